What follows belongs to an exercise in optimizing a design on an open flow for small area and a short achievable clock period; a production flow would make more cautious choices. Where RTL was checked, it was by simulation tests only, not by an equivalence proof against the original. Order is by start time. A run may have started before the one above it ended, and the first run may already hold edits. Not every run is shown, and edits may drop behaviour that the tests do not exercise. For runs 2, 6 to 10, 15 to 19, 22 to 27, 35 to 38, 41, 46, 47, 49 to 51, 56 to 60, 62, 64, 69 to 73 and 75, only the layout was checked, not whether the RTL still works. Power and IR drop assume default switching activity.

--- design.v ---
module PE(
    input wire CLK,                          
    input wire RESET,                        
    input wire EN,                           
    input wire SELECTOR,                     
    input wire W_EN,                          
    input wire signed[7:0]active_left,
    output reg signed[7:0]active_right,
    input wire signed[15:0]in_sum,
    output reg signed[15:0]out_sum,
    input wire signed[7:0]in_weight_above,
    output wire signed[7:0]out_weight_below
	);
    reg signed[7:0] weight_1; 
    reg signed[7:0] weight_2;
    always @(negedge RESET or posedge CLK )begin
        if(~RESET)
        begin
            out_sum <= 0;
            active_right <= 0;
            weight_1 <= 0;
            weight_2 <= 0;
        end
        else
        begin
            if(EN)
            begin
                active_right <= active_left;              
                if(SELECTOR)
                begin                                       
                    out_sum <= weight_2*active_left+in_sum;
                    if(W_EN)
                    begin
                        weight_1 = in_weight_above;
                    end
                end  
                else
                begin
                    out_sum <= weight_1*active_left+in_sum;
                    if(W_EN)
                    begin
                        weight_2 = in_weight_above;
                    end
                end             
            end
        end
    end
    assign out_weight_below = (SELECTOR)?weight_1 :weight_2;
endmodule
--- run.sh ---
#!/bin/bash
# synth_recipe.tcl (not shown) runs the flow's synth.tcl, then flattens the netlist and writes it again
# the make line also repeats each setting of config.mk as NAME=value (left out here)
make -C /OpenROAD-flow-scripts/flow DESIGN_CONFIG=/design/flow/config.mk WORK_HOME=/design/flow/orfs CLKGATE_MAP_FILE= SYNTH_SCRIPT=/design/flow/synth_recipe.tcl finish
--- config.mk ---
export PLATFORM = sky130hd
export DESIGN_NAME = PE
export DESIGN_NICKNAME = PE
export VERILOG_FILES = /design/flow/design.v
export SDC_FILE = /design/flow/constraint.sdc
export NUM_CORES = 4
export LEC_CHECK = 0
export CAP_MARGIN = 20
export CORE_MARGIN = 2
export CORE_UTILIZATION = 40
export SETUP_SLACK_MARGIN = 0.5
export SLEW_MARGIN = 20
--- constraint.sdc ---
create_clock -name core_clock -period 5.5 [get_ports {CLK}]
set_input_delay 1.1000 -clock core_clock [delete_from_list [all_inputs] [get_ports {CLK}]]
set_output_delay 1.1000 -clock core_clock [all_outputs]
set_load 0.01 [all_outputs]
==> impl_metrics.yaml, run 1 <==
routing:
  first_iter_violations: 153
  highest_layer: "met4"
  drc: 0
  wl_per_cell_um: 16.92
  postRouteAntennaNets: 0
  wl_met3_um: 638
  wl_met2_um: 9973
  vias: 5575
  drt_first_pass_iters: 4
  wl_um: 19170
  vias_per_cell: 4.921
  wl_met1_um: 8257
logic_synthesis:
  synthTopCellsByArea: "fa_1, dfrtp_1, ha_1, inv_1, and2_1"
  synth_top_area_share_pct: 37.87
  synth_fp_nets: 994
  synth_cell_types: 43
  ys_seq_area_share_pct: 13.33
  synth-main-ff-cell: "dfrtp_1"
  avgSynthCellArea_um2: 10.13
  netlist_area_um2: 7507
  synth_seq_cells: 40
  synth_warnings: 1
  synth_edf_count: 0
  synth_cells: 741
  synth_area_leader_cell: "fa_1"
  synth-async-reset-ratio_pct: 100.0
global_routing:
  grt_max_degree: 41
  grtUsageTotal_pct: 20.32
  grt_overflow_total: 0
  antenna_found_initial: 0
  grt_pass1_vias: 5989
  grt_pass1_wl_um: 31060
critical_path:
  cp_max_fo: 7
  cpMostUsedCell: "fa_1"
  worstPathCellList: "buf_4 > buf_12 > nand2_2 > fa_1 > fa_1 > inv_2 > fa_1 > fa_1 > fa_2 > ha_4 > o21ai_4 > o21ai_4 > a2111oi_4 > or3b_1 > mux2_4 > o211ai_2"
  cpMaxStageDelayCell: "fa_1"
  end_kind: "flip-flop"
  slowest_delay_ns: 0.54
  path_class: "primary input to flip-flop"
  cp.arrival_ns: 5.35
  worst_ep_required_time_ns: 5.72
  r2r_setup_slack_ns: 0.67
  critPathTopFamily: "adder cells"
  crit_buf_inv: 3
  start_kind: "primary input"
final_layout:
  diodes: 0
  num-fill-cells: 1663
  multi_input_area_um2: 6518
  drive_gt1_share_pct: 29.59
  fin_area_um2: 10290
  final_nets: 1152
  register_area_um2: 1001
  area_delta_synth_final_pct: 37.02
place:
  place_area_um2: 9186
  numPortBuffers: 68
  place.gp.congestion: 0.8256
  hpwl_um: 14990
floorplanning:
  initial_core_util_pct: 40.40
  die_area_um2: 19880
  core-area_um2: 18580
  pin_count: 69
  die_h_um: 141.0
  rows: 50
  die_x_um: 141.0
hold_path:
  hp-class: "flip-flop to flip-flop"
sta:
  setup_violations: 0
  finalHoldViolations: 0
  finalCritPeriodShare_pct: 93.26
  slew_headroom_pct: 34.79
  skew_ns: 0.007144
  setup_tns_ns: 0
  fmax_mhz: 195.0
  grt_setup_unrepaired: "yes"
  final-max-slew-violation-count: 0
  fin_crit_ns: 5.129
  tightest_slew_ns: 0.9782
clocking:
  cts-root-buf: "clkbuf_16"
  clk_latency_ns: 0.30
  cts_num_sinks: 40
  htreeDepth: 2
  numCtsBuffers: 5
  cts_tree: "yes"
  hold_buffers: 0
  clock_path_buffers: 2
  clk_pin_slew_ns: 0.06
job:
  max-cap-violations: 0
status:
  status: "timing/DRC/antenna clean"
## registers in the layout (all words and copies together), names as in the netlist
name,flops
out_sum,16
active_right,8
weight_1,8
weight_2,8
## metal layers
layer,GRT usage (%),vias to the layer above
li1,-,2618
met1,26.97,2830
met2,35.76,107
met3,2.242,20
met4,5.000,0
met5,0,-
## cell usage in the layout, fill, tap and decap left out, types with 33 or more instances in the layout
cell type	count
clkdlybuf4s50_1	52
nand2_1	43
inv_1	121
mux2_2	34
and2_1	55
ha_1	49
dfrtp_1	40
fa_1	130
buf_4	88
xnor2_1	33
## synth_stat cells, types with 10 or more instances
cell	n
mux2_2	35
o21ai_0	17
nor2_1	31
and2_1	64
a21oi_1	22
clkbuf_1	26
fa_1	142
ha_1	74
dfrtp_1	40
inv_1	135
xnor2_1	33
nand2_1	53
mux2i_1	10
## path summary, 6_finish.rpt
check | start | cells after the start | to
min | active_right[4]$_DFFE_PN0P_ | 1 | active_right[4]$_DFFE_PN0P_
max reg2reg | weight_1[7]$_DFFE_PN0P_ | 15 | out_sum[15]$_DFFE_PN0P_
max in group asynchronous | RESET | 1 | weight_1[5]$_DFFE_PN0P_
min in group asynchronous | RESET | 1 | out_sum[1]$_DFFE_PN0P_
min reg2reg | active_right[4]$_DFFE_PN0P_ | 1 | active_right[4]$_DFFE_PN0P_
max | active_left[3] | 16 | out_sum[15]$_DFFE_PN0P_
## worst register-to-register path, stage by stage, from the launching register on
cell,delay (ns)
dfrtp_1,0.62
and2_4,0.26
inv_2,0.04
fa_1,0.47
inv_1,0.05
fa_1,0.51
fa_1,0.44
fa_1,0.54
fa_2,0.47
ha_4,0.30
o21ai_4,0.07
o21ai_4,0.22
a2111oi_4,0.10
or3b_1,0.35
mux2_4,0.27
o211ai_2,0.05
## through the flow
step	cells	worst slack [ns]	hold slack [ns]	util (%)
global route	1133	0.2304	0.5239	55.36
global placement	1096	-0.3809	0.4929	49.44
detailed placement	1096	-0.4544	0.4960	49.44
CTS	1129	0.3407	0.5092	54.03
floorplan	741	0.2662	0.5426	-
finish	1133	0.3708	0.5041	55.36
## final cells by class
type                            instances  share of cell area (%)
Clock buffer                            6                   1.253
Clock inverter                          1                 0.04866
Inverter                              135                   4.963
Multi-Input combinational cell        536                   63.36
Sequential cell                        40                   9.731
Tap cell                              234                   2.846
Timing Repair Buffer                  180                   17.75
Timing Repair inverter                  1                 0.04866
## logic make-up after synthesis
family	count (synthesis)	synth area share (%)
mux	45	6.583
simple gates	162	10.70
buf+inv	165	8.283
compound gates	76	6.583
fa+ha+maj	216	50.20
xor+xnor	37	4.317
flops	40	13.33
## what timing repair did
| item | 4_1_cts | 5_1_grt |
|---|---|---|
| endpoints found under the setup margin | 10 | 8 |
| cloned | 7 | 0 |
| hold endpoints to repair | 0 | 0 |
| gates resized for setup | 132 | 41 |
| pin swaps | 69 | 52 |
| setup buffers | 19 | 4 |
Power of run 1 is not shown: default switching activity piles up to over one toggle a cycle in this logic, so the estimate is an artifact.
## Run 2: large edit since run 1, in outline
design.v: 49 -> 220 lines; modules unchanged: 0
  PE: edited, 49 -> 220 lines, shown in part
==> module PE, changes in run 2, first 24 of 262 lines <==
@@ -1,49 +1,220 @@
 module PE(
-    input wire CLK,                          
-    input wire RESET,                        
-    input wire EN,                           
-    input wire SELECTOR,                     
-    input wire W_EN,                          
-    input wire signed[7:0]active_left,
-    output reg signed[7:0]active_right,
-    input wire signed[15:0]in_sum,
-    output reg signed[15:0]out_sum,
-    input wire signed[7:0]in_weight_above,
-    output wire signed[7:0]out_weight_below
-	);
-    reg signed[7:0] weight_1; 
-    reg signed[7:0] weight_2;
-    always @(negedge RESET or posedge CLK )begin
-        if(~RESET)
-        begin
+    input wire CLK,
+    input wire RESET,
+    input wire EN,
+    input wire SELECTOR,
+    input wire W_EN,
==> run 2 against run 1 <==
Against the previous run:
- the layout now fails its checks (setup timing)
- register-to-register slack worse by 1.5 ns
- synthesized cell count shrank 59%
- critical path depth increased by 8
- sequential cell count is the same
- die area is 51% lower
- largest cell class unchanged
==> impl_metrics.yaml, run 2 <==
status:
  status: "finished with violations"
  violations: "setup timing"
sta:
  timing.hold.ws_ns: 0.5278
  fmax_mhz: 143.4
  fin_crit_ns: 6.973
  setup_tns_ns: -5.327
  setup_violations: 6
  slew_headroom_pct: 38.60
  final-max-slew-violation-count: 0
  tightest_slew_ns: 0.9210
  grt_setup_unrepaired: "yes"
  setup_slack_ns: -1.473
logic_synthesis:
  synth_cells: 307
  synth_fp_nets: 415
  synth_top_area_share_pct: 34.37
  ys_seq_area_share_pct: 27.72
  synth_edf_count: 0
  synth_cell_types: 22
  synth-async-reset-ratio_pct: 100.0
  avgSynthCellArea_um2: 11.76
  yosysMostFrequentCell: "fa_1"
clocking:
  cts_num_sinks: 40
  cts_tree: "yes"
  htreeDepth: 2
  clk_latency_ns: 0.31
routing:
  first_iter_violations: 105
  wl_per_cell_um: 15.12
  wl_met2_um: 4045
  vias_per_cell: 4.681
  postRouteAntennaNets: 0
  drt_first_pass_iters: 4
  wl_met1_um: 3677
  drc: 0
final_layout:
  layout_common_cells: "clkdlybuf4s50_1, buf_4, inv_1"
  multi_input_area_um2: 2451
  layout_commonest_cell: "clkdlybuf4s50_1"
  register_area_um2: 1001
  drive_gt1_share_pct: 31.79
  fin_area_um2: 5021
  fin_util_pct: 57.58
  largest_reg_flops: 16
critical_path:
  r2r_setup_slack_ns: -0.79
  critPathLaunch: "SELECTOR"
  crit_path_end: "out_sum[14]$_DFF_PN0_"
  path_class: "primary input to flip-flop"
  worst_ep_required_time_ns: 5.75
  start_kind: "primary input"
  critPathTopFamily: "adder cells"
  cpMostUsedCell: "fa_2"
  cp.arrival_ns: 7.23
  cp_max_fo: 5
  crit_buf_inv: 7
  end_kind: "flip-flop"
global_routing:
  grt_pass1_vias: 2928
  grt_overflow_total: 0
  grt_max_degree: 41
  grt.busiest_layer: "met2"
  use_met3_pct: 3.972
  antenna_found_initial: 0
  grt_pass1_wl_um: 14200
  grtUsageTotal_pct: 18.61
  met2_usage_pct: 31.81
floorplanning:
  rows: 34
  die_x_um: 99.01
  initial_core_util_pct: 41.41
place:
  place_inst: 529
  post-place-ws_ns: -2.236
  hpwl_um: 6723
hold_path:
  hp-class: "flip-flop to flip-flop"
  hold_end: "active_right[0]$_DFFE_PN0P_"
job:
  max-cap-violations: 0
==> run 2: cell count changes after synthesis, moves of 9 or more <==
cell | before | now
inv_1 | 135 | 53
fa_1 | 142 | 62
ha_1 | 74 | 9
and2_1 | 64 | 1
nand2_1 | 53 | 11
xnor2_1 | 33 | 2
clkbuf_1 | 26 | 0
a21oi_1 | 22 | 0
nor2_1 | 31 | 44
o21ai_0 | 17 | 8
==> run 2: area by class of cell <==
| class | instances | area share (%) |
|---|---|---|
| tap | 108 | 2.691 |
| clock inverter | 3 | 0.9220 |
| clock buffer | 5 | 1.371 |
| multi-input combinational | 207 | 48.82 |
| inverter | 53 | 3.962 |
| sequential | 40 | 19.94 |
| timing repair buffer | 123 | 22.30 |
==> run 2: repair_timing <==
action / in CTS / in global routing
hold buffers: 0 / 0
pin swaps: 2 / 0
setup buffers: 2 / 0
endpoints found under the setup margin: 8 / 8
gates resized for setup: 18 / 2
==> run 2: power breakdown <==
group | internal [W] | switching (W) | leakage [nW]
logic | 0.000693 | 0.000645 | 1.70
clock network | 0.000137 | 0.000125 | 0.0548
registers | 0.000408 | 0.0000566 | 0.473
==> run 2: kinds of logic (layout without fill, tap and decap cells) <==
logic type                 count (synthesis)  in the layout  synth area share (%)
DFF                                       40             40                 27.72
AOI/OAI and AO/OA                          8              8                 1.109
and+or+nand+nor                           75             75                 9.356
adders and majority gates                 71             71                 37.49
muxes                                     51             51                 16.60
xor gates and xnor gates                   2              2                0.4852
buffers and inverters                     60            184                 7.242
==> run 3, diff against run 2 <==
--- a/design.v
+++ b/design.v
@@ -196,11 +196,5 @@
     wire [15:0] rx = {s_in[15], c110, c106, c100, c92, c82, c70, c56, s55, s41, s29, s19, s11, s5, s1, pp_0_0};
     wire [15:0] ry = {c112, s111, s109, s105, s99, s91, s81, s69, 1'b0, 1'b0, 1'b0, 1'b0, 1'b0, 1'b0, 1'b0, s_in[0]};
-    wire [16:0] rc;
-    wire [15:0] rs;
-    assign rc[0] = 1'b0;
-    genvar g;
-    generate for (g = 0; g < 16; g = g + 1) begin : rca
-        assign {rc[g+1], rs[g]} = rx[g] + ry[g] + rc[g];
-    end endgenerate
+    wire [15:0] rs = rx + ry;
     wire [15:0] sum = rs ^ 16'h8000;
     always @(negedge RESET or posedge CLK) begin
==> run 3 against run 2 <==
Against the previous run:
- via count is 13% higher
- now clean on timing, DRC and antenna
- worst setup slack better by 1.7 ns
- synthesized cell count grew 12%
- register-to-register slack improved by 1.6 ns
==> impl_metrics.yaml, run 3 <==
floorplanning:
  die_h_um: 102.4
  rows: 35
  die_area_um2: 10490
  pin_count: 69
place:
  hpwl_um: 7293
  place.gp.congestion: 0.8749
  post-place-ws_ns: -0.5779
  numPortBuffers: 68
routing:
  wl_per_cell_um: 15.16
  postRouteAntennaNets: 0
  vias_per_cell: 4.814
clocking:
  hold_buffers: 0
  cts_tree: "yes"
  clk_latency_ns: 0.31
  htreeDepth: 2
  clock_path_buffers: 2
  cts_num_sinks: 40
final_layout:
  final_nets: 563
  multi_input_area_um2: 2800
  num-fill-cells: 828
  sh_seq_area_pct: 18.83
  diodes: 0
  largest_class: "multi-input gates"
  seq_cell_count: 40
  layout_commonest_cell: "clkdlybuf4s50_1"
  largest_reg_flops: 16
  nonClkBufAreaFrac_pct: 20.32
  multi_input_area_share_pct: 52.68
  nClkBuffers: 5
  multiInputCombCellCount: 253
  top_register: "out_sum"
hold_path:
  hp-class: "flip-flop to flip-flop"
logic_synthesis:
  yosysMostFrequentCell: "fa_1"
  synth_area_leader_cell: "fa_1"
  ys_seq_area_share_pct: 25.84
  synthTopCellsByCount: "fa_1, inv_1, and2_1"
  avgSynthCellArea_um2: 11.29
  synth_cell_types: 41
  synth-main-ff-cell: "dfrtp_1"
  netlist_area_um2: 3874
  synth-async-reset-ratio_pct: 100.0
  synth_cells: 343
critical_path:
  cpMaxStageDelayCell: "fa_1"
  path_class: "primary input to flip-flop"
  cp_max_fo: 5
  worstPathCellList: "buf_6 > buf_8 > mux2i_2 > nor2b_4 > nand2_1 > fa_2 > fa_1 > fa_2 > fa_2 > fa_2 > fa_2 > fa_2 > inv_2 > ha_4 > nor3b_4 > nand3_2 > o221ai_4 > or4b_1 > nand3_1"
  slowest_delay_ns: 0.50
  end_kind: "flip-flop"
  start_kind: "primary input"
  cpMostUsedCell: "fa_2"
  critPathTopFamily: "adder cells"
  crit_buf_inv: 3
  cp.arrival_ns: 5.57
sta:
  final-max-slew-violation-count: 0
  skew_ns: 0.009941
  slew_headroom_pct: 63.00
  fmax_mhz: 187.9
  finalCritPeriodShare_pct: 96.74
  tightest_slew_ns: 0.5550
  fin_crit_ns: 5.321
job:
  max-cap-violations: 0
power_and_ir_drop:
  seq_power_share_pct: 14.0
  p_sw_w: 0.001359
  power_leader: "combinational logic"
  p_int_w: 0.001947
global_routing:
  grt.busiest_layer: "met2"
  grt_max_degree: 41
  antenna_found_initial: 0
  grt_pass1_wl_um: 15060
  grt_util_met1_pct: 25.01
status:
  status: "timing/DRC/antenna clean"
==> run 3: cell types whose count changed after synthesis, sizes merged, moves of 7 or more <==
cell | previous run | this run
inv | 53 | 42
fa | 62 | 55
and2 | 1 | 42
nor2b | 0 | 9
nand2 | 11 | 31
nor2 | 44 | 5
==> run 3: final timing paths <==
| kind | endpoint | cells past startpoint | start | slack (ns) |
|---|---|---|---|---|
| worst max-delay path | out_sum[13]$_DFF_PN0_ | 19 | SELECTOR | 0.18 |
| worst min-delay path | active_right[3]$_DFFE_PN0P_ | 1 | active_right[3]$_DFFE_PN0P_ | 0.51 |
| worst max register to register | out_sum[13]$_DFF_PN0_ | 18 | weight_2[2]$_DFFE_PN0P_ | 0.81 |
| worst min register to register | active_right[3]$_DFFE_PN0P_ | 1 | active_right[3]$_DFFE_PN0P_ | 0.51 |
| max in group asynchronous | weight_1[4]$_DFFE_PN0P_ | 1 | RESET | 4.34 |
| min in group asynchronous | out_sum[7]$_DFF_PN0_ | 1 | RESET | 0.77 |
==> run 3: cells by family (layout without fill, tap and decap cells) <==
group,Yosys count,in the layout,synth area share [%]
simple gates,106,106,15.67
fa+ha+maj,65,65,31.65
compound gates,13,13,2.972
buf+inv,50,169,5.297
xor+xnor,13,13,2.939
flops,40,40,25.84
mux,56,56,15.63
==> run 3: metrics by stage <==
stage               std cells  util, %  area, µm²
finish                    591    56.98       5315
global route              591    56.98       5315
CTS                       590    56.47       5268
detailed placement        575    54.33       5067
global placement          575    54.33       5067
floorplan                 343        -       3980
==> run 4, diff against run 3 <==
--- a/config.mk
+++ b/config.mk
@@ -9,4 +9,5 @@
 export CORE_MARGIN = 2
 export CORE_UTILIZATION = 40
-export SETUP_SLACK_MARGIN = 0.5
+export GPL_TIMING_DRIVEN = 0
+export SETUP_SLACK_MARGIN = 0
 export SLEW_MARGIN = 20
==> run 4 against run 3 <==
Against the previous run:
- final cell count down 7.3%
- sequential power down 1%
- global-route usage down 0.74 points
- clock power down 24%
- critical path depth down 1
- routed wire length down 3.5%
- design area down 7.5%
- hold slack better by 0.00073 ns
- fmax down 1.9%
- synthesized cell count unchanged
- largest cell class unchanged
- largest power group unchanged
==> impl_metrics.yaml, run 4 <==
logic_synthesis:
  synth-simple-area-share_pct: 15.67
  avgSynthCellArea_um2: 11.29
  synth_warnings: 1
  synth_area_leader_cell: "fa_1"
  synthTopCellsByArea: "fa_1, dfrtp_1, mux2_2, and2_1, mux2i_1"
  yosysMostFrequentCell: "fa_1"
  synth_top_family_by_area: "adder cells"
  synth_seq_cells: 40
  synth-main-ff-cell: "dfrtp_1"
  synth-compound-area-share_pct: 2.972
  synth_edf_count: 0
  synth_cells: 343
  synthTopCellsByCount: "fa_1, inv_1, and2_1"
sta:
  grt_setup_unrepaired: "yes"
  setup_slack_ns: 0.07838
  slew_headroom_pct: 59.68
  tightest_slew_ns: 0.6036
  setup_tns_ns: 0
  final-max-slew-violation-count: 0
  timing.hold.ws_ns: 0.5139
  skew_ns: 0.01492
  finalCritPeriodShare_pct: 98.57
critical_path:
  crit_buf_inv: 2
  cpMaxStageDelayCell: "or4b_1"
  worst_ep_required_time_ns: 5.73
  crit_cells: 18
  start_kind: "primary input"
  end_kind: "flip-flop"
  cp.arrival_ns: 5.65
  crit_path_end: "out_sum[13]$_DFF_PN0_"
  regToRegStartpoint: "weight_1[3]$_DFFE_PN0P_"
  critPathTopFamily: "adder cells"
  r2r_setup_slack_ns: 0.71
  slowest_delay_ns: 0.51
  cpMostUsedCell: "fa_2"
  path_class: "primary input to flip-flop"
  timing.rr.end: "out_sum[13]$_DFF_PN0_"
  cp_max_fo: 9
  worstPathCellList: "buf_6 > mux2i_4 > nor2b_4 > nand2_2 > fa_2 > fa_1 > fa_2 > fa_2 > fa_2 > fa_2 > fa_2 > inv_2 > ha_4 > nor3b_4 > nand3_2 > o221ai_4 > or4b_1 > nand3_1"
final_layout:
  diodes: 0
  final_nets: 521
  layout_common_cells: "clkdlybuf4s50_1, fa_1, inv_1, and2_1, dfrtp_1"
  drive_gt1_share_pct: 19.81
  area_delta_synth_final_pct: 26.97
  largest_reg_flops: 16
  fin_util_pct: 52.73
  layout_commonest_cell: "clkdlybuf4s50_1"
place:
  place.gp.congestion: 0.8146
  place_inst: 537
  hpwl_um: 6880
  post-place-ws_ns: -0.4282
global_routing:
  grtUsageTotal_pct: 17.97
  antenna_found_initial: 0
  grt_max_degree: 28
  grt_pass1_wl_um: 14240
  grt_pass1_vias: 2869
floorplanning:
  die_h_um: 102.4
  rows: 35
clocking:
  cts_tree: "yes"
  clk_pin_slew_ns: 0.08
  cts_num_sinks: 40
  cts-root-buf: "clkbuf_8"
routing:
  drt_first_pass_iters: 4
  vias: 2695
  vias_per_cell: 4.918
  postRouteAntennaNets: 0
  drc: 0
status:
  status: "timing/DRC/antenna clean"
hold_path:
  hold_end: "active_right[7]$_DFFE_PN0P_"
  hold_depth: 1
job:
  max-cap-violations: 0
[run 4: power by group]
group / leakage (nW) / switching [W] / internal (W) / total (W)
clock: 0.0400 / 0.000115 / 0.0000862 / 0.000201
combinational: 1.56 / 0.00106 / 0.00102 / 0.00208
sequential: 0.469 / 0.0000496 / 0.000409 / 0.000459
total: 2.07 / 0.00122 / 0.00151 / 0.00274
[run 4: final cells by class]
cell class / instances / area, µm²
flip-flops and latches: 40 / 1001
fillers: 856 / 4409
well taps: 129 / 161.4
clock buffers: 5 / 68.82
clock inverters: 2 / 12.51
inverters: 42 / 157.7
multi-input cells: 253 / 2768
repair buffers: 69 / 679.4
plain buffers: 8 / 70.07
[run 4: per-layer routing]
layer  global-route usage (%)  routed length (µm)
met5                        0                   0
met4                    4.103                 103
met3                    2.462                 382
met2                    31.12                4521
met1                    24.13                3642
[run 4: worst reg2reg max path: stages, from the launching register on]
cell and delay, ns:
dfrtp_1 0.41, mux2i_2 0.22, nor2b_4 0.11, and2_1 0.18, fa_1 0.50, inv_1 0.05, fa_1 0.39, fa_1 0.49
fa_2 0.40, fa_2 0.35, fa_2 0.36, inv_2 0.07, ha_4 0.19, nor3b_4 0.16, nand3_2 0.08, o221ai_4 0.14
or4b_1 0.51, nand3_1 0.10
[run 4: timing repair]
action                                  4_1_cts  5_1_grt
resized for setup                             8        2
hold buffers                                  0        0
endpoints found under the setup margin        3        3
pin swaps                                     0        0
buffers inserted                              0        4
==> run 5, diff against run 4 <==
==> flow/run.sh (new file) <==
#!/bin/bash
# Standard layout, but the port buffers are the smallest buffer cell.
set -euo pipefail
export BUFFER_PORTS_ARGS="-buffer_cell sky130_fd_sc_hd__buf_1"
bash standard.sh finish > flow_standard.log 2>&1
==> standard.sh (new file) <==
#!/bin/bash
# synth_recipe.tcl (not shown) runs the flow's synth.tcl, then flattens the netlist and writes it again
# the make line also repeats each setting of config.mk as NAME=value (left out here)
make -C /OpenROAD-flow-scripts/flow DESIGN_CONFIG=/design/flow/config.mk WORK_HOME=/design/flow/orfs CLKGATE_MAP_FILE= SYNTH_SCRIPT=/design/flow/synth_recipe.tcl "${@:-finish}"
removed: run.sh
==> run 5 against run 4 <==
Against the previous run:
- area after synthesis stayed put
- clock-buffer cell count stayed put
- sequential power hardly changed
- clock skew is 0.0078 ns lower
- critical path depth stayed put
- final cell count is 0.36% higher
- still clean on timing, DRC and antenna
- combinational power is 4% lower
- sequential cell count stayed put
==> impl_metrics.yaml, run 5 <==
status:
  status: "timing/DRC/antenna clean"
logic_synthesis:
  synth_cell_types: 41
  avgSynthCellArea_um2: 11.29
  synth_top_family_by_area: "adder cells"
  synth_seq_cells: 40
  ys_seq_area_share_pct: 25.84
  netlist_area_um2: 3874
  synthTopCellsByArea: "fa_1, dfrtp_1, mux2_2, and2_1, mux2i_1"
  synthTopCellsByCount: "fa_1, inv_1, and2_1"
  synth_xor_area_share_pct: 2.939
  synth_edf_count: 0
  synth_top_area_share_pct: 28.42
  synth_warnings: 1
  synth-async-reset-ratio_pct: 100.0
  synth_area_leader_cell: "fa_1"
routing:
  wl_met3_um: 277
  drt_first_pass_iters: 4
  vias: 2698
  wl_um: 8270
  highest_layer: "met4"
  wl_met1_um: 3634
  wl_per_cell_um: 15.04
  first_iter_violations: 86
  drc: 0
final_layout:
  fin_area_um2: 4614
  top_register: "out_sum"
  diodes: 0
  layoutNonFillerInstCount: 550
  fin_util_pct: 49.47
  area_delta_synth_final_pct: 19.12
  drive_gt1_share_pct: 20.90
  final_nets: 522
  largest_reg_flops: 16
  layout_common_cells: "buf_1, fa_1, inv_1, and2_1, dfrtp_1"
critical_path:
  reg2reg_depth: 18
  r2r_setup_slack_ns: 0.68
  timing.rr.end: "out_sum[13]$_DFF_PN0_"
  slowest_delay_ns: 0.54
  cp.arrival_ns: 5.67
  start_kind: "primary input"
  cpMostUsedCell: "fa_2"
sta:
  finalHoldViolations: 0
  slew_headroom_pct: 60.62
  setup_violations: 0
  final-max-slew-violation-count: 0
  grt_setup_unrepaired: "yes"
  setup_tns_ns: 0
  fmax_mhz: 184.4
  tightest_slew_ns: 0.5895
global_routing:
  grt_pass1_wl_um: 13580
  use_met3_pct: 2.394
  grt.busiest_layer: "met2"
  grt_pass1_vias: 2765
  grt_overflow_total: 0
  antenna_found_initial: 0
  grt_max_degree: 26
  met2_usage_pct: 29.20
  grt_util_met1_pct: 23.52
place:
  place.gp.congestion: 0.8190
  hpwl_um: 6588
  place_area_um2: 4403
  numPortBuffers: 64
clocking:
  clk_latency_ns: 0.30
  cts-root-buf: "clkbuf_8"
  cts_num_sinks: 40
  htreeDepth: 2
job:
  max-cap-violations: 0
hold_path:
  hp-class: "flip-flop to flip-flop"
  hold_end: "active_right[3]$_DFFE_PN0P_"
floorplanning:
  initial_core_util_pct: 41.53
  die_x_um: 102.4
-- run 5: final cells by class --
type / count / area [µm²]
buffer: 8 / 80.08
clock buffer: 5 / 68.82
multi-input combinational: 253 / 2788
clock inverter: 3 / 46.29
tap: 129 / 161.4
fill: 875 / 4713
inverter: 42 / 157.7
sequential: 40 / 1001
timing repair buffer: 70 / 311.5
-- run 5: through the flow --
stage	hold slack (ns)	setup slack (ns)	total power (W)
6_report	0.5084	0.07586	0.002717
4_1_cts	0.5169	0.03007	0.002686
5_1_grt	0.5302	-0.06995	0.003043
2_1_floorplan	0.4956	0.007442	0.002046
3_5_place_dp	0.4955	-0.3888	0.002407
3_3_place_gp	0.4902	-0.3374	0.002383
-- run 5: worst register-to-register path, cell delays in order (launching register included) --
cell	delay [ns]
dfrtp_1	0.42
mux2i_4	0.17
nor2b_4	0.08
buf_12	0.13
and2_1	0.16
fa_1	0.53
inv_1	0.05
fa_1	0.37
fa_1	0.49
fa_2	0.40
fa_2	0.35
fa_2	0.36
inv_2	0.07
ha_4	0.19
nor3b_4	0.16
nand3_2	0.08
o221ai_4	0.13
or4b_4	0.54
nand3_2	0.09
-- run 5: timing repair --
item,CTS,global route
pin swaps,0,4
hold buffers,0,0
setup buffers,0,5
resized for setup,3,9
gates cloned,0,0
setup endpoints to repair,1,2
-- run 5: power breakdown --
part	switching (W)	internal, W
registers	0.0000507	0.000409
clock network	0.000121	0.000137
logic	0.00106	0.000943
## Run 6: large edit since run 5, in outline
design.v: 214 -> 326 lines; modules unchanged: 0
  PE: edited, 214 -> 314 lines, not shown
  pe_fa: new, 3 lines, not shown
  pe_ha: new, 3 lines
  pe_ao22: new, 3 lines, not shown
  pe_aoi22: new, 3 lines, not shown
==> module pe_ha as of run 6 <==
module pe_ha(input wire a, input wire b, output wire s, output wire co);
    assign {co, s} = a + b;
endmodule
removed: flow/run.sh
removed: standard.sh
==> run.sh (new file) <==
#!/bin/bash
# synth_recipe.tcl (not shown) runs the flow's synth.tcl, then flattens the netlist and writes it again
# the make line also repeats each setting of config.mk as NAME=value (left out here)
make -C /OpenROAD-flow-scripts/flow DESIGN_CONFIG=/design/flow/config.mk WORK_HOME=/design/flow/orfs CLKGATE_MAP_FILE= SYNTH_SCRIPT=/design/flow/synth_recipe.tcl finish
--- a/config.mk
+++ b/config.mk
@@ -12,2 +12,3 @@
 export SETUP_SLACK_MARGIN = 0
 export SLEW_MARGIN = 20
+export SYNTH_HIERARCHICAL = 1
==> run 6 against run 5 <==
Against the previous run:
- die area fell by 4.8%
- clock power rose by 4%
- utilization rose by 5.6 points
- power fell by 9.7%
- non-clock buffer count did not move
- critical endpoint is now out_sum[14]$_DFF_PN0_
- largest power group unchanged
==> impl_metrics.yaml, run 6 <==
place:
  hpwl_um: 6895
  place.gp.congestion: 0.8392
sta:
  finalCritPeriodShare_pct: 97.45
  slew_headroom_pct: 60.81
  timing.hold.ws_ns: 0.5068
  finalHoldViolations: 0
  final-max-slew-violation-count: 0
  skew_ns: 0.007593
  tightest_slew_ns: 0.5846
routing:
  vias: 2794
  drt_first_pass_iters: 4
  wl_um: 9146
  vias_per_cell: 5.425
  wl_per_cell_um: 17.76
  drc: 0
  wl_met1_um: 4069
  wl_met3_um: 332
  first_iter_violations: 62
global_routing:
  grt_overflow_total: 0
  grt.busiest_layer: "met2"
  grt_pass1_vias: 3062
  grtUsageTotal_pct: 19.79
  use_met3_pct: 3.203
  grt_max_degree: 29
  grt_util_met1_pct: 26.70
  grt_pass1_wl_um: 15240
floorplanning:
  rows: 34
  die_area_um2: 9983
  pin_count: 69
  initial_core_util_pct: 41.79
  core-area_um2: 8806
  die_h_um: 99.92
logic_synthesis:
  synth-main-ff-cell: "dfrtp_1"
  ys_seq_area_share_pct: 27.20
  synth_top_area_share_pct: 28.29
  synth_edf_count: 0
  synth_warnings: 7
  synth_area_leader_cell: "fa_1"
  synthTopCellsByCount: "fa_1, nand2_1, a22o_1, dfrtp_1, inv_1"
  synthTopCellsByArea: "fa_1, dfrtp_1, a22o_1, ha_1, a22oi_2"
final_layout:
  multiInputCombCellCount: 248
  num-fill-cells: 795
  layout_commonest_cell: "clkdlybuf4s50_1"
  layout_common_cells: "clkdlybuf4s50_1, fa_1, nand2_1"
  buffers_excl_clock: 78
  area_delta_synth_final_pct: 31.86
  largest_class: "multi-input gates"
  largest_reg_flops: 16
  top_register: "out_sum"
clocking:
  postCtsSetupBuffers: 2
  cts-root-buf: "clkbuf_8"
  cts_tree: "yes"
  clock_path_buffers: 2
  hold_buffers: 0
hold_path:
  hold_depth: 1
  worstHoldStart: "active_right[1]$_DFF_PN0_"
job:
  max-cap-violations: 0
critical_path:
  cp_max_fo: 11
  reg2reg_depth: 12
  start_kind: "primary input"
  slowest_delay_ns: 0.53
  r2r_setup_slack_ns: 1.19
  cpMaxStageDelayCell: "fa_1"
  worst_ep_required_time_ns: 5.71
  regToRegStartpoint: "weight_2[2]$_DFF_PN0_"
  path_class: "primary input to flip-flop"
power_and_ir_drop:
  p_int_w: 0.001390
  seq_power_share_pct: 18.7
  p_sw_w: 0.001064
  pg_clk_w: 0.000268
status:
  status: "timing/DRC/antenna clean"
[run 6: cell count changes after synthesis, moves of 12 or more]
cell     before  now
ha_1         10   22
a22oi_2       0   16
mux2_2       36    1
and2_1       41   27
mux2i_1      20    0
a22o_1        0   40
[run 6: worst max path at each step]
stage / start / end / slack, ns / cells after the start
finish: SELECTOR / out_sum[14]$_DFF_PN0_ / 0.14 / 16
global placement: EN / out_sum[14]$_DFF_PN0_ / -3.11 / 15
global route: EN / out_sum[14]$_DFF_PN0_ / -0.01 / 17
floorplan: EN / out_sum[14]$_DFF_PN0_ / 0.0009 / 14
CTS: SELECTOR / out_sum[14]$_DFF_PN0_ / 0.03 / 15
detailed placement: EN / out_sum[14]$_DFF_PN0_ / -1.55 / 16
[run 6: cell families (layout without fill, tap and decap cells)]
| family | count (synthesis) | after routing | share of synthesized area, % |
|---|---|---|---|
| and+or+nand+nor | 86 | 86 | 11.49 |
| DFF | 40 | 40 | 27.20 |
| AOI/OAI and AO/OA | 79 | 79 | 19.96 |
| adders and majority gates | 74 | 74 | 35.77 |
| muxes | 1 | 1 | 0.3060 |
| buffers and inverters | 33 | 119 | 3.366 |
| xor gates and xnor gates | 8 | 8 | 1.904 |
[run 6: through the flow]
step	utilization (%)	cells	worst slack [ns]	TNS, ns	cell area [µm²]
global placement	51.09	497	-3.114	-33.90	4499
global route	55.10	515	-0.01109	-0.01109	4852
CTS	53.54	510	0.03138	0	4715
floorplan	-	321	0.0008984	0	3684
finish	55.10	515	0.1400	0	4852
detailed placement	51.52	499	-1.551	-12.88	4537
==> run 7, diff against run 6 <==
==> flow/run.sh (new file) <==
#!/bin/bash
# Standard layout, but the port buffers are the smallest buffer cell.
set -euo pipefail
export BUFFER_PORTS_ARGS="-buffer_cell sky130_fd_sc_hd__buf_1"
bash standard.sh finish > flow_standard.log 2>&1
==> standard.sh (new file) <==
#!/bin/bash
# synth_recipe.tcl (not shown) runs the flow's synth.tcl, then flattens the netlist and writes it again
# the make line also repeats each setting of config.mk as NAME=value (left out here)
make -C /OpenROAD-flow-scripts/flow DESIGN_CONFIG=/design/flow/config.mk WORK_HOME=/design/flow/orfs CLKGATE_MAP_FILE= SYNTH_SCRIPT=/design/flow/synth_recipe.tcl "${@:-finish}"
removed: run.sh
==> run 7 against run 6 <==
Against the previous run:
- register-to-register slack got worse by 0.02 ns
- die area did not move
- highest routed layer unchanged
- hold slack barely moved
- via count fell by 0.25%
- sequential power barely moved
- largest power group unchanged
- synthesized cell count did not move
- clock-buffer cell count did not move
- combinational power fell by 9.8%
- global-route usage fell by 0.86 points
- worst setup slack improved by 0.079 ns
- critical path depth did not move
- still clean on timing, DRC and antenna
==> impl_metrics.yaml, run 7 <==
routing:
  drc: 0
  postRouteAntennaNets: 0
  wl_um: 8749
  wl_per_cell_um: 16.86
  vias: 2787
  vias_per_cell: 5.370
final_layout:
  largest_reg_flops: 16
  diodes: 0
  seq_cell_count: 40
  clock_area_share_pct: 2.594
  top_register: "out_sum"
  buffers_excl_clock: 82
  fin_area_um2: 4437
  sh_seq_area_pct: 22.56
  fin_util_pct: 50.38
  num-fill-cells: 843
  n_all_inverters: 33
  multiInputCombCellCount: 248
  layout_commonest_cell: "buf_1"
  multi_input_area_share_pct: 59.48
  largest_class: "multi-input gates"
  register_area_um2: 1001
  area_delta_synth_final_pct: 20.57
logic_synthesis:
  synth_cell_types: 34
  synth_fp_nets: 432
  synth_warnings: 7
  ys_seq_area_share_pct: 27.20
  synth-main-ff-cell: "dfrtp_1"
  synth_seq_cells: 40
  synthTopCellsByCount: "fa_1, nand2_1, a22o_1, dfrtp_1, inv_1"
  synth_edf_count: 0
  synth-simple-area-share_pct: 11.49
  synthMuxAreaShare_pct: 0.3060
  synth_area_leader_cell: "fa_1"
clocking:
  clk_pin_slew_ns: 0.10
  cts-root-buf: "clkbuf_8"
  clk_latency_ns: 0.30
floorplanning:
  pin_count: 69
  tapCellCount: 108
  die_x_um: 99.92
  core-area_um2: 8806
global_routing:
  grt_max_degree: 29
  grt_overflow_total: 0
  grt_pass1_vias: 3022
  grt_pass1_wl_um: 14830
place:
  place_inst: 499
  post-place-ws_ns: -1.389
power_and_ir_drop:
  power_w: 0.002280
  p_clk_share_pct: 11.3
  swShare_pct: 44.88
  p_int_w: 0.001257
critical_path:
  worst_ep_required_time_ns: 5.70
  cpMaxStageDelayCell: "fa_1"
  start_kind: "primary input"
  cpMostUsedCell: "fa_1"
  cp.arrival_ns: 5.48
  worstPathCellList: "buf_6 > clkinvlp_4 > nor2_4 > buf_4 > a22o_4 > nand2_1 > fa_1 > fa_1 > fa_1 > fa_1 > ha_1 > and2_1 > a221oi_2 > o21a_1 > nand2_1 > a311oi_2"
  cp_max_fo: 15
  slowest_delay_ns: 0.53
sta:
  fmax_mhz: 189.4
  skew_ns: 0.008984
  fin_crit_ns: 5.281
  finalCritPeriodShare_pct: 96.01
  finalHoldViolations: 0
  setup_violations: 0
  tightest_slew_ns: 0.6072
  timing.hold.ws_ns: 0.5067
  final-max-slew-violation-count: 0
  slew_headroom_pct: 59.30
hold_path:
  hp-class: "flip-flop to flip-flop"
status:
  status: "timing/DRC/antenna clean"
## run 7: cell counts after synthesis
No cell type changed its count.
## run 7: metal layers
metal	global-route usage, %	share of wire, %
met1	25.78	45
met5	0	0
met2	33.26	50
met3	2.298	4.7
met4	3.056	0.43
## run 7: what timing repair did
item | in CTS | in global routing
hold endpoints to repair | 0 | 0
buffers inserted | 1 | 10
gates cloned | 1 | 0
endpoints found under the setup margin | 10 | 5
pin swaps | 0 | 2
gates resized for setup | 9 | 16
## run 7: critical path: cells and delay by family
kind                     cells  cell delay (ns)
AND/OR/NAND/NOR              4             0.59
buffers and inverters        3             0.53
AO/OA/AOI/OAI                4             1.05
adder cells (fa/ha/maj)      5             2.19
## run 7: power by group through the flow
stage	clock (W)	sequential, W	combinational [W]
global placement	0	0.000459	0.00150
finish	0.000259	0.000459	0.00156
CTS	0.000266	0.000457	0.00155
floorplan	0	0.000488	0.00117
global route	0.000277	0.000471	0.00179
detailed placement	0	0.000463	0.00153
## run 7: final timing paths
check                      cells after the start                   endpoint                      start  slack (ns)
max reg2reg                                   12      out_sum[14]$_DFF_PN0_      weight_2[0]$_DFF_PN0_        1.17
min reg2reg                                    1  active_right[0]$_DFF_PN0_  active_right[0]$_DFF_PN0_        0.51
max                                           16      out_sum[14]$_DFF_PN0_                         EN        0.22
min                                            1  active_right[0]$_DFF_PN0_  active_right[0]$_DFF_PN0_        0.51
min in group asynchronous                      1       out_sum[2]$_DFF_PN0_                      RESET        0.69
max in group asynchronous                      2      weight_1[5]$_DFF_PN0_                      RESET        4.34
==> run 8, diff against run 7 <==
--- a/config.mk
+++ b/config.mk
@@ -10,5 +10,5 @@
 export CORE_UTILIZATION = 40
 export GPL_TIMING_DRIVEN = 0
-export SETUP_SLACK_MARGIN = 0
+export SETUP_SLACK_MARGIN = 2.0
 export SLEW_MARGIN = 20
 export SYNTH_HIERARCHICAL = 1
==> run 8 against run 7 <==
Against the previous run:
- utilization grew 5.6 points
- power grew 28%
- sequential cell count is the same
- global-route usage grew 2.7 points
- critical endpoint is now out_sum[15]$_DFF_PN0_
==> impl_metrics.yaml, run 8 <==
power_and_ir_drop:
  combPwrFrac_pct: 75.1
  power_leader: "combinational logic"
  p_seq_w: 0.000460
  swShare_pct: 42.65
  p_clk_share_pct: 9.2
logic_synthesis:
  yosysMostFrequentCell: "fa_1"
  synthTopCellsByCount: "fa_1, nand2_1, a22o_1, dfrtp_1, inv_1"
  synth_warnings: 7
  synth_edf_count: 0
  synth_seq_cells: 40
  synth-async-reset-ratio_pct: 100.0
  synth_area_leader_cell: "fa_1"
  synthTopCellsByArea: "fa_1, dfrtp_1, a22o_1, ha_1, a22oi_2"
  ys_seq_area_share_pct: 27.20
  synth_fp_nets: 432
routing:
  drc: 0
  postRouteAntennaNets: 0
  wl_met1_um: 4269
  highest_layer: "met4"
  drt_first_pass_iters: 4
  wl_met2_um: 4952
  wl_per_cell_um: 18.45
global_routing:
  grt.busiest_layer: "met2"
  antenna_found_initial: 0
  grt_max_degree: 32
  grt_overflow_total: 0
  grtUsageTotal_pct: 21.65
job:
  max-cap-violations: 0
critical_path:
  critPathLaunch: "EN"
  path_class: "primary input to flip-flop"
  cp_max_fo: 8
  end_kind: "flip-flop"
  crit_path_end: "out_sum[15]$_DFF_PN0_"
  start_kind: "primary input"
  regToRegStartpoint: "weight_2[7]$_DFF_PN0_"
  r2r_setup_slack_ns: 1.39
  timing.rr.end: "out_sum[15]$_DFF_PN0_"
clocking:
  hold_buffers: 0
  numCtsBuffers: 5
  clock_path_buffers: 2
  cts-root-buf: "clkbuf_8"
  htreeDepth: 2
place:
  post-place-ws_ns: -1.544
floorplanning:
  die_h_um: 99.92
  core-area_um2: 8806
  die_x_um: 99.92
  pin_count: 69
  tapCellCount: 108
  rows: 34
  initial_core_util_pct: 41.79
final_layout:
  layout_commonest_cell: "buf_1"
  layoutNonFillerInstCount: 541
  multi_input_area_share_pct: 58.83
  top_register: "out_sum"
  n_all_inverters: 33
  largest_class: "multi-input gates"
  diodes: 0
  area_delta_synth_final_pct: 33.87
  sh_seq_area_pct: 20.32
sta:
  grt_setup_unrepaired: "yes"
  tightest_slew_ns: 0.6061
  setup_violations: 0
  setup_tns_ns: 0
  finalCritPeriodShare_pct: 89.38
  final-max-slew-violation-count: 0
  slew_headroom_pct: 59.59
  setup_slack_ns: 0.5841
hold_path:
  hold_end: "active_right[1]$_DFF_PN0_"
  hold_depth: 1
  hp-class: "flip-flop to flip-flop"
status:
  status: "timing/DRC/antenna clean"
==> run 8: cell counts after synthesis <==
Identical to the previous run, type by type.
==> run 8: cells by family (layout without fill, tap and decap cells) <==
kind of cell / after synthesis / after routing / share of synthesized area [%]
and+or+nand+nor: 86 / 86 / 11.49
buffers and inverters: 33 / 145 / 3.366
muxes: 1 / 1 / 0.3060
xor gates and xnor gates: 8 / 8 / 1.904
AOI/OAI and AO/OA: 79 / 79 / 19.96
DFF: 40 / 40 / 27.20
adders and majority gates: 74 / 74 / 35.77
==> run 8: worst max-delay path: stages <==
cell        delay [ns]
buf_16            0.11
clkinvlp_4        0.06
buf_6             0.12
nor2_4            0.05
buf_6             0.12
a22o_4            0.27
and2_4            0.15
fa_1              0.50
fa_2              0.38
fa_1              0.52
fa_1              0.46
ha_4              0.28
and2_4            0.17
a221oi_4          0.30
buf_4             0.17
o211a_1           0.16
a21oi_2           0.06
xnor2_1           0.12
==> run 8: what timing repair did <==
action                     4_1_cts  5_1_grt
pin swaps                       50        6
buffers inserted                30        3
gates resized for setup         41        8
gates cloned                     2        0
hold endpoints to repair         0        0
setup endpoints to repair       16       13
==> run 8: stage by stage <==
stage                     area [µm²]  hold slack (ns)
after detailed placement        4303           0.4812
final                           4926           0.5037
after CTS                       4872           0.5082
after floorplan                 3890           0.4870
after global routing            4926           0.5253
after global placement          4280           0.4782
==> run 8: Yosys stat by module, one instance, submodules excluded <==
module,flops+latches,copies in the design
pe_ha,0,1
pe_aoi22,0,16
pe_fa,0,48
PE,40,1
pe_ao22,0,40
==> run 9, diff against run 8 <==
--- a/config.mk
+++ b/config.mk
@@ -10,5 +10,5 @@
 export CORE_UTILIZATION = 40
 export GPL_TIMING_DRIVEN = 0
-export SETUP_SLACK_MARGIN = 2.0
+export SETUP_SLACK_MARGIN = 1.0
 export SLEW_MARGIN = 20
 export SYNTH_HIERARCHICAL = 1
==> run 9 against run 8 <==
Against the previous run:
- clock-buffer cell count is 1 higher
- clock skew is 0.00075 ns lower
- clock power is 4% lower
- first-iteration DRC count is 4.3% higher
- synthesized cell count stayed put
- critical path type unchanged
- largest power group unchanged
==> impl_metrics.yaml, run 9 <==
final_layout:
  sh_seq_area_pct: 20.51
  seq_cell_count: 40
  layout_commonest_cell: "buf_1"
  n_all_inverters: 33
  multi_input_area_share_pct: 58.73
  multiInputCombCellCount: 248
  top_register: "out_sum"
  final_nets: 541
  multi_input_area_um2: 2867
  largest_class: "multi-input gates"
logic_synthesis:
  ys_seq_area_share_pct: 27.20
  synth_cells: 321
  avgSynthCellArea_um2: 11.46
  yosysMostFrequentCell: "fa_1"
  synthTopCellsByCount: "fa_1, nand2_1, a22o_1, dfrtp_1, inv_1"
  synth_top_area_share_pct: 28.29
  synth_seq_cells: 40
  synthTopCellsByArea: "fa_1, dfrtp_1, a22o_1, ha_1, a22oi_2"
  synth_fp_nets: 432
  synth-async-reset-ratio_pct: 100.0
power_and_ir_drop:
  seq_power_share_pct: 15.2
  p_clk_share_pct: 8.6
  p_int_w: 0.001773
  power_w: 0.003033
  p_sw_w: 0.001260
sta:
  finalCritPeriodShare_pct: 90.95
  setup_violations: 0
  skew_ns: 0.003708
  grt_setup_unrepaired: "yes"
  slew_headroom_pct: 59.65
  setup_tns_ns: 0
critical_path:
  cp.arrival_ns: 5.21
  reg2reg_depth: 12
  worstPathCellList: "buf_16 > clkinvlp_4 > buf_6 > nor2_4 > buf_12 > buf_12 > a22o_4 > and2_4 > fa_1 > fa_2 > fa_1 > fa_1 > ha_4 > and2_4 > a221oi_4 > o21a_1 > nand2_2 > a311oi_2"
  r2r_setup_slack_ns: 1.35
  regToRegStartpoint: "weight_2[0]$_DFF_PN0_"
  path_class: "primary input to flip-flop"
  critPathTopFamily: "adder cells"
  crit_buf_inv: 5
  start_kind: "primary input"
  worst_ep_required_time_ns: 5.70
  cpMaxStageDelayCell: "fa_1"
clocking:
  cts_tree: "yes"
  hold_buffers: 0
  clk_latency_ns: 0.29
  clk_pin_slew_ns: 0.08
  numCtsBuffers: 5
  cts_num_sinks: 40
  clock_path_buffers: 2
floorplanning:
  rows: 34
  die_area_um2: 9983
  pin_count: 69
  tapCellCount: 108
  initial_core_util_pct: 41.79
status:
  status: "timing/DRC/antenna clean"
global_routing:
  grt_overflow_total: 0
  grt_util_met1_pct: 28.15
  met2_usage_pct: 34.46
  grt_pass1_wl_um: 15750
  use_met3_pct: 3.064
routing:
  vias: 2903
  drc: 0
  vias_per_cell: 5.386
  wl_met3_um: 372
  first_iter_violations: 97
hold_path:
  hold_depth: 1
  hp-class: "flip-flop to flip-flop"
place:
  hpwl_um: 6860
  post-place-ws_ns: -1.413
  numPortBuffers: 68
job:
  max-cap-violations: 0
==> run 9: cell counts after synthesis <==
No cell type changed its count.
==> run 9: power by group through the flow <==
stage / combinational (W) / sequential [W] / clock [W]
finish: 0.00231 / 0.000460 / 0.000259
global route: 0.00256 / 0.000472 / 0.000284
floorplan: 0.00143 / 0.000490 / 0
detailed placement: 0.00182 / 0.000465 / 0
CTS: 0.00210 / 0.000461 / 0.000269
global placement: 0.00181 / 0.000463 / 0
==> run 9: cells by family (layout without fill, tap and decap cells) <==
group | count (synthesis) | after routing | share of synthesized area [%]
adders and majority gates | 74 | 74 | 35.77
buffers and inverters | 33 | 143 | 3.366
DFF | 40 | 40 | 27.20
AOI/OAI and AO/OA | 79 | 79 | 19.96
muxes | 1 | 1 | 0.3060
and+or+nand+nor | 86 | 86 | 11.49
xor gates and xnor gates | 8 | 8 | 1.904
==> run 9: worst max-delay path by stage <==
stage	startpoint	depth (start not counted)	to	slack (ns)
floorplan	EN	14	out_sum[14]$_DFF_PN0_	0.23
global placement	EN	15	out_sum[14]$_DFF_PN0_	-2.61
detailed placement	EN	15	out_sum[14]$_DFF_PN0_	-1.41
CTS	EN	17	out_sum[14]$_DFF_PN0_	0.47
global route	EN	18	out_sum[14]$_DFF_PN0_	0.40
finish	EN	18	out_sum[14]$_DFF_PN0_	0.50
==> run 9: timing repair <==
action	CTS	global route
buffers inserted	22	9
gates cloned	2	0
setup endpoints to repair	14	10
endpoints found under the hold margin	0	0
gates resized for setup	29	8
pin swaps	37	25
## Run 10: large edit since run 9, in outline
design.v: 326 -> 331 lines; modules unchanged: 3
  PE: edited, 314 -> 310 lines, shown in part
  pe_mux2i: new, 3 lines, not shown
  pe_xnor2: new, 3 lines, not shown
  pe_xor2: new, 3 lines
  pe_or2: new, 3 lines
  removed: pe_aoi22
==> module PE, changes in run 10, first 4 of 234 lines <==
@@ -33,5 +33,5 @@
     end endgenerate
     generate for (gi = 0; gi < 16; gi = gi + 1) begin : sum_sel
-        pe_aoi22 u_si (.a1(EN), .a2(in_sum[gi]), .b1(en_n), .b2(out_sum[gi]), .y(s_in_n[gi]));
==> module pe_xor2 as of run 10 <==
module pe_xor2(input wire a, input wire b, output wire y);
    assign y = a ^ b;
endmodule
==> module pe_or2 as of run 10 <==
module pe_or2(input wire a, input wire b, output wire y);
    assign y = a | b;
endmodule
--- a/config.mk
+++ b/config.mk
@@ -10,5 +10,5 @@
 export CORE_UTILIZATION = 40
 export GPL_TIMING_DRIVEN = 0
-export SETUP_SLACK_MARGIN = 1.0
+export SETUP_SLACK_MARGIN = 0
 export SLEW_MARGIN = 20
 export SYNTH_HIERARCHICAL = 1
==> run 10 against run 9 <==
Against the previous run:
- largest power group unchanged
- sequential power is 1% lower
- via count is 12% lower
- worst setup slack worse by 0.31 ns
- die area is 6.5% lower
- non-clock buffer count is 20 lower
- critical path depth is 2 lower
- sequential share of layout area is 4.0 points higher
- combinational power is 35% lower
- still clean on timing, DRC and antenna
- routed wire length is 18% lower
- critical path type unchanged
==> impl_metrics.yaml, run 10 <==
status:
  status: "timing/DRC/antenna clean"
critical_path:
  worstPathCellList: "clkbuf_4 > clkinvlp_4 > nor2_4 > buf_4 > a22o_2 > nand2_1 > fa_1 > fa_1 > fa_1 > fa_1 > ha_1 > a21o_1 > a221oi_2 > o21ai_2 > a21o_1 > xnor2_1"
  critPathLaunch: "EN"
  r2r_setup_slack_ns: 1.33
  worst_ep_required_time_ns: 5.73
  crit_buf_inv: 3
  end_kind: "flip-flop"
  start_kind: "primary input"
  cpMostUsedCell: "fa_1"
  regToRegStartpoint: "weight_2[2]$_DFF_PN0_"
  timing.rr.end: "out_sum[14]$_DFF_PN0_"
  cpMaxStageDelayCell: "fa_1"
  critPathTopFamily: "adder cells"
  crit_cells: 16
  slowest_delay_ns: 0.51
logic_synthesis:
  synth-main-ff-cell: "dfrtp_1"
  synth_top_area_share_pct: 30.94
  synth_fp_nets: 398
  synth_warnings: 7
  synth_seq_cells: 40
  synth_edf_count: 0
  synthTopCellsByCount: "fa_1, nand2_1, a22o_1, dfrtp_1, xnor2_1"
  yosysMostFrequentCell: "fa_1"
  synth_cell_types: 24
  netlist_area_um2: 3430
sta:
  finalCritPeriodShare_pct: 96.55
  fin_crit_ns: 5.310
  timing.hold.ws_ns: 0.5076
  tightest_slew_ns: 0.4201
  finalHoldViolations: 0
  setup_slack_ns: 0.1900
  setup_tns_ns: 0
  skew_ns: 0.003585
global_routing:
  antenna_found_initial: 0
  grt_overflow_total: 0
  grt_max_degree: 31
  grtUsageTotal_pct: 18.94
  grt_pass1_vias: 2818
floorplanning:
  pin_count: 69
  core-area_um2: 8258
  die_x_um: 96.60
  die_area_um2: 9331
  rows: 33
final_layout:
  drive_gt1_share_pct: 8.661
  layoutNonFillerInstCount: 486
  fin_area_um2: 4076
  final_nets: 481
  largest_reg_flops: 16
  layout_commonest_cell: "buf_1"
  diodes: 0
  top_register: "out_sum"
clocking:
  cts-root-buf: "clkbuf_8"
  cts_num_sinks: 40
  clk_latency_ns: 0.30
  htreeDepth: 2
  cts_tree: "yes"
  clock_path_buffers: 2
  clk_pin_slew_ns: 0.09
routing:
  drt_first_pass_iters: 4
  postRouteAntennaNets: 0
  first_iter_violations: 88
  vias_per_cell: 5.251
  vias: 2552
place:
  place_area_um2: 3866
  place.gp.congestion: 0.7910
  hpwl_um: 6072
hold_path:
  hp-class: "flip-flop to flip-flop"
  hold_end: "active_right[5]$_DFF_PN0_"
  worstHoldStart: "active_right[5]$_DFF_PN0_"
  hold_depth: 1
power_and_ir_drop:
  power_w: 0.002221
==> run 10: report_power, final <==
group / total, W / internal (W) / switching, W / leakage [nW]
logic: 0.00151 / 0.000718 / 0.000787 / 1.07
clock network: 0.000261 / 0.000137 / 0.000124 / 0.0548
registers: 0.000455 / 0.000408 / 0.0000477 / 0.484
==> run 10: layout make-up <==
cell class	count	area, µm²
buffer	6	22.52
tap	105	131.4
timing repair buffer	76	354.1
fill	797	4182
inverter	12	52.55
clock inverter	3	46.29
sequential	40	1001
multi-input combinational	239	2400
clock buffer	5	68.82
==> run 10: metal layers <==
layer | up-vias | global-route usage [%] | part of all wire [%]
met3 | 8 | 3.026 | 4.5
li1 | 1183 | - | -
met5 | - | 0 | 0
met2 | 71 | 32.81 | 50
met4 | 0 | 5.399 | 1.4
met1 | 1290 | 24.69 | 44
==> run 10: timing repair <==
item / 4_1_cts / 5_1_grt
hold endpoints to repair: 0 / 0
pin swaps: 0 / 1
buffers inserted: 2 / 4
hold buffers: 0 / 0
resized for setup: 6 / 11
endpoints found under the setup margin: 8 / 7
==> run 10: logic make-up (layout without fill, tap and decap cells) <==
kind of cell / after synthesis / after routing / share of synthesized area, %
AO/OA/AOI/OAI: 52 / 52 / 12.81
XOR/XNOR: 18 / 18 / 4.597
adder cells (fa/ha/maj): 64 / 64 / 34.95
buffers and inverters: 18 / 102 / 1.970
flip-flops: 40 / 40 / 29.19
multiplexers: 16 / 16 / 4.670
AND/OR/NAND/NOR: 89 / 89 / 11.82
==> run 11, diff against run 10 <==
--- a/design.v
+++ b/design.v
@@ -234,10 +234,8 @@
     pe_fa u_t119 (.a(xn[3]), .b(yn[3]), .ci(rc118), .s(t119), .co(rc120));
     assign sum[3] = ~t119;
-    wire t121, rc122;
-    pe_fa u_t121 (.a(xn[4]), .b(yn[4]), .ci(rc120), .s(t121), .co(rc122));
-    assign sum[4] = ~t121;
-    wire t123, rc124;
-    pe_fa u_t123 (.a(xn[5]), .b(yn[5]), .ci(rc122), .s(t123), .co(rc124));
-    assign sum[5] = ~t123;
+    wire g4, p4;
+    pe_ha u_pg4 (.a(xn[4]), .b(yn[4]), .s(p4), .co(g4));
+    wire g5, p5;
+    pe_ha u_pg5 (.a(xn[5]), .b(yn[5]), .s(p5), .co(g5));
     wire g6, p6;
     pe_ha u_pg6 (.a(xn[6]), .b(yn[6]), .s(p6), .co(g6));
@@ -260,38 +258,48 @@
     wire g15, p15;
     pe_ha u_pg15 (.a(xn[15]), .b(yn[15]), .s(p15), .co(g15));
-    wire G125 = g6 | (p6 & rc124);
-    wire G126 = g8 | (p8 & g7);
-    wire P127 = p8 & p7;
-    wire G128 = g10 | (p10 & g9);
-    wire P129 = p10 & p9;
-    wire G130 = g12 | (p12 & g11);
-    wire P131 = p12 & p11;
-    wire G132 = g14 | (p14 & g13);
-    wire P133 = p14 & p13;
-    wire G134 = g7 | (p7 & G125);
-    wire G135 = G126 | (P127 & G125);
-    wire G136 = g11 | (p11 & G128);
-    wire P137 = p11 & P129;
-    wire G138 = G130 | (P131 & G128);
-    wire P139 = P131 & P129;
-    wire G140 = g15 | (p15 & G132);
-    wire P141 = p15 & P133;
-    wire G142 = g9 | (p9 & G135);
-    wire G143 = G128 | (P129 & G135);
-    wire G144 = G136 | (P137 & G135);
-    wire G145 = G138 | (P139 & G135);
-    wire G146 = g13 | (p13 & G145);
-    wire G147 = G132 | (P133 & G145);
-    wire G148 = G140 | (P141 & G145);
-    pe_xnor2 u_sum6 (.a(p6), .b(rc124), .y(sum[6]));
-    pe_xnor2 u_sum7 (.a(p7), .b(G125), .y(sum[7]));
-    pe_xnor2 u_sum8 (.a(p8), .b(G134), .y(sum[8]));
-    pe_xnor2 u_sum9 (.a(p9), .b(G135), .y(sum[9]));
-    pe_xnor2 u_sum10 (.a(p10), .b(G142), .y(sum[10]));
-    pe_xnor2 u_sum11 (.a(p11), .b(G143), .y(sum[11]));
-    pe_xnor2 u_sum12 (.a(p12), .b(G144), .y(sum[12]));
-    pe_xnor2 u_sum13 (.a(p13), .b(G145), .y(sum[13]));
-    pe_xnor2 u_sum14 (.a(p14), .b(G146), .y(sum[14]));
-    pe_xor2 u_sum15 (.a(p15), .b(G147), .y(sum[15]));
+    wire G121 = g4 | (p4 & rc120);
+    wire G122 = g6 | (p6 & g5);
+    wire P123 = p6 & p5;
+    wire G124 = g8 | (p8 & g7);
+    wire P125 = p8 & p7;
+    wire G126 = g10 | (p10 & g9);
+    wire P127 = p10 & p9;
+    wire G128 = g12 | (p12 & g11);
+    wire P129 = p12 & p11;
+    wire G130 = g14 | (p14 & g13);
+    wire P131 = p14 & p13;
+    wire G132 = g5 | (p5 & G121);
+    wire G133 = G122 | (P123 & G121);
+    wire G134 = g9 | (p9 & G124);
+    wire P135 = p9 & P125;
+    wire G136 = G126 | (P127 & G124);
+    wire P137 = P127 & P125;
+    wire G138 = g13 | (p13 & G128);
+    wire P139 = p13 & P129;
+    wire G140 = G130 | (P131 & G128);
+    wire P141 = P131 & P129;
+    wire G142 = g7 | (p7 & G133);
+    wire G143 = G124 | (P125 & G133);
+    wire G144 = G134 | (P135 & G133);
+    wire G145 = G136 | (P137 & G133);
+    wire G146 = g15 | (p15 & G140);
+    wire P147 = p15 & P141;
+    wire G148 = g11 | (p11 & G145);
+    wire G149 = G128 | (P129 & G145);
+    wire G150 = G138 | (P139 & G145);
+    wire G151 = G140 | (P141 & G145);
+    wire G152 = G146 | (P147 & G145);
+    pe_xnor2 u_sum4 (.a(p4), .b(rc120), .y(sum[4]));
+    pe_xnor2 u_sum5 (.a(p5), .b(G121), .y(sum[5]));
+    pe_xnor2 u_sum6 (.a(p6), .b(G132), .y(sum[6]));
+    pe_xnor2 u_sum7 (.a(p7), .b(G133), .y(sum[7]));
+    pe_xnor2 u_sum8 (.a(p8), .b(G142), .y(sum[8]));
+    pe_xnor2 u_sum9 (.a(p9), .b(G143), .y(sum[9]));
+    pe_xnor2 u_sum10 (.a(p10), .b(G144), .y(sum[10]));
+    pe_xnor2 u_sum11 (.a(p11), .b(G145), .y(sum[11]));
+    pe_xnor2 u_sum12 (.a(p12), .b(G148), .y(sum[12]));
+    pe_xnor2 u_sum13 (.a(p13), .b(G149), .y(sum[13]));
+    pe_xnor2 u_sum14 (.a(p14), .b(G150), .y(sum[14]));
+    pe_xor2 u_sum15 (.a(p15), .b(G151), .y(sum[15]));
     always @(negedge RESET or posedge CLK) begin
         if (~RESET) begin
==> run 11 against run 10 <==
Against the previous run:
- still clean on timing, DRC and antenna
- synthesized cell count fell by 0.34%
- design area up 0.49%
- global-route usage is 1.1 points lower
- fmax is 0.84% higher
- sequential share of layout area decreased by 0.12 points
- routed wire length grew 1.6%
- worst setup slack improved by 0.044 ns
- non-clock buffer count fell by 3
- critical path type unchanged
==> impl_metrics.yaml, run 11 <==
power_and_ir_drop:
  pg_clk_w: 0.000257
  p_sw_w: 0.0009597
  p_int_w: 0.001285
  p_comb_w: 0.00153
  p_seq_w: 0.000459
  swShare_pct: 42.76
  power_leader: "combinational logic"
  p_clk_share_pct: 11.5
  power_w: 0.002244
  combPwrFrac_pct: 68.1
global_routing:
  use_met3_pct: 2.890
  grtUsageTotal_pct: 17.80
  grt_pass1_wl_um: 13400
  grt_overflow_total: 0
logic_synthesis:
  netlist_area_um2: 3443
  synth-async-reset-ratio_pct: 100.0
  synth_fp_nets: 397
  synthAdderAreaFrac_pct: 34.38
  synth_warnings: 7
  synth_edf_count: 0
  synthTopCellsByArea: "fa_1, dfrtp_1, a22o_1, nand2_1, xnor2_1"
  synth-compound-area-share_pct: 13.95
  synth_cell_types: 26
  synth_xor_area_share_pct: 5.087
  synth-main-ff-cell: "dfrtp_1"
  avgSynthCellArea_um2: 11.63
  synthTopCellsByCount: "nand2_1, fa_1, a22o_1, dfrtp_1, xnor2_1"
  synth_top_family_by_area: "adder cells"
  synth_top_area_share_pct: 29.65
  yosysMostFrequentCell: "nand2_1"
critical_path:
  cp.arrival_ns: 5.46
  path_class: "primary input to flip-flop"
  worst_ep_required_time_ns: 5.70
place:
  hpwl_um: 5992
  numPortBuffers: 68
clocking:
  clk_latency_ns: 0.30
  postCtsSetupBuffers: 2
  cts-root-buf: "clkbuf_8"
  cts_num_sinks: 40
  numCtsBuffers: 5
  clock_path_buffers: 2
  clk_pin_slew_ns: 0.09
  cts_resized: 10
sta:
  finalCritPeriodShare_pct: 95.74
  tightest_slew_ns: 0.3833
  setup_tns_ns: 0
  slew_headroom_pct: 74.37
  timing.hold.ws_ns: 0.5008
  setup_slack_ns: 0.2343
  setup_violations: 0
  skew_ns: 0.008759
  fin_crit_ns: 5.266
routing:
  wl_um: 7909
  wl_met1_um: 3481
  vias_per_cell: 5.313
  postRouteAntennaNets: 0
  wl_met2_um: 3977
  drc: 0
final_layout:
  num-fill-cells: 771
  area_delta_synth_final_pct: 18.97
  layoutNonFillerInstCount: 482
  fin_area_um2: 4096
  top_register: "out_sum"
status:
  status: "timing/DRC/antenna clean"
floorplanning:
  core-area_um2: 8299
  die_h_um: 96.78
  rows: 33
  initial_core_util_pct: 41.49
  pin_count: 69
job:
  max-cap-violations: 0
hold_path:
  hp-class: "flip-flop to flip-flop"
## run 11: worst paths after layout
path / start / to / slack [ns] / cells past startpoint
max: EN / out_sum[15]$_DFF_PN0_ / 0.23 / 16
min: active_right[2]$_DFF_PN0_ / active_right[2]$_DFF_PN0_ / 0.50 / 1
max reg2reg: weight_2[0]$_DFF_PN0_ / out_sum[15]$_DFF_PN0_ / 1.24 / 13
min reg2reg: active_right[2]$_DFF_PN0_ / active_right[2]$_DFF_PN0_ / 0.50 / 1
max in group asynchronous: RESET / weight_2[2]$_DFF_PN0_ / 4.37 / 2
min in group asynchronous: RESET / out_sum[9]$_DFF_PN0_ / 0.67 / 1
## run 11: cell type report
type | count | area (µm²) | area share, %
clock buffers | 5 | 68.82 | 1.680
flip-flops and latches | 40 | 1001 | 24.43
multi-input cells | 240 | 2455 | 59.93
plain buffers | 6 | 22.52 | 0.5498
clock inverters | 3 | 46.29 | 1.130
repair buffers | 73 | 326.6 | 7.972
well taps | 105 | 131.4 | 3.207
inverters | 10 | 45.04 | 1.100
## run 11: critical path: stages
cell and delay (ns):
buf_12 0.18, clkinvlp_4 0.19, nor2_4 0.31, a22o_2 0.32, nand2_1 0.10, fa_1 0.44
fa_1 0.47, fa_1 0.51, fa_1 0.41, ha_1 0.36, a21oi_1 0.15, o21ai_0 0.12
a22oi_1 0.26, o21ai_1 0.15, a21o_1 0.21, xor2_1 0.16
--- run 12: outline of the changes from run 11 ---
design.v: 339 -> 460 lines; modules unchanged: 7
  PE: edited, 318 -> 430 lines, shown in part
  pe_nand2: new, 3 lines
  pe_nor2: new, 3 lines
  pe_xor3: new, 3 lines
==> module PE, changes in run 12, first 11 of 658 lines <==
@@ -20,11 +20,10 @@
     wire ld1_n = ~ld1;
     wire ld2_n = ~ld2;
-    wire sel2 = EN & SELECTOR;
-    wire sel1 = EN & ~SELECTOR;
-    wire [7:0] w_use, ar_d, w1_d, w2_d, wb;
-    wire [15:0] s_in_n;
+    wire [7:0] w_n, a_n, ar_d, w1_d, w2_d, wb;
+    wire [15:0] s_in;
     genvar gi;
     generate for (gi = 0; gi < 8; gi = gi + 1) begin : byte_sel
==> module pe_nand2 as of run 12 <==
module pe_nand2(input wire a, input wire b, output wire y);
    assign y = ~(a & b);
endmodule
==> module pe_nor2 as of run 12 <==
module pe_nor2(input wire a, input wire b, output wire y);
    assign y = ~(a | b);
endmodule
==> module pe_xor3 as of run 12 <==
module pe_xor3(input wire a, input wire b, input wire c, output wire y);
    assign y = a ^ b ^ c;
endmodule
==> run 12 against run 11 <==
Against the previous run:
- synthesized cell count decreased by 3.7%
- clock-buffer cell count unchanged
- clock skew shrank 0.0026 ns
- final cell count is 2.5% lower
- sequential power down 2%
- critical path type unchanged
- largest cell class unchanged
- largest power group unchanged
- highest routed layer unchanged
==> impl_metrics.yaml, run 12 <==
final_layout:
  drive_gt1_share_pct: 7.671
  buffers_excl_clock: 71
  multiInputCombCellCount: 239
  nClkBuffers: 5
  register_area_um2: 1001
  fin_util_pct: 49.14
  top_register: "out_sum"
  layoutNonFillerInstCount: 470
  largest_class: "multi-input gates"
  layout_commonest_cell: "buf_1"
  largest_reg_flops: 16
  multi_input_area_share_pct: 60.92
  diodes: 0
  seq_cell_count: 40
  area_delta_synth_final_pct: 18.73
logic_synthesis:
  synth-async-reset-ratio_pct: 100.0
  synth_area_leader_cell: "fa_1"
  synth-main-ff-cell: "dfrtp_1"
  synth_cell_types: 24
  synth_cells: 285
  yosysMostFrequentCell: "fa_1"
  synth_top_area_share_pct: 30.02
  synth_warnings: 7
  synth_edf_count: 0
  synth_seq_cells: 40
critical_path:
  end_kind: "flip-flop"
  slowest_delay_ns: 0.57
  cp.arrival_ns: 5.38
  crit_path_end: "out_sum[13]$_DFF_PN0_"
  path_class: "primary input to flip-flop"
  worst_ep_required_time_ns: 5.69
  reg2reg_depth: 13
  critPathLaunch: "SELECTOR"
floorplanning:
  rows: 33
  die_area_um2: 9255
  initial_core_util_pct: 41.39
  die_h_um: 96.21
  tapCellCount: 105
routing:
  wl_met1_um: 3886
  wl_um: 8046
  vias: 2501
  wl_met3_um: 426
  wl_met2_um: 3704
  drt_first_pass_iters: 4
status:
  status: "timing/DRC/antenna clean"
sta:
  timing.hold.ws_ns: 0.5028
  fmax_mhz: 192.6
  grt_setup_unrepaired: "no"
  finalHoldViolations: 0
  slew_headroom_pct: 62.63
  setup_violations: 0
  setup_slack_ns: 0.3080
  finalCritPeriodShare_pct: 94.40
  final-max-slew-violation-count: 0
job:
  max-cap-violations: 0
power_and_ir_drop:
  p_int_w: 0.001063
  swShare_pct: 43.92
  seq_power_share_pct: 23.7
clocking:
  numCtsBuffers: 5
  htreeDepth: 2
  hold_buffers: 0
  cts_tree: "yes"
hold_path:
  hold_depth: 1
  hp-class: "flip-flop to flip-flop"
place:
  post-place-ws_ns: -0.6711
  place.gp.congestion: 0.8144
global_routing:
  grt_max_degree: 37
  grt_pass1_wl_um: 13170
  antenna_found_initial: 0
  grt_pass1_vias: 2602
  grt_overflow_total: 0
run 12: logic make-up after synthesis:
| group | share of synthesized area [%] |
|---|---|
| AND/OR/NAND/NOR | 10.63 |
| adder cells (fa/ha/maj) | 37.38 |
| AO/OA/AOI/OAI | 16.19 |
| flip-flops | 29.43 |
| XOR/XNOR | 3.348 |
| multiplexers | 2.355 |
| buffers and inverters | 0.6622 |
run 12: layer usage:
| metal | vias up | global-route usage (%) |
|---|---|---|
| li1 | 1164 | - |
| met1 | 1263 | 28.11 |
| met2 | 72 | 29.57 |
| met3 | 2 | 2.584 |
| met4 | 0 | 4.643 |
| met5 | - | 0 |
run 12: repair_timing:
action	CTS	global route
gates resized for setup	11	10
endpoints found under the setup margin	6	5
buffers inserted	0	2
cloned	1	0
run 12: modules after synthesis (local to each module, per instance), excerpt:
| module | cells inside | area, µm² |
|---|---|---|
| pe_ao22 | 1 | 8.758 |
| pe_ha | 1 | 12.51 |
| pe_xor2 | 1 | 8.758 |
| pe_fa | 1 | 20.02 |
| pe_mux2i | 1 | 10.01 |
| pe_nand2 | 1 | 3.754 |
| PE | 72 | 1204 |
| pe_xnor2 | 1 | 8.758 |
run 12: power by group through the flow:
stage	Sequential (W)	Clock, W	Combinational, W
floorplan	0.000474	0	0.000856
finish	0.000450	0.000257	0.00119
global placement	0.000446	0	0.00115
CTS	0.000445	0.000269	0.00119
global route	0.000462	0.000281	0.00136
detailed placement	0.000449	0	0.00116
==> run 13, diff against run 12 <==
--- a/config.mk
+++ b/config.mk
@@ -10,5 +10,5 @@
 export CORE_UTILIZATION = 40
 export GPL_TIMING_DRIVEN = 0
-export SETUP_SLACK_MARGIN = 0
+export SETUP_SLACK_MARGIN = 0.5
 export SLEW_MARGIN = 20
 export SYNTH_HIERARCHICAL = 1
==> run 13 against run 12 <==
Against the previous run:
- combinational power rose by 12%
- final cell count increased by 2.3%
- sequential power about the same
- register-to-register slack better by 0.20 ns
- hold slack worse by 0.00093 ns
- design area up 4.4%
- non-clock buffer count rose by 11
- clock power barely moved
- worst setup slack improved by 0.34 ns
- critical path type unchanged
- critical endpoint is now out_sum[10]$_DFF_PN0_
==> impl_metrics.yaml, run 13 <==
status:
  status: "timing/DRC/antenna clean"
sta:
  final-max-slew-violation-count: 0
  finalCritPeriodShare_pct: 88.22
  skew_ns: 0.005804
  setup_slack_ns: 0.6482
clocking:
  numCtsBuffers: 5
  postCtsSetupBuffers: 3
  clk_latency_ns: 0.30
  hold_buffers: 0
  clock_path_buffers: 2
  cts_tree: "yes"
logic_synthesis:
  synth_fp_nets: 393
  ys_seq_area_share_pct: 29.43
  yosysMostFrequentCell: "fa_1"
  synth-async-reset-ratio_pct: 100.0
  synth_cells: 285
  synth-compound-area-share_pct: 16.19
  avgSynthCellArea_um2: 11.93
  synth_warnings: 7
  synth-simple-area-share_pct: 10.63
  synthMuxAreaShare_pct: 2.355
  netlist_area_um2: 3401
  synth_cell_types: 24
  synth_seq_cells: 40
final_layout:
  drive_gt1_share_pct: 11.97
  final_nets: 483
  multi_input_area_um2: 2526
  top_register: "out_sum"
  area_delta_synth_final_pct: 23.91
  largest_reg_flops: 16
  layout_commonest_cell: "buf_1"
global_routing:
  grt_pass1_wl_um: 13300
  use_met3_pct: 2.584
  grt.busiest_layer: "met2"
  grt_pass1_vias: 2616
  grtUsageTotal_pct: 19.16
job:
  max-cap-violations: 0
routing:
  wl_um: 8208
  wl_met3_um: 329
  postRouteAntennaNets: 0
  highest_layer: "met4"
  wl_met2_um: 3833
  wl_per_cell_um: 17.06
  vias: 2563
  drt_first_pass_iters: 4
critical_path:
  path_class: "primary input to flip-flop"
  slowest_delay_ns: 0.51
  start_kind: "primary input"
  critPathTopFamily: "adder cells"
  cpMostUsedCell: "fa_1"
  cpMaxStageDelayCell: "fa_1"
  worst_ep_required_time_ns: 5.69
  cp_max_fo: 36
  r2r_setup_slack_ns: 1.36
floorplanning:
  die_x_um: 96.21
  initial_core_util_pct: 41.39
  die_h_um: 96.21
  die_area_um2: 9255
  pin_count: 69
  rows: 33
  core-area_um2: 8217
power_and_ir_drop:
  p_sw_w: 0.0008740
  p_seq_w: 0.000451
  p_int_w: 0.001158
  seq_power_share_pct: 22.2
  power_w: 0.002032
  p_comb_w: 0.00133
  pg_clk_w: 0.000254
  p_clk_share_pct: 12.5
place:
  numPortBuffers: 68
  place_inst: 459
## run 13: final cells by class
cell class	instances	share of cell area [%]
clock buffer	5	1.633
inverter	6	0.6235
tap	105	3.118
timing repair buffer	82	9.709
sequential	40	23.75
clock inverter	3	1.099
multi-input combinational	239	59.95
timing repair inverter	1	0.1188
## run 13: per-module statistics from Yosys (local to each module, per instance), excerpt
| module | cells | copies in the design |
|---|---|---|
| PE | 72 | 1 |
| pe_ha | 1 | 20 |
| pe_mux2i | 1 | 8 |
| pe_xor2 | 1 | 11 |
| pe_ao22 | 1 | 48 |
| pe_xnor2 | 1 | 2 |
## run 13: metrics by stage
| stage | instance area [µm²] | TNS, ns |
|---|---|---|
| floorplan | 3401 | 0 |
| global placement | 3787 | -12.48 |
| detailed placement | 3810 | -3.568 |
| CTS | 4071 | 0 |
| global route | 4214 | 0 |
| finish | 4214 | 0 |
## run 13: path summary, 6_finish.rpt
check,startpoint,end,cells past startpoint
worst max register to register,weight_1[0]$_DFF_PN0_,out_sum[10]$_DFF_PN0_,13
worst min-delay path,active_right[0]$_DFF_PN0_,active_right[0]$_DFF_PN0_,1
worst max-delay path,EN,out_sum[10]$_DFF_PN0_,16
max in group asynchronous,RESET,weight_1[7]$_DFF_PN0_,2
min in group asynchronous,RESET,out_sum[3]$_DFF_PN0_,1
worst min register to register,active_right[0]$_DFF_PN0_,active_right[0]$_DFF_PN0_,1
==> run 14, diff against run 13 <==
--- a/config.mk
+++ b/config.mk
@@ -8,7 +8,7 @@
 export CAP_MARGIN = 20
 export CORE_MARGIN = 2
-export CORE_UTILIZATION = 40
+export CORE_UTILIZATION = 65
 export GPL_TIMING_DRIVEN = 0
-export SETUP_SLACK_MARGIN = 0.5
+export SETUP_SLACK_MARGIN = 0
 export SLEW_MARGIN = 20
 export SYNTH_HIERARCHICAL = 1
==> run 14 against run 13 <==
Against the previous run:
- combinational power shrank 11%
- clock-buffer cell count is the same
- fmax shrank 5.6%
- die area fell by 37%
- global-route usage up 11 points
- clock skew rose by 0.0038 ns
- largest cell class unchanged
- highest routed layer unchanged
==> impl_metrics.yaml, run 14 <==
status:
  status: "timing/DRC/antenna clean"
logic_synthesis:
  synthTopCellsByCount: "fa_1, nor2_1, a22o_1"
  synth-main-ff-cell: "dfrtp_1"
  synthTopCellsByArea: "fa_1, dfrtp_1, a22o_1, ha_1, nor2_1"
  synth_top_family_by_area: "adder cells"
  netlist_area_um2: 3401
  synth_warnings: 7
  synth_top_area_share_pct: 30.02
  synth-compound-area-share_pct: 16.19
  ys_seq_area_share_pct: 29.43
  synth_seq_cells: 40
  synthMuxAreaShare_pct: 2.355
  yosysMostFrequentCell: "fa_1"
power_and_ir_drop:
  seq_power_share_pct: 23.9
  p_clk_share_pct: 13.4
final_layout:
  layout_commonest_cell: "buf_1"
  layout_common_cells: "buf_1, fa_1, nor2_1"
  drive_gt1_share_pct: 7.923
  largest_reg_flops: 16
  fin_util_pct: 78.85
  num-fill-cells: 330
  top_register: "out_sum"
  diodes: 0
floorplanning:
  rows: 26
  die_x_um: 76.33
  die_h_um: 76.33
  die_area_um2: 5826
  pin_count: 69
critical_path:
  end_kind: "flip-flop"
  cp.arrival_ns: 5.33
  cp_max_fo: 18
  slowest_delay_ns: 0.54
  crit_cells: 14
  reg2reg_depth: 13
  path_class: "primary input to flip-flop"
  critPathLaunch: "SELECTOR"
  critPathTopFamily: "adder cells"
  worst_ep_required_time_ns: 5.69
  crit_path_end: "out_sum[13]$_DFF_PN0_"
  worstPathCellList: "clkbuf_4 > mux2i_2 > nor2_1 > fa_1 > fa_1 > fa_1 > fa_1 > ha_1 > a21oi_1 > o21ai_0 > a22oi_1 > nand2b_1 > a21o_1 > xor2_1"
sta:
  setup_violations: 0
  fin_crit_ns: 5.141
  finalCritPeriodShare_pct: 93.47
  grt_setup_unrepaired: "no"
place:
  post-place-ws_ns: -0.6085
  numPortBuffers: 68
  place.gp.congestion: 0.8425
routing:
  postRouteAntennaNets: 0
  wl_met1_um: 3292
  wl_per_cell_um: 18.26
  vias_per_cell: 6.014
  drt_first_pass_iters: 4
  wl_met3_um: 528
  wl_met2_um: 4072
clocking:
  numCtsBuffers: 5
  cts_tree: "yes"
  clock_path_buffers: 2
  clk_latency_ns: 0.30
  postCtsSetupBuffers: 0
  cts_resized: 8
  clk_pin_slew_ns: 0.09
  cts_num_sinks: 40
global_routing:
  grt_util_met1_pct: 41.83
  grt_overflow_total: 0
  antenna_found_initial: 0
  met2_usage_pct: 49.56
  grt_pass1_vias: 2753
hold_path:
  hold_depth: 1
  hold_end: "active_right[2]$_DFF_PN0_"
  hp-class: "flip-flop to flip-flop"
  worstHoldStart: "active_right[2]$_DFF_PN0_"
-- run 14: metrics by stage --
step | total power, W | hold WS (ns) | instance area (µm²) | setup TNS (ns) | std cells
after global routing | 0.002082 | 0.5283 | 4001 | 0 | 436
after floorplan | 0.001330 | 0.4852 | 3401 | 0 | 285
after global placement | 0.001577 | 0.4772 | 3744 | -10.31 | 423
after detailed placement | 0.001600 | 0.4868 | 3766 | -3.230 | 424
after CTS | 0.001886 | 0.5074 | 3915 | 0 | 433
final | 0.001890 | 0.5041 | 4001 | 0 | 436
-- run 14: modules after synthesis (local to each module, per instance), a selection --
module,flops+latches,cells inside,copies in the design,area (µm²)
PE,40,72,1,1204
pe_ao22,0,1,48,8.758
pe_xnor2,0,1,2,8.758
pe_mux2i,0,1,8,10.01
pe_nand2,0,1,8,3.754
pe_nor2,0,1,50,3.754
pe_ha,0,1,20,12.51
-- run 14: layout make-up --
cell class                      instances  area (µm²)  share of cell area [%]
Timing Repair Buffer                   72       306.5                   7.661
Sequential cell                        40        1001                   25.02
Inverter                                6       26.28                  0.6567
Tap cell                               70       87.58                   2.189
Multi-Input combinational cell        239        2460                   61.48
Clock buffer                            5       68.82                   1.720
Clock inverter                          3       46.29                   1.157
Timing Repair inverter                  1       5.005                  0.1251
-- run 14: power groups by stage --
stage	combinational, W	sequential (W)	clock, W
CTS	0.00118	0.000444	0.000258
floorplan	0.000856	0.000474	0
global route	0.00135	0.000462	0.000269
global placement	0.00113	0.000445	0
finish	0.00119	0.000452	0.000253
detailed placement	0.00115	0.000448	0
--- run 15: outline of the changes from run 14 ---
design.v: 460 -> 464 lines; modules unchanged: 10
  PE: edited, 430 -> 434 lines, shown in part
==> module PE, changes in run 15, first 5 of 137 lines <==
@@ -34,4 +34,8 @@
         pe_ao22 u_si (.a1(EN), .a2(in_sum[gi]), .b1(en_n), .b2(out_sum[gi]), .x(s_in[gi]));
     end endgenerate
+    wire [7:0] w_nb;
+    generate for (gi = 0; gi < 8; gi = gi + 1) begin : wdup
==> flow/run.sh (replaced) <==
#!/bin/bash
# Standard layout with two changes: the port buffers are the smallest buffer
# cell, and clock tree synthesis inserts no dummy loads.
set -euo pipefail
export BUFFER_PORTS_ARGS="-buffer_cell sky130_fd_sc_hd__buf_1"
export CTS_ARGS="-sink_clustering_enable -repair_clock_nets -dont_use_dummy_load"
bash standard.sh finish > flow_standard.log 2>&1
--- a/config.mk
+++ b/config.mk
@@ -10,5 +10,5 @@
 export CORE_UTILIZATION = 65
 export GPL_TIMING_DRIVEN = 0
-export SETUP_SLACK_MARGIN = 0
+export SETUP_SLACK_MARGIN = 0.5
 export SLEW_MARGIN = 20
 export SYNTH_HIERARCHICAL = 1
==> run 15 against run 14 <==
Against the previous run:
- still clean
- routed wire length is 3.7% lower
- sequential share of layout area is 0.28 points lower
- largest cell class unchanged
- via count is 0.27% higher
- global-route usage is 1.8 points lower
- design area is 1.1% higher
- synthesized cell count is 2.8% higher
- critical endpoint is now out_sum[10]$_DFF_PN0_
- critical path depth is 1 higher
- combinational power hardly changed
==> impl_metrics.yaml, run 15 <==
final_layout:
  final_nets: 480
  layoutNonFillerInstCount: 440
  diodes: 0
  layout_commonest_cell: "buf_1"
  largest_reg_flops: 16
  fin_area_um2: 4046
  fin_util_pct: 78.72
  top_register: "out_sum"
sta:
  tightest_slew_ns: 0.5338
  grt_setup_unrepaired: "no"
  setup_slack_ns: 0.6756
  final-max-slew-violation-count: 0
  finalCritPeriodShare_pct: 87.72
  skew_ns: 0.02526
  setup_violations: 0
  finalHoldViolations: 0
  fmax_mhz: 207.3
  fin_crit_ns: 4.824
floorplanning:
  core-area_um2: 5140
  rows: 26
  die_x_um: 77.18
logic_synthesis:
  synth_fp_nets: 401
  yosysMostFrequentCell: "fa_1"
  ys_seq_area_share_pct: 28.76
  synth_top_area_share_pct: 29.33
  netlist_area_um2: 3481
  synth_seq_cells: 40
  synthTopCellsByArea: "fa_1, dfrtp_1, a22o_1, ha_1, nor2_1"
  synth_cell_types: 24
  synth_area_leader_cell: "fa_1"
  synth_edf_count: 0
  synth-async-reset-ratio_pct: 100.0
critical_path:
  cp_max_fo: 36
  r2r_setup_slack_ns: 1.34
  cp.arrival_ns: 4.98
  worst_ep_required_time_ns: 5.66
  crit_buf_inv: 3
  slowest_delay_ns: 0.52
  regToRegStartpoint: "weight_2[5]$_DFF_PN0_"
  critPathTopFamily: "adder cells"
  cpMostUsedCell: "fa_1"
global_routing:
  grt_overflow_total: 0
  grtUsageTotal_pct: 28.03
  grt_max_degree: 37
  grt_pass1_wl_um: 13010
power_and_ir_drop:
  p_sw_w: 0.0007992
  p_int_w: 0.001017
  power_leader: "combinational logic"
  power_w: 0.001816
  p_seq_w: 0.000457
  p_clk_share_pct: 10.0
  p_comb_w: 0.00118
  swShare_pct: 44.01
  pg_clk_w: 0.000181
status:
  status: "timing/DRC/antenna clean"
clocking:
  cts-root-buf: "clkbuf_8"
  numCtsBuffers: 5
  clock_path_buffers: 2
  cts_tree: "yes"
  htreeDepth: 2
routing:
  drc: 0
  drt_first_pass_iters: 4
  vias_per_cell: 5.975
  postRouteAntennaNets: 0
  wl_um: 7668
hold_path:
  worstHoldStart: "active_right[0]$_DFF_PN0_"
  hold_end: "active_right[0]$_DFF_PN0_"
place:
  numPortBuffers: 68
  place_area_um2: 3855
  place.gp.congestion: 0.8540
  place_inst: 432
## run 15: logic make-up (layout without fill, tap and decap cells)
family,Yosys count,after routing,synth area share (%)
adders and majority gates,71,71,36.52
buffers and inverters,6,83,0.6470
AOI/OAI and AO/OA,65,65,15.82
muxes,16,16,4.601
xor gates and xnor gates,13,13,3.271
DFF,40,40,28.76
and+or+nand+nor,82,82,10.39
## run 15: metal layers
layer	GRT usage [%]	share of wire, %	vias to the layer above	wire length (µm)
met1	40.60	44	1343	3383
li1	-	-	1196	-
met2	45.74	50	82	3834
met3	3.882	4.9	8	375
met5	0	0	-	0
met4	6.250	0.97	0	74
## run 15: worst max path at each step
stage	slack, ns	to	cells after the start	startpoint
after global routing	0.47	out_sum[10]$_DFF_PN0_	15	EN
after global placement	-1.31	out_sum[15]$_DFF_PN0_	14	EN
after floorplan	0.74	out_sum[13]$_DFF_PN0_	13	EN
final	0.68	out_sum[10]$_DFF_PN0_	15	EN
after detailed placement	-0.55	out_sum[15]$_DFF_PN0_	14	EN
after CTS	0.54	out_sum[15]$_DFF_PN0_	14	EN
## run 15: area by class of cell
cell class	count	area [µm²]
Timing Repair Buffer	71	326.6
Inverter	6	26.28
Clock buffer	5	68.82
Timing Repair inverter	1	5.005
Fill cell	348	1094
Tap cell	70	87.58
Multi-Input combinational cell	247	2531
Sequential cell	40	1001
## run 15: timing repair
action,in CTS,in global routing
cloned,1,0
setup buffers,2,0
gates resized for setup,13,10
setup endpoints to repair,8,4
pin swaps,0,1
==> run 16: too many edits to list; what changed since run 15 <==
design.v: 464 -> 452 lines; modules unchanged: 10
  PE: edited, 434 -> 422 lines, not shown
==> run 16 against run 15 <==
Against the previous run:
- clock-buffer cell count is the same
- via count shrank 1.7%
- clock skew shrank 0.0087 ns
- combinational power grew 8%
- hold slack gained 0.0027 ns
- fmax shrank 1.5%
- clock power shrank 2%
- critical path depth shrank 1
- global-route usage grew 2.2 points
- sequential power is essentially flat
- still clean
- critical path type unchanged
- first-iteration DRC count shrank 12%
- sequential share of layout area grew 0.23 points
==> impl_metrics.yaml, run 16 <==
routing:
  wl_met3_um: 386
  first_iter_violations: 114
  vias_per_cell: 5.954
  wl_per_cell_um: 18.25
  wl_met2_um: 4114
  highest_layer: "met4"
logic_synthesis:
  synth-main-ff-cell: "dfrtp_1"
  avgSynthCellArea_um2: 11.90
  synth_top_family_by_area: "adder cells"
  synth_cell_types: 23
  synth_warnings: 7
  synth_fp_nets: 392
  yosysMostFrequentCell: "nor2_1"
  synth_seq_cells: 40
  netlist_area_um2: 3379
  synth_cells: 284
clocking:
  clock_path_buffers: 2
  cts-root-buf: "clkbuf_8"
  clk_latency_ns: 0.29
  clk_pin_slew_ns: 0.08
  cts_tree: "yes"
  cts_num_sinks: 40
place:
  hpwl_um: 5669
  numPortBuffers: 68
  place.gp.congestion: 0.8524
  post-place-ws_ns: -0.6999
final_layout:
  layout_commonest_cell: "buf_1"
  area_delta_synth_final_pct: 18.62
  largest_reg_flops: 16
  drive_gt1_share_pct: 8.516
  top_register: "out_sum"
  layout_common_cells: "buf_1, nor2_1, fa_1"
  layoutNonFillerInstCount: 434
  final_nets: 474
  diodes: 0
power_and_ir_drop:
  p_clk_share_pct: 9.3
  power_leader: "combinational logic"
  p_seq_w: 0.000456
  p_int_w: 0.001066
  power_w: 0.001906
  swShare_pct: 44.09
  p_sw_w: 0.0008405
global_routing:
  grt_overflow_total: 0
  grt.busiest_layer: "met2"
  use_met3_pct: 5.095
  grt_pass1_wl_um: 13580
status:
  status: "timing/DRC/antenna clean"
critical_path:
  cpMostUsedCell: "fa_1"
  cp_max_fo: 36
  crit_cells: 14
  critPathTopFamily: "adder cells"
  worst_ep_required_time_ns: 5.66
  slowest_delay_ns: 0.51
  worstPathCellList: "buf_12 > clkinvlp_4 > buf_4 > a22o_1 > fa_1 > fa_1 > fa_1 > fa_1 > ha_1 > and2_1 > a221oi_2 > o21ai_2 > a21o_1 > xor2_1"
  end_kind: "flip-flop"
floorplanning:
  die_x_um: 76.11
  initial_core_util_pct: 66.59
  core-area_um2: 5075
  die_h_um: 76.11
  rows: 26
  die_area_um2: 5792
hold_path:
  hp-class: "flip-flop to flip-flop"
  hold_depth: 1
sta:
  timing.hold.ws_ns: 0.5001
  skew_ns: 0.01653
  setup_violations: 0
  tightest_slew_ns: 0.5138
  grt_setup_unrepaired: "yes"
  setup_tns_ns: 0
  final-max-slew-violation-count: 0
  setup_slack_ns: 0.6039
==> run 16: cell families (layout without fill, tap and decap cells) <==
family / Yosys count / after routing
buffers and inverters: 6 / 86
AO/OA/AOI/OAI: 60 / 60
multiplexers: 8 / 8
adder cells (fa/ha/maj): 71 / 71
XOR/XNOR: 11 / 11
flip-flops: 40 / 40
AND/OR/NAND/NOR: 88 / 88
==> run 16: what timing repair did <==
item,4_1_cts,5_1_grt
pin swaps,0,3
gates resized for setup,24,7
endpoints found under the setup margin,10,5
buffers inserted,4,1
gates cloned,1,0
==> run 16: cell type report <==
type                            count  area [µm²]
Timing Repair Buffer               74       349.1
Inverter                            6       26.28
Tap cell                           70       87.58
Fill cell                         352        1066
Timing Repair inverter              1       5.005
Clock buffer                        5       68.82
Multi-Input combinational cell    238        2471
Sequential cell                    40        1001
==> run 16: worst paths after layout <==
kind | slack (ns) | startpoint | to
max in group asynchronous | 4.26 | RESET | weight_1[5]$_DFF_PN0_
min in group asynchronous | 0.75 | RESET | out_sum[3]$_DFF_PN0_
max reg2reg | 1.33 | weight_2[0]$_DFF_PN0_ | out_sum[15]$_DFF_PN0_
min reg2reg | 0.50 | active_right[0]$_DFF_PN0_ | active_right[0]$_DFF_PN0_
min | 0.50 | active_right[0]$_DFF_PN0_ | active_right[0]$_DFF_PN0_
max | 0.60 | EN | out_sum[14]$_DFF_PN0_
--- run 17: outline of the changes from run 16 ---
design.v: 452 -> 490 lines; modules unchanged: 10
  PE: edited, 422 -> 460 lines, not shown
==> run 17 against run 16 <==
Against the previous run:
- sequential power hardly changed
- critical path type unchanged
- still clean
- largest cell class unchanged
- global-route usage is 0.51 points higher
- design area is 0.87% higher
==> impl_metrics.yaml, run 17 <==
logic_synthesis:
  synth-async-reset-ratio_pct: 100.0
  netlist_area_um2: 3407
  synth_area_leader_cell: "fa_1"
  synth_cells: 283
  synth_seq_cells: 40
  synth-main-ff-cell: "dfrtp_1"
  ys_seq_area_share_pct: 29.38
  synthTopCellsByArea: "fa_1, dfrtp_1, a22o_1, ha_1, nor2_1"
clocking:
  htreeDepth: 2
  clock_path_buffers: 2
  hold_buffers: 0
  numCtsBuffers: 5
  cts-root-buf: "clkbuf_8"
  cts_tree: "yes"
  postCtsSetupBuffers: 5
floorplanning:
  die_x_um: 76.40
  die_area_um2: 5837
  rows: 26
  core-area_um2: 5075
  tapCellCount: 70
  die_h_um: 76.40
critical_path:
  critPathLaunch: "EN"
  timing.rr.end: "out_sum[13]$_DFF_PN0_"
  crit_cells: 13
  path_class: "primary input to flip-flop"
  cpMaxStageDelayCell: "fa_1"
  cp.arrival_ns: 5.03
  reg2reg_depth: 11
  slowest_delay_ns: 0.53
  worstPathCellList: "buf_12 > clkinvlp_4 > buf_4 > a22o_1 > fa_1 > fa_1 > fa_1 > fa_1 > ha_1 > a21oi_1 > o21ai_0 > a221o_1 > xnor2_1"
  end_kind: "flip-flop"
  cpMostUsedCell: "fa_1"
final_layout:
  top_register: "out_sum"
  buffers_excl_clock: 78
  sh_seq_area_pct: 24.75
  largest_reg_flops: 16
  largest_class: "multi-input gates"
  nClkBuffers: 5
  fin_area_um2: 4044
  layoutNonFillerInstCount: 437
  nonClkBufAreaFrac_pct: 9.189
  fin_util_pct: 79.68
  clock_area_share_pct: 1.702
  final_nets: 477
  n_all_inverters: 7
  drive_gt1_share_pct: 9.809
global_routing:
  grt.busiest_layer: "met2"
  grt_pass1_wl_um: 13860
  antenna_found_initial: 0
  grt_max_degree: 37
  grtUsageTotal_pct: 30.71
  grt_overflow_total: 0
sta:
  finalCritPeriodShare_pct: 88.20
  setup_slack_ns: 0.6488
  setup_tns_ns: 0
  setup_violations: 0
  skew_ns: 0.01939
routing:
  first_iter_violations: 207
  drc: 0
  postRouteAntennaNets: 0
  wl_per_cell_um: 18.46
  drt_first_pass_iters: 4
  vias_per_cell: 6.053
  wl_met3_um: 544
  wl_met2_um: 3846
status:
  status: "timing/DRC/antenna clean"
place:
  place_area_um2: 3772
  hpwl_um: 5723
  place_inst: 422
  place.gp.congestion: 0.8373
hold_path:
  hold_end: "active_right[0]$_DFF_PN0_"
==> run 17: where the power goes <==
| group | leakage (nW) | internal, W | total, W | switching (W) |
|---|---|---|---|---|
| registers | 0.485 | 0.000396 | 0.000453 | 0.0000563 |
| logic | 1.33 | 0.000581 | 0.00125 | 0.000674 |
| clock network | 0.0359 | 0.0000819 | 0.000180 | 0.0000981 |
==> run 17: logic make-up (layout without fill, tap and decap cells) <==
logic type | after synthesis | after routing | share of synthesized area (%)
adders and majority gates | 71 | 71 | 37.31
muxes | 8 | 8 | 2.350
DFF | 40 | 40 | 29.38
AOI/OAI and AO/OA | 66 | 66 | 16.86
buffers and inverters | 6 | 90 | 0.6610
and+or+nand+nor | 79 | 79 | 10.10
xor gates and xnor gates | 13 | 13 | 3.342
==> run 17: Yosys stat by module, one instance, submodules excluded <==
| module | copies in the design | cell area [µm²] | cells | flops+latches |
|---|---|---|---|---|
| PE | 1 | 1210 | 70 | 40 |
| pe_ao22 | 48 | 8.758 | 1 | 0 |
| pe_fa | 51 | 20.02 | 1 | 0 |
| pe_ha | 20 | 12.51 | 1 | 0 |
| pe_mux2i | 8 | 10.01 | 1 | 0 |
| pe_nand2 | 8 | 3.754 | 1 | 0 |
| pe_nor2 | 50 | 3.754 | 1 | 0 |
| pe_or2 | 15 | 6.256 | 1 | 0 |
| pe_xnor2 | 2 | 8.758 | 1 | 0 |
| pe_xor2 | 11 | 8.758 | 1 | 0 |
==> run 18, diff against run 17 <==
--- a/design.v
+++ b/design.v
@@ -371,77 +371,41 @@
     pe_ha u_x257 (.a(rx[15]), .b(ry[15]), .s(p15), .co(g15));
     wire G258 = g4 | (p4 & rc244);
-    wire G259 = g5 | (p5 & g4);
-    wire P260 = p5 & p4;
-    wire G261 = g6 | (p6 & g5);
-    wire P262 = p6 & p5;
-    wire G263 = g7 | (p7 & g6);
-    wire P264 = p7 & p6;
-    wire G265 = g8 | (p8 & g7);
-    wire P266 = p8 & p7;
-    wire G267 = g9 | (p9 & g8);
-    wire P268 = p9 & p8;
-    wire G269 = g10 | (p10 & g9);
-    wire P270 = p10 & p9;
-    wire G271 = g11 | (p11 & g10);
-    wire P272 = p11 & p10;
-    wire G273 = g12 | (p12 & g11);
-    wire P274 = p12 & p11;
-    wire G275 = g13 | (p13 & g12);
-    wire P276 = p13 & p12;
-    wire G277 = g14 | (p14 & g13);
-    wire P278 = p14 & p13;
-    wire G279 = g15 | (p15 & g14);
-    wire P280 = p15 & p14;
-    wire G281 = G259 | (P260 & rc244);
-    wire G282 = G261 | (P262 & G258);
-    wire G283 = G263 | (P264 & G259);
-    wire P284 = P264 & P260;
-    wire G285 = G265 | (P266 & G261);
-    wire P286 = P266 & P262;
-    wire G287 = G267 | (P268 & G263);
-    wire P288 = P268 & P264;
-    wire G289 = G269 | (P270 & G265);
-    wire P290 = P270 & P266;
-    wire G291 = G271 | (P272 & G267);
-    wire P292 = P272 & P268;
-    wire G293 = G273 | (P274 & G269);
-    wire P294 = P274 & P270;
-    wire G295 = G275 | (P276 & G271);
-    wire P296 = P276 & P272;
-    wire G297 = G277 | (P278 & G273);
-    wire P298 = P278 & P274;
-    wire G299 = G279 | (P280 & G275);
-    wire P300 = P280 & P276;
-    wire G301 = G283 | (P284 & rc244);
-    wire G302 = G285 | (P286 & G258);
-    wire G303 = G287 | (P288 & G281);
-    wire G304 = G289 | (P290 & G282);
-    wire G305 = G291 | (P292 & G283);
-    wire P306 = P292 & P284;
-    wire G307 = G293 | (P294 & G285);
-    wire P308 = P294 & P286;
-    wire G309 = G295 | (P296 & G287);
-    wire P310 = P296 & P288;
-    wire G311 = G297 | (P298 & G289);
-    wire P312 = P298 & P290;
-    wire G313 = G299 | (P300 & G291);
-    wire P314 = P300 & P292;
-    wire G315 = G305 | (P306 & rc244);
-    wire G316 = G307 | (P308 & G258);
-    wire G317 = G309 | (P310 & G281);
-    wire G318 = G311 | (P312 & G282);
-    wire G319 = G313 | (P314 & G301);
-    pe_xor2 u_x320 (.a(p4), .b(rc244), .y(sum[4]));
-    pe_xor2 u_x321 (.a(p5), .b(G258), .y(sum[5]));
-    pe_xor2 u_x322 (.a(p6), .b(G281), .y(sum[6]));
-    pe_xor2 u_x323 (.a(p7), .b(G282), .y(sum[7]));
-    pe_xor2 u_x324 (.a(p8), .b(G301), .y(sum[8]));
-    pe_xor2 u_x325 (.a(p9), .b(G302), .y(sum[9]));
-    pe_xor2 u_x326 (.a(p10), .b(G303), .y(sum[10]));
-    pe_xor2 u_x327 (.a(p11), .b(G304), .y(sum[11]));
-    pe_xor2 u_x328 (.a(p12), .b(G315), .y(sum[12]));
-    pe_xor2 u_x329 (.a(p13), .b(G316), .y(sum[13]));
-    pe_xor2 u_x330 (.a(p14), .b(G317), .y(sum[14]));
-    pe_xnor2 u_x331 (.a(p15), .b(G318), .y(sum[15]));
+    wire G259 = g6 | (p6 & g5);
+    wire P260 = p6 & p5;
+    wire G261 = g8 | (p8 & g7);
+    wire P262 = p8 & p7;
+    wire G263 = g10 | (p10 & g9);
+    wire P264 = p10 & p9;
+    wire G265 = g12 | (p12 & g11);
+    wire P266 = p12 & p11;
+    wire G267 = g14 | (p14 & g13);
+    wire P268 = p14 & p13;
+    wire G269 = G259 | (P260 & G258);
+    wire G270 = G263 | (P264 & G261);
+    wire P271 = P264 & P262;
+    wire G272 = G267 | (P268 & G265);
+    wire P273 = P268 & P266;
+    wire G274 = G270 | (P271 & G269);
+    wire G275 = G272 | (P273 & G274);
+    wire G276 = G261 | (P262 & G269);
+    wire G277 = G265 | (P266 & G274);
+    wire G278 = g5 | (p5 & G258);
+    wire G279 = g7 | (p7 & G269);
+    wire G280 = g9 | (p9 & G276);
+    wire G281 = g11 | (p11 & G274);
+    wire G282 = g13 | (p13 & G277);
+    wire G283 = g15 | (p15 & G275);
+    pe_xor2 u_x284 (.a(p4), .b(rc244), .y(sum[4]));
+    pe_xor2 u_x285 (.a(p5), .b(G258), .y(sum[5]));
+    pe_xor2 u_x286 (.a(p6), .b(G278), .y(sum[6]));
+    pe_xor2 u_x287 (.a(p7), .b(G269), .y(sum[7]));
+    pe_xor2 u_x288 (.a(p8), .b(G279), .y(sum[8]));
+    pe_xor2 u_x289 (.a(p9), .b(G276), .y(sum[9]));
+    pe_xor2 u_x290 (.a(p10), .b(G280), .y(sum[10]));
+    pe_xor2 u_x291 (.a(p11), .b(G274), .y(sum[11]));
+    pe_xor2 u_x292 (.a(p12), .b(G281), .y(sum[12]));
+    pe_xor2 u_x293 (.a(p13), .b(G277), .y(sum[13]));
+    pe_xor2 u_x294 (.a(p14), .b(G282), .y(sum[14]));
+    pe_xnor2 u_x295 (.a(p15), .b(G275), .y(sum[15]));
     always @(negedge RESET or posedge CLK) begin
         if (~RESET) begin
==> run 18 against run 17 <==
Against the previous run:
- power rose by 1.7%
- clock power about the same
- synthesized cell count is 2.8% higher
- worst setup slack better by 0.086 ns
- routed wire length fell by 0.21%
- clock-buffer cell count unchanged
- combinational power hardly changed
- via count is 2.0% higher
- first-iteration DRC count shrank 15%
- final cell count increased by 1.6%
- hold slack got worse by 0.00088 ns
==> impl_metrics.yaml, run 18 <==
logic_synthesis:
  synthTopCellsByCount: "nor2_1, fa_1, a22o_1"
  synth-simple-area-share_pct: 11.05
  yosysMostFrequentCell: "nor2_1"
  netlist_area_um2: 3408
  synth-compound-area-share_pct: 16.15
  synth-async-reset-ratio_pct: 100.0
  ys_seq_area_share_pct: 29.37
  synthMuxAreaShare_pct: 2.349
  synthAdderAreaFrac_pct: 37.30
  synth_xor_area_share_pct: 3.341
  synth_cell_types: 23
  synth_edf_count: 0
global_routing:
  met2_usage_pct: 50.62
  grtUsageTotal_pct: 31.10
  grt.busiest_layer: "met2"
  grt_max_degree: 37
critical_path:
  cp_max_fo: 36
  crit_cells: 13
  path_class: "primary input to flip-flop"
  r2r_setup_slack_ns: 1.46
  critPathTopFamily: "adder cells"
  reg2reg_depth: 12
  critPathLaunch: "EN"
  crit_buf_inv: 2
  worstPathCellList: "buf_8 > clkinvlp_4 > a22o_1 > fa_1 > fa_1 > fa_1 > fa_1 > ha_1 > a21oi_1 > o21ai_0 > a21o_1 > a21o_1 > xor2_1"
routing:
  first_iter_violations: 175
  vias_per_cell: 6.079
  drc: 0
  wl_met1_um: 3227
  postRouteAntennaNets: 0
clocking:
  clock_path_buffers: 2
  htreeDepth: 2
  cts-root-buf: "clkbuf_8"
  numCtsBuffers: 5
floorplanning:
  initial_core_util_pct: 67.16
  core-area_um2: 5075
  die_area_um2: 5838
final_layout:
  num-fill-cells: 351
  layout_common_cells: "buf_1, nor2_1, fa_1"
  layout_commonest_cell: "buf_1"
  multi_input_area_um2: 2501
  fin_area_um2: 4038
  drive_gt1_share_pct: 8.021
  largest_reg_flops: 16
  nClkBuffers: 5
  largest_class: "multi-input gates"
  layoutNonFillerInstCount: 444
  diodes: 0
  clock_area_share_pct: 1.704
  n_all_inverters: 5
  top_register: "out_sum"
  sh_seq_area_pct: 24.79
power_and_ir_drop:
  combPwrFrac_pct: 66.9
  p_sw_w: 0.0008684
  swShare_pct: 45.24
  power_w: 0.001919
sta:
  setup_tns_ns: 0
  slew_headroom_pct: 68.53
  fin_crit_ns: 4.766
  grt_setup_unrepaired: "no"
  finalCritPeriodShare_pct: 86.65
  timing.hold.ws_ns: 0.4968
  tightest_slew_ns: 0.4694
  skew_ns: 0.01830
place:
  place.gp.congestion: 0.8754
  place_area_um2: 3774
  post-place-ws_ns: -0.4825
  place_inst: 430
hold_path:
  worstHoldStart: "active_right[7]$_DFF_PN0_"
status:
  status: "timing/DRC/antenna clean"
job:
  max-cap-violations: 0
==> run 18: cell count changes after synthesis, sizes merged <==
| cell | before | now |
|---|---|---|
| a211oi | 1 | 0 |
| a221o | 2 | 0 |
| nand2b | 0 | 1 |
| nor2 | 50 | 56 |
| a31o | 3 | 1 |
| o211ai | 0 | 1 |
| o21ai | 2 | 3 |
| o21a | 0 | 1 |
| inv | 6 | 4 |
| or3 | 0 | 1 |
| nor3 | 0 | 1 |
| a21oi | 3 | 6 |
| and3 | 3 | 0 |
| nand2 | 9 | 12 |
==> run 18: power groups by stage <==
stage	combinational [W]	sequential [W]	clock (W)
final	0.00128	0.000456	0.000179
after global routing	0.00146	0.000469	0.000198
after CTS	0.00126	0.000453	0.000183
after detailed placement	0.00123	0.000450	0
after global placement	0.00118	0.000445	0
after floorplan	0.000896	0.000475	0
==> run 18: Yosys stat by module, one instance, submodules excluded <==
module,flip-flops and latches,area (µm²),times used,cells
pe_ha,0,12.51,20,1
pe_xor2,0,8.758,11,1
pe_mux2i,0,10.01,8,1
pe_nand2,0,3.754,8,1
PE,40,1211,1,78
pe_nor2,0,3.754,50,1
pe_xnor2,0,8.758,2,1
pe_ao22,0,8.758,48,1
pe_or2,0,6.256,15,1
pe_fa,0,20.02,51,1
==> run 18: what timing repair did <==
item                                    CTS  global route
setup buffers                             2             6
cloned                                    1             0
resized for setup                        23             5
endpoints found under the setup margin    9             4
--- run 19: outline of the changes from run 18 ---
design.v: 454 -> 470 lines; modules unchanged: 10
  PE: edited, 424 -> 440 lines, not shown
==> run 19 against run 18 <==
Against the previous run:
- still clean
- via count grew 2.9%
- synthesized cell count grew 1.7%
- non-clock buffer count grew 5
- register-to-register slack lost 0.12 ns
- combinational power is essentially flat
- critical path type unchanged
- largest cell class unchanged
==> impl_metrics.yaml, run 19 <==
status:
  status: "timing/DRC/antenna clean"
final_layout:
  num-fill-cells: 349
  fin_area_um2: 4149
  layout_common_cells: "buf_1, nor2_1, fa_1"
  multi_input_area_um2: 2546
  layout_commonest_cell: "buf_1"
  drive_gt1_share_pct: 10.94
  area_delta_synth_final_pct: 20.06
  fin_util_pct: 81.23
  diodes: 0
  final_nets: 494
critical_path:
  end_kind: "flip-flop"
  crit_path_end: "out_sum[15]$_DFF_PN0_"
  regToRegStartpoint: "weight_1[2]$_DFF_PN0_"
  critPathLaunch: "EN"
  timing.rr.end: "out_sum[13]$_DFF_PN0_"
  cp_max_fo: 36
  r2r_setup_slack_ns: 1.34
  path_class: "primary input to flip-flop"
  cp.arrival_ns: 5.07
clocking:
  clk_latency_ns: 0.30
  cts_resized: 26
  numCtsBuffers: 5
  clk_pin_slew_ns: 0.07
  hold_buffers: 0
  postCtsSetupBuffers: 13
power_and_ir_drop:
  p_int_w: 0.001069
  p_sw_w: 0.0008667
  power_leader: "combinational logic"
  swShare_pct: 44.78
  power_w: 0.001936
sta:
  finalCritPeriodShare_pct: 88.24
  tightest_slew_ns: 0.5192
  timing.hold.ws_ns: 0.4998
  skew_ns: 0.01500
  setup_slack_ns: 0.6467
  setup_tns_ns: 0
  slew_headroom_pct: 65.20
  fin_crit_ns: 4.853
  setup_violations: 0
floorplanning:
  core-area_um2: 5107
  die_x_um: 76.92
  rows: 26
  initial_core_util_pct: 67.66
routing:
  wl_met1_um: 3557
  wl_met3_um: 601
  wl_met2_um: 4395
  drc: 0
  drt_first_pass_iters: 4
  first_iter_violations: 182
global_routing:
  grtUsageTotal_pct: 31.84
  grt.busiest_layer: "met2"
  use_met3_pct: 6.588
  grt_pass1_wl_um: 14370
  met2_usage_pct: 52.81
  grt_overflow_total: 0
  grt_pass1_vias: 2882
place:
  place_inst: 435
  place.gp.congestion: 0.8361
  hpwl_um: 6138
logic_synthesis:
  synth-main-ff-cell: "dfrtp_1"
  synth_cell_types: 28
  avgSynthCellArea_um2: 11.68
  synth_area_leader_cell: "dfrtp_1"
  synth_warnings: 7
  netlist_area_um2: 3456
  synth-async-reset-ratio_pct: 100.0
  synth_cells: 296
  synthTopCellsByArea: "dfrtp_1, fa_1, a22o_1, ha_1, nor2_1"
hold_path:
  hp-class: "flip-flop to flip-flop"
job:
  max-cap-violations: 0
-- run 19: area by class of cell --
class	instances	area share (%)
timing repair inverter	1	0.1206
inverter	8	0.8142
sequential	40	24.13
multi-input combinational	248	61.37
tap	70	2.111
clock buffer	5	1.659
timing repair buffer	82	9.801
-- run 19: critical path, cell delays in order --
cell	delay, ns
buf_12	0.18
clkinvlp_4	0.20
buf_4	0.18
a22o_1	0.23
fa_1	0.49
fa_1	0.41
fa_1	0.53
fa_1	0.42
ha_1	0.35
and4_1	0.26
and4_1	0.27
nand2_1	0.11
a31oi_2	0.18
xnor2_1	0.13
-- run 19: how the worst min path moves through the flow --
stage,startpoint,end,slack (ns),cells after the start
3_3_place_gp,active_right[0]$_DFF_PN0_,active_right[0]$_DFF_PN0_,0.48,1
4_1_cts,active_right[0]$_DFF_PN0_,active_right[0]$_DFF_PN0_,0.50,1
5_1_grt,active_right[2]$_DFF_PN0_,active_right[2]$_DFF_PN0_,0.52,1
3_5_place_dp,active_right[0]$_DFF_PN0_,active_right[0]$_DFF_PN0_,0.48,1
6_report,active_right[5]$_DFF_PN0_,active_right[5]$_DFF_PN0_,0.50,1
2_1_floorplan,weight_1[0]$_DFF_PN0_,weight_1[0]$_DFF_PN0_,0.49,1
-- run 19: kinds of logic after synthesis --
kind of cell / after synthesis / synth area share (%)
flops: 40 / 28.96
buf+inv: 8 / 0.8690
mux: 8 / 2.317
simple gates: 84 / 10.75
xor+xnor: 15 / 3.802
compound gates: 70 / 16.94
fa+ha+maj: 71 / 36.35
==> run 20, diff against run 19 <==
==> design.v: back to that of run 12 <==
==> run 20 against run 19 <==
Against the previous run:
- combinational power about the same
- synthesized cell count down 3.7%
- utilization hardly changed
- power barely moved
- critical endpoint is now out_sum[10]$_DFF_PN0_
- largest cell class unchanged
==> impl_metrics.yaml, run 20 <==
logic_synthesis:
  avgSynthCellArea_um2: 11.93
  synth_edf_count: 0
  synthTopCellsByCount: "fa_1, nor2_1, a22o_1"
  yosysMostFrequentCell: "fa_1"
  synth_cells: 285
  synth_top_area_share_pct: 30.02
  synth_area_leader_cell: "fa_1"
  synth-async-reset-ratio_pct: 100.0
  ys_seq_area_share_pct: 29.43
  synth-main-ff-cell: "dfrtp_1"
  synth_cell_types: 24
  synth_fp_nets: 393
  synth_seq_cells: 40
sta:
  fmax_mhz: 206.6
  timing.hold.ws_ns: 0.5006
  grt_setup_unrepaired: "no"
  setup_slack_ns: 0.6586
  setup_violations: 0
  finalHoldViolations: 0
  slew_headroom_pct: 67.82
  final-max-slew-violation-count: 0
final_layout:
  drive_gt1_share_pct: 11.29
  largest_reg_flops: 16
  layout_commonest_cell: "buf_1"
  fin_util_pct: 81.21
  top_register: "out_sum"
routing:
  vias: 2666
  drc: 0
  drt_first_pass_iters: 4
  first_iter_violations: 142
  wl_per_cell_um: 18.15
  vias_per_cell: 6.032
hold_path:
  hold_end: "active_right[2]$_DFF_PN0_"
  hold_depth: 1
power_and_ir_drop:
  p_int_w: 0.001097
  combPwrFrac_pct: 67.4
  power_w: 0.001936
  p_clk_share_pct: 9.1
  seq_power_share_pct: 23.5
  p_seq_w: 0.000456
  p_sw_w: 0.0008390
place:
  place_inst: 424
  post-place-ws_ns: -0.6085
  hpwl_um: 5879
  place.gp.congestion: 0.8425
  place_area_um2: 3766
  numPortBuffers: 68
clocking:
  hold_buffers: 0
  clk_latency_ns: 0.30
  clock_path_buffers: 2
  cts-root-buf: "clkbuf_8"
  clk_pin_slew_ns: 0.07
  numCtsBuffers: 5
  htreeDepth: 2
critical_path:
  cpMostUsedCell: "fa_1"
  crit_path_end: "out_sum[10]$_DFF_PN0_"
  crit_buf_inv: 4
  critPathLaunch: "EN"
  timing.rr.end: "out_sum[15]$_DFF_PN0_"
  cpMaxStageDelayCell: "fa_1"
  cp_max_fo: 36
  reg2reg_depth: 13
global_routing:
  antenna_found_initial: 0
  grt_max_degree: 37
  grtUsageTotal_pct: 30.09
  grt_pass1_vias: 2782
status:
  status: "timing/DRC/antenna clean"
floorplanning:
  core-area_um2: 5075
  die_h_um: 76.33
  rows: 26
  die_area_um2: 5826
-- run 20: layer usage --
layer	vias to the layer above	share of wire, %	track usage, %
li1	1180	-	-
met1	1369	42	42.01
met2	106	50	48.67
met3	11	6.2	6.635
met4	0	1.4	8.000
met5	-	0	0
-- run 20: modules after synthesis, one instance, submodules excluded --
module    area [µm²]  copies in the design
pe_fa          20.02                    51
pe_xor2        8.758                    11
pe_nor2        3.754                    50
pe_ao22        8.758                    48
pe_ha          12.51                    20
pe_mux2i       10.01                     8
pe_or2         6.256                    15
pe_nand2       3.754                     8
PE              1204                     1
pe_xnor2       8.758                     2
-- run 20: logic make-up after synthesis --
| logic type | count (synthesis) | share of synthesized area, % |
|---|---|---|
| AOI/OAI and AO/OA | 65 | 16.19 |
| xor gates and xnor gates | 13 | 3.348 |
| adders and majority gates | 71 | 37.38 |
| buffers and inverters | 6 | 0.6622 |
| DFF | 40 | 29.43 |
| muxes | 8 | 2.355 |
| and+or+nand+nor | 82 | 10.63 |
-- run 20: cell type report --
class,instances,area (µm²),area share (%)
flip-flops and latches,40,1001,24.29
repair buffers,81,399.1,9.684
inverters,6,26.28,0.6375
multi-input cells,239,2534,61.48
repair inverters,1,5.005,0.1214
well taps,70,87.58,2.125
clock buffers,5,68.82,1.670
-- run 20: repair_timing --
action,4_1_cts,5_1_grt
setup endpoints to repair,8,5
gates resized for setup,25,12
gates cloned,1,0
buffers inserted,4,8
pin swaps,0,2
--- run 21: outline of the changes from run 20 ---
design.v: 460 -> 458 lines; modules unchanged: 10
  PE: edited, 430 -> 428 lines, not shown
==> run 21 against run 20 <==
Against the previous run:
- highest routed layer unchanged
- clock power up 4%
- critical endpoint is now out_sum[15]$_DFF_PN0_
- clock skew decreased by 0.0057 ns
- design area down 2.7%
- clock-buffer cell count stayed put
- combinational power is 3% lower
- routed wire length up 1.7%
- register-to-register slack better by 0.07 ns
- still clean on timing, DRC and antenna
- worst setup slack better by 0.046 ns
- synthesized cell count up 4.9%
- sequential power is essentially flat
- critical path type unchanged
- sequential share of layout area grew 0.68 points
- power shrank 2.0%
==> impl_metrics.yaml, run 21 <==
logic_synthesis:
  yosysMostFrequentCell: "nor2_1"
  synth_top_family_by_area: "adder cells"
  synth_seq_cells: 40
  ys_seq_area_share_pct: 28.69
  synth-main-ff-cell: "dfrtp_1"
  synth_cells: 299
  synthAdderAreaFrac_pct: 36.44
  synth-compound-area-share_pct: 15.78
  synth_cell_types: 23
  synth-simple-area-share_pct: 10.80
  synth-async-reset-ratio_pct: 100.0
  netlist_area_um2: 3488
  synthMuxAreaShare_pct: 4.591
  synthTopCellsByCount: "nor2_1, fa_1, a22o_1"
clocking:
  cts_num_sinks: 40
  clk_pin_slew_ns: 0.08
  clk_latency_ns: 0.29
  clock_path_buffers: 2
  hold_buffers: 0
  cts_tree: "yes"
  htreeDepth: 2
sta:
  final-max-slew-violation-count: 0
  finalCritPeriodShare_pct: 87.19
  finalHoldViolations: 0
  skew_ns: 0.01291
  fmax_mhz: 208.5
  fin_crit_ns: 4.795
  tightest_slew_ns: 0.4917
final_layout:
  top_register: "out_sum"
  drive_gt1_share_pct: 6.383
  diodes: 0
  n_all_inverters: 5
  layout_commonest_cell: "buf_1"
  layoutNonFillerInstCount: 446
  final_nets: 486
  area_delta_synth_final_pct: 14.92
  nClkBuffers: 5
  multi_input_area_um2: 2517
  clock_area_share_pct: 1.717
  num-fill-cells: 361
  fin_area_um2: 4009
  sh_seq_area_pct: 24.97
global_routing:
  antenna_found_initial: 0
  use_met3_pct: 4.000
  met2_usage_pct: 51.22
  grt_overflow_total: 0
  grt.busiest_layer: "met2"
job:
  max-cap-violations: 0
status:
  status: "timing/DRC/antenna clean"
floorplanning:
  initial_core_util_pct: 67.87
  core-area_um2: 5140
  pin_count: 69
place:
  post-place-ws_ns: -0.4810
  place_inst: 438
  place_area_um2: 3855
critical_path:
  timing.rr.end: "out_sum[15]$_DFF_PN0_"
  reg2reg_depth: 12
  start_kind: "primary input"
  worst_ep_required_time_ns: 5.67
power_and_ir_drop:
  p_comb_w: 0.00126
  p_int_w: 0.001034
  p_seq_w: 0.000454
  p_sw_w: 0.0008644
  p_clk_share_pct: 9.6
  power_leader: "combinational logic"
routing:
  wl_per_cell_um: 18.30
  vias_per_cell: 5.969
  postRouteAntennaNets: 0
  first_iter_violations: 182
  wl_um: 8160
hold_path:
  worstHoldStart: "active_right[7]$_DFF_PN0_"
-- run 21: timing repair --
| item | 4_1_cts | 5_1_grt |
|---|---|---|
| resized for setup | 5 | 12 |
| buffers inserted | 2 | 0 |
| endpoints found under the setup margin | 9 | 4 |
| gates cloned | 1 | 0 |
-- run 21: logic make-up (layout without fill, tap and decap cells) --
kind of cell	count (synthesis)	in the layout
buffers and inverters	4	81
multiplexers	16	16
flip-flops	40	40
AND/OR/NAND/NOR	88	88
AO/OA/AOI/OAI	67	67
XOR/XNOR	13	13
adder cells (fa/ha/maj)	71	71
-- run 21: how the worst min path moves through the flow --
stage | endpoint | slack (ns) | cells after the start
finish | active_right[7]$_DFF_PN0_ | 0.50 | 1
global route | active_right[2]$_DFF_PN0_ | 0.53 | 1
CTS | active_right[7]$_DFF_PN0_ | 0.50 | 1
detailed placement | active_right[4]$_DFF_PN0_ | 0.48 | 1
global placement | active_right[3]$_DFF_PN0_ | 0.48 | 1
floorplan | weight_1[0]$_DFF_PN0_ | 0.51 | 1
-- run 21: critical path, cell delays in order --
cell     delay [ns]
buf_6          0.26
mux2i_2        0.40
or2_1          0.18
fa_1           0.45
fa_1           0.45
fa_1           0.52
fa_1           0.43
ha_1           0.34
nand2_1        0.09
nor2_1         0.19
a21oi_2        0.11
o31ai_1        0.32
xnor2_1        0.13
-- run 21: per-layer routing --
metal,wire (µm),part of all wire [%]
met5,0,0
met4,70,0.86
met3,426,5.2
met2,4331,53
met1,3331,41
## Run 22: large edit since run 21, in outline
design.v: 458 -> 448 lines; modules unchanged: 10
  PE: edited, 428 -> 418 lines, not shown
==> run 22 against run 21 <==
Against the previous run:
- sequential power barely moved
- die area fell by 3.0%
- first-iteration DRC count fell by 32%
- fmax fell by 1.5%
- global-route usage fell by 1.4 points
- still clean
- highest routed layer unchanged
- design area fell by 0.16%
- critical path depth rose by 1
- area after synthesis fell by 3.1%
- sequential share of layout area barely moved
- utilization rose by 0.88 points
- worst setup slack got worse by 0.071 ns
- sequential cell count did not move
==> impl_metrics.yaml, run 22 <==
final_layout:
  num-fill-cells: 348
  drive_gt1_share_pct: 8.540
  seq_cell_count: 40
  nClkBuffers: 5
  multiInputCombCellCount: 238
  top_register: "out_sum"
  final_nets: 473
  largest_reg_flops: 16
  buffers_excl_clock: 73
  layout_commonest_cell: "buf_1"
  largest_class: "multi-input gates"
  clock_area_share_pct: 1.719
  area_delta_synth_final_pct: 18.44
  fin_util_pct: 78.87
power_and_ir_drop:
  power_w: 0.001893
  p_clk_share_pct: 9.7
  p_seq_w: 0.000452
  seq_power_share_pct: 23.9
  p_sw_w: 0.0008361
  pg_clk_w: 0.000183
logic_synthesis:
  synthTopCellsByCount: "nor2_1, fa_1, a22o_1"
  synth_top_area_share_pct: 31.40
  synth_fp_nets: 392
  synth_edf_count: 0
  synth_warnings: 7
  netlist_area_um2: 3379
  yosysMostFrequentCell: "nor2_1"
  synth_area_leader_cell: "fa_1"
sta:
  setup_tns_ns: 0
  setup_violations: 0
  skew_ns: 0.01903
  fin_crit_ns: 4.866
  final-max-slew-violation-count: 0
  finalHoldViolations: 0
clocking:
  clk_latency_ns: 0.30
  htreeDepth: 2
  numCtsBuffers: 5
  clk_pin_slew_ns: 0.06
  cts-root-buf: "clkbuf_8"
floorplanning:
  tapCellCount: 70
  rows: 26
  die_x_um: 76.11
  die_h_um: 76.11
  initial_core_util_pct: 66.59
  core-area_um2: 5075
hold_path:
  hp-class: "flip-flop to flip-flop"
  hold_depth: 1
  hold_end: "active_right[7]$_DFF_PN0_"
  worstHoldStart: "active_right[7]$_DFF_PN0_"
critical_path:
  regToRegStartpoint: "weight_2[0]$_DFF_PN0_"
  crit_buf_inv: 3
  cp.arrival_ns: 5.03
  worstPathCellList: "buf_12 > clkinvlp_4 > buf_4 > a22o_1 > fa_1 > fa_1 > fa_1 > fa_1 > ha_1 > and2_1 > a221oi_2 > o21ai_2 > a21o_1 > xor2_1"
  r2r_setup_slack_ns: 1.37
  start_kind: "primary input"
  crit_cells: 14
  cp_max_fo: 36
  critPathLaunch: "EN"
  critPathTopFamily: "adder cells"
  path_class: "primary input to flip-flop"
global_routing:
  antenna_found_initial: 0
  grt_util_met1_pct: 40.93
  grt.busiest_layer: "met2"
  grt_overflow_total: 0
routing:
  drt_first_pass_iters: 4
  wl_um: 7707
  drc: 0
  vias: 2583
place:
  place_inst: 423
  place_area_um2: 3752
status:
  status: "timing/DRC/antenna clean"
run 22: changes by cell type in the layout (fill, tap and decap cells not counted), moves of 2 or more:
| cell | change |
|---|---|
| xor2_1 | -2 |
| mux2i_4 | +6 |
| o21ai_0 | -2 |
| inv_1 | +2 |
| ha_1 | -3 |
| a21o_1 | -2 |
| mux2i_2 | -6 |
| nor2_1 | -2 |
| mux2i_1 | -8 |
| buf_4 | +2 |
| a21oi_1 | -2 |
run 22: kinds of logic (layout without fill, tap and decap cells):
logic type	after synthesis	count (layout)	share of synthesized area, %
muxes	8	8	2.370
adders and majority gates	71	71	38.06
AOI/OAI and AO/OA	60	60	15.07
buffers and inverters	6	85	0.6664
and+or+nand+nor	88	88	11.37
xor gates and xnor gates	11	11	2.851
DFF	40	40	29.62
run 22: Yosys stat by module (local to each module, per instance):
module	area (µm²)	copies in the design
pe_mux2i	10.01	8
pe_nor2	3.754	50
pe_or2	6.256	15
pe_ha	12.51	18
pe_fa	20.02	53
pe_xor2	8.758	9
pe_nand2	3.754	8
pe_ao22	8.758	48
pe_xnor2	8.758	2
PE	1185	1
run 22: timing repair:
| item | in CTS | in global routing |
|---|---|---|
| setup buffers | 4 | 0 |
| cloned | 1 | 0 |
| pin swaps | 0 | 1 |
| endpoints found under the setup margin | 10 | 6 |
| resized for setup | 20 | 12 |
| hold buffers | 0 | 0 |
run 22: metal layers:
layer / part of all wire (%) / routed length (µm)
met1: 45 / 3456
met2: 50 / 3842
met3: 3.7 / 286
met4: 1.6 / 121
met5: 0 / 0
==> run 23, diff against run 22 <==
--- a/design.v
+++ b/design.v
@@ -349,57 +349,62 @@
     pe_fa u_x248 (.a(rx[4]), .b(ry[4]), .ci(rc244), .s(t246), .co(rc247));
     assign sum[4] = t246;
-    wire t249, rc250;
-    pe_fa u_x251 (.a(rx[5]), .b(ry[5]), .ci(rc247), .s(t249), .co(rc250));
-    assign sum[5] = t249;
+    wire g5, p5;
+    pe_ha u_x249 (.a(rx[5]), .b(ry[5]), .s(p5), .co(g5));
     wire g6, p6;
-    pe_ha u_x252 (.a(rx[6]), .b(ry[6]), .s(p6), .co(g6));
+    pe_ha u_x250 (.a(rx[6]), .b(ry[6]), .s(p6), .co(g6));
     wire g7, p7;
-    pe_ha u_x253 (.a(rx[7]), .b(ry[7]), .s(p7), .co(g7));
+    pe_ha u_x251 (.a(rx[7]), .b(ry[7]), .s(p7), .co(g7));
     wire g8, p8;
-    pe_ha u_x254 (.a(rx[8]), .b(ry[8]), .s(p8), .co(g8));
+    pe_ha u_x252 (.a(rx[8]), .b(ry[8]), .s(p8), .co(g8));
     wire g9, p9;
-    pe_ha u_x255 (.a(rx[9]), .b(ry[9]), .s(p9), .co(g9));
+    pe_ha u_x253 (.a(rx[9]), .b(ry[9]), .s(p9), .co(g9));
     wire g10, p10;
-    pe_ha u_x256 (.a(rx[10]), .b(ry[10]), .s(p10), .co(g10));
+    pe_ha u_x254 (.a(rx[10]), .b(ry[10]), .s(p10), .co(g10));
     wire g11, p11;
-    pe_ha u_x257 (.a(rx[11]), .b(ry[11]), .s(p11), .co(g11));
+    pe_ha u_x255 (.a(rx[11]), .b(ry[11]), .s(p11), .co(g11));
     wire g12, p12;
-    pe_ha u_x258 (.a(rx[12]), .b(ry[12]), .s(p12), .co(g12));
+    pe_ha u_x256 (.a(rx[12]), .b(ry[12]), .s(p12), .co(g12));
     wire g13, p13;
-    pe_ha u_x259 (.a(rx[13]), .b(ry[13]), .s(p13), .co(g13));
+    pe_ha u_x257 (.a(rx[13]), .b(ry[13]), .s(p13), .co(g13));
     wire g14, p14;
-    pe_ha u_x260 (.a(rx[14]), .b(ry[14]), .s(p14), .co(g14));
+    pe_ha u_x258 (.a(rx[14]), .b(ry[14]), .s(p14), .co(g14));
     wire g15, p15;
-    pe_ha u_x261 (.a(rx[15]), .b(ry[15]), .s(p15), .co(g15));
-    wire G262 = g6 | (p6 & rc250);
-    wire G263 = g8 | (p8 & g7);
-    wire P264 = p8 & p7;
-    wire G265 = g10 | (p10 & g9);
-    wire P266 = p10 & p9;
-    wire G267 = g12 | (p12 & g11);
-    wire P268 = p12 & p11;
-    wire G269 = g14 | (p14 & g13);
-    wire P270 = p14 & p13;
-    wire G271 = G263 | (P264 & G262);
-    wire G272 = G267 | (P268 & G265);
-    wire P273 = P268 & P266;
-    wire G274 = G272 | (P273 & G271);
-    wire G275 = G265 | (P266 & G271);
-    wire G276 = G269 | (P270 & G274);
-    wire G277 = g7 | (p7 & G262);
-    wire G278 = g9 | (p9 & G271);
-    wire G279 = g11 | (p11 & G275);
-    wire G280 = g13 | (p13 & G274);
-    wire G281 = g15 | (p15 & G276);
-    pe_xor2 u_x282 (.a(p6), .b(rc250), .y(sum[6]));
-    pe_xor2 u_x283 (.a(p7), .b(G262), .y(sum[7]));
-    pe_xor2 u_x284 (.a(p8), .b(G277), .y(sum[8]));
-    pe_xor2 u_x285 (.a(p9), .b(G271), .y(sum[9]));
-    pe_xor2 u_x286 (.a(p10), .b(G278), .y(sum[10]));
-    pe_xor2 u_x287 (.a(p11), .b(G275), .y(sum[11]));
-    pe_xor2 u_x288 (.a(p12), .b(G279), .y(sum[12]));
-    pe_xor2 u_x289 (.a(p13), .b(G274), .y(sum[13]));
-    pe_xor2 u_x290 (.a(p14), .b(G280), .y(sum[14]));
-    pe_xnor2 u_x291 (.a(p15), .b(G276), .y(sum[15]));
+    pe_ha u_x259 (.a(rx[15]), .b(ry[15]), .s(p15), .co(g15));
+    wire G260 = g5 | (p5 & rc247);
+    wire G261 = g7 | (p7 & g6);
+    wire P262 = p7 & p6;
+    wire G263 = g9 | (p9 & g8);
+    wire P264 = p9 & p8;
+    wire G265 = g11 | (p11 & g10);
+    wire P266 = p11 & p10;
+    wire G267 = g13 | (p13 & g12);
+    wire P268 = p13 & p12;
+    wire G269 = g15 | (p15 & g14);
+    wire P270 = p15 & p14;
+    wire G271 = G261 | (P262 & G260);
+    wire G272 = G265 | (P266 & G263);
+    wire P273 = P266 & P264;
+    wire G274 = G269 | (P270 & G267);
+    wire P275 = P270 & P268;
+    wire G276 = G272 | (P273 & G271);
+    wire G277 = G274 | (P275 & G276);
+    wire G278 = G263 | (P264 & G271);
+    wire G279 = G267 | (P268 & G276);
+    wire G280 = g6 | (p6 & G260);
+    wire G281 = g8 | (p8 & G271);
+    wire G282 = g10 | (p10 & G278);
+    wire G283 = g12 | (p12 & G276);
+    wire G284 = g14 | (p14 & G279);
+    pe_xor2 u_x285 (.a(p5), .b(rc247), .y(sum[5]));
+    pe_xor2 u_x286 (.a(p6), .b(G260), .y(sum[6]));
+    pe_xor2 u_x287 (.a(p7), .b(G280), .y(sum[7]));
+    pe_xor2 u_x288 (.a(p8), .b(G271), .y(sum[8]));
+    pe_xor2 u_x289 (.a(p9), .b(G281), .y(sum[9]));
+    pe_xor2 u_x290 (.a(p10), .b(G278), .y(sum[10]));
+    pe_xor2 u_x291 (.a(p11), .b(G282), .y(sum[11]));
+    pe_xor2 u_x292 (.a(p12), .b(G276), .y(sum[12]));
+    pe_xor2 u_x293 (.a(p13), .b(G283), .y(sum[13]));
+    pe_xor2 u_x294 (.a(p14), .b(G279), .y(sum[14]));
+    pe_xnor2 u_x295 (.a(p15), .b(G284), .y(sum[15]));
     always @(negedge RESET or posedge CLK) begin
         if (~RESET) begin
==> run 23 against run 22 <==
Against the previous run:
- clock power about the same
- largest cell class unchanged
- via count is 0.39% lower
- hold slack worse by 0.0015 ns
- fmax increased by 0.47%
- global-route usage is 0.15 points lower
==> impl_metrics.yaml, run 23 <==
sta:
  final-max-slew-violation-count: 0
  finalHoldViolations: 0
  fmax_mhz: 206.5
  setup_violations: 0
  skew_ns: 0.01760
  setup_slack_ns: 0.6566
  fin_crit_ns: 4.843
  slew_headroom_pct: 66.84
place:
  post-place-ws_ns: -0.5614
hold_path:
  worstHoldStart: "active_right[3]$_DFF_PN0_"
  hp-class: "flip-flop to flip-flop"
  hold_depth: 1
floorplanning:
  die_h_um: 76.03
  rows: 26
  initial_core_util_pct: 66.87
  die_x_um: 76.03
final_layout:
  drive_gt1_share_pct: 7.163
  diodes: 0
  top_register: "out_sum"
  layoutNonFillerInstCount: 433
  layout_commonest_cell: "buf_1"
  fin_util_pct: 79.16
  layout_common_cells: "buf_1, fa_1, nor2_1"
  area_delta_synth_final_pct: 18.37
  fin_area_um2: 3991
logic_synthesis:
  synthTopCellsByArea: "fa_1, dfrtp_1, a22o_1, ha_1, nor2_1"
  synth_warnings: 7
  synth_fp_nets: 390
  avgSynthCellArea_um2: 11.96
  synth_cells: 282
  synthTopCellsByCount: "fa_1, nor2_1, a22o_1"
  synth-simple-area-share_pct: 10.09
  synth_edf_count: 0
  yosysMostFrequentCell: "fa_1"
  synth_area_leader_cell: "fa_1"
  ys_seq_area_share_pct: 29.68
  synth-compound-area-share_pct: 15.92
  synthAdderAreaFrac_pct: 37.92
  synth_cell_types: 20
routing:
  drc: 0
  wl_per_cell_um: 17.30
  vias_per_cell: 5.942
  postRouteAntennaNets: 0
  drt_first_pass_iters: 5
job:
  max-cap-violations: 0
power_and_ir_drop:
  seq_power_share_pct: 24.7
  p_comb_w: 0.00120
  power_leader: "combinational logic"
  p_sw_w: 0.0008091
  power_w: 0.001829
  p_int_w: 0.001019
critical_path:
  cp_max_fo: 18
  r2r_setup_slack_ns: 1.37
  worst_ep_required_time_ns: 5.68
  regToRegStartpoint: "weight_1[0]$_DFF_PN0_"
  worstPathCellList: "buf_6 > mux2i_4 > nor2_1 > fa_1 > fa_1 > fa_1 > fa_1 > ha_1 > a21o_1 > a31o_1 > a21o_1 > a31o_1 > xor2_1"
  reg2reg_depth: 12
  crit_buf_inv: 1
  slowest_delay_ns: 0.51
  timing.rr.end: "out_sum[11]$_DFF_PN0_"
  cpMostUsedCell: "fa_1"
  path_class: "primary input to flip-flop"
global_routing:
  grt_pass1_wl_um: 13040
  grt_max_degree: 37
  grt_pass1_vias: 2704
status:
  status: "timing/DRC/antenna clean"
clocking:
  hold_buffers: 0
  htreeDepth: 2
  cts_resized: 23
  clk_latency_ns: 0.30
  postCtsSetupBuffers: 5
-- run 23: cell types whose count changed in the layout (fill, tap and decap cells not counted), moves of 2 or more --
cell | before | now
a21o_1 | 3 | 6
inv_1 | 5 | 7
ha_1 | 17 | 19
nor2_1 | 54 | 50
a31o_1 | 0 | 2
nor3_1 | 2 | 0
buf_4 | 4 | 6
-- run 23: metal layers --
| layer | up-vias | part of all wire (%) |
|---|---|---|
| li1 | 1157 | - |
| met1 | 1299 | 44 |
| met2 | 100 | 48 |
| met3 | 17 | 6.2 |
| met4 | 0 | 1.9 |
| met5 | - | 0 |
-- run 23: layout make-up --
type / instances / area [µm²] / area share [%]
repair inverters: 1 / 5.005 / 0.1254
well taps: 70 / 87.58 / 2.194
inverters: 8 / 33.78 / 0.8464
multi-input cells: 234 / 2450 / 61.38
repair buffers: 75 / 345.3 / 8.652
flip-flops and latches: 40 / 1001 / 25.08
clock buffers: 5 / 68.82 / 1.724
-- run 23: how the worst max path moves through the flow --
stage                        start                     to  slack (ns)
after floorplan                 EN  out_sum[11]$_DFF_PN0_        0.71
after global placement          EN  out_sum[14]$_DFF_PN0_       -1.30
after detailed placement  SELECTOR  out_sum[14]$_DFF_PN0_       -0.56
after CTS                 SELECTOR  out_sum[14]$_DFF_PN0_        0.52
after global routing      SELECTOR  out_sum[14]$_DFF_PN0_        0.45
final                     SELECTOR  out_sum[11]$_DFF_PN0_        0.66
==> run 24, diff against run 23 <==
--- a/design.v
+++ b/design.v
@@ -343,68 +343,72 @@
     pe_fa u_x242 (.a(rx[2]), .b(ry[2]), .ci(rc238), .s(t240), .co(rc241));
     assign sum[2] = t240;
-    wire t243, rc244;
-    pe_fa u_x245 (.a(rx[3]), .b(ry[3]), .ci(rc241), .s(t243), .co(rc244));
-    assign sum[3] = t243;
-    wire t246, rc247;
-    pe_fa u_x248 (.a(rx[4]), .b(ry[4]), .ci(rc244), .s(t246), .co(rc247));
-    assign sum[4] = t246;
+    wire g3, p3;
+    pe_ha u_x243 (.a(rx[3]), .b(ry[3]), .s(p3), .co(g3));
+    wire g4, p4;
+    pe_ha u_x244 (.a(rx[4]), .b(ry[4]), .s(p4), .co(g4));
     wire g5, p5;
-    pe_ha u_x249 (.a(rx[5]), .b(ry[5]), .s(p5), .co(g5));
+    pe_ha u_x245 (.a(rx[5]), .b(ry[5]), .s(p5), .co(g5));
     wire g6, p6;
-    pe_ha u_x250 (.a(rx[6]), .b(ry[6]), .s(p6), .co(g6));
+    pe_ha u_x246 (.a(rx[6]), .b(ry[6]), .s(p6), .co(g6));
     wire g7, p7;
-    pe_ha u_x251 (.a(rx[7]), .b(ry[7]), .s(p7), .co(g7));
+    pe_ha u_x247 (.a(rx[7]), .b(ry[7]), .s(p7), .co(g7));
     wire g8, p8;
-    pe_ha u_x252 (.a(rx[8]), .b(ry[8]), .s(p8), .co(g8));
+    pe_ha u_x248 (.a(rx[8]), .b(ry[8]), .s(p8), .co(g8));
     wire g9, p9;
-    pe_ha u_x253 (.a(rx[9]), .b(ry[9]), .s(p9), .co(g9));
+    pe_ha u_x249 (.a(rx[9]), .b(ry[9]), .s(p9), .co(g9));
     wire g10, p10;
-    pe_ha u_x254 (.a(rx[10]), .b(ry[10]), .s(p10), .co(g10));
+    pe_ha u_x250 (.a(rx[10]), .b(ry[10]), .s(p10), .co(g10));
     wire g11, p11;
-    pe_ha u_x255 (.a(rx[11]), .b(ry[11]), .s(p11), .co(g11));
+    pe_ha u_x251 (.a(rx[11]), .b(ry[11]), .s(p11), .co(g11));
     wire g12, p12;
-    pe_ha u_x256 (.a(rx[12]), .b(ry[12]), .s(p12), .co(g12));
+    pe_ha u_x252 (.a(rx[12]), .b(ry[12]), .s(p12), .co(g12));
     wire g13, p13;
-    pe_ha u_x257 (.a(rx[13]), .b(ry[13]), .s(p13), .co(g13));
+    pe_ha u_x253 (.a(rx[13]), .b(ry[13]), .s(p13), .co(g13));
     wire g14, p14;
-    pe_ha u_x258 (.a(rx[14]), .b(ry[14]), .s(p14), .co(g14));
+    pe_ha u_x254 (.a(rx[14]), .b(ry[14]), .s(p14), .co(g14));
     wire g15, p15;
-    pe_ha u_x259 (.a(rx[15]), .b(ry[15]), .s(p15), .co(g15));
-    wire G260 = g5 | (p5 & rc247);
-    wire G261 = g7 | (p7 & g6);
-    wire P262 = p7 & p6;
-    wire G263 = g9 | (p9 & g8);
-    wire P264 = p9 & p8;
-    wire G265 = g11 | (p11 & g10);
-    wire P266 = p11 & p10;
-    wire G267 = g13 | (p13 & g12);
-    wire P268 = p13 & p12;
-    wire G269 = g15 | (p15 & g14);
-    wire P270 = p15 & p14;
-    wire G271 = G261 | (P262 & G260);
+    pe_ha u_x255 (.a(rx[15]), .b(ry[15]), .s(p15), .co(g15));
+    wire G256 = g3 | (p3 & rc241);
+    wire G257 = g5 | (p5 & g4);
+    wire P258 = p5 & p4;
+    wire G259 = g7 | (p7 & g6);
+    wire P260 = p7 & p6;
+    wire G261 = g9 | (p9 & g8);
+    wire P262 = p9 & p8;
+    wire G263 = g11 | (p11 & g10);
+    wire P264 = p11 & p10;
+    wire G265 = g13 | (p13 & g12);
+    wire P266 = p13 & p12;
+    wire G267 = g15 | (p15 & g14);
+    wire P268 = p15 & p14;
+    wire G269 = G257 | (P258 & G256);
+    wire G270 = G261 | (P262 & G259);
+    wire P271 = P262 & P260;
     wire G272 = G265 | (P266 & G263);
     wire P273 = P266 & P264;
-    wire G274 = G269 | (P270 & G267);
-    wire P275 = P270 & P268;
-    wire G276 = G272 | (P273 & G271);
-    wire G277 = G274 | (P275 & G276);
-    wire G278 = G263 | (P264 & G271);
-    wire G279 = G267 | (P268 & G276);
-    wire G280 = g6 | (p6 & G260);
-    wire G281 = g8 | (p8 & G271);
-    wire G282 = g10 | (p10 & G278);
-    wire G283 = g12 | (p12 & G276);
-    wire G284 = g14 | (p14 & G279);
-    pe_xor2 u_x285 (.a(p5), .b(rc247), .y(sum[5]));
-    pe_xor2 u_x286 (.a(p6), .b(G260), .y(sum[6]));
-    pe_xor2 u_x287 (.a(p7), .b(G280), .y(sum[7]));
-    pe_xor2 u_x288 (.a(p8), .b(G271), .y(sum[8]));
-    pe_xor2 u_x289 (.a(p9), .b(G281), .y(sum[9]));
-    pe_xor2 u_x290 (.a(p10), .b(G278), .y(sum[10]));
-    pe_xor2 u_x291 (.a(p11), .b(G282), .y(sum[11]));
-    pe_xor2 u_x292 (.a(p12), .b(G276), .y(sum[12]));
-    pe_xor2 u_x293 (.a(p13), .b(G283), .y(sum[13]));
-    pe_xor2 u_x294 (.a(p14), .b(G279), .y(sum[14]));
-    pe_xnor2 u_x295 (.a(p15), .b(G284), .y(sum[15]));
+    wire G274 = G270 | (P271 & G269);
+    wire G275 = G272 | (P273 & G274);
+    wire G276 = G259 | (P260 & G269);
+    wire G277 = G263 | (P264 & G274);
+    wire G278 = G267 | (P268 & G275);
+    wire G279 = g4 | (p4 & G256);
+    wire G280 = g6 | (p6 & G269);
+    wire G281 = g8 | (p8 & G276);
+    wire G282 = g10 | (p10 & G274);
+    wire G283 = g12 | (p12 & G277);
+    wire G284 = g14 | (p14 & G275);
+    pe_xor2 u_x285 (.a(p3), .b(rc241), .y(sum[3]));
+    pe_xor2 u_x286 (.a(p4), .b(G256), .y(sum[4]));
+    pe_xor2 u_x287 (.a(p5), .b(G279), .y(sum[5]));
+    pe_xor2 u_x288 (.a(p6), .b(G269), .y(sum[6]));
+    pe_xor2 u_x289 (.a(p7), .b(G280), .y(sum[7]));
+    pe_xor2 u_x290 (.a(p8), .b(G276), .y(sum[8]));
+    pe_xor2 u_x291 (.a(p9), .b(G281), .y(sum[9]));
+    pe_xor2 u_x292 (.a(p10), .b(G274), .y(sum[10]));
+    pe_xor2 u_x293 (.a(p11), .b(G282), .y(sum[11]));
+    pe_xor2 u_x294 (.a(p12), .b(G277), .y(sum[12]));
+    pe_xor2 u_x295 (.a(p13), .b(G283), .y(sum[13]));
+    pe_xor2 u_x296 (.a(p14), .b(G275), .y(sum[14]));
+    pe_xnor2 u_x297 (.a(p15), .b(G284), .y(sum[15]));
     always @(negedge RESET or posedge CLK) begin
         if (~RESET) begin
==> run 24 against run 23 <==
Against the previous run:
- critical endpoint is now out_sum[12]$_DFF_PN0_
- still clean on timing, DRC and antenna
- hold slack improved by 0.0032 ns
- routed wire length increased by 21%
- final cell count increased by 4.8%
- register-to-register slack got worse by 0.19 ns
==> impl_metrics.yaml, run 24 <==
power_and_ir_drop:
  p_clk_share_pct: 8.5
  power_w: 0.002092
  combPwrFrac_pct: 69.7
clocking:
  htreeDepth: 2
  cts_num_sinks: 40
  cts-root-buf: "clkbuf_8"
  clock_path_buffers: 2
  hold_buffers: 0
  cts_tree: "yes"
critical_path:
  reg2reg_depth: 13
  regToRegStartpoint: "weight_1[0]$_DFF_PN0_"
  crit_buf_inv: 2
  start_kind: "primary input"
  r2r_setup_slack_ns: 1.18
  cp_max_fo: 18
  timing.rr.end: "out_sum[12]$_DFF_PN0_"
  worst_ep_required_time_ns: 5.66
  end_kind: "flip-flop"
  cp.arrival_ns: 5.15
  cpMaxStageDelayCell: "fa_1"
  critPathTopFamily: "adder cells"
  cpMostUsedCell: "fa_1"
  path_class: "primary input to flip-flop"
  crit_path_end: "out_sum[12]$_DFF_PN0_"
  slowest_delay_ns: 0.55
logic_synthesis:
  synth_fp_nets: 394
  synth_cells: 286
  synth_top_area_share_pct: 29.48
  synthTopCellsByArea: "dfrtp_1, fa_1, a22o_1, ha_1, nor2_1"
  synth_seq_cells: 40
  synth_area_leader_cell: "dfrtp_1"
sta:
  setup_violations: 0
  grt_setup_unrepaired: "no"
  skew_ns: 0.02131
  timing.hold.ws_ns: 0.5022
  fin_crit_ns: 4.997
  tightest_slew_ns: 0.4343
  final-max-slew-violation-count: 0
  fmax_mhz: 200.1
routing:
  wl_met2_um: 4687
  first_iter_violations: 217
  wl_met3_um: 603
  wl_per_cell_um: 19.99
  drt_first_pass_iters: 4
  postRouteAntennaNets: 0
  wl_um: 9075
hold_path:
  hold_depth: 1
  hold_end: "active_right[7]$_DFF_PN0_"
  worstHoldStart: "active_right[7]$_DFF_PN0_"
final_layout:
  largest_reg_flops: 16
  layout_commonest_cell: "buf_1"
  drive_gt1_share_pct: 13.54
  area_delta_synth_final_pct: 25.57
  num-fill-cells: 301
  final_nets: 494
  layout_common_cells: "buf_1, nor2_1, a22o_1, fa_1, dfrtp_1"
place:
  post-place-ws_ns: -0.7199
  hpwl_um: 6036
  place_area_um2: 3769
  place_inst: 425
floorplanning:
  die_area_um2: 5819
  die_x_um: 76.28
  pin_count: 69
  initial_core_util_pct: 66.91
status:
  status: "timing/DRC/antenna clean"
global_routing:
  grt_overflow_total: 0
  grt.busiest_layer: "met2"
  met2_usage_pct: 52.12
  antenna_found_initial: 0
  grt_util_met1_pct: 39.92
job:
  max-cap-violations: 0
==> run 24: cell types whose count changed after synthesis, moves of 2 or more <==
| cell | delta |
|---|---|
| ha_1 | +2 |
| a31o_1 | -2 |
| inv_1 | -4 |
| xor2_1 | +2 |
| nor2_1 | +2 |
| a21o_1 | +4 |
| fa_1 | -2 |
==> run 24: cells by family (layout without fill, tap and decap cells) <==
family                     after synthesis  count (layout)  share of synthesized area (%)
and+or+nand+nor                         83              83                          10.61
adders and majority gates               71              71                          37.21
AOI/OAI and AO/OA                       66              66                          16.29
DFF                                     40              40                          29.48
xor gates and xnor gates                14              14                          3.611
muxes                                    8               8                          2.358
buffers and inverters                    4             102                         0.4420
==> run 24: power groups by stage <==
stage               logic, W  registers (W)  clock network, W
floorplan           0.000846       0.000474                 0
global placement     0.00113       0.000445                 0
detailed placement   0.00118       0.000448                 0
CTS                  0.00124       0.000453          0.000180
global route         0.00157       0.000464          0.000194
finish               0.00146       0.000456          0.000178
==> run 24: cell type report <==
cell class,instances,area (µm²),share of cell area [%]
Inverter,4,18.77,0.4401
Timing Repair Buffer,92,538.0,12.62
Sequential cell,40,1001,23.47
Multi-Input combinational cell,242,2545,59.68
Clock buffer,5,68.82,1.614
Timing Repair inverter,1,5.005,0.1174
Tap cell,70,87.58,2.054
==> run 24: timing repair <==
action                     4_1_cts  5_1_grt
setup endpoints to repair        9        3
resized for setup               28       14
gates cloned                     1        1
buffers inserted                13        9
pin swaps                        0        1
==> run 25, diff against run 24 <==
==> design.v: back to that of run 18 <==
--- a/config.mk
+++ b/config.mk
@@ -9,4 +9,6 @@
 export CORE_MARGIN = 2
 export CORE_UTILIZATION = 65
+export CTS_CLUSTER_DIAMETER = 100
+export CTS_CLUSTER_SIZE = 20
 export GPL_TIMING_DRIVEN = 0
 export SETUP_SLACK_MARGIN = 0.5
==> run 25 against run 24 <==
Against the previous run:
- critical path depth decreased by 1
- critical path type unchanged
- still clean on timing, DRC and antenna
- utilization decreased by 4.5 points
- non-clock buffer count decreased by 15
- highest routed layer unchanged
- worst setup slack improved by 0.23 ns
- sequential cell count unchanged
- area after synthesis increased by 0.37%
==> impl_metrics.yaml, run 25 <==
floorplanning:
  die_area_um2: 5838
  core-area_um2: 5075
  die_x_um: 76.41
  initial_core_util_pct: 67.16
  rows: 26
final_layout:
  fin_area_um2: 4038
  diodes: 0
  drive_gt1_share_pct: 8.021
  layoutNonFillerInstCount: 444
  fin_util_pct: 79.56
  layout_commonest_cell: "buf_1"
  layout_common_cells: "buf_1, nor2_1, fa_1"
sta:
  skew_ns: 0.01830
  finalHoldViolations: 0
  slew_headroom_pct: 68.53
  setup_violations: 0
  tightest_slew_ns: 0.4694
  setup_tns_ns: 0
power_and_ir_drop:
  p_sw_w: 0.0008684
  p_comb_w: 0.00128
  seq_power_share_pct: 23.7
  p_seq_w: 0.000456
  pg_clk_w: 0.000179
  p_clk_share_pct: 9.3
  power_w: 0.001919
  combPwrFrac_pct: 66.9
logic_synthesis:
  synth_edf_count: 0
  yosysMostFrequentCell: "nor2_1"
  synth_seq_cells: 40
  synth_fp_nets: 399
  synth-main-ff-cell: "dfrtp_1"
  synth_cells: 291
  synthTopCellsByCount: "nor2_1, fa_1, a22o_1"
  synth-simple-area-share_pct: 11.05
  synth_top_area_share_pct: 29.96
  synth-async-reset-ratio_pct: 100.0
  synthTopCellsByArea: "fa_1, dfrtp_1, a22o_1, ha_1, nor2_1"
clocking:
  cts-root-buf: "clkbuf_8"
  hold_buffers: 0
  clock_path_buffers: 2
  clk_pin_slew_ns: 0.07
  numCtsBuffers: 5
job:
  max-cap-violations: 0
place:
  post-place-ws_ns: -0.4825
  hpwl_um: 5864
  place_area_um2: 3774
  place.gp.congestion: 0.8754
global_routing:
  met2_usage_pct: 50.62
  use_met3_pct: 5.569
  grt_max_degree: 37
  grt_overflow_total: 0
  grtUsageTotal_pct: 31.10
hold_path:
  hold_depth: 1
  hp-class: "flip-flop to flip-flop"
  worstHoldStart: "active_right[7]$_DFF_PN0_"
critical_path:
  critPathLaunch: "EN"
  crit_buf_inv: 2
  cpMostUsedCell: "fa_1"
  crit_cells: 13
  worstPathCellList: "buf_8 > clkinvlp_4 > a22o_1 > fa_1 > fa_1 > fa_1 > fa_1 > ha_1 > a21oi_1 > o21ai_0 > a21o_1 > a21o_1 > xor2_1"
  path_class: "primary input to flip-flop"
  slowest_delay_ns: 0.54
routing:
  drc: 0
  wl_met2_um: 4168
  highest_layer: "met4"
  first_iter_violations: 175
  drt_first_pass_iters: 7
  wl_met1_um: 3227
  vias: 2699
  vias_per_cell: 6.079
status:
  status: "timing/DRC/antenna clean"
-- run 25: cell count changes in the layout (fill, tap and decap cells not counted), moves of 4 or more --
| cell | previous run | this run |
|---|---|---|
| buf_4 | 20 | 8 |
| a21o_1 | 10 | 5 |
| nor2_1 | 52 | 56 |
| nand2_1 | 7 | 12 |
| ha_4 | 4 | 0 |
-- run 25: logic make-up (layout without fill, tap and decap cells) --
logic type                 count (synthesis)  count (layout)
DFF                                       40              40
xor gates and xnor gates                  13              13
muxes                                      8               8
and+or+nand+nor                           88              88
adders and majority gates                 71              71
AOI/OAI and AO/OA                         67              67
buffers and inverters                      4              87
-- run 25: final cells by class --
class | count | area, µm²
Multi-Input combinational cell | 247 | 2501
Sequential cell | 40 | 1001
Inverter | 4 | 18.77
Timing Repair inverter | 1 | 5.005
Clock buffer | 5 | 68.82
Tap cell | 70 | 87.58
Fill cell | 351 | 1037
Timing Repair Buffer | 77 | 355.3
-- run 25: per-module statistics from Yosys, one instance, submodules excluded, a selection --
module    flip-flops and latches  cells
pe_fa                          0      1
pe_or2                         0      1
pe_nor2                        0      1
pe_xor2                        0      1
pe_mux2i                       0      1
pe_ao22                        0      1
-- run 25: worst reg2reg max path: cells and delay by family, from the launching register on --
family / cells / cell delay, ns
compound gates: 4 / 0.69
xor+xnor: 1 / 0.15
fa+ha+maj: 5 / 2.24
flops: 1 / 0.44
mux: 1 / 0.15
simple gates: 1 / 0.26
==> run 26, diff against run 25 <==
--- a/config.mk
+++ b/config.mk
@@ -8,8 +8,7 @@
 export CAP_MARGIN = 20
 export CORE_MARGIN = 2
-export CORE_UTILIZATION = 65
-export CTS_CLUSTER_DIAMETER = 100
-export CTS_CLUSTER_SIZE = 20
+export CORE_UTILIZATION = 75
 export GPL_TIMING_DRIVEN = 0
+export PLACE_DENSITY = 0.8
 export SETUP_SLACK_MARGIN = 0.5
 export SLEW_MARGIN = 20
==> run 26 against run 25 <==
Against the previous run:
- highest routed layer unchanged
- largest power group unchanged
- critical path type unchanged
- fmax shrank 2.4%
- worst setup slack lost 0.12 ns
- still clean on timing, DRC and antenna
- final cell count decreased by 4.3%
==> impl_metrics.yaml, run 26 <==
final_layout:
  final_nets: 483
  seq_cell_count: 40
  nonClkBufAreaFrac_pct: 8.818
  num-fill-cells: 174
  largest_class: "multi-input gates"
  layout_common_cells: "buf_1, nor2_1, fa_1"
  n_all_inverters: 5
  drive_gt1_share_pct: 7.775
  diodes: 0
  register_area_um2: 1001
  buffers_excl_clock: 76
  top_register: "out_sum"
  clock_area_share_pct: 1.720
critical_path:
  slowest_delay_ns: 0.53
  reg2reg_depth: 12
  cpMostUsedCell: "fa_1"
  worstPathCellList: "buf_6 > mux2i_4 > or2_1 > fa_1 > fa_1 > fa_1 > fa_1 > ha_1 > a21oi_1 > o21ai_0 > a21o_1 > a21o_1 > xor2_1"
  critPathLaunch: "SELECTOR"
  start_kind: "primary input"
  path_class: "primary input to flip-flop"
  cp.arrival_ns: 5.05
  end_kind: "flip-flop"
  timing.rr.end: "out_sum[12]$_DFF_PN0_"
logic_synthesis:
  synth_warnings: 7
  synth-compound-area-share_pct: 16.15
  synth_top_area_share_pct: 29.96
  synth-main-ff-cell: "dfrtp_1"
  synth_cell_types: 23
  synth-simple-area-share_pct: 11.05
  synth_seq_cells: 40
  synthTopCellsByCount: "nor2_1, fa_1, a22o_1"
  synth-async-reset-ratio_pct: 100.0
  synthMuxAreaShare_pct: 2.349
  synth_fp_nets: 399
  netlist_area_um2: 3408
global_routing:
  grtUsageTotal_pct: 37.09
  grt_overflow_total: 0
  grt_pass1_vias: 2815
  antenna_found_initial: 0
routing:
  first_iter_violations: 249
  wl_um: 9590
  postRouteAntennaNets: 0
  wl_per_cell_um: 22.56
  drt_first_pass_iters: 5
  drc: 0
  vias: 2922
hold_path:
  hp-class: "flip-flop to flip-flop"
  hold_end: "active_right[5]$_DFF_PN0_"
  hold_depth: 1
sta:
  grt_setup_unrepaired: "no"
  finalHoldViolations: 0
  final-max-slew-violation-count: 0
  slew_headroom_pct: 66.74
  fmax_mhz: 204.7
job:
  max-cap-violations: 0
power_and_ir_drop:
  seq_power_share_pct: 23.8
  power_w: 0.001938
  p_sw_w: 0.0008882
  power_leader: "combinational logic"
clocking:
  htreeDepth: 2
  cts_resized: 22
  cts-root-buf: "clkbuf_8"
  clock_path_buffers: 2
  clk_latency_ns: 0.30
floorplanning:
  die_x_um: 71.41
  core-area_um2: 4354
  die_h_um: 71.41
status:
  status: "timing/DRC/antenna clean"
place:
  hpwl_um: 6249
  numPortBuffers: 68
  place.gp.congestion: 0.8809
[run 26: cell counts after synthesis]
No cell type changed its count.
[run 26: worst max path at each step]
stage / slack (ns) / endpoint / depth (start not counted)
4_1_cts: 0.53 / out_sum[14]$_DFF_PN0_ / 13
5_1_grt: 0.48 / out_sum[12]$_DFF_PN0_ / 13
3_3_place_gp: -1.12 / out_sum[14]$_DFF_PN0_ / 13
2_1_floorplan: 0.84 / out_sum[12]$_DFF_PN0_ / 12
3_5_place_dp: -0.44 / out_sum[14]$_DFF_PN0_ / 13
6_report: 0.62 / out_sum[12]$_DFF_PN0_ / 13
[run 26: metrics by stage]
stage | setup TNS [ns] | area (µm²) | std cells | hold slack, ns | setup WS [ns]
2_1_floorplan | 0 | 3408 | 291 | 0.4852 | 0.8431
3_3_place_gp | -8.437 | 3729 | 411 | 0.4772 | -1.123
3_5_place_dp | -2.145 | 3751 | 412 | 0.4837 | -0.4369
4_1_cts | 0 | 3936 | 420 | 0.5051 | 0.5337
5_1_grt | 0 | 4001 | 425 | 0.5204 | 0.4781
6_report | 0 | 4001 | 425 | 0.5043 | 0.6153
[run 26: metal layers]
| metal | global-route usage (%) | up-vias | routed length [µm] |
|---|---|---|---|
| met2 | 59.26 | 228 | 4887 |
| li1 | - | 1202 | - |
| met3 | 7.876 | 48 | 835 |
| met4 | 15.09 | 0 | 365 |
| met5 | 0 | - | 0 |
| met1 | 50.45 | 1444 | 3502 |
==> run 27, diff against run 26 <==
==> flow/run.sh (replaced) <==
#!/bin/bash
# Standard layout with two changes: the port buffers are the smallest buffer
# cell, and clock tree synthesis inserts no dummy loads, and
# power recovery downsizes gates off the critical paths after global routing.
set -euo pipefail
export BUFFER_PORTS_ARGS="-buffer_cell sky130_fd_sc_hd__buf_1"
export RECOVER_POWER=100
export CTS_ARGS="-sink_clustering_enable -repair_clock_nets -dont_use_dummy_load"
bash standard.sh finish > flow_standard.log 2>&1
--- a/config.mk
+++ b/config.mk
@@ -8,7 +8,6 @@
 export CAP_MARGIN = 20
 export CORE_MARGIN = 2
-export CORE_UTILIZATION = 75
+export CORE_UTILIZATION = 65
 export GPL_TIMING_DRIVEN = 0
-export PLACE_DENSITY = 0.8
 export SETUP_SLACK_MARGIN = 0.5
 export SLEW_MARGIN = 20
==> run 27 against run 26 <==
Against the previous run:
- non-clock buffer count rose by 1
- critical path depth did not move
- fmax fell by 1.2%
- first-iteration DRC count fell by 38%
- final cell count rose by 4.5%
- area after synthesis did not move
- hold slack got worse by 0.0070 ns
- sequential power fell by 1%
- register-to-register slack improved by 0.15 ns
- combinational power barely moved
- utilization fell by 13 points
- critical endpoint is now out_sum[15]$_DFF_PN0_
- largest power group unchanged
==> impl_metrics.yaml, run 27 <==
status:
  status: "timing/DRC/antenna clean"
power_and_ir_drop:
  swShare_pct: 45.26
  p_clk_share_pct: 9.4
  combPwrFrac_pct: 66.7
sta:
  skew_ns: 0.02109
  setup_violations: 0
  slew_headroom_pct: 8.615
  finalHoldViolations: 0
  fin_crit_ns: 4.942
logic_synthesis:
  synth_area_leader_cell: "fa_1"
  synthTopCellsByArea: "fa_1, dfrtp_1, a22o_1, ha_1, nor2_1"
  yosysMostFrequentCell: "nor2_1"
  synth_seq_cells: 40
  synthMuxAreaShare_pct: 2.349
  synth-compound-area-share_pct: 16.15
  synthAdderAreaFrac_pct: 37.30
  synth_warnings: 7
  synth_cell_types: 23
  synth_fp_nets: 399
final_layout:
  top_register: "out_sum"
  multi_input_area_share_pct: 62.18
  largest_reg_flops: 16
  nClkBuffers: 5
  layoutNonFillerInstCount: 444
  n_all_inverters: 5
  seq_cell_count: 40
  multiInputCombCellCount: 247
  multi_input_area_um2: 2487
  buffers_excl_clock: 77
  nonClkBufAreaFrac_pct: 8.352
  diodes: 0
floorplanning:
  pin_count: 69
  rows: 26
  core-area_um2: 5075
  die_x_um: 76.41
critical_path:
  regToRegStartpoint: "weight_2[0]$_DFF_PN0_"
  start_kind: "primary input"
  worst_ep_required_time_ns: 5.67
  cpMaxStageDelayCell: "fa_1"
  slowest_delay_ns: 0.53
  crit_path_end: "out_sum[15]$_DFF_PN0_"
  worstPathCellList: "buf_8 > clkinvlp_2 > clkbuf_1 > a22o_1 > fa_1 > fa_1 > fa_1 > fa_1 > ha_1 > o21a_1 > nor2_1 > o31ai_1 > xnor2_1"
  cp.arrival_ns: 5.11
  cpMostUsedCell: "fa_1"
  critPathLaunch: "EN"
  timing.rr.end: "out_sum[12]$_DFF_PN0_"
  reg2reg_depth: 12
routing:
  vias: 2666
  first_iter_violations: 154
  wl_met1_um: 3230
  vias_per_cell: 6.005
  drt_first_pass_iters: 4
  drc: 0
  postRouteAntennaNets: 0
  wl_met3_um: 531
  wl_um: 8064
clocking:
  clk_pin_slew_ns: 0.07
  cts_tree: "yes"
  cts-root-buf: "clkbuf_8"
  clk_latency_ns: 0.30
  cts_num_sinks: 40
  htreeDepth: 2
  numCtsBuffers: 5
place:
  hpwl_um: 5864
global_routing:
  grt_max_degree: 37
  grtUsageTotal_pct: 31.10
  antenna_found_initial: 0
  grt_overflow_total: 0
  grt_pass1_wl_um: 14120
job:
  max-cap-violations: 0
hold_path:
  hold_end: "active_right[1]$_DFF_PN0_"
-- run 27: through the flow --
step	power (W)	area [µm²]	setup slack [ns]	util, %
after floorplan	0.001371	3408	0.8431	-
after global placement	0.001630	3751	-1.228	73.92
after detailed placement	0.001679	3774	-0.4825	74.36
after CTS	0.001899	3968	0.5484	78.18
after global routing	0.002111	4000	0.3346	78.82
final	0.001907	4000	0.5577	78.82
-- run 27: per-layer routing --
layer,global-route usage (%),up-vias
met5,0,-
met4,10.00,0
met3,5.569,17
met2,50.62,112
met1,43.13,1344
li1,-,1193
-- run 27: power by group through the flow --
stage | clock [W] | sequential (W) | combinational [W]
6_report | 0.000180 | 0.000455 | 0.00127
5_1_grt | 0.000198 | 0.000469 | 0.00145
4_1_cts | 0.000183 | 0.000453 | 0.00126
3_5_place_dp | 0 | 0.000450 | 0.00123
3_3_place_gp | 0 | 0.000445 | 0.00118
2_1_floorplan | 0 | 0.000475 | 0.000896
-- run 27: logic make-up (layout without fill, tap and decap cells) --
family | Yosys count | in the layout
flip-flops | 40 | 40
AO/OA/AOI/OAI | 67 | 67
buffers and inverters | 4 | 87
AND/OR/NAND/NOR | 88 | 88
adder cells (fa/ha/maj) | 71 | 71
multiplexers | 8 | 8
XOR/XNOR | 13 | 13
-- run 27: repair_timing --
item,in CTS,in global routing
hold buffers,0,0
setup buffers,2,6
setup endpoints to repair,9,4
gates resized for setup,23,5
endpoints found under the hold margin,0,0
cloned,1,0
==> run 28, diff against run 27 <==
==> design.v: back to that of run 21 <==
==> flow/run.sh (replaced) <==
#!/bin/bash
# Standard layout with two changes: the port buffers are the smallest buffer
# cell, and clock tree synthesis inserts no dummy loads.
set -euo pipefail
export BUFFER_PORTS_ARGS="-buffer_cell sky130_fd_sc_hd__buf_1"
export CTS_ARGS="-sink_clustering_enable -repair_clock_nets -dont_use_dummy_load"
bash standard.sh finish > flow_standard.log 2>&1
--- a/config.mk
+++ b/config.mk
@@ -10,5 +10,5 @@
 export CORE_UTILIZATION = 65
 export GPL_TIMING_DRIVEN = 0
-export SETUP_SLACK_MARGIN = 0.5
+export SETUP_SLACK_MARGIN = 0.3
 export SLEW_MARGIN = 20
 export SYNTH_HIERARCHICAL = 1
==> run 28 against run 27 <==
Against the previous run:
- final cell count increased by 0.45%
- clock-buffer cell count unchanged
- register-to-register slack got worse by 0.06 ns
- first-iteration DRC count increased by 30%
- synthesized cell count increased by 2.7%
- die area increased by 2.2%
- clock power increased by 2%
- worst setup slack got worse by 0.021 ns
- routed wire length increased by 0.30%
- clock skew decreased by 0.0080 ns
- largest cell class unchanged
==> impl_metrics.yaml, run 28 <==
status:
  status: "timing/DRC/antenna clean"
hold_path:
  hp-class: "flip-flop to flip-flop"
place:
  numPortBuffers: 68
  hpwl_um: 6207
  place_area_um2: 3855
  place_inst: 438
global_routing:
  grtUsageTotal_pct: 30.26
  met2_usage_pct: 51.13
  grt_util_met1_pct: 42.42
  grt_pass1_vias: 2848
  antenna_found_initial: 0
  grt_overflow_total: 0
  grt.busiest_layer: "met2"
sta:
  setup_tns_ns: 0
  timing.hold.ws_ns: 0.5001
  skew_ns: 0.01310
  final-max-slew-violation-count: 0
  setup_violations: 0
  finalCritPeriodShare_pct: 90.24
  grt_setup_unrepaired: "no"
  setup_slack_ns: 0.5367
routing:
  drt_first_pass_iters: 4
  vias: 2658
  postRouteAntennaNets: 0
  wl_met2_um: 4259
  wl_met3_um: 412
  highest_layer: "met4"
  vias_per_cell: 5.960
logic_synthesis:
  synth_cell_types: 23
  synth-main-ff-cell: "dfrtp_1"
  synthTopCellsByCount: "nor2_1, fa_1, a22o_1"
  synth_top_family_by_area: "adder cells"
  synth_top_area_share_pct: 29.27
  synth_seq_cells: 40
  synthAdderAreaFrac_pct: 36.44
  synth_cells: 299
  ys_seq_area_share_pct: 28.69
  synth_warnings: 7
  yosysMostFrequentCell: "nor2_1"
critical_path:
  cpMaxStageDelayCell: "fa_1"
  end_kind: "flip-flop"
  path_class: "primary input to flip-flop"
  start_kind: "primary input"
  worst_ep_required_time_ns: 5.68
power_and_ir_drop:
  p_int_w: 0.001029
  p_clk_share_pct: 9.7
  swShare_pct: 45.35
  combPwrFrac_pct: 66.2
clocking:
  clk_pin_slew_ns: 0.08
  clk_latency_ns: 0.30
  cts_num_sinks: 40
  numCtsBuffers: 5
  cts_tree: "yes"
  cts-root-buf: "clkbuf_8"
  hold_buffers: 0
final_layout:
  area_delta_synth_final_pct: 14.20
  layoutNonFillerInstCount: 446
  seq_cell_count: 40
  multiInputCombCellCount: 255
  multi_input_area_share_pct: 62.75
  final_nets: 486
  largest_reg_flops: 16
  largest_class: "multi-input gates"
  layout_commonest_cell: "buf_1"
  register_area_um2: 1001
  num-fill-cells: 369
floorplanning:
  die_h_um: 77.26
  rows: 26
  tapCellCount: 70
  core-area_um2: 5140
  initial_core_util_pct: 67.87
-- run 28: changes by cell type in the layout (fill, tap and decap cells not counted), moves of 3 or more --
cell      before  now
mux2i_4        8    1
mux2i_2        0    4
buf_4          6    2
clkbuf_1       3    0
mux2i_1        0   11
-- run 28: power by group through the flow --
stage               Combinational, W  Clock, W  Sequential, W
floorplan                   0.000901         0       0.000478
detailed placement           0.00124         0       0.000454
finish                       0.00125  0.000184       0.000452
global placement             0.00118         0       0.000450
global route                 0.00142  0.000200       0.000461
CTS                          0.00125  0.000188       0.000449
-- run 28: repair_timing --
item | in CTS | in global routing
gates cloned | 1 | 0
setup endpoints to repair | 7 | 4
pin swaps | 0 | 0
setup buffers | 2 | 0
gates resized for setup | 3 | 7
-- run 28: worst paths after layout --
kind | from | to | slack (ns) | cells after the start
worst max register to register | weight_2[2]$_DFF_PN0_ | out_sum[14]$_DFF_PN0_ | 1.38 | 12
max in group asynchronous | RESET | weight_2[5]$_DFF_PN0_ | 4.35 | 2
worst max-delay path | SELECTOR | out_sum[14]$_DFF_PN0_ | 0.54 | 13
worst min register to register | active_right[4]$_DFF_PN0_ | active_right[4]$_DFF_PN0_ | 0.50 | 1
min in group asynchronous | RESET | out_sum[4]$_DFF_PN0_ | 0.69 | 1
worst min-delay path | active_right[4]$_DFF_PN0_ | active_right[4]$_DFF_PN0_ | 0.50 | 1
==> run 29, diff against run 28 <==
--- a/config.mk
+++ b/config.mk
@@ -6,9 +6,9 @@
 export NUM_CORES = 4
 export LEC_CHECK = 0
-export CAP_MARGIN = 20
+export CAP_MARGIN = 0
 export CORE_MARGIN = 2
 export CORE_UTILIZATION = 65
 export GPL_TIMING_DRIVEN = 0
-export SETUP_SLACK_MARGIN = 0.3
-export SLEW_MARGIN = 20
+export SETUP_SLACK_MARGIN = 0.5
+export SLEW_MARGIN = 0
 export SYNTH_HIERARCHICAL = 1
==> run 29 against run 28 <==
Against the previous run:
- largest cell class unchanged
- still clean
- sequential cell count unchanged
- hold slack worse by 0.00065 ns
- via count down 0.53%
- area after synthesis is the same
- critical path depth unchanged
- clock skew is 0.00051 ns higher
==> impl_metrics.yaml, run 29 <==
critical_path:
  reg2reg_depth: 12
  start_kind: "primary input"
  crit_path_end: "out_sum[15]$_DFF_PN0_"
  cpMaxStageDelayCell: "fa_1"
  regToRegStartpoint: "weight_2[2]$_DFF_PN0_"
  critPathTopFamily: "adder cells"
  slowest_delay_ns: 0.53
  critPathLaunch: "EN"
  cp_max_fo: 36
  r2r_setup_slack_ns: 1.43
  cpMostUsedCell: "fa_1"
logic_synthesis:
  avgSynthCellArea_um2: 11.67
  synth-async-reset-ratio_pct: 100.0
  synth_seq_cells: 40
  synth_warnings: 7
  netlist_area_um2: 3488
  synth_area_leader_cell: "fa_1"
  synth_fp_nets: 407
  synthTopCellsByArea: "fa_1, dfrtp_1, a22o_1, ha_1, nor2_1"
  synth_cells: 299
  yosysMostFrequentCell: "nor2_1"
  synth_edf_count: 0
power_and_ir_drop:
  p_sw_w: 0.0008623
  p_int_w: 0.001032
  p_comb_w: 0.00126
  p_seq_w: 0.000454
  power_leader: "combinational logic"
  combPwrFrac_pct: 66.5
  power_w: 0.001895
  p_clk_share_pct: 9.6
  seq_power_share_pct: 23.9
final_layout:
  top_register: "out_sum"
  num-fill-cells: 363
  diodes: 0
  register_area_um2: 1001
  multi_input_area_um2: 2511
  area_delta_synth_final_pct: 14.74
sta:
  finalCritPeriodShare_pct: 87.31
  finalHoldViolations: 0
  fmax_mhz: 208.3
  fin_crit_ns: 4.802
  tightest_slew_ns: 0.5072
  grt_setup_unrepaired: "no"
  final-max-slew-violation-count: 0
  skew_ns: 0.01361
routing:
  wl_um: 8117
  postRouteAntennaNets: 0
  first_iter_violations: 177
  drc: 0
  wl_per_cell_um: 18.20
global_routing:
  grt_pass1_vias: 2836
  grtUsageTotal_pct: 30.03
  grt_max_degree: 37
  antenna_found_initial: 0
job:
  max-cap-violations: 0
clocking:
  clk_latency_ns: 0.30
  htreeDepth: 2
  numCtsBuffers: 5
  clk_pin_slew_ns: 0.07
  cts-root-buf: "clkbuf_8"
  cts_num_sinks: 40
status:
  status: "timing/DRC/antenna clean"
place:
  hpwl_um: 6213
hold_path:
  hold_end: "active_right[7]$_DFF_PN0_"
  hp-class: "flip-flop to flip-flop"
  worstHoldStart: "active_right[7]$_DFF_PN0_"
floorplanning:
  die_x_um: 77.26
  die_area_um2: 5968
  rows: 26
  pin_count: 69
  core-area_um2: 5140
==> run 29: cell counts after synthesis <==
Identical to the previous run, type by type.
==> run 29: cell type report <==
class / instances / share of cell area (%)
tap: 70 / 2.188
sequential: 40 / 25.01
clock buffer: 5 / 1.719
timing repair inverter: 1 / 0.1250
timing repair buffer: 71 / 7.752
inverter: 4 / 0.4689
multi-input combinational: 255 / 62.74
==> run 29: timing repair <==
item / 4_1_cts / 5_1_grt
resized for setup: 9 / 10
gates cloned: 1 / 0
endpoints found under the setup margin: 9 / 4
hold buffers: 0 / 0
setup buffers: 2 / 0
==> run 29: per-layer routing <==
layer / global-route usage, % / wire length [µm]
met5: 0 / 0
met3: 3.176 / 403
met4: 7.679 / 102
met2: 49.91 / 4220
met1: 42.82 / 3392
==> run 29: cells by family after synthesis <==
logic type | Yosys count | synth area share, %
mux | 16 | 4.591
fa+ha+maj | 71 | 36.44
compound gates | 67 | 15.78
xor+xnor | 13 | 3.264
simple gates | 88 | 10.80
buf+inv | 4 | 0.4303
flops | 40 | 28.69
==> run 29: metrics by stage <==
step | setup slack [ns] | util [%] | cell area (µm²) | TNS, ns
floorplan | 0.8630 | - | 3488 | 0
global placement | -1.234 | 74.54 | 3831 | -9.399
detailed placement | -0.6948 | 74.98 | 3854 | -3.914
CTS | 0.5314 | 77.04 | 3960 | 0
global route | 0.5102 | 77.87 | 4003 | 0
finish | 0.6981 | 77.87 | 4003 | 0
==> run 30, diff against run 29 <==
--- a/config.mk
+++ b/config.mk
@@ -6,9 +6,9 @@
 export NUM_CORES = 4
 export LEC_CHECK = 0
-export CAP_MARGIN = 0
+export CAP_MARGIN = 20
 export CORE_MARGIN = 2
 export CORE_UTILIZATION = 65
 export GPL_TIMING_DRIVEN = 0
-export SETUP_SLACK_MARGIN = 0.5
-export SLEW_MARGIN = 0
+export SETUP_SLACK_MARGIN = 0.8
+export SLEW_MARGIN = 20
 export SYNTH_HIERARCHICAL = 1
==> run 30 against run 29 <==
Against the previous run:
- still clean on timing, DRC and antenna
- via count up 4.1%
- worst setup slack better by 0.23 ns
- register-to-register slack better by 0.12 ns
- sequential share of layout area down 1.0 points
- design area up 4.3%
- largest power group unchanged
==> impl_metrics.yaml, run 30 <==
status:
  status: "timing/DRC/antenna clean"
logic_synthesis:
  synth-async-reset-ratio_pct: 100.0
  synth_warnings: 7
  netlist_area_um2: 3488
  yosysMostFrequentCell: "nor2_1"
  synthMuxAreaShare_pct: 4.591
  synthTopCellsByArea: "fa_1, dfrtp_1, a22o_1, ha_1, nor2_1"
  synth_cells: 299
  synth_xor_area_share_pct: 3.264
  synth_seq_cells: 40
  synth-main-ff-cell: "dfrtp_1"
  synthAdderAreaFrac_pct: 36.44
  synth_fp_nets: 407
  ys_seq_area_share_pct: 28.69
  synth_cell_types: 23
  avgSynthCellArea_um2: 11.67
routing:
  postRouteAntennaNets: 0
  drc: 0
  wl_um: 8678
  vias: 2753
  vias_per_cell: 6.159
  first_iter_violations: 206
  wl_per_cell_um: 19.41
  drt_first_pass_iters: 6
critical_path:
  slowest_delay_ns: 0.52
  worstPathCellList: "buf_12 > mux2i_4 > or2_1 > fa_1 > fa_1 > fa_1 > fa_1 > ha_4 > nand2_1 > o211ai_1 > a21oi_2 > o31ai_2 > xnor2_1"
  crit_buf_inv: 1
  cp_max_fo: 26
  cp.arrival_ns: 4.79
  cpMostUsedCell: "fa_1"
  critPathTopFamily: "adder cells"
  start_kind: "primary input"
final_layout:
  final_nets: 487
  diodes: 0
  area_delta_synth_final_pct: 19.73
  largest_reg_flops: 16
  fin_area_um2: 4177
  fin_util_pct: 81.26
  top_register: "out_sum"
  layoutNonFillerInstCount: 447
  layout_common_cells: "buf_1, nor2_1, fa_1"
clocking:
  cts_tree: "yes"
  cts_num_sinks: 40
  clock_path_buffers: 2
  numCtsBuffers: 5
  htreeDepth: 2
  cts-root-buf: "clkbuf_8"
global_routing:
  grtUsageTotal_pct: 30.51
  antenna_found_initial: 0
  grt_pass1_wl_um: 14040
sta:
  setup_violations: 0
  final-max-slew-violation-count: 0
  grt_setup_unrepaired: "no"
  slew_headroom_pct: 66.71
  setup_tns_ns: 0
  finalCritPeriodShare_pct: 83.09
  fin_crit_ns: 4.570
  setup_slack_ns: 0.9300
power_and_ir_drop:
  pg_clk_w: 0.000184
  p_seq_w: 0.000460
  p_int_w: 0.001139
  p_sw_w: 0.0009308
  power_leader: "combinational logic"
  p_comb_w: 0.00143
  seq_power_share_pct: 22.2
  combPwrFrac_pct: 68.9
place:
  numPortBuffers: 68
  place.gp.congestion: 0.8511
job:
  max-cap-violations: 0
floorplanning:
  rows: 26
  die_area_um2: 5968
-- run 30: final timing paths --
kind                                      startpoint                        end  slack, ns  cells past startpoint
max                                         SELECTOR      out_sum[15]$_DFF_PN0_       0.93                     13
min                        active_right[7]$_DFF_PN0_  active_right[7]$_DFF_PN0_       0.50                      1
max reg2reg                    weight_2[2]$_DFF_PN0_      out_sum[15]$_DFF_PN0_       1.55                     12
min reg2reg                active_right[7]$_DFF_PN0_  active_right[7]$_DFF_PN0_       0.50                      1
max in group asynchronous                      RESET      weight_2[5]$_DFF_PN0_       4.34                      2
min in group asynchronous                      RESET       out_sum[4]$_DFF_PN0_       0.68                      1
-- run 30: area by class of cell --
cell class              instances  area, µm²
multi-input cells             255       2639
flip-flops and latches         40       1001
fillers                       319      963.4
repair buffers                 72      356.6
well taps                      70      87.58
clock buffers                   5      68.82
inverters                       4      18.77
repair inverters                1      5.005
-- run 30: what timing repair did --
item	4_1_cts	5_1_grt
resized for setup	18	20
buffers inserted	2	0
cloned	1	1
pin swaps	0	2
setup endpoints to repair	9	6
-- run 30: layer usage --
metal  wire, µm  track usage [%]  up-vias  part of all wire (%)
met4        160            7.321        0                   1.8
met5          0                0        -                     0
met3        413            4.000       13                   4.8
li1           -                -     1218                     -
met1       3566            42.36     1410                    41
met2       4538            51.65      112                    52
==> run 31, diff against run 30 <==
--- a/config.mk
+++ b/config.mk
@@ -10,5 +10,5 @@
 export CORE_UTILIZATION = 65
 export GPL_TIMING_DRIVEN = 0
-export SETUP_SLACK_MARGIN = 0.8
+export SETUP_SLACK_MARGIN = 0.7
 export SLEW_MARGIN = 20
 export SYNTH_HIERARCHICAL = 1
==> run 31 against run 30 <==
Against the previous run:
- synthesized cell count unchanged
- still clean
- design area decreased by 3.5%
- non-clock buffer count down 1
- hold slack better by 0.0018 ns
- die area unchanged
- sequential share of layout area increased by 0.86 points
- critical endpoint is now out_sum[12]$_DFF_PN0_
- fmax down 2.6%
==> impl_metrics.yaml, run 31 <==
status:
  status: "timing/DRC/antenna clean"
global_routing:
  grt_max_degree: 37
  antenna_found_initial: 0
  grt_pass1_vias: 2861
  grt.busiest_layer: "met2"
  grt_pass1_wl_um: 13980
  grt_util_met1_pct: 42.13
  met2_usage_pct: 51.48
logic_synthesis:
  synth_area_leader_cell: "fa_1"
  synth_fp_nets: 407
  avgSynthCellArea_um2: 11.67
  synth_seq_cells: 40
  synth_warnings: 7
  synth-async-reset-ratio_pct: 100.0
  synth_cells: 299
  synth_top_area_share_pct: 29.27
  synthTopCellsByCount: "nor2_1, fa_1, a22o_1"
  ys_seq_area_share_pct: 28.69
  synth_cell_types: 23
  synthTopCellsByArea: "fa_1, dfrtp_1, a22o_1, ha_1, nor2_1"
sta:
  setup_tns_ns: 0
  grt_setup_unrepaired: "yes"
  final-max-slew-violation-count: 0
  setup_violations: 0
  slew_headroom_pct: 66.22
  skew_ns: 0.01282
  timing.hold.ws_ns: 0.5003
  finalHoldViolations: 0
clocking:
  numCtsBuffers: 5
  clk_pin_slew_ns: 0.07
  cts_num_sinks: 40
  hold_buffers: 0
  cts-root-buf: "clkbuf_8"
  clk_latency_ns: 0.29
final_layout:
  layoutNonFillerInstCount: 446
  num-fill-cells: 354
  largest_reg_flops: 16
  sh_seq_area_pct: 24.83
  buffers_excl_clock: 71
  fin_area_um2: 4031
  area_delta_synth_final_pct: 15.57
  layout_commonest_cell: "buf_1"
  register_area_um2: 1001
  layout_common_cells: "buf_1, nor2_1, fa_1"
  multi_input_area_share_pct: 62.66
  largest_class: "multi-input gates"
  multiInputCombCellCount: 255
  clock_area_share_pct: 1.707
routing:
  postRouteAntennaNets: 0
  drt_first_pass_iters: 4
  first_iter_violations: 232
  drc: 0
  wl_um: 8173
  wl_met2_um: 4324
  vias_per_cell: 5.989
floorplanning:
  die_x_um: 77.26
  tapCellCount: 70
  core-area_um2: 5140
  rows: 26
critical_path:
  worstPathCellList: "buf_12 > clkinvlp_4 > buf_4 > a22o_1 > ha_1 > fa_1 > fa_1 > fa_1 > ha_1 > a21o_1 > a31o_4 > a21o_1 > a21o_1 > xor2_1"
  crit_buf_inv: 3
  critPathTopFamily: "adder cells"
  r2r_setup_slack_ns: 1.46
  cpMaxStageDelayCell: "fa_1"
  start_kind: "primary input"
  critPathLaunch: "EN"
  worst_ep_required_time_ns: 5.68
  cp.arrival_ns: 4.87
place:
  place.gp.congestion: 0.8511
  hpwl_um: 6207
hold_path:
  hp-class: "flip-flop to flip-flop"
## run 31: cell counts after synthesis
Identical to the previous run, type by type.
## run 31: final timing paths
check                                       endpoint  cells after the start
setup reg to reg               out_sum[12]$_DFF_PN0_                     12
max in group asynchronous      weight_2[5]$_DFF_PN0_                      2
setup / recovery               out_sum[12]$_DFF_PN0_                     14
min in group asynchronous       out_sum[4]$_DFF_PN0_                      1
hold reg to reg            active_right[7]$_DFF_PN0_                      1
hold / removal             active_right[7]$_DFF_PN0_                      1
## run 31: timing repair
item / CTS / global route
setup endpoints to repair: 9 / 4
gates resized for setup: 11 / 11
cloned: 1 / 0
setup buffers: 2 / 0
## run 31: cells by family (layout without fill, tap and decap cells)
family / count (synthesis) / in the layout / share of synthesized area, %
buf+inv: 4 / 81 / 0.4303
compound gates: 67 / 67 / 15.78
mux: 16 / 16 / 4.591
flops: 40 / 40 / 28.69
xor+xnor: 13 / 13 / 3.264
fa+ha+maj: 71 / 71 / 36.44
simple gates: 88 / 88 / 10.80
## run 31: stage by stage
stage | setup slack, ns | power [W]
6_report | 0.8082 | 0.001917
4_1_cts | 0.7324 | 0.001901
2_1_floorplan | 0.8630 | 0.001379
3_5_place_dp | -0.4810 | 0.001691
3_3_place_gp | -1.234 | 0.001630
5_1_grt | 0.6954 | 0.002110
## run 31: power by group
part           switching [W]  total [W]  internal, W  leakage [nW]
clock network      0.0000997   0.000182    0.0000820        0.0359
logic               0.000719    0.00128     0.000563          1.34
registers          0.0000573   0.000454     0.000397         0.485
total               0.000876    0.00192      0.00104          1.86
==> run 32, diff against run 31 <==
--- a/config.mk
+++ b/config.mk
@@ -10,5 +10,5 @@
 export CORE_UTILIZATION = 65
 export GPL_TIMING_DRIVEN = 0
-export SETUP_SLACK_MARGIN = 0.7
+export SETUP_SLACK_MARGIN = 0.9
 export SLEW_MARGIN = 20
 export SYNTH_HIERARCHICAL = 1
==> run 32 against run 31 <==
Against the previous run:
- register-to-register slack gained 0.14 ns
- via count grew 4.0%
- worst setup slack gained 0.21 ns
- area after synthesis is the same
- power grew 8.8%
==> impl_metrics.yaml, run 32 <==
status:
  status: "timing/DRC/antenna clean"
critical_path:
  timing.rr.end: "out_sum[12]$_DFF_PN0_"
  start_kind: "primary input"
  reg2reg_depth: 12
  path_class: "primary input to flip-flop"
  r2r_setup_slack_ns: 1.60
  cp.arrival_ns: 4.67
  critPathLaunch: "EN"
  crit_path_end: "out_sum[12]$_DFF_PN0_"
  worst_ep_required_time_ns: 5.69
sta:
  timing.hold.ws_ns: 0.5057
  setup_slack_ns: 1.014
  final-max-slew-violation-count: 0
  setup_tns_ns: 0
  grt_setup_unrepaired: "yes"
  finalCritPeriodShare_pct: 81.56
  slew_headroom_pct: 64.19
  setup_violations: 0
  fin_crit_ns: 4.486
  finalHoldViolations: 0
logic_synthesis:
  synth_seq_cells: 40
  synth_edf_count: 0
  synthTopCellsByCount: "nor2_1, fa_1, a22o_1"
  synth_cells: 299
  ys_seq_area_share_pct: 28.69
  synth_warnings: 7
  synth-main-ff-cell: "dfrtp_1"
  synth-async-reset-ratio_pct: 100.0
  netlist_area_um2: 3488
job:
  max-cap-violations: 0
floorplanning:
  die_x_um: 77.26
  core-area_um2: 5140
  pin_count: 69
  die_area_um2: 5968
  rows: 26
  initial_core_util_pct: 67.87
clocking:
  htreeDepth: 2
  cts-root-buf: "clkbuf_8"
  clk_pin_slew_ns: 0.07
  hold_buffers: 0
  postCtsSetupBuffers: 3
  clock_path_buffers: 2
  cts_tree: "yes"
global_routing:
  grt_max_degree: 37
  grtUsageTotal_pct: 30.61
  grt_overflow_total: 0
  grt_pass1_wl_um: 14090
  antenna_found_initial: 0
routing:
  vias_per_cell: 6.130
  wl_um: 8912
  postRouteAntennaNets: 0
  wl_per_cell_um: 19.67
final_layout:
  layout_commonest_cell: "buf_1"
  largest_reg_flops: 16
  area_delta_synth_final_pct: 23.06
  top_register: "out_sum"
  fin_util_pct: 83.52
  layout_common_cells: "buf_1, nor2_1, a22o_1"
  num-fill-cells: 282
  multi_input_area_um2: 2664
  layoutNonFillerInstCount: 453
  fin_area_um2: 4293
  final_nets: 493
place:
  place.gp.congestion: 0.8378
  numPortBuffers: 68
  place_inst: 438
  place_area_um2: 3871
hold_path:
  worstHoldStart: "active_right[7]$_DFF_PN0_"
  hold_end: "active_right[7]$_DFF_PN0_"
  hp-class: "flip-flop to flip-flop"
power_and_ir_drop:
  power_w: 0.002086
run 32: critical path, cell delays in order:
cell	delay, ns
buf_16	0.14
clkinvlp_4	0.16
buf_4	0.17
a22o_1	0.20
ha_1	0.31
fa_1	0.38
fa_1	0.51
fa_1	0.41
ha_1	0.34
a21o_1	0.20
a31o_4	0.24
a21o_1	0.18
a21o_1	0.19
xor2_1	0.15
run 32: kinds of logic (layout without fill, tap and decap cells):
logic type | Yosys count | count (layout) | share of synthesized area [%]
adders and majority gates | 71 | 71 | 36.44
muxes | 16 | 16 | 4.591
AOI/OAI and AO/OA | 67 | 67 | 15.78
and+or+nand+nor | 88 | 88 | 10.80
DFF | 40 | 40 | 28.69
xor gates and xnor gates | 13 | 13 | 3.264
buffers and inverters | 4 | 88 | 0.4303
run 32: per-layer routing:
layer / vias to the layer above / part of all wire (%) / track usage [%]
li1: 1234 / - / -
met1: 1398 / 38 / 39.56
met2: 126 / 53 / 53.48
met3: 19 / 7.3 / 6.000
met4: 0 / 2.2 / 7.321
met5: - / 0 / 0
run 32: power by group:
| group | total (W) | internal, W | switching, W |
|---|---|---|---|
| registers | 0.000464 | 0.000397 | 0.0000673 |
| logic | 0.00144 | 0.000674 | 0.000768 |
| clock network | 0.000179 | 0.0000818 | 0.0000976 |
run 32: area by class of cell:
cell class              instances  share of cell area, %
multi-input cells             255                  62.05
well taps                      70                  2.040
repair buffers                 78                  10.43
flip-flops and latches         40                  23.32
repair inverters                1                 0.1166
inverters                       4                 0.4372
clock buffers                   5                  1.603
==> run 33, diff against run 32 <==
--- a/config.mk
+++ b/config.mk
@@ -10,5 +10,5 @@
 export CORE_UTILIZATION = 65
 export GPL_TIMING_DRIVEN = 0
-export SETUP_SLACK_MARGIN = 0.9
+export SETUP_SLACK_MARGIN = 0.6
 export SLEW_MARGIN = 20
 export SYNTH_HIERARCHICAL = 1
==> run 33 against run 32 <==
Against the previous run:
- largest power group unchanged
- still clean on timing, DRC and antenna
- clock skew shrank 0.014 ns
- first-iteration DRC count rose by 13%
- sequential share of layout area increased by 1.6 points
- final cell count decreased by 1.5%
- synthesized cell count is the same
- register-to-register slack worse by 0.15 ns
==> impl_metrics.yaml, run 33 <==
floorplanning:
  initial_core_util_pct: 67.87
  die_x_um: 77.26
  core-area_um2: 5140
  pin_count: 69
  die_h_um: 77.26
  die_area_um2: 5968
critical_path:
  critPathLaunch: "SELECTOR"
  reg2reg_depth: 12
  regToRegStartpoint: "weight_2[2]$_DFF_PN0_"
  start_kind: "primary input"
  path_class: "primary input to flip-flop"
  end_kind: "flip-flop"
  cp.arrival_ns: 4.90
  r2r_setup_slack_ns: 1.45
  worst_ep_required_time_ns: 5.68
hold_path:
  hp-class: "flip-flop to flip-flop"
  worstHoldStart: "active_right[4]$_DFF_PN0_"
  hold_depth: 1
  hold_end: "active_right[4]$_DFF_PN0_"
sta:
  final-max-slew-violation-count: 0
  finalCritPeriodShare_pct: 85.77
  tightest_slew_ns: 0.4938
  finalHoldViolations: 0
  skew_ns: 0.01082
  fmax_mhz: 212.0
  setup_slack_ns: 0.7828
  slew_headroom_pct: 66.90
  grt_setup_unrepaired: "no"
final_layout:
  diodes: 0
  drive_gt1_share_pct: 6.649
  final_nets: 486
  fin_util_pct: 78.26
  top_register: "out_sum"
  layout_commonest_cell: "buf_1"
  largest_reg_flops: 16
  layout_common_cells: "buf_1, nor2_1, fa_1"
  layoutNonFillerInstCount: 446
clocking:
  clk_latency_ns: 0.29
  clock_path_buffers: 2
  numCtsBuffers: 5
  cts_tree: "yes"
  cts-root-buf: "clkbuf_8"
global_routing:
  grtUsageTotal_pct: 30.29
  use_met3_pct: 4.118
  grt_pass1_vias: 2861
  antenna_found_initial: 0
  grt_overflow_total: 0
  met2_usage_pct: 51.48
  grt_util_met1_pct: 42.13
logic_synthesis:
  synth_area_leader_cell: "fa_1"
  synth_top_area_share_pct: 29.27
  netlist_area_um2: 3488
  yosysMostFrequentCell: "nor2_1"
  avgSynthCellArea_um2: 11.67
  synth_cell_types: 23
  synth_cells: 299
  synth_edf_count: 0
  synthTopCellsByArea: "fa_1, dfrtp_1, a22o_1, ha_1, nor2_1"
status:
  status: "timing/DRC/antenna clean"
place:
  numPortBuffers: 68
  place_area_um2: 3855
  post-place-ws_ns: -0.4810
  place_inst: 438
routing:
  vias_per_cell: 6.018
  wl_met1_um: 3289
  wl_um: 8208
  wl_met3_um: 471
  drt_first_pass_iters: 4
  drc: 0
power_and_ir_drop:
  power_w: 0.001909
job:
  max-cap-violations: 0
## run 33: per-module statistics from Yosys, one instance, submodules excluded, excerpt
module    cell area [µm²]  times used
pe_fa               20.02          51
pe_ao22             8.758          48
PE                   1211           1
pe_mux2i            10.01          16
pe_nor2             3.754          50
pe_or2              6.256          15
pe_ha               12.51          20
## run 33: report_power, final
part	total, W	switching, W	internal [W]
sequential	0.000454	0.0000578	0.000397
clock	0.000183	0.000101	0.0000820
combinational	0.00127	0.000712	0.000559
## run 33: kinds of logic after synthesis
family	synth area share (%)
mux	4.591
xor+xnor	3.264
fa+ha+maj	36.44
buf+inv	0.4303
simple gates	10.80
compound gates	15.78
flops	28.69
## run 33: layout make-up
type / instances / area, µm²
Sequential cell: 40 / 1001
Multi-Input combinational cell: 255 / 2522
Timing Repair Buffer: 71 / 319.1
Timing Repair inverter: 1 / 5.005
Tap cell: 70 / 87.58
Fill cell: 357 / 1117
Inverter: 4 / 18.77
Clock buffer: 5 / 68.82
## run 33: critical path, cell delays in order
cell and delay, ns:
buf_8 0.22, mux2i_2 0.38, or2_1 0.18, fa_1 0.45
fa_1 0.45, fa_1 0.52, fa_1 0.43, ha_1 0.33
a21oi_1 0.20, o21ai_0 0.11, a21o_1 0.18, a21o_1 0.19
xor2_1 0.15
## run 33: repair_timing
action	CTS	global route
setup buffers	2	0
resized for setup	10	10
endpoints found under the setup margin	9	4
gates cloned	1	0
hold endpoints to repair	0	0
==> run 34, diff against run 33 <==
--- a/config.mk
+++ b/config.mk
@@ -9,6 +9,6 @@
 export CORE_MARGIN = 2
 export CORE_UTILIZATION = 65
-export GPL_TIMING_DRIVEN = 0
-export SETUP_SLACK_MARGIN = 0.6
+export GPL_TIMING_DRIVEN = 1
+export SETUP_SLACK_MARGIN = 0.7
 export SLEW_MARGIN = 20
 export SYNTH_HIERARCHICAL = 1
==> run 34 against run 33 <==
Against the previous run:
- utilization up 3.5 points
- power up 7.9%
- largest power group unchanged
- still clean
- design area up 4.4%
- sequential cell count unchanged
==> impl_metrics.yaml, run 34 <==
status:
  status: "timing/DRC/antenna clean"
clocking:
  cts-root-buf: "clkbuf_8"
  numCtsBuffers: 5
  clock_path_buffers: 2
  hold_buffers: 0
  clk_latency_ns: 0.30
  clk_pin_slew_ns: 0.07
place:
  place_inst: 445
  numPortBuffers: 68
  place_area_um2: 3905
  place.gp.congestion: 0.8581
  hpwl_um: 6476
routing:
  wl_um: 8460
  wl_met2_um: 4456
  drc: 0
  postRouteAntennaNets: 0
  first_iter_violations: 203
  wl_met3_um: 435
  vias: 2765
  highest_layer: "met4"
logic_synthesis:
  synth_cells: 299
  synthAdderAreaFrac_pct: 36.44
  yosysMostFrequentCell: "nor2_1"
  synth_edf_count: 0
  synth_xor_area_share_pct: 3.264
  synth_seq_cells: 40
  synthTopCellsByCount: "nor2_1, fa_1, a22o_1"
  synth-main-ff-cell: "dfrtp_1"
  synth_fp_nets: 407
  synthMuxAreaShare_pct: 4.591
  synth_area_leader_cell: "fa_1"
  synth_top_area_share_pct: 29.27
  synth-compound-area-share_pct: 15.78
global_routing:
  grt_overflow_total: 0
  grt_pass1_wl_um: 14200
  grtUsageTotal_pct: 30.87
  met2_usage_pct: 52.00
  antenna_found_initial: 0
  use_met3_pct: 5.529
  grt_util_met1_pct: 41.20
  grt_pass1_vias: 2938
  grt_max_degree: 41
final_layout:
  largest_reg_flops: 16
  num-fill-cells: 344
  layoutNonFillerInstCount: 455
  layout_commonest_cell: "buf_1"
  drive_gt1_share_pct: 11.95
  layout_common_cells: "buf_1, nor2_1, fa_1"
  register_area_um2: 1001
  area_delta_synth_final_pct: 20.41
floorplanning:
  die_area_um2: 5968
  die_h_um: 77.26
  rows: 26
sta:
  setup_tns_ns: 0
  tightest_slew_ns: 0.9194
  final-max-slew-violation-count: 0
  setup_slack_ns: 0.8168
  setup_violations: 0
  finalHoldViolations: 0
  timing.hold.ws_ns: 0.4978
critical_path:
  regToRegStartpoint: "weight_1[0]$_DFF_PN0_"
  end_kind: "flip-flop"
  slowest_delay_ns: 0.56
  worstPathCellList: "clkbuf_4 > buf_12 > mux2i_1 > buf_4 > or2_1 > fa_2 > fa_2 > fa_1 > fa_1 > ha_4 > a21oi_2 > o21ai_0 > a21o_1 > a21o_1 > xor2_1"
  start_kind: "primary input"
  cp_max_fo: 7
  critPathTopFamily: "adder cells"
  cp.arrival_ns: 4.87
power_and_ir_drop:
  power_w: 0.002060
hold_path:
  hp-class: "flip-flop to flip-flop"
job:
  max-cap-violations: 0
-- run 34: cell type report --
type,count,area share [%]
clock buffers,5,1.638
inverters,4,0.3575
multi-input cells,255,62.23
flip-flops and latches,40,23.83
well taps,70,2.085
repair buffers,81,9.860
-- run 34: cell families after synthesis --
kind of cell             Yosys count
AO/OA/AOI/OAI                     67
XOR/XNOR                          13
adder cells (fa/ha/maj)           71
buffers and inverters              4
flip-flops                        40
multiplexers                      16
AND/OR/NAND/NOR                   88
-- run 34: final timing paths --
check | end | slack (ns) | depth (start not counted)
setup / recovery | out_sum[12]$_DFF_PN0_ | 0.82 | 15
hold / removal | active_right[7]$_DFF_PN0_ | 0.50 | 1
setup reg to reg | out_sum[12]$_DFF_PN0_ | 1.53 | 13
hold reg to reg | active_right[7]$_DFF_PN0_ | 0.50 | 1
max in group asynchronous | weight_1[4]$_DFF_PN0_ | 3.99 | 1
min in group asynchronous | weight_2[0]$_DFF_PN0_ | 0.94 | 1
-- run 34: power breakdown --
part | leakage [nW] | switching, W | total [W] | internal, W
sequential | 0.485 | 0.0000609 | 0.000457 | 0.000397
combinational | 1.40 | 0.000763 | 0.00142 | 0.000656
clock | 0.0359 | 0.000101 | 0.000182 | 0.0000820
total | 1.92 | 0.000925 | 0.00206 | 0.00113
-- run 34: what timing repair did --
item | CTS | global route
gates cloned | 0 | 2
pin swaps | 0 | 3
buffers inserted | 0 | 3
setup endpoints to repair | 4 | 6
resized for setup | 4 | 31
==> run 35, diff against run 34 <==
--- a/design.v
+++ b/design.v
@@ -350,66 +350,65 @@
     pe_fa u_x245 (.a(rx[3]), .b(ry[3]), .ci(rc241), .s(t243), .co(rc244));
     assign sum[3] = t243;
-    wire g4, p4;
-    pe_ha u_x246 (.a(rx[4]), .b(ry[4]), .s(p4), .co(g4));
+    wire t246, rc247;
+    pe_fa u_x248 (.a(rx[4]), .b(ry[4]), .ci(rc244), .s(t246), .co(rc247));
+    assign sum[4] = t246;
     wire g5, p5;
-    pe_ha u_x247 (.a(rx[5]), .b(ry[5]), .s(p5), .co(g5));
+    pe_ha u_x249 (.a(rx[5]), .b(ry[5]), .s(p5), .co(g5));
     wire g6, p6;
-    pe_ha u_x248 (.a(rx[6]), .b(ry[6]), .s(p6), .co(g6));
+    pe_ha u_x250 (.a(rx[6]), .b(ry[6]), .s(p6), .co(g6));
     wire g7, p7;
-    pe_ha u_x249 (.a(rx[7]), .b(ry[7]), .s(p7), .co(g7));
+    pe_ha u_x251 (.a(rx[7]), .b(ry[7]), .s(p7), .co(g7));
     wire g8, p8;
-    pe_ha u_x250 (.a(rx[8]), .b(ry[8]), .s(p8), .co(g8));
+    pe_ha u_x252 (.a(rx[8]), .b(ry[8]), .s(p8), .co(g8));
     wire g9, p9;
-    pe_ha u_x251 (.a(rx[9]), .b(ry[9]), .s(p9), .co(g9));
+    pe_ha u_x253 (.a(rx[9]), .b(ry[9]), .s(p9), .co(g9));
     wire g10, p10;
-    pe_ha u_x252 (.a(rx[10]), .b(ry[10]), .s(p10), .co(g10));
+    pe_ha u_x254 (.a(rx[10]), .b(ry[10]), .s(p10), .co(g10));
     wire g11, p11;
-    pe_ha u_x253 (.a(rx[11]), .b(ry[11]), .s(p11), .co(g11));
+    pe_ha u_x255 (.a(rx[11]), .b(ry[11]), .s(p11), .co(g11));
     wire g12, p12;
-    pe_ha u_x254 (.a(rx[12]), .b(ry[12]), .s(p12), .co(g12));
+    pe_ha u_x256 (.a(rx[12]), .b(ry[12]), .s(p12), .co(g12));
     wire g13, p13;
-    pe_ha u_x255 (.a(rx[13]), .b(ry[13]), .s(p13), .co(g13));
+    pe_ha u_x257 (.a(rx[13]), .b(ry[13]), .s(p13), .co(g13));
     wire g14, p14;
-    pe_ha u_x256 (.a(rx[14]), .b(ry[14]), .s(p14), .co(g14));
+    pe_ha u_x258 (.a(rx[14]), .b(ry[14]), .s(p14), .co(g14));
     wire g15, p15;
-    pe_ha u_x257 (.a(rx[15]), .b(ry[15]), .s(p15), .co(g15));
-    wire G258 = g4 | (p4 & rc244);
-    wire G259 = g6 | (p6 & g5);
-    wire P260 = p6 & p5;
-    wire G261 = g8 | (p8 & g7);
-    wire P262 = p8 & p7;
-    wire G263 = g10 | (p10 & g9);
-    wire P264 = p10 & p9;
-    wire G265 = g12 | (p12 & g11);
-    wire P266 = p12 & p11;
-    wire G267 = g14 | (p14 & g13);
-    wire P268 = p14 & p13;
-    wire G269 = G259 | (P260 & G258);
-    wire G270 = G263 | (P264 & G261);
-    wire P271 = P264 & P262;
-    wire G272 = G267 | (P268 & G265);
-    wire P273 = P268 & P266;
-    wire G274 = G270 | (P271 & G269);
-    wire G275 = G272 | (P273 & G274);
-    wire G276 = G261 | (P262 & G269);
-    wire G277 = G265 | (P266 & G274);
-    wire G278 = g5 | (p5 & G258);
-    wire G279 = g7 | (p7 & G269);
-    wire G280 = g9 | (p9 & G276);
-    wire G281 = g11 | (p11 & G274);
-    wire G282 = g13 | (p13 & G277);
-    wire G283 = g15 | (p15 & G275);
-    pe_xor2 u_x284 (.a(p4), .b(rc244), .y(sum[4]));
-    pe_xor2 u_x285 (.a(p5), .b(G258), .y(sum[5]));
-    pe_xor2 u_x286 (.a(p6), .b(G278), .y(sum[6]));
-    pe_xor2 u_x287 (.a(p7), .b(G269), .y(sum[7]));
-    pe_xor2 u_x288 (.a(p8), .b(G279), .y(sum[8]));
-    pe_xor2 u_x289 (.a(p9), .b(G276), .y(sum[9]));
-    pe_xor2 u_x290 (.a(p10), .b(G280), .y(sum[10]));
-    pe_xor2 u_x291 (.a(p11), .b(G274), .y(sum[11]));
-    pe_xor2 u_x292 (.a(p12), .b(G281), .y(sum[12]));
-    pe_xor2 u_x293 (.a(p13), .b(G277), .y(sum[13]));
-    pe_xor2 u_x294 (.a(p14), .b(G282), .y(sum[14]));
-    pe_xnor2 u_x295 (.a(p15), .b(G275), .y(sum[15]));
+    pe_ha u_x259 (.a(rx[15]), .b(ry[15]), .s(p15), .co(g15));
+    wire G260 = g5 | (p5 & rc247);
+    wire G261 = g7 | (p7 & g6);
+    wire P262 = p7 & p6;
+    wire G263 = g9 | (p9 & g8);
+    wire P264 = p9 & p8;
+    wire G265 = g11 | (p11 & g10);
+    wire P266 = p11 & p10;
+    wire G267 = g13 | (p13 & g12);
+    wire P268 = p13 & p12;
+    wire G269 = g15 | (p15 & g14);
+    wire P270 = p15 & p14;
+    wire G271 = G261 | (P262 & G260);
+    wire G272 = G265 | (P266 & G263);
+    wire P273 = P266 & P264;
+    wire G274 = G269 | (P270 & G267);
+    wire P275 = P270 & P268;
+    wire G276 = G272 | (P273 & G271);
+    wire G277 = G274 | (P275 & G276);
+    wire G278 = G263 | (P264 & G271);
+    wire G279 = G267 | (P268 & G276);
+    wire G280 = g6 | (p6 & G260);
+    wire G281 = g8 | (p8 & G271);
+    wire G282 = g10 | (p10 & G278);
+    wire G283 = g12 | (p12 & G276);
+    wire G284 = g14 | (p14 & G279);
+    pe_xor2 u_x285 (.a(p5), .b(rc247), .y(sum[5]));
+    pe_xor2 u_x286 (.a(p6), .b(G260), .y(sum[6]));
+    pe_xor2 u_x287 (.a(p7), .b(G280), .y(sum[7]));
+    pe_xor2 u_x288 (.a(p8), .b(G271), .y(sum[8]));
+    pe_xor2 u_x289 (.a(p9), .b(G281), .y(sum[9]));
+    pe_xor2 u_x290 (.a(p10), .b(G278), .y(sum[10]));
+    pe_xor2 u_x291 (.a(p11), .b(G282), .y(sum[11]));
+    pe_xor2 u_x292 (.a(p12), .b(G276), .y(sum[12]));
+    pe_xor2 u_x293 (.a(p13), .b(G283), .y(sum[13]));
+    pe_xor2 u_x294 (.a(p14), .b(G279), .y(sum[14]));
+    pe_xnor2 u_x295 (.a(p15), .b(G284), .y(sum[15]));
     always @(negedge RESET or posedge CLK) begin
         if (~RESET) begin
--- a/config.mk
+++ b/config.mk
@@ -9,5 +9,5 @@
 export CORE_MARGIN = 2
 export CORE_UTILIZATION = 65
-export GPL_TIMING_DRIVEN = 1
+export GPL_TIMING_DRIVEN = 0
 export SETUP_SLACK_MARGIN = 0.7
 export SLEW_MARGIN = 20
==> run 35 against run 34 <==
Against the previous run:
- critical path depth did not move
- area after synthesis shrank 1.0%
- synthesized cell count down 3.0%
- first-iteration DRC count decreased by 33%
- via count shrank 2.8%
- combinational power fell by 8%
- design area shrank 2.1%
- sequential share of layout area grew 0.51 points
- clock-buffer cell count did not move
- clock power shrank 3%
- largest power group unchanged
- highest routed layer unchanged
==> impl_metrics.yaml, run 35 <==
status:
  status: "timing/DRC/antenna clean"
place:
  hpwl_um: 5989
  place_inst: 429
  numPortBuffers: 68
  place.gp.congestion: 0.8081
sta:
  finalCritPeriodShare_pct: 85.11
  tightest_slew_ns: 0.5512
  skew_ns: 0.01359
  finalHoldViolations: 0
  fmax_mhz: 213.6
  grt_setup_unrepaired: "yes"
  setup_slack_ns: 0.8188
  setup_tns_ns: 0
  fin_crit_ns: 4.681
logic_synthesis:
  synth-main-ff-cell: "dfrtp_1"
  synth_top_area_share_pct: 30.16
  ys_seq_area_share_pct: 29.00
  synth_edf_count: 0
  synthTopCellsByArea: "fa_1, dfrtp_1, a22o_1, ha_1, nor2_1"
  synth_seq_cells: 40
  synthTopCellsByCount: "fa_1, nor2_1, a22o_1"
final_layout:
  clock_area_share_pct: 1.673
  drive_gt1_share_pct: 8.378
  sh_seq_area_pct: 24.34
  area_delta_synth_final_pct: 19.14
  layoutNonFillerInstCount: 440
  n_all_inverters: 9
  diodes: 0
  top_register: "out_sum"
  nonClkBufAreaFrac_pct: 9.036
  multi_input_area_share_pct: 61.88
  seq_cell_count: 40
  multiInputCombCellCount: 242
  layout_commonest_cell: "buf_1"
  final_nets: 480
global_routing:
  grt.busiest_layer: "met2"
  grtUsageTotal_pct: 30.32
  use_met3_pct: 5.059
  grt_pass1_vias: 2865
  met2_usage_pct: 53.60
  grt_overflow_total: 0
  grt_pass1_wl_um: 13740
  antenna_found_initial: 0
  grt_max_degree: 37
routing:
  wl_um: 8319
  wl_met3_um: 443
  wl_per_cell_um: 18.91
  wl_met2_um: 4492
  highest_layer: "met4"
  drt_first_pass_iters: 4
  postRouteAntennaNets: 0
critical_path:
  slowest_delay_ns: 0.41
  start_kind: "primary input"
  reg2reg_depth: 13
  cpMaxStageDelayCell: "fa_1"
  worst_ep_required_time_ns: 5.67
  cpMostUsedCell: "fa_1"
clocking:
  cts_tree: "yes"
  clock_path_buffers: 2
  cts-root-buf: "clkbuf_8"
power_and_ir_drop:
  power_leader: "combinational logic"
  p_comb_w: 0.00130
  pg_clk_w: 0.000176
  p_seq_w: 0.000458
  swShare_pct: 44.63
  p_int_w: 0.001071
job:
  max-cap-violations: 0
floorplanning:
  die_x_um: 76.88
  tapCellCount: 70
  core-area_um2: 5107
  initial_core_util_pct: 67.59
run 35: changes by cell type after synthesis, moves of 2 or more:
| cell | previous run | this run |
|---|---|---|
| nor2_1 | 56 | 50 |
| inv_1 | 4 | 8 |
| a21oi_1 | 6 | 3 |
| a31o_1 | 0 | 2 |
| nand2_1 | 12 | 10 |
run 35: path summary, 6_finish.rpt:
kind | startpoint | slack, ns | to
worst max-delay path | EN | 0.82 | out_sum[11]$_DFF_PN0_
worst min-delay path | active_right[3]$_DFF_PN0_ | 0.50 | active_right[3]$_DFF_PN0_
worst max register to register | weight_2[0]$_DFF_PN0_ | 1.46 | out_sum[15]$_DFF_PN0_
worst min register to register | active_right[3]$_DFF_PN0_ | 0.50 | active_right[3]$_DFF_PN0_
max in group asynchronous | RESET | 4.34 | out_sum[4]$_DFF_PN0_
min in group asynchronous | RESET | 0.70 | out_sum[13]$_DFF_PN0_
run 35: timing repair:
action	in CTS	in global routing
endpoints found under the setup margin	9	6
hold buffers	0	0
buffers inserted	4	0
resized for setup	19	13
cloned	1	1
run 35: worst max-delay path: cells and delay by family:
family,cells,cell delay (ns)
xor gates and xnor gates,1,0.16
adders and majority gates,5,1.88
AOI/OAI and AO/OA,5,1.14
buffers and inverters,4,0.53
run 35: cell families after synthesis:
logic type | Yosys count | share of synthesized area, %
compound gates | 64 | 15.55
buf+inv | 8 | 0.8699
fa+ha+maj | 71 | 37.04
flops | 40 | 29.00
simple gates | 79 | 9.859
xor+xnor | 12 | 3.045
mux | 16 | 4.639
==> run 36, diff against run 35 <==
==> design.v: back to that of run 15 <==
==> run 36 against run 35 <==
Against the previous run:
- largest cell class unchanged
- worst setup slack lost 0.0093 ns
- utilization grew 1.3 points
- final cell count grew 0.68%
- clock skew grew 0.011 ns
- power grew 0.82%
==> impl_metrics.yaml, run 36 <==
critical_path:
  slowest_delay_ns: 0.50
  start_kind: "primary input"
  cp.arrival_ns: 4.86
  path_class: "primary input to flip-flop"
  reg2reg_depth: 13
  critPathTopFamily: "adder cells"
  worstPathCellList: "buf_16 > clkinvlp_4 > buf_6 > a22o_1 > ha_1 > fa_1 > fa_1 > fa_1 > ha_2 > a21oi_4 > o22ai_2 > or2_4 > a21o_1 > a21o_1 > xor2_1"
  crit_path_end: "out_sum[10]$_DFF_PN0_"
  crit_cells: 15
  cp_max_fo: 18
  regToRegStartpoint: "weight_1[0]$_DFF_PN0_"
routing:
  drt_first_pass_iters: 4
  postRouteAntennaNets: 0
  highest_layer: "met4"
  wl_per_cell_um: 18.97
  wl_met2_um: 4198
  wl_um: 8403
  first_iter_violations: 149
  wl_met3_um: 263
sta:
  finalHoldViolations: 0
  fin_crit_ns: 4.690
  tightest_slew_ns: 0.5336
  setup_violations: 0
  grt_setup_unrepaired: "yes"
  fmax_mhz: 213.2
  final-max-slew-violation-count: 0
power_and_ir_drop:
  power_w: 0.001950
global_routing:
  use_met3_pct: 3.647
  grtUsageTotal_pct: 29.01
  grt_util_met1_pct: 40.55
  antenna_found_initial: 0
  grt.busiest_layer: "met2"
  met2_usage_pct: 48.35
  grt_pass1_vias: 2784
logic_synthesis:
  synth_cell_types: 24
  avgSynthCellArea_um2: 11.88
  yosysMostFrequentCell: "fa_1"
  synth_top_family_by_area: "adder cells"
  synthTopCellsByCount: "fa_1, nor2_1, a22o_1"
  synth_warnings: 7
  synthTopCellsByArea: "fa_1, dfrtp_1, a22o_1, ha_1, nor2_1"
  synth_area_leader_cell: "fa_1"
  synth_xor_area_share_pct: 3.271
  synth-async-reset-ratio_pct: 100.0
  synth-main-ff-cell: "dfrtp_1"
  synth_seq_cells: 40
  synthMuxAreaShare_pct: 4.601
  synth-compound-area-share_pct: 15.82
hold_path:
  hold_depth: 1
  hold_end: "active_right[0]$_DFF_PN0_"
clocking:
  cts_num_sinks: 40
  clock_path_buffers: 2
  numCtsBuffers: 5
  htreeDepth: 2
  cts-root-buf: "clkbuf_8"
  clk_latency_ns: 0.30
floorplanning:
  rows: 26
  core-area_um2: 5140
  pin_count: 69
final_layout:
  drive_gt1_share_pct: 9.383
  largest_reg_flops: 16
  fin_util_pct: 81.82
  layout_common_cells: "buf_1, fa_1, nor2_1"
  area_delta_synth_final_pct: 20.81
  final_nets: 483
place:
  place_inst: 432
  place.gp.congestion: 0.8540
  numPortBuffers: 68
  hpwl_um: 5814
status:
  status: "timing/DRC/antenna clean"
job:
  max-cap-violations: 0
[run 36: report_power, final]
group / internal (W) / switching [W] / total [W]
Combinational: 0.000624 / 0.000683 / 0.00131
Sequential: 0.000396 / 0.0000659 / 0.000462
Clock: 0.0000820 / 0.0000994 / 0.000181
Total: 0.00110 / 0.000848 / 0.00195
[run 36: through the flow]
step / TNS (ns) / hold slack, ns / setup WS [ns]
after floorplan: 0 / 0.5068 / 0.7354
after global placement: -9.505 / 0.4779 / -1.311
after detailed placement: -2.572 / 0.4808 / -0.5517
after CTS: 0 / 0.5014 / 0.7070
after global routing: 0 / 0.5277 / 0.6534
final: 0 / 0.4972 / 0.8095
[run 36: repair_timing]
| item | CTS | global route |
|---|---|---|
| hold buffers | 0 | 0 |
| pin swaps | 2 | 1 |
| gates cloned | 1 | 2 |
| endpoints found under the hold margin | 0 | 0 |
| setup endpoints to repair | 9 | 5 |
| setup buffers | 2 | 1 |
| gates resized for setup | 27 | 9 |
[run 36: layout make-up]
| class | instances | area (µm²) | area share, % |
|---|---|---|---|
| flip-flops and latches | 40 | 1001 | 23.80 |
| clock buffers | 5 | 68.82 | 1.636 |
| repair inverters | 1 | 5.005 | 0.1190 |
| inverters | 6 | 26.28 | 0.6248 |
| well taps | 70 | 87.58 | 2.083 |
| repair buffers | 74 | 407.9 | 9.699 |
| multi-input cells | 247 | 2609 | 62.04 |
==> run 37, diff against run 36 <==
--- a/design.v
+++ b/design.v
@@ -350,72 +350,60 @@
     pe_fa u_x245 (.a(rx[3]), .b(ry[3]), .ci(rc241), .s(t243), .co(rc244));
     assign sum[3] = t243;
-    wire g4, p4;
-    pe_ha u_x246 (.a(rx[4]), .b(ry[4]), .s(p4), .co(g4));
-    wire g5, p5;
-    pe_ha u_x247 (.a(rx[5]), .b(ry[5]), .s(p5), .co(g5));
+    wire t246, rc247;
+    pe_fa u_x248 (.a(rx[4]), .b(ry[4]), .ci(rc244), .s(t246), .co(rc247));
+    assign sum[4] = t246;
+    wire t249, rc250;
+    pe_fa u_x251 (.a(rx[5]), .b(ry[5]), .ci(rc247), .s(t249), .co(rc250));
+    assign sum[5] = t249;
     wire g6, p6;
-    pe_ha u_x248 (.a(rx[6]), .b(ry[6]), .s(p6), .co(g6));
+    pe_ha u_x252 (.a(rx[6]), .b(ry[6]), .s(p6), .co(g6));
     wire g7, p7;
-    pe_ha u_x249 (.a(rx[7]), .b(ry[7]), .s(p7), .co(g7));
+    pe_ha u_x253 (.a(rx[7]), .b(ry[7]), .s(p7), .co(g7));
     wire g8, p8;
-    pe_ha u_x250 (.a(rx[8]), .b(ry[8]), .s(p8), .co(g8));
+    pe_ha u_x254 (.a(rx[8]), .b(ry[8]), .s(p8), .co(g8));
     wire g9, p9;
-    pe_ha u_x251 (.a(rx[9]), .b(ry[9]), .s(p9), .co(g9));
+    pe_ha u_x255 (.a(rx[9]), .b(ry[9]), .s(p9), .co(g9));
     wire g10, p10;
-    pe_ha u_x252 (.a(rx[10]), .b(ry[10]), .s(p10), .co(g10));
+    pe_ha u_x256 (.a(rx[10]), .b(ry[10]), .s(p10), .co(g10));
     wire g11, p11;
-    pe_ha u_x253 (.a(rx[11]), .b(ry[11]), .s(p11), .co(g11));
+    pe_ha u_x257 (.a(rx[11]), .b(ry[11]), .s(p11), .co(g11));
     wire g12, p12;
-    pe_ha u_x254 (.a(rx[12]), .b(ry[12]), .s(p12), .co(g12));
+    pe_ha u_x258 (.a(rx[12]), .b(ry[12]), .s(p12), .co(g12));
     wire g13, p13;
-    pe_ha u_x255 (.a(rx[13]), .b(ry[13]), .s(p13), .co(g13));
+    pe_ha u_x259 (.a(rx[13]), .b(ry[13]), .s(p13), .co(g13));
     wire g14, p14;
-    pe_ha u_x256 (.a(rx[14]), .b(ry[14]), .s(p14), .co(g14));
+    pe_ha u_x260 (.a(rx[14]), .b(ry[14]), .s(p14), .co(g14));
     wire g15, p15;
-    pe_ha u_x257 (.a(rx[15]), .b(ry[15]), .s(p15), .co(g15));
-    wire G258 = g4 | (p4 & rc244);
-    wire G259 = g6 | (p6 & g5);
-    wire P260 = p6 & p5;
-    wire G261 = g8 | (p8 & g7);
-    wire P262 = p8 & p7;
-    wire G263 = g10 | (p10 & g9);
-    wire P264 = p10 & p9;
-    wire G265 = g12 | (p12 & g11);
-    wire P266 = p12 & p11;
-    wire G267 = g14 | (p14 & g13);
-    wire P268 = p14 & p13;
-    wire G269 = g5 | (p5 & G258);
-    wire G270 = G259 | (P260 & G258);
-    wire G271 = g9 | (p9 & G261);
-    wire P272 = p9 & P262;
-    wire G273 = G263 | (P264 & G261);
-    wire P274 = P264 & P262;
-    wire G275 = g13 | (p13 & G265);
-    wire P276 = p13 & P266;
-    wire G277 = G267 | (P268 & G265);
-    wire P278 = P268 & P266;
-    wire G279 = g7 | (p7 & G270);
-    wire G280 = G261 | (P262 & G270);
-    wire G281 = G271 | (P272 & G270);
-    wire G282 = G273 | (P274 & G270);
-    wire G283 = g15 | (p15 & G277);
-    wire P284 = p15 & P278;
-    wire G285 = g11 | (p11 & G282);
-    wire G286 = G265 | (P266 & G282);
-    wire G287 = G275 | (P276 & G282);
-    wire G288 = G277 | (P278 & G282);
-    wire G289 = G283 | (P284 & G282);
-    pe_xor2 u_x290 (.a(p4), .b(rc244), .y(sum[4]));
-    pe_xor2 u_x291 (.a(p5), .b(G258), .y(sum[5]));
-    pe_xor2 u_x292 (.a(p6), .b(G269), .y(sum[6]));
-    pe_xor2 u_x293 (.a(p7), .b(G270), .y(sum[7]));
-    pe_xor2 u_x294 (.a(p8), .b(G279), .y(sum[8]));
-    pe_xor2 u_x295 (.a(p9), .b(G280), .y(sum[9]));
-    pe_xor2 u_x296 (.a(p10), .b(G281), .y(sum[10]));
-    pe_xor2 u_x297 (.a(p11), .b(G282), .y(sum[11]));
-    pe_xor2 u_x298 (.a(p12), .b(G285), .y(sum[12]));
-    pe_xor2 u_x299 (.a(p13), .b(G286), .y(sum[13]));
-    pe_xor2 u_x300 (.a(p14), .b(G287), .y(sum[14]));
-    pe_xnor2 u_x301 (.a(p15), .b(G288), .y(sum[15]));
+    pe_ha u_x261 (.a(rx[15]), .b(ry[15]), .s(p15), .co(g15));
+    wire G262 = g6 | (p6 & rc250);
+    wire G263 = g8 | (p8 & g7);
+    wire P264 = p8 & p7;
+    wire G265 = g10 | (p10 & g9);
+    wire P266 = p10 & p9;
+    wire G267 = g12 | (p12 & g11);
+    wire P268 = p12 & p11;
+    wire G269 = g14 | (p14 & g13);
+    wire P270 = p14 & p13;
+    wire G271 = G263 | (P264 & G262);
+    wire G272 = G267 | (P268 & G265);
+    wire P273 = P268 & P266;
+    wire G274 = G272 | (P273 & G271);
+    wire G275 = G265 | (P266 & G271);
+    wire G276 = G269 | (P270 & G274);
+    wire G277 = g7 | (p7 & G262);
+    wire G278 = g9 | (p9 & G271);
+    wire G279 = g11 | (p11 & G275);
+    wire G280 = g13 | (p13 & G274);
+    wire G281 = g15 | (p15 & G276);
+    pe_xor2 u_x282 (.a(p6), .b(rc250), .y(sum[6]));
+    pe_xor2 u_x283 (.a(p7), .b(G262), .y(sum[7]));
+    pe_xor2 u_x284 (.a(p8), .b(G277), .y(sum[8]));
+    pe_xor2 u_x285 (.a(p9), .b(G271), .y(sum[9]));
+    pe_xor2 u_x286 (.a(p10), .b(G278), .y(sum[10]));
+    pe_xor2 u_x287 (.a(p11), .b(G275), .y(sum[11]));
+    pe_xor2 u_x288 (.a(p12), .b(G279), .y(sum[12]));
+    pe_xor2 u_x289 (.a(p13), .b(G274), .y(sum[13]));
+    pe_xor2 u_x290 (.a(p14), .b(G280), .y(sum[14]));
+    pe_xnor2 u_x291 (.a(p15), .b(G276), .y(sum[15]));
     always @(negedge RESET or posedge CLK) begin
         if (~RESET) begin
==> run 37 against run 36 <==
Against the previous run:
- still clean
- fmax down 0.34%
- worst setup slack worse by 0.016 ns
- combinational power about the same
- register-to-register slack gained 0.06 ns
- global-route usage rose by 0.91 points
- first-iteration DRC count is 4.7% lower
- critical path type unchanged
- largest cell class unchanged
==> impl_metrics.yaml, run 37 <==
status:
  status: "timing/DRC/antenna clean"
logic_synthesis:
  synth_edf_count: 0
  ys_seq_area_share_pct: 28.93
  synthTopCellsByCount: "nor2_1, fa_1, a22o_1"
  synth-main-ff-cell: "dfrtp_1"
  yosysMostFrequentCell: "nor2_1"
  synth_fp_nets: 400
  synth-async-reset-ratio_pct: 100.0
  netlist_area_um2: 3460
  synth_cell_types: 23
  synthTopCellsByArea: "fa_1, dfrtp_1, a22o_1, ha_1, nor2_1"
critical_path:
  cp_max_fo: 18
  crit_buf_inv: 4
  reg2reg_depth: 12
  worstPathCellList: "buf_16 > clkinvlp_4 > buf_4 > buf_12 > a22o_1 > fa_2 > fa_1 > fa_1 > fa_1 > ha_4 > a21o_1 > a221oi_2 > o21ai_2 > a21o_1 > xor2_1"
  cpMaxStageDelayCell: "fa_1"
  cpMostUsedCell: "fa_1"
  timing.rr.end: "out_sum[14]$_DFF_PN0_"
  path_class: "primary input to flip-flop"
  slowest_delay_ns: 0.53
  end_kind: "flip-flop"
  start_kind: "primary input"
final_layout:
  layout_common_cells: "buf_1, nor2_1, fa_1"
  area_delta_synth_final_pct: 19.86
  num-fill-cells: 333
  diodes: 0
  final_nets: 483
  fin_util_pct: 81.19
  layout_commonest_cell: "buf_1"
routing:
  wl_um: 8087
  drt_first_pass_iters: 4
  first_iter_violations: 142
  wl_per_cell_um: 18.26
  vias_per_cell: 5.928
  drc: 0
floorplanning:
  die_h_um: 76.96
  core-area_um2: 5107
  die_area_um2: 5922
  die_x_um: 76.96
power_and_ir_drop:
  combPwrFrac_pct: 67.8
  power_leader: "combinational logic"
  swShare_pct: 42.91
  power_w: 0.001968
  p_clk_share_pct: 9.0
  p_comb_w: 0.00134
  pg_clk_w: 0.000176
  seq_power_share_pct: 23.2
place:
  place_area_um2: 3834
  place_inst: 431
  post-place-ws_ns: -0.5628
sta:
  setup_slack_ns: 0.7933
  finalCritPeriodShare_pct: 85.58
  timing.hold.ws_ns: 0.4970
  slew_headroom_pct: 63.85
  grt_setup_unrepaired: "yes"
  fmax_mhz: 212.5
  setup_violations: 0
  tightest_slew_ns: 0.5393
clocking:
  cts_resized: 16
  clock_path_buffers: 2
  clk_pin_slew_ns: 0.06
  cts_num_sinks: 40
  hold_buffers: 0
  htreeDepth: 2
  cts_tree: "yes"
global_routing:
  grt_pass1_wl_um: 13540
  grt_max_degree: 27
  grt_overflow_total: 0
  antenna_found_initial: 0
  grtUsageTotal_pct: 29.93
hold_path:
  hp-class: "flip-flop to flip-flop"
==> run 37: cell type report <==
type,instances,area [µm²],area share [%]
Clock buffer,5,68.82,1.660
Timing Repair Buffer,75,406.6,9.807
Multi-Input combinational cell,246,2551,61.53
Inverter,6,26.28,0.6337
Sequential cell,40,1001,24.14
Tap cell,70,87.58,2.112
Timing Repair inverter,1,5.005,0.1207
==> run 37: metal layers <==
metal  GRT usage [%]  part of all wire, %
met5               0                    0
met4           9.091                 0.96
met3           4.824                  5.4
met2           48.77                   52
met1           41.84                   41
==> run 37: how the worst max path moves through the flow <==
| stage | depth (start not counted) | to | slack [ns] |
|---|---|---|---|
| final | 15 | out_sum[14]$_DFF_PN0_ | 0.79 |
| after global routing | 16 | out_sum[11]$_DFF_PN0_ | 0.69 |
| after CTS | 15 | out_sum[12]$_DFF_PN0_ | 0.70 |
| after detailed placement | 15 | out_sum[12]$_DFF_PN0_ | -0.56 |
| after global placement | 15 | out_sum[12]$_DFF_PN0_ | -1.42 |
| after floorplan | 13 | out_sum[14]$_DFF_PN0_ | 0.70 |
==> run 37: kinds of logic (layout without fill, tap and decap cells) <==
logic type | after synthesis | after routing | share of synthesized area (%)
fa+ha+maj | 71 | 71 | 37.18
buf+inv | 6 | 87 | 0.6509
mux | 16 | 16 | 4.629
compound gates | 60 | 60 | 14.72
flops | 40 | 40 | 28.93
xor+xnor | 11 | 11 | 2.785
simple gates | 88 | 88 | 11.10
==> run 38, diff against run 37 <==
==> design.v: back to that of run 18 <==
==> run 38 against run 37 <==
Against the previous run:
- still clean on timing, DRC and antenna
- global-route usage increased by 1.8 points
- register-to-register slack gained 0.07 ns
- sequential power is essentially flat
- non-clock buffer count grew 7
- sequential share of layout area grew 0.28 points
- first-iteration DRC count up 39%
- clock power about the same
- hold slack better by 0.0024 ns
- die area down 1.4%
- via count up 3.2%
- combinational power about the same
- final cell count increased by 1.4%
- critical path type unchanged
==> impl_metrics.yaml, run 38 <==
sta:
  setup_slack_ns: 0.8611
  fin_crit_ns: 4.639
  slew_headroom_pct: 68.15
  fmax_mhz: 215.6
  finalHoldViolations: 0
  tightest_slew_ns: 0.4752
  final-max-slew-violation-count: 0
  finalCritPeriodShare_pct: 84.34
logic_synthesis:
  synth_top_area_share_pct: 29.96
  synth-simple-area-share_pct: 11.05
  synth-async-reset-ratio_pct: 100.0
  synth_area_leader_cell: "fa_1"
  avgSynthCellArea_um2: 11.71
  synth_cell_types: 23
  synth_fp_nets: 399
  synthAdderAreaFrac_pct: 37.30
  synthMuxAreaShare_pct: 2.349
  synth_seq_cells: 40
  synthTopCellsByArea: "fa_1, dfrtp_1, a22o_1, ha_1, nor2_1"
place:
  hpwl_um: 5864
  numPortBuffers: 68
  post-place-ws_ns: -0.4825
  place_area_um2: 3774
final_layout:
  layout_common_cells: "buf_1, nor2_1, fa_1"
  sh_seq_area_pct: 24.42
  multi_input_area_share_pct: 61.39
  n_all_inverters: 5
  register_area_um2: 1001
  final_nets: 489
  clock_area_share_pct: 1.679
  fin_util_pct: 80.77
  num-fill-cells: 339
  layoutNonFillerInstCount: 449
  largest_reg_flops: 16
  nonClkBufAreaFrac_pct: 9.799
  seq_cell_count: 40
  diodes: 0
critical_path:
  cpMaxStageDelayCell: "fa_1"
  slowest_delay_ns: 0.54
  crit_buf_inv: 2
  cp_max_fo: 36
  crit_cells: 13
  r2r_setup_slack_ns: 1.54
  crit_path_end: "out_sum[12]$_DFF_PN0_"
  worstPathCellList: "buf_12 > clkinvlp_4 > a22o_1 > fa_1 > fa_1 > fa_1 > fa_1 > ha_2 > a21oi_2 > o21ai_0 > a21o_1 > a21o_1 > xor2_1"
power_and_ir_drop:
  p_int_w: 0.001075
  power_w: 0.001968
  p_clk_share_pct: 9.0
  seq_power_share_pct: 23.2
  swShare_pct: 45.36
routing:
  drt_first_pass_iters: 4
  wl_per_cell_um: 18.79
  vias: 2710
  vias_per_cell: 6.036
floorplanning:
  pin_count: 69
  die_area_um2: 5838
  initial_core_util_pct: 67.16
  core-area_um2: 5075
status:
  status: "timing/DRC/antenna clean"
clocking:
  cts_num_sinks: 40
  clock_path_buffers: 2
  cts_tree: "yes"
  numCtsBuffers: 5
  clk_latency_ns: 0.30
  clk_pin_slew_ns: 0.07
hold_path:
  hold_end: "active_right[7]$_DFF_PN0_"
global_routing:
  grt.busiest_layer: "met2"
  grt_overflow_total: 0
  grtUsageTotal_pct: 31.75
  grt_pass1_vias: 2928
job:
  max-cap-violations: 0
==> run 38: layer usage <==
| metal | part of all wire (%) | wire [µm] | vias to the layer above |
|---|---|---|---|
| li1 | - | - | 1209 |
| met1 | 40 | 3374 | 1364 |
| met2 | 51 | 4296 | 121 |
| met3 | 7.5 | 631 | 16 |
| met4 | 1.6 | 135 | 0 |
| met5 | 0 | 0 | - |
==> run 38: what timing repair did <==
item                                    CTS  global route
resized for setup                        26             9
endpoints found under the setup margin    9             6
pin swaps                                 0             1
setup buffers                            13             0
gates cloned                              1             0
==> run 38: power by group through the flow <==
stage | Clock [W] | Sequential (W) | Combinational, W
global placement | 0 | 0.000445 | 0.00118
finish | 0.000178 | 0.000457 | 0.00133
detailed placement | 0 | 0.000450 | 0.00123
global route | 0.000197 | 0.000470 | 0.00151
floorplan | 0 | 0.000475 | 0.000896
CTS | 0.000183 | 0.000453 | 0.00130
==> run 38: worst reg2reg max path, delay by kind of cell, from the launching register on <==
| kind | cells | cell delay (ns) |
|---|---|---|
| compound gates | 4 | 0.64 |
| simple gates | 1 | 0.25 |
| flops | 1 | 0.44 |
| xor+xnor | 1 | 0.15 |
| mux | 1 | 0.12 |
| fa+ha+maj | 5 | 2.24 |
==> run 39, diff against run 38 <==
==> design.v: back to that of run 21 <==
--- a/flow/run.sh
+++ b/flow/run.sh
@@ -4,4 +4,4 @@
 set -euo pipefail
 export BUFFER_PORTS_ARGS="-buffer_cell sky130_fd_sc_hd__buf_1"
-export CTS_ARGS="-sink_clustering_enable -repair_clock_nets -dont_use_dummy_load"
+export CTS_ARGS="-sink_clustering_enable -repair_clock_nets -dont_use_dummy_load -sink_clustering_size 20 -sink_clustering_max_diameter 100"
 bash standard.sh finish > flow_standard.log 2>&1
==> run 39 against run 38 <==
Against the previous run:
- sequential cell count unchanged
- design area fell by 1.6%
- final cell count decreased by 0.67%
- routed wire length fell by 3.1%
- synthesized cell count rose by 2.7%
- largest power group unchanged
==> impl_metrics.yaml, run 39 <==
floorplanning:
  pin_count: 69
  die_area_um2: 5968
  initial_core_util_pct: 67.87
  rows: 26
  die_h_um: 77.26
  die_x_um: 77.26
  tapCellCount: 70
final_layout:
  nonClkBufAreaFrac_pct: 8.038
  nClkBuffers: 5
  layout_commonest_cell: "buf_1"
  sh_seq_area_pct: 24.83
  largest_class: "multi-input gates"
  area_delta_synth_final_pct: 15.57
  multi_input_area_um2: 2526
  n_all_inverters: 5
  multiInputCombCellCount: 255
  largest_reg_flops: 16
  buffers_excl_clock: 71
  layout_common_cells: "buf_1, nor2_1, fa_1"
  drive_gt1_share_pct: 6.915
  top_register: "out_sum"
routing:
  postRouteAntennaNets: 0
  vias: 2671
  first_iter_violations: 232
  drt_first_pass_iters: 4
  wl_um: 8173
logic_synthesis:
  yosysMostFrequentCell: "nor2_1"
  synth_cells: 299
  avgSynthCellArea_um2: 11.67
  synth_seq_cells: 40
  synth_fp_nets: 407
  netlist_area_um2: 3488
  synthTopCellsByCount: "nor2_1, fa_1, a22o_1"
  synth_warnings: 7
  synthTopCellsByArea: "fa_1, dfrtp_1, a22o_1, ha_1, nor2_1"
job:
  max-cap-violations: 0
clocking:
  postCtsSetupBuffers: 2
  hold_buffers: 0
  cts_tree: "yes"
  cts-root-buf: "clkbuf_8"
  numCtsBuffers: 5
critical_path:
  worstPathCellList: "buf_12 > clkinvlp_4 > buf_4 > a22o_1 > ha_1 > fa_1 > fa_1 > fa_1 > ha_1 > a21o_1 > a31o_4 > a21o_1 > a21o_1 > xor2_1"
  cpMaxStageDelayCell: "fa_1"
  slowest_delay_ns: 0.51
  r2r_setup_slack_ns: 1.46
  start_kind: "primary input"
  cp.arrival_ns: 4.87
  path_class: "primary input to flip-flop"
sta:
  grt_setup_unrepaired: "yes"
  timing.hold.ws_ns: 0.5003
  setup_violations: 0
  fmax_mhz: 213.1
  fin_crit_ns: 4.692
  skew_ns: 0.01282
  final-max-slew-violation-count: 0
  slew_headroom_pct: 66.22
  setup_tns_ns: 0
power_and_ir_drop:
  p_sw_w: 0.0008756
  p_seq_w: 0.000454
  p_int_w: 0.001041
  p_comb_w: 0.00128
  seq_power_share_pct: 23.7
  swShare_pct: 45.68
place:
  post-place-ws_ns: -0.4810
  hpwl_um: 6207
  place.gp.congestion: 0.8511
global_routing:
  antenna_found_initial: 0
  grt_pass1_wl_um: 13980
  grtUsageTotal_pct: 30.29
  grt_max_degree: 37
status:
  status: "timing/DRC/antenna clean"
-- run 39: cell families (layout without fill, tap and decap cells) --
family | count (synthesis) | in the layout | synth area share [%]
compound gates | 67 | 67 | 15.78
xor+xnor | 13 | 13 | 3.264
fa+ha+maj | 71 | 71 | 36.44
buf+inv | 4 | 81 | 0.4303
flops | 40 | 40 | 28.69
mux | 16 | 16 | 4.591
simple gates | 88 | 88 | 10.80
-- run 39: worst paths after layout --
| check | cells after the start | from | to |
|---|---|---|---|
| setup / recovery | 14 | EN | out_sum[12]$_DFF_PN0_ |
| hold / removal | 1 | active_right[7]$_DFF_PN0_ | active_right[7]$_DFF_PN0_ |
| setup reg to reg | 12 | weight_2[2]$_DFF_PN0_ | out_sum[12]$_DFF_PN0_ |
| hold reg to reg | 1 | active_right[7]$_DFF_PN0_ | active_right[7]$_DFF_PN0_ |
| max in group asynchronous | 2 | RESET | weight_2[5]$_DFF_PN0_ |
| min in group asynchronous | 1 | RESET | out_sum[4]$_DFF_PN0_ |
-- run 39: per-layer routing --
layer	track usage, %	share of wire (%)	vias to the layer above
met5	0	0	-
met3	4.118	4.8	7
met2	51.48	53	99
met1	42.13	41	1351
li1	-	-	1214
met4	6.429	0.86	0
-- run 39: worst max-delay path: cells and delay by family --
| family | cells | cell delay [ns] |
|---|---|---|
| adder cells (fa/ha/maj) | 5 | 1.97 |
| buffers and inverters | 3 | 0.59 |
| AO/OA/AOI/OAI | 5 | 1.04 |
| XOR/XNOR | 1 | 0.15 |
==> run 40, diff against run 39 <==
==> flow/run.sh (replaced) <==
#!/bin/bash
# Standard layout with two changes: the port buffers are the smallest buffer
# cell, and clock tree synthesis inserts no dummy loads.
set -euo pipefail
export BUFFER_PORTS_ARGS="-buffer_cell sky130_fd_sc_hd__buf_1"
export CTS_ARGS="-repair_clock_nets -dont_use_dummy_load -buf_list sky130_fd_sc_hd__clkbuf_16"
bash standard.sh finish > flow_standard.log 2>&1
==> run 40 against run 39 <==
Against the previous run:
- worst setup slack better by 0.0022 ns
- synthesized cell count unchanged
- via count grew 2.1%
- largest power group unchanged
- sequential share of layout area decreased by 0.62 points
- design area grew 2.6%
- utilization is 2.0 points higher
- power is 9.5% higher
- register-to-register slack better by 0.12 ns
- still clean
- clock power grew about 50%
- critical path type unchanged
- largest cell class unchanged
==> impl_metrics.yaml, run 40 <==
status:
  status: "timing/DRC/antenna clean"
final_layout:
  layout_commonest_cell: "buf_1"
  diodes: 0
  layout_common_cells: "buf_1, nor2_1, fa_1"
  drive_gt1_share_pct: 7.979
  fin_area_um2: 4135
  largest_reg_flops: 16
  final_nets: 486
  layoutNonFillerInstCount: 446
  top_register: "out_sum"
global_routing:
  antenna_found_initial: 0
  grt_max_degree: 37
  met2_usage_pct: 51.74
  grt.busiest_layer: "met2"
  grtUsageTotal_pct: 30.68
  use_met3_pct: 4.118
  grt_util_met1_pct: 41.64
floorplanning:
  rows: 26
  initial_core_util_pct: 67.87
  die_area_um2: 5968
  die_x_um: 77.26
  die_h_um: 77.26
  core-area_um2: 5140
routing:
  drc: 0
  first_iter_violations: 227
  wl_met1_um: 3378
  vias_per_cell: 6.117
  wl_um: 8483
  wl_per_cell_um: 19.02
  postRouteAntennaNets: 0
  highest_layer: "met4"
logic_synthesis:
  synth_cells: 299
  synth_top_area_share_pct: 29.27
  synth_seq_cells: 40
  synth_warnings: 7
  ys_seq_area_share_pct: 28.69
  synth-async-reset-ratio_pct: 100.0
  synth_fp_nets: 407
  netlist_area_um2: 3488
  synth_edf_count: 0
  avgSynthCellArea_um2: 11.67
  synth_area_leader_cell: "fa_1"
  synth_cell_types: 23
  synthTopCellsByCount: "nor2_1, fa_1, a22o_1"
  synthTopCellsByArea: "fa_1, dfrtp_1, a22o_1, ha_1, nor2_1"
  synth-main-ff-cell: "dfrtp_1"
sta:
  grt_setup_unrepaired: "no"
  fin_crit_ns: 4.690
  setup_violations: 0
  skew_ns: 0.009883
  finalCritPeriodShare_pct: 85.27
  setup_slack_ns: 0.8104
  timing.hold.ws_ns: 0.4913
place:
  place_area_um2: 3855
  post-place-ws_ns: -0.4810
  numPortBuffers: 68
clocking:
  htreeDepth: 2
  clk_pin_slew_ns: 0.06
  cts-root-buf: "clkbuf_16"
  clock_path_buffers: 2
  numCtsBuffers: 5
critical_path:
  cp.arrival_ns: 4.86
  end_kind: "flip-flop"
  reg2reg_depth: 12
  cp_max_fo: 36
  regToRegStartpoint: "weight_2[2]$_DFF_PN0_"
  timing.rr.end: "out_sum[15]$_DFF_PN0_"
  start_kind: "primary input"
power_and_ir_drop:
  power_w: 0.002099
job:
  max-cap-violations: 0
hold_path:
  hp-class: "flip-flop to flip-flop"
run 40: cell counts after synthesis:
No cell type changed its count.
run 40: area by class of cell:
cell class	count	area, µm²
Multi-Input combinational cell	255	2566
Fill cell	334	1005
Sequential cell	40	1001
Timing Repair Buffer	71	331.6
Clock buffer	5	125.1
Tap cell	70	87.58
Inverter	4	18.77
Timing Repair inverter	1	5.005
run 40: kinds of logic after synthesis:
group                    count (synthesis)  share of synthesized area, %
multiplexers                            16                         4.591
flip-flops                              40                         28.69
AND/OR/NAND/NOR                         88                         10.80
XOR/XNOR                                13                         3.264
adder cells (fa/ha/maj)                 71                         36.44
AO/OA/AOI/OAI                           67                         15.78
buffers and inverters                    4                        0.4303
run 40: what timing repair did:
| item | in CTS | in global routing |
|---|---|---|
| gates cloned | 1 | 0 |
| resized for setup | 12 | 16 |
| endpoints found under the setup margin | 9 | 4 |
| buffers inserted | 2 | 0 |
run 40: worst max-delay path, cell delays in order:
cell and delay (ns):
buf_16 0.18, clkinvlp_4 0.20, buf_4 0.20, a22o_1 0.22
ha_1 0.32, fa_1 0.38, fa_1 0.51, fa_1 0.42
ha_1 0.34, a21o_1 0.21, a31o_4 0.23, a21o_1 0.18
a21o_1 0.19, xor2_1 0.15
run 40: power by group:
| group | internal (W) | switching [W] |
|---|---|---|
| sequential | 0.000397 | 0.0000589 |
| clock | 0.000161 | 0.000113 |
| combinational | 0.000618 | 0.000751 |
==> run 41, diff against run 40 <==
--- a/design.v
+++ b/design.v
@@ -14,5 +14,8 @@
     reg signed [7:0] weight_1;
     reg signed [7:0] weight_2;
-    wire en_n = ~EN;
+    wire en_n, en_n_lo, en_n_hi;
+    pe_inv u_enn (.a(EN), .y(en_n));
+    pe_inv u_ennl (.a(EN), .y(en_n_lo));
+    pe_inv u_ennh (.a(EN), .y(en_n_hi));
     wire sel_n = ~SELECTOR;
     wire ld1 = EN & W_EN & SELECTOR;
@@ -32,5 +35,5 @@
     end endgenerate
     generate for (gi = 0; gi < 16; gi = gi + 1) begin : sum_sel
-        pe_ao22 u_si (.a1(EN), .a2(in_sum[gi]), .b1(en_n), .b2(out_sum[gi]), .x(s_in[gi]));
+        pe_ao22 u_si (.a1(EN), .a2(in_sum[gi]), .b1(gi < 8 ? en_n_lo : en_n_hi), .b2(out_sum[gi]), .x(s_in[gi]));
     end endgenerate
     wire [7:0] w_nb;
@@ -439,4 +442,7 @@
     assign y = ~(s ? a1 : a0);
 endmodule
+module pe_inv(input wire a, output wire y);
+    assign y = ~a;
+endmodule
 module pe_nand2(input wire a, input wire b, output wire y);
     assign y = ~(a & b);
==> flow/run.sh (replaced) <==
#!/bin/bash
# Standard layout with two changes: the port buffers are the smallest buffer
# cell, and clock tree synthesis inserts no dummy loads.
set -euo pipefail
export BUFFER_PORTS_ARGS="-buffer_cell sky130_fd_sc_hd__buf_1"
export CTS_ARGS="-sink_clustering_enable -repair_clock_nets -dont_use_dummy_load"
bash standard.sh finish > flow_standard.log 2>&1
==> run 41 against run 40 <==
Against the previous run:
- still clean on timing, DRC and antenna
- fmax about the same
- clock power decreased by 32%
- final cell count increased by 0.45%
- global-route usage decreased by 1.3 points
- design area decreased by 1.8%
- power decreased by 10%
- synthesized cell count increased by 0.67%
- sequential power increased by 2%
- via count increased by 1.8%
- clock-buffer cell count unchanged
- largest cell class unchanged
- largest power group unchanged
- highest routed layer unchanged
==> impl_metrics.yaml, run 41 <==
sta:
  setup_slack_ns: 0.8129
  fmax_mhz: 213.4
  grt_setup_unrepaired: "no"
  fin_crit_ns: 4.687
  skew_ns: 0.01563
  timing.hold.ws_ns: 0.5036
  final-max-slew-violation-count: 0
  slew_headroom_pct: 70.55
  setup_violations: 0
  setup_tns_ns: 0
  finalHoldViolations: 0
final_layout:
  top_register: "out_sum"
  fin_area_um2: 4061
  final_nets: 488
  layout_commonest_cell: "buf_1"
  largest_reg_flops: 16
  layoutNonFillerInstCount: 448
  diodes: 0
  drive_gt1_share_pct: 6.614
  area_delta_synth_final_pct: 16.18
  fin_util_pct: 79.02
  layout_common_cells: "buf_1, nor2_1, fa_1"
critical_path:
  cp.arrival_ns: 4.85
  regToRegStartpoint: "weight_1[6]$_DFF_PN0_"
  start_kind: "primary input"
  worst_ep_required_time_ns: 5.67
  timing.rr.end: "out_sum[15]$_DFF_PN0_"
  r2r_setup_slack_ns: 1.45
  critPathLaunch: "EN"
  end_kind: "flip-flop"
  crit_path_end: "out_sum[15]$_DFF_PN0_"
logic_synthesis:
  synth_cells: 301
  synth_edf_count: 0
  synth-async-reset-ratio_pct: 100.0
  synth-main-ff-cell: "dfrtp_1"
  synth_top_area_share_pct: 29.21
  synth_fp_nets: 409
  netlist_area_um2: 3496
  synth_cell_types: 23
hold_path:
  worstHoldStart: "active_right[5]$_DFF_PN0_"
  hold_end: "active_right[5]$_DFF_PN0_"
  hp-class: "flip-flop to flip-flop"
routing:
  first_iter_violations: 169
  wl_per_cell_um: 18.23
  postRouteAntennaNets: 0
  drt_first_pass_iters: 4
  wl_um: 8168
  vias_per_cell: 6.196
  drc: 0
global_routing:
  grt_pass1_vias: 2756
  grt_pass1_wl_um: 13570
  grtUsageTotal_pct: 29.36
floorplanning:
  pin_count: 69
  die_area_um2: 5981
  core-area_um2: 5140
  die_x_um: 77.34
  die_h_um: 77.34
clocking:
  cts-root-buf: "clkbuf_8"
  clk_pin_slew_ns: 0.08
  htreeDepth: 2
  cts_num_sinks: 40
  cts_tree: "yes"
  numCtsBuffers: 5
place:
  hpwl_um: 6262
  place_inst: 440
  post-place-ws_ns: -0.04855
  place.gp.congestion: 0.8779
  numPortBuffers: 68
job:
  max-cap-violations: 0
status:
  status: "timing/DRC/antenna clean"
power_and_ir_drop:
  power_w: 0.001888
[run 41: logic make-up after synthesis]
logic type	share of synthesized area (%)
AO/OA/AOI/OAI	15.75
XOR/XNOR	3.257
adder cells (fa/ha/maj)	36.36
buffers and inverters	0.6442
flip-flops	28.63
multiplexers	4.581
AND/OR/NAND/NOR	10.77
[run 41: what timing repair did]
item | CTS | global route
endpoints found under the hold margin | 0 | 0
gates resized for setup | 12 | 12
hold buffers | 0 | 0
endpoints found under the setup margin | 8 | 4
setup buffers | 0 | 3
[run 41: layer usage]
| layer | GRT usage (%) | vias up | share of wire (%) |
|---|---|---|---|
| li1 | - | 1223 | - |
| met5 | 0 | - | 0 |
| met3 | 5.930 | 16 | 6.0 |
| met2 | 49.83 | 114 | 52 |
| met1 | 39.66 | 1423 | 41 |
| met4 | 6.429 | 0 | 1.4 |
[run 41: critical path: stages]
cell,delay [ns]
buf_12,0.18
nand2_1,0.24
or2_1,0.31
fa_1,0.47
fa_1,0.42
fa_1,0.51
fa_1,0.41
ha_1,0.34
nand2_1,0.10
nor2_1,0.19
a21oi_2,0.11
o31ai_1,0.33
xnor2_1,0.12
[run 41: report_power, final]
group,internal [W],switching (W),total (W)
clock,0.0000820,0.000103,0.000185
sequential,0.000397,0.0000669,0.000464
combinational,0.000550,0.000689,0.00124
[run 41: layout make-up]
type	count	area [µm²]
Clock buffer	5	68.82
Multi-Input combinational cell	255	2546
Tap cell	70	87.58
Timing Repair Buffer	72	331.6
Sequential cell	40	1001
Fill cell	348	1079
Inverter	6	26.28
==> run 42: too many edits to list; what changed since run 41 <==
design.v: 464 -> 422 lines; modules unchanged: 11
  PE: edited, 431 -> 383 lines, shown in part
  pe_and2: new, 3 lines
  pe_and3b: new, 3 lines
==> module PE as of run 42, first 10 of 383 lines <==
module PE(
    input wire CLK,
    input wire RESET,
    input wire EN,
    input wire SELECTOR,
    input wire W_EN,
    input wire signed [7:0] active_left,
    output reg signed [7:0] active_right,
    input wire signed [15:0] in_sum,
    output reg signed [15:0] out_sum,
==> module pe_and2 as of run 42 <==
module pe_and2(input wire a, input wire b, output wire y);
    assign y = a & b;
endmodule
==> module pe_and3b as of run 42 <==
module pe_and3b(input wire an, input wire b, input wire c, output wire y);
    assign y = ~an & b & c;
endmodule
--- a/config.mk
+++ b/config.mk
@@ -10,5 +10,5 @@
 export CORE_UTILIZATION = 65
 export GPL_TIMING_DRIVEN = 0
-export SETUP_SLACK_MARGIN = 0.7
+export SETUP_SLACK_MARGIN = 0.9
 export SLEW_MARGIN = 20
 export SYNTH_HIERARCHICAL = 1
==> run 42 against run 41 <==
Against the previous run:
- hold slack got worse by 0.0048 ns
- first-iteration DRC count is 16% lower
- fmax rose by 3.2%
- sequential share of layout area decreased by 0.53 points
- routed wire length shrank 7.8%
- synthesized cell count shrank 1.3%
- via count shrank 2.1%
- combinational power is 14% higher
- critical path type unchanged
==> impl_metrics.yaml, run 42 <==
status:
  status: "timing/DRC/antenna clean"
final_layout:
  largest_reg_flops: 16
  final_nets: 475
  drive_gt1_share_pct: 10.39
  diodes: 0
  area_delta_synth_final_pct: 19.52
  layout_common_cells: "a22o_1, buf_1, xor2_1"
  fin_util_pct: 80.77
  top_register: "out_sum"
floorplanning:
  rows: 26
  initial_core_util_pct: 67.58
  core-area_um2: 5140
  pin_count: 69
  die_area_um2: 5944
routing:
  first_iter_violations: 142
  drc: 0
  wl_per_cell_um: 16.55
  wl_um: 7528
  drt_first_pass_iters: 4
  vias_per_cell: 5.976
  postRouteAntennaNets: 0
  wl_met2_um: 3677
  wl_met1_um: 3441
  wl_met3_um: 350
logic_synthesis:
  synth_fp_nets: 385
  synth_cell_types: 24
  synth_warnings: 7
  netlist_area_um2: 3473
  synth_cells: 297
  yosysMostFrequentCell: "a22o_1"
  synth-main-ff-cell: "dfrtp_1"
  ys_seq_area_share_pct: 28.82
  synth-async-reset-ratio_pct: 100.0
  synth_seq_cells: 40
global_routing:
  grt_pass1_vias: 2685
  grt_overflow_total: 0
  grt_util_met1_pct: 36.68
  antenna_found_initial: 0
  grt.busiest_layer: "met2"
place:
  place.gp.congestion: 0.8186
  hpwl_um: 5624
  numPortBuffers: 68
  post-place-ws_ns: -0.2603
  place_inst: 436
sta:
  fin_crit_ns: 4.540
  final-max-slew-violation-count: 0
  setup_slack_ns: 0.9597
  finalCritPeriodShare_pct: 82.55
  skew_ns: 0.01406
  finalHoldViolations: 0
  grt_setup_unrepaired: "yes"
  slew_headroom_pct: 62.22
  fmax_mhz: 220.3
critical_path:
  crit_path_end: "out_sum[12]$_DFF_PN0_"
  start_kind: "primary input"
  path_class: "primary input to flip-flop"
  cpMaxStageDelayCell: "fa_1"
  crit_cells: 15
  cp_max_fo: 7
  worstPathCellList: "buf_16 > clkinvlp_4 > buf_6 > a22o_4 > a22o_1 > xor2_1 > ha_1 > fa_1 > fa_1 > ha_4 > a21o_1 > a31o_4 > a21o_1 > a21o_1 > xor2_1"
  reg2reg_depth: 12
  critPathTopFamily: "adder cells"
  regToRegStartpoint: "weight_2[2]$_DFF_PN0_"
  crit_buf_inv: 3
  worst_ep_required_time_ns: 5.67
job:
  max-cap-violations: 0
hold_path:
  hp-class: "flip-flop to flip-flop"
  hold_end: "active_right[7]$_DFF_PN0_"
clocking:
  numCtsBuffers: 5
  cts_tree: "yes"
  cts_num_sinks: 40
## run 42: cell count changes in the layout (fill, tap and decap cells not counted), sizes merged, moves of 12 or more
cell	change
a22o	+40
and2	+12
fa	-24
mux2i	-16
nor2	-50
xor2	+38
## run 42: metrics by stage
step / area [µm²] / TNS, ns
floorplan: 3473 / 0
global placement: 3816 / -2.835
detailed placement: 3839 / -0.9489
CTS: 3984 / 0
global route: 4151 / 0
finish: 4151 / 0
## run 42: cells by family after synthesis
logic type	after synthesis	share of synthesized area, %
xor+xnor	58	14.63
simple gates	35	5.763
flops	40	28.82
buf+inv	6	0.6484
compound gates	107	25.94
fa+ha+maj	51	24.21
## run 42: worst reg2reg max path: cells and delay by family, from the launching register on
family / cells / cell delay (ns)
DFF: 1 / 0.42
adders and majority gates: 4 / 1.63
AOI/OAI and AO/OA: 6 / 1.30
xor gates and xnor gates: 2 / 0.30
## run 42: area by class of cell
| cell class | instances | area, µm² |
|---|---|---|
| timing repair buffer | 83 | 420.4 |
| sequential | 40 | 1001 |
| tap | 70 | 87.58 |
| fill | 340 | 988.4 |
| inverter | 6 | 26.28 |
| clock buffer | 5 | 68.82 |
| multi-input combinational | 251 | 2547 |
## run 42: repair_timing
action	4_1_cts	5_1_grt
setup endpoints to repair	11	8
setup buffers	4	10
gates resized for setup	15	17
pin swaps	0	9
## run 42: power breakdown
part | internal [W] | switching [W]
combinational | 0.000658 | 0.000754
sequential | 0.000401 | 0.0000520
clock | 0.0000819 | 0.0000966
total | 0.00114 | 0.000903
==> run 43, diff against run 42 <==
--- a/config.mk
+++ b/config.mk
@@ -10,5 +10,5 @@
 export CORE_UTILIZATION = 65
 export GPL_TIMING_DRIVEN = 0
-export SETUP_SLACK_MARGIN = 0.9
+export SETUP_SLACK_MARGIN = 1.1
 export SLEW_MARGIN = 20
 export SYNTH_HIERARCHICAL = 1
==> run 43 against run 42 <==
Against the previous run:
- design area grew 4.3%
- sequential share of layout area fell by 0.99 points
- area after synthesis did not move
- sequential cell count unchanged
- routed wire length grew 15%
- global-route usage grew 3.8 points
- critical path depth increased by 1
- via count is 6.5% higher
- utilization is 3.5 points higher
- critical path type unchanged
==> impl_metrics.yaml, run 43 <==
status:
  status: "timing/DRC/antenna clean"
logic_synthesis:
  synthTopCellsByArea: "dfrtp_1, a22o_1, fa_1, xor2_1, ha_1"
  synthTopCellsByCount: "a22o_1, xor2_1, dfrtp_1"
  synth_cells: 297
  ys_seq_area_share_pct: 28.82
  synth-main-ff-cell: "dfrtp_1"
  synth_fp_nets: 385
  netlist_area_um2: 3473
  synth_warnings: 7
  synth-async-reset-ratio_pct: 100.0
  synth_cell_types: 24
  synth_edf_count: 0
final_layout:
  area_delta_synth_final_pct: 24.64
  fin_util_pct: 84.23
  diodes: 0
  num-fill-cells: 309
  register_area_um2: 1001
  final_nets: 483
  fin_area_um2: 4329
  layout_common_cells: "a22o_1, buf_1, xor2_1"
  multi_input_area_um2: 2645
  layout_commonest_cell: "a22o_1"
  largest_reg_flops: 16
  layoutNonFillerInstCount: 463
place:
  hpwl_um: 5867
  place_inst: 436
  numPortBuffers: 68
  post-place-ws_ns: -0.4471
routing:
  wl_um: 8671
  first_iter_violations: 170
  postRouteAntennaNets: 0
  wl_met3_um: 467
  vias: 2895
  drc: 0
  drt_first_pass_iters: 5
  wl_met1_um: 3527
  wl_met2_um: 4449
global_routing:
  grtUsageTotal_pct: 30.09
  grt_util_met1_pct: 39.07
  grt_overflow_total: 0
  met2_usage_pct: 51.67
  grt_pass1_wl_um: 14070
  grt_pass1_vias: 2973
critical_path:
  slowest_delay_ns: 0.55
  worstPathCellList: "buf_16 > clkinvlp_4 > buf_6 > a22o_4 > buf_4 > a22o_1 > xor2_1 > ha_1 > fa_2 > fa_1 > ha_2 > nand2_1 > nor2_2 > a21o_1 > a21o_1 > xor2_1"
  cp.arrival_ns: 4.65
  cpMaxStageDelayCell: "fa_2"
  cp_max_fo: 9
  end_kind: "flip-flop"
sta:
  finalCritPeriodShare_pct: 80.78
  slew_headroom_pct: 62.53
  fmax_mhz: 225.1
power_and_ir_drop:
  swShare_pct: 44.87
  pg_clk_w: 0.000178
  power_w: 0.002322
  p_comb_w: 0.00168
  power_leader: "combinational logic"
  p_seq_w: 0.000459
  p_clk_share_pct: 7.6
hold_path:
  hp-class: "flip-flop to flip-flop"
clocking:
  numCtsBuffers: 5
  cts-root-buf: "clkbuf_8"
  clk_latency_ns: 0.29
  clock_path_buffers: 2
  cts_num_sinks: 40
  clk_pin_slew_ns: 0.07
  cts_resized: 29
job:
  max-cap-violations: 0
floorplanning:
  pin_count: 69
  die_area_um2: 5944
  die_h_um: 77.10
## run 43: logic make-up (layout without fill, tap and decap cells)
group	count (synthesis)	in the layout	synth area share [%]
adders and majority gates	51	51	24.21
DFF	40	40	28.82
buffers and inverters	6	102	0.6484
and+or+nand+nor	35	35	5.763
AOI/OAI and AO/OA	107	107	25.94
xor gates and xnor gates	58	58	14.63
## run 43: worst max-delay path, delay by kind of cell
family	cells	cell delay, ns
adders and majority gates	4	1.70
buffers and inverters	4	0.49
xor gates and xnor gates	2	0.28
and+or+nand+nor	2	0.28
AOI/OAI and AO/OA	4	0.79
## run 43: worst paths after layout
check	from	end	slack, ns	depth (start not counted)
setup / recovery	SELECTOR	out_sum[12]$_DFF_PN0_	1.06	16
min in group asynchronous	RESET	out_sum[3]$_DFF_PN0_	0.69	1
hold / removal	active_right[7]$_DFF_PN0_	active_right[7]$_DFF_PN0_	0.51	1
max in group asynchronous	RESET	active_right[1]$_DFF_PN0_	4.36	2
hold reg to reg	active_right[7]$_DFF_PN0_	active_right[7]$_DFF_PN0_	0.51	1
setup reg to reg	weight_2[3]$_DFF_PN0_	out_sum[12]$_DFF_PN0_	1.74	13
## run 43: area by class of cell
class / count / share of cell area, %
clock buffer: 5 / 1.590
sequential: 40 / 23.12
inverter: 6 / 0.6069
tap: 70 / 2.023
multi-input combinational: 251 / 61.10
timing repair buffer: 91 / 11.56
==> run 44, diff against run 43 <==
--- a/config.mk
+++ b/config.mk
@@ -10,5 +10,5 @@
 export CORE_UTILIZATION = 65
 export GPL_TIMING_DRIVEN = 0
-export SETUP_SLACK_MARGIN = 1.1
+export SETUP_SLACK_MARGIN = 0.7
 export SLEW_MARGIN = 20
 export SYNTH_HIERARCHICAL = 1
==> run 44 against run 43 <==
Against the previous run:
- still clean on timing, DRC and antenna
- final cell count is 3.7% lower
- clock power hardly changed
- hold slack got worse by 0.0064 ns
- design area shrank 7.4%
==> impl_metrics.yaml, run 44 <==
sta:
  fmax_mhz: 215.3
  skew_ns: 0.01383
  tightest_slew_ns: 0.5650
  slew_headroom_pct: 62.33
  final-max-slew-violation-count: 0
  setup_slack_ns: 0.8560
  grt_setup_unrepaired: "no"
  finalHoldViolations: 0
critical_path:
  crit_path_end: "out_sum[12]$_DFF_PN0_"
  path_class: "primary input to flip-flop"
  slowest_delay_ns: 0.55
  cp_max_fo: 18
  critPathLaunch: "SELECTOR"
  cpMaxStageDelayCell: "fa_1"
  crit_buf_inv: 3
  worst_ep_required_time_ns: 5.67
  cpMostUsedCell: "a21o_1"
  worstPathCellList: "buf_6 > clkinvlp_4 > buf_4 > a22o_2 > a22o_1 > xor2_1 > ha_1 > fa_1 > fa_1 > ha_4 > a21o_1 > a31o_4 > a21o_1 > a21o_1 > xor2_1"
  end_kind: "flip-flop"
  timing.rr.end: "out_sum[15]$_DFF_PN0_"
  cp.arrival_ns: 4.82
  r2r_setup_slack_ns: 1.71
  reg2reg_depth: 12
  start_kind: "primary input"
hold_path:
  worstHoldStart: "active_right[7]$_DFF_PN0_"
  hold_depth: 1
final_layout:
  multiInputCombCellCount: 251
  final_nets: 466
  nonClkBufAreaFrac_pct: 8.115
  layout_common_cells: "a22o_1, buf_1, xor2_1"
  drive_gt1_share_pct: 7.979
  diodes: 0
  nClkBuffers: 5
  multi_input_area_um2: 2500
  layout_commonest_cell: "a22o_1"
  num-fill-cells: 369
  n_all_inverters: 6
  buffers_excl_clock: 74
  area_delta_synth_final_pct: 15.42
place:
  place.gp.congestion: 0.8186
  hpwl_um: 5624
  numPortBuffers: 68
clocking:
  clk_latency_ns: 0.30
  htreeDepth: 2
  clock_path_buffers: 2
  cts-root-buf: "clkbuf_8"
  numCtsBuffers: 5
  cts_num_sinks: 40
routing:
  wl_um: 7291
  wl_per_cell_um: 16.35
  vias_per_cell: 6.074
floorplanning:
  pin_count: 69
  die_h_um: 77.10
  die_area_um2: 5944
  tapCellCount: 70
  die_x_um: 77.10
  rows: 26
status:
  status: "timing/DRC/antenna clean"
logic_synthesis:
  yosysMostFrequentCell: "a22o_1"
  synth_cells: 297
  synth_edf_count: 0
  synth_top_area_share_pct: 28.82
  netlist_area_um2: 3473
  synth_fp_nets: 385
  synthTopCellsByArea: "dfrtp_1, a22o_1, fa_1, xor2_1, ha_1"
  synth_area_leader_cell: "dfrtp_1"
  synth_seq_cells: 40
  synth-main-ff-cell: "dfrtp_1"
job:
  max-cap-violations: 0
global_routing:
  grtUsageTotal_pct: 26.26
  grt_max_degree: 42
run 44: cell counts after synthesis:
No cell type changed its count.
run 44: what timing repair did:
action | 4_1_cts | 5_1_grt
pin swaps | 0 | 1
setup buffers | 4 | 1
setup endpoints to repair | 10 | 7
hold buffers | 0 | 0
gates resized for setup | 5 | 15
run 44: worst register-to-register path, delay by kind of cell (launching register included):
kind,cells,cell delay (ns)
xor gates and xnor gates,2,0.27
AOI/OAI and AO/OA,6,1.27
adders and majority gates,4,1.74
DFF,1,0.40
run 44: report_power, final:
| group | switching [W] | internal, W |
|---|---|---|
| combinational | 0.000720 | 0.000592 |
| clock | 0.0000980 | 0.0000819 |
| sequential | 0.0000505 | 0.000401 |
run 44: per-stage QoR:
stage                     cell area (µm²)  std cells  setup TNS [ns]  hold WS, ns
after floorplan                      3473        297               0       0.4870
final                                4009        446               0       0.4988
after global placement               3816        435          -2.835       0.4771
after detailed placement             3839        436         -0.9489       0.4801
after CTS                            3951        445               0       0.5026
after global routing                 4009        446               0       0.5228
run 44: logic make-up after synthesis:
kind of cell / after synthesis / share of synthesized area [%]
AOI/OAI and AO/OA: 107 / 25.94
xor gates and xnor gates: 58 / 14.63
adders and majority gates: 51 / 24.21
DFF: 40 / 28.82
and+or+nand+nor: 35 / 5.763
buffers and inverters: 6 / 0.6484
run 44: routing by layer:
metal	GRT usage (%)	up-vias	wire length (µm)
li1	-	1284	-
met4	6.786	0	59
met3	3.765	7	415
met5	0	-	0
met2	43.51	92	3493
met1	36.58	1326	3322
==> run 45, diff against run 44 <==
--- a/design.v
+++ b/design.v
@@ -18,5 +18,7 @@
     pe_inv u_ennl (.a(EN), .y(en_n_lo));
     pe_inv u_ennh (.a(EN), .y(en_n_hi));
-    wire sel_n = ~SELECTOR;
+    wire sel_n, sel_n_w;
+    pe_inv u_seln (.a(SELECTOR), .y(sel_n));
+    pe_inv u_selnw (.a(SELECTOR), .y(sel_n_w));
     wire ld1 = EN & W_EN & SELECTOR;
     wire ld2 = EN & W_EN & ~SELECTOR;
@@ -27,5 +29,5 @@
     genvar gi;
     generate for (gi = 0; gi < 8; gi = gi + 1) begin : byte_sel
-        pe_ao22 u_wu (.a1(SELECTOR), .a2(weight_2[gi]), .b1(sel_n), .b2(weight_1[gi]), .x(w_use[gi]));
+        pe_ao22 u_wu (.a1(SELECTOR), .a2(weight_2[gi]), .b1(sel_n_w), .b2(weight_1[gi]), .x(w_use[gi]));
         pe_ao22 u_ar (.a1(EN), .a2(active_left[gi]), .b1(en_n), .b2(active_right[gi]), .x(ar_d[gi]));
         pe_ao22 u_w1 (.a1(ld1), .a2(in_weight_above[gi]), .b1(ld1_n), .b2(weight_1[gi]), .x(w1_d[gi]));
--- a/config.mk
+++ b/config.mk
@@ -10,5 +10,5 @@
 export CORE_UTILIZATION = 65
 export GPL_TIMING_DRIVEN = 0
-export SETUP_SLACK_MARGIN = 0.7
+export SETUP_SLACK_MARGIN = 0.6
 export SLEW_MARGIN = 20
 export SYNTH_HIERARCHICAL = 1
==> run 45 against run 44 <==
Against the previous run:
- power barely moved
- utilization fell by 0.95 points
- clock-buffer cell count did not move
- area after synthesis rose by 0.25%
- critical path type unchanged
- largest power group unchanged
==> impl_metrics.yaml, run 45 <==
floorplanning:
  rows: 26
  die_h_um: 77.19
  pin_count: 69
  tapCellCount: 70
  die_x_um: 77.19
  die_area_um2: 5958
  initial_core_util_pct: 67.75
critical_path:
  slowest_delay_ns: 0.43
  r2r_setup_slack_ns: 1.64
  worst_ep_required_time_ns: 5.68
  regToRegStartpoint: "weight_2[1]$_DFF_PN0_"
  reg2reg_depth: 12
  timing.rr.end: "out_sum[12]$_DFF_PN0_"
  critPathLaunch: "SELECTOR"
  cpMaxStageDelayCell: "fa_1"
  worstPathCellList: "buf_4 > clkinvlp_4 > a22o_2 > a22o_1 > xor2_1 > ha_1 > fa_1 > fa_1 > fa_1 > a21o_1 > a31o_4 > a21o_1 > a21o_1 > xor2_1"
final_layout:
  clock_area_share_pct: 1.738
  nonClkBufAreaFrac_pct: 7.172
  layout_commonest_cell: "a22o_1"
  num-fill-cells: 374
  drive_gt1_share_pct: 5.362
  fin_util_pct: 77.04
  layoutNonFillerInstCount: 443
  final_nets: 463
  top_register: "out_sum"
  seq_cell_count: 40
  multi_input_area_um2: 2489
  diodes: 0
  sh_seq_area_pct: 25.28
  layout_common_cells: "a22o_1, buf_1, xor2_1"
  register_area_um2: 1001
  multiInputCombCellCount: 252
global_routing:
  grt_util_met1_pct: 37.67
  met2_usage_pct: 47.91
  grt_pass1_vias: 2780
  use_met3_pct: 4.353
  grtUsageTotal_pct: 27.96
logic_synthesis:
  synth_edf_count: 0
  synthMuxAreaShare_pct: 0
  synth_area_leader_cell: "dfrtp_1"
  synth-compound-area-share_pct: 25.87
  synthTopCellsByCount: "a22o_1, xor2_1, dfrtp_1"
  synth_top_family_by_area: "compound AO/OA/AOI/OAI gates"
  avgSynthCellArea_um2: 11.65
  synth_top_area_share_pct: 28.75
  synthTopCellsByArea: "dfrtp_1, a22o_1, fa_1, xor2_1, ha_1"
hold_path:
  hp-class: "flip-flop to flip-flop"
routing:
  drc: 0
  wl_um: 7743
  drt_first_pass_iters: 4
  vias: 2720
  vias_per_cell: 6.140
  wl_met1_um: 3459
sta:
  setup_violations: 0
  setup_tns_ns: 0
  setup_slack_ns: 0.7464
  slew_headroom_pct: 61.04
  fin_crit_ns: 4.754
  finalCritPeriodShare_pct: 86.43
  finalHoldViolations: 0
  grt_setup_unrepaired: "no"
clocking:
  cts_num_sinks: 40
  postCtsSetupBuffers: 0
  cts_tree: "yes"
power_and_ir_drop:
  combPwrFrac_pct: 67.1
  p_seq_w: 0.000455
  p_int_w: 0.001056
  power_w: 0.001943
place:
  place.gp.congestion: 0.8282
  place_inst: 438
status:
  status: "timing/DRC/antenna clean"
-- run 45: cell count changes in the layout (fill, tap and decap cells not counted), moves of 2 or more --
cell and change:
ha_1 +2, buf_4 -4, fa_1 +2, a22o_2 -2
fa_2 -2
-- run 45: cell families after synthesis --
family	count (synthesis)
AO/OA/AOI/OAI	107
AND/OR/NAND/NOR	36
XOR/XNOR	58
buffers and inverters	7
adder cells (fa/ha/maj)	51
flip-flops	40
-- run 45: worst min-delay path by stage --
| stage | from | endpoint | slack, ns | cells past startpoint |
|---|---|---|---|---|
| after floorplan | weight_2[0]$_DFF_PN0_ | weight_2[0]$_DFF_PN0_ | 0.49 | 1 |
| after global placement | active_right[3]$_DFF_PN0_ | active_right[3]$_DFF_PN0_ | 0.48 | 1 |
| after detailed placement | active_right[4]$_DFF_PN0_ | active_right[4]$_DFF_PN0_ | 0.48 | 1 |
| after CTS | active_right[4]$_DFF_PN0_ | active_right[4]$_DFF_PN0_ | 0.50 | 1 |
| after global routing | active_right[5]$_DFF_PN0_ | active_right[5]$_DFF_PN0_ | 0.53 | 1 |
| final | active_right[7]$_DFF_PN0_ | active_right[7]$_DFF_PN0_ | 0.50 | 1 |
-- run 45: timing repair --
item	4_1_cts	5_1_grt
cloned	0	0
hold buffers	0	0
resized for setup	3	12
setup endpoints to repair	8	4
-- run 45: worst max-delay path, delay by kind of cell --
family                   cells  cell delay (ns)
XOR/XNOR                     2             0.30
adder cells (fa/ha/maj)      4             1.58
buffers and inverters        2             0.45
AO/OA/AOI/OAI                6             1.50
==> run 46, diff against run 45 <==
--- a/design.v
+++ b/design.v
@@ -307,66 +307,65 @@
     pe_fa u_x223 (.a(rx[3]), .b(ry[3]), .ci(rc219), .s(t221), .co(rc222));
     assign sum[3] = t221;
-    wire g4, p4;
-    pe_ha u_x224 (.a(rx[4]), .b(ry[4]), .s(p4), .co(g4));
+    wire t224, rc225;
+    pe_fa u_x226 (.a(rx[4]), .b(ry[4]), .ci(rc222), .s(t224), .co(rc225));
+    assign sum[4] = t224;
     wire g5, p5;
-    pe_ha u_x225 (.a(rx[5]), .b(ry[5]), .s(p5), .co(g5));
+    pe_ha u_x227 (.a(rx[5]), .b(ry[5]), .s(p5), .co(g5));
     wire g6, p6;
-    pe_ha u_x226 (.a(rx[6]), .b(ry[6]), .s(p6), .co(g6));
+    pe_ha u_x228 (.a(rx[6]), .b(ry[6]), .s(p6), .co(g6));
     wire g7, p7;
-    pe_ha u_x227 (.a(rx[7]), .b(ry[7]), .s(p7), .co(g7));
+    pe_ha u_x229 (.a(rx[7]), .b(ry[7]), .s(p7), .co(g7));
     wire g8, p8;
-    pe_ha u_x228 (.a(rx[8]), .b(ry[8]), .s(p8), .co(g8));
+    pe_ha u_x230 (.a(rx[8]), .b(ry[8]), .s(p8), .co(g8));
     wire g9, p9;
-    pe_ha u_x229 (.a(rx[9]), .b(ry[9]), .s(p9), .co(g9));
+    pe_ha u_x231 (.a(rx[9]), .b(ry[9]), .s(p9), .co(g9));
     wire g10, p10;
-    pe_ha u_x230 (.a(rx[10]), .b(ry[10]), .s(p10), .co(g10));
+    pe_ha u_x232 (.a(rx[10]), .b(ry[10]), .s(p10), .co(g10));
     wire g11, p11;
-    pe_ha u_x231 (.a(rx[11]), .b(ry[11]), .s(p11), .co(g11));
+    pe_ha u_x233 (.a(rx[11]), .b(ry[11]), .s(p11), .co(g11));
     wire g12, p12;
-    pe_ha u_x232 (.a(rx[12]), .b(ry[12]), .s(p12), .co(g12));
+    pe_ha u_x234 (.a(rx[12]), .b(ry[12]), .s(p12), .co(g12));
     wire g13, p13;
-    pe_ha u_x233 (.a(rx[13]), .b(ry[13]), .s(p13), .co(g13));
+    pe_ha u_x235 (.a(rx[13]), .b(ry[13]), .s(p13), .co(g13));
     wire g14, p14;
-    pe_ha u_x234 (.a(rx[14]), .b(ry[14]), .s(p14), .co(g14));
+    pe_ha u_x236 (.a(rx[14]), .b(ry[14]), .s(p14), .co(g14));
     wire g15, p15;
-    pe_ha u_x235 (.a(rx[15]), .b(ry[15]), .s(p15), .co(g15));
-    wire G236 = g4 | (p4 & rc222);
-    wire G237 = g6 | (p6 & g5);
-    wire P238 = p6 & p5;
-    wire G239 = g8 | (p8 & g7);
-    wire P240 = p8 & p7;
-    wire G241 = g10 | (p10 & g9);
-    wire P242 = p10 & p9;
-    wire G243 = g12 | (p12 & g11);
-    wire P244 = p12 & p11;
-    wire G245 = g14 | (p14 & g13);
-    wire P246 = p14 & p13;
-    wire G247 = G237 | (P238 & G236);
-    wire G248 = G241 | (P242 & G239);
-    wire P249 = P242 & P240;
-    wire G250 = G245 | (P246 & G243);
-    wire P251 = P246 & P244;
-    wire G252 = G248 | (P249 & G247);
-    wire G253 = G250 | (P251 & G252);
-    wire G254 = G239 | (P240 & G247);
-    wire G255 = G243 | (P244 & G252);
-    wire G256 = g5 | (p5 & G236);
-    wire G257 = g7 | (p7 & G247);
-    wire G258 = g9 | (p9 & G254);
-    wire G259 = g11 | (p11 & G252);
-    wire G260 = g13 | (p13 & G255);
-    wire G261 = g15 | (p15 & G253);
-    pe_xor2 u_x262 (.a(p4), .b(rc222), .y(sum[4]));
-    pe_xor2 u_x263 (.a(p5), .b(G236), .y(sum[5]));
-    pe_xor2 u_x264 (.a(p6), .b(G256), .y(sum[6]));
-    pe_xor2 u_x265 (.a(p7), .b(G247), .y(sum[7]));
-    pe_xor2 u_x266 (.a(p8), .b(G257), .y(sum[8]));
-    pe_xor2 u_x267 (.a(p9), .b(G254), .y(sum[9]));
-    pe_xor2 u_x268 (.a(p10), .b(G258), .y(sum[10]));
-    pe_xor2 u_x269 (.a(p11), .b(G252), .y(sum[11]));
-    pe_xor2 u_x270 (.a(p12), .b(G259), .y(sum[12]));
-    pe_xor2 u_x271 (.a(p13), .b(G255), .y(sum[13]));
-    pe_xor2 u_x272 (.a(p14), .b(G260), .y(sum[14]));
-    pe_xnor2 u_x273 (.a(p15), .b(G253), .y(sum[15]));
+    pe_ha u_x237 (.a(rx[15]), .b(ry[15]), .s(p15), .co(g15));
+    wire G238 = g5 | (p5 & rc225);
+    wire G239 = g7 | (p7 & g6);
+    wire P240 = p7 & p6;
+    wire G241 = g9 | (p9 & g8);
+    wire P242 = p9 & p8;
+    wire G243 = g11 | (p11 & g10);
+    wire P244 = p11 & p10;
+    wire G245 = g13 | (p13 & g12);
+    wire P246 = p13 & p12;
+    wire G247 = g15 | (p15 & g14);
+    wire P248 = p15 & p14;
+    wire G249 = G239 | (P240 & G238);
+    wire G250 = G243 | (P244 & G241);
+    wire P251 = P244 & P242;
+    wire G252 = G247 | (P248 & G245);
+    wire P253 = P248 & P246;
+    wire G254 = G250 | (P251 & G249);
+    wire G255 = G252 | (P253 & G254);
+    wire G256 = G241 | (P242 & G249);
+    wire G257 = G245 | (P246 & G254);
+    wire G258 = g6 | (p6 & G238);
+    wire G259 = g8 | (p8 & G249);
+    wire G260 = g10 | (p10 & G256);
+    wire G261 = g12 | (p12 & G254);
+    wire G262 = g14 | (p14 & G257);
+    pe_xor2 u_x263 (.a(p5), .b(rc225), .y(sum[5]));
+    pe_xor2 u_x264 (.a(p6), .b(G238), .y(sum[6]));
+    pe_xor2 u_x265 (.a(p7), .b(G258), .y(sum[7]));
+    pe_xor2 u_x266 (.a(p8), .b(G249), .y(sum[8]));
+    pe_xor2 u_x267 (.a(p9), .b(G259), .y(sum[9]));
+    pe_xor2 u_x268 (.a(p10), .b(G256), .y(sum[10]));
+    pe_xor2 u_x269 (.a(p11), .b(G260), .y(sum[11]));
+    pe_xor2 u_x270 (.a(p12), .b(G254), .y(sum[12]));
+    pe_xor2 u_x271 (.a(p13), .b(G261), .y(sum[13]));
+    pe_xor2 u_x272 (.a(p14), .b(G257), .y(sum[14]));
+    pe_xnor2 u_x273 (.a(p15), .b(G262), .y(sum[15]));
     always @(negedge RESET or posedge CLK) begin
         if (~RESET) begin
--- a/config.mk
+++ b/config.mk
@@ -10,5 +10,5 @@
 export CORE_UTILIZATION = 65
 export GPL_TIMING_DRIVEN = 0
-export SETUP_SLACK_MARGIN = 0.6
+export SETUP_SLACK_MARGIN = 0.7
 export SLEW_MARGIN = 20
 export SYNTH_HIERARCHICAL = 1
==> run 46 against run 45 <==
Against the previous run:
- utilization increased by 3.4 points
- sequential share of layout area shrank 0.90 points
- critical endpoint is now out_sum[15]$_DFF_PN0_
- routed wire length rose by 3.7%
- first-iteration DRC count is 25% higher
- largest power group unchanged
- still clean on timing, DRC and antenna
- power grew 1.6%
- combinational power rose by 3%
- clock skew increased by 0.0049 ns
- sequential cell count unchanged
- via count is 0.22% lower
==> impl_metrics.yaml, run 46 <==
logic_synthesis:
  synth-main-ff-cell: "dfrtp_1"
  synth_top_family_by_area: "compound AO/OA/AOI/OAI gates"
  yosysMostFrequentCell: "a22o_1"
  synth_fp_nets: 378
  synth_edf_count: 0
  synth-compound-area-share_pct: 25.74
  avgSynthCellArea_um2: 11.88
  synth-async-reset-ratio_pct: 100.0
  synth_cells: 290
  synthTopCellsByArea: "dfrtp_1, a22o_1, fa_1, xor2_1, ha_1"
  synth_cell_types: 21
sta:
  final-max-slew-violation-count: 0
  slew_headroom_pct: 60.62
  finalHoldViolations: 0
  fmax_mhz: 209.8
  setup_slack_ns: 0.7325
global_routing:
  grt_overflow_total: 0
  grt_pass1_wl_um: 13160
  grt_pass1_vias: 2718
  antenna_found_initial: 0
floorplanning:
  die_area_um2: 5900
  core-area_um2: 5107
  die_x_um: 76.81
  initial_core_util_pct: 67.47
  rows: 26
  die_h_um: 76.81
critical_path:
  critPathLaunch: "SELECTOR"
  r2r_setup_slack_ns: 1.38
  regToRegStartpoint: "weight_2[1]$_DFF_PN0_"
  start_kind: "primary input"
  timing.rr.end: "out_sum[15]$_DFF_PN0_"
  worst_ep_required_time_ns: 5.68
  crit_buf_inv: 2
  slowest_delay_ns: 0.42
  cp.arrival_ns: 4.95
  crit_cells: 15
hold_path:
  hold_depth: 1
  hold_end: "active_right[6]$_DFF_PN0_"
  hp-class: "flip-flop to flip-flop"
  worstHoldStart: "active_right[6]$_DFF_PN0_"
power_and_ir_drop:
  swShare_pct: 44.00
  combPwrFrac_pct: 67.8
  p_int_w: 0.001105
  seq_power_share_pct: 23.0
  power_leader: "combinational logic"
  p_seq_w: 0.000454
clocking:
  clk_latency_ns: 0.30
  numCtsBuffers: 5
  postCtsSetupBuffers: 3
  cts_num_sinks: 40
  htreeDepth: 2
  cts_resized: 19
  clk_pin_slew_ns: 0.07
  hold_buffers: 0
routing:
  drc: 0
  wl_per_cell_um: 18.05
  first_iter_violations: 140
  postRouteAntennaNets: 0
  wl_um: 8032
  vias: 2714
final_layout:
  largest_reg_flops: 16
  diodes: 0
  layout_common_cells: "a22o_1, buf_1, xor2_1"
  top_register: "out_sum"
  fin_area_um2: 4106
  area_delta_synth_final_pct: 19.17
status:
  status: "timing/DRC/antenna clean"
place:
  hpwl_um: 5722
  place.gp.congestion: 0.8444
  place_area_um2: 3820
job:
  max-cap-violations: 0
run 46: cell count changes in the layout (fill, tap and decap cells not counted), sizes merged, moves of 2 or more:
cell	before	now
buf	69	79
nand2	5	3
inv	6	9
nor2	6	0
a21oi	6	3
run 46: cell families after synthesis:
logic type,after synthesis
and+or+nand+nor,27
adders and majority gates,51
AOI/OAI and AO/OA,104
buffers and inverters,11
DFF,40
xor gates and xnor gates,57
run 46: through the flow:
step	std cells	setup TNS (ns)	hold WS [ns]	utilization [%]	total power, W
floorplan	290	0	0.4870	-	0.001343
global placement	428	-6.490	0.4775	74.35	0.001553
detailed placement	429	-3.590	0.4806	74.79	0.001611
CTS	437	0	0.5030	77.81	0.001860
global route	445	0	0.5315	80.40	0.002157
finish	445	0	0.5003	80.40	0.001974
run 46: final cells by class:
class,instances,area [µm²]
clock buffers,5,68.82
fillers,348,1001
inverters,11,48.80
multi-input cells,239,2489
flip-flops and latches,40,1001
well taps,70,87.58
repair buffers,80,411.6
run 46: metal layers:
metal | routed length, µm | part of all wire, % | GRT usage (%)
met1 | 3496 | 44 | 40.39
met2 | 3979 | 50 | 45.96
met3 | 397 | 4.9 | 3.176
met4 | 159 | 2.0 | 8.727
met5 | 0 | 0 | 0
run 46: Yosys stat by module (local to each module, per instance):
module,area [µm²],times used
pe_and2,6.256,12
pe_fa,20.02,28
pe_inv,3.754,5
pe_xor2,8.758,48
pe_xnor2,8.758,9
pe_ha,12.51,23
pe_or2,6.256,4
pe_and3b,8.758,4
pe_ao22,8.758,88
PE,1174,1
==> run 47, diff against run 46 <==
--- a/design.v
+++ b/design.v
@@ -307,65 +307,72 @@
     pe_fa u_x223 (.a(rx[3]), .b(ry[3]), .ci(rc219), .s(t221), .co(rc222));
     assign sum[3] = t221;
-    wire t224, rc225;
-    pe_fa u_x226 (.a(rx[4]), .b(ry[4]), .ci(rc222), .s(t224), .co(rc225));
-    assign sum[4] = t224;
+    wire g4, p4;
+    pe_ha u_x224 (.a(rx[4]), .b(ry[4]), .s(p4), .co(g4));
     wire g5, p5;
-    pe_ha u_x227 (.a(rx[5]), .b(ry[5]), .s(p5), .co(g5));
+    pe_ha u_x225 (.a(rx[5]), .b(ry[5]), .s(p5), .co(g5));
     wire g6, p6;
-    pe_ha u_x228 (.a(rx[6]), .b(ry[6]), .s(p6), .co(g6));
+    pe_ha u_x226 (.a(rx[6]), .b(ry[6]), .s(p6), .co(g6));
     wire g7, p7;
-    pe_ha u_x229 (.a(rx[7]), .b(ry[7]), .s(p7), .co(g7));
+    pe_ha u_x227 (.a(rx[7]), .b(ry[7]), .s(p7), .co(g7));
     wire g8, p8;
-    pe_ha u_x230 (.a(rx[8]), .b(ry[8]), .s(p8), .co(g8));
+    pe_ha u_x228 (.a(rx[8]), .b(ry[8]), .s(p8), .co(g8));
     wire g9, p9;
-    pe_ha u_x231 (.a(rx[9]), .b(ry[9]), .s(p9), .co(g9));
+    pe_ha u_x229 (.a(rx[9]), .b(ry[9]), .s(p9), .co(g9));
     wire g10, p10;
-    pe_ha u_x232 (.a(rx[10]), .b(ry[10]), .s(p10), .co(g10));
+    pe_ha u_x230 (.a(rx[10]), .b(ry[10]), .s(p10), .co(g10));
     wire g11, p11;
-    pe_ha u_x233 (.a(rx[11]), .b(ry[11]), .s(p11), .co(g11));
+    pe_ha u_x231 (.a(rx[11]), .b(ry[11]), .s(p11), .co(g11));
     wire g12, p12;
-    pe_ha u_x234 (.a(rx[12]), .b(ry[12]), .s(p12), .co(g12));
+    pe_ha u_x232 (.a(rx[12]), .b(ry[12]), .s(p12), .co(g12));
     wire g13, p13;
-    pe_ha u_x235 (.a(rx[13]), .b(ry[13]), .s(p13), .co(g13));
+    pe_ha u_x233 (.a(rx[13]), .b(ry[13]), .s(p13), .co(g13));
     wire g14, p14;
-    pe_ha u_x236 (.a(rx[14]), .b(ry[14]), .s(p14), .co(g14));
+    pe_ha u_x234 (.a(rx[14]), .b(ry[14]), .s(p14), .co(g14));
     wire g15, p15;
-    pe_ha u_x237 (.a(rx[15]), .b(ry[15]), .s(p15), .co(g15));
-    wire G238 = g5 | (p5 & rc225);
-    wire G239 = g7 | (p7 & g6);
-    wire P240 = p7 & p6;
-    wire G241 = g9 | (p9 & g8);
-    wire P242 = p9 & p8;
-    wire G243 = g11 | (p11 & g10);
-    wire P244 = p11 & p10;
-    wire G245 = g13 | (p13 & g12);
-    wire P246 = p13 & p12;
-    wire G247 = g15 | (p15 & g14);
-    wire P248 = p15 & p14;
-    wire G249 = G239 | (P240 & G238);
-    wire G250 = G243 | (P244 & G241);
-    wire P251 = P244 & P242;
-    wire G252 = G247 | (P248 & G245);
-    wire P253 = P248 & P246;
-    wire G254 = G250 | (P251 & G249);
-    wire G255 = G252 | (P253 & G254);
-    wire G256 = G241 | (P242 & G249);
-    wire G257 = G245 | (P246 & G254);
-    wire G258 = g6 | (p6 & G238);
-    wire G259 = g8 | (p8 & G249);
-    wire G260 = g10 | (p10 & G256);
-    wire G261 = g12 | (p12 & G254);
-    wire G262 = g14 | (p14 & G257);
-    pe_xor2 u_x263 (.a(p5), .b(rc225), .y(sum[5]));
-    pe_xor2 u_x264 (.a(p6), .b(G238), .y(sum[6]));
-    pe_xor2 u_x265 (.a(p7), .b(G258), .y(sum[7]));
-    pe_xor2 u_x266 (.a(p8), .b(G249), .y(sum[8]));
-    pe_xor2 u_x267 (.a(p9), .b(G259), .y(sum[9]));
-    pe_xor2 u_x268 (.a(p10), .b(G256), .y(sum[10]));
-    pe_xor2 u_x269 (.a(p11), .b(G260), .y(sum[11]));
-    pe_xor2 u_x270 (.a(p12), .b(G254), .y(sum[12]));
-    pe_xor2 u_x271 (.a(p13), .b(G261), .y(sum[13]));
-    pe_xor2 u_x272 (.a(p14), .b(G257), .y(sum[14]));
-    pe_xnor2 u_x273 (.a(p15), .b(G262), .y(sum[15]));
+    pe_ha u_x235 (.a(rx[15]), .b(ry[15]), .s(p15), .co(g15));
+    wire G236 = g4 | (p4 & rc222);
+    wire G237 = g6 | (p6 & g5);
+    wire P238 = p6 & p5;
+    wire G239 = g8 | (p8 & g7);
+    wire P240 = p8 & p7;
+    wire G241 = g10 | (p10 & g9);
+    wire P242 = p10 & p9;
+    wire G243 = g12 | (p12 & g11);
+    wire P244 = p12 & p11;
+    wire G245 = g14 | (p14 & g13);
+    wire P246 = p14 & p13;
+    wire G247 = g5 | (p5 & G236);
+    wire G248 = G237 | (P238 & G236);
+    wire G249 = g9 | (p9 & G239);
+    wire P250 = p9 & P240;
+    wire G251 = G241 | (P242 & G239);
+    wire P252 = P242 & P240;
+    wire G253 = g13 | (p13 & G243);
+    wire P254 = p13 & P244;
+    wire G255 = G245 | (P246 & G243);
+    wire P256 = P246 & P244;
+    wire G257 = g7 | (p7 & G248);
+    wire G258 = G239 | (P240 & G248);
+    wire G259 = G249 | (P250 & G248);
+    wire G260 = G251 | (P252 & G248);
+    wire G261 = g15 | (p15 & G255);
+    wire P262 = p15 & P256;
+    wire G263 = g11 | (p11 & G260);
+    wire G264 = G243 | (P244 & G260);
+    wire G265 = G253 | (P254 & G260);
+    wire G266 = G255 | (P256 & G260);
+    wire G267 = G261 | (P262 & G260);
+    pe_xor2 u_x268 (.a(p4), .b(rc222), .y(sum[4]));
+    pe_xor2 u_x269 (.a(p5), .b(G236), .y(sum[5]));
+    pe_xor2 u_x270 (.a(p6), .b(G247), .y(sum[6]));
+    pe_xor2 u_x271 (.a(p7), .b(G248), .y(sum[7]));
+    pe_xor2 u_x272 (.a(p8), .b(G257), .y(sum[8]));
+    pe_xor2 u_x273 (.a(p9), .b(G258), .y(sum[9]));
+    pe_xor2 u_x274 (.a(p10), .b(G259), .y(sum[10]));
+    pe_xor2 u_x275 (.a(p11), .b(G260), .y(sum[11]));
+    pe_xor2 u_x276 (.a(p12), .b(G263), .y(sum[12]));
+    pe_xor2 u_x277 (.a(p13), .b(G264), .y(sum[13]));
+    pe_xor2 u_x278 (.a(p14), .b(G265), .y(sum[14]));
+    pe_xnor2 u_x279 (.a(p15), .b(G266), .y(sum[15]));
     always @(negedge RESET or posedge CLK) begin
         if (~RESET) begin
==> run 47 against run 46 <==
Against the previous run:
- largest power group unchanged
- sequential cell count unchanged
- non-clock buffer count shrank 5
- synthesized cell count up 1.0%
- worst setup slack gained 0.051 ns
- via count grew 0.59%
- clock skew up 0.0043 ns
- global-route usage shrank 0.23 points
- utilization shrank 1.2 points
- sequential share of layout area grew 0.22 points
- first-iteration DRC count shrank 49%
- area after synthesis is 0.84% higher
==> impl_metrics.yaml, run 47 <==
global_routing:
  grt_overflow_total: 0
  grtUsageTotal_pct: 28.14
  grt_util_met1_pct: 37.27
  grt_max_degree: 42
  use_met3_pct: 4.353
  met2_usage_pct: 46.23
  grt_pass1_wl_um: 13210
routing:
  vias: 2730
  wl_per_cell_um: 17.49
  vias_per_cell: 6.163
  drc: 0
  postRouteAntennaNets: 0
  first_iter_violations: 72
  wl_um: 7750
floorplanning:
  pin_count: 69
  core-area_um2: 5140
  initial_core_util_pct: 67.60
  die_area_um2: 5947
  die_h_um: 77.12
  die_x_um: 77.12
place:
  post-place-ws_ns: -0.3581
  place_area_um2: 3840
  numPortBuffers: 68
  hpwl_um: 5761
clocking:
  clk_latency_ns: 0.29
  htreeDepth: 2
  numCtsBuffers: 5
  postCtsSetupBuffers: 1
  cts_resized: 15
  hold_buffers: 0
  cts_num_sinks: 40
  clock_path_buffers: 2
final_layout:
  layout_commonest_cell: "a22o_1"
  register_area_um2: 1001
  multi_input_area_um2: 2530
  largest_reg_flops: 16
  final_nets: 463
  drive_gt1_share_pct: 11.26
  num-fill-cells: 359
  diodes: 0
  layout_common_cells: "a22o_1, buf_1, xor2_1"
  layoutNonFillerInstCount: 443
sta:
  setup_violations: 0
  tightest_slew_ns: 0.5682
  finalCritPeriodShare_pct: 85.75
  final-max-slew-violation-count: 0
  timing.hold.ws_ns: 0.4989
  setup_slack_ns: 0.7835
  skew_ns: 0.01925
logic_synthesis:
  synth_cells: 293
  avgSynthCellArea_um2: 11.86
  synth_cell_types: 25
  synthTopCellsByArea: "dfrtp_1, a22o_1, fa_1, xor2_1, ha_1"
  synth_edf_count: 0
  yosysMostFrequentCell: "a22o_1"
  synth_fp_nets: 381
  synth-async-reset-ratio_pct: 100.0
critical_path:
  crit_cells: 16
  slowest_delay_ns: 0.54
  cp_max_fo: 20
  path_class: "primary input to flip-flop"
  critPathTopFamily: "adder cells"
  worst_ep_required_time_ns: 5.66
  worstPathCellList: "buf_12 > clkinvlp_4 > buf_4 > a22o_2 > a22o_1 > xor2_1 > ha_1 > fa_1 > fa_1 > ha_4 > a21oi_2 > o22ai_2 > or2_4 > a21o_1 > a21o_1 > xor2_1"
  cp.arrival_ns: 4.88
  crit_buf_inv: 3
  start_kind: "primary input"
hold_path:
  hold_depth: 1
  hp-class: "flip-flop to flip-flop"
status:
  status: "timing/DRC/antenna clean"
power_and_ir_drop:
  power_w: 0.001974
run 47: final cells by class:
class / count / area share (%)
Inverter: 9 / 0.9222
Multi-Input combinational cell: 244 / 62.16
Sequential cell: 40 / 24.59
Clock buffer: 5 / 1.691
Timing Repair Buffer: 75 / 8.484
Tap cell: 70 / 2.152
run 47: final timing paths:
check | slack [ns] | from | endpoint
worst min register to register | 0.50 | active_right[5]$_DFF_PN0_ | active_right[5]$_DFF_PN0_
worst max-delay path | 0.78 | SELECTOR | out_sum[10]$_DFF_PN0_
min in group asynchronous | 0.68 | RESET | out_sum[2]$_DFF_PN0_
worst max register to register | 1.59 | weight_2[7]$_DFF_PN0_ | out_sum[13]$_DFF_PN0_
max in group asynchronous | 4.35 | RESET | out_sum[13]$_DFF_PN0_
worst min-delay path | 0.50 | active_right[5]$_DFF_PN0_ | active_right[5]$_DFF_PN0_
run 47: cell families after synthesis:
| kind of cell | count (synthesis) | share of synthesized area [%] |
|---|---|---|
| buffers and inverters | 9 | 0.9722 |
| and+or+nand+nor | 30 | 5.473 |
| AOI/OAI and AO/OA | 105 | 25.93 |
| adders and majority gates | 51 | 24.20 |
| DFF | 40 | 28.81 |
| xor gates and xnor gates | 58 | 14.62 |
run 47: power breakdown:
part	leakage, nW	internal [W]	switching (W)	total (W)
clock	0.0359	0.0000819	0.0000971	0.000179
sequential	0.484	0.000401	0.0000495	0.000450
combinational	1.46	0.000638	0.000706	0.00134
total	1.98	0.00112	0.000853	0.00197
==> run 48, diff against run 47 <==
==> design.v: back to that of run 45 <==
==> run 48 against run 47 <==
Against the previous run:
- utilization shrank 1.9 points
- power down 1.6%
- critical path depth decreased by 2
- fmax grew 1.3%
- highest routed layer unchanged
- largest cell class unchanged
- sequential power up 1%
- die area increased by 0.19%
- final cell count did not move
- sequential cell count stayed put
- clock skew shrank 0.0099 ns
- still clean
==> impl_metrics.yaml, run 48 <==
status:
  status: "timing/DRC/antenna clean"
floorplanning:
  rows: 26
  core-area_um2: 5140
  die_x_um: 77.19
final_layout:
  layout_common_cells: "a22o_1, buf_1, xor2_1"
  layout_commonest_cell: "a22o_1"
  multi_input_area_share_pct: 62.87
  multiInputCombCellCount: 252
  drive_gt1_share_pct: 5.630
  final_nets: 463
  largest_reg_flops: 16
  seq_cell_count: 40
  num-fill-cells: 370
  largest_class: "multi-input gates"
  clock_area_share_pct: 1.732
  fin_area_um2: 3973
  nClkBuffers: 5
  layoutNonFillerInstCount: 443
  nonClkBufAreaFrac_pct: 7.244
  diodes: 0
  buffers_excl_clock: 69
  top_register: "out_sum"
  sh_seq_area_pct: 25.20
clocking:
  clock_path_buffers: 2
  postCtsSetupBuffers: 0
  clk_pin_slew_ns: 0.07
  cts_resized: 5
  clk_latency_ns: 0.30
  cts-root-buf: "clkbuf_8"
  htreeDepth: 2
routing:
  wl_um: 7771
  wl_per_cell_um: 17.54
  vias_per_cell: 6.147
  drt_first_pass_iters: 5
critical_path:
  worst_ep_required_time_ns: 5.68
  slowest_delay_ns: 0.50
  end_kind: "flip-flop"
  critPathTopFamily: "adder cells"
  crit_buf_inv: 2
  worstPathCellList: "buf_6 > clkinvlp_4 > a22o_2 > a22o_1 > xor2_1 > ha_1 > fa_1 > fa_1 > ha_1 > a21o_1 > a31o_4 > a21o_1 > a21o_1 > xor2_1"
  cp.arrival_ns: 4.83
sta:
  fmax_mhz: 214.8
  grt_setup_unrepaired: "yes"
  slew_headroom_pct: 61.35
  final-max-slew-violation-count: 0
  setup_tns_ns: 0
  timing.hold.ws_ns: 0.4999
  finalHoldViolations: 0
  setup_slack_ns: 0.8452
  skew_ns: 0.009328
job:
  max-cap-violations: 0
global_routing:
  antenna_found_initial: 0
  grt_pass1_wl_um: 13230
  grtUsageTotal_pct: 28.17
logic_synthesis:
  synth_area_leader_cell: "dfrtp_1"
  synth_seq_cells: 40
  ys_seq_area_share_pct: 28.75
  synth_edf_count: 0
  synthTopCellsByCount: "a22o_1, xor2_1, dfrtp_1"
  synth-async-reset-ratio_pct: 100.0
  avgSynthCellArea_um2: 11.65
  synthTopCellsByArea: "dfrtp_1, a22o_1, fa_1, xor2_1, ha_1"
  synth_fp_nets: 387
  yosysMostFrequentCell: "a22o_1"
  synthMuxAreaShare_pct: 0
  synth_xor_area_share_pct: 14.59
  netlist_area_um2: 3482
place:
  place.gp.congestion: 0.8282
  place_area_um2: 3847
  numPortBuffers: 68
power_and_ir_drop:
  power_w: 0.001942
==> run 48: layer usage <==
layer / part of all wire (%) / routed length [µm] / vias to the layer above / GRT usage [%]
met1: 45 / 3496 / 1359 / 37.90
met3: 4.5 / 350 / 10 / 4.353
met2: 49 / 3840 / 75 / 48.35
met5: 0 / 0 / - / 0
met4: 1.1 / 83 / 0 / 6.071
li1: - / - / 1279 / -
==> run 48: worst paths after layout <==
path                                                start                   endpoint  slack (ns)  depth (start not counted)
max in group asynchronous                           RESET      out_sum[13]$_DFF_PN0_        4.36                          2
worst max register to register      weight_2[1]$_DFF_PN0_      out_sum[12]$_DFF_PN0_        1.66                         12
worst min-delay path            active_right[7]$_DFF_PN0_  active_right[7]$_DFF_PN0_        0.50                          1
worst max-delay path                             SELECTOR      out_sum[12]$_DFF_PN0_        0.85                         14
min in group asynchronous                           RESET       out_sum[4]$_DFF_PN0_        0.68                          1
worst min register to register  active_right[7]$_DFF_PN0_  active_right[7]$_DFF_PN0_        0.50                          1
==> run 48: report_power, final <==
group	leakage (nW)	internal [W]	switching (W)
Clock	0.0359	0.0000820	0.000100
Sequential	0.484	0.000401	0.0000546
Combinational	1.42	0.000575	0.000730
Total	1.94	0.00106	0.000885
==> run 48: kinds of logic after synthesis <==
group	count (synthesis)
AOI/OAI and AO/OA	107
xor gates and xnor gates	58
adders and majority gates	51
buffers and inverters	7
DFF	40
and+or+nand+nor	36
--- run 49: outline of the changes from run 48 ---
design.v: 424 -> 460 lines; modules unchanged: 13
  PE: edited, 385 -> 421 lines, not shown
==> run 49 against run 48 <==
Against the previous run:
- combinational power increased by 9%
- non-clock buffer count increased by 16
- synthesized cell count increased by 1.3%
==> impl_metrics.yaml, run 49 <==
final_layout:
  num-fill-cells: 334
  clock_area_share_pct: 1.644
  multi_input_area_um2: 2530
  n_all_inverters: 11
  largest_class: "multi-input gates"
  layout_commonest_cell: "a22o_1"
  fin_area_um2: 4185
  seq_cell_count: 40
  largest_reg_flops: 16
  area_delta_synth_final_pct: 20.71
  layout_common_cells: "a22o_1, buf_1, xor2_1"
  multi_input_area_share_pct: 60.45
  drive_gt1_share_pct: 15.01
critical_path:
  worstPathCellList: "buf_16 > clkinvlp_4 > a22o_4 > buf_6 > a22o_1 > xor2_1 > ha_1 > fa_1 > fa_2 > xor2_2 > nor2b_4 > a311o_2 > a21bo_1 > a21bo_1 > a21bo_1 > xor2_1"
  critPathTopFamily: "compound AO/OA/AOI/OAI gates"
  critPathLaunch: "SELECTOR"
  crit_path_end: "out_sum[10]$_DFF_PN0_"
  reg2reg_depth: 14
  cpMaxStageDelayCell: "fa_1"
  crit_buf_inv: 3
  cp.arrival_ns: 4.95
  slowest_delay_ns: 0.53
  crit_cells: 16
  r2r_setup_slack_ns: 1.39
hold_path:
  hp-class: "flip-flop to flip-flop"
  worstHoldStart: "active_right[4]$_DFF_PN0_"
  hold_end: "active_right[4]$_DFF_PN0_"
routing:
  wl_per_cell_um: 17.46
  postRouteAntennaNets: 0
  vias_per_cell: 6.028
  vias: 2791
logic_synthesis:
  synthMuxAreaShare_pct: 0
  synth-simple-area-share_pct: 6.532
  synthTopCellsByCount: "a22o_1, xor2_1, dfrtp_1"
  yosysMostFrequentCell: "a22o_1"
  avgSynthCellArea_um2: 11.44
  synthAdderAreaFrac_pct: 19.92
  synth_fp_nets: 379
  synth_xor_area_share_pct: 17.68
  ys_seq_area_share_pct: 28.87
  synth_area_leader_cell: "dfrtp_1"
  synth_edf_count: 0
  synth-main-ff-cell: "dfrtp_1"
  netlist_area_um2: 3467
  synth_seq_cells: 40
sta:
  setup_violations: 0
  finalCritPeriodShare_pct: 87.32
  setup_slack_ns: 0.6977
  fmax_mhz: 208.2
  slew_headroom_pct: 63.19
  finalHoldViolations: 0
  skew_ns: 0.02023
  timing.hold.ws_ns: 0.4964
floorplanning:
  die_h_um: 77.04
  rows: 26
  core-area_um2: 5140
clocking:
  htreeDepth: 2
  hold_buffers: 0
  cts-root-buf: "clkbuf_8"
  cts_num_sinks: 40
  clk_latency_ns: 0.30
  clock_path_buffers: 2
  numCtsBuffers: 5
place:
  hpwl_um: 5762
  post-place-ws_ns: -0.4182
  place_area_um2: 3844
  numPortBuffers: 68
global_routing:
  grt_pass1_wl_um: 13210
  grt_max_degree: 42
power_and_ir_drop:
  power_w: 0.002049
status:
  status: "timing/DRC/antenna clean"
## run 49: cell types whose count changed after synthesis, sizes merged, moves of 4 or more
cell   previous run  this run
a21bo             0         6
a21o              5         0
a21oi             6         0
ha               24        12
inv               7        11
nand2             5        15
nor2              6         0
xor2             49        61
## run 49: what timing repair did
| action | 4_1_cts | 5_1_grt |
|---|---|---|
| buffers inserted | 4 | 11 |
| gates resized for setup | 17 | 22 |
| gates cloned | 0 | 1 |
| setup endpoints to repair | 9 | 6 |
| pin swaps | 9 | 11 |
## run 49: per-layer routing
metal | global-route usage (%) | part of all wire, % | up-vias
met5 | 0 | 0 | -
met4 | 7.500 | 1.1 | 0
met3 | 4.000 | 4.7 | 10
met2 | 48.95 | 51 | 96
met1 | 37.46 | 43 | 1386
li1 | - | - | 1299
## run 49: through the flow
stage | instances | utilization, % | setup TNS (ns)
after floorplan | 303 | - | 0
after CTS | 451 | 77.85 | 0
after global placement | 441 | 74.34 | -4.913
after global routing | 463 | 81.43 | 0
after detailed placement | 442 | 74.78 | -1.870
final | 463 | 81.43 | 0
## run 49: power breakdown
| part | total (W) | switching (W) | internal [W] |
|---|---|---|---|
| logic | 0.00142 | 0.000753 | 0.000666 |
| clock network | 0.000174 | 0.0000925 | 0.0000817 |
| registers | 0.000455 | 0.0000542 | 0.000401 |
| total | 0.00205 | 0.000900 | 0.00115 |
==> run 50: too many edits to list; what changed since run 49 <==
design.v: 460 -> 471 lines; modules unchanged: 13
  PE: edited, 421 -> 432 lines, not shown
==> run 50 against run 49 <==
Against the previous run:
- largest cell class unchanged
- largest power group unchanged
- fmax rose by 0.37%
- combinational power increased by 3%
- hold slack gained 0.0017 ns
- first-iteration DRC count is 1.7% lower
- sequential power about the same
- global-route usage increased by 1.6 points
==> impl_metrics.yaml, run 50 <==
logic_synthesis:
  synth_xor_area_share_pct: 20.30
  synth-compound-area-share_pct: 25.60
  ys_seq_area_share_pct: 28.64
  synth_top_family_by_area: "compound AO/OA/AOI/OAI gates"
  netlist_area_um2: 3495
  synth_edf_count: 0
  synth_area_leader_cell: "dfrtp_1"
  yosysMostFrequentCell: "a22o_1"
  synthAdderAreaFrac_pct: 15.83
  synthTopCellsByArea: "dfrtp_1, a22o_1, xor2_1, fa_1, and2_1"
  synth_fp_nets: 379
  synth-async-reset-ratio_pct: 100.0
  synth_cell_types: 25
  synthTopCellsByCount: "a22o_1, xor2_1, dfrtp_1"
  synth_top_area_share_pct: 28.64
power_and_ir_drop:
  p_sw_w: 0.0009468
  swShare_pct: 45.14
  p_clk_share_pct: 8.7
  p_seq_w: 0.000455
  seq_power_share_pct: 21.7
  pg_clk_w: 0.000182
routing:
  wl_met2_um: 4513
  wl_per_cell_um: 18.46
  highest_layer: "met4"
  vias: 2897
  drt_first_pass_iters: 4
  vias_per_cell: 6.151
  first_iter_violations: 117
  postRouteAntennaNets: 0
  wl_met3_um: 441
  drc: 0
clocking:
  cts-root-buf: "clkbuf_8"
  clk_pin_slew_ns: 0.06
  cts_resized: 29
  clock_path_buffers: 2
global_routing:
  grt_overflow_total: 0
  grt_pass1_vias: 2897
  grt_max_degree: 42
  grtUsageTotal_pct: 29.80
  grt.busiest_layer: "met2"
  grt_util_met1_pct: 38.71
final_layout:
  diodes: 0
  n_all_inverters: 11
  seq_cell_count: 40
  clock_area_share_pct: 1.621
  fin_area_um2: 4247
  sh_seq_area_pct: 23.57
  nonClkBufAreaFrac_pct: 10.05
  buffers_excl_clock: 82
  layout_common_cells: "a22o_1, buf_1, xor2_1"
  multi_input_area_share_pct: 61.64
  drive_gt1_share_pct: 15.21
  largest_class: "multi-input gates"
  register_area_um2: 1001
  nClkBuffers: 5
  top_register: "out_sum"
  largest_reg_flops: 16
place:
  numPortBuffers: 68
critical_path:
  end_kind: "flip-flop"
  cp.arrival_ns: 4.95
  start_kind: "primary input"
  worstPathCellList: "buf_16 > clkinvlp_4 > buf_6 > a22o_4 > a22o_1 > xor2_2 > xor2_2 > fa_1 > fa_2 > xor2_4 > nor2b_4 > a311o_2 > a21bo_1 > a21bo_1 > a21bo_1 > xor2_1"
  cp_max_fo: 8
floorplanning:
  die_area_um2: 5979
  die_h_um: 77.33
  die_x_um: 77.33
sta:
  skew_ns: 0.01626
  slew_headroom_pct: 63.70
  setup_violations: 0
status:
  status: "timing/DRC/antenna clean"
hold_path:
  hp-class: "flip-flop to flip-flop"
-- run 50: changes by cell type in the layout (fill, tap and decap cells not counted), moves of 2 or more --
cell      change
buf_1         +3
xor2_1        +6
and2_1        +9
xor2_2        +4
ha_1         -11
clkbuf_2      -3
buf_4         -3
a22o_1        -2
and2_2        +2
-- run 50: worst paths after layout --
check	to	depth (start not counted)	slack, ns	from
setup / recovery	out_sum[10]$_DFF_PN0_	16	0.72	SELECTOR
hold / removal	active_right[5]$_DFF_PN0_	1	0.50	active_right[5]$_DFF_PN0_
setup reg to reg	out_sum[10]$_DFF_PN0_	13	1.47	weight_2[1]$_DFF_PN0_
hold reg to reg	active_right[5]$_DFF_PN0_	1	0.50	active_right[5]$_DFF_PN0_
max in group asynchronous	out_sum[13]$_DFF_PN0_	2	4.34	RESET
min in group asynchronous	out_sum[3]$_DFF_PN0_	1	0.69	RESET
-- run 50: metrics by stage --
stage                     setup slack, ns  setup TNS, ns  hold slack [ns]  std cells  power (W)
final                              0.7153              0           0.4981        471   0.002097
after global routing               0.6209              0           0.5198        471   0.002249
after CTS                          0.6876              0           0.5023        459   0.001893
after detailed placement          -0.4582         -2.235           0.4818        453   0.001675
after global placement            -0.7457         -4.708           0.4777        452   0.001598
after floorplan                    0.7521              0           0.4870        314   0.001403
--- run 51: outline of the changes from run 50 ---
design.v: 471 -> 464 lines; modules unchanged: 13
  PE: edited, 432 -> 425 lines, not shown
==> run 51 against run 50 <==
Against the previous run:
- clock power barely moved
- critical path type unchanged
- synthesized cell count fell by 0.96%
- largest power group unchanged
- power fell by 1.0%
- critical endpoint unchanged
- clock-buffer cell count did not move
- still clean on timing, DRC and antenna
- area after synthesis rose by 1.2%
- hold slack improved by 0.00089 ns
==> impl_metrics.yaml, run 51 <==
logic_synthesis:
  synth_top_family_by_area: "compound AO/OA/AOI/OAI gates"
  synthMuxAreaShare_pct: 0
  synth-main-ff-cell: "dfrtp_1"
  synthTopCellsByArea: "dfrtp_1, a22o_1, fa_1, xor2_1, ha_1"
  synth_cells: 311
  yosysMostFrequentCell: "a22o_1"
  synth_xor_area_share_pct: 17.33
  synth_warnings: 7
  synth_fp_nets: 387
  synth-simple-area-share_pct: 6.403
  synth_edf_count: 0
  netlist_area_um2: 3537
  avgSynthCellArea_um2: 11.37
final_layout:
  drive_gt1_share_pct: 13.57
  layout_common_cells: "a22o_1, buf_1, xor2_1"
  area_delta_synth_final_pct: 20.48
  layoutNonFillerInstCount: 468
  register_area_um2: 1001
  top_register: "out_sum"
  layout_commonest_cell: "a22o_1"
  final_nets: 476
  num-fill-cells: 315
sta:
  finalHoldViolations: 0
  finalCritPeriodShare_pct: 85.44
  skew_ns: 0.01986
  fmax_mhz: 212.8
  fin_crit_ns: 4.699
  final-max-slew-violation-count: 0
  slew_headroom_pct: 60.90
  tightest_slew_ns: 0.5864
  setup_tns_ns: 0
  grt_setup_unrepaired: "no"
place:
  place_area_um2: 3914
  place.gp.congestion: 0.7901
  hpwl_um: 6058
  post-place-ws_ns: -0.8256
  numPortBuffers: 68
  place_inst: 450
critical_path:
  critPathLaunch: "EN"
  cpMaxStageDelayCell: "and2_1"
  cp_max_fo: 41
  end_kind: "flip-flop"
  cpMostUsedCell: "a21bo_1"
  crit_cells: 13
  slowest_delay_ns: 0.56
  worstPathCellList: "buf_6 > and2_1 > xor2_1 > ha_1 > fa_1 > fa_1 > xor2_2 > nor2b_2 > a311o_2 > a21bo_1 > a21bo_1 > a21bo_1 > xor2_1"
  path_class: "primary input to flip-flop"
  r2r_setup_slack_ns: 1.43
  critPathTopFamily: "adder cells"
  reg2reg_depth: 13
routing:
  first_iter_violations: 94
  wl_per_cell_um: 18.04
  wl_um: 8444
  drt_first_pass_iters: 4
  vias_per_cell: 6.295
  postRouteAntennaNets: 0
power_and_ir_drop:
  p_clk_share_pct: 8.8
  p_int_w: 0.001159
  seq_power_share_pct: 22.2
clocking:
  cts_num_sinks: 40
  clk_pin_slew_ns: 0.06
  hold_buffers: 0
  htreeDepth: 2
  numCtsBuffers: 5
  clk_latency_ns: 0.30
  cts_tree: "yes"
status:
  status: "timing/DRC/antenna clean"
job:
  max-cap-violations: 0
global_routing:
  antenna_found_initial: 0
  grt_overflow_total: 0
floorplanning:
  rows: 26
-- run 51: changes by cell type after synthesis, sizes merged --
cell | before | now
and2 | 23 | 12
ha | 1 | 12
xor2 | 72 | 61
a22o | 88 | 96
-- run 51: what timing repair did --
action,CTS,global route
pin swaps,4,12
cloned,0,2
buffers inserted,3,8
setup endpoints to repair,11,6
resized for setup,14,23
-- run 51: through the flow --
stage                     power [W]  hold slack, ns
final                      0.002076          0.4990
after global placement     0.001603          0.4782
after floorplan            0.001409          0.5095
after global routing       0.002238          0.5357
after CTS                  0.001882          0.5030
after detailed placement   0.001674          0.4818
-- run 51: power groups by stage --
| stage | logic, W | registers, W | clock network (W) |
|---|---|---|---|
| 2_1_floorplan | 0.000924 | 0.000485 | 0 |
| 3_3_place_gp | 0.00115 | 0.000455 | 0 |
| 3_5_place_dp | 0.00121 | 0.000460 | 0 |
| 4_1_cts | 0.00124 | 0.000455 | 0.000183 |
| 5_1_grt | 0.00157 | 0.000469 | 0.000200 |
| 6_report | 0.00143 | 0.000460 | 0.000182 |
-- run 51: layout make-up --
type                       count  area share, %
timing repair buffer          82          11.04
sequential                    40          23.49
inverter                      11          1.057
multi-input combinational    260          60.75
clock buffer                   5          1.615
tap                           70          2.055
-- run 51: layer usage --
| metal | up-vias | track usage (%) | share of wire, % |
|---|---|---|---|
| met5 | - | 0 | 0 |
| li1 | 1334 | - | - |
| met4 | 0 | 8.393 | 2.1 |
| met3 | 15 | 4.651 | 6.2 |
| met1 | 1478 | 37.79 | 43 |
| met2 | 119 | 45.43 | 48 |
==> run 52, diff against run 51 <==
==> design.v: back to that of run 45 <==
--- a/config.mk
+++ b/config.mk
@@ -8,5 +8,5 @@
 export CAP_MARGIN = 20
 export CORE_MARGIN = 2
-export CORE_UTILIZATION = 65
+export CORE_UTILIZATION = 50
 export GPL_TIMING_DRIVEN = 0
 export SETUP_SLACK_MARGIN = 0.7
==> run 52 against run 51 <==
Against the previous run:
- routed wire length is 8.0% lower
- worst setup slack better by 0.0086 ns
- register-to-register slack better by 0.25 ns
- first-iteration DRC count is 50% higher
- via count is 10% lower
- critical path type unchanged
==> impl_metrics.yaml, run 52 <==
sta:
  final-max-slew-violation-count: 0
  finalCritPeriodShare_pct: 85.28
  fin_crit_ns: 4.690
  grt_setup_unrepaired: "no"
  timing.hold.ws_ns: 0.4980
  skew_ns: 0.01933
  setup_slack_ns: 0.8096
  setup_violations: 0
  slew_headroom_pct: 61.66
  tightest_slew_ns: 0.5751
routing:
  wl_met2_um: 3541
  drc: 0
  postRouteAntennaNets: 0
  wl_per_cell_um: 16.92
  vias: 2648
  wl_um: 7767
clocking:
  clk_latency_ns: 0.30
  cts_tree: "yes"
  cts_num_sinks: 40
  clk_pin_slew_ns: 0.07
  clock_path_buffers: 2
global_routing:
  met2_usage_pct: 31.34
  grt_pass1_wl_um: 12840
  grt.busiest_layer: "met1"
  grt_util_met1_pct: 33.56
  grt_overflow_total: 0
  grt_max_degree: 42
  grt_pass1_vias: 2574
status:
  status: "timing/DRC/antenna clean"
logic_synthesis:
  synth-main-ff-cell: "dfrtp_1"
  synth_top_family_by_area: "compound AO/OA/AOI/OAI gates"
  synth_top_area_share_pct: 28.75
  synth_seq_cells: 40
  synthTopCellsByCount: "a22o_1, xor2_1, dfrtp_1"
  synth_xor_area_share_pct: 14.59
  synthMuxAreaShare_pct: 0
  synth_warnings: 7
  synthTopCellsByArea: "dfrtp_1, a22o_1, fa_1, xor2_1, ha_1"
  synth_cell_types: 25
  avgSynthCellArea_um2: 11.65
  synth-async-reset-ratio_pct: 100.0
  synth-compound-area-share_pct: 25.87
  synth_cells: 299
  synth_area_leader_cell: "dfrtp_1"
place:
  place_area_um2: 3860
  post-place-ws_ns: -0.1977
  numPortBuffers: 68
  place_inst: 448
  place.gp.congestion: 0.7945
critical_path:
  worst_ep_required_time_ns: 5.67
  cp.arrival_ns: 4.86
  critPathTopFamily: "adder cells"
  crit_buf_inv: 2
  cp_max_fo: 20
  cpMostUsedCell: "fa_1"
  start_kind: "primary input"
  end_kind: "flip-flop"
  cpMaxStageDelayCell: "fa_1"
final_layout:
  layout_common_cells: "a22o_1, buf_1, xor2_1"
  fin_util_pct: 60.30
  drive_gt1_share_pct: 7.652
  layout_commonest_cell: "a22o_1"
  final_nets: 469
  top_register: "out_sum"
  largest_reg_flops: 16
floorplanning:
  initial_core_util_pct: 51.54
  rows: 30
  die_x_um: 87.45
hold_path:
  hp-class: "flip-flop to flip-flop"
job:
  max-cap-violations: 0
power_and_ir_drop:
  power_w: 0.001912
==> run 52: changes by cell type after synthesis, moves of 5 or more <==
cell     before  now
a21o_1        0    5
nand2_1      15    5
xor2_1       61   49
a22o_1       96   88
a21oi_1       0    6
ha_1         12   24
nor2_1        0    6
==> run 52: cell type report <==
cell class	instances	area (µm²)	share of cell area (%)
inverter	7	30.03	0.7371
multi-input combinational	252	2537	62.28
timing repair buffer	75	336.6	8.262
tap	80	100.1	2.457
sequential	40	1001	24.57
clock buffer	5	68.82	1.689
==> run 52: final timing paths <==
kind,slack [ns],start,endpoint,cells past startpoint
min in group asynchronous,0.70,RESET,out_sum[1]$_DFF_PN0_,1
min reg2reg,0.50,active_right[7]$_DFF_PN0_,active_right[7]$_DFF_PN0_,1
max in group asynchronous,4.33,RESET,out_sum[15]$_DFF_PN0_,2
max reg2reg,1.68,weight_2[7]$_DFF_PN0_,out_sum[14]$_DFF_PN0_,12
max,0.81,SELECTOR,out_sum[14]$_DFF_PN0_,14
min,0.50,active_right[7]$_DFF_PN0_,active_right[7]$_DFF_PN0_,1
==> run 52: where the power goes <==
part           total, W  leakage [nW]  switching (W)  internal, W
clock          0.000179        0.0359      0.0000972    0.0000819
combinational   0.00128          1.48       0.000700     0.000576
sequential     0.000457         0.484      0.0000557     0.000401
==> run 52: timing repair <==
item | CTS | global route
pin swaps | 0 | 3
setup buffers | 0 | 6
gates cloned | 0 | 0
resized for setup | 5 | 20
setup endpoints to repair | 9 | 4
hold buffers | 0 | 0
==> run 53, diff against run 52 <==
--- a/config.mk
+++ b/config.mk
@@ -8,5 +8,5 @@
 export CAP_MARGIN = 20
 export CORE_MARGIN = 2
-export CORE_UTILIZATION = 50
+export CORE_UTILIZATION = 70
 export GPL_TIMING_DRIVEN = 0
 export SETUP_SLACK_MARGIN = 0.7
==> run 53 against run 52 <==
Against the previous run:
- critical path depth increased by 1
- utilization rose by 23 points
- via count up 3.5%
- combinational power hardly changed
- clock-buffer cell count did not move
- synthesized cell count is the same
- final cell count fell by 3.9%
- register-to-register slack got worse by 0.09 ns
- critical path type unchanged
==> impl_metrics.yaml, run 53 <==
routing:
  highest_layer: "met4"
  wl_met2_um: 4045
  drc: 0
  drt_first_pass_iters: 4
  wl_per_cell_um: 17.83
  wl_um: 7861
  first_iter_violations: 127
status:
  status: "timing/DRC/antenna clean"
floorplanning:
  core-area_um2: 4755
  pin_count: 69
  die_h_um: 74.53
  die_area_um2: 5555
  die_x_um: 74.53
  initial_core_util_pct: 73.24
final_layout:
  final_nets: 464
  area_delta_synth_final_pct: 13.62
  register_area_um2: 1001
  diodes: 0
  largest_reg_flops: 16
  top_register: "out_sum"
sta:
  final-max-slew-violation-count: 0
  grt_setup_unrepaired: "no"
  tightest_slew_ns: 0.5655
  setup_tns_ns: 0
  finalCritPeriodShare_pct: 85.46
  slew_headroom_pct: 62.30
  fmax_mhz: 212.8
  finalHoldViolations: 0
  skew_ns: 0.01219
  fin_crit_ns: 4.700
global_routing:
  use_met3_pct: 4.472
  grt_pass1_vias: 2776
  grt_max_degree: 42
  grtUsageTotal_pct: 30.53
  met2_usage_pct: 50.64
  antenna_found_initial: 0
  grt_pass1_wl_um: 12800
  grt_overflow_total: 0
logic_synthesis:
  yosysMostFrequentCell: "a22o_1"
  synth_cells: 299
  synth_cell_types: 25
  synth_area_leader_cell: "dfrtp_1"
  netlist_area_um2: 3482
  synth_top_area_share_pct: 28.75
  synth_seq_cells: 40
  ys_seq_area_share_pct: 28.75
clocking:
  clock_path_buffers: 2
  clk_latency_ns: 0.29
  clk_pin_slew_ns: 0.07
  numCtsBuffers: 5
  cts_tree: "yes"
  cts_num_sinks: 40
place:
  hpwl_um: 5947
  place_area_um2: 3844
  place_inst: 435
  place.gp.congestion: 0.8342
  numPortBuffers: 68
hold_path:
  hold_depth: 1
  hp-class: "flip-flop to flip-flop"
  hold_end: "active_right[7]$_DFF_PN0_"
power_and_ir_drop:
  p_sw_w: 0.0008752
  p_int_w: 0.001054
  swShare_pct: 45.37
  power_leader: "combinational logic"
  p_clk_share_pct: 9.3
  pg_clk_w: 0.000179
  p_seq_w: 0.000455
critical_path:
  end_kind: "flip-flop"
  r2r_setup_slack_ns: 1.59
  path_class: "primary input to flip-flop"
  timing.rr.end: "out_sum[12]$_DFF_PN0_"
run 53: repair_timing:
action,in CTS,in global routing
gates resized for setup,5,8
endpoints found under the setup margin,9,4
setup buffers,0,1
run 53: worst max-delay path, cell delays in order:
cell and delay (ns):
buf_6 0.17, clkinvlp_4 0.17, buf_4 0.17, a22o_2 0.30, a22o_1 0.21, xor2_1 0.14
ha_1 0.33, fa_1 0.50, fa_1 0.41, ha_1 0.34, a21o_1 0.21, a31o_4 0.24
a21o_1 0.19, a21o_1 0.20, xor2_1 0.16
run 53: kinds of logic after synthesis:
logic type      synth area share (%)
buf+inv                       0.7547
fa+ha+maj                      24.15
flops                          28.75
xor+xnor                       14.59
simple gates                   5.893
compound gates                 25.87
run 53: Yosys stat by module, one instance, submodules excluded:
module,copies in the design,area (µm²),flops+latches,cells
PE,1,1209,40,77
pe_fa,27,20.02,0,1
pe_ha,24,12.51,0,1
pe_and3b,4,8.758,0,1
pe_ao22,88,8.758,0,1
pe_xnor2,9,8.758,0,1
pe_xor2,49,8.758,0,1
pe_and2,12,6.256,0,1
pe_or2,4,6.256,0,1
pe_inv,5,3.754,0,1
run 53: layout make-up:
class / instances / share of cell area (%)
Multi-Input combinational cell: 252 / 62.62
Sequential cell: 40 / 25.30
Timing Repair Buffer: 70 / 7.464
Tap cell: 67 / 2.119
Clock buffer: 5 / 1.739
Inverter: 7 / 0.7590
==> run 54, diff against run 53 <==
--- a/config.mk
+++ b/config.mk
@@ -8,7 +8,7 @@
 export CAP_MARGIN = 20
 export CORE_MARGIN = 2
-export CORE_UTILIZATION = 70
+export CORE_UTILIZATION = 65
 export GPL_TIMING_DRIVEN = 0
-export SETUP_SLACK_MARGIN = 0.7
+export SETUP_SLACK_MARGIN = 0.75
 export SLEW_MARGIN = 20
 export SYNTH_HIERARCHICAL = 1
==> run 54 against run 53 <==
Against the previous run:
- global-route usage is 2.4 points lower
- largest cell class unchanged
- design area is 4.5% higher
- largest power group unchanged
- sequential cell count stayed put
- clock skew is 0.0019 ns lower
- sequential power hardly changed
- non-clock buffer count is 6 higher
- highest routed layer unchanged
==> impl_metrics.yaml, run 54 <==
logic_synthesis:
  ys_seq_area_share_pct: 28.75
  synthTopCellsByArea: "dfrtp_1, a22o_1, fa_1, xor2_1, ha_1"
  avgSynthCellArea_um2: 11.65
  synth_cells: 299
  synth-async-reset-ratio_pct: 100.0
  netlist_area_um2: 3482
  synth_seq_cells: 40
  synth_top_area_share_pct: 28.75
  synth_fp_nets: 387
  synthTopCellsByCount: "a22o_1, xor2_1, dfrtp_1"
  synth-main-ff-cell: "dfrtp_1"
  synth_cell_types: 25
global_routing:
  antenna_found_initial: 0
  grt_overflow_total: 0
  grt_pass1_vias: 2797
  grt.busiest_layer: "met2"
  met2_usage_pct: 48.35
  grt_pass1_wl_um: 13230
  grt_util_met1_pct: 37.90
  grtUsageTotal_pct: 28.17
  use_met3_pct: 4.353
final_layout:
  top_register: "out_sum"
  drive_gt1_share_pct: 9.474
  diodes: 0
  fin_area_um2: 4134
  final_nets: 470
  largest_reg_flops: 16
  layout_commonest_cell: "a22o_1"
floorplanning:
  die_h_um: 77.19
  rows: 26
  die_area_um2: 5958
  core-area_um2: 5140
  pin_count: 69
  die_x_um: 77.19
status:
  status: "timing/DRC/antenna clean"
sta:
  final-max-slew-violation-count: 0
  finalCritPeriodShare_pct: 83.89
  fin_crit_ns: 4.614
  fmax_mhz: 216.7
  setup_slack_ns: 0.8862
  setup_violations: 0
  slew_headroom_pct: 60.08
  grt_setup_unrepaired: "no"
hold_path:
  hold_depth: 1
  hp-class: "flip-flop to flip-flop"
  hold_end: "active_right[7]$_DFF_PN0_"
place:
  hpwl_um: 5902
  post-place-ws_ns: -0.1631
  place.gp.congestion: 0.8282
  numPortBuffers: 68
critical_path:
  cpMostUsedCell: "a21o_1"
  slowest_delay_ns: 0.44
  cp.arrival_ns: 4.79
  r2r_setup_slack_ns: 1.71
  start_kind: "primary input"
  regToRegStartpoint: "weight_2[1]$_DFF_PN0_"
  worst_ep_required_time_ns: 5.68
  timing.rr.end: "out_sum[12]$_DFF_PN0_"
routing:
  drt_first_pass_iters: 4
  highest_layer: "met4"
  vias: 2777
  wl_per_cell_um: 18.01
  vias_per_cell: 6.171
  drc: 0
  postRouteAntennaNets: 0
  first_iter_violations: 137
clocking:
  htreeDepth: 2
  cts_num_sinks: 40
  cts_tree: "yes"
  clk_latency_ns: 0.30
  clock_path_buffers: 2
[run 54: cell type report]
| type | count | area [µm²] |
|---|---|---|
| Inverter | 7 | 30.03 |
| Fill cell | 350 | 1006 |
| Timing Repair Buffer | 76 | 349.1 |
| Clock buffer | 5 | 68.82 |
| Tap cell | 70 | 87.58 |
| Multi-Input combinational cell | 252 | 2597 |
| Sequential cell | 40 | 1001 |
[run 54: worst max path at each step]
stage,start,to,slack (ns),cells past startpoint
6_report,SELECTOR,out_sum[12]$_DFF_PN0_,0.89,14
5_1_grt,SELECTOR,out_sum[12]$_DFF_PN0_,0.75,14
4_1_cts,SELECTOR,out_sum[15]$_DFF_PN0_,0.81,14
3_5_place_dp,SELECTOR,out_sum[14]$_DFF_PN0_,-0.16,14
3_3_place_gp,EN,out_sum[14]$_DFF_PN0_,-0.50,13
2_1_floorplan,SELECTOR,out_sum[12]$_DFF_PN0_,1.07,13
[run 54: report_power, final]
| part | switching (W) | internal (W) |
|---|---|---|
| sequential | 0.0000570 | 0.000401 |
| combinational | 0.000778 | 0.000665 |
| clock | 0.000102 | 0.0000820 |
[run 54: kinds of logic after synthesis]
group,Yosys count,share of synthesized area (%)
AND/OR/NAND/NOR,36,5.893
adder cells (fa/ha/maj),51,24.15
buffers and inverters,7,0.7547
AO/OA/AOI/OAI,107,25.87
XOR/XNOR,58,14.59
flip-flops,40,28.75
[run 54: metrics by stage]
stage,util [%],instances
finish,80.43,450
global route,80.43,450
CTS,76.41,443
detailed placement,74.85,438
global placement,74.42,437
floorplan,-,299
==> run 55, diff against run 54 <==
--- a/config.mk
+++ b/config.mk
@@ -10,5 +10,5 @@
 export CORE_UTILIZATION = 65
 export GPL_TIMING_DRIVEN = 0
-export SETUP_SLACK_MARGIN = 0.75
+export SETUP_SLACK_MARGIN = 0.8
 export SLEW_MARGIN = 20
 export SYNTH_HIERARCHICAL = 1
==> run 55 against run 54 <==
Against the previous run:
- still clean on timing, DRC and antenna
- first-iteration DRC count increased by 6.6%
- routed wire length hardly changed
- final cell count unchanged
- sequential power hardly changed
- fmax increased by 0.47%
- hold slack worse by 0.0034 ns
- power about the same
- design area about the same
- largest cell class unchanged
- largest power group unchanged
- highest routed layer unchanged
==> impl_metrics.yaml, run 55 <==
sta:
  setup_violations: 0
  setup_slack_ns: 0.9079
  setup_tns_ns: 0
  timing.hold.ws_ns: 0.5007
  finalCritPeriodShare_pct: 83.49
  slew_headroom_pct: 59.94
  fin_crit_ns: 4.592
  finalHoldViolations: 0
  final-max-slew-violation-count: 0
  tightest_slew_ns: 0.6008
  grt_setup_unrepaired: "no"
job:
  max-cap-violations: 0
routing:
  wl_per_cell_um: 18.02
  wl_met2_um: 4034
  wl_met3_um: 374
  wl_met1_um: 3556
  vias_per_cell: 6.176
logic_synthesis:
  yosysMostFrequentCell: "a22o_1"
  synth_top_area_share_pct: 28.75
  synth-async-reset-ratio_pct: 100.0
  avgSynthCellArea_um2: 11.65
  synth_fp_nets: 387
  synth_seq_cells: 40
  synthTopCellsByCount: "a22o_1, xor2_1, dfrtp_1"
  synth_cells: 299
final_layout:
  multi_input_area_um2: 2599
  fin_area_um2: 4135
  register_area_um2: 1001
  layout_common_cells: "a22o_1, buf_1, xor2_1"
  layout_commonest_cell: "a22o_1"
  area_delta_synth_final_pct: 18.76
  layoutNonFillerInstCount: 450
  top_register: "out_sum"
  final_nets: 470
  drive_gt1_share_pct: 9.737
  num-fill-cells: 351
clocking:
  clk_latency_ns: 0.30
  clock_path_buffers: 2
  numCtsBuffers: 5
critical_path:
  cp.arrival_ns: 4.77
  path_class: "primary input to flip-flop"
  worst_ep_required_time_ns: 5.68
  timing.rr.end: "out_sum[12]$_DFF_PN0_"
  end_kind: "flip-flop"
  cpMaxStageDelayCell: "fa_1"
  cp_max_fo: 20
  crit_buf_inv: 2
  start_kind: "primary input"
  critPathTopFamily: "adder cells"
global_routing:
  grt_pass1_wl_um: 13230
  use_met3_pct: 4.353
  grt_util_met1_pct: 37.90
  met2_usage_pct: 48.35
  grt.busiest_layer: "met2"
  grtUsageTotal_pct: 28.17
  grt_max_degree: 42
power_and_ir_drop:
  p_seq_w: 0.000458
  power_w: 0.002087
  power_leader: "combinational logic"
  p_int_w: 0.001148
  combPwrFrac_pct: 69.2
  p_sw_w: 0.0009386
  pg_clk_w: 0.000185
hold_path:
  hold_depth: 1
  worstHoldStart: "active_right[7]$_DFF_PN0_"
floorplanning:
  rows: 26
  die_x_um: 77.19
  die_area_um2: 5958
place:
  post-place-ws_ns: -0.1631
  place_area_um2: 3847
status:
  status: "timing/DRC/antenna clean"
-- run 55: cell counts after synthesis --
Identical to the previous run, type by type.
-- run 55: area by class of cell --
| class | instances | share of cell area (%) |
|---|---|---|
| well taps | 70 | 2.118 |
| multi-input cells | 252 | 62.84 |
| flip-flops and latches | 40 | 24.21 |
| repair buffers | 76 | 8.442 |
| clock buffers | 5 | 1.664 |
| inverters | 7 | 0.7262 |
-- run 55: what timing repair did --
item                       in CTS  in global routing
hold buffers                    0                  0
buffers inserted                0                  7
setup endpoints to repair      10                  6
resized for setup               5                 31
pin swaps                       0                  9
-- run 55: worst max path at each step --
| stage | start | to | slack [ns] |
|---|---|---|---|
| detailed placement | SELECTOR | out_sum[14]$_DFF_PN0_ | -0.16 |
| global route | SELECTOR | out_sum[12]$_DFF_PN0_ | 0.77 |
| finish | SELECTOR | out_sum[12]$_DFF_PN0_ | 0.91 |
| floorplan | SELECTOR | out_sum[12]$_DFF_PN0_ | 1.07 |
| global placement | EN | out_sum[14]$_DFF_PN0_ | -0.50 |
| CTS | SELECTOR | out_sum[15]$_DFF_PN0_ | 0.81 |
-- run 55: kinds of logic (layout without fill, tap and decap cells) --
kind of cell / Yosys count / in the layout / share of synthesized area [%]
buffers and inverters: 7 / 88 / 0.7547
adder cells (fa/ha/maj): 51 / 51 / 24.15
AND/OR/NAND/NOR: 36 / 36 / 5.893
XOR/XNOR: 58 / 58 / 14.59
AO/OA/AOI/OAI: 107 / 107 / 25.87
flip-flops: 40 / 40 / 28.75
==> run 56, diff against run 55 <==
--- a/design.v
+++ b/design.v
@@ -331,42 +331,80 @@
     wire g15, p15;
     pe_ha u_x235 (.a(rx[15]), .b(ry[15]), .s(p15), .co(g15));
-    wire G236 = g4 | (p4 & rc222);
-    wire G237 = g6 | (p6 & g5);
-    wire P238 = p6 & p5;
-    wire G239 = g8 | (p8 & g7);
-    wire P240 = p8 & p7;
-    wire G241 = g10 | (p10 & g9);
-    wire P242 = p10 & p9;
-    wire G243 = g12 | (p12 & g11);
-    wire P244 = p12 & p11;
-    wire G245 = g14 | (p14 & g13);
-    wire P246 = p14 & p13;
-    wire G247 = G237 | (P238 & G236);
-    wire G248 = G241 | (P242 & G239);
-    wire P249 = P242 & P240;
-    wire G250 = G245 | (P246 & G243);
-    wire P251 = P246 & P244;
-    wire G252 = G248 | (P249 & G247);
-    wire G253 = G250 | (P251 & G252);
-    wire G254 = G239 | (P240 & G247);
-    wire G255 = G243 | (P244 & G252);
-    wire G256 = g5 | (p5 & G236);
-    wire G257 = g7 | (p7 & G247);
-    wire G258 = g9 | (p9 & G254);
-    wire G259 = g11 | (p11 & G252);
-    wire G260 = g13 | (p13 & G255);
-    wire G261 = g15 | (p15 & G253);
-    pe_xor2 u_x262 (.a(p4), .b(rc222), .y(sum[4]));
-    pe_xor2 u_x263 (.a(p5), .b(G236), .y(sum[5]));
-    pe_xor2 u_x264 (.a(p6), .b(G256), .y(sum[6]));
-    pe_xor2 u_x265 (.a(p7), .b(G247), .y(sum[7]));
-    pe_xor2 u_x266 (.a(p8), .b(G257), .y(sum[8]));
-    pe_xor2 u_x267 (.a(p9), .b(G254), .y(sum[9]));
-    pe_xor2 u_x268 (.a(p10), .b(G258), .y(sum[10]));
-    pe_xor2 u_x269 (.a(p11), .b(G252), .y(sum[11]));
-    pe_xor2 u_x270 (.a(p12), .b(G259), .y(sum[12]));
-    pe_xor2 u_x271 (.a(p13), .b(G255), .y(sum[13]));
-    pe_xor2 u_x272 (.a(p14), .b(G260), .y(sum[14]));
-    pe_xnor2 u_x273 (.a(p15), .b(G253), .y(sum[15]));
+    wire G236;
+    pe_ao21 u_x237 (.a(g4), .b(p4), .c(rc222), .y(G236));
+    wire G238;
+    pe_ao21 u_x239 (.a(g6), .b(p6), .c(g5), .y(G238));
+    wire P240;
+    pe_and2 u_x241 (.a(p6), .b(p5), .y(P240));
+    wire G242;
+    pe_ao21 u_x243 (.a(g8), .b(p8), .c(g7), .y(G242));
+    wire P244;
+    pe_and2 u_x245 (.a(p8), .b(p7), .y(P244));
+    wire G246;
+    pe_ao21 u_x247 (.a(g10), .b(p10), .c(g9), .y(G246));
+    wire P248;
+    pe_and2 u_x249 (.a(p10), .b(p9), .y(P248));
+    wire G250;
+    pe_ao21 u_x251 (.a(g12), .b(p12), .c(g11), .y(G250));
+    wire P252;
+    pe_and2 u_x253 (.a(p12), .b(p11), .y(P252));
+    wire G254;
+    pe_ao21 u_x255 (.a(g14), .b(p14), .c(g13), .y(G254));
+    wire P256;
+    pe_and2 u_x257 (.a(p14), .b(p13), .y(P256));
+    wire G258;
+    pe_ao21 u_x259 (.a(g5), .b(p5), .c(G236), .y(G258));
+    wire G260;
+    pe_ao21 u_x261 (.a(G238), .b(P240), .c(G236), .y(G260));
+    wire G262;
+    pe_ao21 u_x263 (.a(g9), .b(p9), .c(G242), .y(G262));
+    wire P264;
+    pe_and2 u_x265 (.a(p9), .b(P244), .y(P264));
+    wire G266;
+    pe_ao21 u_x267 (.a(G246), .b(P248), .c(G242), .y(G266));
+    wire P268;
+    pe_and2 u_x269 (.a(P248), .b(P244), .y(P268));
+    wire G270;
+    pe_ao21 u_x271 (.a(g13), .b(p13), .c(G250), .y(G270));
+    wire P272;
+    pe_and2 u_x273 (.a(p13), .b(P252), .y(P272));
+    wire G274;
+    pe_ao21 u_x275 (.a(G254), .b(P256), .c(G250), .y(G274));
+    wire P276;
+    pe_and2 u_x277 (.a(P256), .b(P252), .y(P276));
+    wire G278;
+    pe_ao21 u_x279 (.a(g7), .b(p7), .c(G260), .y(G278));
+    wire G280;
+    pe_ao21 u_x281 (.a(G242), .b(P244), .c(G260), .y(G280));
+    wire G282;
+    pe_ao21 u_x283 (.a(G262), .b(P264), .c(G260), .y(G282));
+    wire G284;
+    pe_ao21 u_x285 (.a(G266), .b(P268), .c(G260), .y(G284));
+    wire G286;
+    pe_ao21 u_x287 (.a(g15), .b(p15), .c(G274), .y(G286));
+    wire P288;
+    pe_and2 u_x289 (.a(p15), .b(P276), .y(P288));
+    wire G290;
+    pe_ao21 u_x291 (.a(g11), .b(p11), .c(G284), .y(G290));
+    wire G292;
+    pe_ao21 u_x293 (.a(G250), .b(P252), .c(G284), .y(G292));
+    wire G294;
+    pe_ao21 u_x295 (.a(G270), .b(P272), .c(G284), .y(G294));
+    wire G296;
+    pe_ao21 u_x297 (.a(G274), .b(P276), .c(G284), .y(G296));
+    wire G298;
+    pe_ao21 u_x299 (.a(G286), .b(P288), .c(G284), .y(G298));
+    pe_xor2 u_x300 (.a(p4), .b(rc222), .y(sum[4]));
+    pe_xor2 u_x301 (.a(p5), .b(G236), .y(sum[5]));
+    pe_xor2 u_x302 (.a(p6), .b(G258), .y(sum[6]));
+    pe_xor2 u_x303 (.a(p7), .b(G260), .y(sum[7]));
+    pe_xor2 u_x304 (.a(p8), .b(G278), .y(sum[8]));
+    pe_xor2 u_x305 (.a(p9), .b(G280), .y(sum[9]));
+    pe_xor2 u_x306 (.a(p10), .b(G282), .y(sum[10]));
+    pe_xor2 u_x307 (.a(p11), .b(G284), .y(sum[11]));
+    pe_xor2 u_x308 (.a(p12), .b(G290), .y(sum[12]));
+    pe_xor2 u_x309 (.a(p13), .b(G292), .y(sum[13]));
+    pe_xor2 u_x310 (.a(p14), .b(G294), .y(sum[14]));
+    pe_xnor2 u_x311 (.a(p15), .b(G296), .y(sum[15]));
     always @(negedge RESET or posedge CLK) begin
         if (~RESET) begin
@@ -399,4 +437,7 @@
     assign y = ~a;
 endmodule
+module pe_ao21(input wire a, input wire b, input wire c, output wire y);
+    assign y = a | (b & c);
+endmodule
 module pe_and2(input wire a, input wire b, output wire y);
     assign y = a & b;
--- a/config.mk
+++ b/config.mk
@@ -10,5 +10,5 @@
 export CORE_UTILIZATION = 65
 export GPL_TIMING_DRIVEN = 0
-export SETUP_SLACK_MARGIN = 0.8
+export SETUP_SLACK_MARGIN = 0.7
 export SLEW_MARGIN = 20
 export SYNTH_HIERARCHICAL = 1
==> run 56 against run 55 <==
Against the previous run:
- sequential cell count unchanged
- clock power decreased by 3%
- synthesized cell count decreased by 1.3%
- sequential power about the same
- fmax decreased by 2.3%
- utilization decreased by 1.5 points
- largest power group unchanged
==> impl_metrics.yaml, run 56 <==
final_layout:
  sh_seq_area_pct: 24.50
  n_all_inverters: 5
  area_delta_synth_final_pct: 16.44
  top_register: "out_sum"
  multiInputCombCellCount: 250
  largest_reg_flops: 16
  nonClkBufAreaFrac_pct: 8.116
  layout_commonest_cell: "a22o_1"
  clock_area_share_pct: 1.685
  fin_util_pct: 78.98
  largest_class: "multi-input gates"
  buffers_excl_clock: 72
  final_nets: 462
  fin_area_um2: 4085
  layout_common_cells: "a22o_1, buf_1, xor2_1"
power_and_ir_drop:
  power_w: 0.001924
  combPwrFrac_pct: 66.8
  p_seq_w: 0.000459
  p_comb_w: 0.00128
  p_int_w: 0.001102
routing:
  drc: 0
  wl_per_cell_um: 17.69
  vias: 2705
  first_iter_violations: 129
  drt_first_pass_iters: 4
clocking:
  cts_tree: "yes"
  cts_num_sinks: 40
  cts-root-buf: "clkbuf_8"
  clk_pin_slew_ns: 0.06
  hold_buffers: 0
  htreeDepth: 2
  cts_resized: 4
  postCtsSetupBuffers: 0
  clock_path_buffers: 2
global_routing:
  antenna_found_initial: 0
  grt_pass1_wl_um: 12910
  grtUsageTotal_pct: 27.74
sta:
  setup_violations: 0
  final-max-slew-violation-count: 0
  grt_setup_unrepaired: "no"
  fmax_mhz: 212.8
  fin_crit_ns: 4.700
  finalCritPeriodShare_pct: 85.46
floorplanning:
  initial_core_util_pct: 67.83
  pin_count: 69
  tapCellCount: 70
  die_x_um: 77.47
status:
  status: "timing/DRC/antenna clean"
critical_path:
  cpMaxStageDelayCell: "fa_1"
  cp_max_fo: 22
  cp.arrival_ns: 4.87
  worst_ep_required_time_ns: 5.67
  start_kind: "primary input"
  r2r_setup_slack_ns: 1.64
  worstPathCellList: "buf_12 > clkinvlp_4 > a22o_4 > a22o_1 > xor2_1 > fa_1 > fa_1 > fa_1 > ha_1 > a21o_1 > a21o_1 > a21o_4 > a21o_1 > xor2_1"
  crit_buf_inv: 2
  path_class: "primary input to flip-flop"
place:
  hpwl_um: 5738
  place.gp.congestion: 0.8439
  place_inst: 434
logic_synthesis:
  yosysMostFrequentCell: "a22o_1"
  ys_seq_area_share_pct: 28.53
  synth_seq_cells: 40
  synth_cell_types: 14
  synth_warnings: 7
  synth_fp_nets: 383
  avgSynthCellArea_um2: 11.89
  synth_edf_count: 0
  synth-main-ff-cell: "dfrtp_1"
  netlist_area_um2: 3508
hold_path:
  hp-class: "flip-flop to flip-flop"
run 56: cell types whose count changed after synthesis, moves of 2 or more:
cell     change
nor2_1       -6
inv_1        -2
a21oi_1      -6
and2_1       +9
a21o_1      +15
nand2_1      -5
o21ai_0      -3
run 56: kinds of logic (layout without fill, tap and decap cells):
kind of cell    count (synthesis)  after routing  share of synthesized area [%]
compound gates                108            108                          26.25
simple gates                   33             33                          6.241
buf+inv                         5             82                         0.5350
xor+xnor                       58             58                          14.48
fa+ha+maj                      51             51                          23.97
flops                          40             40                          28.53
run 56: path summary, 6_finish.rpt:
kind,from,end,cells after the start
worst max-delay path,SELECTOR,out_sum[14]$_DFF_PN0_,14
worst min-delay path,active_right[5]$_DFF_PN0_,active_right[5]$_DFF_PN0_,1
worst max register to register,weight_2[7]$_DFF_PN0_,out_sum[14]$_DFF_PN0_,12
worst min register to register,active_right[5]$_DFF_PN0_,active_right[5]$_DFF_PN0_,1
max in group asynchronous,RESET,active_right[7]$_DFF_PN0_,2
min in group asynchronous,RESET,out_sum[3]$_DFF_PN0_,1
run 56: routing by layer:
metal | global-route usage (%) | wire length (µm) | share of wire (%)
met1 | 36.85 | 3479 | 45
met2 | 47.65 | 3856 | 49
met3 | 4.186 | 362 | 4.6
met4 | 7.500 | 117 | 1.5
met5 | 0 | 0 | 0
run 56: modules after synthesis, one instance, submodules excluded, a selection:
module	cells	times used
pe_ao22	1	88
pe_inv	1	5
pe_ha	1	24
PE	44	1
pe_xor2	1	49
pe_or2	1	4
pe_and3b	1	4
pe_xnor2	1	9
==> run 57, diff against run 56 <==
--- a/design.v
+++ b/design.v
@@ -354,57 +354,45 @@
     pe_and2 u_x257 (.a(p14), .b(p13), .y(P256));
     wire G258;
-    pe_ao21 u_x259 (.a(g5), .b(p5), .c(G236), .y(G258));
+    pe_ao21 u_x259 (.a(G238), .b(P240), .c(G236), .y(G258));
     wire G260;
-    pe_ao21 u_x261 (.a(G238), .b(P240), .c(G236), .y(G260));
-    wire G262;
-    pe_ao21 u_x263 (.a(g9), .b(p9), .c(G242), .y(G262));
-    wire P264;
-    pe_and2 u_x265 (.a(p9), .b(P244), .y(P264));
-    wire G266;
-    pe_ao21 u_x267 (.a(G246), .b(P248), .c(G242), .y(G266));
-    wire P268;
-    pe_and2 u_x269 (.a(P248), .b(P244), .y(P268));
+    pe_ao21 u_x261 (.a(G246), .b(P248), .c(G242), .y(G260));
+    wire P262;
+    pe_and2 u_x263 (.a(P248), .b(P244), .y(P262));
+    wire G264;
+    pe_ao21 u_x265 (.a(G254), .b(P256), .c(G250), .y(G264));
+    wire P266;
+    pe_and2 u_x267 (.a(P256), .b(P252), .y(P266));
+    wire G268;
+    pe_ao21 u_x269 (.a(G260), .b(P262), .c(G258), .y(G268));
     wire G270;
-    pe_ao21 u_x271 (.a(g13), .b(p13), .c(G250), .y(G270));
-    wire P272;
-    pe_and2 u_x273 (.a(p13), .b(P252), .y(P272));
+    pe_ao21 u_x271 (.a(G264), .b(P266), .c(G268), .y(G270));
+    wire G272;
+    pe_ao21 u_x273 (.a(G242), .b(P244), .c(G258), .y(G272));
     wire G274;
-    pe_ao21 u_x275 (.a(G254), .b(P256), .c(G250), .y(G274));
-    wire P276;
-    pe_and2 u_x277 (.a(P256), .b(P252), .y(P276));
+    pe_ao21 u_x275 (.a(G250), .b(P252), .c(G268), .y(G274));
+    wire G276;
+    pe_ao21 u_x277 (.a(g5), .b(p5), .c(G236), .y(G276));
     wire G278;
-    pe_ao21 u_x279 (.a(g7), .b(p7), .c(G260), .y(G278));
+    pe_ao21 u_x279 (.a(g7), .b(p7), .c(G258), .y(G278));
     wire G280;
-    pe_ao21 u_x281 (.a(G242), .b(P244), .c(G260), .y(G280));
+    pe_ao21 u_x281 (.a(g9), .b(p9), .c(G272), .y(G280));
     wire G282;
-    pe_ao21 u_x283 (.a(G262), .b(P264), .c(G260), .y(G282));
+    pe_ao21 u_x283 (.a(g11), .b(p11), .c(G268), .y(G282));
     wire G284;
-    pe_ao21 u_x285 (.a(G266), .b(P268), .c(G260), .y(G284));
+    pe_ao21 u_x285 (.a(g13), .b(p13), .c(G274), .y(G284));
     wire G286;
-    pe_ao21 u_x287 (.a(g15), .b(p15), .c(G274), .y(G286));
-    wire P288;
-    pe_and2 u_x289 (.a(p15), .b(P276), .y(P288));
-    wire G290;
-    pe_ao21 u_x291 (.a(g11), .b(p11), .c(G284), .y(G290));
-    wire G292;
-    pe_ao21 u_x293 (.a(G250), .b(P252), .c(G284), .y(G292));
-    wire G294;
-    pe_ao21 u_x295 (.a(G270), .b(P272), .c(G284), .y(G294));
-    wire G296;
-    pe_ao21 u_x297 (.a(G274), .b(P276), .c(G284), .y(G296));
-    wire G298;
-    pe_ao21 u_x299 (.a(G286), .b(P288), .c(G284), .y(G298));
-    pe_xor2 u_x300 (.a(p4), .b(rc222), .y(sum[4]));
-    pe_xor2 u_x301 (.a(p5), .b(G236), .y(sum[5]));
-    pe_xor2 u_x302 (.a(p6), .b(G258), .y(sum[6]));
-    pe_xor2 u_x303 (.a(p7), .b(G260), .y(sum[7]));
-    pe_xor2 u_x304 (.a(p8), .b(G278), .y(sum[8]));
-    pe_xor2 u_x305 (.a(p9), .b(G280), .y(sum[9]));
-    pe_xor2 u_x306 (.a(p10), .b(G282), .y(sum[10]));
-    pe_xor2 u_x307 (.a(p11), .b(G284), .y(sum[11]));
-    pe_xor2 u_x308 (.a(p12), .b(G290), .y(sum[12]));
-    pe_xor2 u_x309 (.a(p13), .b(G292), .y(sum[13]));
-    pe_xor2 u_x310 (.a(p14), .b(G294), .y(sum[14]));
-    pe_xnor2 u_x311 (.a(p15), .b(G296), .y(sum[15]));
+    pe_ao21 u_x287 (.a(g15), .b(p15), .c(G270), .y(G286));
+    pe_xor2 u_x288 (.a(p4), .b(rc222), .y(sum[4]));
+    pe_xor2 u_x289 (.a(p5), .b(G236), .y(sum[5]));
+    pe_xor2 u_x290 (.a(p6), .b(G276), .y(sum[6]));
+    pe_xor2 u_x291 (.a(p7), .b(G258), .y(sum[7]));
+    pe_xor2 u_x292 (.a(p8), .b(G278), .y(sum[8]));
+    pe_xor2 u_x293 (.a(p9), .b(G272), .y(sum[9]));
+    pe_xor2 u_x294 (.a(p10), .b(G280), .y(sum[10]));
+    pe_xor2 u_x295 (.a(p11), .b(G268), .y(sum[11]));
+    pe_xor2 u_x296 (.a(p12), .b(G282), .y(sum[12]));
+    pe_xor2 u_x297 (.a(p13), .b(G274), .y(sum[13]));
+    pe_xor2 u_x298 (.a(p14), .b(G284), .y(sum[14]));
+    pe_xnor2 u_x299 (.a(p15), .b(G270), .y(sum[15]));
     always @(negedge RESET or posedge CLK) begin
         if (~RESET) begin
==> run 57 against run 56 <==
Against the previous run:
- sequential share of layout area shrank 1.1 points
- fmax shrank 0.95%
- clock skew shrank 0.0013 ns
- first-iteration DRC count grew 19%
- register-to-register slack lost 0.15 ns
- clock-buffer cell count is the same
- critical endpoint unchanged
==> impl_metrics.yaml, run 57 <==
critical_path:
  path_class: "primary input to flip-flop"
  worst_ep_required_time_ns: 5.67
  end_kind: "flip-flop"
place:
  hpwl_um: 5897
  post-place-ws_ns: -0.3731
  numPortBuffers: 68
  place_inst: 430
  place_area_um2: 3846
routing:
  highest_layer: "met4"
  vias_per_cell: 6.247
  drt_first_pass_iters: 5
  wl_per_cell_um: 18.67
  vias: 2836
  postRouteAntennaNets: 0
  wl_met1_um: 3631
logic_synthesis:
  synth-async-reset-ratio_pct: 100.0
  synth_fp_nets: 379
  synth-simple-area-share_pct: 5.931
  synth_area_leader_cell: "dfrtp_1"
  ys_seq_area_share_pct: 28.76
  synth-main-ff-cell: "dfrtp_1"
  synth_top_family_by_area: "compound AO/OA/AOI/OAI gates"
  synth-compound-area-share_pct: 26.02
  synthTopCellsByArea: "dfrtp_1, a22o_1, fa_1, xor2_1, ha_1"
  synth_edf_count: 0
  synth_seq_cells: 40
  yosysMostFrequentCell: "a22o_1"
  synth_top_area_share_pct: 28.76
  synthTopCellsByCount: "a22o_1, xor2_1, dfrtp_1"
final_layout:
  top_register: "out_sum"
  multi_input_area_um2: 2634
  area_delta_synth_final_pct: 23.11
  layout_common_cells: "a22o_1, buf_1, xor2_1"
  register_area_um2: 1001
  drive_gt1_share_pct: 15.36
  final_nets: 474
  layout_commonest_cell: "a22o_1"
sta:
  fmax_mhz: 210.7
  setup_slack_ns: 0.7546
  slew_headroom_pct: 62.18
  skew_ns: 0.01370
  finalHoldViolations: 0
  setup_tns_ns: 0
  tightest_slew_ns: 0.5674
  setup_violations: 0
clocking:
  clk_latency_ns: 0.29
  hold_buffers: 0
  clock_path_buffers: 2
  numCtsBuffers: 5
  cts_tree: "yes"
  cts_resized: 24
  cts_num_sinks: 40
global_routing:
  use_met3_pct: 3.765
  met2_usage_pct: 47.83
  antenna_found_initial: 0
  grtUsageTotal_pct: 28.10
power_and_ir_drop:
  pg_clk_w: 0.000182
  seq_power_share_pct: 21.9
  power_leader: "combinational logic"
  p_seq_w: 0.000457
  p_sw_w: 0.0008746
  power_w: 0.002093
  p_clk_share_pct: 8.7
  p_comb_w: 0.00145
  swShare_pct: 41.78
status:
  status: "timing/DRC/antenna clean"
floorplanning:
  die_h_um: 77.18
  core-area_um2: 5140
  die_area_um2: 5957
  rows: 26
  pin_count: 69
## run 57: changes by cell type in the layout (fill, tap and decap cells not counted), moves of 3 or more
cell and change:
ha_4 +5, clkbuf_2 +3, and2_1 -9, and3b_1 -3, and3b_2 +3, buf_4 +13, ha_1 -5, and2_2 +7
## run 57: area by class of cell
cell class / count / area share (%)
timing repair buffer: 88 / 11.01
inverter: 5 / 0.5255
clock buffer: 5 / 1.606
tap: 70 / 2.044
multi-input combinational: 246 / 61.46
sequential: 40 / 23.36
## run 57: critical path, stage by stage
cell        delay [ns]
buf_16            0.09
clkinvlp_4        0.16
buf_6             0.18
a22o_4            0.24
buf_4             0.14
a22o_1            0.18
xor2_1            0.15
ha_1              0.31
fa_1              0.49
fa_1              0.61
ha_4              0.22
and2_1            0.15
and2_1            0.15
a21o_4            0.23
a21o_1            0.19
a21o_1            0.17
xor2_1            0.15
## run 57: worst paths after layout
path / startpoint / slack, ns / depth (start not counted) / to
max: SELECTOR / 0.75 / 17 / out_sum[14]$_DFF_PN0_
min: active_right[7]$_DFF_PN0_ / 0.51 / 1 / active_right[7]$_DFF_PN0_
max reg2reg: weight_2[6]$_DFF_PN0_ / 1.49 / 13 / out_sum[14]$_DFF_PN0_
min reg2reg: active_right[7]$_DFF_PN0_ / 0.51 / 1 / active_right[7]$_DFF_PN0_
max in group asynchronous: RESET / 4.33 / 2 / active_right[7]$_DFF_PN0_
min in group asynchronous: RESET / 0.69 / 1 / out_sum[2]$_DFF_PN0_
--- run 58: outline of the changes from run 57 ---
design.v: 453 -> 431 lines; modules unchanged: 14
  PE: edited, 411 -> 389 lines, not shown
==> run 58 against run 57 <==
Against the previous run:
- highest routed layer unchanged
- largest cell class unchanged
- critical endpoint unchanged
- global-route usage is 0.15 points higher
- first-iteration DRC count is 35% lower
- register-to-register slack better by 0.20 ns
- via count is 0.67% lower
==> impl_metrics.yaml, run 58 <==
status:
  status: "timing/DRC/antenna clean"
clocking:
  cts-root-buf: "clkbuf_8"
  numCtsBuffers: 5
  cts_num_sinks: 40
  clk_pin_slew_ns: 0.06
  cts_tree: "yes"
  hold_buffers: 0
  clk_latency_ns: 0.30
  htreeDepth: 2
  clock_path_buffers: 2
floorplanning:
  core-area_um2: 5205
  die_area_um2: 6072
  initial_core_util_pct: 68.25
  pin_count: 69
power_and_ir_drop:
  p_seq_w: 0.000456
  power_leader: "combinational logic"
  pg_clk_w: 0.000181
  combPwrFrac_pct: 67.6
  power_w: 0.001967
  seq_power_share_pct: 23.2
  p_int_w: 0.001083
global_routing:
  grt_pass1_vias: 2775
  grt_pass1_wl_um: 13310
  grt_overflow_total: 0
final_layout:
  top_register: "out_sum"
  fin_util_pct: 77.86
  drive_gt1_share_pct: 5.208
  num-fill-cells: 390
  fin_area_um2: 4053
  layout_common_cells: "a22o_1, buf_1, xor2_1"
  final_nets: 474
  area_delta_synth_final_pct: 14.09
routing:
  first_iter_violations: 100
  vias_per_cell: 6.205
  drc: 0
logic_synthesis:
  synth_top_area_share_pct: 28.18
  ys_seq_area_share_pct: 28.18
  avgSynthCellArea_um2: 11.57
  synth_fp_nets: 395
  synth_cell_types: 25
  synth_seq_cells: 40
  synth_area_leader_cell: "dfrtp_1"
  synth-main-ff-cell: "dfrtp_1"
  synth_cells: 307
  synthTopCellsByCount: "a22o_1, xor2_1, dfrtp_1"
  synthTopCellsByArea: "dfrtp_1, a22o_1, fa_1, xor2_1, ha_1"
  yosysMostFrequentCell: "a22o_1"
  netlist_area_um2: 3552
place:
  place_inst: 446
  numPortBuffers: 68
  post-place-ws_ns: -0.4806
  place_area_um2: 3918
  hpwl_um: 6073
critical_path:
  worst_ep_required_time_ns: 5.66
  start_kind: "primary input"
  end_kind: "flip-flop"
  critPathLaunch: "SELECTOR"
  cp.arrival_ns: 4.78
  cp_max_fo: 28
  cpMaxStageDelayCell: "fa_1"
  r2r_setup_slack_ns: 1.69
  slowest_delay_ns: 0.44
sta:
  setup_violations: 0
  setup_slack_ns: 0.8746
  slew_headroom_pct: 62.53
  setup_tns_ns: 0
  skew_ns: 0.02040
  fmax_mhz: 216.2
  fin_crit_ns: 4.625
  grt_setup_unrepaired: "no"
  finalCritPeriodShare_pct: 84.10
run 58: cell types whose count changed in the layout (fill, tap and decap cells not counted), moves of 3 or more:
cell	change
a22o_1	+16
a21o_1	-12
buf_4	-12
a22o_4	-8
and2_2	-6
nor2_1	+6
nand2_1	+5
a21oi_1	+4
ha_1	+4
ha_4	-4
and3b_2	-3
clkbuf_2	-3
o21ai_0	+3
run 58: final timing paths:
check	end	cells after the start
setup reg to reg	out_sum[14]$_DFF_PN0_	12
hold reg to reg	active_right[5]$_DFF_PN0_	1
setup / recovery	out_sum[14]$_DFF_PN0_	15
min in group asynchronous	out_sum[2]$_DFF_PN0_	1
max in group asynchronous	out_sum[13]$_DFF_PN0_	2
hold / removal	active_right[5]$_DFF_PN0_	1
run 58: logic make-up (layout without fill, tap and decap cells):
group / Yosys count / in the layout / share of synthesized area (%)
compound gates: 115 / 115 / 27.33
xor+xnor: 58 / 58 / 14.30
fa+ha+maj: 51 / 51 / 23.67
buf+inv: 7 / 84 / 0.7398
flops: 40 / 40 / 28.18
simple gates: 36 / 36 / 5.776
run 58: layout make-up:
type	instances	area share, %
well taps	70	2.161
multi-input cells	260	62.95
clock buffers	5	1.698
repair buffers	72	7.749
flip-flops and latches	40	24.70
inverters	7	0.7410
run 58: routing by layer:
metal	share of wire, %	track usage (%)
met1	45	39.44
met2	48	47.16
met3	5.2	3.605
met4	1.1	7.018
met5	0	0
run 58: what timing repair did:
item,CTS,global route
setup endpoints to repair,11,5
buffers inserted,3,0
gates resized for setup,8,6
pin swaps,0,1
## Run 59: large edit since run 58, in outline
design.v: 431 -> 430 lines; modules unchanged: 14
  PE: edited, 389 -> 388 lines, not shown
==> run 59 against run 58 <==
Against the previous run:
- synthesized cell count down 4.2%
- first-iteration DRC count rose by 50%
- die area shrank 2.2%
- utilization up 3.9 points
- final cell count shrank 0.66%
- sequential share of layout area fell by 0.88 points
- hold slack lost 0.0034 ns
- via count rose by 0.18%
- critical path type unchanged
- largest cell class unchanged
==> impl_metrics.yaml, run 59 <==
status:
  status: "timing/DRC/antenna clean"
clocking:
  cts_num_sinks: 40
  numCtsBuffers: 5
  htreeDepth: 2
  hold_buffers: 0
  clk_latency_ns: 0.30
  clock_path_buffers: 2
final_layout:
  layout_commonest_cell: "a22o_1"
  fin_area_um2: 4202
  area_delta_synth_final_pct: 21.10
  register_area_um2: 1001
  num-fill-cells: 312
  diodes: 0
  layout_common_cells: "a22o_1, buf_1, xor2_1"
critical_path:
  path_class: "primary input to flip-flop"
  cpMaxStageDelayCell: "fa_1"
  slowest_delay_ns: 0.53
  worst_ep_required_time_ns: 5.71
  reg2reg_depth: 14
  timing.rr.end: "out_sum[15]$_DFF_PN0_"
  end_kind: "flip-flop"
  critPathTopFamily: "adder cells"
  crit_cells: 16
  r2r_setup_slack_ns: 1.42
  worstPathCellList: "buf_16 > clkinvlp_4 > a22o_4 > a22o_1 > xor2_1 > ha_1 > fa_1 > fa_1 > ha_4 > and3_4 > a22o_1 > a41o_1 > buf_4 > nand2_2 > a311oi_2 > xnor2_1"
routing:
  wl_per_cell_um: 18.46
  postRouteAntennaNets: 0
  drt_first_pass_iters: 4
  first_iter_violations: 150
  drc: 0
  vias_per_cell: 6.257
  wl_um: 8326
global_routing:
  antenna_found_initial: 0
  grt_pass1_vias: 2777
  grt_pass1_wl_um: 13400
floorplanning:
  die_x_um: 77.06
  initial_core_util_pct: 67.50
  pin_count: 69
  die_area_um2: 5938
sta:
  setup_tns_ns: 0
  finalCritPeriodShare_pct: 87.52
  setup_violations: 0
  fmax_mhz: 207.7
  tightest_slew_ns: 0.5753
  slew_headroom_pct: 61.65
power_and_ir_drop:
  swShare_pct: 43.30
  p_clk_share_pct: 8.8
  p_int_w: 0.001191
  power_leader: "combinational logic"
  combPwrFrac_pct: 69.5
  p_sw_w: 0.0009100
place:
  place_area_um2: 3835
  place.gp.congestion: 0.8534
  hpwl_um: 5607
logic_synthesis:
  synth-async-reset-ratio_pct: 100.0
  synth_fp_nets: 382
  synth_top_area_share_pct: 28.85
  synth_cell_types: 21
  synth_area_leader_cell: "dfrtp_1"
  yosysMostFrequentCell: "a22o_1"
  synth-main-ff-cell: "dfrtp_1"
  ys_seq_area_share_pct: 28.85
  synth_edf_count: 0
  synth_warnings: 7
  synthTopCellsByCount: "a22o_1, xor2_1, dfrtp_1"
  synth_seq_cells: 40
  synthTopCellsByArea: "dfrtp_1, a22o_1, fa_1, xor2_1, ha_1"
hold_path:
  hold_end: "active_right[0]$_DFF_PN0_"
  hp-class: "flip-flop to flip-flop"
  hold_depth: 1
  worstHoldStart: "active_right[0]$_DFF_PN0_"
[run 59: cell count changes after synthesis, moves of 3 or more]
cell,before,now
a22o_1,96,89
a21oi_1,6,3
a21o_1,5,10
nor2_1,6,2
[run 59: per-stage QoR]
stage	util, %	instances	hold slack [ns]	total power, W	setup slack [ns]
floorplan	-	294	0.4870	0.001362	0.8137
global placement	74.17	432	0.4809	0.001583	-0.5858
detailed placement	74.61	433	0.4787	0.001625	-0.3299
CTS	78.94	441	0.5060	0.001930	0.7040
global route	81.74	451	0.5167	0.002260	0.5483
finish	81.74	451	0.5022	0.002101	0.6862
[run 59: cells by family after synthesis]
family / synth area share, %
AOI/OAI and AO/OA: 26.04
xor gates and xnor gates: 14.89
adders and majority gates: 24.02
buffers and inverters: 0.7574
DFF: 28.85
and+or+nand+nor: 5.445
[run 59: metal layers]
metal	routed length (µm)	vias to the layer above	GRT usage (%)	part of all wire (%)
li1	-	1297	-	-
met1	3562	1405	38.46	43
met2	4138	97	47.72	50
met3	443	23	4.235	5.3
met4	182	0	8.036	2.2
met5	0	-	0	0
[run 59: repair_timing]
| item | 4_1_cts | 5_1_grt |
|---|---|---|
| setup buffers | 3 | 9 |
| cloned | 0 | 1 |
| pin swaps | 3 | 15 |
| gates resized for setup | 28 | 18 |
| setup endpoints to repair | 9 | 7 |
[run 59: cell type report]
cell class	instances	area share (%)
sequential	40	23.82
timing repair buffer	82	10.21
inverter	7	0.7147
clock buffer	5	1.638
tap	70	2.085
multi-input combinational	247	61.52
==> run 60, diff against run 59 <==
--- a/design.v
+++ b/design.v
@@ -301,75 +301,76 @@
     pe_fa u_x217 (.a(rx[1]), .b(ry[1]), .ci(rc213), .s(t215), .co(rc216));
     assign sum[1] = t215;
-    wire t218, rc219;
-    pe_fa u_x220 (.a(rx[2]), .b(ry[2]), .ci(rc216), .s(t218), .co(rc219));
-    assign sum[2] = t218;
+    wire g2, p2;
+    pe_ha u_x218 (.a(rx[2]), .b(ry[2]), .s(p2), .co(g2));
     wire g3, p3;
-    pe_ha u_x221 (.a(rx[3]), .b(ry[3]), .s(p3), .co(g3));
+    pe_ha u_x219 (.a(rx[3]), .b(ry[3]), .s(p3), .co(g3));
     wire g4, p4;
-    pe_ha u_x222 (.a(rx[4]), .b(ry[4]), .s(p4), .co(g4));
+    pe_ha u_x220 (.a(rx[4]), .b(ry[4]), .s(p4), .co(g4));
     wire g5, p5;
-    pe_ha u_x223 (.a(rx[5]), .b(ry[5]), .s(p5), .co(g5));
+    pe_ha u_x221 (.a(rx[5]), .b(ry[5]), .s(p5), .co(g5));
     wire g6, p6;
-    pe_ha u_x224 (.a(rx[6]), .b(ry[6]), .s(p6), .co(g6));
+    pe_ha u_x222 (.a(rx[6]), .b(ry[6]), .s(p6), .co(g6));
     wire g7, p7;
-    pe_ha u_x225 (.a(rx[7]), .b(ry[7]), .s(p7), .co(g7));
+    pe_ha u_x223 (.a(rx[7]), .b(ry[7]), .s(p7), .co(g7));
     wire g8, p8;
-    pe_ha u_x226 (.a(rx[8]), .b(ry[8]), .s(p8), .co(g8));
+    pe_ha u_x224 (.a(rx[8]), .b(ry[8]), .s(p8), .co(g8));
     wire g9, p9;
-    pe_ha u_x227 (.a(rx[9]), .b(ry[9]), .s(p9), .co(g9));
+    pe_ha u_x225 (.a(rx[9]), .b(ry[9]), .s(p9), .co(g9));
     wire g10, p10;
-    pe_ha u_x228 (.a(rx[10]), .b(ry[10]), .s(p10), .co(g10));
+    pe_ha u_x226 (.a(rx[10]), .b(ry[10]), .s(p10), .co(g10));
     wire g11, p11;
-    pe_ha u_x229 (.a(rx[11]), .b(ry[11]), .s(p11), .co(g11));
+    pe_ha u_x227 (.a(rx[11]), .b(ry[11]), .s(p11), .co(g11));
     wire g12, p12;
-    pe_ha u_x230 (.a(rx[12]), .b(ry[12]), .s(p12), .co(g12));
+    pe_ha u_x228 (.a(rx[12]), .b(ry[12]), .s(p12), .co(g12));
     wire g13, p13;
-    pe_ha u_x231 (.a(rx[13]), .b(ry[13]), .s(p13), .co(g13));
+    pe_ha u_x229 (.a(rx[13]), .b(ry[13]), .s(p13), .co(g13));
     wire g14, p14;
-    pe_ha u_x232 (.a(rx[14]), .b(ry[14]), .s(p14), .co(g14));
+    pe_ha u_x230 (.a(rx[14]), .b(ry[14]), .s(p14), .co(g14));
     wire g15, p15;
-    pe_ha u_x233 (.a(rx[15]), .b(ry[15]), .s(p15), .co(g15));
-    wire G234 = g3 | (p3 & rc219);
-    wire G235 = g5 | (p5 & g4);
-    wire P236 = p5 & p4;
-    wire G237 = g7 | (p7 & g6);
-    wire P238 = p7 & p6;
-    wire G239 = g9 | (p9 & g8);
-    wire P240 = p9 & p8;
-    wire G241 = g11 | (p11 & g10);
-    wire P242 = p11 & p10;
-    wire G243 = g13 | (p13 & g12);
-    wire P244 = p13 & p12;
-    wire G245 = g15 | (p15 & g14);
-    wire P246 = p15 & p14;
-    wire G247 = G235 | (P236 & G234);
-    wire G248 = G239 | (P240 & G237);
-    wire P249 = P240 & P238;
-    wire G250 = G243 | (P244 & G241);
-    wire P251 = P244 & P242;
-    wire G252 = G248 | (P249 & G247);
-    wire G253 = G250 | (P251 & G252);
-    wire G254 = G237 | (P238 & G247);
-    wire G255 = G241 | (P242 & G252);
-    wire G256 = G245 | (P246 & G253);
-    wire G257 = g4 | (p4 & G234);
-    wire G258 = g6 | (p6 & G247);
-    wire G259 = g8 | (p8 & G254);
-    wire G260 = g10 | (p10 & G252);
-    wire G261 = g12 | (p12 & G255);
-    wire G262 = g14 | (p14 & G253);
-    pe_xor2 u_x263 (.a(p3), .b(rc219), .y(sum[3]));
-    pe_xor2 u_x264 (.a(p4), .b(G234), .y(sum[4]));
-    pe_xor2 u_x265 (.a(p5), .b(G257), .y(sum[5]));
-    pe_xor2 u_x266 (.a(p6), .b(G247), .y(sum[6]));
-    pe_xor2 u_x267 (.a(p7), .b(G258), .y(sum[7]));
-    pe_xor2 u_x268 (.a(p8), .b(G254), .y(sum[8]));
-    pe_xor2 u_x269 (.a(p9), .b(G259), .y(sum[9]));
-    pe_xor2 u_x270 (.a(p10), .b(G252), .y(sum[10]));
-    pe_xor2 u_x271 (.a(p11), .b(G260), .y(sum[11]));
-    pe_xor2 u_x272 (.a(p12), .b(G255), .y(sum[12]));
-    pe_xor2 u_x273 (.a(p13), .b(G261), .y(sum[13]));
-    pe_xor2 u_x274 (.a(p14), .b(G253), .y(sum[14]));
-    pe_xnor2 u_x275 (.a(p15), .b(G262), .y(sum[15]));
+    pe_ha u_x231 (.a(rx[15]), .b(ry[15]), .s(p15), .co(g15));
+    wire G232 = g2 | (p2 & rc216);
+    wire G233 = g4 | (p4 & g3);
+    wire P234 = p4 & p3;
+    wire G235 = g6 | (p6 & g5);
+    wire P236 = p6 & p5;
+    wire G237 = g8 | (p8 & g7);
+    wire P238 = p8 & p7;
+    wire G239 = g10 | (p10 & g9);
+    wire P240 = p10 & p9;
+    wire G241 = g12 | (p12 & g11);
+    wire P242 = p12 & p11;
+    wire G243 = g14 | (p14 & g13);
+    wire P244 = p14 & p13;
+    wire G245 = G233 | (P234 & G232);
+    wire G246 = G237 | (P238 & G235);
+    wire P247 = P238 & P236;
+    wire G248 = G241 | (P242 & G239);
+    wire P249 = P242 & P240;
+    wire G250 = G246 | (P247 & G245);
+    wire G251 = G248 | (P249 & G250);
+    wire G252 = G235 | (P236 & G245);
+    wire G253 = G239 | (P240 & G250);
+    wire G254 = G243 | (P244 & G251);
+    wire G255 = g3 | (p3 & G232);
+    wire G256 = g5 | (p5 & G245);
+    wire G257 = g7 | (p7 & G252);
+    wire G258 = g9 | (p9 & G250);
+    wire G259 = g11 | (p11 & G253);
+    wire G260 = g13 | (p13 & G251);
+    wire G261 = g15 | (p15 & G254);
+    pe_xor2 u_x262 (.a(p2), .b(rc216), .y(sum[2]));
+    pe_xor2 u_x263 (.a(p3), .b(G232), .y(sum[3]));
+    pe_xor2 u_x264 (.a(p4), .b(G255), .y(sum[4]));
+    pe_xor2 u_x265 (.a(p5), .b(G245), .y(sum[5]));
+    pe_xor2 u_x266 (.a(p6), .b(G256), .y(sum[6]));
+    pe_xor2 u_x267 (.a(p7), .b(G252), .y(sum[7]));
+    pe_xor2 u_x268 (.a(p8), .b(G257), .y(sum[8]));
+    pe_xor2 u_x269 (.a(p9), .b(G250), .y(sum[9]));
+    pe_xor2 u_x270 (.a(p10), .b(G258), .y(sum[10]));
+    pe_xor2 u_x271 (.a(p11), .b(G253), .y(sum[11]));
+    pe_xor2 u_x272 (.a(p12), .b(G259), .y(sum[12]));
+    pe_xor2 u_x273 (.a(p13), .b(G251), .y(sum[13]));
+    pe_xor2 u_x274 (.a(p14), .b(G260), .y(sum[14]));
+    pe_xnor2 u_x275 (.a(p15), .b(G254), .y(sum[15]));
     always @(negedge RESET or posedge CLK) begin
         if (~RESET) begin
==> run 60 against run 59 <==
Against the previous run:
- clock skew rose by 0.011 ns
- worst setup slack better by 0.15 ns
- still clean on timing, DRC and antenna
- die area up 1.8%
- largest cell class unchanged
- via count fell by 1.0%
- largest power group unchanged
- sequential cell count did not move
- final cell count grew 0.44%
==> impl_metrics.yaml, run 60 <==
global_routing:
  grt_pass1_wl_um: 13160
  grt_pass1_vias: 2762
  use_met3_pct: 3.953
  grt.busiest_layer: "met2"
routing:
  postRouteAntennaNets: 0
  first_iter_violations: 105
  wl_met1_um: 3770
  vias_per_cell: 6.166
  vias: 2793
  highest_layer: "met4"
  drc: 0
floorplanning:
  die_h_um: 77.76
  initial_core_util_pct: 68.36
  pin_count: 69
  die_x_um: 77.76
  rows: 26
  core-area_um2: 5172
clocking:
  clk_pin_slew_ns: 0.07
  cts_resized: 13
  clock_path_buffers: 2
  hold_buffers: 0
  cts_tree: "yes"
  htreeDepth: 2
  cts-root-buf: "clkbuf_8"
final_layout:
  fin_area_um2: 4190
  register_area_um2: 1001
  multi_input_area_um2: 2669
  num-fill-cells: 330
  top_register: "out_sum"
  fin_util_pct: 81.01
  final_nets: 473
  drive_gt1_share_pct: 11.23
  layout_commonest_cell: "a22o_1"
  area_delta_synth_final_pct: 18.51
logic_synthesis:
  synth_fp_nets: 395
  synth_area_leader_cell: "dfrtp_1"
  synth-simple-area-share_pct: 5.874
  synth_top_area_share_pct: 28.31
  synth_warnings: 7
  synth_cell_types: 26
  synthAdderAreaFrac_pct: 23.35
  ys_seq_area_share_pct: 28.31
  synthTopCellsByCount: "a22o_1, xor2_1, dfrtp_1"
  synth-main-ff-cell: "dfrtp_1"
  netlist_area_um2: 3536
sta:
  grt_setup_unrepaired: "no"
  timing.hold.ws_ns: 0.5014
  setup_violations: 0
  fin_crit_ns: 4.668
  setup_slack_ns: 0.8316
  finalHoldViolations: 0
  skew_ns: 0.02812
  slew_headroom_pct: 64.09
  setup_tns_ns: 0
power_and_ir_drop:
  p_int_w: 0.001193
  p_sw_w: 0.0009966
  combPwrFrac_pct: 71.0
  swShare_pct: 45.53
  p_clk_share_pct: 8.2
hold_path:
  hold_end: "active_right[7]$_DFF_PN0_"
  hp-class: "flip-flop to flip-flop"
  hold_depth: 1
critical_path:
  start_kind: "primary input"
  path_class: "primary input to flip-flop"
  timing.rr.end: "out_sum[14]$_DFF_PN0_"
place:
  hpwl_um: 6104
  place.gp.congestion: 0.8439
  place_inst: 446
  post-place-ws_ns: -0.3411
status:
  status: "timing/DRC/antenna clean"
job:
  max-cap-violations: 0
-- run 60: area by class of cell --
cell class                      instances  share of cell area (%)
Multi-Input combinational cell        255                   63.69
Inverter                               12                   1.165
Clock buffer                            5                   1.642
Tap cell                               70                   2.090
Timing Repair Buffer                   71                   7.525
Sequential cell                        40                   23.89
-- run 60: power groups by stage --
stage,logic [W],registers (W),clock network (W)
3_3_place_gp,0.00121,0.000448,0
5_1_grt,0.00171,0.000465,0.000189
4_1_cts,0.00132,0.000451,0.000179
6_report,0.00155,0.000455,0.000179
2_1_floorplan,0.000946,0.000481,0
3_5_place_dp,0.00127,0.000456,0
-- run 60: worst max-delay path: stages --
cell and delay (ns):
buf_12 0.14, clkinvlp_4 0.24, a22o_4 0.33, a22o_1 0.23
xor2_1 0.16, ha_1 0.34, fa_1 0.40, fa_1 0.57
ha_4 0.23, a21o_1 0.21, a21o_1 0.22, a221oi_4 0.36
a21oi_1 0.14, xor2_1 0.17
-- run 60: how the worst max path moves through the flow --
stage	depth (start not counted)	slack, ns	endpoint	start
3_3_place_gp	12	-0.41	out_sum[15]$_DFF_PN0_	EN
2_1_floorplan	13	0.97	out_sum[14]$_DFF_PN0_	SELECTOR
4_1_cts	14	0.76	out_sum[15]$_DFF_PN0_	SELECTOR
3_5_place_dp	14	-0.34	out_sum[15]$_DFF_PN0_	SELECTOR
5_1_grt	14	0.68	out_sum[15]$_DFF_PN0_	SELECTOR
6_report	14	0.83	out_sum[14]$_DFF_PN0_	SELECTOR
## Run 61: large edit since run 60, in outline
design.v: 431 -> 427 lines; modules unchanged: 14
  PE: edited, 389 -> 385 lines, not shown
==> run 61 against run 60 <==
Against the previous run:
- clock power up 2%
- sequential share of layout area grew 1.4 points
- first-iteration DRC count down 1.9%
- highest routed layer unchanged
- sequential cell count unchanged
- combinational power decreased by 6%
==> impl_metrics.yaml, run 61 <==
status:
  status: "timing/DRC/antenna clean"
hold_path:
  hp-class: "flip-flop to flip-flop"
  worstHoldStart: "active_right[6]$_DFF_PN0_"
sta:
  final-max-slew-violation-count: 0
  fmax_mhz: 215.0
  tightest_slew_ns: 0.3810
  slew_headroom_pct: 74.60
  fin_crit_ns: 4.652
  setup_tns_ns: 0
  setup_violations: 0
logic_synthesis:
  synth_area_leader_cell: "dfrtp_1"
  netlist_area_um2: 3457
  synthTopCellsByArea: "dfrtp_1, a22o_1, fa_1, xor2_1, ha_1"
  synthTopCellsByCount: "a22o_1, xor2_1, dfrtp_1"
  ys_seq_area_share_pct: 28.95
  synth_fp_nets: 383
  synth-async-reset-ratio_pct: 100.0
place:
  hpwl_um: 5741
  place.gp.congestion: 0.8566
global_routing:
  use_met3_pct: 4.471
  antenna_found_initial: 0
  grt_util_met1_pct: 37.70
  met2_usage_pct: 45.09
  grt_overflow_total: 0
routing:
  drt_first_pass_iters: 4
  vias_per_cell: 6.121
  wl_per_cell_um: 17.10
  wl_met1_um: 3368
  vias: 2687
  wl_met3_um: 340
clocking:
  clk_pin_slew_ns: 0.06
  clk_latency_ns: 0.30
  htreeDepth: 2
  hold_buffers: 0
  cts_resized: 9
  numCtsBuffers: 5
  cts_num_sinks: 40
  clock_path_buffers: 2
final_layout:
  layout_common_cells: "a22o_1, buf_1, xor2_1"
  clock_area_share_pct: 1.742
  seq_cell_count: 40
  n_all_inverters: 7
  largest_class: "multi-input gates"
  diodes: 0
  buffers_excl_clock: 69
  multi_input_area_share_pct: 62.35
  final_nets: 459
  multi_input_area_um2: 2464
  top_register: "out_sum"
  multiInputCombCellCount: 248
  sh_seq_area_pct: 25.33
floorplanning:
  die_x_um: 76.93
  pin_count: 69
  rows: 26
  core-area_um2: 5107
  tapCellCount: 70
power_and_ir_drop:
  seq_power_share_pct: 21.9
  p_int_w: 0.001138
  swShare_pct: 45.86
  p_clk_share_pct: 8.7
  combPwrFrac_pct: 69.4
  power_leader: "combinational logic"
job:
  max-cap-violations: 0
critical_path:
  path_class: "primary input to flip-flop"
  critPathLaunch: "SELECTOR"
  end_kind: "flip-flop"
  worstPathCellList: "buf_6 > clkinvlp_4 > a22o_1 > a22o_1 > xor2_1 > ha_1 > fa_1 > fa_1 > ha_1 > a21o_1 > a31o_4 > a21o_1 > a21o_1 > xor2_1"
  crit_buf_inv: 2
  start_kind: "primary input"
  regToRegStartpoint: "weight_2[7]$_DFF_PN0_"
  cpMaxStageDelayCell: "fa_1"
## run 61: changes by cell type after synthesis, moves of 2 or more
cell | before | now
ha_1 | 26 | 24
nand3_1 | 3 | 1
nor2_1 | 2 | 6
xor2_1 | 51 | 49
and2_1 | 12 | 8
fa_1 | 25 | 27
inv_1 | 12 | 7
o21bai_1 | 3 | 1
## run 61: cells by family after synthesis
kind of cell | count (synthesis) | synth area share, %
AO/OA/AOI/OAI | 107 | 26.06
adder cells (fa/ha/maj) | 51 | 24.32
AND/OR/NAND/NOR | 32 | 5.212
buffers and inverters | 7 | 0.7602
XOR/XNOR | 58 | 14.69
flip-flops | 40 | 28.95
## run 61: through the flow
step,total power [W],worst slack (ns),util [%],area (µm²)
2_1_floorplan,0.001541,1.087,-,3457
3_3_place_gp,0.001800,-0.3680,74.40,3800
3_5_place_dp,0.001870,-0.3155,74.84,3822
4_1_cts,0.002070,0.7407,76.51,3908
5_1_grt,0.002309,0.7007,77.36,3951
6_report,0.002102,0.8481,77.36,3951
## run 61: worst paths after layout
| kind | endpoint | slack, ns | cells after the start |
|---|---|---|---|
| max in group asynchronous | out_sum[13]$_DFF_PN0_ | 4.34 | 2 |
| max reg2reg | out_sum[14]$_DFF_PN0_ | 1.62 | 12 |
| max | out_sum[12]$_DFF_PN0_ | 0.85 | 14 |
| min reg2reg | active_right[6]$_DFF_PN0_ | 0.50 | 1 |
| min in group asynchronous | out_sum[3]$_DFF_PN0_ | 0.70 | 1 |
| min | active_right[6]$_DFF_PN0_ | 0.50 | 1 |
## Run 62: large edit since run 61, in outline
design.v: 427 -> 432 lines; modules unchanged: 14
  PE: edited, 385 -> 384 lines, not shown
  pe_oai22: new, 3 lines
  pe_nand3b: new, 3 lines
==> module pe_oai22 as of run 62 <==
module pe_oai22(input wire a1, input wire a2, input wire b1, input wire b2, output wire y);
    assign y = ~((a1 | a2) & (b1 | b2));
endmodule
==> module pe_nand3b as of run 62 <==
module pe_nand3b(input wire an, input wire b, input wire c, output wire y);
    assign y = ~(~an & b & c);
endmodule
==> run 62 against run 61 <==
Against the previous run:
- sequential power increased by 3%
- worst setup slack gained 0.032 ns
- still clean
- via count is 1.8% higher
==> impl_metrics.yaml, run 62 <==
clocking:
  numCtsBuffers: 5
  htreeDepth: 2
critical_path:
  critPathTopFamily: "adder cells"
  path_class: "primary input to flip-flop"
  timing.rr.end: "out_sum[14]$_DFF_PN0_"
  r2r_setup_slack_ns: 1.67
  start_kind: "primary input"
  end_kind: "flip-flop"
  worst_ep_required_time_ns: 5.66
  regToRegStartpoint: "weight_1[0]$_DFF_PN0_"
  critPathLaunch: "active_left[1]"
  cp.arrival_ns: 4.78
  worstPathCellList: "clkbuf_4 > xor2_1 > nand3b_1 > o22ai_1 > xor2_1 > ha_1 > fa_1 > fa_1 > ha_1 > a21o_1 > a31o_4 > a21oi_2 > o21bai_1 > xor2_1"
  crit_path_end: "out_sum[14]$_DFF_PN0_"
  cpMostUsedCell: "xor2_1"
final_layout:
  multi_input_area_um2: 2441
  diodes: 0
  fin_area_um2: 4038
  final_nets: 471
  area_delta_synth_final_pct: 20.23
  num-fill-cells: 321
  fin_util_pct: 80.07
  register_area_um2: 1001
routing:
  drt_first_pass_iters: 5
  first_iter_violations: 199
  drc: 0
  postRouteAntennaNets: 0
  highest_layer: "met4"
  wl_per_cell_um: 17.38
logic_synthesis:
  synthTopCellsByCount: "xor2_1, a22o_1, dfrtp_1"
  synth_xor_area_share_pct: 15.13
  synth_cells: 294
  synth_top_family_by_area: "adder cells"
  synth_seq_cells: 40
  synthAdderAreaFrac_pct: 25.04
  synth-simple-area-share_pct: 4.620
  synth_warnings: 7
  synth_cell_types: 26
  yosysMostFrequentCell: "xor2_1"
  synth-async-reset-ratio_pct: 100.0
  synthMuxAreaShare_pct: 2.385
  synthTopCellsByArea: "dfrtp_1, fa_1, xor2_1, a22o_1, ha_1"
place:
  place_area_um2: 3724
  hpwl_um: 5748
  post-place-ws_ns: -0.5093
power_and_ir_drop:
  power_leader: "combinational logic"
  seq_power_share_pct: 21.7
  p_clk_share_pct: 8.1
  p_int_w: 0.001175
  p_sw_w: 0.0009986
  p_seq_w: 0.000472
  combPwrFrac_pct: 70.2
  pg_clk_w: 0.000176
floorplanning:
  core-area_um2: 5042
  initial_core_util_pct: 66.60
  die_x_um: 75.88
  die_h_um: 75.88
  rows: 26
sta:
  final-max-slew-violation-count: 0
  tightest_slew_ns: 0.3891
  skew_ns: 0.01670
  setup_slack_ns: 0.8799
  setup_violations: 0
  finalHoldViolations: 0
global_routing:
  grt.busiest_layer: "met2"
  grt_max_degree: 38
  met2_usage_pct: 45.79
  antenna_found_initial: 0
  use_met3_pct: 4.365
hold_path:
  hp-class: "flip-flop to flip-flop"
status:
  status: "timing/DRC/antenna clean"
==> run 62: Yosys stat by module (local to each module, per instance), a selection <==
module	flip-flops and latches	cells
pe_oai22	0	1
pe_inv	0	1
pe_fa	0	1
pe_xor2	0	1
pe_mux2i	0	1
PE	40	77
==> run 62: per-stage QoR <==
step / TNS, ns / cells
floorplan: 0 / 294
global placement: -2.883 / 432
detailed placement: -2.212 / 433
CTS: 0 / 440
global route: 0 / 451
finish: 0 / 451
==> run 62: how the worst min path moves through the flow <==
stage	from	endpoint	slack [ns]	cells after the start
2_1_floorplan	weight_1[0]$_DFF_PN0_	weight_1[0]$_DFF_PN0_	0.49	1
3_3_place_gp	active_right[5]$_DFF_PN0_	active_right[5]$_DFF_PN0_	0.48	1
3_5_place_dp	active_right[1]$_DFF_PN0_	active_right[1]$_DFF_PN0_	0.48	1
4_1_cts	active_right[7]$_DFF_PN0_	active_right[7]$_DFF_PN0_	0.50	1
5_1_grt	active_right[2]$_DFF_PN0_	active_right[2]$_DFF_PN0_	0.53	1
6_report	active_right[7]$_DFF_PN0_	active_right[7]$_DFF_PN0_	0.50	1
==> run 62: area by class of cell <==
type	count	area share (%)
Multi-Input combinational cell	248	60.46
Sequential cell	40	24.79
Tap cell	70	2.169
Clock buffer	5	1.704
Inverter	6	0.5578
Timing Repair Buffer	82	10.32
--- run 63: outline of the changes from run 62 ---
design.v: 432 -> 436 lines; modules unchanged: 16
  PE: edited, 384 -> 388 lines, shown in part
==> module PE, changes in run 63, first 16 of 87 lines <==
@@ -37,4 +37,8 @@
         pe_ao22 u_si (.a1(EN), .a2(in_sum[gi]), .b1(gi < 8 ? en_n_lo : en_n_hi), .b2(out_sum[gi]), .x(s_in[gi]));
     end endgenerate
+    wire [7:0] w_n_b;
+    generate for (gi = 0; gi < 8; gi = gi + 1) begin : wdup
+        pe_mux2i u_wnb (.s(SELECTOR), .a1(weight_2[gi]), .a0(weight_1[gi]), .y(w_n_b[gi]));
+    end endgenerate
     wire b_one0, b_two0, b_neg0;
     pe_nand2 u_x1 (.a(EN), .b(active_left[0]), .y(b_one0));
@@ -110,29 +114,29 @@
     assign b_neg2 = active_left[5];
     wire bs_2_0, bx_2_0;
-    pe_nor2 u_x47 (.a(b_one2), .b(w_n[0]), .y(bs_2_0));
+    pe_nor2 u_x47 (.a(b_one2), .b(w_n_b[0]), .y(bs_2_0));
     pe_xor2 u_x48 (.a(bs_2_0), .b(b_neg2), .y(bx_2_0));
     wire bs_2_1, bx_2_1;
==> run 63 against run 62 <==
Against the previous run:
- critical path depth is the same
- final cell count rose by 0.22%
- combinational power about the same
- clock skew fell by 0.0028 ns
- critical endpoint is now out_sum[12]$_DFF_PN0_
==> impl_metrics.yaml, run 63 <==
place:
  place_area_um2: 3812
  place.gp.congestion: 0.8606
  hpwl_um: 5949
  numPortBuffers: 68
critical_path:
  critPathLaunch: "active_left[1]"
  critPathTopFamily: "adder cells"
  cp.arrival_ns: 4.79
  reg2reg_depth: 12
  crit_cells: 14
  crit_buf_inv: 1
  slowest_delay_ns: 0.51
  regToRegStartpoint: "weight_2[1]$_DFF_PN0_"
  crit_path_end: "out_sum[12]$_DFF_PN0_"
  r2r_setup_slack_ns: 1.69
  timing.rr.end: "out_sum[12]$_DFF_PN0_"
  worstPathCellList: "buf_2 > xor2_1 > nand3b_1 > o22ai_1 > xor2_1 > fa_1 > fa_1 > fa_1 > ha_1 > a21oi_1 > o21ai_0 > a21o_1 > a21o_1 > xor2_1"
final_layout:
  diodes: 0
  clock_area_share_pct: 1.738
  nClkBuffers: 5
  multiInputCombCellCount: 256
  top_register: "out_sum"
  layout_common_cells: "buf_1, xor2_1, a22o_1"
  register_area_um2: 1001
  sh_seq_area_pct: 25.28
  nonClkBufAreaFrac_pct: 8.628
  n_all_inverters: 6
  layout_commonest_cell: "buf_1"
  drive_gt1_share_pct: 7.068
  multi_input_area_um2: 2437
  buffers_excl_clock: 75
  multi_input_area_share_pct: 61.57
  largest_reg_flops: 16
logic_synthesis:
  synth_warnings: 7
  netlist_area_um2: 3438
  synth_area_leader_cell: "dfrtp_1"
  synth_cell_types: 26
  ys_seq_area_share_pct: 29.11
  synth_edf_count: 0
  synth-async-reset-ratio_pct: 100.0
global_routing:
  grtUsageTotal_pct: 28.00
  grt_pass1_wl_um: 13010
  use_met3_pct: 3.176
  grt_overflow_total: 0
  grt.busiest_layer: "met2"
  grt_max_degree: 38
  grt_pass1_vias: 2605
status:
  status: "timing/DRC/antenna clean"
floorplanning:
  core-area_um2: 5107
  initial_core_util_pct: 67.32
  die_h_um: 76.73
  tapCellCount: 70
  pin_count: 69
  die_x_um: 76.73
routing:
  vias_per_cell: 6.066
  wl_per_cell_um: 17.42
  wl_met2_um: 3894
  wl_met1_um: 3478
  vias: 2742
  postRouteAntennaNets: 0
hold_path:
  hold_end: "active_right[3]$_DFF_PN0_"
  worstHoldStart: "active_right[3]$_DFF_PN0_"
  hp-class: "flip-flop to flip-flop"
  hold_depth: 1
sta:
  timing.hold.ws_ns: 0.4969
  grt_setup_unrepaired: "no"
  finalHoldViolations: 0
  finalCritPeriodShare_pct: 84.02
clocking:
  clk_latency_ns: 0.30
  clk_pin_slew_ns: 0.07
  htreeDepth: 2
job:
  max-cap-violations: 0
==> run 63: cell types whose count changed after synthesis <==
cell / before / now
mux2i_1: 8 / 16
==> run 63: per-stage QoR <==
| stage | setup WS (ns) | total power (W) | util [%] | setup TNS, ns | instances |
|---|---|---|---|---|---|
| 2_1_floorplan | 1.158 | 0.001591 | - | 0 | 302 |
| 3_3_place_gp | -0.4133 | 0.001884 | 74.03 | -2.540 | 440 |
| 3_5_place_dp | 0.1212 | 0.001928 | 74.64 | 0 | 441 |
| 4_1_cts | 0.7213 | 0.002155 | 77.00 | 0 | 448 |
| 5_1_grt | 0.6904 | 0.002375 | 77.51 | 0 | 452 |
| 6_report | 0.8788 | 0.002150 | 77.51 | 0 | 452 |
==> run 63: repair_timing <==
action                     in CTS  in global routing
hold buffers                    0                  0
setup endpoints to repair       8                  5
buffers inserted                2                  4
cloned                          0                  0
pin swaps                       0                  1
gates resized for setup        10                 11
==> run 63: cells by family (layout without fill, tap and decap cells) <==
family	Yosys count	count (layout)	synth area share, %
compound gates	99	99	21.83
xor+xnor	58	58	14.77
fa+ha+maj	51	51	24.45
buf+inv	6	86	0.6550
flops	40	40	29.11
mux	16	16	4.658
simple gates	32	32	4.512
==> run 63: power breakdown <==
group / internal, W / switching, W / leakage (nW)
clock network: 0.0000819 / 0.0000980 / 0.0359
registers: 0.000409 / 0.0000578 / 0.484
logic: 0.000667 / 0.000836 / 1.30
total: 0.00116 / 0.000992 / 1.81
==> run 64, diff against run 63 <==
==> design.v: back to that of run 62 <==
--- a/config.mk
+++ b/config.mk
@@ -10,5 +10,5 @@
 export CORE_UTILIZATION = 65
 export GPL_TIMING_DRIVEN = 0
-export SETUP_SLACK_MARGIN = 0.7
+export SETUP_SLACK_MARGIN = 0.5
 export SLEW_MARGIN = 20
 export SYNTH_HIERARCHICAL = 1
==> run 64 against run 63 <==
Against the previous run:
- critical endpoint is now out_sum[14]$_DFF_PN0_
- utilization down 0.14 points
- die area down 2.2%
- clock-buffer cell count unchanged
- first-iteration DRC count up 43%
- combinational power about the same
- highest routed layer unchanged
==> impl_metrics.yaml, run 64 <==
status:
  status: "timing/DRC/antenna clean"
global_routing:
  grt_pass1_wl_um: 12040
  grtUsageTotal_pct: 28.25
  grt_overflow_total: 0
  antenna_found_initial: 0
  grt_pass1_vias: 2463
floorplanning:
  initial_core_util_pct: 66.60
  rows: 26
  die_x_um: 75.88
  pin_count: 69
  die_h_um: 75.88
  die_area_um2: 5758
clocking:
  cts_num_sinks: 40
  cts_tree: "yes"
  cts-root-buf: "clkbuf_8"
  clock_path_buffers: 2
  clk_pin_slew_ns: 0.06
  numCtsBuffers: 5
  htreeDepth: 2
place:
  post-place-ws_ns: -0.5093
  hpwl_um: 5748
  place_inst: 433
  place.gp.congestion: 0.8820
critical_path:
  worstPathCellList: "clkdlybuf4s15_2 > xor2_1 > nand2_1 > o22ai_1 > xor2_1 > ha_1 > fa_1 > fa_1 > ha_1 > a21o_1 > a31o_4 > a21oi_2 > o21bai_1 > xor2_1"
  cpMostUsedCell: "xor2_1"
  path_class: "primary input to flip-flop"
  r2r_setup_slack_ns: 1.53
  worst_ep_required_time_ns: 5.67
  timing.rr.end: "out_sum[14]$_DFF_PN0_"
  reg2reg_depth: 12
  crit_cells: 14
  regToRegStartpoint: "weight_1[6]$_DFF_PN0_"
  cpMaxStageDelayCell: "fa_1"
  critPathTopFamily: "adder cells"
  crit_path_end: "out_sum[14]$_DFF_PN0_"
  slowest_delay_ns: 0.51
  start_kind: "primary input"
sta:
  slew_headroom_pct: 65.41
  setup_tns_ns: 0
  timing.hold.ws_ns: 0.4990
  grt_setup_unrepaired: "no"
  fin_crit_ns: 4.835
  finalCritPeriodShare_pct: 87.91
  setup_violations: 0
final_layout:
  diodes: 0
  largest_reg_flops: 16
  area_delta_synth_final_pct: 16.17
  fin_util_pct: 77.37
  final_nets: 461
  fin_area_um2: 3901
hold_path:
  hold_depth: 1
  hold_end: "active_right[7]$_DFF_PN0_"
routing:
  drt_first_pass_iters: 5
  wl_per_cell_um: 17.23
  drc: 0
  vias_per_cell: 6.039
  postRouteAntennaNets: 0
  first_iter_violations: 243
logic_synthesis:
  synth-main-ff-cell: "dfrtp_1"
  synth_edf_count: 0
  synth_top_area_share_pct: 29.81
  synth_warnings: 7
  synth_fp_nets: 382
  synthTopCellsByCount: "xor2_1, a22o_1, dfrtp_1"
  yosysMostFrequentCell: "xor2_1"
  synth_seq_cells: 40
  synthTopCellsByArea: "dfrtp_1, fa_1, xor2_1, a22o_1, ha_1"
  netlist_area_um2: 3358
  synth_cell_types: 26
  synth-async-reset-ratio_pct: 100.0
power_and_ir_drop:
  power_w: 0.002141
## run 64: cell families (layout without fill, tap and decap cells)
kind of cell | Yosys count | after routing | synth area share [%]
compound gates | 99 | 99 | 22.35
xor+xnor | 58 | 58 | 15.13
fa+ha+maj | 51 | 51 | 25.04
buf+inv | 6 | 83 | 0.6706
flops | 40 | 40 | 29.81
mux | 8 | 8 | 2.385
simple gates | 32 | 32 | 4.620
## run 64: repair_timing
item,CTS,global route
resized for setup,19,6
cloned,0,0
buffers inserted,0,3
endpoints found under the setup margin,9,5
hold buffers,0,0
pin swaps,0,0
## run 64: report_power, final
part | switching [W] | total (W) | internal (W)
logic | 0.000831 | 0.00149 | 0.000663
clock network | 0.0000969 | 0.000179 | 0.0000819
registers | 0.0000595 | 0.000469 | 0.000409
total | 0.000987 | 0.00214 | 0.00115
## run 64: cell type report
cell class / count / area [µm²] / share of cell area, %
Inverter: 6 / 22.52 / 0.5773
Sequential cell: 40 / 1001 / 25.66
Timing Repair Buffer: 72 / 317.8 / 8.146
Multi-Input combinational cell: 248 / 2404 / 61.61
Tap cell: 70 / 87.58 / 2.245
Clock buffer: 5 / 68.82 / 1.764
## run 64: layer usage
| layer | routed length (µm) | vias up | global-route usage [%] |
|---|---|---|---|
| met5 | 0 | - | 0 |
| met4 | 116 | 0 | 8.577 |
| met3 | 483 | 11 | 3.968 |
| met2 | 3730 | 102 | 45.40 |
| met1 | 3267 | 1285 | 39.98 |
| li1 | - | 1265 | - |
==> run 65, diff against run 64 <==
==> design.v: back to that of run 63 <==
--- a/config.mk
+++ b/config.mk
@@ -8,7 +8,7 @@
 export CAP_MARGIN = 20
 export CORE_MARGIN = 2
-export CORE_UTILIZATION = 65
+export CORE_UTILIZATION = 70
 export GPL_TIMING_DRIVEN = 0
-export SETUP_SLACK_MARGIN = 0.5
+export SETUP_SLACK_MARGIN = 0.7
 export SLEW_MARGIN = 20
 export SYNTH_HIERARCHICAL = 1
==> run 65 against run 64 <==
Against the previous run:
- first-iteration DRC count shrank 48%
- register-to-register slack improved by 0.16 ns
- critical endpoint unchanged
- final cell count is 1.8% higher
- area after synthesis up 2.4%
==> impl_metrics.yaml, run 65 <==
routing:
  wl_per_cell_um: 18.06
  first_iter_violations: 126
  vias: 2824
  drt_first_pass_iters: 5
  wl_um: 8107
logic_synthesis:
  synth-main-ff-cell: "dfrtp_1"
  synth_top_area_share_pct: 29.11
  ys_seq_area_share_pct: 29.11
  netlist_area_um2: 3438
  synth_fp_nets: 390
  synth_cell_types: 26
  synth_cells: 302
  synth-async-reset-ratio_pct: 100.0
  synth_warnings: 7
floorplanning:
  die_area_um2: 5489
  core-area_um2: 4723
  rows: 25
  initial_core_util_pct: 72.79
  pin_count: 69
  die_x_um: 74.09
final_layout:
  diodes: 0
  top_register: "out_sum"
  layoutNonFillerInstCount: 449
  layout_common_cells: "buf_1, xor2_1, a22o_1"
  drive_gt1_share_pct: 7.853
  largest_reg_flops: 16
  layout_commonest_cell: "buf_1"
  num-fill-cells: 269
  fin_util_pct: 84.11
  area_delta_synth_final_pct: 15.54
power_and_ir_drop:
  swShare_pct: 46.57
  p_int_w: 0.001159
  seq_power_share_pct: 21.7
  p_seq_w: 0.000470
  p_clk_share_pct: 8.3
  pg_clk_w: 0.000180
  combPwrFrac_pct: 70.0
  p_sw_w: 0.001010
  power_leader: "combinational logic"
global_routing:
  grt_pass1_wl_um: 12840
  grt_overflow_total: 0
  grt_max_degree: 38
  antenna_found_initial: 0
  grt_pass1_vias: 2735
place:
  post-place-ws_ns: 0.1720
  hpwl_um: 5947
  place_area_um2: 3809
  place.gp.congestion: 0.8806
sta:
  fin_crit_ns: 4.651
  grt_setup_unrepaired: "no"
  fmax_mhz: 215.0
  final-max-slew-violation-count: 0
  setup_violations: 0
  slew_headroom_pct: 63.89
  tightest_slew_ns: 0.5266
  setup_tns_ns: 0
critical_path:
  regToRegStartpoint: "weight_2[0]$_DFF_PN0_"
  critPathLaunch: "active_left[3]"
  cp_max_fo: 13
  reg2reg_depth: 12
clocking:
  clk_pin_slew_ns: 0.07
  clock_path_buffers: 2
  cts_tree: "yes"
  cts_num_sinks: 40
  numCtsBuffers: 5
  htreeDepth: 2
hold_path:
  hold_end: "active_right[5]$_DFF_PN0_"
  worstHoldStart: "active_right[5]$_DFF_PN0_"
  hp-class: "flip-flop to flip-flop"
status:
  status: "timing/DRC/antenna clean"
job:
  max-cap-violations: 0
[run 65: changes by cell type after synthesis, sizes merged]
cell	before	now
mux2i	8	16
[run 65: per-layer routing]
metal / GRT usage (%) / vias to the layer above / wire [µm]
li1: - / 1303 / -
met2: 50.79 / 116 / 3925
met1: 41.55 / 1380 / 3478
met4: 11.92 / 0 / 280
met5: 0 / - / 0
met3: 4.607 / 25 / 423
[run 65: final cells by class]
class | count | area, µm² | area share (%)
clock buffers | 5 | 68.82 | 1.732
well taps | 67 | 83.83 | 2.110
inverters | 6 | 22.52 | 0.5669
flip-flops and latches | 40 | 1001 | 25.20
multi-input cells | 256 | 2447 | 61.61
repair buffers | 75 | 349.1 | 8.787
[run 65: cell families (layout without fill, tap and decap cells)]
family	after synthesis	in the layout	synth area share [%]
AOI/OAI and AO/OA	99	99	21.83
xor gates and xnor gates	58	58	14.77
adders and majority gates	51	51	24.45
buffers and inverters	6	86	0.6550
DFF	40	40	29.11
muxes	16	16	4.658
and+or+nand+nor	32	32	4.512
[run 65: critical path, cell delays in order]
cell and delay [ns]:
clkbuf_4 0.22, xor2_1 0.21, nand3b_1 0.34, o22ai_1 0.26, xor2_1 0.17, ha_1 0.26, fa_1 0.50, fa_1 0.41
ha_1 0.34, a21o_1 0.20, a31o_4 0.23, a21oi_1 0.25, o21bai_1 0.13, xor2_1 0.18
==> run 66, diff against run 65 <==
--- a/config.mk
+++ b/config.mk
@@ -8,7 +8,7 @@
 export CAP_MARGIN = 20
 export CORE_MARGIN = 2
-export CORE_UTILIZATION = 70
+export CORE_UTILIZATION = 65
 export GPL_TIMING_DRIVEN = 0
-export SETUP_SLACK_MARGIN = 0.7
+export SETUP_SLACK_MARGIN = 0.8
 export SLEW_MARGIN = 20
 export SYNTH_HIERARCHICAL = 1
==> run 66 against run 65 <==
Against the previous run:
- clock power barely moved
- power fell by 0.47%
- die area is 7.3% higher
- global-route usage decreased by 2.7 points
- largest cell class unchanged
==> impl_metrics.yaml, run 66 <==
place:
  post-place-ws_ns: 0.1212
  place_inst: 441
  place.gp.congestion: 0.8606
clocking:
  numCtsBuffers: 5
  cts-root-buf: "clkbuf_8"
  clock_path_buffers: 2
  clk_pin_slew_ns: 0.07
global_routing:
  grt_overflow_total: 0
  antenna_found_initial: 0
  grtUsageTotal_pct: 28.18
  grt_max_degree: 38
hold_path:
  hold_depth: 1
  hp-class: "flip-flop to flip-flop"
  worstHoldStart: "active_right[3]$_DFF_PN0_"
power_and_ir_drop:
  power_w: 0.002160
  seq_power_share_pct: 21.7
  pg_clk_w: 0.000177
  p_comb_w: 0.00151
  combPwrFrac_pct: 70.1
  p_int_w: 0.001163
  swShare_pct: 46.16
  p_clk_share_pct: 8.2
logic_synthesis:
  synth-main-ff-cell: "dfrtp_1"
  synth_cell_types: 26
  synth_seq_cells: 40
  synth-async-reset-ratio_pct: 100.0
  yosysMostFrequentCell: "xor2_1"
  synthTopCellsByCount: "xor2_1, a22o_1, dfrtp_1"
  synthTopCellsByArea: "dfrtp_1, fa_1, xor2_1, a22o_1, ha_1"
  ys_seq_area_share_pct: 29.11
  synth_cells: 302
  synth_area_leader_cell: "dfrtp_1"
  synth_edf_count: 0
critical_path:
  crit_buf_inv: 1
  worstPathCellList: "buf_6 > mux2i_1 > o22ai_1 > xor2_1 > ha_1 > fa_1 > fa_1 > fa_1 > a21o_1 > a31o_4 > a21o_1 > a21o_1 > xor2_1"
  slowest_delay_ns: 0.43
  crit_path_end: "out_sum[12]$_DFF_PN0_"
  crit_cells: 13
  cp_max_fo: 27
  path_class: "primary input to flip-flop"
  worst_ep_required_time_ns: 5.66
  timing.rr.end: "out_sum[12]$_DFF_PN0_"
  critPathTopFamily: "adder cells"
  end_kind: "flip-flop"
  reg2reg_depth: 12
  critPathLaunch: "SELECTOR"
  start_kind: "primary input"
sta:
  fmax_mhz: 222.2
  final-max-slew-violation-count: 0
  skew_ns: 0.01615
  grt_setup_unrepaired: "no"
  setup_violations: 0
  fin_crit_ns: 4.501
  finalHoldViolations: 0
  timing.hold.ws_ns: 0.4964
  tightest_slew_ns: 0.6006
  setup_tns_ns: 0
final_layout:
  layout_commonest_cell: "buf_1"
  layoutNonFillerInstCount: 452
  area_delta_synth_final_pct: 16.16
  fin_util_pct: 78.20
  layout_common_cells: "buf_1, xor2_1, a22o_1"
floorplanning:
  rows: 26
  pin_count: 69
  core-area_um2: 5107
  die_x_um: 76.73
routing:
  wl_um: 7802
  drc: 0
  drt_first_pass_iters: 4
status:
  status: "timing/DRC/antenna clean"
job:
  max-cap-violations: 0
[run 66: cell counts after synthesis]
Identical to the previous run, type by type.
[run 66: cells by family after synthesis]
family          count (synthesis)  synth area share [%]
simple gates                   32                 4.512
buf+inv                         6                0.6550
mux                            16                 4.658
xor+xnor                       58                 14.77
compound gates                 99                 21.83
flops                          40                 29.11
fa+ha+maj                      51                 24.45
[run 66: per-module statistics from Yosys (local to each module, per instance)]
module     copies in the design  cells  cell area [µm²]
pe_or2                        4      1            6.256
pe_nor2                       4      1            3.754
pe_mux2i                     16      1            10.01
pe_nand3b                     4      1            7.507
pe_ha                        24      1            12.51
pe_oai22                     32      1            6.256
pe_inv                        4      1            3.754
pe_fa                        27      1            20.02
pe_nand2                      4      1            3.754
pe_xor2                      49      1            8.758
PE                            1     77             1209
pe_xnor2                      9      1            8.758
pe_ao22                      48      1            8.758
[run 66: repair_timing]
item                                    in CTS  in global routing
gates resized for setup                     15                 15
pin swaps                                    0                  1
hold buffers                                 0                  0
buffers inserted                             6                  0
endpoints found under the setup margin       8                  8
cloned                                       0                  0
[run 66: per-layer routing]
layer / track usage (%) / vias to the layer above / wire [µm]
met1: 40.59 / 1350 / 3534
li1: - / 1302 / -
met4: 8.909 / 0 / 174
met3: 3.176 / 12 / 304
met2: 45.09 / 72 / 3789
met5: 0 / - / 0
[run 66: area by class of cell]
cell class,count,area (µm²)
tap,70,87.58
inverter,6,22.52
fill,371,1114
sequential,40,1001
multi-input combinational,256,2457
timing repair buffer,75,356.6
clock buffer,5,68.82
==> run 67, diff against run 66 <==
--- a/config.mk
+++ b/config.mk
@@ -10,5 +10,5 @@
 export CORE_UTILIZATION = 65
 export GPL_TIMING_DRIVEN = 0
-export SETUP_SLACK_MARGIN = 0.8
+export SETUP_SLACK_MARGIN = 0.9
 export SLEW_MARGIN = 20
 export SYNTH_HIERARCHICAL = 1
==> run 67 against run 66 <==
Against the previous run:
- still clean
- area after synthesis did not move
- clock-buffer cell count did not move
- design area rose by 2.3%
- highest routed layer unchanged
==> impl_metrics.yaml, run 67 <==
critical_path:
  crit_path_end: "out_sum[12]$_DFF_PN0_"
  r2r_setup_slack_ns: 1.76
  end_kind: "flip-flop"
  crit_cells: 14
  regToRegStartpoint: "weight_2[0]$_DFF_PN0_"
  critPathTopFamily: "adder cells"
  cpMaxStageDelayCell: "fa_1"
  cp.arrival_ns: 4.67
  cp_max_fo: 13
  worstPathCellList: "clkbuf_4 > xor2_1 > nand3b_1 > o22ai_1 > xor2_1 > ha_1 > fa_1 > fa_1 > ha_1 > a21o_1 > a31o_4 > a21o_1 > a21o_1 > xor2_1"
  crit_buf_inv: 1
  worst_ep_required_time_ns: 5.67
sta:
  finalCritPeriodShare_pct: 81.86
  slew_headroom_pct: 60.57
  setup_slack_ns: 0.9977
  tightest_slew_ns: 0.5749
  setup_tns_ns: 0
  skew_ns: 0.01433
place:
  place_area_um2: 3812
  hpwl_um: 5949
  place.gp.congestion: 0.8606
  numPortBuffers: 68
status:
  status: "timing/DRC/antenna clean"
logic_synthesis:
  netlist_area_um2: 3438
  synth_area_leader_cell: "dfrtp_1"
  yosysMostFrequentCell: "xor2_1"
  synth_top_area_share_pct: 29.11
  synth_seq_cells: 40
  synth-main-ff-cell: "dfrtp_1"
  ys_seq_area_share_pct: 29.11
  synthTopCellsByCount: "xor2_1, a22o_1, dfrtp_1"
  synth_warnings: 7
  synth-async-reset-ratio_pct: 100.0
power_and_ir_drop:
  p_int_w: 0.001227
  seq_power_share_pct: 20.8
  pg_clk_w: 0.000179
  combPwrFrac_pct: 71.3
  p_seq_w: 0.000471
  p_sw_w: 0.001038
clocking:
  hold_buffers: 0
  numCtsBuffers: 5
  clk_pin_slew_ns: 0.07
  cts_tree: "yes"
  cts_num_sinks: 40
  cts-root-buf: "clkbuf_8"
  htreeDepth: 2
final_layout:
  top_register: "out_sum"
  layout_common_cells: "buf_1, a22o_1, xor2_1"
  largest_reg_flops: 16
  area_delta_synth_final_pct: 18.89
  diodes: 0
  final_nets: 472
  fin_area_um2: 4088
floorplanning:
  die_h_um: 76.73
  initial_core_util_pct: 67.32
global_routing:
  grt_max_degree: 38
  grt_pass1_wl_um: 13050
  antenna_found_initial: 0
  grtUsageTotal_pct: 28.07
  grt.busiest_layer: "met2"
  grt_pass1_vias: 2667
  use_met3_pct: 3.176
hold_path:
  hp-class: "flip-flop to flip-flop"
routing:
  wl_per_cell_um: 17.90
  wl_um: 8089
  drc: 0
  postRouteAntennaNets: 0
  vias_per_cell: 6.155
  wl_met3_um: 405
  drt_first_pass_iters: 4
  highest_layer: "met4"
==> run 67: how the worst min path moves through the flow <==
| stage | end | slack, ns | cells past startpoint | from |
|---|---|---|---|---|
| 2_1_floorplan | weight_1[0]$_DFF_PN0_ | 0.51 | 1 | weight_1[0]$_DFF_PN0_ |
| 3_3_place_gp | active_right[5]$_DFF_PN0_ | 0.48 | 1 | active_right[5]$_DFF_PN0_ |
| 3_5_place_dp | active_right[3]$_DFF_PN0_ | 0.48 | 1 | active_right[3]$_DFF_PN0_ |
| 4_1_cts | active_right[3]$_DFF_PN0_ | 0.50 | 1 | active_right[3]$_DFF_PN0_ |
| 5_1_grt | active_right[2]$_DFF_PN0_ | 0.51 | 1 | active_right[2]$_DFF_PN0_ |
| 6_report | active_right[3]$_DFF_PN0_ | 0.50 | 1 | active_right[3]$_DFF_PN0_ |
==> run 67: repair_timing <==
action                     4_1_cts  5_1_grt
resized for setup               20       26
setup endpoints to repair        9        8
buffers inserted                 6        0
pin swaps                        0        2
cloned                           0        0
==> run 67: cells by family after synthesis <==
| logic type | count (synthesis) | share of synthesized area (%) |
|---|---|---|
| flops | 40 | 29.11 |
| xor+xnor | 58 | 14.77 |
| buf+inv | 6 | 0.6550 |
| fa+ha+maj | 51 | 24.45 |
| compound gates | 99 | 21.83 |
| simple gates | 32 | 4.512 |
| mux | 16 | 4.658 |
==> run 67: final cells by class <==
class	count	area, µm²
clock buffer	5	68.82
fill	352	1020
inverter	6	22.52
multi-input combinational	256	2544
sequential	40	1001
tap	70	87.58
timing repair buffer	75	364.1
==> run 68, diff against run 67 <==
--- a/config.mk
+++ b/config.mk
@@ -10,5 +10,5 @@
 export CORE_UTILIZATION = 65
 export GPL_TIMING_DRIVEN = 0
-export SETUP_SLACK_MARGIN = 0.9
+export SETUP_SLACK_MARGIN = 1.0
 export SLEW_MARGIN = 20
 export SYNTH_HIERARCHICAL = 1
==> run 68 against run 67 <==
Against the previous run:
- register-to-register slack worse by 0.02 ns
- power is 4.4% higher
- sequential cell count did not move
- sequential share of layout area shrank 0.85 points
- critical path depth decreased by 1
- utilization grew 2.9 points
- design area is 3.6% higher
- combinational power rose by 6%
- still clean
- final cell count grew 0.66%
- largest power group unchanged
- hold slack better by 0.00092 ns
==> impl_metrics.yaml, run 68 <==
sta:
  skew_ns: 0.01768
  final-max-slew-violation-count: 0
  setup_slack_ns: 1.077
  setup_violations: 0
  tightest_slew_ns: 0.6054
  finalCritPeriodShare_pct: 80.41
  fmax_mhz: 226.1
  timing.hold.ws_ns: 0.4966
  fin_crit_ns: 4.423
place:
  place_area_um2: 3812
  post-place-ws_ns: 0.1212
  hpwl_um: 5949
  place.gp.congestion: 0.8606
  place_inst: 441
final_layout:
  fin_area_um2: 4235
  final_nets: 475
  fin_util_pct: 82.93
  layout_commonest_cell: "buf_1"
  layoutNonFillerInstCount: 455
  drive_gt1_share_pct: 15.32
logic_synthesis:
  synth_area_leader_cell: "dfrtp_1"
  ys_seq_area_share_pct: 29.11
  synth_top_family_by_area: "adder cells"
  synth-compound-area-share_pct: 21.83
  synth-main-ff-cell: "dfrtp_1"
  synth_xor_area_share_pct: 14.77
  synthAdderAreaFrac_pct: 24.45
  synth_cells: 302
  netlist_area_um2: 3438
  synthTopCellsByArea: "dfrtp_1, fa_1, xor2_1, a22o_1, ha_1"
  synth_fp_nets: 390
  avgSynthCellArea_um2: 11.39
  synth_top_area_share_pct: 29.11
  synth-async-reset-ratio_pct: 100.0
clocking:
  clock_path_buffers: 2
  clk_latency_ns: 0.30
  clk_pin_slew_ns: 0.07
  postCtsSetupBuffers: 6
  cts_tree: "yes"
  hold_buffers: 0
critical_path:
  end_kind: "flip-flop"
  cp.arrival_ns: 4.59
  crit_buf_inv: 1
  timing.rr.end: "out_sum[12]$_DFF_PN0_"
  slowest_delay_ns: 0.43
  worstPathCellList: "buf_1 > nand3b_1 > o22ai_2 > xor2_1 > ha_1 > fa_1 > fa_1 > fa_1 > a21o_1 > a31o_4 > a21o_1 > a21o_1 > xor2_1"
  start_kind: "primary input"
  reg2reg_depth: 12
  crit_path_end: "out_sum[12]$_DFF_PN0_"
  regToRegStartpoint: "weight_2[1]$_DFF_PN0_"
  crit_cells: 13
  critPathTopFamily: "adder cells"
floorplanning:
  core-area_um2: 5107
  rows: 26
  die_x_um: 76.73
  initial_core_util_pct: 67.32
  die_area_um2: 5887
status:
  status: "timing/DRC/antenna clean"
routing:
  wl_per_cell_um: 19.57
  vias_per_cell: 6.330
  postRouteAntennaNets: 0
  vias: 2880
  drt_first_pass_iters: 5
global_routing:
  antenna_found_initial: 0
  grt_max_degree: 38
  grt_overflow_total: 0
  grt_pass1_vias: 2668
hold_path:
  hold_depth: 1
  hold_end: "active_right[3]$_DFF_PN0_"
job:
  max-cap-violations: 0
power_and_ir_drop:
  power_w: 0.002366
[run 68: cell counts after synthesis]
Identical to the previous run, type by type.
[run 68: area by class of cell]
| class | instances | area (µm²) |
|---|---|---|
| Fill cell | 319 | 872.1 |
| Clock buffer | 5 | 68.82 |
| Tap cell | 70 | 87.58 |
| Inverter | 6 | 22.52 |
| Multi-Input combinational cell | 256 | 2646 |
| Timing Repair Buffer | 78 | 409.1 |
| Sequential cell | 40 | 1001 |
[run 68: Yosys stat by module (local to each module, per instance), excerpt]
module | cells | times used | area (µm²)
pe_oai22 | 1 | 32 | 6.256
pe_xor2 | 1 | 49 | 8.758
pe_inv | 1 | 4 | 3.754
pe_ao22 | 1 | 48 | 8.758
PE | 77 | 1 | 1209
pe_mux2i | 1 | 16 | 10.01
pe_xnor2 | 1 | 9 | 8.758
pe_or2 | 1 | 4 | 6.256
pe_nand3b | 1 | 4 | 7.507
[run 68: cell families (layout without fill, tap and decap cells)]
kind of cell               count (synthesis)  in the layout
muxes                                     16             16
xor gates and xnor gates                  58             58
AOI/OAI and AO/OA                         99             99
buffers and inverters                      6             89
and+or+nand+nor                           32             32
DFF                                       40             40
adders and majority gates                 51             51
[run 68: power breakdown]
part	switching [W]	internal, W	leakage, nW
combinational	0.000923	0.000784	1.34
clock	0.000100	0.0000820	0.0359
sequential	0.0000676	0.000409	0.484
[run 68: layer usage]
layer / routed length [µm] / track usage (%)
met1: 3648 / 40.71
met2: 4521 / 45.00
met3: 470 / 3.176
met4: 265 / 8.909
met5: 0 / 0
--- run 69: outline of the changes from run 68 ---
design.v: 436 -> 440 lines; modules unchanged: 16
  PE: edited, 388 -> 392 lines, not shown
--- a/config.mk
+++ b/config.mk
@@ -10,5 +10,5 @@
 export CORE_UTILIZATION = 65
 export GPL_TIMING_DRIVEN = 0
-export SETUP_SLACK_MARGIN = 1.0
+export SETUP_SLACK_MARGIN = 0.8
 export SLEW_MARGIN = 20
 export SYNTH_HIERARCHICAL = 1
==> run 69 against run 68 <==
Against the previous run:
- still clean on timing, DRC and antenna
- worst setup slack worse by 0.31 ns
- die area up 1.5%
- register-to-register slack worse by 0.24 ns
- critical path type unchanged
- largest cell class unchanged
- largest power group unchanged
==> impl_metrics.yaml, run 69 <==
status:
  status: "timing/DRC/antenna clean"
logic_synthesis:
  synth-main-ff-cell: "dfrtp_1"
  synth_edf_count: 0
  ys_seq_area_share_pct: 28.66
  synth_seq_cells: 40
  synth_area_leader_cell: "dfrtp_1"
  synth-async-reset-ratio_pct: 100.0
  synth_warnings: 7
  synthTopCellsByCount: "xor2_1, a22o_1, dfrtp_1"
  netlist_area_um2: 3492
  synth_top_area_share_pct: 28.66
  synth_cells: 310
  synth_fp_nets: 398
  synthTopCellsByArea: "dfrtp_1, fa_1, xor2_1, a22o_1, ha_1"
  yosysMostFrequentCell: "xor2_1"
final_layout:
  drive_gt1_share_pct: 12.21
  top_register: "out_sum"
  fin_area_um2: 4174
  fin_util_pct: 81.21
  layoutNonFillerInstCount: 463
  diodes: 0
  layout_common_cells: "buf_1, xor2_1, a22o_1"
  num-fill-cells: 336
sta:
  finalCritPeriodShare_pct: 86.14
  setup_violations: 0
  slew_headroom_pct: 63.63
  tightest_slew_ns: 0.5303
clocking:
  cts_resized: 22
  clk_pin_slew_ns: 0.07
  clock_path_buffers: 2
  hold_buffers: 0
  numCtsBuffers: 5
  clk_latency_ns: 0.30
  cts-root-buf: "clkbuf_8"
  cts_num_sinks: 40
power_and_ir_drop:
  swShare_pct: 46.87
  power_w: 0.002368
  p_sw_w: 0.001110
  combPwrFrac_pct: 72.7
  seq_power_share_pct: 19.8
routing:
  wl_um: 8652
  vias_per_cell: 6.188
  drc: 0
  wl_per_cell_um: 18.69
  first_iter_violations: 141
  vias: 2865
  postRouteAntennaNets: 0
place:
  numPortBuffers: 68
  place_area_um2: 3866
  post-place-ws_ns: -0.1406
critical_path:
  end_kind: "flip-flop"
  crit_path_end: "out_sum[13]$_DFF_PN0_"
  worstPathCellList: "buf_6 > mux2i_1 > o22ai_2 > xor2_1 > ha_1 > fa_1 > fa_1 > ha_1 > a21oi_1 > o21ai_2 > a221oi_4 > nand2_1 > xor2_1"
  slowest_delay_ns: 0.52
  cpMaxStageDelayCell: "mux2i_1"
  cp_max_fo: 27
  path_class: "primary input to flip-flop"
  cp.arrival_ns: 4.90
  start_kind: "primary input"
  r2r_setup_slack_ns: 1.50
global_routing:
  grt_overflow_total: 0
  grt_pass1_wl_um: 14150
  grtUsageTotal_pct: 30.36
  grt_pass1_vias: 2862
floorplanning:
  die_area_um2: 5975
  initial_core_util_pct: 67.94
  die_x_um: 77.30
  rows: 26
  pin_count: 69
  core-area_um2: 5140
hold_path:
  hp-class: "flip-flop to flip-flop"
run 69: layer usage:
metal | up-vias | wire, µm | track usage (%)
li1 | 1341 | - | -
met1 | 1418 | 3670 | 40.19
met2 | 90 | 4402 | 51.13
met3 | 16 | 429 | 5.059
met4 | 0 | 150 | 9.464
met5 | - | 0 | 0
run 69: cell type report:
type	count	area (µm²)	share of cell area (%)
clock buffer	5	68.82	1.649
inverter	11	41.29	0.9892
multi-input combinational	259	2592	62.11
sequential	40	1001	23.98
tap	70	87.58	2.098
timing repair buffer	78	382.9	9.173
run 69: cell families after synthesis:
family                     synth area share (%)
AOI/OAI and AO/OA                         22.36
xor gates and xnor gates                  15.05
adders and majority gates                 23.65
buffers and inverters                     1.182
DFF                                       28.66
muxes                                     4.586
and+or+nand+nor                           4.514
run 69: power by group through the flow:
stage | sequential, W | combinational [W] | clock [W]
floorplan | 0.000493 | 0.00113 | 0
global placement | 0.000463 | 0.00145 | 0
finish | 0.000468 | 0.00172 | 0.000178
detailed placement | 0.000469 | 0.00152 | 0
CTS | 0.000465 | 0.00154 | 0.000182
global route | 0.000477 | 0.00190 | 0.000193
run 69: worst min path at each step:
stage,end
2_1_floorplan,weight_1[0]$_DFF_PN0_
3_3_place_gp,active_right[2]$_DFF_PN0_
3_5_place_dp,active_right[0]$_DFF_PN0_
4_1_cts,active_right[7]$_DFF_PN0_
5_1_grt,active_right[1]$_DFF_PN0_
6_report,active_right[0]$_DFF_PN0_
==> run 70, diff against run 69 <==
--- a/design.v
+++ b/design.v
@@ -304,76 +304,75 @@
     pe_fa u_x213 (.a(rx[1]), .b(ry[1]), .ci(rc209), .s(t211), .co(rc212));
     assign sum[1] = t211;
-    wire g2, p2;
-    pe_ha u_x214 (.a(rx[2]), .b(ry[2]), .s(p2), .co(g2));
+    wire t214, rc215;
+    pe_fa u_x216 (.a(rx[2]), .b(ry[2]), .ci(rc212), .s(t214), .co(rc215));
+    assign sum[2] = t214;
     wire g3, p3;
-    pe_ha u_x215 (.a(rx[3]), .b(ry[3]), .s(p3), .co(g3));
+    pe_ha u_x217 (.a(rx[3]), .b(ry[3]), .s(p3), .co(g3));
     wire g4, p4;
-    pe_ha u_x216 (.a(rx[4]), .b(ry[4]), .s(p4), .co(g4));
+    pe_ha u_x218 (.a(rx[4]), .b(ry[4]), .s(p4), .co(g4));
     wire g5, p5;
-    pe_ha u_x217 (.a(rx[5]), .b(ry[5]), .s(p5), .co(g5));
+    pe_ha u_x219 (.a(rx[5]), .b(ry[5]), .s(p5), .co(g5));
     wire g6, p6;
-    pe_ha u_x218 (.a(rx[6]), .b(ry[6]), .s(p6), .co(g6));
+    pe_ha u_x220 (.a(rx[6]), .b(ry[6]), .s(p6), .co(g6));
     wire g7, p7;
-    pe_ha u_x219 (.a(rx[7]), .b(ry[7]), .s(p7), .co(g7));
+    pe_ha u_x221 (.a(rx[7]), .b(ry[7]), .s(p7), .co(g7));
     wire g8, p8;
-    pe_ha u_x220 (.a(rx[8]), .b(ry[8]), .s(p8), .co(g8));
+    pe_ha u_x222 (.a(rx[8]), .b(ry[8]), .s(p8), .co(g8));
     wire g9, p9;
-    pe_ha u_x221 (.a(rx[9]), .b(ry[9]), .s(p9), .co(g9));
+    pe_ha u_x223 (.a(rx[9]), .b(ry[9]), .s(p9), .co(g9));
     wire g10, p10;
-    pe_ha u_x222 (.a(rx[10]), .b(ry[10]), .s(p10), .co(g10));
+    pe_ha u_x224 (.a(rx[10]), .b(ry[10]), .s(p10), .co(g10));
     wire g11, p11;
-    pe_ha u_x223 (.a(rx[11]), .b(ry[11]), .s(p11), .co(g11));
+    pe_ha u_x225 (.a(rx[11]), .b(ry[11]), .s(p11), .co(g11));
     wire g12, p12;
-    pe_ha u_x224 (.a(rx[12]), .b(ry[12]), .s(p12), .co(g12));
+    pe_ha u_x226 (.a(rx[12]), .b(ry[12]), .s(p12), .co(g12));
     wire g13, p13;
-    pe_ha u_x225 (.a(rx[13]), .b(ry[13]), .s(p13), .co(g13));
+    pe_ha u_x227 (.a(rx[13]), .b(ry[13]), .s(p13), .co(g13));
     wire g14, p14;
-    pe_ha u_x226 (.a(rx[14]), .b(ry[14]), .s(p14), .co(g14));
+    pe_ha u_x228 (.a(rx[14]), .b(ry[14]), .s(p14), .co(g14));
     wire g15, p15;
-    pe_ha u_x227 (.a(rx[15]), .b(ry[15]), .s(p15), .co(g15));
-    wire G228 = g2 | (p2 & rc212);
-    wire G229 = g4 | (p4 & g3);
-    wire P230 = p4 & p3;
-    wire G231 = g6 | (p6 & g5);
-    wire P232 = p6 & p5;
-    wire G233 = g8 | (p8 & g7);
-    wire P234 = p8 & p7;
-    wire G235 = g10 | (p10 & g9);
-    wire P236 = p10 & p9;
-    wire G237 = g12 | (p12 & g11);
-    wire P238 = p12 & p11;
-    wire G239 = g14 | (p14 & g13);
-    wire P240 = p14 & p13;
-    wire G241 = G229 | (P230 & G228);
-    wire G242 = G233 | (P234 & G231);
-    wire P243 = P234 & P232;
-    wire G244 = G237 | (P238 & G235);
-    wire P245 = P238 & P236;
-    wire G246 = G242 | (P243 & G241);
-    wire G247 = G244 | (P245 & G246);
-    wire G248 = G231 | (P232 & G241);
-    wire G249 = G235 | (P236 & G246);
-    wire G250 = G239 | (P240 & G247);
-    wire G251 = g3 | (p3 & G228);
-    wire G252 = g5 | (p5 & G241);
-    wire G253 = g7 | (p7 & G248);
-    wire G254 = g9 | (p9 & G246);
-    wire G255 = g11 | (p11 & G249);
-    wire G256 = g13 | (p13 & G247);
-    wire G257 = g15 | (p15 & G250);
-    pe_xor2 u_x258 (.a(p2), .b(rc212), .y(sum[2]));
-    pe_xor2 u_x259 (.a(p3), .b(G228), .y(sum[3]));
-    pe_xor2 u_x260 (.a(p4), .b(G251), .y(sum[4]));
-    pe_xor2 u_x261 (.a(p5), .b(G241), .y(sum[5]));
-    pe_xor2 u_x262 (.a(p6), .b(G252), .y(sum[6]));
-    pe_xor2 u_x263 (.a(p7), .b(G248), .y(sum[7]));
-    pe_xor2 u_x264 (.a(p8), .b(G253), .y(sum[8]));
-    pe_xor2 u_x265 (.a(p9), .b(G246), .y(sum[9]));
-    pe_xor2 u_x266 (.a(p10), .b(G254), .y(sum[10]));
-    pe_xor2 u_x267 (.a(p11), .b(G249), .y(sum[11]));
-    pe_xor2 u_x268 (.a(p12), .b(G255), .y(sum[12]));
-    pe_xor2 u_x269 (.a(p13), .b(G247), .y(sum[13]));
-    pe_xor2 u_x270 (.a(p14), .b(G256), .y(sum[14]));
-    pe_xnor2 u_x271 (.a(p15), .b(G250), .y(sum[15]));
+    pe_ha u_x229 (.a(rx[15]), .b(ry[15]), .s(p15), .co(g15));
+    wire G230 = g3 | (p3 & rc215);
+    wire G231 = g5 | (p5 & g4);
+    wire P232 = p5 & p4;
+    wire G233 = g7 | (p7 & g6);
+    wire P234 = p7 & p6;
+    wire G235 = g9 | (p9 & g8);
+    wire P236 = p9 & p8;
+    wire G237 = g11 | (p11 & g10);
+    wire P238 = p11 & p10;
+    wire G239 = g13 | (p13 & g12);
+    wire P240 = p13 & p12;
+    wire G241 = g15 | (p15 & g14);
+    wire P242 = p15 & p14;
+    wire G243 = G231 | (P232 & G230);
+    wire G244 = G235 | (P236 & G233);
+    wire P245 = P236 & P234;
+    wire G246 = G239 | (P240 & G237);
+    wire P247 = P240 & P238;
+    wire G248 = G244 | (P245 & G243);
+    wire G249 = G246 | (P247 & G248);
+    wire G250 = G233 | (P234 & G243);
+    wire G251 = G237 | (P238 & G248);
+    wire G252 = G241 | (P242 & G249);
+    wire G253 = g4 | (p4 & G230);
+    wire G254 = g6 | (p6 & G243);
+    wire G255 = g8 | (p8 & G250);
+    wire G256 = g10 | (p10 & G248);
+    wire G257 = g12 | (p12 & G251);
+    wire G258 = g14 | (p14 & G249);
+    pe_xor2 u_x259 (.a(p3), .b(rc215), .y(sum[3]));
+    pe_xor2 u_x260 (.a(p4), .b(G230), .y(sum[4]));
+    pe_xor2 u_x261 (.a(p5), .b(G253), .y(sum[5]));
+    pe_xor2 u_x262 (.a(p6), .b(G243), .y(sum[6]));
+    pe_xor2 u_x263 (.a(p7), .b(G254), .y(sum[7]));
+    pe_xor2 u_x264 (.a(p8), .b(G250), .y(sum[8]));
+    pe_xor2 u_x265 (.a(p9), .b(G255), .y(sum[9]));
+    pe_xor2 u_x266 (.a(p10), .b(G248), .y(sum[10]));
+    pe_xor2 u_x267 (.a(p11), .b(G256), .y(sum[11]));
+    pe_xor2 u_x268 (.a(p12), .b(G251), .y(sum[12]));
+    pe_xor2 u_x269 (.a(p13), .b(G257), .y(sum[13]));
+    pe_xor2 u_x270 (.a(p14), .b(G249), .y(sum[14]));
+    pe_xnor2 u_x271 (.a(p15), .b(G258), .y(sum[15]));
     always @(negedge RESET or posedge CLK) begin
         if (~RESET) begin
==> run 70 against run 69 <==
Against the previous run:
- still clean on timing, DRC and antenna
- via count shrank 2.2%
- design area grew 0.90%
- hold slack gained 0.0059 ns
- critical path depth grew 1
- global-route usage shrank 1.5 points
- utilization grew 1.3 points
- clock power is essentially flat
- first-iteration DRC count grew 51%
- area after synthesis shrank 1.9%
- critical endpoint is now out_sum[14]$_DFF_PN0_
==> impl_metrics.yaml, run 70 <==
hold_path:
  hp-class: "flip-flop to flip-flop"
  hold_depth: 1
  hold_end: "active_right[6]$_DFF_PN0_"
critical_path:
  start_kind: "primary input"
  reg2reg_depth: 13
  regToRegStartpoint: "weight_2[4]$_DFF_PN0_"
  r2r_setup_slack_ns: 1.55
  critPathLaunch: "SELECTOR"
  path_class: "primary input to flip-flop"
  end_kind: "flip-flop"
logic_synthesis:
  synth-main-ff-cell: "dfrtp_1"
  synth-compound-area-share_pct: 21.99
  synth_fp_nets: 385
  synth_top_family_by_area: "adder cells"
  synth_top_area_share_pct: 29.22
  synth-async-reset-ratio_pct: 100.0
  yosysMostFrequentCell: "xor2_1"
  synthAdderAreaFrac_pct: 24.32
  synth_warnings: 7
  synth_xor_area_share_pct: 15.08
  synthTopCellsByArea: "dfrtp_1, fa_1, xor2_1, a22o_1, ha_1"
  synth_area_leader_cell: "dfrtp_1"
  synthMuxAreaShare_pct: 4.675
sta:
  timing.hold.ws_ns: 0.5018
  grt_setup_unrepaired: "yes"
  tightest_slew_ns: 0.5178
  slew_headroom_pct: 64.49
  fmax_mhz: 215.1
  skew_ns: 0.01247
place:
  numPortBuffers: 68
  place_area_um2: 3800
  place.gp.congestion: 0.8361
  post-place-ws_ns: -0.1846
  place_inst: 436
power_and_ir_drop:
  seq_power_share_pct: 19.5
  combPwrFrac_pct: 73.3
  power_w: 0.002436
  p_int_w: 0.001387
final_layout:
  num-fill-cells: 329
  fin_area_um2: 4212
  layoutNonFillerInstCount: 453
  layout_common_cells: "buf_1, a22o_1, xor2_1"
  diodes: 0
  area_delta_synth_final_pct: 22.94
  largest_reg_flops: 16
  register_area_um2: 1001
  layout_commonest_cell: "buf_1"
routing:
  wl_um: 8388
  wl_met1_um: 3385
  vias_per_cell: 6.188
  wl_met2_um: 4374
  drc: 0
  drt_first_pass_iters: 4
  vias: 2803
floorplanning:
  die_area_um2: 5867
  initial_core_util_pct: 67.07
  core-area_um2: 5107
global_routing:
  grt_pass1_vias: 2785
  grt_max_degree: 38
  use_met3_pct: 3.791
  antenna_found_initial: 0
  grt_util_met1_pct: 38.03
clocking:
  htreeDepth: 2
  numCtsBuffers: 5
  cts-root-buf: "clkbuf_8"
  cts_resized: 28
  clock_path_buffers: 2
  postCtsSetupBuffers: 6
  clk_latency_ns: 0.29
  hold_buffers: 0
status:
  status: "timing/DRC/antenna clean"
## run 70: cell types whose count changed in the layout (fill, tap and decap cells not counted), moves of 3 or more
cell / delta
o21bai_1: -3
inv_1: -5
mux2i_1: -3
ha_4: +3
mux2i_4: +5
ha_1: -3
o22ai_2: -3
a21o_1: +4
## run 70: Yosys stat by module (local to each module, per instance), excerpt
| module | flip-flops and latches | copies in the design | cells inside |
|---|---|---|---|
| pe_mux2i | 0 | 16 | 1 |
| PE | 40 | 1 | 71 |
| pe_ha | 0 | 25 | 1 |
| pe_oai22 | 0 | 32 | 1 |
| pe_xor2 | 0 | 50 | 1 |
| pe_nor2 | 0 | 4 | 1 |
## run 70: worst max-delay path: stages
cell and delay [ns]:
buf_8 0.25, mux2i_4 0.38, o22ai_1 0.15, xor2_1 0.17, fa_1 0.41, fa_1 0.51
fa_1 0.43, ha_1 0.37, nand2_1 0.10, o21ai_0 0.13, a41o_4 0.29, a21bo_1 0.21
a21o_1 0.16, xor2_1 0.15
## run 70: power groups by stage
stage / Combinational (W) / Sequential [W] / Clock [W]
final: 0.00178 / 0.000476 / 0.000176
after global routing: 0.00196 / 0.000485 / 0.000195
after CTS: 0.00141 / 0.000469 / 0.000182
after detailed placement: 0.00138 / 0.000471 / 0
after global placement: 0.00133 / 0.000465 / 0
after floorplan: 0.00104 / 0.000492 / 0
## run 70: final cells by class
type,instances,area share (%)
clock buffer,5,1.634
multi-input combinational,251,61.82
timing repair buffer,81,10.16
inverter,6,0.5348
sequential,40,23.77
tap,70,2.080
==> run 71, diff against run 70 <==
--- a/design.v
+++ b/design.v
@@ -307,72 +307,68 @@
     pe_fa u_x216 (.a(rx[2]), .b(ry[2]), .ci(rc212), .s(t214), .co(rc215));
     assign sum[2] = t214;
-    wire g3, p3;
-    pe_ha u_x217 (.a(rx[3]), .b(ry[3]), .s(p3), .co(g3));
-    wire g4, p4;
-    pe_ha u_x218 (.a(rx[4]), .b(ry[4]), .s(p4), .co(g4));
+    wire t217, rc218;
+    pe_fa u_x219 (.a(rx[3]), .b(ry[3]), .ci(rc215), .s(t217), .co(rc218));
+    assign sum[3] = t217;
+    wire t220, rc221;
+    pe_fa u_x222 (.a(rx[4]), .b(ry[4]), .ci(rc218), .s(t220), .co(rc221));
+    assign sum[4] = t220;
     wire g5, p5;
-    pe_ha u_x219 (.a(rx[5]), .b(ry[5]), .s(p5), .co(g5));
+    pe_ha u_x223 (.a(rx[5]), .b(ry[5]), .s(p5), .co(g5));
     wire g6, p6;
-    pe_ha u_x220 (.a(rx[6]), .b(ry[6]), .s(p6), .co(g6));
+    pe_ha u_x224 (.a(rx[6]), .b(ry[6]), .s(p6), .co(g6));
     wire g7, p7;
-    pe_ha u_x221 (.a(rx[7]), .b(ry[7]), .s(p7), .co(g7));
+    pe_ha u_x225 (.a(rx[7]), .b(ry[7]), .s(p7), .co(g7));
     wire g8, p8;
-    pe_ha u_x222 (.a(rx[8]), .b(ry[8]), .s(p8), .co(g8));
+    pe_ha u_x226 (.a(rx[8]), .b(ry[8]), .s(p8), .co(g8));
     wire g9, p9;
-    pe_ha u_x223 (.a(rx[9]), .b(ry[9]), .s(p9), .co(g9));
+    pe_ha u_x227 (.a(rx[9]), .b(ry[9]), .s(p9), .co(g9));
     wire g10, p10;
-    pe_ha u_x224 (.a(rx[10]), .b(ry[10]), .s(p10), .co(g10));
+    pe_ha u_x228 (.a(rx[10]), .b(ry[10]), .s(p10), .co(g10));
     wire g11, p11;
-    pe_ha u_x225 (.a(rx[11]), .b(ry[11]), .s(p11), .co(g11));
+    pe_ha u_x229 (.a(rx[11]), .b(ry[11]), .s(p11), .co(g11));
     wire g12, p12;
-    pe_ha u_x226 (.a(rx[12]), .b(ry[12]), .s(p12), .co(g12));
+    pe_ha u_x230 (.a(rx[12]), .b(ry[12]), .s(p12), .co(g12));
     wire g13, p13;
-    pe_ha u_x227 (.a(rx[13]), .b(ry[13]), .s(p13), .co(g13));
+    pe_ha u_x231 (.a(rx[13]), .b(ry[13]), .s(p13), .co(g13));
     wire g14, p14;
-    pe_ha u_x228 (.a(rx[14]), .b(ry[14]), .s(p14), .co(g14));
+    pe_ha u_x232 (.a(rx[14]), .b(ry[14]), .s(p14), .co(g14));
     wire g15, p15;
-    pe_ha u_x229 (.a(rx[15]), .b(ry[15]), .s(p15), .co(g15));
-    wire G230 = g3 | (p3 & rc215);
-    wire G231 = g5 | (p5 & g4);
-    wire P232 = p5 & p4;
-    wire G233 = g7 | (p7 & g6);
-    wire P234 = p7 & p6;
-    wire G235 = g9 | (p9 & g8);
-    wire P236 = p9 & p8;
-    wire G237 = g11 | (p11 & g10);
-    wire P238 = p11 & p10;
-    wire G239 = g13 | (p13 & g12);
-    wire P240 = p13 & p12;
-    wire G241 = g15 | (p15 & g14);
-    wire P242 = p15 & p14;
-    wire G243 = G231 | (P232 & G230);
-    wire G244 = G235 | (P236 & G233);
-    wire P245 = P236 & P234;
+    pe_ha u_x233 (.a(rx[15]), .b(ry[15]), .s(p15), .co(g15));
+    wire G234 = g5 | (p5 & rc221);
+    wire G235 = g7 | (p7 & g6);
+    wire P236 = p7 & p6;
+    wire G237 = g9 | (p9 & g8);
+    wire P238 = p9 & p8;
+    wire G239 = g11 | (p11 & g10);
+    wire P240 = p11 & p10;
+    wire G241 = g13 | (p13 & g12);
+    wire P242 = p13 & p12;
+    wire G243 = g15 | (p15 & g14);
+    wire P244 = p15 & p14;
+    wire G245 = G235 | (P236 & G234);
     wire G246 = G239 | (P240 & G237);
     wire P247 = P240 & P238;
-    wire G248 = G244 | (P245 & G243);
-    wire G249 = G246 | (P247 & G248);
-    wire G250 = G233 | (P234 & G243);
-    wire G251 = G237 | (P238 & G248);
-    wire G252 = G241 | (P242 & G249);
-    wire G253 = g4 | (p4 & G230);
-    wire G254 = g6 | (p6 & G243);
-    wire G255 = g8 | (p8 & G250);
-    wire G256 = g10 | (p10 & G248);
-    wire G257 = g12 | (p12 & G251);
-    wire G258 = g14 | (p14 & G249);
-    pe_xor2 u_x259 (.a(p3), .b(rc215), .y(sum[3]));
-    pe_xor2 u_x260 (.a(p4), .b(G230), .y(sum[4]));
-    pe_xor2 u_x261 (.a(p5), .b(G253), .y(sum[5]));
-    pe_xor2 u_x262 (.a(p6), .b(G243), .y(sum[6]));
-    pe_xor2 u_x263 (.a(p7), .b(G254), .y(sum[7]));
-    pe_xor2 u_x264 (.a(p8), .b(G250), .y(sum[8]));
-    pe_xor2 u_x265 (.a(p9), .b(G255), .y(sum[9]));
-    pe_xor2 u_x266 (.a(p10), .b(G248), .y(sum[10]));
-    pe_xor2 u_x267 (.a(p11), .b(G256), .y(sum[11]));
-    pe_xor2 u_x268 (.a(p12), .b(G251), .y(sum[12]));
-    pe_xor2 u_x269 (.a(p13), .b(G257), .y(sum[13]));
-    pe_xor2 u_x270 (.a(p14), .b(G249), .y(sum[14]));
-    pe_xnor2 u_x271 (.a(p15), .b(G258), .y(sum[15]));
+    wire G248 = G243 | (P244 & G241);
+    wire P249 = P244 & P242;
+    wire G250 = G246 | (P247 & G245);
+    wire G251 = G248 | (P249 & G250);
+    wire G252 = G237 | (P238 & G245);
+    wire G253 = G241 | (P242 & G250);
+    wire G254 = g6 | (p6 & G234);
+    wire G255 = g8 | (p8 & G245);
+    wire G256 = g10 | (p10 & G252);
+    wire G257 = g12 | (p12 & G250);
+    wire G258 = g14 | (p14 & G253);
+    pe_xor2 u_x259 (.a(p5), .b(rc221), .y(sum[5]));
+    pe_xor2 u_x260 (.a(p6), .b(G234), .y(sum[6]));
+    pe_xor2 u_x261 (.a(p7), .b(G254), .y(sum[7]));
+    pe_xor2 u_x262 (.a(p8), .b(G245), .y(sum[8]));
+    pe_xor2 u_x263 (.a(p9), .b(G255), .y(sum[9]));
+    pe_xor2 u_x264 (.a(p10), .b(G252), .y(sum[10]));
+    pe_xor2 u_x265 (.a(p11), .b(G256), .y(sum[11]));
+    pe_xor2 u_x266 (.a(p12), .b(G250), .y(sum[12]));
+    pe_xor2 u_x267 (.a(p13), .b(G257), .y(sum[13]));
+    pe_xor2 u_x268 (.a(p14), .b(G253), .y(sum[14]));
+    pe_xnor2 u_x269 (.a(p15), .b(G258), .y(sum[15]));
     always @(negedge RESET or posedge CLK) begin
         if (~RESET) begin
==> run 71 against run 70 <==
Against the previous run:
- critical path depth shrank 1
- still clean on timing, DRC and antenna
- hold slack lost 0.0055 ns
- utilization fell by 1.3 points
- largest cell class unchanged
- register-to-register slack is essentially flat
- clock skew is 0.0046 ns higher
- via count up 1.7%
- highest routed layer unchanged
==> impl_metrics.yaml, run 71 <==
logic_synthesis:
  synth_top_family_by_area: "adder cells"
  synth_top_area_share_pct: 29.42
  synth-async-reset-ratio_pct: 100.0
  synth_edf_count: 0
  synth_cell_types: 23
  synthTopCellsByArea: "dfrtp_1, fa_1, a22o_1, xor2_1, ha_1"
  synth_cells: 293
  avgSynthCellArea_um2: 11.61
  synth_xor_area_share_pct: 14.67
floorplanning:
  initial_core_util_pct: 67.04
  die_x_um: 76.35
  rows: 26
  die_area_um2: 5829
place:
  place_area_um2: 3776
  numPortBuffers: 68
  place.gp.congestion: 0.8760
final_layout:
  layout_common_cells: "buf_1, a22o_1, xor2_1"
  nonClkBufAreaFrac_pct: 11.18
  clock_area_share_pct: 1.670
  nClkBuffers: 5
  multi_input_area_share_pct: 59.73
  n_all_inverters: 10
  seq_cell_count: 40
  final_nets: 471
  multi_input_area_um2: 2461
  layout_commonest_cell: "buf_1"
  diodes: 0
  sh_seq_area_pct: 24.29
critical_path:
  reg2reg_depth: 13
  cp.arrival_ns: 4.75
  regToRegStartpoint: "weight_2[1]$_DFF_PN0_"
  crit_path_end: "out_sum[11]$_DFF_PN0_"
  end_kind: "flip-flop"
  critPathLaunch: "SELECTOR"
  start_kind: "primary input"
  timing.rr.end: "out_sum[11]$_DFF_PN0_"
  worst_ep_required_time_ns: 5.67
  cp_max_fo: 27
routing:
  wl_um: 8477
  vias: 2850
  postRouteAntennaNets: 0
  wl_per_cell_um: 18.80
  vias_per_cell: 6.319
  drc: 0
clocking:
  clk_pin_slew_ns: 0.07
  postCtsSetupBuffers: 6
  cts_num_sinks: 40
  cts_resized: 37
  clk_latency_ns: 0.30
  cts_tree: "yes"
power_and_ir_drop:
  p_clk_share_pct: 8.3
  pg_clk_w: 0.000179
  p_comb_w: 0.00150
  p_int_w: 0.001178
  swShare_pct: 45.34
sta:
  setup_violations: 0
  grt_setup_unrepaired: "no"
  finalCritPeriodShare_pct: 83.30
  tightest_slew_ns: 0.5281
  slew_headroom_pct: 63.79
  timing.hold.ws_ns: 0.4963
hold_path:
  hp-class: "flip-flop to flip-flop"
  hold_end: "active_right[7]$_DFF_PN0_"
  worstHoldStart: "active_right[7]$_DFF_PN0_"
  hold_depth: 1
global_routing:
  grt_overflow_total: 0
  antenna_found_initial: 0
  grt_pass1_wl_um: 13680
  grtUsageTotal_pct: 29.71
status:
  status: "timing/DRC/antenna clean"
job:
  max-cap-violations: 0
[run 71: changes by cell type after synthesis, moves of 2 or more]
cell | before | now
or2_1 | 6 | 4
inv_1 | 6 | 10
xor2_1 | 50 | 48
ha_1 | 25 | 23
fa_1 | 26 | 28
a21o_1 | 10 | 6
a31o_1 | 0 | 2
nor2_1 | 6 | 4
[run 71: stage by stage]
stage          utilization [%]  TNS (ns)  total power, W  std cells  setup slack, ns
4_1_cts                  79.07         0        0.002081        443           0.8028
3_5_place_dp             74.41    -1.106        0.001836        432          -0.2222
6_report                 81.19         0        0.002156        451           0.9182
3_3_place_gp             73.79    -6.630        0.001772        431          -0.8974
5_1_grt                  81.19         0        0.002362        451           0.7894
2_1_floorplan                -         0        0.001508        293           0.8423
[run 71: layer usage]
metal / global-route usage [%] / routed length, µm / vias to the layer above / share of wire (%)
met5: 0 / 0 / - / 0
met2: 49.38 / 4248 / 109 / 50
li1: - / - / 1282 / -
met1: 39.28 / 3535 / 1441 / 42
met3: 5.450 / 473 / 18 / 5.6
met4: 10.73 / 219 / 0 / 2.6
[run 71: critical path, stage by stage]
cell	delay (ns)
buf_16	0.18
mux2i_1	0.44
o22ai_1	0.18
xor2_1	0.17
ha_1	0.32
fa_1	0.53
fa_1	0.43
ha_1	0.36
a21o_1	0.21
a31o_4	0.23
a21o_1	0.21
a31o_1	0.23
xor2_1	0.15
--- run 72: outline of the changes from run 71 ---
design.v: 435 -> 472 lines; modules unchanged: 16
  PE: edited, 387 -> 424 lines, not shown
==> run 72 against run 71 <==
Against the previous run:
- design area up 0.12%
- fmax down 1.2%
- sequential cell count unchanged
- area after synthesis up 1.3%
- still clean
- clock skew down 0.0037 ns
- worst setup slack worse by 0.054 ns
- highest routed layer unchanged
- global-route usage down 1.7 points
- largest cell class unchanged
==> impl_metrics.yaml, run 72 <==
power_and_ir_drop:
  seq_power_share_pct: 21.2
  power_w: 0.002213
  p_sw_w: 0.001003
  p_int_w: 0.001210
clocking:
  htreeDepth: 2
  clk_pin_slew_ns: 0.07
  cts-root-buf: "clkbuf_8"
  numCtsBuffers: 5
  clock_path_buffers: 2
  cts_resized: 26
  cts_num_sinks: 40
critical_path:
  critPathLaunch: "active_left[3]"
  reg2reg_depth: 12
  end_kind: "flip-flop"
  cpMaxStageDelayCell: "fa_1"
  worst_ep_required_time_ns: 5.67
  r2r_setup_slack_ns: 1.53
  slowest_delay_ns: 0.51
  cp_max_fo: 13
  critPathTopFamily: "adder cells"
  crit_path_end: "out_sum[13]$_DFF_PN0_"
  cp.arrival_ns: 4.81
  crit_buf_inv: 1
sta:
  final-max-slew-violation-count: 0
  setup_violations: 0
  fmax_mhz: 215.7
  tightest_slew_ns: 0.5495
  finalHoldViolations: 0
  slew_headroom_pct: 62.32
  fin_crit_ns: 4.635
  skew_ns: 0.01337
global_routing:
  grt.busiest_layer: "met2"
  grt_util_met1_pct: 39.29
  grt_pass1_wl_um: 13190
  grt_pass1_vias: 2776
  grt_max_degree: 38
final_layout:
  area_delta_synth_final_pct: 19.76
  fin_util_pct: 80.77
  top_register: "out_sum"
  final_nets: 469
  layoutNonFillerInstCount: 449
  clock_area_share_pct: 1.668
  largest_class: "multi-input gates"
  register_area_um2: 1001
  n_all_inverters: 8
  multi_input_area_share_pct: 61.03
  sh_seq_area_pct: 24.26
job:
  max-cap-violations: 0
floorplanning:
  die_x_um: 76.80
  rows: 26
  core-area_um2: 5107
  die_area_um2: 5897
routing:
  wl_met1_um: 3436
  drc: 0
  vias: 2786
  highest_layer: "met4"
logic_synthesis:
  avgSynthCellArea_um2: 11.72
  synth_fp_nets: 382
  synth_top_area_share_pct: 29.06
  synth-main-ff-cell: "dfrtp_1"
  synth_warnings: 7
  synthTopCellsByCount: "xor2_1, a22o_1, dfrtp_1"
  synth_area_leader_cell: "dfrtp_1"
  synth_cell_types: 27
  synth_edf_count: 0
  synth_seq_cells: 40
place:
  post-place-ws_ns: -0.04198
  place_inst: 433
  hpwl_um: 5761
  place_area_um2: 3819
status:
  status: "timing/DRC/antenna clean"
## run 72: worst min path at each step
stage | startpoint | endpoint | slack, ns | depth (start not counted)
after floorplan | weight_1[0]$_DFF_PN0_ | weight_1[0]$_DFF_PN0_ | 0.51 | 1
after global placement | active_right[2]$_DFF_PN0_ | active_right[2]$_DFF_PN0_ | 0.48 | 1
after detailed placement | active_right[2]$_DFF_PN0_ | active_right[2]$_DFF_PN0_ | 0.49 | 1
after CTS | active_right[2]$_DFF_PN0_ | active_right[2]$_DFF_PN0_ | 0.50 | 1
after global routing | active_right[2]$_DFF_PN0_ | active_right[2]$_DFF_PN0_ | 0.52 | 1
final | active_right[7]$_DFF_PN0_ | active_right[7]$_DFF_PN0_ | 0.50 | 1
## run 72: cells by family (layout without fill, tap and decap cells)
group	after synthesis	count (layout)	share of synthesized area (%)
compound gates	98	98	22.70
xor+xnor	58	58	14.75
fa+ha+maj	51	51	24.41
flops	40	40	29.06
simple gates	23	23	3.560
mux	16	16	4.649
buf+inv	8	93	0.8718
## run 72: power groups by stage
| stage | sequential [W] | clock [W] | combinational [W] |
|---|---|---|---|
| 2_1_floorplan | 0.000492 | 0 | 0.00111 |
| 3_3_place_gp | 0.000461 | 0 | 0.00141 |
| 3_5_place_dp | 0.000466 | 0 | 0.00147 |
| 4_1_cts | 0.000463 | 0.000180 | 0.00149 |
| 5_1_grt | 0.000483 | 0.000192 | 0.00175 |
| 6_report | 0.000470 | 0.000178 | 0.00157 |
==> run 73, diff against run 72 <==
--- a/design.v
+++ b/design.v
@@ -335,77 +335,47 @@
     pe_ha u_x231 (.a(rx[15]), .b(ry[15]), .s(p15), .co(g15));
     wire G232 = g4 | (p4 & rc218);
-    wire G233 = g5 | (p5 & g4);
-    wire P234 = p5 & p4;
-    wire G235 = g6 | (p6 & g5);
-    wire P236 = p6 & p5;
-    wire G237 = g7 | (p7 & g6);
-    wire P238 = p7 & p6;
-    wire G239 = g8 | (p8 & g7);
-    wire P240 = p8 & p7;
-    wire G241 = g9 | (p9 & g8);
-    wire P242 = p9 & p8;
-    wire G243 = g10 | (p10 & g9);
-    wire P244 = p10 & p9;
-    wire G245 = g11 | (p11 & g10);
-    wire P246 = p11 & p10;
-    wire G247 = g12 | (p12 & g11);
-    wire P248 = p12 & p11;
-    wire G249 = g13 | (p13 & g12);
-    wire P250 = p13 & p12;
-    wire G251 = g14 | (p14 & g13);
-    wire P252 = p14 & p13;
-    wire G253 = g15 | (p15 & g14);
-    wire P254 = p15 & p14;
-    wire G255 = G233 | (P234 & rc218);
-    wire G256 = G235 | (P236 & G232);
-    wire G257 = G237 | (P238 & G233);
-    wire P258 = P238 & P234;
-    wire G259 = G239 | (P240 & G235);
-    wire P260 = P240 & P236;
-    wire G261 = G241 | (P242 & G237);
-    wire P262 = P242 & P238;
-    wire G263 = G243 | (P244 & G239);
-    wire P264 = P244 & P240;
-    wire G265 = G245 | (P246 & G241);
-    wire P266 = P246 & P242;
-    wire G267 = G247 | (P248 & G243);
-    wire P268 = P248 & P244;
-    wire G269 = G249 | (P250 & G245);
-    wire P270 = P250 & P246;
-    wire G271 = G251 | (P252 & G247);
-    wire P272 = P252 & P248;
-    wire G273 = G253 | (P254 & G249);
-    wire P274 = P254 & P250;
-    wire G275 = G257 | (P258 & rc218);
-    wire G276 = G259 | (P260 & G232);
-    wire G277 = G261 | (P262 & G255);
-    wire G278 = G263 | (P264 & G256);
-    wire G279 = G265 | (P266 & G257);
-    wire P280 = P266 & P258;
-    wire G281 = G267 | (P268 & G259);
-    wire P282 = P268 & P260;
-    wire G283 = G269 | (P270 & G261);
-    wire P284 = P270 & P262;
-    wire G285 = G271 | (P272 & G263);
-    wire P286 = P272 & P264;
-    wire G287 = G273 | (P274 & G265);
-    wire P288 = P274 & P266;
-    wire G289 = G279 | (P280 & rc218);
-    wire G290 = G281 | (P282 & G232);
-    wire G291 = G283 | (P284 & G255);
-    wire G292 = G285 | (P286 & G256);
-    wire G293 = G287 | (P288 & G275);
-    pe_xor2 u_x294 (.a(p4), .b(rc218), .y(sum[4]));
-    pe_xor2 u_x295 (.a(p5), .b(G232), .y(sum[5]));
-    pe_xor2 u_x296 (.a(p6), .b(G255), .y(sum[6]));
-    pe_xor2 u_x297 (.a(p7), .b(G256), .y(sum[7]));
-    pe_xor2 u_x298 (.a(p8), .b(G275), .y(sum[8]));
-    pe_xor2 u_x299 (.a(p9), .b(G276), .y(sum[9]));
-    pe_xor2 u_x300 (.a(p10), .b(G277), .y(sum[10]));
-    pe_xor2 u_x301 (.a(p11), .b(G278), .y(sum[11]));
-    pe_xor2 u_x302 (.a(p12), .b(G289), .y(sum[12]));
-    pe_xor2 u_x303 (.a(p13), .b(G290), .y(sum[13]));
-    pe_xor2 u_x304 (.a(p14), .b(G291), .y(sum[14]));
-    pe_xnor2 u_x305 (.a(p15), .b(G292), .y(sum[15]));
+    wire G233 = g6 | (p6 & g5);
+    wire P234 = p6 & p5;
+    wire G235 = g8 | (p8 & g7);
+    wire P236 = p8 & p7;
+    wire G237 = g10 | (p10 & g9);
+    wire P238 = p10 & p9;
+    wire G239 = g12 | (p12 & g11);
+    wire P240 = p12 & p11;
+    wire G241 = g14 | (p14 & g13);
+    wire P242 = p14 & p13;
+    wire G243 = g5 | (p5 & G232);
+    wire G244 = G233 | (P234 & G232);
+    wire G245 = g9 | (p9 & G235);
+    wire P246 = p9 & P236;
+    wire G247 = G237 | (P238 & G235);
+    wire P248 = P238 & P236;
+    wire G249 = g13 | (p13 & G239);
+    wire P250 = p13 & P240;
+    wire G251 = G241 | (P242 & G239);
+    wire P252 = P242 & P240;
+    wire G253 = g7 | (p7 & G244);
+    wire G254 = G235 | (P236 & G244);
+    wire G255 = G245 | (P246 & G244);
+    wire G256 = G247 | (P248 & G244);
+    wire G257 = g15 | (p15 & G251);
+    wire P258 = p15 & P252;
+    wire G259 = g11 | (p11 & G256);
+    wire G260 = G239 | (P240 & G256);
+    wire G261 = G249 | (P250 & G256);
+    wire G262 = G251 | (P252 & G256);
+    wire G263 = G257 | (P258 & G256);
+    pe_xor2 u_x264 (.a(p4), .b(rc218), .y(sum[4]));
+    pe_xor2 u_x265 (.a(p5), .b(G232), .y(sum[5]));
+    pe_xor2 u_x266 (.a(p6), .b(G243), .y(sum[6]));
+    pe_xor2 u_x267 (.a(p7), .b(G244), .y(sum[7]));
+    pe_xor2 u_x268 (.a(p8), .b(G253), .y(sum[8]));
+    pe_xor2 u_x269 (.a(p9), .b(G254), .y(sum[9]));
+    pe_xor2 u_x270 (.a(p10), .b(G255), .y(sum[10]));
+    pe_xor2 u_x271 (.a(p11), .b(G256), .y(sum[11]));
+    pe_xor2 u_x272 (.a(p12), .b(G259), .y(sum[12]));
+    pe_xor2 u_x273 (.a(p13), .b(G260), .y(sum[13]));
+    pe_xor2 u_x274 (.a(p14), .b(G261), .y(sum[14]));
+    pe_xnor2 u_x275 (.a(p15), .b(G262), .y(sum[15]));
     always @(negedge RESET or posedge CLK) begin
         if (~RESET) begin
==> run 73 against run 72 <==
Against the previous run:
- worst setup slack worse by 0.046 ns
- combinational power up 11%
- utilization grew 1.4 points
- largest cell class unchanged
- routed wire length grew 3.2%
- sequential power up 1%
- highest routed layer unchanged
- register-to-register slack improved by 0.11 ns
- via count grew 0.79%
- design area increased by 1.7%
- area after synthesis shrank 0.40%
==> impl_metrics.yaml, run 73 <==
sta:
  fin_crit_ns: 4.681
  finalHoldViolations: 0
  finalCritPeriodShare_pct: 85.12
  grt_setup_unrepaired: "no"
  skew_ns: 0.01353
  final-max-slew-violation-count: 0
  setup_violations: 0
  fmax_mhz: 213.6
routing:
  drc: 0
  wl_um: 8424
  drt_first_pass_iters: 4
  postRouteAntennaNets: 0
  vias: 2808
  wl_per_cell_um: 18.76
critical_path:
  r2r_setup_slack_ns: 1.64
  cp_max_fo: 13
  worst_ep_required_time_ns: 5.66
  cp.arrival_ns: 4.84
  cpMaxStageDelayCell: "fa_1"
  end_kind: "flip-flop"
  timing.rr.end: "out_sum[10]$_DFF_PN0_"
final_layout:
  multi_input_area_share_pct: 61.75
  num-fill-cells: 328
  nClkBuffers: 5
  fin_area_um2: 4197
  register_area_um2: 1001
  diodes: 0
  largest_class: "multi-input gates"
  layout_commonest_cell: "buf_1"
  clock_area_share_pct: 1.640
  multi_input_area_um2: 2591
  largest_reg_flops: 16
  multiInputCombCellCount: 248
  n_all_inverters: 8
  seq_cell_count: 40
  final_nets: 469
  sh_seq_area_pct: 23.85
  layoutNonFillerInstCount: 449
  buffers_excl_clock: 78
  fin_util_pct: 82.17
logic_synthesis:
  synthTopCellsByArea: "dfrtp_1, fa_1, xor2_1, a22o_1, ha_1"
  netlist_area_um2: 3431
  synthTopCellsByCount: "xor2_1, a22o_1, dfrtp_1"
  synth-main-ff-cell: "dfrtp_1"
  yosysMostFrequentCell: "xor2_1"
  synth_seq_cells: 40
  synth_warnings: 7
  synth-simple-area-share_pct: 4.085
  synth-compound-area-share_pct: 21.88
  synth_fp_nets: 384
  synth_top_area_share_pct: 29.18
  synth_edf_count: 0
global_routing:
  use_met3_pct: 4.235
  grt_pass1_vias: 2739
  grt_overflow_total: 0
place:
  place.gp.congestion: 0.8814
  numPortBuffers: 68
clocking:
  clk_pin_slew_ns: 0.07
  cts-root-buf: "clkbuf_8"
floorplanning:
  pin_count: 69
  rows: 26
  initial_core_util_pct: 67.17
  die_area_um2: 5875
  tapCellCount: 70
  core-area_um2: 5107
hold_path:
  hold_depth: 1
  hp-class: "flip-flop to flip-flop"
  worstHoldStart: "active_right[5]$_DFF_PN0_"
status:
  status: "timing/DRC/antenna clean"
job:
  max-cap-violations: 0
power_and_ir_drop:
  power_w: 0.002397
-- run 73: changes by cell type after synthesis, sizes merged, moves of 2 or more --
cell / before / now
and3: 3 / 0
a221o: 2 / 0
a21oi: 3 / 5
nand2: 6 / 8
a31o: 3 / 0
-- run 73: how the worst max path moves through the flow --
stage,from,end,slack [ns],depth (start not counted)
CTS,active_left[1],out_sum[13]$_DFF_PN0_,0.80,15
detailed placement,active_left[3],out_sum[10]$_DFF_PN0_,-0.07,15
floorplan,active_left[1],out_sum[10]$_DFF_PN0_,1.03,14
global route,active_left[1],out_sum[10]$_DFF_PN0_,0.71,16
global placement,EN,out_sum[15]$_DFF_PN0_,-0.61,14
finish,active_left[1],out_sum[10]$_DFF_PN0_,0.82,16
-- run 73: metrics by stage --
step	hold WS, ns	TNS, ns	setup WS [ns]
2_1_floorplan	0.5068	0	1.026
3_3_place_gp	0.4780	-3.411	-0.6138
3_5_place_dp	0.4843	-0.2080	-0.07238
4_1_cts	0.4996	0	0.8007
5_1_grt	0.5209	0	0.7106
6_report	0.4952	0	0.8186
-- run 73: per-layer routing --
| layer | up-vias | share of wire [%] |
|---|---|---|
| li1 | 1286 | - |
| met1 | 1407 | 42 |
| met2 | 97 | 51 |
| met3 | 18 | 4.4 |
| met4 | 0 | 1.6 |
| met5 | - | 0 |
-- run 73: power breakdown --
| part | switching, W | internal (W) |
|---|---|---|
| logic | 0.000915 | 0.000827 |
| clock network | 0.0000986 | 0.0000820 |
| registers | 0.0000667 | 0.000408 |
| total | 0.00108 | 0.00132 |
==> run 74, diff against run 73 <==
==> design.v: back to that of run 63 <==
--- a/config.mk
+++ b/config.mk
@@ -10,5 +10,5 @@
 export CORE_UTILIZATION = 65
 export GPL_TIMING_DRIVEN = 0
-export SETUP_SLACK_MARGIN = 0.8
+export SETUP_SLACK_MARGIN = 0.75
 export SLEW_MARGIN = 20
 export SYNTH_HIERARCHICAL = 1
==> run 74 against run 73 <==
Against the previous run:
- still clean
- sequential share of layout area increased by 1.2 points
- fmax increased by 2.5%
- clock power about the same
- sequential cell count unchanged
- global-route usage decreased by 0.60 points
- synthesized cell count increased by 2.0%
- routed wire length decreased by 5.3%
- power decreased by 10%
- via count decreased by 0.21%
- final cell count increased by 0.89%
- first-iteration DRC count increased by 15%
- clock skew increased by 0.0044 ns
- critical path type unchanged
- highest routed layer unchanged
==> impl_metrics.yaml, run 74 <==
power_and_ir_drop:
  p_sw_w: 0.0009947
  swShare_pct: 46.12
  p_comb_w: 0.00151
  p_seq_w: 0.000469
  p_int_w: 0.001162
  combPwrFrac_pct: 69.9
  seq_power_share_pct: 21.7
  p_clk_share_pct: 8.3
  pg_clk_w: 0.000179
  power_w: 0.002157
global_routing:
  grt_max_degree: 38
  grt_overflow_total: 0
  antenna_found_initial: 0
  grtUsageTotal_pct: 28.03
final_layout:
  fin_util_pct: 78.30
  area_delta_synth_final_pct: 16.30
  drive_gt1_share_pct: 8.355
  layout_commonest_cell: "buf_1"
  layout_common_cells: "buf_1, xor2_1, a22o_1"
  multi_input_area_um2: 2460
  diodes: 0
  num-fill-cells: 376
  layoutNonFillerInstCount: 453
critical_path:
  worst_ep_required_time_ns: 5.67
  end_kind: "flip-flop"
  r2r_setup_slack_ns: 1.72
  slowest_delay_ns: 0.50
  path_class: "primary input to flip-flop"
  critPathTopFamily: "adder cells"
  crit_buf_inv: 1
  cp_max_fo: 13
  worstPathCellList: "buf_2 > xor2_1 > nand2_2 > o22ai_1 > xor2_1 > ha_1 > fa_1 > fa_1 > ha_1 > a21o_1 > a31o_4 > a21o_1 > a21o_1 > xor2_1"
sta:
  tightest_slew_ns: 0.6264
  setup_violations: 0
  fmax_mhz: 219.1
  finalCritPeriodShare_pct: 83.00
  setup_slack_ns: 0.9349
  finalHoldViolations: 0
  final-max-slew-violation-count: 0
  slew_headroom_pct: 57.04
routing:
  drt_first_pass_iters: 5
  wl_um: 7974
  drc: 0
  vias_per_cell: 6.185
  first_iter_violations: 156
  wl_per_cell_um: 17.60
logic_synthesis:
  synth_top_area_share_pct: 29.11
  synth_cells: 302
  synth_area_leader_cell: "dfrtp_1"
  synthAdderAreaFrac_pct: 24.45
  synthMuxAreaShare_pct: 4.658
  synthTopCellsByCount: "xor2_1, a22o_1, dfrtp_1"
  synth_fp_nets: 390
  netlist_area_um2: 3438
  yosysMostFrequentCell: "xor2_1"
  ys_seq_area_share_pct: 29.11
  synth_xor_area_share_pct: 14.77
  synth-simple-area-share_pct: 4.512
  synth_cell_types: 26
job:
  max-cap-violations: 0
place:
  hpwl_um: 5949
  numPortBuffers: 68
  post-place-ws_ns: 0.1212
  place.gp.congestion: 0.8606
clocking:
  clk_pin_slew_ns: 0.07
  clk_latency_ns: 0.30
  hold_buffers: 0
floorplanning:
  die_h_um: 76.73
  pin_count: 69
  rows: 26
status:
  status: "timing/DRC/antenna clean"
==> run 74: cell type report <==
class / count / area share (%)
tap: 70 / 2.190
inverter: 6 / 0.5632
clock buffer: 5 / 1.721
sequential: 40 / 25.03
timing repair buffer: 76 / 8.980
multi-input combinational: 256 / 61.51
==> run 74: path summary, 6_finish.rpt <==
| path | start | end | depth (start not counted) |
|---|---|---|---|
| max | active_left[3] | out_sum[12]$_DFF_PN0_ | 14 |
| min | active_right[3]$_DFF_PN0_ | active_right[3]$_DFF_PN0_ | 1 |
| max reg2reg | weight_2[1]$_DFF_PN0_ | out_sum[12]$_DFF_PN0_ | 12 |
| min reg2reg | active_right[3]$_DFF_PN0_ | active_right[3]$_DFF_PN0_ | 1 |
| max in group asynchronous | RESET | out_sum[11]$_DFF_PN0_ | 2 |
| min in group asynchronous | RESET | out_sum[2]$_DFF_PN0_ | 1 |
==> run 74: per-layer routing <==
metal / GRT usage (%) / wire [µm]
met1: 40.74 / 3473
met4: 7.818 / 133
met5: 0 / 0
met3: 3.176 / 407
met2: 44.91 / 3959
==> run 74: repair_timing <==
item,CTS,global route
pin swaps,0,1
gates cloned,0,0
gates resized for setup,11,18
setup endpoints to repair,8,8
buffers inserted,4,3
==> run 74: per-module statistics from Yosys (local to each module, per instance), a selection <==
module    cells  times used  flops+latches
pe_xnor2      1           9              0
pe_nand2      1           4              0
pe_nor2       1           4              0
pe_xor2       1          49              0
pe_ao22       1          48              0
pe_ha         1          24              0
pe_oai22      1          32              0
pe_or2        1           4              0
pe_mux2i      1          16              0
--- run 75: outline of the changes from run 74 ---
design.v: 436 -> 447 lines; modules unchanged: 16
  PE: edited, 388 -> 399 lines, not shown
--- a/config.mk
+++ b/config.mk
@@ -10,5 +10,5 @@
 export CORE_UTILIZATION = 65
 export GPL_TIMING_DRIVEN = 0
-export SETUP_SLACK_MARGIN = 0.75
+export SETUP_SLACK_MARGIN = 0.8
 export SLEW_MARGIN = 20
 export SYNTH_HIERARCHICAL = 1
==> run 75 against run 74 <==
Against the previous run:
- utilization grew 0.79 points
- sequential power is essentially flat
- critical path type unchanged
- sequential share of layout area shrank 0.41 points
- combinational power grew 3%
- first-iteration DRC count shrank 4.5%
- critical path depth is the same
- still clean on timing, DRC and antenna
- power grew 2.2%
==> impl_metrics.yaml, run 75 <==
status:
  status: "timing/DRC/antenna clean"
routing:
  wl_um: 8305
  first_iter_violations: 149
  vias_per_cell: 6.166
  wl_per_cell_um: 17.90
  postRouteAntennaNets: 0
floorplanning:
  die_area_um2: 5932
  core-area_um2: 5140
  die_h_um: 77.02
  rows: 26
  die_x_um: 77.02
critical_path:
  crit_buf_inv: 1
  worstPathCellList: "buf_4 > xor2_2 > nand3b_1 > o22ai_2 > xor2_2 > xor2_1 > fa_1 > fa_1 > ha_4 > a21o_1 > a31o_4 > a21o_1 > a21o_1 > xor2_1"
  critPathTopFamily: "adder cells"
  reg2reg_depth: 12
  cpMaxStageDelayCell: "fa_1"
  timing.rr.end: "out_sum[12]$_DFF_PN0_"
  worst_ep_required_time_ns: 5.68
  cp.arrival_ns: 4.78
  start_kind: "primary input"
  r2r_setup_slack_ns: 1.63
  cp_max_fo: 14
  path_class: "primary input to flip-flop"
hold_path:
  hold_depth: 1
  hold_end: "active_right[6]$_DFF_PN0_"
sta:
  finalHoldViolations: 0
  fin_crit_ns: 4.601
  grt_setup_unrepaired: "no"
  setup_tns_ns: 0
  setup_violations: 0
  timing.hold.ws_ns: 0.5014
  slew_headroom_pct: 63.56
  setup_slack_ns: 0.8987
  final-max-slew-violation-count: 0
  fmax_mhz: 217.3
final_layout:
  multi_input_area_um2: 2526
  drive_gt1_share_pct: 9.645
  diodes: 0
  final_nets: 473
  num-fill-cells: 354
  layout_common_cells: "buf_1, xor2_1, a22o_1"
  register_area_um2: 1001
  layout_commonest_cell: "buf_1"
logic_synthesis:
  synth_top_area_share_pct: 28.88
  synth_area_leader_cell: "dfrtp_1"
  ys_seq_area_share_pct: 28.88
  avgSynthCellArea_um2: 11.07
  synth_warnings: 7
  synth-async-reset-ratio_pct: 100.0
  synth_fp_nets: 390
  synthTopCellsByArea: "dfrtp_1, fa_1, xor2_1, a22o_1, o22ai_1"
  synth_cell_types: 27
  synthTopCellsByCount: "xor2_1, a22o_1, dfrtp_1"
  synth_edf_count: 0
  netlist_area_um2: 3466
  synth_seq_cells: 40
  yosysMostFrequentCell: "xor2_1"
global_routing:
  antenna_found_initial: 0
  grt_pass1_wl_um: 13520
  grt_max_degree: 38
  grtUsageTotal_pct: 28.76
  grt_overflow_total: 0
clocking:
  clk_pin_slew_ns: 0.06
  postCtsSetupBuffers: 1
  clk_latency_ns: 0.30
  hold_buffers: 0
  clock_path_buffers: 2
  htreeDepth: 2
place:
  hpwl_um: 6102
  post-place-ws_ns: -0.02287
  place.gp.congestion: 0.8767
[run 75: cell count changes in the layout (fill, tap and decap cells not counted), moves of 2 or more]
cell	delta
buf_4	+2
xor2_1	+8
ha_1	-12
o22ai_2	+2
buf_2	-3
xor2_2	+3
o22ai_1	-2
and2_1	+11
[run 75: through the flow]
step	instances	utilization (%)	total power, W	area (µm²)
3_5_place_dp	452	74.56	0.001943	3832
5_1_grt	464	79.09	0.002424	4065
2_1_floorplan	313	-	0.001601	3466
4_1_cts	458	76.41	0.002149	3928
6_report	464	79.09	0.002204	4065
3_3_place_gp	451	74.10	0.001866	3809
[run 75: power breakdown]
part           switching (W)  internal (W)
combinational       0.000866      0.000687
clock              0.0000967     0.0000819
sequential         0.0000628      0.000409
total                0.00103       0.00118
[run 75: area by class of cell]
type / count / share of cell area (%)
clock buffers: 5 / 1.693
inverters: 6 / 0.5540
multi-input cells: 267 / 62.14
flip-flops and latches: 40 / 24.62
well taps: 70 / 2.155
repair buffers: 76 / 8.833
[run 75: cell families (layout without fill, tap and decap cells)]
logic type,after synthesis,count (layout),synth area share [%]
AOI/OAI and AO/OA,99,99,21.66
xor gates and xnor gates,69,69,17.44
and+or+nand+nor,43,43,6.462
adders and majority gates,40,40,20.29
DFF,40,40,28.88
muxes,16,16,4.621
buffers and inverters,6,87,0.6498
[run 75: layer usage]
metal,global-route usage (%),share of wire (%),vias to the layer above
met4,8.036,0.55,0
met2,48.42,51,106
met5,0,0,-
met1,38.67,43,1426
li1,-,-,1324
met3,4.824,4.8,5
==> run 76, diff against run 75 <==
==> design.v: back to that of run 63 <==
--- a/config.mk
+++ b/config.mk
@@ -8,5 +8,5 @@
 export CAP_MARGIN = 20
 export CORE_MARGIN = 2
-export CORE_UTILIZATION = 65
+export CORE_UTILIZATION = 60
 export GPL_TIMING_DRIVEN = 0
 export SETUP_SLACK_MARGIN = 0.8
==> run 76 against run 75 <==
Against the previous run:
- power fell by 0.27%
- synthesized cell count shrank 3.5%
- final cell count is 2.2% lower
- routed wire length shrank 4.0%
- design area shrank 1.3%
- area after synthesis fell by 0.79%
- sequential cell count is the same
- via count down 3.4%
- still clean
- die area increased by 7.1%
- fmax grew 1.3%
- register-to-register slack better by 0.04 ns
- hold slack got worse by 0.0043 ns
==> impl_metrics.yaml, run 76 <==
status:
  status: "timing/DRC/antenna clean"
logic_synthesis:
  synthMuxAreaShare_pct: 4.658
  synth_edf_count: 0
  synthTopCellsByCount: "xor2_1, a22o_1, dfrtp_1"
  synth_xor_area_share_pct: 14.77
  synth_cell_types: 26
  netlist_area_um2: 3438
  synth_seq_cells: 40
  synth-main-ff-cell: "dfrtp_1"
  synthTopCellsByArea: "dfrtp_1, fa_1, xor2_1, a22o_1, ha_1"
  synth_top_family_by_area: "adder cells"
  synth-async-reset-ratio_pct: 100.0
  synth-compound-area-share_pct: 21.83
  avgSynthCellArea_um2: 11.39
  synth-simple-area-share_pct: 4.512
place:
  place.gp.congestion: 0.8377
  numPortBuffers: 68
  hpwl_um: 6122
clocking:
  clk_pin_slew_ns: 0.07
  clk_latency_ns: 0.29
  cts_tree: "yes"
  htreeDepth: 2
  cts-root-buf: "clkbuf_8"
  clock_path_buffers: 2
global_routing:
  grt_pass1_vias: 2638
  use_met3_pct: 4.864
  grt_max_degree: 38
  grt_util_met1_pct: 36.13
  grtUsageTotal_pct: 26.17
  met2_usage_pct: 43.28
  grt.busiest_layer: "met2"
  antenna_found_initial: 0
final_layout:
  layoutNonFillerInstCount: 454
  largest_reg_flops: 16
  multi_input_area_um2: 2475
  register_area_um2: 1001
  final_nets: 472
  layout_commonest_cell: "buf_1"
  fin_util_pct: 72.89
  drive_gt1_share_pct: 8.115
  top_register: "out_sum"
  area_delta_synth_final_pct: 16.74
critical_path:
  cp.arrival_ns: 4.71
  cpMaxStageDelayCell: "fa_1"
  critPathTopFamily: "adder cells"
  regToRegStartpoint: "weight_2[1]$_DFF_PN0_"
  start_kind: "primary input"
  cpMostUsedCell: "a21o_1"
  slowest_delay_ns: 0.55
  worstPathCellList: "buf_6 > mux2i_1 > o22ai_2 > xor2_1 > ha_1 > fa_1 > fa_1 > ha_4 > a21o_1 > a31o_4 > a21o_1 > a21o_1 > xor2_1"
  crit_buf_inv: 1
sta:
  finalHoldViolations: 0
  final-max-slew-violation-count: 0
  skew_ns: 0.01335
  setup_slack_ns: 0.9578
  tightest_slew_ns: 0.5384
  slew_headroom_pct: 63.08
  setup_violations: 0
routing:
  first_iter_violations: 120
  wl_met2_um: 3869
  vias: 2765
  drc: 0
  wl_met3_um: 431
  highest_layer: "met4"
  wl_met1_um: 3610
  vias_per_cell: 6.090
floorplanning:
  die_h_um: 79.70
  pin_count: 69
  die_area_um2: 6352
  initial_core_util_pct: 62.44
job:
  max-cap-violations: 0
-- run 76: worst paths after layout --
check | depth (start not counted) | slack, ns | to
max | 13 | 0.96 | out_sum[12]$_DFF_PN0_
min | 1 | 0.50 | active_right[6]$_DFF_PN0_
max reg2reg | 12 | 1.67 | out_sum[12]$_DFF_PN0_
min reg2reg | 1 | 0.50 | active_right[6]$_DFF_PN0_
max in group asynchronous | 2 | 4.25 | out_sum[11]$_DFF_PN0_
min in group asynchronous | 1 | 0.76 | out_sum[2]$_DFF_PN0_
-- run 76: metrics by stage --
step / hold WS (ns) / instance area (µm²)
after floorplan: 0.5068 / 3438
after global placement: 0.4776 / 3784
after detailed placement: 0.4794 / 3815
after CTS: 0.5008 / 3911
after global routing: 0.5080 / 4014
final: 0.4970 / 4014
-- run 76: cell type report --
class | count | share of cell area (%)
Tap cell | 72 | 2.244
Clock buffer | 5 | 1.714
Inverter | 6 | 0.5611
Timing Repair Buffer | 75 | 8.884
Multi-Input combinational cell | 256 | 61.66
Sequential cell | 40 | 24.94
-- run 76: where the power goes --
group          switching [W]  internal (W)  total (W)
Clock              0.0000973     0.0000819   0.000179
Sequential         0.0000587      0.000409   0.000468
Combinational       0.000856      0.000694    0.00155
Total                0.00101       0.00119    0.00220
-- run 76: what timing repair did --
action                     CTS  global route
resized for setup           11            17
pin swaps                    0             1
setup buffers                1             5
hold endpoints to repair     0             0
setup endpoints to repair    8             7

-- what the ideal ports hide --
How much do the figures lean on ideal ports? The routed layouts below were timed once more, with nothing changed but the port constraints. Step 1 sets driving cells, clkbuf_16 on the clock port and buf_2 on the other inputs (assumed; they add their load-dependent delay and slew). Step 2 also shifts input and output timing later by t, the mid clock arrival at the registers, as if the neighbouring blocks saw the same clock. Three values: ideal, step 1, step 2; two values: the first two.
run | shift t [ns] | slack for setup (ns) | hold WS [ns] | slew at the worst register clock pin (ns)
run 1 | 0.335 | 0.371 / 0.379 / 0.045 | 0.504 / 0.504 / 0.504 | 0.06 / 0.06
run 2 | 0.342 | -1.473 / -1.481 / -1.823 | 0.528 / 0.528 / 0.528 | 0.09 / 0.09
run 3 | 0.334 | 0.179 / 0.179 / -0.155 | 0.513 / 0.513 / 0.513 | 0.10 / 0.10
run 4 | 0.329 | 0.078 / 0.070 / -0.258 | 0.514 / 0.514 / 0.514 | 0.10 / 0.10
run 5 | 0.328 | 0.076 / 0.056 / -0.271 | 0.508 / 0.508 / 0.508 | 0.09 / 0.09
run 6 | 0.338 | 0.140 / 0.149 / -0.188 | 0.507 / 0.507 / 0.507 | 0.10 / 0.10
run 7 | 0.326 | 0.219 / 0.211 / -0.115 | 0.507 / 0.507 / 0.507 | 0.10 / 0.10
run 8 | 0.338 | 0.584 / 0.448 / 0.110 | 0.504 / 0.504 / 0.504 | 0.10 / 0.10
run 9 | 0.326 | 0.498 / 0.413 / 0.087 | 0.497 / 0.497 / 0.497 | 0.08 / 0.08
run 10 | 0.335 | 0.190 / 0.196 / -0.139 | 0.508 / 0.508 / 0.508 | 0.09 / 0.09
run 11 | 0.325 | 0.234 / 0.199 / -0.126 | 0.501 / 0.501 / 0.501 | 0.09 / 0.09
run 12 | 0.331 | 0.308 / 0.311 / -0.019 | 0.503 / 0.503 / 0.503 | 0.09 / 0.09
run 13 | 0.328 | 0.648 / 0.591 / 0.263 | 0.502 / 0.502 / 0.502 | 0.09 / 0.09
run 14 | 0.327 | 0.359 / 0.363 / 0.036 | 0.504 / 0.504 / 0.504 | 0.09 / 0.09
run 15 | 0.316 | 0.676 / 0.634 / 0.318 | 0.497 / 0.497 / 0.497 | 0.09 / 0.09
run 16 | 0.314 | 0.604 / 0.564 / 0.250 | 0.500 / 0.500 / 0.500 | 0.08 / 0.08
run 17 | 0.321 | 0.649 / 0.606 / 0.285 | 0.498 / 0.498 / 0.498 | 0.09 / 0.09
run 18 | 0.316 | 0.734 / 0.709 / 0.393 | 0.497 / 0.497 / 0.497 | 0.09 / 0.09
run 19 | 0.322 | 0.647 / 0.610 / 0.288 | 0.500 / 0.500 / 0.500 | 0.08 / 0.08
run 20 | 0.316 | 0.659 / 0.623 / 0.307 | 0.501 / 0.501 / 0.501 | 0.08 / 0.08
run 21 | 0.312 | 0.705 / 0.691 / 0.379 | 0.500 / 0.500 / 0.500 | 0.08 / 0.08
run 22 | 0.317 | 0.634 / 0.593 / 0.277 | 0.501 / 0.501 / 0.501 | 0.09 / 0.09
run 23 | 0.315 | 0.657 / 0.621 / 0.307 | 0.499 / 0.499 / 0.499 | 0.08 / 0.08
run 24 | 0.315 | 0.503 / 0.380 / 0.065 | 0.502 / 0.502 / 0.502 | 0.08 / 0.08
run 25 | 0.316 | 0.734 / 0.709 / 0.393 | 0.497 / 0.497 / 0.497 | 0.09 / 0.09
run 26 | 0.318 | 0.615 / 0.603 / 0.285 | 0.504 / 0.504 / 0.504 | 0.09 / 0.09
run 27 | 0.317 | 0.558 / 0.532 / 0.216 | 0.497 / 0.497 / 0.497 | 0.09 / 0.09
run 28 | 0.316 | 0.537 / 0.537 / 0.222 | 0.500 / 0.500 / 0.500 | 0.08 / 0.08
run 29 | 0.314 | 0.698 / 0.671 / 0.357 | 0.499 / 0.499 / 0.499 | 0.08 / 0.08
run 30 | 0.314 | 0.930 / 0.788 / 0.475 | 0.498 / 0.498 / 0.498 | 0.08 / 0.08
run 31 | 0.312 | 0.808 / 0.768 / 0.455 | 0.500 / 0.500 / 0.500 | 0.08 / 0.08
run 32 | 0.324 | 1.014 / 0.877 / 0.554 | 0.506 / 0.506 / 0.506 | 0.09 / 0.09
run 33 | 0.314 | 0.783 / 0.755 / 0.442 | 0.499 / 0.499 / 0.499 | 0.08 / 0.08
run 34 | 0.322 | 0.817 / 0.822 / 0.500 | 0.498 / 0.498 / 0.498 | 0.08 / 0.08
run 35 | 0.316 | 0.819 / 0.694 / 0.379 | 0.496 / 0.496 / 0.496 | 0.08 / 0.08
run 36 | 0.315 | 0.810 / 0.667 / 0.352 | 0.497 / 0.497 / 0.497 | 0.09 / 0.09
run 37 | 0.316 | 0.793 / 0.685 / 0.370 | 0.497 / 0.497 / 0.497 | 0.09 / 0.09
run 38 | 0.314 | 0.861 / 0.822 / 0.508 | 0.499 / 0.499 / 0.499 | 0.09 / 0.09
run 39 | 0.312 | 0.808 / 0.768 / 0.455 | 0.500 / 0.500 / 0.500 | 0.08 / 0.08
run 40 | 0.316 | 0.810 / 0.758 / 0.442 | 0.491 / 0.491 / 0.491 | 0.06 / 0.06
run 41 | 0.324 | 0.813 / 0.767 / 0.443 | 0.504 / 0.504 / 0.504 | 0.09 / 0.09
run 42 | 0.315 | 0.960 / 0.901 / 0.586 | 0.499 / 0.499 / 0.499 | 0.08 / 0.08
run 43 | 0.318 | 1.057 / 1.002 / 0.685 | 0.505 / 0.505 / 0.505 | 0.08 / 0.08
run 44 | 0.316 | 0.856 / 0.842 / 0.526 | 0.499 / 0.499 / 0.499 | 0.08 / 0.08
run 45 | 0.322 | 0.746 / 0.748 / 0.426 | 0.503 / 0.503 / 0.503 | 0.08 / 0.08
run 46 | 0.325 | 0.733 / 0.626 / 0.301 | 0.500 / 0.500 / 0.500 | 0.09 / 0.09
run 47 | 0.314 | 0.784 / 0.738 / 0.424 | 0.499 / 0.499 / 0.499 | 0.08 / 0.08
run 48 | 0.321 | 0.845 / 0.836 / 0.515 | 0.500 / 0.500 / 0.500 | 0.08 / 0.08
run 49 | 0.317 | 0.698 / 0.599 / 0.282 | 0.496 / 0.496 / 0.496 | 0.08 / 0.08
run 50 | 0.321 | 0.715 / 0.618 / 0.297 | 0.498 / 0.498 / 0.498 | 0.08 / 0.08
run 51 | 0.319 | 0.801 / 0.700 / 0.381 | 0.499 / 0.499 / 0.499 | 0.09 / 0.09
run 52 | 0.323 | 0.810 / 0.786 / 0.463 | 0.498 / 0.498 / 0.498 | 0.09 / 0.09
run 53 | 0.315 | 0.800 / 0.790 / 0.475 | 0.500 / 0.500 / 0.500 | 0.08 / 0.08
run 54 | 0.324 | 0.886 / 0.831 / 0.508 | 0.504 / 0.504 / 0.504 | 0.08 / 0.08
run 55 | 0.323 | 0.908 / 0.852 / 0.530 | 0.501 / 0.501 / 0.501 | 0.08 / 0.08
run 56 | 0.323 | 0.800 / 0.768 / 0.445 | 0.503 / 0.503 / 0.503 | 0.08 / 0.08
run 57 | 0.317 | 0.755 / 0.655 / 0.339 | 0.505 / 0.505 / 0.505 | 0.08 / 0.08
run 58 | 0.320 | 0.875 / 0.841 / 0.521 | 0.506 / 0.506 / 0.506 | 0.09 / 0.09
run 59 | 0.320 | 0.686 / 0.582 / 0.262 | 0.502 / 0.502 / 0.502 | 0.09 / 0.09
run 60 | 0.322 | 0.832 / 0.800 / 0.478 | 0.501 / 0.501 / 0.501 | 0.09 / 0.09
run 61 | 0.318 | 0.848 / 0.842 / 0.524 | 0.504 / 0.504 / 0.504 | 0.09 / 0.09
run 62 | 0.312 | 0.880 / 0.881 / 0.568 | 0.497 / 0.497 / 0.497 | 0.08 / 0.08
run 63 | 0.321 | 0.879 / 0.883 / 0.562 | 0.497 / 0.497 / 0.497 | 0.08 / 0.08
run 64 | 0.317 | 0.665 / 0.661 / 0.344 | 0.499 / 0.499 / 0.499 | 0.08 / 0.08
run 65 | 0.314 | 0.849 / 0.846 / 0.532 | 0.494 / 0.494 / 0.494 | 0.08 / 0.08
run 66 | 0.316 | 0.999 / 0.988 / 0.672 | 0.496 / 0.496 / 0.496 | 0.08 / 0.08
run 67 | 0.318 | 0.998 / 1.005 / 0.687 | 0.496 / 0.496 / 0.496 | 0.08 / 0.08
run 68 | 0.321 | 1.077 / 1.045 / 0.724 | 0.497 / 0.497 / 0.497 | 0.08 / 0.08
run 69 | 0.318 | 0.762 / 0.751 / 0.434 | 0.496 / 0.496 / 0.496 | 0.08 / 0.08
run 70 | 0.317 | 0.851 / 0.834 / 0.517 | 0.502 / 0.502 / 0.502 | 0.08 / 0.08
run 71 | 0.323 | 0.918 / 0.865 / 0.543 | 0.496 / 0.496 / 0.496 | 0.09 / 0.09
run 72 | 0.319 | 0.865 / 0.857 / 0.538 | 0.500 / 0.500 / 0.500 | 0.08 / 0.08
run 73 | 0.317 | 0.819 / 0.802 / 0.486 | 0.495 / 0.495 / 0.495 | 0.08 / 0.08
run 74 | 0.321 | 0.935 / 0.944 / 0.623 | 0.496 / 0.496 / 0.496 | 0.08 / 0.08
run 75 | 0.317 | 0.899 / 0.902 / 0.585 | 0.501 / 0.501 / 0.501 | 0.09 / 0.09
run 76 | 0.319 | 0.958 / 0.952 / 0.633 | 0.497 / 0.497 / 0.497 | 0.08 / 0.08
With both steps, setup timing fails in 8 of these runs, where it was met with ideal ports. The setup slack of run 8, which loses most, moves by -0.136 ns with the drivers and by -0.474 ns with both steps.
